Source: an optimization exercise on an open RTL-to-GDS flow (aim: small area, a short achievable clock period and few clock cycles per item). Production flows keep margins and buffers that such runs may drop. RTL that was checked went through simulation tests only; none was proved equivalent to the original. The runs stand in the order in which they began. Some may have run side by side, so a run need not build on the results above it, and the first need not be the original design. The series may have gaps, and a smaller design here may also do less where the tests do not look. Only the layout flow was run in runs 12 to 14, 19 to 21, 24 to 29, 31 and 32; the RTL was not checked for function there.

<file path="design/flow/run.sh">
#!/bin/bash
# synth_recipe.tcl (not shown) runs the flow's synth.tcl, then flattens the netlist and writes it again
# the make line also repeats each setting of config.mk as NAME=value (left out here)
make -C /OpenROAD-flow-scripts/flow DESIGN_CONFIG=/design/flow/config.mk WORK_HOME=/design/flow/orfs CLKGATE_MAP_FILE= SYNTH_SCRIPT=/design/flow/synth_recipe.tcl finish
</file>
<file path="design/flow/config.mk">
export PLATFORM = sky130hd
export DESIGN_NAME = CNC
export DESIGN_NICKNAME = CNC
export VERILOG_FILES = /design/flow/design.v
export SDC_FILE = /design/flow/constraint.sdc
export NUM_CORES = 4
export LEC_CHECK = 0
export CAP_MARGIN = 20
export CORE_MARGIN = 2
export CORE_UTILIZATION = 40
export SLEW_MARGIN = 20
</file>
<file path="design/flow/constraint.sdc">
create_clock -name core_clock -period 7.5 [get_ports {clk}]
set_input_delay 1.5000 -clock core_clock [delete_from_list [all_inputs] [get_ports {clk}]]
set_output_delay 1.5000 -clock core_clock [all_outputs]
set_load 0.01 [all_outputs]
</file>
<file path="design/flow/design.v">
module CNC(
    clk,
    rst_n,
    IN_VALID,
    MODE,
    IN,
    OUT_VALID,
    OUT
    );
input           clk, rst_n, IN_VALID;
input   [ 1:0]  MODE;
input   [ 7:0]  IN;
output          OUT_VALID;
output  [16:0]  OUT;
parameter s_idle = 3'd0; 
parameter s_input = 3'd1;
parameter s_add = 3'd2;
parameter s_sub = 3'd3;
parameter s_mul = 3'd4;
parameter s_output = 3'd6; 
reg        OUT_VALID;
reg [16:0] OUT;
reg [2:0] current_state, next_state;
reg [2:0] cnt;
reg [1:0] MODE_r;
reg signed  [7:0] A, B, C, D;
reg signed [16:0] E, F;
wire       [16:0] ACC_OUT;
reg signed  [8:0] ACC_A, ACC_B;
reg signed [15:0] ACC_C;
always @(posedge clk) begin
    if(!rst_n)
        current_state <= s_idle;
    else
        current_state <= next_state;
end
always @(*) begin
    case(current_state)
		s_idle: if(IN_VALID) next_state = s_input;
				else         next_state = s_idle;
		s_input: if(cnt==2'd2)
					 case(MODE_r)
					 2'd0: next_state = s_add;
					 2'd1: next_state = s_sub;
					 2'd2: next_state = s_mul;
					 default: next_state = s_input;
					 endcase
				 else
					 next_state = s_input;
		s_add:   if(cnt==2'd1) next_state = s_output;
				 else next_state = s_add;
		s_sub:   if(cnt==2'd1) next_state = s_output;
				 else next_state = s_sub;
		s_mul:   if(cnt==2'd3) next_state = s_output;
				 else next_state = s_mul;
		s_output: if(cnt==2'd1) next_state = s_idle;
				 else next_state = s_output; 
		default: next_state = current_state;
    endcase
end
always @(posedge clk) begin
    if(!rst_n)
        cnt <= 'b0;
    else
		case(current_state)
			s_idle: cnt <= 2'b0;
			s_input: if(cnt==2'd2) cnt <= 2'b0;
					 else cnt <= cnt+1'b1;
			s_add:   if(cnt==2'd1) cnt <= 2'b0;
					 else cnt <= cnt+1'b1;
			s_sub:   if(cnt==2'd1) cnt <= 2'b0;
					 else cnt <= cnt+1'b1;
			s_mul:   if(cnt==2'd3) cnt <= 2'b0;
					 else cnt <= cnt+1'b1;
			s_output: if(cnt==2'd1) cnt <= 2'b0;
					 else cnt <= cnt+1'b1;
			default: cnt <= cnt;
		endcase
end
always @(posedge clk) begin
    if(!rst_n)
        MODE_r <= 2'b0;
    else
		case(current_state)
			s_idle: if(IN_VALID) MODE_r <= MODE;
			default: MODE_r <= MODE_r;
		endcase
end
always @(posedge clk) begin
    if(!rst_n)
        A <= 8'b0;
    else
		case(current_state)
			s_input: if(IN_VALID) A <= B;
			default: A <= A;
		endcase
end
always @(posedge clk) begin
    if(!rst_n)
        B <= 8'b0;
    else
		case(current_state)
			s_input: if(IN_VALID) B <= C;
			default: B <= B;
		endcase
end
always @(posedge clk) begin
    if(!rst_n)
        C <= 8'b0;
    else
		case(current_state)
			s_input: if(IN_VALID) C <= D;
			default: C <= C;
		endcase
end
always @(posedge clk) begin
    if(!rst_n)
        D <= 8'b0;
    else
		case(current_state)
			s_idle: if(IN_VALID) D <= IN;
			s_input: if(IN_VALID) D <= IN;
			default: D <= D;
		endcase
end
assign ACC_OUT = ACC_C + ACC_A * ACC_B;
always @(*) begin
    case(current_state)
		s_add: if(cnt==2'b0) ACC_C = A; else ACC_C = B;
		s_sub: if(cnt==2'b0) ACC_C = A; else ACC_C = B;
		s_mul: if(cnt==0) ACC_C = 0;
		       else if(cnt==1)  ACC_C = E;
			   else if(cnt==2)  ACC_C = 0;
			   else  		ACC_C = F;  
		default: ACC_C = 8'b0;
    endcase
end
always @(*) begin
    case(current_state)
		s_add: if(cnt==2'b0) ACC_A = C; else ACC_A = D;
		s_sub: if(cnt==0) ACC_A = C; else ACC_A = D;
		s_mul: if(cnt==0) ACC_A = A;
			else if(cnt==1)  ACC_A = B;
                        else if(cnt==2)  ACC_A = A;
                        else  ACC_A = B;
		default: ACC_A = 8'b0;
    endcase
end
always @(*) begin
    case(current_state)
		s_add: ACC_B = 8'b1;
		s_sub: ACC_B = -1;
		s_mul: if(cnt==2'b0) ACC_B = C;
		       else if(cnt==1)  ACC_B = -D;
                       else if(cnt==2)  ACC_B = D;
                       else ACC_B = C;
		default: ACC_B = 8'b0;
    endcase
end
always @(posedge clk) begin
    if(!rst_n)
        E <= 17'b0;
    else
    case(current_state)
		s_add: if(cnt==2'b0) E <= ACC_OUT; else E <= E;
		s_sub: if(cnt==2'b0) E <= ACC_OUT; else E <= E;
		s_mul: begin
			if(cnt==2'd0 || cnt==2'd1) E <= ACC_OUT;  
			else E <= E;
		end
		default: E <= E;
    endcase
end
always @(posedge clk) begin
    if(!rst_n)
        F <= 17'b0;
    else
    case(current_state)
		s_add: if(cnt==2'b1) F <= ACC_OUT; else F <= F;
		s_sub: if(cnt==2'b1) F <= ACC_OUT; else F <= F;
		s_mul: begin
			if(cnt==2'd2 || cnt==2'd3) F <= ACC_OUT;  
			else F <= F;
		end
		default: F <= F;
    endcase
end
always @(posedge clk) begin
    if(!rst_n)
        OUT_VALID <= 1'b0;
    else
		case(current_state)
		s_output: OUT_VALID <= 1'b1;
		default: OUT_VALID <= 1'b0;
		endcase
end
always @(posedge clk) begin
    if(!rst_n)
        OUT <= 17'b0;
    else
		case(current_state)
		s_output: if(cnt==2'b00) OUT <= E; else OUT <= F;
		default: OUT <= 17'b0;
		endcase
end
endmodule
</file>
==> results of run 1 <==
-- worst paths after layout --
path / startpoint / cells after the start / slack, ps / to
hold / removal: E[16]$_SDFFE_PN0P_ / 2 / 460 / OUT[16]$_SDFF_PN0_
hold reg to reg: E[16]$_SDFFE_PN0P_ / 2 / 460 / OUT[16]$_SDFF_PN0_
setup / recovery: cnt[1]$_SDFFE_PN0P_ / 24 / 480 / E[14]$_SDFFE_PN0P_
setup reg to reg: cnt[1]$_SDFFE_PN0P_ / 24 / 480 / E[14]$_SDFFE_PN0P_
-- layout make-up --
| type | count | area, um2 | share of cell area [%] |
|---|---|---|---|
| clock buffers | 9 | 225 | 2.50 |
| clock inverters | 7 | 86.3 | 0.957 |
| inverters | 113 | 424 | 4.70 |
| multi-input cells | 750 | 5670 | 62.8 |
| flip-flops and latches | 92 | 1840 | 20.4 |
| well taps | 270 | 338 | 3.75 |
| repair buffers | 49 | 438 | 4.86 |
-- cells in the final DEF (no fill, tap or decap), types with 9 or more instances in the layout --
| cell type | n |
|---|---|
| sky130_fd_sc_hd__nand2b_1 | 15 |
| sky130_fd_sc_hd__xnor2_1 | 15 |
| sky130_fd_sc_hd__a21boi_0 | 53 |
| sky130_fd_sc_hd__nand2_1 | 202 |
| sky130_fd_sc_hd__dfxtp_1 | 92 |
| sky130_fd_sc_hd__mux2i_1 | 15 |
| sky130_fd_sc_hd__a21oi_1 | 58 |
| sky130_fd_sc_hd__clkdlybuf4s50_1 | 29 |
| sky130_fd_sc_hd__clkbuf_16 | 9 |
| sky130_fd_sc_hd__buf_4 | 19 |
| sky130_fd_sc_hd__nor2_1 | 64 |
| sky130_fd_sc_hd__o21ai_0 | 43 |
| sky130_fd_sc_hd__a22oi_1 | 16 |
| sky130_fd_sc_hd__ha_1 | 52 |
| sky130_fd_sc_hd__nand4_1 | 10 |
| sky130_fd_sc_hd__inv_1 | 111 |
| sky130_fd_sc_hd__fa_1 | 76 |
| sky130_fd_sc_hd__nand3_1 | 15 |
-- registers in the layout, indices dropped and copies added (netlist names) --
| name | flops |
|---|---|
| A | 8 |
| E | 17 |
| cnt | 3 |
| OUT_VALID | 1 |
| D | 8 |
| current_state | 3 |
| OUT | 17 |
| C | 8 |
| MODE_r | 2 |
| B | 8 |
| F | 17 |
-- per-stage QoR --
stage / setup slack (ps) / cell area, um2
after floorplan: 1060 / 8230
after global placement: 642 / 8710
after detailed placement: 580 / 8710
after CTS: 515 / 9020
after global routing: 23.1 / 9020
final: 478 / 9020
-- per-layer routing --
metal	GRT usage (%)	wire length [um]	vias up
met2	32.5	9560	185
met1	30.1	10500	3331
li1	-	-	3336
met5	0	0	-
met3	2.59	1010	37
met4	6.97	442	0
-- worst register-to-register path: cells and delay by family (launching register included) --
kind | cells | cell delay, ps
adder cells (fa/ha/maj) | 7 | 3590
AO/OA/AOI/OAI | 5 | 1130
AND/OR/NAND/NOR | 4 | 790
buffers and inverters | 6 | 610
flip-flops | 1 | 430
multiplexers | 1 | 250
XOR/XNOR | 1 | 130
-- logic make-up after synthesis --
family          Yosys count  synth area share, %
simple gates            356                 19.6
mux                      15                 1.82
fa+ha+maj               128                 26.4
compound gates          232                 18.9
buf+inv                 166                 8.79
flops                    92                 22.4
xor+xnor                 19                 2.02
==> results.py, run 1 <==
metrics = {
    "synthesis": {
        "postSynthAreaPerCell_um2": 8.16,
        "synthFlopType": "sky130_fd_sc_hd__dfxtp_1",
        "async_flop_share_pct": 0,
        "ff_latch_count_synth": 92,
        "ys_seq_area_share_pct": 22.4,
        "yosysMostFrequentCell": "sky130_fd_sc_hd__nand2_1",
        "ys_top_cells_by_area": "sky130_fd_sc_hd__dfxtp_1 (22%), sky130_fd_sc_hd__fa_1 (18%), sky130_fd_sc_hd__nand2_1 (9.2%)",
        "synthesis.area_um2": 8230,
        "synth-edff-count": 0,
        "synth.largest_area_cell": "sky130_fd_sc_hd__dfxtp_1",
        "synth_top_area_share_pct": 22.4,
        "synthesis.yosys.warnings": 1,
        "yosys-top-cells-count": "sky130_fd_sc_hd__nand2_1 (202), sky130_fd_sc_hd__inv_1 (111), sky130_fd_sc_hd__dfxtp_1 (92)",
        "synth_nets": 1149,
        "synth_cells": 1008,
        "netlist-cell-type-count": 72,
    },
    "clock_tree": {
        "cts_tree": "yes",
        "post_cts_setup_buffer_count": 0,
        "clock_insertion_delay_worst_skew_ps": 360,
        "cts_hold_buf": 0,
        "htree_levels": 3,
        "clk_pin_slew_ps": 80,
        "clock_tree.buffer_depth": 2,
        "clock-sinks": 92,
        "cts-buffers-inserted": 9,
        "postCtsResizedCells": 0,
        "clk_root_buffer_cell": "sky130_fd_sc_hd__clkbuf_16",
    },
    "critical_path": {
        "max_stage_delay_ps": 660,
        "timing.critical_path.required_ps": 7760,
        "critical_path_buf_inv_count": 6,
        "worstPathCellList": "inv_1 > ha_1 > nand2b_4 > a21oi_2 > buf_4 > mux2i_1 > o22a_1 > a21oi_1 > fa_1 > inv_1 > fa_1 > inv_1 > fa_1 > fa_1 > inv_1 > fa_1 > inv_1 > ha_1 > and4_1 > nand4_1 > and3_1 > o21ai_0 > xor2_1 > a31o_2",
        "path_class": "flop to flop",
        "startpoint_types": "flop",
        "crit_family": "adder cells",
        "arrival_time_of_the_worst_setup_path_ps": 7280,
        "worst_setup_path_end_kind": "flop",
        "cp_max_fo": 14,
        "slowest_stage": "sky130_fd_sc_hd__fa_1",
    },
    "placement": {
        "portBuffers": 30,
        "routability_congestion_estimate": 0.885,
        "placedCellCount": 1274,
        "detailedPlacementHpwl_um": 16200,
    },
    "detailed_routing": {
        "first_iter_violations": 446,
        "drt_pre_antenna_iters": 5,
        "drc": 0,
        "via_per_inst": 5.34,
        "ant_nets": 0,
        "routed-via-count": 6889,
        "route.detailed.wl_per_inst_um": 16.7,
        "routed_wirelength_um": 21500,
    },
    "sta": {
        "maxSlewViolCount": 0,
        "max_clock_skew_ps": 12.3,
        "worst_pin_slew_ps": 978,
        "setup_repair_after_global_routing_missed_its_margin": "false",
        "hold_fails_final_rpt": 0,
        "timing.fmax_mhz": 142,
        "max-slew-margin-rel_pct": 34.6,
        "fin_crit_sh_pct": 93.6,
        "fin_crit_ps": 7020,
        "final-setup-viol-count": 0,
        "final.setup.tns_ps": 0,
        "holdWs_ps": 462,
    },
    "finish": {
        "diodes": 0,
        "areaGrowthSynthToFinish_pct": 9.61,
        "final_net_count": 1156,
        "nFillCells": 1993,
        "post_route_cells_drive_above_1_share_pct": 6.18,
        "instances_no_fill": 1290,
        "layout.core_utilization_pct": 44.6,
    },
    "floorplanning": {
        "num_rows": 52,
        "die-width_um": 147,
        "design.core.area_um2": 20200,
        "dieHeight_um": 147,
        "floorplan.initialDensity_pct": 40.7,
        "floorplan.die_area_um2": 21700,
        "design.portCount": 31,
    },
    "global_route": {
        "grt_first_pass_wirelength_um": 36300,
        "number_of_antenna_violations_at_the_first_check_in_global_routing": 0,
        "grt_max_degree": 60,
        "grt.overflow.total": 0,
        "grt_usage_pct": 20.8,
        "vias_in_the_first_global_route": 6884,
    },
    "min_path": {
        "holdCritPathClass": "flop to flop",
    },
    "status": {
        "status": "timing/DRC/antenna clean",
    },
    "job": {
        "max-cap-violations": 0,
    },
}
Testbench counts, summed over its fixed seeds: cycles 10,420, items 1,200.
Power of run 1 is not shown: the default activity estimate is doubtful for this run.
==> run 2, diff against run 1 <==
==> design/flow/design.v (replaced) <==
module CNC(
    clk,
    rst_n,
    IN_VALID,
    MODE,
    IN,
    OUT_VALID,
    OUT
    );
input           clk, rst_n, IN_VALID;
input   [ 1:0]  MODE;
input   [ 7:0]  IN;
output          OUT_VALID;
output  [16:0]  OUT;
reg        OUT_VALID;
reg [16:0] OUT;
reg p1, p2, p3, p4;
reg mul, sub;
reg [8:0]  X;      
reg [8:0]  AB;     
reg [8:0]  S;      
reg [15:0] P;      
wire busy = p1 | p2 | p3;
wire [8:0] in_s = {IN[7], IN};
wire [8:0]  Y  = p4 ? S : in_s;
wire        g  = p4 & mul;                       
wire        z  = (p2 & mul) | (p4 & !mul);       
wire [16:0] A1 = !(busy | p4) ? {{8{IN[7]}}, in_s} : (z ? 17'd0 : OUT);
    wire pp0_0 = X[0] & Y[0];
    wire pp0_1 = X[0] & Y[1];
    wire pp0_2 = X[0] & Y[2];
    wire pp0_3 = X[0] & Y[3];
    wire pp0_4 = X[0] & Y[4];
    wire pp0_5 = X[0] & Y[5];
    wire pp0_6 = X[0] & Y[6];
    wire pp0_7 = X[0] & Y[7];
    wire pp0_8 = ~(X[0] & Y[8]);
    wire pp1_0 = X[1] & Y[0];
    wire pp1_1 = X[1] & Y[1];
    wire pp1_2 = X[1] & Y[2];
    wire pp1_3 = X[1] & Y[3];
    wire pp1_4 = X[1] & Y[4];
    wire pp1_5 = X[1] & Y[5];
    wire pp1_6 = X[1] & Y[6];
    wire pp1_7 = X[1] & Y[7];
    wire pp1_8 = ~(X[1] & Y[8]);
    wire pp2_0 = X[2] & Y[0];
    wire pp2_1 = X[2] & Y[1];
    wire pp2_2 = X[2] & Y[2];
    wire pp2_3 = X[2] & Y[3];
    wire pp2_4 = X[2] & Y[4];
    wire pp2_5 = X[2] & Y[5];
    wire pp2_6 = X[2] & Y[6];
    wire pp2_7 = X[2] & Y[7];
    wire pp2_8 = ~(X[2] & Y[8]);
    wire pp3_0 = X[3] & Y[0];
    wire pp3_1 = X[3] & Y[1];
    wire pp3_2 = X[3] & Y[2];
    wire pp3_3 = X[3] & Y[3];
    wire pp3_4 = X[3] & Y[4];
    wire pp3_5 = X[3] & Y[5];
    wire pp3_6 = X[3] & Y[6];
    wire pp3_7 = X[3] & Y[7];
    wire pp3_8 = ~(X[3] & Y[8]);
    wire pp4_0 = X[4] & Y[0];
    wire pp4_1 = X[4] & Y[1];
    wire pp4_2 = X[4] & Y[2];
    wire pp4_3 = X[4] & Y[3];
    wire pp4_4 = X[4] & Y[4];
    wire pp4_5 = X[4] & Y[5];
    wire pp4_6 = X[4] & Y[6];
    wire pp4_7 = X[4] & Y[7];
    wire pp4_8 = ~(X[4] & Y[8]);
    wire pp5_0 = X[5] & Y[0];
    wire pp5_1 = X[5] & Y[1];
    wire pp5_2 = X[5] & Y[2];
    wire pp5_3 = X[5] & Y[3];
    wire pp5_4 = X[5] & Y[4];
    wire pp5_5 = X[5] & Y[5];
    wire pp5_6 = X[5] & Y[6];
    wire pp5_7 = X[5] & Y[7];
    wire pp5_8 = ~(X[5] & Y[8]);
    wire pp6_0 = X[6] & Y[0];
    wire pp6_1 = X[6] & Y[1];
    wire pp6_2 = X[6] & Y[2];
    wire pp6_3 = X[6] & Y[3];
    wire pp6_4 = X[6] & Y[4];
    wire pp6_5 = X[6] & Y[5];
    wire pp6_6 = X[6] & Y[6];
    wire pp6_7 = X[6] & Y[7];
    wire pp6_8 = ~(X[6] & Y[8]);
    wire pp7_0 = X[7] & Y[0];
    wire pp7_1 = X[7] & Y[1];
    wire pp7_2 = X[7] & Y[2];
    wire pp7_3 = X[7] & Y[3];
    wire pp7_4 = X[7] & Y[4];
    wire pp7_5 = X[7] & Y[5];
    wire pp7_6 = X[7] & Y[6];
    wire pp7_7 = X[7] & Y[7];
    wire pp7_8 = ~(X[7] & Y[8]);
    wire pp8_0 = ~(X[8] & Y[0]);
    wire pp8_1 = ~(X[8] & Y[1]);
    wire pp8_2 = ~(X[8] & Y[2]);
    wire pp8_3 = ~(X[8] & Y[3]);
    wire pp8_4 = ~(X[8] & Y[4]);
    wire pp8_5 = ~(X[8] & Y[5]);
    wire pp8_6 = ~(X[8] & Y[6]);
    wire pp8_7 = ~(X[8] & Y[7]);
    wire pp8_8 = X[8] & Y[8];
    wire a2_1 = g & ~P[0];
    wire a2_2 = g & ~P[1];
    wire a2_3 = g & ~P[2];
    wire a2_4 = g & ~P[3];
    wire a2_5 = g & ~P[4];
    wire a2_6 = g & ~P[5];
    wire a2_7 = g & ~P[6];
    wire a2_8 = g & ~P[7];
    wire a2_9 = g & ~P[8];
    wire a2_10 = g & ~P[9];
    wire a2_11 = g & ~P[10];
    wire a2_12 = g & ~P[11];
    wire a2_13 = g & ~P[12];
    wire a2_14 = g & ~P[13];
    wire a2_15 = g & ~P[14];
    wire a2_16 = g & ~P[15];
    wire ts0 = A1[7] ^ a2_7;
    wire tc0 = A1[7] & a2_7;
    wire ts1 = A1[8] ^ a2_8 ^ pp0_8;
    wire tc1 = (A1[8] & a2_8) | (A1[8] & pp0_8) | (a2_8 & pp0_8);
    wire ts2 = pp1_7 ^ pp2_6;
    wire tc2 = pp1_7 & pp2_6;
    wire ts3 = 1'b1 ^ A1[9] ^ a2_9;
    wire tc3 = (1'b1 & A1[9]) | (1'b1 & a2_9) | (A1[9] & a2_9);
    wire ts4 = pp1_8 ^ pp2_7 ^ pp3_6;
    wire tc4 = (pp1_8 & pp2_7) | (pp1_8 & pp3_6) | (pp2_7 & pp3_6);
    wire ts5 = A1[10] ^ a2_10 ^ pp2_8;
    wire tc5 = (A1[10] & a2_10) | (A1[10] & pp2_8) | (a2_10 & pp2_8);
    wire ts6 = A1[4] ^ a2_4;
    wire tc6 = A1[4] & a2_4;
    wire ts7 = A1[5] ^ a2_5 ^ pp0_5;
    wire tc7 = (A1[5] & a2_5) | (A1[5] & pp0_5) | (a2_5 & pp0_5);
    wire ts8 = pp1_4 ^ pp2_3;
    wire tc8 = pp1_4 & pp2_3;
    wire ts9 = A1[6] ^ a2_6 ^ pp0_6;
    wire tc9 = (A1[6] & a2_6) | (A1[6] & pp0_6) | (a2_6 & pp0_6);
    wire ts10 = pp1_5 ^ pp2_4 ^ pp3_3;
    wire tc10 = (pp1_5 & pp2_4) | (pp1_5 & pp3_3) | (pp2_4 & pp3_3);
    wire ts11 = pp4_2 ^ pp5_1;
    wire tc11 = pp4_2 & pp5_1;
    wire ts12 = ts0 ^ pp0_7 ^ pp1_6;
    wire tc12 = (ts0 & pp0_7) | (ts0 & pp1_6) | (pp0_7 & pp1_6);
    wire ts13 = pp2_5 ^ pp3_4 ^ pp4_3;
    wire tc13 = (pp2_5 & pp3_4) | (pp2_5 & pp4_3) | (pp3_4 & pp4_3);
    wire ts14 = pp5_2 ^ pp6_1 ^ pp7_0;
    wire tc14 = (pp5_2 & pp6_1) | (pp5_2 & pp7_0) | (pp6_1 & pp7_0);
    wire ts15 = tc0 ^ pp3_5 ^ pp4_4;
    wire tc15 = (tc0 & pp3_5) | (tc0 & pp4_4) | (pp3_5 & pp4_4);
    wire ts16 = pp5_3 ^ pp6_2 ^ pp7_1;
    wire tc16 = (pp5_3 & pp6_2) | (pp5_3 & pp7_1) | (pp6_2 & pp7_1);
    wire ts17 = pp8_0 ^ ts2 ^ ts1;
    wire tc17 = (pp8_0 & ts2) | (pp8_0 & ts1) | (ts2 & ts1);
    wire ts18 = ts3 ^ pp4_5 ^ pp5_4;
    wire tc18 = (ts3 & pp4_5) | (ts3 & pp5_4) | (pp4_5 & pp5_4);
    wire ts19 = pp6_3 ^ pp7_2 ^ pp8_1;
    wire tc19 = (pp6_3 & pp7_2) | (pp6_3 & pp8_1) | (pp7_2 & pp8_1);
    wire ts20 = tc2 ^ tc1 ^ ts4;
    wire tc20 = (tc2 & tc1) | (tc2 & ts4) | (tc1 & ts4);
    wire ts21 = tc3 ^ pp3_7 ^ pp4_6;
    wire tc21 = (tc3 & pp3_7) | (tc3 & pp4_6) | (pp3_7 & pp4_6);
    wire ts22 = pp5_5 ^ pp6_4 ^ pp7_3;
    wire tc22 = (pp5_5 & pp6_4) | (pp5_5 & pp7_3) | (pp6_4 & pp7_3);
    wire ts23 = pp8_2 ^ tc4 ^ ts5;
    wire tc23 = (pp8_2 & tc4) | (pp8_2 & ts5) | (tc4 & ts5);
    wire ts24 = A1[11] ^ a2_11 ^ pp3_8;
    wire tc24 = (A1[11] & a2_11) | (A1[11] & pp3_8) | (a2_11 & pp3_8);
    wire ts25 = pp4_7 ^ pp5_6 ^ pp6_5;
    wire tc25 = (pp4_7 & pp5_6) | (pp4_7 & pp6_5) | (pp5_6 & pp6_5);
    wire ts26 = pp7_4 ^ pp8_3 ^ tc5;
    wire tc26 = (pp7_4 & pp8_3) | (pp7_4 & tc5) | (pp8_3 & tc5);
    wire ts27 = A1[12] ^ a2_12 ^ pp4_8;
    wire tc27 = (A1[12] & a2_12) | (A1[12] & pp4_8) | (a2_12 & pp4_8);
    wire ts28 = pp5_7 ^ pp6_6 ^ pp7_5;
    wire tc28 = (pp5_7 & pp6_6) | (pp5_7 & pp7_5) | (pp6_6 & pp7_5);
    wire ts29 = A1[13] ^ a2_13 ^ pp5_8;
    wire tc29 = (A1[13] & a2_13) | (A1[13] & pp5_8) | (a2_13 & pp5_8);
    wire ts30 = A1[1] ^ a2_1;
    wire tc30 = A1[1] & a2_1;
    wire ts31 = A1[2] ^ a2_2 ^ pp0_2;
    wire tc31 = (A1[2] & a2_2) | (A1[2] & pp0_2) | (a2_2 & pp0_2);
    wire ts32 = A1[3] ^ a2_3 ^ pp0_3;
    wire tc32 = (A1[3] & a2_3) | (A1[3] & pp0_3) | (a2_3 & pp0_3);
    wire ts33 = pp1_2 ^ pp2_1;
    wire tc33 = pp1_2 & pp2_1;
    wire ts34 = ts6 ^ pp0_4 ^ pp1_3;
    wire tc34 = (ts6 & pp0_4) | (ts6 & pp1_3) | (pp0_4 & pp1_3);
    wire ts35 = pp2_2 ^ pp3_1 ^ pp4_0;
    wire tc35 = (pp2_2 & pp3_1) | (pp2_2 & pp4_0) | (pp3_1 & pp4_0);
    wire ts36 = tc6 ^ pp3_2 ^ pp4_1;
    wire tc36 = (tc6 & pp3_2) | (tc6 & pp4_1) | (pp3_2 & pp4_1);
    wire ts37 = pp5_0 ^ ts8 ^ ts7;
    wire tc37 = (pp5_0 & ts8) | (pp5_0 & ts7) | (ts8 & ts7);
    wire ts38 = pp6_0 ^ tc8 ^ ts11;
    wire tc38 = (pp6_0 & tc8) | (pp6_0 & ts11) | (tc8 & ts11);
    wire ts39 = tc7 ^ ts9 ^ ts10;
    wire tc39 = (tc7 & ts9) | (tc7 & ts10) | (ts9 & ts10);
    wire ts40 = tc11 ^ tc9 ^ tc10;
    wire tc40 = (tc11 & tc9) | (tc11 & tc10) | (tc9 & tc10);
    wire ts41 = ts12 ^ ts13 ^ ts14;
    wire tc41 = (ts12 & ts13) | (ts12 & ts14) | (ts13 & ts14);
    wire ts42 = tc12 ^ tc13 ^ tc14;
    wire tc42 = (tc12 & tc13) | (tc12 & tc14) | (tc13 & tc14);
    wire ts43 = ts15 ^ ts16 ^ ts17;
    wire tc43 = (ts15 & ts16) | (ts15 & ts17) | (ts16 & ts17);
    wire ts44 = tc15 ^ tc16 ^ ts18;
    wire tc44 = (tc15 & tc16) | (tc15 & ts18) | (tc16 & ts18);
    wire ts45 = ts19 ^ tc17 ^ ts20;
    wire tc45 = (ts19 & tc17) | (ts19 & ts20) | (tc17 & ts20);
    wire ts46 = tc18 ^ tc19 ^ ts21;
    wire tc46 = (tc18 & tc19) | (tc18 & ts21) | (tc19 & ts21);
    wire ts47 = ts22 ^ tc20 ^ ts23;
    wire tc47 = (ts22 & tc20) | (ts22 & ts23) | (tc20 & ts23);
    wire ts48 = tc21 ^ tc22 ^ ts24;
    wire tc48 = (tc21 & tc22) | (tc21 & ts24) | (tc22 & ts24);
    wire ts49 = ts25 ^ tc23 ^ ts26;
    wire tc49 = (ts25 & tc23) | (ts25 & ts26) | (tc23 & ts26);
    wire ts50 = pp8_4 ^ tc24 ^ tc25;
    wire tc50 = (pp8_4 & tc24) | (pp8_4 & tc25) | (tc24 & tc25);
    wire ts51 = ts27 ^ ts28 ^ tc26;
    wire tc51 = (ts27 & ts28) | (ts27 & tc26) | (ts28 & tc26);
    wire ts52 = pp6_7 ^ pp7_6 ^ pp8_5;
    wire tc52 = (pp6_7 & pp7_6) | (pp6_7 & pp8_5) | (pp7_6 & pp8_5);
    wire ts53 = tc27 ^ tc28 ^ ts29;
    wire tc53 = (tc27 & tc28) | (tc27 & ts29) | (tc28 & ts29);
    wire ts54 = A1[14] ^ a2_14 ^ pp6_8;
    wire tc54 = (A1[14] & a2_14) | (A1[14] & pp6_8) | (a2_14 & pp6_8);
    wire ts55 = pp7_7 ^ pp8_6 ^ tc29;
    wire tc55 = (pp7_7 & pp8_6) | (pp7_7 & tc29) | (pp8_6 & tc29);
    wire ts56 = A1[15] ^ a2_15 ^ pp7_8;
    wire tc56 = (A1[15] & a2_15) | (A1[15] & pp7_8) | (a2_15 & pp7_8);
    wire ts57 = g ^ ts30;
    wire tc57 = g & ts30;
    wire ts58 = tc30 ^ pp1_1 ^ pp2_0;
    wire tc58 = (tc30 & pp1_1) | (tc30 & pp2_0) | (pp1_1 & pp2_0);
    wire ts59 = pp3_0 ^ ts33 ^ tc31;
    wire tc59 = (pp3_0 & ts33) | (pp3_0 & tc31) | (ts33 & tc31);
    wire ts60 = tc33 ^ tc32 ^ ts34;
    wire tc60 = (tc33 & tc32) | (tc33 & ts34) | (tc32 & ts34);
    wire ts61 = tc34 ^ tc35 ^ ts36;
    wire tc61 = (tc34 & tc35) | (tc34 & ts36) | (tc35 & ts36);
    wire ts62 = tc36 ^ ts38 ^ tc37;
    wire tc62 = (tc36 & ts38) | (tc36 & tc37) | (ts38 & tc37);
    wire ts63 = tc38 ^ tc39 ^ ts40;
    wire tc63 = (tc38 & tc39) | (tc38 & ts40) | (tc39 & ts40);
    wire ts64 = tc40 ^ tc41 ^ ts42;
    wire tc64 = (tc40 & tc41) | (tc40 & ts42) | (tc41 & ts42);
    wire ts65 = tc42 ^ ts44 ^ tc43;
    wire tc65 = (tc42 & ts44) | (tc42 & tc43) | (ts44 & tc43);
    wire ts66 = tc44 ^ ts46 ^ tc45;
    wire tc66 = (tc44 & ts46) | (tc44 & tc45) | (ts46 & tc45);
    wire ts67 = tc46 ^ ts48 ^ tc47;
    wire tc67 = (tc46 & ts48) | (tc46 & tc47) | (ts48 & tc47);
    wire ts68 = tc48 ^ ts50 ^ tc49;
    wire tc68 = (tc48 & ts50) | (tc48 & tc49) | (ts50 & tc49);
    wire ts69 = ts52 ^ tc50 ^ ts53;
    wire tc69 = (ts52 & tc50) | (ts52 & ts53) | (tc50 & ts53);
    wire ts70 = tc52 ^ ts54 ^ tc53;
    wire tc70 = (tc52 & ts54) | (tc52 & tc53) | (ts54 & tc53);
    wire ts71 = pp8_7 ^ tc54 ^ ts56;
    wire tc71 = (pp8_7 & tc54) | (pp8_7 & ts56) | (tc54 & ts56);
    wire ts72 = A1[16] ^ a2_16 ^ pp8_8;
    wire tc72 = (A1[16] & a2_16) | (A1[16] & pp8_8) | (a2_16 & pp8_8);
    wire ts73 = ts57 ^ pp0_1;
    wire tc73 = ts57 & pp0_1;
    wire ts74 = tc57 ^ ts58 ^ ts31;
    wire tc74 = (tc57 & ts58) | (tc57 & ts31) | (ts58 & ts31);
    wire ts75 = tc58 ^ ts32 ^ ts59;
    wire tc75 = (tc58 & ts32) | (tc58 & ts59) | (ts32 & ts59);
    wire ts76 = ts35 ^ tc59 ^ ts60;
    wire tc76 = (ts35 & tc59) | (ts35 & ts60) | (tc59 & ts60);
    wire ts77 = tc60 ^ ts61 ^ ts37;
    wire tc77 = (tc60 & ts61) | (tc60 & ts37) | (ts61 & ts37);
    wire ts78 = tc61 ^ ts39 ^ ts62;
    wire tc78 = (tc61 & ts39) | (tc61 & ts62) | (ts39 & ts62);
    wire ts79 = ts41 ^ tc62 ^ ts63;
    wire tc79 = (ts41 & tc62) | (ts41 & ts63) | (tc62 & ts63);
    wire ts80 = tc63 ^ ts64 ^ ts43;
    wire tc80 = (tc63 & ts64) | (tc63 & ts43) | (ts64 & ts43);
    wire ts81 = tc64 ^ ts45 ^ ts65;
    wire tc81 = (tc64 & ts45) | (tc64 & ts65) | (ts45 & ts65);
    wire ts82 = ts47 ^ tc65 ^ ts66;
    wire tc82 = (ts47 & tc65) | (ts47 & ts66) | (tc65 & ts66);
    wire ts83 = ts49 ^ tc66 ^ ts67;
    wire tc83 = (ts49 & tc66) | (ts49 & ts67) | (tc66 & ts67);
    wire ts84 = ts51 ^ tc67 ^ ts68;
    wire tc84 = (ts51 & tc67) | (ts51 & ts68) | (tc67 & ts68);
    wire ts85 = tc51 ^ ts69 ^ tc68;
    wire tc85 = (tc51 & ts69) | (tc51 & tc68) | (ts69 & tc68);
    wire ts86 = ts55 ^ tc69 ^ ts70;
    wire tc86 = (ts55 & tc69) | (ts55 & ts70) | (tc69 & ts70);
    wire ts87 = tc55 ^ ts71 ^ tc70;
    wire tc87 = (tc55 & ts71) | (tc55 & tc70) | (ts71 & tc70);
    wire ts88 = tc56 ^ ts72 ^ tc71;
    wire tc88 = (tc56 & ts72) | (tc56 & tc71) | (ts72 & tc71);
    wire [16:0] R0 = {ts88, tc86, ts86, tc84, tc83, tc82, tc81, tc80, tc79, tc78, tc77, tc76, tc75, tc74, tc73, pp1_0, A1[0]};
    wire [16:0] R1 = {tc87, ts87, tc85, ts85, ts84, ts83, ts82, ts81, ts80, ts79, ts78, ts77, ts76, ts75, ts74, ts73, pp0_0};
    wire [16:0] M = R0 + R1;
always @(posedge clk) begin
    OUT <= M;
    if (p3) P <= OUT[15:0];
    if (rst_n & p1)      X <= mul ? OUT[8:0] : (sub ? 9'h1ff : 9'h001);
    else if (rst_n & p2) X <= mul ? X - AB : 9'h000;
    else if (rst_n & p3) X <= mul ? AB : 9'h001;
    else                 X <= 9'h000;
    if (p1) AB <= OUT[8:0] + in_s;
    if (p1 | (p2 & mul)) S <= in_s;
    else if (p3)         S <= sub ? S - in_s : S + in_s;
end
always @(posedge clk) begin
    if (!busy) begin
        mul <= MODE[1];
        sub <= MODE[0];
    end
end
always @(posedge clk) begin
    if (!rst_n) begin
        p1 <= 1'b0; p2 <= 1'b0; p3 <= 1'b0; p4 <= 1'b0;
        OUT_VALID <= 1'b0;
    end else begin
        p1 <= IN_VALID & !busy;
        p2 <= p1;
        p3 <= p2;
        p4 <= p3;
        OUT_VALID <= p3 | p4;
    end
end
endmodule
==> results.py, run 2 <==
metrics = {
    "critical_path": {
        "arrival_time_of_the_worst_setup_path_ps": 6730,
        "critPathLaunch": "IN[7]",
        "r2r-start": "p1$_SDFF_PN0_",
        "worst_setup_path_end_kind": "flop",
        "regToRegSetupSlack_ps": 1570,
        "path_class": "input pin to flop",
        "startpoint_types": "input pin",
        "timing.critical_path.required_ps": 7730,
        "cp_max_fo": 10,
    },
    "synthesis": {
        "yosys-top-cells-count": "sky130_fd_sc_hd__inv_1 (113), sky130_fd_sc_hd__fa_1 (81), sky130_fd_sc_hd__nand2_1 (53)",
        "synth_nets": 879,
        "postSynthAreaPerCell_um2": 9.44,
        "synth.largest_area_cell": "sky130_fd_sc_hd__fa_1",
        "ys_seq_area_share_pct": 24.5,
        "async_flop_share_pct": 0,
        "netlist-cell-type-count": 53,
        "synth-edff-count": 36,
        "synthesis.yosys.warnings": 1,
        "synthFlopType": "sky130_fd_sc_hd__edfxtp_1",
        "ys_top_cells_by_area": "sky130_fd_sc_hd__fa_1 (23%), sky130_fd_sc_hd__edfxtp_1 (16%), sky130_fd_sc_hd__ha_1 (9.2%)",
        "yosysMostFrequentCell": "sky130_fd_sc_hd__inv_1",
        "ff_latch_count_synth": 67,
        "synth_top_area_share_pct": 23.4,
        "synth_cells": 734,
        "synthesis.area_um2": 6930,
    },
    "sta": {
        "setup_repair_after_global_routing_missed_its_margin": "false",
        "fin_crit_ps": 6490,
        "final.setup.tns_ps": 0,
        "timing.fmax_mhz": 154,
        "max-slew-margin-rel_pct": 27.0,
        "worst_pin_slew_ps": 1060,
        "hold_fails_final_rpt": 0,
        "fin_crit_sh_pct": 86.6,
        "final-setup-viol-count": 0,
        "max_clock_skew_ps": 8.13,
        "holdWs_ps": 550,
        "maxSlewViolCount": 0,
    },
    "placement": {
        "placedCellCount": 979,
        "portBuffers": 30,
        "detailedPlacementHpwl_um": 13800,
        "routability_congestion_estimate": 0.862,
    },
    "detailed_routing": {
        "first_iter_violations": 407,
        "routed_wirelength_um": 17800,
        "ant_nets": 0,
        "routed-via-count": 5278,
        "drc": 0,
        "via_per_inst": 5.30,
        "route.detailed.wl_per_inst_um": 17.9,
        "drt_pre_antenna_iters": 4,
    },
    "finish": {
        "areaGrowthSynthToFinish_pct": 12.5,
        "final_net_count": 910,
        "largest_reg_flops": 17,
        "instances_no_fill": 995,
        "layout_common_cells": "sky130_fd_sc_hd__inv_1 (113), sky130_fd_sc_hd__fa_1 (81), sky130_fd_sc_hd__nand2_1 (53)",
        "final_common_cell": "sky130_fd_sc_hd__inv_1",
        "post_route_cells_drive_above_1_share_pct": 4.55,
        "max_flop_register": "OUT",
        "diodes": 0,
        "largestRegisters": "OUT (17), P (16)",
        "nFillCells": 1627,
    },
    "status": {
        "status": "timing/DRC/antenna clean",
    },
    "clock_tree": {
        "htree_levels": 3,
        "postCtsResizedCells": 0,
        "cts-buffers-inserted": 9,
        "clock_tree.buffer_depth": 2,
        "clk_root_buffer_cell": "sky130_fd_sc_hd__clkbuf_16",
        "clock-sinks": 67,
        "cts_tree": "yes",
        "clk_pin_slew_ps": 60,
        "post_cts_setup_buffer_count": 0,
        "cts_hold_buf": 0,
        "clock_insertion_delay_worst_skew_ps": 350,
    },
    "global_route": {
        "number_of_antenna_violations_at_the_first_check_in_global_routing": 0,
        "grt_usage_pct": 20.8,
        "grt.overflow.total": 0,
        "grt_first_pass_wirelength_um": 29000,
        "vias_in_the_first_global_route": 5618,
        "grt_max_degree": 24,
    },
    "min_path": {
        "holdCritPathClass": "flop to flop",
        "hold_start": "OUT[12]$_DFF_P_",
    },
    "floorplanning": {
        "die-width_um": 136,
        "dieHeight_um": 136,
        "design.portCount": 31,
        "design.core.area_um2": 17100,
        "num_rows": 48,
        "floorplan.die_area_um2": 18400,
        "floorplan.initialDensity_pct": 40.5,
    },
    "job": {
        "max-cap-violations": 0,
    },
}
run 2: cell families after synthesis:
family	share of synthesized area (%)
xor gates and xnor gates	5.31
DFF	24.5
adders and majority gates	32.6
AOI/OAI and AO/OA	12.3
buffers and inverters	7.17
and+or+nand+nor	16.6
muxes	1.48
run 2: worst max-delay path, stage by stage:
cell                              delay (ps)
sky130_fd_sc_hd__clkdlybuf4s50_1         650
sky130_fd_sc_hd__nor2b_1                 210
sky130_fd_sc_hd__and2_1                  500
sky130_fd_sc_hd__a21oi_1                 100
sky130_fd_sc_hd__ha_1                    320
sky130_fd_sc_hd__inv_1                    60
sky130_fd_sc_hd__fa_1                    530
sky130_fd_sc_hd__inv_1                    50
sky130_fd_sc_hd__fa_1                    470
sky130_fd_sc_hd__inv_1                    50
sky130_fd_sc_hd__fa_1                    510
sky130_fd_sc_hd__fa_1                    410
sky130_fd_sc_hd__ha_1                    390
sky130_fd_sc_hd__nand4_1                 140
sky130_fd_sc_hd__a21oi_1                 140
sky130_fd_sc_hd__a21oi_1                 120
sky130_fd_sc_hd__a21oi_1                 280
sky130_fd_sc_hd__a31oi_1                 150
sky130_fd_sc_hd__xnor2_1                 140
run 2: cell type report:
type	instances	area [um2]	share of cell area (%)
clock buffers	10	239	3.06
clock inverters	6	62.6	0.802
inverters	113	424	5.44
multi-input cells	537	4740	60.8
flip-flops and latches	67	1700	21.8
well taps	225	282	3.61
repair buffers	37	353	4.52
run 2: final timing paths:
kind	cells past startpoint	end
max reg2reg	19	OUT[16]$_DFF_P_
min	0	P[12]$_DFFE_PP_
max	19	OUT[16]$_DFF_P_
min reg2reg	0	P[12]$_DFFE_PP_
run 2: through the flow:
step,worst slack (ps),cell area (um2),util [%]
3_3_place_gp,796,7490,43.8
4_1_cts,1040,7790,45.5
6_report,1010,7800,45.6
5_1_grt,676,7800,45.6
2_1_floorplan,1630,6930,-
3_5_place_dp,680,7490,43.8
run 2: per-layer routing:
layer	wire, um	up-vias	global-route usage (%)
met5	0	-	0
met4	386	0	8.56
met3	652	24	2.10
met2	8700	100	35.1
met1	8090	2669	27.3
li1	-	2485	-
Testbench counts for the RTL of run 2, summed over its fixed seeds: cycles 6,008, items 1,200.
Power of run 2 is not shown: the default activity estimate is doubtful for this run.
==> run 3, diff against run 2 <==
--- a/design/flow/config.mk
+++ b/design/flow/config.mk
@@ -7,5 +7,6 @@
 export LEC_CHECK = 0
 export CAP_MARGIN = 20
 export CORE_MARGIN = 2
-export CORE_UTILIZATION = 40
+export CORE_UTILIZATION = 65
+export SETUP_SLACK_MARGIN = 1.5
 export SLEW_MARGIN = 20
==> results.py, run 3 <==
metrics = {
    "finish": {
        "multi_input_area_um2": 4810,
        "post_route_cells_drive_above_1_share_pct": 5.59,
        "regArea_um2": 1700,
        "max_flop_register": "OUT",
        "final_common_cell": "sky130_fd_sc_hd__inv_1",
        "areaGrowthSynthToFinish_pct": 10.2,
        "largest_reg_flops": 17,
        "diodes": 0,
        "nFillCells": 773,
        "largestRegisters": "OUT (17), P (16)",
        "layout_common_cells": "sky130_fd_sc_hd__inv_1 (113), sky130_fd_sc_hd__fa_1 (81), sky130_fd_sc_hd__nand2_1 (53)",
        "final_net_count": 909,
    },
    "critical_path": {
        "startpoint_types": "input pin",
        "max_stage_delay_ps": 610,
        "worstPathCellList": "clkdlybuf4s50_1 > mux2i_4 > nor2b_1 > fa_1 > inv_1 > fa_1 > fa_1 > inv_1 > fa_1 > ha_1 > a21oi_1 > nor2b_1 > o31ai_2 > nand3b_1 > a211oi_1 > nor2_1",
        "arrival_time_of_the_worst_setup_path_ps": 6000,
        "worst_setup_path_end_kind": "flop",
        "slowest_stage": "sky130_fd_sc_hd__clkdlybuf4s50_1",
        "timing.critical_path.required_ps": 7770,
        "worst_path_most_repeated_cell": "sky130_fd_sc_hd__fa_1",
        "cp_max_fo": 9,
        "path_class": "input pin to flop",
    },
    "sta": {
        "worst_pin_slew_ps": 743,
        "maxSlewViolCount": 0,
        "fin_crit_ps": 5730,
        "final.setup.tns_ps": 0,
        "setup_repair_after_global_routing_missed_its_margin": "false",
        "fin_crit_sh_pct": 76.4,
        "timing.fmax_mhz": 174,
        "max-slew-margin-rel_pct": 50.5,
        "hold_fails_final_rpt": 0,
        "max_clock_skew_ps": 11.0,
        "final-setup-viol-count": 0,
    },
    "synthesis": {
        "synth-edff-count": 36,
        "ys_top_cells_by_area": "sky130_fd_sc_hd__fa_1 (23%), sky130_fd_sc_hd__edfxtp_1 (16%), sky130_fd_sc_hd__ha_1 (9.2%)",
        "async_flop_share_pct": 0,
        "synth_nets": 879,
        "postSynthAreaPerCell_um2": 9.44,
        "ys_seq_area_share_pct": 24.5,
        "synth.largest_area_cell": "sky130_fd_sc_hd__fa_1",
        "synth_cells": 734,
        "synthesis.area_um2": 6930,
        "ff_latch_count_synth": 67,
        "netlist-cell-type-count": 53,
        "synthesis.yosys.warnings": 1,
        "yosysMostFrequentCell": "sky130_fd_sc_hd__inv_1",
        "synthFlopType": "sky130_fd_sc_hd__edfxtp_1",
        "yosys-top-cells-count": "sky130_fd_sc_hd__inv_1 (113), sky130_fd_sc_hd__fa_1 (81), sky130_fd_sc_hd__nand2_1 (53)",
        "synth_top_area_share_pct": 23.4,
    },
    "floorplanning": {
        "design.portCount": 31,
        "floorplan.die_area_um2": 11500,
        "num_rows": 37,
        "dieHeight_um": 107,
        "design.core.area_um2": 10300,
        "floorplan.initialDensity_pct": 67.1,
        "die-width_um": 107,
    },
    "clock_tree": {
        "clk_pin_slew_ps": 80,
        "clock-sinks": 67,
        "cts_tree": "yes",
        "post_cts_setup_buffer_count": 0,
        "clk_root_buffer_cell": "sky130_fd_sc_hd__clkbuf_8",
        "clock_tree.buffer_depth": 2,
        "cts-buffers-inserted": 9,
        "clock_insertion_delay_worst_skew_ps": 380,
        "cts_hold_buf": 0,
        "htree_levels": 3,
    },
    "placement": {
        "detailedPlacementHpwl_um": 13200,
        "routability_congestion_estimate": 0.854,
        "portBuffers": 30,
    },
    "global_route": {
        "grt.overflow.total": 0,
        "grt_max_degree": 24,
        "vias_in_the_first_global_route": 5596,
        "number_of_antenna_violations_at_the_first_check_in_global_routing": 0,
        "grt_first_pass_wirelength_um": 27700,
        "grt_usage_pct": 32.1,
    },
    "detailed_routing": {
        "drc": 0,
        "met2WireLength_um": 8030,
        "route.detailed.wl_per_inst_um": 18.8,
        "routed_wirelength_um": 17000,
        "drt_pre_antenna_iters": 6,
        "via_per_inst": 5.88,
        "routed-via-count": 5325,
        "detail_route.wirelength.met1_um": 7440,
        "ant_nets": 0,
        "wl_met3_um": 1220,
        "top_layer_used": "met4",
        "first_iter_violations": 308,
    },
    "status": {
        "status": "timing/DRC/antenna clean",
    },
    "job": {
        "max-cap-violations": 0,
    },
    "min_path": {
        "holdCritPathClass": "flop to flop",
    },
}
[run 3: metrics by stage]
| step | area (um2) | setup WS (ps) | instances | util (%) | hold WS [ps] |
|---|---|---|---|---|---|
| after global routing | 7640 | 1490 | 905 | 74.0 | 539 |
| after detailed placement | 7370 | 749 | 889 | 71.4 | 523 |
| final | 7640 | 1770 | 905 | 74.0 | 545 |
| after floorplan | 6930 | 1630 | 734 | - | 500 |
| after CTS | 7570 | 1500 | 905 | 73.4 | 534 |
| after global placement | 7370 | 884 | 889 | 71.4 | 525 |
[run 3: layer usage]
layer / vias to the layer above / GRT usage [%]
met5: - / 0
met4: 0 / 12.2
met3: 33 / 5.99
met2: 196 / 52.0
met1: 2609 / 43.2
li1: 2487 / -
[run 3: worst max-delay path: cells and delay by family]
family / cells / cell delay, ps
AO/OA/AOI/OAI: 3 / 690
AND/OR/NAND/NOR: 4 / 390
adder cells (fa/ha/maj): 5 / 2270
buffers and inverters: 3 / 710
multiplexers: 1 / 440
[run 3: what timing repair did]
item                       4_1_cts  5_1_grt
gates resized for setup          6       16
pin swaps                        0        0
setup endpoints to repair        5        6
[run 3: area by class of cell]
class                      instances  area share, %
multi-input combinational        537           63.0
sequential                        67           22.3
inverter                         113           5.55
timing repair buffer              36           4.55
tap                              136           2.23
clock buffer                      10           1.67
clock inverter                     6          0.737
[run 3: worst paths after layout]
check / cells after the start / slack, ps / start / endpoint
worst max-delay path: 16 / 1770 / IN[2] / OUT[13]$_DFF_P_
worst min-delay path: 0 / 550 / OUT[13]$_DFF_P_ / P[13]$_DFFE_PP_
worst max register to register: 20 / 1770 / mul$_DFFE_PN_ / OUT[16]$_DFF_P_
worst min register to register: 0 / 550 / OUT[13]$_DFF_P_ / P[13]$_DFFE_PP_
[run 3: cell families (layout without fill, tap and decap cells)]
family | after synthesis | after routing | synth area share [%]
DFF | 67 | 67 | 24.5
xor gates and xnor gates | 42 | 42 | 5.31
and+or+nand+nor | 223 | 223 | 16.6
muxes | 10 | 10 | 1.48
buffers and inverters | 130 | 165 | 7.17
adders and majority gates | 132 | 132 | 32.6
AOI/OAI and AO/OA | 130 | 130 | 12.3
Power of run 3 is not shown: the default activity estimate is doubtful for this run.
==> run 4, diff against run 3 <==
--- a/design/flow/config.mk
+++ b/design/flow/config.mk
@@ -7,6 +7,6 @@
 export LEC_CHECK = 0
 export CAP_MARGIN = 20
 export CORE_MARGIN = 2
-export CORE_UTILIZATION = 65
+export CORE_UTILIZATION = 40
 export SETUP_SLACK_MARGIN = 1.5
 export SLEW_MARGIN = 20
==> results.py, run 4 <==
metrics = {
    "clock_tree": {
        "cts_tree": "yes",
        "clk_pin_slew_ps": 60,
        "cts-buffers-inserted": 9,
        "clock_insertion_delay_worst_skew_ps": 350,
        "htree_levels": 3,
        "clk_root_buffer_cell": "sky130_fd_sc_hd__clkbuf_16",
        "clock-sinks": 67,
        "clock_tree.buffer_depth": 2,
    },
    "global_route": {
        "grt_usage_pct": 20.8,
        "number_of_antenna_violations_at_the_first_check_in_global_routing": 0,
        "grt.overflow.total": 0,
        "grt_max_degree": 24,
        "vias_in_the_first_global_route": 5629,
        "grt_first_pass_wirelength_um": 29100,
    },
    "finish": {
        "final_net_count": 912,
        "layout_common_cells": "sky130_fd_sc_hd__inv_1 (113), sky130_fd_sc_hd__fa_1 (81), sky130_fd_sc_hd__nand2_1 (53)",
        "areaGrowthSynthToFinish_pct": 13.5,
        "max_flop_register": "OUT",
        "diodes": 0,
        "largest_reg_flops": 17,
        "post_route_cells_drive_above_1_share_pct": 6.22,
        "layout.core_utilization_pct": 46.0,
        "final_common_cell": "sky130_fd_sc_hd__inv_1",
        "finalInstanceArea_um2": 7870,
        "largestRegisters": "OUT (17), P (16)",
    },
    "critical_path": {
        "worst_setup_path_end_kind": "flop",
        "startpoint_types": "input pin",
        "timing.reg2reg.worst_path_depth": 17,
        "path_class": "input pin to flop",
        "regToRegEndpoint": "OUT[16]$_DFF_P_",
        "timing.critical_path.required_ps": 7730,
        "regToRegSetupSlack_ps": 1930,
        "r2r-start": "mul$_DFFE_PN_",
        "cp_max_fo": 9,
        "arrival_time_of_the_worst_setup_path_ps": 6040,
    },
    "min_path": {
        "holdCritPathClass": "flop to flop",
        "hold_start": "OUT[9]$_DFF_P_",
        "timing.hold.worst_path_depth": 0,
        "holdPathEnd": "P[9]$_DFFE_PP_",
    },
    "synthesis": {
        "synthesis.area_um2": 6930,
        "synthFlopType": "sky130_fd_sc_hd__edfxtp_1",
        "synth_top_area_share_pct": 23.4,
        "netlist-cell-type-count": 53,
        "synth.largest_area_cell": "sky130_fd_sc_hd__fa_1",
        "ff_latch_count_synth": 67,
        "ys_top_cells_by_area": "sky130_fd_sc_hd__fa_1 (23%), sky130_fd_sc_hd__edfxtp_1 (16%), sky130_fd_sc_hd__ha_1 (9.2%)",
        "synthesis.yosys.warnings": 1,
        "async_flop_share_pct": 0,
        "yosys-top-cells-count": "sky130_fd_sc_hd__inv_1 (113), sky130_fd_sc_hd__fa_1 (81), sky130_fd_sc_hd__nand2_1 (53)",
        "yosysMostFrequentCell": "sky130_fd_sc_hd__inv_1",
        "synth_nets": 879,
        "synth_cells": 734,
        "ys_seq_area_share_pct": 24.5,
        "postSynthAreaPerCell_um2": 9.44,
        "synth-edff-count": 36,
    },
    "placement": {
        "routability_congestion_estimate": 0.862,
        "detailedPlacementHpwl_um": 13800,
        "dpl-instance-area_um2": 7490,
        "portBuffers": 30,
    },
    "detailed_routing": {
        "first_iter_violations": 387,
        "routed-via-count": 5339,
        "routed_wirelength_um": 18000,
        "ant_nets": 0,
        "via_per_inst": 5.36,
        "drc": 0,
        "route.detailed.wl_per_inst_um": 18.1,
        "drt_pre_antenna_iters": 6,
    },
    "sta": {
        "worst_pin_slew_ps": 723,
        "final.setup.tns_ps": 0,
        "hold_fails_final_rpt": 0,
        "fin_crit_sh_pct": 77.4,
        "setup_repair_after_global_routing_missed_its_margin": "false",
        "maxSlewViolCount": 0,
        "max_clock_skew_ps": 14.9,
        "final-setup-viol-count": 0,
        "max-slew-margin-rel_pct": 51.4,
        "timing.fmax_mhz": 172,
        "fin_crit_ps": 5810,
    },
    "floorplanning": {
        "die-width_um": 136,
        "dieHeight_um": 136,
        "design.portCount": 31,
        "num_rows": 48,
        "design.core.area_um2": 17100,
        "floorplan.initialDensity_pct": 40.5,
        "floorplan.die_area_um2": 18400,
    },
    "status": {
        "status": "timing/DRC/antenna clean",
    },
    "job": {
        "max-cap-violations": 0,
    },
}
-- run 4: cell counts after synthesis --
Identical to the previous run, type by type.
-- run 4: cell families (layout without fill, tap and decap cells) --
| kind of cell | count (synthesis) | after routing | synth area share, % |
|---|---|---|---|
| and+or+nand+nor | 223 | 223 | 16.6 |
| DFF | 67 | 67 | 24.5 |
| xor gates and xnor gates | 42 | 42 | 5.31 |
| buffers and inverters | 130 | 168 | 7.17 |
| adders and majority gates | 132 | 132 | 32.6 |
| muxes | 10 | 10 | 1.48 |
| AOI/OAI and AO/OA | 130 | 130 | 12.3 |
-- run 4: cell type report --
cell class,count,area [um2]
inverter,113,424
timing repair buffer,39,364
multi-input combinational,537,4790
fill,1623,9250
clock buffer,10,239
sequential,67,1700
tap,225,282
clock inverter,6,62.6
-- run 4: critical path, cell delays in order --
cell and delay (ps):
sky130_fd_sc_hd__dlygate4sd2_1 350, sky130_fd_sc_hd__mux2_4 390, sky130_fd_sc_hd__and2_1 190, sky130_fd_sc_hd__fa_1 490
sky130_fd_sc_hd__fa_1 440, sky130_fd_sc_hd__fa_1 430, sky130_fd_sc_hd__fa_1 530, sky130_fd_sc_hd__fa_1 420
sky130_fd_sc_hd__ha_1 380, sky130_fd_sc_hd__nand4_1 140, sky130_fd_sc_hd__a21oi_1 190, sky130_fd_sc_hd__a21oi_2 100
sky130_fd_sc_hd__a21oi_2 210, sky130_fd_sc_hd__a31oi_1 130, sky130_fd_sc_hd__xnor2_1 140
-- run 4: how the worst max path moves through the flow --
| stage | from | endpoint | slack, ps | depth (start not counted) |
|---|---|---|---|---|
| global route | IN[7] | OUT[16]$_DFF_P_ | 1470 | 19 |
| global placement | IN[7] | OUT[16]$_DFF_P_ | 800 | 19 |
| detailed placement | IN[7] | OUT[16]$_DFF_P_ | 680 | 19 |
| CTS | IN[5] | OUT[13]$_DFF_P_ | 1520 | 17 |
| floorplan | IN[7] | OUT[16]$_DFF_P_ | 1630 | 19 |
| finish | IN[6] | OUT[16]$_DFF_P_ | 1690 | 15 |
-- run 4: through the flow --
step | hold WS [ps] | cells | setup slack [ps]
after floorplan | 500 | 734 | 1630
after global placement | 530 | 979 | 796
after detailed placement | 521 | 979 | 680
after CTS | 535 | 995 | 1520
after global routing | 544 | 997 | 1470
final | 545 | 997 | 1690
-- run 4: metal layers --
layer  vias up  GRT usage [%]  share of wire, %
met3        29           2.10               3.9
li1       2491              -                 -
met4         0           8.56               2.4
met2       124           35.2                49
met5         -              0                 0
met1      2695           27.4                45
-- run 4: what timing repair did --
action                                  4_1_cts  5_1_grt
hold buffers                                  0        0
buffers inserted                              0        2
endpoints found under the hold margin         0        0
endpoints found under the setup margin        7        4
gates cloned                                  0        0
resized for setup                            10       10
Power of run 4 is not shown: the default activity estimate is doubtful for this run.
==> run 5, diff against run 4 <==
==> design/flow/design.v (replaced) <==
module CNC(
    clk,
    rst_n,
    IN_VALID,
    MODE,
    IN,
    OUT_VALID,
    OUT
    );
input           clk, rst_n, IN_VALID;
input   [ 1:0]  MODE;
input   [ 7:0]  IN;
output          OUT_VALID;
output  [16:0]  OUT;
reg        OUT_VALID;
reg [16:0] OUT;
reg p1, p2, p3, p4, p5;
reg mul, sub;
reg [4:0]  BO, BT, BN;  
reg [8:0]  X;      
reg [8:0]  S;      
reg [15:0] P;      
wire busy = p1 | p2 | p3;
wire [8:0] V = p4 ? S : {IN[7], IN};
wire [10:0] Vx = {V[8], V, 1'b0};
wire [4:0] vo, vt, vn;
genvar k;
generate for (k = 0; k < 5; k = k + 1) begin : enc
    assign vo[k] = Vx[2*k+1] ^ Vx[2*k];
    assign vt[k] = (Vx[2*k+2] & ~Vx[2*k+1] & ~Vx[2*k]) | (~Vx[2*k+2] & Vx[2*k+1] & Vx[2*k]);
    assign vn[k] = Vx[2*k+2] & ~(Vx[2*k+1] & Vx[2*k]);
end endgenerate
reg         g;                                   
reg         a1en;                                
wire [16:0] A1 = a1en ? OUT : 17'd0;
    wire pp0_0 = ((BO[0] & X[0])) ^ BN[0];
    wire pp0_1 = ((BO[0] & X[1]) | (BT[0] & X[0])) ^ BN[0];
    wire pp0_2 = ((BO[0] & X[2]) | (BT[0] & X[1])) ^ BN[0];
    wire pp0_3 = ((BO[0] & X[3]) | (BT[0] & X[2])) ^ BN[0];
    wire pp0_4 = ((BO[0] & X[4]) | (BT[0] & X[3])) ^ BN[0];
    wire pp0_5 = ((BO[0] & X[5]) | (BT[0] & X[4])) ^ BN[0];
    wire pp0_6 = ((BO[0] & X[6]) | (BT[0] & X[5])) ^ BN[0];
    wire pp0_7 = ((BO[0] & X[7]) | (BT[0] & X[6])) ^ BN[0];
    wire pp0_8 = ((BO[0] & X[8]) | (BT[0] & X[7])) ^ BN[0];
    wire pp0_9 = ~(((BO[0] & X[8]) | (BT[0] & X[8])) ^ BN[0]);
    wire pp1_0 = ((BO[1] & X[0])) ^ BN[1];
    wire pp1_1 = ((BO[1] & X[1]) | (BT[1] & X[0])) ^ BN[1];
    wire pp1_2 = ((BO[1] & X[2]) | (BT[1] & X[1])) ^ BN[1];
    wire pp1_3 = ((BO[1] & X[3]) | (BT[1] & X[2])) ^ BN[1];
    wire pp1_4 = ((BO[1] & X[4]) | (BT[1] & X[3])) ^ BN[1];
    wire pp1_5 = ((BO[1] & X[5]) | (BT[1] & X[4])) ^ BN[1];
    wire pp1_6 = ((BO[1] & X[6]) | (BT[1] & X[5])) ^ BN[1];
    wire pp1_7 = ((BO[1] & X[7]) | (BT[1] & X[6])) ^ BN[1];
    wire pp1_8 = ((BO[1] & X[8]) | (BT[1] & X[7])) ^ BN[1];
    wire pp1_9 = ~(((BO[1] & X[8]) | (BT[1] & X[8])) ^ BN[1]);
    wire pp2_0 = ((BO[2] & X[0])) ^ BN[2];
    wire pp2_1 = ((BO[2] & X[1]) | (BT[2] & X[0])) ^ BN[2];
    wire pp2_2 = ((BO[2] & X[2]) | (BT[2] & X[1])) ^ BN[2];
    wire pp2_3 = ((BO[2] & X[3]) | (BT[2] & X[2])) ^ BN[2];
    wire pp2_4 = ((BO[2] & X[4]) | (BT[2] & X[3])) ^ BN[2];
    wire pp2_5 = ((BO[2] & X[5]) | (BT[2] & X[4])) ^ BN[2];
    wire pp2_6 = ((BO[2] & X[6]) | (BT[2] & X[5])) ^ BN[2];
    wire pp2_7 = ((BO[2] & X[7]) | (BT[2] & X[6])) ^ BN[2];
    wire pp2_8 = ((BO[2] & X[8]) | (BT[2] & X[7])) ^ BN[2];
    wire pp2_9 = ~(((BO[2] & X[8]) | (BT[2] & X[8])) ^ BN[2]);
    wire pp3_0 = ((BO[3] & X[0])) ^ BN[3];
    wire pp3_1 = ((BO[3] & X[1]) | (BT[3] & X[0])) ^ BN[3];
    wire pp3_2 = ((BO[3] & X[2]) | (BT[3] & X[1])) ^ BN[3];
    wire pp3_3 = ((BO[3] & X[3]) | (BT[3] & X[2])) ^ BN[3];
    wire pp3_4 = ((BO[3] & X[4]) | (BT[3] & X[3])) ^ BN[3];
    wire pp3_5 = ((BO[3] & X[5]) | (BT[3] & X[4])) ^ BN[3];
    wire pp3_6 = ((BO[3] & X[6]) | (BT[3] & X[5])) ^ BN[3];
    wire pp3_7 = ((BO[3] & X[7]) | (BT[3] & X[6])) ^ BN[3];
    wire pp3_8 = ((BO[3] & X[8]) | (BT[3] & X[7])) ^ BN[3];
    wire pp3_9 = ~(((BO[3] & X[8]) | (BT[3] & X[8])) ^ BN[3]);
    wire pp4_0 = ((BO[4] & X[0])) ^ BN[4];
    wire pp4_1 = ((BO[4] & X[1]) | (BT[4] & X[0])) ^ BN[4];
    wire pp4_2 = ((BO[4] & X[2]) | (BT[4] & X[1])) ^ BN[4];
    wire pp4_3 = ((BO[4] & X[3]) | (BT[4] & X[2])) ^ BN[4];
    wire pp4_4 = ((BO[4] & X[4]) | (BT[4] & X[3])) ^ BN[4];
    wire pp4_5 = ((BO[4] & X[5]) | (BT[4] & X[4])) ^ BN[4];
    wire pp4_6 = ((BO[4] & X[6]) | (BT[4] & X[5])) ^ BN[4];
    wire pp4_7 = ((BO[4] & X[7]) | (BT[4] & X[6])) ^ BN[4];
    wire pp4_8 = ((BO[4] & X[8]) | (BT[4] & X[7])) ^ BN[4];
    wire a2_1 = g & ~P[0];
    wire a2_2 = g & ~P[1];
    wire a2_3 = g & ~P[2];
    wire a2_4 = g & ~P[3];
    wire a2_5 = g & ~P[4];
    wire a2_6 = g & ~P[5];
    wire a2_7 = g & ~P[6];
    wire a2_8 = g & ~P[7];
    wire a2_9 = g & ~P[8];
    wire a2_10 = g & ~P[9];
    wire a2_11 = g & ~P[10];
    wire a2_12 = g & ~P[11];
    wire a2_13 = g & ~P[12];
    wire a2_14 = g & ~P[13];
    wire a2_15 = g & ~P[14];
    wire a2_16 = g & ~P[15];
    wire ts0, tc0;
    CNC_ha uts0 (.a(pp0_6), .b(pp1_4), .s(ts0), .co(tc0));
    wire ts1, tc1;
    CNC_ha uts1 (.a(pp0_7), .b(pp1_5), .s(ts1), .co(tc1));
    wire ts2, tc2;
    CNC_fa uts2 (.a(pp0_8), .b(pp1_6), .c(pp2_4), .s(ts2), .co(tc2));
    wire ts3, tc3;
    CNC_ha uts3 (.a(pp3_2), .b(pp4_0), .s(ts3), .co(tc3));
    wire ts4 = ~(pp0_9 ^ pp1_7);
    wire tc4 = pp0_9 | pp1_7;
    wire ts5, tc5;
    CNC_fa uts5 (.a(pp2_5), .b(pp3_3), .c(pp4_1), .s(ts5), .co(tc5));
    wire ts6 = ~(pp1_8 ^ pp2_6);
    wire tc6 = pp1_8 | pp2_6;
    wire ts7, tc7;
    CNC_ha uts7 (.a(pp3_4), .b(pp4_2), .s(ts7), .co(tc7));
    wire ts8, tc8;
    CNC_fa uts8 (.a(pp1_9), .b(pp2_7), .c(pp3_5), .s(ts8), .co(tc8));
    wire ts9 = ~pp2_8;
    wire tc9 = pp2_8;
    wire ts10, tc10;
    CNC_ha uts10 (.a(pp0_2), .b(pp1_0), .s(ts10), .co(tc10));
    wire ts11, tc11;
    CNC_ha uts11 (.a(pp0_3), .b(pp1_1), .s(ts11), .co(tc11));
    wire ts12, tc12;
    CNC_fa uts12 (.a(pp0_4), .b(pp1_2), .c(pp2_0), .s(ts12), .co(tc12));
    wire ts13, tc13;
    CNC_ha uts13 (.a(BN[2]), .b(A1[4]), .s(ts13), .co(tc13));
    wire ts14, tc14;
    CNC_fa uts14 (.a(pp0_5), .b(pp1_3), .c(pp2_1), .s(ts14), .co(tc14));
    wire ts15, tc15;
    CNC_ha uts15 (.a(A1[5]), .b(a2_5), .s(ts15), .co(tc15));
    wire ts16, tc16;
    CNC_fa uts16 (.a(pp2_2), .b(pp3_0), .c(BN[3]), .s(ts16), .co(tc16));
    wire ts17, tc17;
    CNC_fa uts17 (.a(A1[6]), .b(a2_6), .c(ts0), .s(ts17), .co(tc17));
    wire ts18, tc18;
    CNC_fa uts18 (.a(pp2_3), .b(pp3_1), .c(A1[7]), .s(ts18), .co(tc18));
    wire ts19, tc19;
    CNC_fa uts19 (.a(a2_7), .b(tc0), .c(ts1), .s(ts19), .co(tc19));
    wire ts20, tc20;
    CNC_fa uts20 (.a(BN[4]), .b(A1[8]), .c(a2_8), .s(ts20), .co(tc20));
    wire ts21, tc21;
    CNC_fa uts21 (.a(tc1), .b(ts3), .c(ts2), .s(ts21), .co(tc21));
    wire ts22, tc22;
    CNC_fa uts22 (.a(A1[9]), .b(a2_9), .c(tc3), .s(ts22), .co(tc22));
    wire ts23, tc23;
    CNC_fa uts23 (.a(tc2), .b(ts4), .c(ts5), .s(ts23), .co(tc23));
    wire ts24, tc24;
    CNC_fa uts24 (.a(A1[10]), .b(a2_10), .c(ts7), .s(ts24), .co(tc24));
    wire ts25, tc25;
    CNC_fa uts25 (.a(tc4), .b(tc5), .c(ts6), .s(ts25), .co(tc25));
    wire ts26, tc26;
    CNC_fa uts26 (.a(pp4_3), .b(A1[11]), .c(a2_11), .s(ts26), .co(tc26));
    wire ts27, tc27;
    CNC_fa uts27 (.a(tc7), .b(tc6), .c(ts8), .s(ts27), .co(tc27));
    wire ts28, tc28;
    CNC_fa uts28 (.a(pp3_6), .b(pp4_4), .c(A1[12]), .s(ts28), .co(tc28));
    wire ts29, tc29;
    CNC_fa uts29 (.a(a2_12), .b(ts9), .c(tc8), .s(ts29), .co(tc29));
    wire ts30, tc30;
    CNC_fa uts30 (.a(pp2_9), .b(pp3_7), .c(pp4_5), .s(ts30), .co(tc30));
    wire ts31, tc31;
    CNC_fa uts31 (.a(A1[13]), .b(a2_13), .c(tc9), .s(ts31), .co(tc31));
    wire ts32 = ~(pp3_8 ^ pp4_6);
    wire tc32 = pp3_8 | pp4_6;
    wire ts33, tc33;
    CNC_ha uts33 (.a(A1[14]), .b(a2_14), .s(ts33), .co(tc33));
    wire ts34, tc34;
    CNC_fa uts34 (.a(pp3_9), .b(pp4_7), .c(A1[15]), .s(ts34), .co(tc34));
    wire ts35 = ~pp4_8;
    wire tc35 = pp4_8;
    wire ts36, tc36;
    CNC_ha uts36 (.a(pp0_1), .b(A1[1]), .s(ts36), .co(tc36));
    wire ts37, tc37;
    CNC_fa uts37 (.a(BN[1]), .b(A1[2]), .c(a2_2), .s(ts37), .co(tc37));
    wire ts38, tc38;
    CNC_fa uts38 (.a(A1[3]), .b(a2_3), .c(tc10), .s(ts38), .co(tc38));
    wire ts39, tc39;
    CNC_fa uts39 (.a(a2_4), .b(tc11), .c(ts13), .s(ts39), .co(tc39));
    wire ts40, tc40;
    CNC_fa uts40 (.a(tc13), .b(ts15), .c(tc12), .s(ts40), .co(tc40));
    wire ts41, tc41;
    CNC_fa uts41 (.a(tc15), .b(tc14), .c(ts16), .s(ts41), .co(tc41));
    wire ts42, tc42;
    CNC_fa uts42 (.a(tc16), .b(ts18), .c(tc17), .s(ts42), .co(tc42));
    wire ts43, tc43;
    CNC_fa uts43 (.a(tc18), .b(ts20), .c(tc19), .s(ts43), .co(tc43));
    wire ts44, tc44;
    CNC_fa uts44 (.a(tc20), .b(ts22), .c(tc21), .s(ts44), .co(tc44));
    wire ts45, tc45;
    CNC_fa uts45 (.a(tc22), .b(ts24), .c(tc23), .s(ts45), .co(tc45));
    wire ts46, tc46;
    CNC_fa uts46 (.a(ts26), .b(tc24), .c(tc25), .s(ts46), .co(tc46));
    wire ts47, tc47;
    CNC_fa uts47 (.a(tc26), .b(ts28), .c(ts29), .s(ts47), .co(tc47));
    wire ts48, tc48;
    CNC_fa uts48 (.a(tc28), .b(ts30), .c(ts31), .s(ts48), .co(tc48));
    wire ts49, tc49;
    CNC_fa uts49 (.a(ts33), .b(tc30), .c(ts32), .s(ts49), .co(tc49));
    wire ts50, tc50;
    CNC_fa uts50 (.a(a2_15), .b(tc33), .c(tc32), .s(ts50), .co(tc50));
    wire ts51, tc51;
    CNC_fa uts51 (.a(A1[16]), .b(a2_16), .c(ts35), .s(ts51), .co(tc51));
    wire ts52, tc52;
    CNC_ha uts52 (.a(pp0_0), .b(BN[0]), .s(ts52), .co(tc52));
    wire ts53, tc53;
    CNC_fa uts53 (.a(a2_1), .b(g), .c(ts36), .s(ts53), .co(tc53));
    wire ts54, tc54;
    CNC_fa uts54 (.a(tc36), .b(ts10), .c(ts37), .s(ts54), .co(tc54));
    wire ts55, tc55;
    CNC_fa uts55 (.a(ts11), .b(tc37), .c(ts38), .s(ts55), .co(tc55));
    wire ts56, tc56;
    CNC_fa uts56 (.a(ts12), .b(tc38), .c(ts39), .s(ts56), .co(tc56));
    wire ts57, tc57;
    CNC_fa uts57 (.a(ts14), .b(tc39), .c(ts40), .s(ts57), .co(tc57));
    wire ts58, tc58;
    CNC_fa uts58 (.a(ts17), .b(tc40), .c(ts41), .s(ts58), .co(tc58));
    wire ts59, tc59;
    CNC_fa uts59 (.a(ts19), .b(tc41), .c(ts42), .s(ts59), .co(tc59));
    wire ts60, tc60;
    CNC_fa uts60 (.a(ts21), .b(tc42), .c(ts43), .s(ts60), .co(tc60));
    wire ts61, tc61;
    CNC_fa uts61 (.a(ts23), .b(tc43), .c(ts44), .s(ts61), .co(tc61));
    wire ts62, tc62;
    CNC_fa uts62 (.a(ts25), .b(tc44), .c(ts45), .s(ts62), .co(tc62));
    wire ts63, tc63;
    CNC_fa uts63 (.a(ts27), .b(tc45), .c(ts46), .s(ts63), .co(tc63));
    wire ts64, tc64;
    CNC_fa uts64 (.a(tc27), .b(tc46), .c(ts47), .s(ts64), .co(tc64));
    wire ts65, tc65;
    CNC_fa uts65 (.a(tc29), .b(ts48), .c(tc47), .s(ts65), .co(tc65));
    wire ts66, tc66;
    CNC_fa uts66 (.a(tc31), .b(ts49), .c(tc48), .s(ts66), .co(tc66));
    wire ts67, tc67;
    CNC_fa uts67 (.a(ts34), .b(ts50), .c(tc49), .s(ts67), .co(tc67));
    wire ts68, tc68;
    CNC_fa uts68 (.a(tc34), .b(ts51), .c(tc50), .s(ts68), .co(tc68));
    wire [16:0] R0 = {ts68, ts67, ts66, tc64, tc63, tc62, tc61, tc60, tc59, tc58, tc57, tc56, tc55, tc54, tc53, tc52, A1[0]};
    wire [16:0] R1 = {tc67, tc66, tc65, ts65, ts64, ts63, ts62, ts61, ts60, ts59, ts58, ts57, ts56, ts55, ts54, ts53, ts52};
    wire [16:0] M = R0 + R1;
always @(posedge clk) begin
    OUT <= M;
    g    <= p4 & mul;
    a1en <= p3 | (p4 & mul) | ((p1 | p2) & !mul);
    P[15:9] <= OUT[15:9];
    P[8:0]  <= p3 ? X + OUT[8:0] : OUT[8:0];
    BO  <= vo;
    BT  <= vt;
    BN  <= vn;
    if (p3)              S <= sub ? S - {IN[7], IN} : S + {IN[7], IN};
    else if (p2 & !mul)  S <= S;
    else                 S <= {IN[7], IN};
    if (!rst_n)          X <= 9'h001;
    else if (p1)         X <= mul ? 9'h001 : 9'h000;
    else if (p2)         X <= mul ? OUT[8:0] : (sub ? 9'h1ff : 9'h001);
    else if (p3)         X <= mul ? -OUT[8:0] : 9'h000;
    else if (p4)         X <= mul ? P[8:0] : 9'h001;
    else                 X <= 9'h001;
end
always @(posedge clk) begin
    if (!(busy | p4 | p5)) begin
        mul <= MODE[1];
        sub <= MODE[0];
    end
end
always @(posedge clk) begin
    if (!rst_n) begin
        p1 <= 1'b0; p2 <= 1'b0; p3 <= 1'b0; p4 <= 1'b0; p5 <= 1'b0;
        OUT_VALID <= 1'b0;
    end else begin
        p1 <= IN_VALID & !busy;
        p2 <= p1;
        p3 <= p2;
        p4 <= p3;
        p5 <= p4;
        OUT_VALID <= p4 | p5;
    end
end
endmodule
module CNC_fa(a, b, c, s, co);
input a, b, c;
output s, co;
assign s = a ^ b ^ c;
assign co = (a & b) | (a & c) | (b & c);
endmodule
module CNC_ha(a, b, s, co);
input a, b;
output s, co;
assign s = a ^ b;
assign co = a & b;
endmodule
--- a/design/flow/config.mk
+++ b/design/flow/config.mk
@@ -7,6 +7,8 @@
 export LEC_CHECK = 0
 export CAP_MARGIN = 20
 export CORE_MARGIN = 2
-export CORE_UTILIZATION = 40
-export SETUP_SLACK_MARGIN = 1.5
+export CORE_UTILIZATION = 65
+export SETUP_SLACK_MARGIN = 2.5
 export SLEW_MARGIN = 20
+export SYNTH_HIERARCHICAL = 1
+export SYNTH_MINIMUM_KEEP_SIZE = 0
==> results.py, run 5 <==
metrics = {
    "synthesis": {
        "netlist-cell-type-count": 68,
        "synth_cells": 702,
        "synthesis.yosys.warnings": 7,
        "async_flop_share_pct": 0,
        "ff_latch_count_synth": 75,
        "synthFlopType": "sky130_fd_sc_hd__dfxtp_1",
        "synth_nets": 823,
        "synthesis.area_um2": 6650,
        "ys_seq_area_share_pct": 24.2,
        "synth.largest_area_cell": "sky130_fd_sc_hd__dfxtp_1",
        "yosysMostFrequentCell": "sky130_fd_sc_hd__dfxtp_1",
        "ys_top_cells_by_area": "sky130_fd_sc_hd__dfxtp_1 (19%), sky130_fd_sc_hd__fa_1 (17%), sky130_fd_sc_hd__ha_1 (9.8%)",
        "postSynthAreaPerCell_um2": 9.47,
        "yosys-top-cells-count": "sky130_fd_sc_hd__dfxtp_1 (64), sky130_fd_sc_hd__xnor2_1 (62), sky130_fd_sc_hd__fa_1 (56)",
        "synth_top_area_share_pct": 19.3,
        "synth-edff-count": 11,
    },
    "detailed_routing": {
        "detail_route.wirelength.met1_um": 6680,
        "ant_nets": 0,
        "routed-via-count": 5118,
        "drt_pre_antenna_iters": 5,
        "via_per_inst": 6.11,
        "met2WireLength_um": 6950,
        "routed_wirelength_um": 14700,
        "top_layer_used": "met4",
        "drc": 0,
        "wl_met3_um": 761,
        "first_iter_violations": 252,
        "route.detailed.wl_per_inst_um": 17.5,
    },
    "finish": {
        "largestRegisters": "OUT (17), P (16)",
        "post_route_cells_drive_above_1_share_pct": 3.97,
        "final_common_cell": "sky130_fd_sc_hd__dfxtp_1",
        "final_net_count": 822,
        "diodes": 0,
        "areaGrowthSynthToFinish_pct": 6.72,
        "max_flop_register": "OUT",
        "layout_common_cells": "sky130_fd_sc_hd__dfxtp_1 (64), sky130_fd_sc_hd__xnor2_1 (62), sky130_fd_sc_hd__fa_1 (56)",
        "largest_reg_flops": 17,
    },
    "critical_path": {
        "r2r-start": "X[8]$_SDFF_PP0_",
        "crit_family": "adder cells",
        "worstSetupPathDepth": 12,
        "worst_path_most_repeated_cell": "sky130_fd_sc_hd__fa_1",
        "regToRegEndpoint": "OUT[16]$_DFF_P_",
        "critical_path_buf_inv_count": 0,
        "regToRegSetupSlack_ps": 3120,
        "timing.critical_path.required_ps": 7790,
        "cp_max_fo": 14,
        "critPathCapture": "OUT[16]$_DFF_P_",
        "worst_setup_path_end_kind": "flop",
        "timing.reg2reg.worst_path_depth": 12,
        "max_stage_delay_ps": 600,
        "slowest_stage": "sky130_fd_sc_hd__dfxtp_1",
        "worstPathCellList": "a22oi_1 > xnor2_1 > fa_1 > fa_1 > fa_1 > fa_1 > ha_1 > a21oi_1 > o21ai_0 > a21oi_1 > a21oi_1 > nor3b_1",
        "arrival_time_of_the_worst_setup_path_ps": 4670,
        "critPathLaunch": "X[8]$_SDFF_PP0_",
        "startpoint_types": "flop",
        "path_class": "flop to flop",
    },
    "floorplanning": {
        "dieHeight_um": 105,
        "design.portCount": 31,
        "floorplan.die_area_um2": 11100,
        "num_rows": 36,
        "die-width_um": 105,
        "floorplan.initialDensity_pct": 67.4,
        "design.core.area_um2": 9860,
    },
    "placement": {
        "detailedPlacementHpwl_um": 11500,
        "routability_congestion_estimate": 0.883,
        "portBuffers": 30,
    },
    "clock_tree": {
        "postCtsResizedCells": 0,
        "clock_insertion_delay_worst_skew_ps": 380,
        "cts_hold_buf": 0,
        "clock-sinks": 75,
        "cts-buffers-inserted": 9,
        "cts_tree": "yes",
        "clk_pin_slew_ps": 80,
        "post_cts_setup_buffer_count": 0,
        "clk_root_buffer_cell": "sky130_fd_sc_hd__clkbuf_8",
        "clock_tree.buffer_depth": 2,
        "htree_levels": 3,
    },
    "global_route": {
        "grt_first_pass_wirelength_um": 24900,
        "grt.overflow.total": 0,
        "grt_usage_pct": 28.4,
        "vias_in_the_first_global_route": 5209,
        "number_of_antenna_violations_at_the_first_check_in_global_routing": 0,
        "grt_max_degree": 38,
    },
    "sta": {
        "maxSlewViolCount": 0,
        "final-setup-viol-count": 0,
        "setup_repair_after_global_routing_missed_its_margin": "false",
        "max-slew-margin-rel_pct": 42.0,
        "fin_crit_sh_pct": 58.4,
        "final.setup.tns_ps": 0,
        "hold_fails_final_rpt": 0,
        "max_clock_skew_ps": 18.7,
        "fin_crit_ps": 4380,
        "worst_pin_slew_ps": 869,
        "timing.fmax_mhz": 228,
    },
    "min_path": {
        "holdCritPathClass": "flop to flop",
    },
    "status": {
        "status": "timing/DRC/antenna clean",
    },
    "job": {
        "max-cap-violations": 0,
    },
}
[run 5: worst min path at each step]
stage                    endpoint  depth (start not counted)       startpoint  slack (ps)
finish              P[10]$_DFF_P_                          0  OUT[10]$_DFF_P_         370
global route        P[10]$_DFF_P_                          0  OUT[10]$_DFF_P_         390
CTS                 P[10]$_DFF_P_                          0  OUT[10]$_DFF_P_         380
detailed placement   P[9]$_DFF_P_                          0   OUT[9]$_DFF_P_         360
global placement     P[9]$_DFF_P_                          0   OUT[9]$_DFF_P_         360
floorplan           P[10]$_DFF_P_                          0  OUT[10]$_DFF_P_         390
[run 5: logic make-up (layout without fill, tap and decap cells)]
kind of cell | after synthesis | after routing | synth area share (%)
buffers and inverters | 81 | 84 | 4.98
DFF | 75 | 75 | 24.2
and+or+nand+nor | 172 | 172 | 13.8
AOI/OAI and AO/OA | 172 | 172 | 17.6
xor gates and xnor gates | 79 | 79 | 10.4
adders and majority gates | 108 | 108 | 26.6
muxes | 15 | 15 | 2.35
[run 5: modules after synthesis (local to each module, per instance)]
module	cells	flops+latches	area, um2
CNC	638	75	5450
CNC_fa	1	0	20.0
CNC_ha	1	0	12.5
[run 5: metrics by stage]
step | util [%] | cells | area [um2] | setup WS, ps | hold slack (ps)
after global placement | 70.3 | 823 | 6940 | 3260 | 356
final | 72.0 | 838 | 7100 | 3120 | 373
after floorplan | - | 702 | 6650 | 3420 | 389
after detailed placement | 70.3 | 823 | 6940 | 3130 | 363
after global routing | 72.0 | 838 | 7100 | 2830 | 389
after CTS | 72.0 | 838 | 7100 | 3150 | 377
[run 5: worst reg2reg max path, delay by kind of cell (launching register included)]
family | cells | cell delay, ps
adders and majority gates | 5 | 2260
AOI/OAI and AO/OA | 5 | 1050
DFF | 1 | 600
and+or+nand+nor | 1 | 220
xor gates and xnor gates | 1 | 200
[run 5: final cells by class]
type	count	area [um2]
Multi-Input combinational cell	546	4710
Clock buffer	13	149
Sequential cell	75	1610
Clock inverter	2	12.5
Inverter	38	143
Fill cell	780	2770
Tap cell	133	166
Timing Repair Buffer	31	308
[run 5: metal layers]
metal / global-route usage (%) / vias up
met5: 0 / -
met3: 4.62 / 21
met4: 10.6 / 0
met2: 46.3 / 165
li1: - / 2443
met1: 38.2 / 2489
Testbench counts for the RTL of run 5, summed over its fixed seeds: cycles 7,208, items 1,200.
Power of run 5 is not shown: the default activity estimate is doubtful for this run.
==> run 6, diff against run 5 <==
--- a/design/flow/config.mk
+++ b/design/flow/config.mk
@@ -8,7 +8,7 @@
 export CAP_MARGIN = 20
 export CORE_MARGIN = 2
 export CORE_UTILIZATION = 65
-export SETUP_SLACK_MARGIN = 2.5
+export SETUP_SLACK_MARGIN = 3.5
 export SLEW_MARGIN = 20
 export SYNTH_HIERARCHICAL = 1
 export SYNTH_MINIMUM_KEEP_SIZE = 0
==> results.py, run 6 <==
metrics = {
    "critical_path": {
        "timing.critical_path.required_ps": 7740,
        "critical_path_buf_inv_count": 1,
        "crit_family": "adder cells",
        "critPathLaunch": "X[6]$_SDFF_PP0_",
        "worstPathCellList": "a22oi_1 > xnor2_1 > fa_1 > fa_2 > fa_1 > fa_1 > ha_4 > clkbuf_2 > nor3b_1 > a311o_1 > a311o_1",
        "arrival_time_of_the_worst_setup_path_ps": 4210,
        "worst_setup_path_end_kind": "flop",
        "r2r-start": "X[6]$_SDFF_PP0_",
        "startpoint_types": "flop",
        "max_stage_delay_ps": 500,
        "path_class": "flop to flop",
        "cp_max_fo": 10,
        "slowest_stage": "sky130_fd_sc_hd__fa_1",
        "worst_path_most_repeated_cell": "sky130_fd_sc_hd__fa_1",
    },
    "global_route": {
        "grt_usage_pct": 28.3,
        "grt_first_pass_wirelength_um": 24700,
        "grt_max_degree": 37,
        "number_of_antenna_violations_at_the_first_check_in_global_routing": 0,
        "grt.overflow.total": 0,
        "vias_in_the_first_global_route": 5058,
    },
    "finish": {
        "layout_common_cells": "sky130_fd_sc_hd__xnor2_1 (61), sky130_fd_sc_hd__fa_1 (54), sky130_fd_sc_hd__ha_1 (47)",
        "final_net_count": 828,
        "diodes": 0,
        "layout.core_utilization_pct": 74.8,
        "post_route_cells_drive_above_1_share_pct": 11.0,
        "largest_reg_flops": 17,
        "areaGrowthSynthToFinish_pct": 11.0,
        "max_flop_register": "OUT",
        "final_common_cell": "sky130_fd_sc_hd__xnor2_1",
        "largestRegisters": "OUT (17), P (16)",
    },
    "min_path": {
        "hold_start": "OUT[11]$_DFF_P_",
        "holdCritPathClass": "flop to flop",
    },
    "synthesis": {
        "synth.largest_area_cell": "sky130_fd_sc_hd__dfxtp_1",
        "ys_seq_area_share_pct": 24.2,
        "synth_nets": 823,
        "ff_latch_count_synth": 75,
        "synthesis.yosys.warnings": 7,
        "ys_top_cells_by_area": "sky130_fd_sc_hd__dfxtp_1 (19%), sky130_fd_sc_hd__fa_1 (17%), sky130_fd_sc_hd__ha_1 (9.8%)",
        "yosysMostFrequentCell": "sky130_fd_sc_hd__dfxtp_1",
        "synth-edff-count": 11,
        "synthesis.area_um2": 6650,
        "synthFlopType": "sky130_fd_sc_hd__dfxtp_1",
        "async_flop_share_pct": 0,
        "synth_cells": 702,
        "synth_top_area_share_pct": 19.3,
        "yosys-top-cells-count": "sky130_fd_sc_hd__dfxtp_1 (64), sky130_fd_sc_hd__xnor2_1 (62), sky130_fd_sc_hd__fa_1 (56)",
        "netlist-cell-type-count": 68,
        "postSynthAreaPerCell_um2": 9.47,
    },
    "job": {
        "max-cap-violations": 0,
    },
    "sta": {
        "fin_crit_ps": 3970,
        "holdWs_ps": 374,
        "worst_pin_slew_ps": 837,
        "max-slew-margin-rel_pct": 44.1,
        "final-setup-viol-count": 0,
        "hold_fails_final_rpt": 0,
        "max_clock_skew_ps": 11.0,
        "setup_repair_after_global_routing_missed_its_margin": "true",
        "timing.fmax_mhz": 252,
        "maxSlewViolCount": 0,
        "fin_crit_sh_pct": 52.9,
        "final.setup.tns_ps": 0,
    },
    "detailed_routing": {
        "met2WireLength_um": 7340,
        "routed-via-count": 5142,
        "routed_wirelength_um": 15100,
        "via_per_inst": 6.09,
        "wl_met3_um": 787,
        "ant_nets": 0,
        "first_iter_violations": 324,
        "drt_pre_antenna_iters": 5,
        "top_layer_used": "met4",
        "drc": 0,
        "route.detailed.wl_per_inst_um": 17.9,
        "detail_route.wirelength.met1_um": 6710,
    },
    "floorplanning": {
        "die-width_um": 105,
        "num_rows": 36,
        "dieHeight_um": 105,
        "floorplan.die_area_um2": 11100,
        "design.portCount": 31,
        "floorplan.initialDensity_pct": 67.4,
        "design.core.area_um2": 9860,
    },
    "placement": {
        "detailedPlacementHpwl_um": 11500,
        "routability_congestion_estimate": 0.902,
        "portBuffers": 30,
    },
    "clock_tree": {
        "clk_root_buffer_cell": "sky130_fd_sc_hd__clkbuf_8",
        "cts-buffers-inserted": 9,
        "clock-sinks": 75,
        "clock_tree.buffer_depth": 2,
        "clk_pin_slew_ps": 80,
        "cts_tree": "yes",
        "htree_levels": 3,
        "clock_insertion_delay_worst_skew_ps": 370,
    },
    "status": {
        "status": "timing/DRC/antenna clean",
    },
}
-- run 6: cell counts after synthesis --
No cell type changed its count.
-- run 6: worst register-to-register path, cell delays in order, from the launching register on --
cell and delay, ps:
sky130_fd_sc_hd__dfxtp_4 390, sky130_fd_sc_hd__a22oi_1 230, sky130_fd_sc_hd__xnor2_1 170, sky130_fd_sc_hd__fa_1 470, sky130_fd_sc_hd__fa_2 360, sky130_fd_sc_hd__fa_1 500, sky130_fd_sc_hd__fa_1 460, sky130_fd_sc_hd__ha_4 290
sky130_fd_sc_hd__clkbuf_2 150, sky130_fd_sc_hd__nor3b_1 160, sky130_fd_sc_hd__a311o_1 320, sky130_fd_sc_hd__a311o_1 340
-- run 6: cell type report --
type | instances | area [um2]
Fill cell | 704 | 2480
Inverter | 38 | 143
Multi-Input combinational cell | 546 | 4810
Clock inverter | 3 | 68.8
Timing Repair Buffer | 37 | 360
Sequential cell | 75 | 1670
Tap cell | 133 | 166
Clock buffer | 13 | 169
-- run 6: Yosys stat by module, one instance, submodules excluded --
module / flip-flops and latches / cells / copies in the design
CNC_ha: 0 / 1 / 11
CNC_fa: 0 / 1 / 53
CNC: 75 / 638 / 1
-- run 6: through the flow --
stage,setup slack (ps),std cells,instance area [um2]
2_1_floorplan,3510,702,6660
5_1_grt,3440,845,7380
4_1_cts,3520,839,7220
6_report,3530,845,7380
3_3_place_gp,3270,823,6940
3_5_place_dp,3150,823,6940
-- run 6: metal layers --
metal	vias to the layer above	track usage [%]
li1	2465	-
met5	-	0
met3	20	5.86
met1	2501	37.1
met2	156	46.9
met4	0	9.14
-- run 6: worst paths after layout --
path              cells past startpoint             end  slack (ps)
setup / recovery                     11  OUT[9]$_DFF_P_        3530
hold / removal                        0   P[11]$_DFF_P_         370
setup reg to reg                     11  OUT[9]$_DFF_P_        3530
hold reg to reg                       0   P[11]$_DFF_P_         370
-- run 6: what timing repair did --
action | in CTS | in global routing
gates resized for setup | 27 | 32
pin swaps | 1 | 7
buffers inserted | 0 | 6
hold endpoints to repair | 0 | 0
setup endpoints to repair | 7 | 7
hold buffers | 0 | 0
-- run 6: cells by family after synthesis --
group | count (synthesis) | synth area share (%)
compound gates | 172 | 17.6
simple gates | 172 | 13.8
fa+ha+maj | 108 | 26.6
buf+inv | 81 | 4.98
xor+xnor | 79 | 10.4
flops | 75 | 24.2
mux | 15 | 2.35
Power of run 6 is not shown: the default activity estimate is doubtful for this run.
==> run 7, diff against run 6 <==
--- a/design/flow/config.mk
+++ b/design/flow/config.mk
@@ -8,7 +8,7 @@
 export CAP_MARGIN = 20
 export CORE_MARGIN = 2
 export CORE_UTILIZATION = 65
-export SETUP_SLACK_MARGIN = 3.5
+export SETUP_SLACK_MARGIN = 4.5
 export SLEW_MARGIN = 20
 export SYNTH_HIERARCHICAL = 1
 export SYNTH_MINIMUM_KEEP_SIZE = 0
==> results.py, run 7 <==
metrics = {
    "finish": {
        "instances_no_fill": 872,
        "max_flop_register": "OUT",
        "final_net_count": 855,
        "largest_reg_flops": 17,
        "areaGrowthSynthToFinish_pct": 20.1,
        "regArea_um2": 1690,
        "multi_input_area_um2": 5190,
        "post_route_cells_drive_above_1_share_pct": 24.1,
        "largestRegisters": "OUT (17), P (16)",
        "nFillCells": 612,
        "diodes": 0,
        "final_common_cell": "sky130_fd_sc_hd__xnor2_1",
        "layout_common_cells": "sky130_fd_sc_hd__xnor2_1 (57), sky130_fd_sc_hd__fa_1 (48), sky130_fd_sc_hd__nand2_1 (41)",
    },
    "global_route": {
        "grt_usage_pct": 30.6,
        "number_of_antenna_violations_at_the_first_check_in_global_routing": 0,
        "grt_first_pass_wirelength_um": 26600,
        "vias_in_the_first_global_route": 5458,
        "grt.overflow.total": 0,
        "grt_max_degree": 37,
    },
    "sta": {
        "maxSlewViolCount": 0,
        "fin_crit_sh_pct": 52.3,
        "final.setup.tns_ps": 0,
        "fin_crit_ps": 3920,
        "max_clock_skew_ps": 14.7,
        "timing.fmax_mhz": 255,
        "max-slew-margin-rel_pct": 42.5,
        "setup_repair_after_global_routing_missed_its_margin": "true",
        "hold_fails_final_rpt": 0,
        "final-setup-viol-count": 0,
        "holdWs_ps": 369,
        "worst_pin_slew_ps": 862,
    },
    "detailed_routing": {
        "routed-via-count": 5389,
        "routed_wirelength_um": 16500,
        "drc": 0,
        "drt_pre_antenna_iters": 5,
        "via_per_inst": 6.18,
        "route.detailed.wl_per_inst_um": 19.0,
        "first_iter_violations": 403,
        "ant_nets": 0,
    },
    "synthesis": {
        "ff_latch_count_synth": 75,
        "yosysMostFrequentCell": "sky130_fd_sc_hd__dfxtp_1",
        "ys_top_cells_by_area": "sky130_fd_sc_hd__dfxtp_1 (19%), sky130_fd_sc_hd__fa_1 (17%), sky130_fd_sc_hd__ha_1 (9.8%)",
        "ys_seq_area_share_pct": 24.2,
        "synthesis.yosys.warnings": 7,
        "synth-edff-count": 11,
        "synth_top_area_share_pct": 19.3,
        "postSynthAreaPerCell_um2": 9.47,
        "synth.largest_area_cell": "sky130_fd_sc_hd__dfxtp_1",
        "synthFlopType": "sky130_fd_sc_hd__dfxtp_1",
        "synthesis.area_um2": 6650,
        "async_flop_share_pct": 0,
        "netlist-cell-type-count": 68,
        "synth_cells": 702,
        "yosys-top-cells-count": "sky130_fd_sc_hd__dfxtp_1 (64), sky130_fd_sc_hd__xnor2_1 (62), sky130_fd_sc_hd__fa_1 (56)",
        "synth_nets": 823,
    },
    "clock_tree": {
        "clock-sinks": 75,
        "clk_pin_slew_ps": 80,
        "clock_tree.buffer_depth": 2,
        "cts_hold_buf": 0,
        "cts_tree": "yes",
        "cts-buffers-inserted": 9,
        "clock_insertion_delay_worst_skew_ps": 380,
        "htree_levels": 3,
        "clk_root_buffer_cell": "sky130_fd_sc_hd__clkbuf_8",
    },
    "placement": {
        "portBuffers": 30,
        "routability_congestion_estimate": 0.890,
        "detailedPlacementHpwl_um": 11600,
        "placedCellCount": 823,
    },
    "min_path": {
        "holdCritPathClass": "flop to flop",
    },
    "critical_path": {
        "timing.critical_path.required_ps": 7750,
        "startpoint_types": "flop",
        "arrival_time_of_the_worst_setup_path_ps": 4170,
        "path_class": "flop to flop",
        "cp_max_fo": 5,
        "worst_setup_path_end_kind": "flop",
    },
    "floorplanning": {
        "die-width_um": 105,
        "floorplan.die_area_um2": 11100,
        "design.portCount": 31,
        "dieHeight_um": 105,
        "floorplan.initialDensity_pct": 67.4,
        "design.core.area_um2": 9860,
        "num_rows": 36,
    },
    "status": {
        "status": "timing/DRC/antenna clean",
    },
    "job": {
        "max-cap-violations": 0,
    },
}
-- run 7: cell counts after synthesis --
No cell type changed its count.
-- run 7: cell families (layout without fill, tap and decap cells) --
kind of cell,Yosys count,in the layout,synth area share [%]
flops,75,75,24.2
xor+xnor,79,79,10.4
compound gates,172,172,17.6
simple gates,172,172,13.8
buf+inv,81,118,4.98
mux,15,15,2.35
fa+ha+maj,108,108,26.6
-- run 7: area by class of cell --
| class | count | share of cell area, % |
|---|---|---|
| flip-flops and latches | 75 | 21.2 |
| repair buffers | 64 | 7.52 |
| well taps | 133 | 2.08 |
| multi-input cells | 546 | 65.0 |
| clock buffers | 12 | 1.69 |
| clock inverters | 4 | 0.642 |
| inverters | 38 | 1.88 |
-- run 7: per-module statistics from Yosys (local to each module, per instance) --
module / flops+latches / area, um2 / cells inside / copies in the design
CNC_ha: 0 / 12.5 / 1 / 11
CNC_fa: 0 / 20.0 / 1 / 53
CNC: 75 / 5450 / 638 / 1
-- run 7: critical path: stages (launching register included) --
cell and delay (ps):
sky130_fd_sc_hd__dfxtp_4 370, sky130_fd_sc_hd__a22oi_2 240, sky130_fd_sc_hd__xnor2_2 150, sky130_fd_sc_hd__fa_1 470, sky130_fd_sc_hd__fa_2 370, sky130_fd_sc_hd__fa_1 510, sky130_fd_sc_hd__fa_1 450, sky130_fd_sc_hd__ha_4 320
sky130_fd_sc_hd__buf_12 100, sky130_fd_sc_hd__nand3b_1 90, sky130_fd_sc_hd__o21ai_1 70, sky130_fd_sc_hd__a311o_1 330, sky130_fd_sc_hd__a311o_1 300
-- run 7: final timing paths --
path | from | end | slack, ps | depth (start not counted)
worst max register to register | BO[0]$_DFF_P_ | OUT[9]$_DFF_P_ | 3580 | 12
worst min register to register | OUT[11]$_DFF_P_ | P[11]$_DFF_P_ | 370 | 0
worst max-delay path | BO[0]$_DFF_P_ | OUT[9]$_DFF_P_ | 3580 | 12
worst min-delay path | OUT[11]$_DFF_P_ | P[11]$_DFF_P_ | 370 | 0
-- run 7: timing repair --
item	CTS	global route
resized for setup	116	36
endpoints found under the setup margin	29	19
setup buffers	29	4
pin swaps	37	19
-- run 7: layer usage --
layer | wire length [um] | part of all wire, % | GRT usage (%)
met1 | 7110 | 43 | 39.1
met2 | 8200 | 50 | 52.2
met3 | 905 | 5.5 | 5.99
met4 | 321 | 1.9 | 9.90
met5 | 0 | 0 | 0
-- run 7: metrics by stage --
step	util (%)	setup slack [ps]	cell area [um2]
floorplan	-	3730	6930
global placement	72.1	3180	7110
detailed placement	72.1	3060	7110
CTS	78.8	3690	7780
global route	81.0	3510	7990
finish	81.0	3580	7990
Power of run 7 is not shown: the default activity estimate is doubtful for this run.
==> run 8, diff against run 7 <==
--- a/design/flow/config.mk
+++ b/design/flow/config.mk
@@ -8,7 +8,7 @@
 export CAP_MARGIN = 20
 export CORE_MARGIN = 2
 export CORE_UTILIZATION = 65
-export SETUP_SLACK_MARGIN = 4.5
+export SETUP_SLACK_MARGIN = 5.0
 export SLEW_MARGIN = 20
 export SYNTH_HIERARCHICAL = 1
 export SYNTH_MINIMUM_KEEP_SIZE = 0
==> results.py, run 8 <==
metrics = {
    "sta": {
        "maxSlewViolCount": 0,
        "hold_fails_final_rpt": 0,
        "setup_repair_after_global_routing_missed_its_margin": "true",
        "max_clock_skew_ps": 16.6,
        "timing.fmax_mhz": 258,
        "fin_crit_sh_pct": 51.7,
        "worst_pin_slew_ps": 877,
        "max-slew-margin-rel_pct": 41.5,
        "fin_crit_ps": 3880,
        "timing.final.ws_setup_ps": 3620,
        "final.setup.tns_ps": 0,
        "final-setup-viol-count": 0,
    },
    "synthesis": {
        "synth_nets": 823,
        "ys_top_cells_by_area": "sky130_fd_sc_hd__dfxtp_1 (19%), sky130_fd_sc_hd__fa_1 (17%), sky130_fd_sc_hd__ha_1 (9.8%)",
        "synthesis.yosys.warnings": 7,
        "netlist-cell-type-count": 68,
        "synth.largest_area_cell": "sky130_fd_sc_hd__dfxtp_1",
        "ff_latch_count_synth": 75,
        "synthesis.area_um2": 6650,
        "yosysMostFrequentCell": "sky130_fd_sc_hd__dfxtp_1",
        "synth_cells": 702,
        "synth-edff-count": 11,
        "async_flop_share_pct": 0,
        "yosys-top-cells-count": "sky130_fd_sc_hd__dfxtp_1 (64), sky130_fd_sc_hd__xnor2_1 (62), sky130_fd_sc_hd__fa_1 (56)",
        "ys_seq_area_share_pct": 24.2,
        "synth_top_area_share_pct": 19.3,
        "postSynthAreaPerCell_um2": 9.47,
        "synthFlopType": "sky130_fd_sc_hd__dfxtp_1",
    },
    "floorplanning": {
        "num_rows": 36,
        "design.portCount": 31,
        "floorplan.die_area_um2": 11100,
        "die-width_um": 105,
        "design.core.area_um2": 9860,
        "dieHeight_um": 105,
        "floorplan.initialDensity_pct": 67.4,
    },
    "detailed_routing": {
        "routed_wirelength_um": 17500,
        "drt_pre_antenna_iters": 7,
        "drc": 0,
        "ant_nets": 0,
        "first_iter_violations": 349,
        "routed-via-count": 5600,
        "route.detailed.wl_per_inst_um": 19.6,
        "via_per_inst": 6.29,
    },
    "finish": {
        "max_flop_register": "OUT",
        "areaGrowthSynthToFinish_pct": 24.2,
        "final_common_cell": "sky130_fd_sc_hd__xnor2_1",
        "final_net_count": 875,
        "layout_common_cells": "sky130_fd_sc_hd__xnor2_1 (55), sky130_fd_sc_hd__fa_1 (49), sky130_fd_sc_hd__buf_4 (43)",
        "post_route_cells_drive_above_1_share_pct": 29.2,
        "largest_reg_flops": 17,
        "finalInstanceArea_um2": 8260,
        "diodes": 0,
        "largestRegisters": "OUT (17), P (16)",
    },
    "critical_path": {
        "cp_max_fo": 5,
        "max_stage_delay_ps": 510,
        "worstPathCellList": "a22oi_2 > xnor2_2 > fa_1 > fa_2 > fa_1 > fa_1 > ha_4 > buf_12 > nand3b_1 > o21ai_1 > a311o_1 > a311o_1",
        "worst_path_most_repeated_cell": "sky130_fd_sc_hd__fa_1",
        "path_class": "flop to flop",
        "startpoint_types": "flop",
        "worst_setup_path_end_kind": "flop",
        "slowest_stage": "sky130_fd_sc_hd__fa_1",
        "arrival_time_of_the_worst_setup_path_ps": 4140,
        "timing.critical_path.required_ps": 7760,
    },
    "placement": {
        "dpl-instance-area_um2": 7130,
        "detailedPlacementHpwl_um": 11600,
        "dp_worst_setup_slack_ps": 3090,
        "portBuffers": 30,
        "routability_congestion_estimate": 0.894,
    },
    "global_route": {
        "vias_in_the_first_global_route": 5593,
        "grt.overflow.total": 0,
        "number_of_antenna_violations_at_the_first_check_in_global_routing": 0,
        "grt_first_pass_wirelength_um": 27900,
        "grt_max_degree": 37,
        "grt_usage_pct": 31.9,
    },
    "min_path": {
        "holdCritPathClass": "flop to flop",
    },
    "clock_tree": {
        "clk_pin_slew_ps": 90,
        "clock-sinks": 75,
        "cts_tree": "yes",
        "htree_levels": 3,
        "clk_root_buffer_cell": "sky130_fd_sc_hd__clkbuf_8",
        "cts-buffers-inserted": 9,
        "clock_tree.buffer_depth": 2,
        "cts_hold_buf": 0,
        "clock_insertion_delay_worst_skew_ps": 380,
    },
    "status": {
        "status": "timing/DRC/antenna clean",
    },
    "job": {
        "max-cap-violations": 0,
    },
}
-- run 8: changes by cell type in the layout (fill, tap and decap cells not counted), sizes merged --
cell and change:
buf +25, clkbuf +1, clkdlybuf4s15 +7, clkdlybuf4s50 -15
clkinv -1, dlygate4sd2 +1, dlymetal6s2s +1
-- run 8: cell families after synthesis --
logic type	share of synthesized area, %
compound gates	17.6
xor+xnor	10.4
fa+ha+maj	26.6
buf+inv	4.98
flops	24.2
mux	2.35
simple gates	13.8
-- run 8: area by class of cell --
cell class              count  area, um2
clock buffers              12        156
clock inverters             3       46.3
fillers                   557       1600
inverters                  38        150
multi-input cells         546       5250
flip-flops and latches     75       1710
well taps                 133        166
repair buffers             84        786
-- run 8: worst paths after layout --
check | startpoint | end | slack, ps | cells after the start
setup / recovery | X[8]$_SDFF_PP0_ | OUT[9]$_DFF_P_ | 3620 | 12
hold / removal | OUT[11]$_DFF_P_ | P[11]$_DFF_P_ | 380 | 0
setup reg to reg | X[8]$_SDFF_PP0_ | OUT[9]$_DFF_P_ | 3620 | 12
hold reg to reg | OUT[11]$_DFF_P_ | P[11]$_DFF_P_ | 380 | 0
-- run 8: Yosys stat by module (local to each module, per instance) --
module | cell area, um2 | times used
CNC | 5450 | 1
CNC_fa | 20.0 | 53
CNC_ha | 12.5 | 11
-- run 8: metrics by stage --
step / utilization [%] / hold WS [ps] / std cells
floorplan: - / 389 / 702
global placement: 72.3 / 355 / 824
detailed placement: 72.3 / 360 / 824
CTS: 80.7 / 368 / 874
global route: 83.8 / 382 / 891
finish: 83.8 / 378 / 891
-- run 8: what timing repair did --
item | CTS | global route
pin swaps | 42 | 25
setup endpoints to repair | 47 | 38
gates cloned | 0 | 0
setup buffers | 35 | 17
resized for setup | 181 | 40
-- run 8: per-layer routing --
metal	track usage, %	wire, um	share of wire, %	up-vias
li1	-	-	-	2560
met1	40.7	7340	42	2782
met2	54.3	8750	50	208
met3	6.92	1020	5.8	50
met4	10.0	382	2.2	0
met5	0	0	0	-
-- run 8: critical path, delay by kind of cell (launching register included) --
kind,cells,cell delay [ps]
flip-flops,1,370
XOR/XNOR,1,140
buffers and inverters,1,100
AND/OR/NAND/NOR,1,100
AO/OA/AOI/OAI,4,920
adder cells (fa/ha/maj),5,2120
Power of run 8 is not shown: the default activity estimate is doubtful for this run.
==> run 9, diff against run 8 <==
--- a/design/flow/config.mk
+++ b/design/flow/config.mk
@@ -5,10 +5,11 @@
 export SDC_FILE = /design/flow/constraint.sdc
 export NUM_CORES = 4
 export LEC_CHECK = 0
+export ABC_CLOCK_PERIOD_IN_PS = 3500
 export CAP_MARGIN = 20
 export CORE_MARGIN = 2
 export CORE_UTILIZATION = 65
-export SETUP_SLACK_MARGIN = 5.0
+export SETUP_SLACK_MARGIN = 3.5
 export SLEW_MARGIN = 20
 export SYNTH_HIERARCHICAL = 1
 export SYNTH_MINIMUM_KEEP_SIZE = 0
==> results.py, run 9 <==
metrics = {
    "status": {
        "status": "timing/DRC/antenna clean",
    },
    "synthesis": {
        "synthesis.yosys.warnings": 7,
        "postSynthAreaPerCell_um2": 9.47,
        "ys_seq_area_share_pct": 24.2,
        "ff_latch_count_synth": 75,
        "synth-edff-count": 11,
        "synthFlopType": "sky130_fd_sc_hd__dfxtp_1",
        "synth_nets": 823,
        "netlist-cell-type-count": 68,
        "yosysMostFrequentCell": "sky130_fd_sc_hd__dfxtp_1",
        "async_flop_share_pct": 0,
        "yosys-top-cells-count": "sky130_fd_sc_hd__dfxtp_1 (64), sky130_fd_sc_hd__xnor2_1 (62), sky130_fd_sc_hd__fa_1 (56)",
        "synthesis.area_um2": 6650,
        "synth_top_area_share_pct": 19.3,
        "synth_cells": 702,
        "ys_top_cells_by_area": "sky130_fd_sc_hd__dfxtp_1 (19%), sky130_fd_sc_hd__fa_1 (17%), sky130_fd_sc_hd__ha_1 (9.8%)",
        "synth.largest_area_cell": "sky130_fd_sc_hd__dfxtp_1",
    },
    "clock_tree": {
        "clock-sinks": 75,
        "clk_root_buffer_cell": "sky130_fd_sc_hd__clkbuf_8",
        "clock_insertion_delay_worst_skew_ps": 370,
        "cts-buffers-inserted": 9,
        "clk_pin_slew_ps": 80,
        "cts_tree": "yes",
        "clock_tree.buffer_depth": 2,
        "htree_levels": 3,
    },
    "placement": {
        "routability_congestion_estimate": 0.902,
        "portBuffers": 30,
        "placedCellCount": 823,
        "detailedPlacementHpwl_um": 11500,
    },
    "sta": {
        "setup_repair_after_global_routing_missed_its_margin": "true",
        "final.setup.tns_ps": 0,
        "maxSlewViolCount": 0,
        "fin_crit_ps": 3970,
        "worst_pin_slew_ps": 837,
        "timing.fmax_mhz": 252,
        "holdWs_ps": 374,
        "final-setup-viol-count": 0,
        "max_clock_skew_ps": 11.0,
        "hold_fails_final_rpt": 0,
        "max-slew-margin-rel_pct": 44.1,
        "fin_crit_sh_pct": 52.9,
    },
    "global_route": {
        "grt_usage_pct": 28.3,
        "grt.overflow.total": 0,
        "grt_max_degree": 37,
        "grt_first_pass_wirelength_um": 24700,
        "vias_in_the_first_global_route": 5058,
        "number_of_antenna_violations_at_the_first_check_in_global_routing": 0,
    },
    "finish": {
        "largestRegisters": "OUT (17), P (16)",
        "final_common_cell": "sky130_fd_sc_hd__xnor2_1",
        "largest_reg_flops": 17,
        "diodes": 0,
        "instances_no_fill": 845,
        "layout.core_utilization_pct": 74.8,
        "max_flop_register": "OUT",
        "nFillCells": 704,
        "post_route_cells_drive_above_1_share_pct": 11.0,
        "areaGrowthSynthToFinish_pct": 11.0,
        "layout_common_cells": "sky130_fd_sc_hd__xnor2_1 (61), sky130_fd_sc_hd__fa_1 (54), sky130_fd_sc_hd__ha_1 (47)",
        "final_net_count": 828,
    },
    "critical_path": {
        "cp_max_fo": 10,
        "worst_setup_path_end_kind": "flop",
        "timing.critical_path.required_ps": 7740,
        "regToRegSetupSlack_ps": 3530,
        "arrival_time_of_the_worst_setup_path_ps": 4210,
        "path_class": "flop to flop",
        "startpoint_types": "flop",
    },
    "detailed_routing": {
        "route.detailed.wl_per_inst_um": 17.9,
        "drc": 0,
        "detail_route.wirelength.met1_um": 6710,
        "via_per_inst": 6.09,
        "wl_met3_um": 787,
        "first_iter_violations": 324,
        "drt_pre_antenna_iters": 5,
        "top_layer_used": "met4",
        "routed_wirelength_um": 15100,
        "routed-via-count": 5142,
        "ant_nets": 0,
        "met2WireLength_um": 7340,
    },
    "floorplanning": {
        "die-width_um": 105,
        "floorplan.initialDensity_pct": 67.4,
        "design.core.area_um2": 9860,
        "floorplan.die_area_um2": 11100,
        "dieHeight_um": 105,
        "num_rows": 36,
        "design.portCount": 31,
    },
    "min_path": {
        "holdCritPathClass": "flop to flop",
    },
    "job": {
        "max-cap-violations": 0,
    },
}
## run 9: modules after synthesis (local to each module, per instance)
module | area (um2) | flops+latches
CNC_fa | 20.0 | 0
CNC_ha | 12.5 | 0
CNC | 5450 | 75
## run 9: area by class of cell
| type | instances | area, um2 | share of cell area [%] |
|---|---|---|---|
| well taps | 133 | 166 | 2.25 |
| flip-flops and latches | 75 | 1670 | 22.6 |
| multi-input cells | 546 | 4810 | 65.2 |
| clock inverters | 3 | 68.8 | 0.932 |
| clock buffers | 13 | 169 | 2.29 |
| repair buffers | 37 | 360 | 4.88 |
| inverters | 38 | 143 | 1.93 |
## run 9: worst paths after layout
path | startpoint | end | cells past startpoint
setup / recovery | X[6]$_SDFF_PP0_ | OUT[9]$_DFF_P_ | 11
hold / removal | OUT[11]$_DFF_P_ | P[11]$_DFF_P_ | 0
setup reg to reg | X[6]$_SDFF_PP0_ | OUT[9]$_DFF_P_ | 11
hold reg to reg | OUT[11]$_DFF_P_ | P[11]$_DFF_P_ | 0
## run 9: cells by family (layout without fill, tap and decap cells)
| family | after synthesis | after routing | share of synthesized area, % |
|---|---|---|---|
| compound gates | 172 | 172 | 17.6 |
| simple gates | 172 | 172 | 13.8 |
| fa+ha+maj | 108 | 108 | 26.6 |
| buf+inv | 81 | 91 | 4.98 |
| xor+xnor | 79 | 79 | 10.4 |
| flops | 75 | 75 | 24.2 |
| mux | 15 | 15 | 2.35 |
## run 9: metrics by stage
stage | instance area (um2) | setup slack [ps]
finish | 7380 | 3530
global route | 7380 | 3440
CTS | 7220 | 3520
detailed placement | 6940 | 3150
global placement | 6940 | 3270
floorplan | 6660 | 3510
## run 9: repair_timing
item | in CTS | in global routing
hold buffers | 0 | 0
buffers inserted | 0 | 6
pin swaps | 1 | 7
resized for setup | 27 | 32
setup endpoints to repair | 7 | 7
## run 9: critical path, cell delays in order, from the launching register on
cell	delay, ps
sky130_fd_sc_hd__dfxtp_4	390
sky130_fd_sc_hd__a22oi_1	220
sky130_fd_sc_hd__xnor2_1	170
sky130_fd_sc_hd__fa_1	470
sky130_fd_sc_hd__fa_2	360
sky130_fd_sc_hd__fa_1	500
sky130_fd_sc_hd__fa_1	460
sky130_fd_sc_hd__ha_4	290
sky130_fd_sc_hd__clkbuf_2	150
sky130_fd_sc_hd__nor3b_1	160
sky130_fd_sc_hd__a311o_1	320
sky130_fd_sc_hd__a311o_1	340
## run 9: metal layers
| metal | track usage [%] | vias up |
|---|---|---|
| li1 | - | 2465 |
| met4 | 9.14 | 0 |
| met3 | 5.86 | 20 |
| met1 | 37.1 | 2501 |
| met2 | 46.9 | 156 |
| met5 | 0 | - |
Power of run 9 is not shown: the default activity estimate is doubtful for this run.
==> run 10, diff against run 9 <==
==> design/flow/flow/run.sh (new file) <==
#!/bin/bash
set -euo pipefail
export BUFFER_PORTS_ARGS="-buffer_cell sky130_fd_sc_hd__buf_2"
bash standard.sh > flow_make.log 2>&1
==> design/flow/standard.sh (new file) <==
#!/bin/bash
# synth_recipe.tcl (not shown) runs the flow's synth.tcl, then flattens the netlist and writes it again
# the make line also repeats each setting of config.mk as NAME=value (left out here)
make -C /OpenROAD-flow-scripts/flow DESIGN_CONFIG=/design/flow/config.mk WORK_HOME=/design/flow/orfs CLKGATE_MAP_FILE= SYNTH_SCRIPT=/design/flow/synth_recipe.tcl "${@:-finish}"
--- a/design/flow/config.mk
+++ b/design/flow/config.mk
@@ -5,7 +5,6 @@
 export SDC_FILE = /design/flow/constraint.sdc
 export NUM_CORES = 4
 export LEC_CHECK = 0
-export ABC_CLOCK_PERIOD_IN_PS = 3500
 export CAP_MARGIN = 20
 export CORE_MARGIN = 2
 export CORE_UTILIZATION = 65
removed: design/flow/run.sh
==> results.py, run 10 <==
metrics = {
    "min_path": {
        "hold_start": "OUT[10]$_DFF_P_",
        "holdCritPathClass": "flop to flop",
    },
    "clock_tree": {
        "cts_tree": "yes",
        "clock_tree.buffer_depth": 2,
        "clock_insertion_delay_worst_skew_ps": 390,
        "htree_levels": 3,
        "clock-sinks": 75,
        "clk_pin_slew_ps": 90,
        "cts-buffers-inserted": 9,
        "clk_root_buffer_cell": "sky130_fd_sc_hd__clkbuf_8",
        "cts_hold_buf": 0,
    },
    "critical_path": {
        "r2r-start": "X[3]$_SDFF_PP0_",
        "timing.critical_path.required_ps": 7790,
        "worst_setup_path_end_kind": "flop",
        "arrival_time_of_the_worst_setup_path_ps": 4170,
        "critPathLaunch": "X[3]$_SDFF_PP0_",
        "cp_max_fo": 12,
        "path_class": "flop to flop",
        "startpoint_types": "flop",
    },
    "detailed_routing": {
        "drc": 0,
        "routed_wirelength_um": 15500,
        "first_iter_violations": 257,
        "routed-via-count": 5127,
        "ant_nets": 0,
        "drt_pre_antenna_iters": 5,
        "route.detailed.wl_per_inst_um": 18.4,
        "via_per_inst": 6.09,
    },
    "synthesis": {
        "synth_cells": 702,
        "synth.largest_area_cell": "sky130_fd_sc_hd__dfxtp_1",
        "yosys-top-cells-count": "sky130_fd_sc_hd__dfxtp_1 (64), sky130_fd_sc_hd__xnor2_1 (62), sky130_fd_sc_hd__fa_1 (56)",
        "ys_seq_area_share_pct": 24.2,
        "synthFlopType": "sky130_fd_sc_hd__dfxtp_1",
        "netlist-cell-type-count": 68,
        "synthesis.yosys.warnings": 7,
        "async_flop_share_pct": 0,
        "synth_top_area_share_pct": 19.3,
        "ff_latch_count_synth": 75,
        "synth-edff-count": 11,
        "ys_top_cells_by_area": "sky130_fd_sc_hd__dfxtp_1 (19%), sky130_fd_sc_hd__fa_1 (17%), sky130_fd_sc_hd__ha_1 (9.8%)",
        "yosysMostFrequentCell": "sky130_fd_sc_hd__dfxtp_1",
        "synth_nets": 823,
        "postSynthAreaPerCell_um2": 9.47,
        "synthesis.area_um2": 6650,
    },
    "sta": {
        "worst_pin_slew_ps": 804,
        "fin_crit_sh_pct": 51.8,
        "setup_repair_after_global_routing_missed_its_margin": "false",
        "timing.fmax_mhz": 258,
        "final.setup.tns_ps": 0,
        "fin_crit_ps": 3880,
        "max-slew-margin-rel_pct": 46.3,
        "maxSlewViolCount": 0,
        "max_clock_skew_ps": 10.0,
        "final-setup-viol-count": 0,
        "hold_fails_final_rpt": 0,
    },
    "global_route": {
        "grt_first_pass_wirelength_um": 24900,
        "number_of_antenna_violations_at_the_first_check_in_global_routing": 0,
        "grt_max_degree": 37,
        "vias_in_the_first_global_route": 5004,
        "grt_usage_pct": 28.8,
        "grt.overflow.total": 0,
    },
    "status": {
        "status": "timing/DRC/antenna clean",
    },
    "finish": {
        "nFillCells": 740,
        "final_common_cell": "sky130_fd_sc_hd__xnor2_1",
        "final_net_count": 825,
        "multi_input_area_um2": 4780,
        "max_flop_register": "OUT",
        "regArea_um2": 1660,
        "areaGrowthSynthToFinish_pct": 6.92,
        "largest_reg_flops": 17,
        "post_route_cells_drive_above_1_share_pct": 14.0,
        "largestRegisters": "OUT (17), P (16)",
        "diodes": 0,
        "layout_common_cells": "sky130_fd_sc_hd__xnor2_1 (62), sky130_fd_sc_hd__fa_1 (56), sky130_fd_sc_hd__ha_1 (48)",
        "finalInstanceArea_um2": 7110,
    },
    "placement": {
        "routability_congestion_estimate": 0.895,
        "portBuffers": 30,
        "dpl-instance-area_um2": 6790,
        "detailedPlacementHpwl_um": 11700,
    },
    "floorplanning": {
        "floorplan.initialDensity_pct": 67.4,
        "design.core.area_um2": 9860,
        "design.portCount": 31,
        "dieHeight_um": 105,
        "floorplan.die_area_um2": 11100,
        "die-width_um": 105,
        "num_rows": 36,
    },
    "job": {
        "max-cap-violations": 0,
    },
}
==> run 10: through the flow <==
step,hold WS [ps],instances,util (%),worst slack (ps)
detailed placement,371,823,68.8,3220
floorplan,389,702,-,3510
global placement,362,823,68.8,3370
global route,389,842,72.1,3520
CTS,381,839,71.0,3490
finish,382,842,72.1,3620
==> run 10: cell families (layout without fill, tap and decap cells) <==
group	after synthesis	in the layout	share of synthesized area (%)
AOI/OAI and AO/OA	172	172	17.6
and+or+nand+nor	172	172	13.8
adders and majority gates	108	108	26.6
buffers and inverters	81	88	4.98
xor gates and xnor gates	79	79	10.4
DFF	75	75	24.2
muxes	15	15	2.35
==> run 10: what timing repair did <==
action	in CTS	in global routing
setup buffers	0	3
endpoints found under the setup margin	7	7
pin swaps	0	1
gates resized for setup	23	23
==> run 10: final timing paths <==
kind                            slack [ps]             end  cells past startpoint
worst min-delay path                   380   P[10]$_DFF_P_                      0
worst max-delay path                  3620  OUT[9]$_DFF_P_                     11
worst min register to register         380   P[10]$_DFF_P_                      0
worst max register to register        3620  OUT[9]$_DFF_P_                     11
==> run 10: cell type report <==
class / count / share of cell area (%)
multi-input cells: 546 / 67.2
flip-flops and latches: 75 / 23.3
repair buffers: 34 / 2.53
well taps: 133 / 2.34
inverters: 38 / 2.01
clock buffers: 9 / 1.74
clock inverters: 7 / 0.862
==> run 10: worst max-delay path, cell delays in order (launching register included) <==
cell and delay, ps:
sky130_fd_sc_hd__dfxtp_2 390, sky130_fd_sc_hd__a22oi_1 250, sky130_fd_sc_hd__xnor2_1 170, sky130_fd_sc_hd__fa_1 460, sky130_fd_sc_hd__fa_1 400, sky130_fd_sc_hd__fa_1 510
sky130_fd_sc_hd__fa_1 450, sky130_fd_sc_hd__ha_4 360, sky130_fd_sc_hd__nand3b_1 110, sky130_fd_sc_hd__o21ai_0 100, sky130_fd_sc_hd__a311o_1 270, sky130_fd_sc_hd__a311o_1 310
==> run 10: routing by layer <==
layer / global-route usage [%] / wire length, um
met5: 0 / 0
met3: 7.11 / 1030
met1: 39.0 / 6970
met2: 46.7 / 7230
met4: 6.86 / 242
==> run 10: Yosys stat by module (local to each module, per instance) <==
module	times used	cells	flip-flops and latches	area (um2)
CNC	1	638	75	5450
CNC_fa	53	1	0	20.0
CNC_ha	11	1	0	12.5
Power of run 10 is not shown: the default activity estimate is doubtful for this run.
==> run 11, diff against run 10 <==
--- a/design/flow/config.mk
+++ b/design/flow/config.mk
@@ -5,6 +5,7 @@
 export SDC_FILE = /design/flow/constraint.sdc
 export NUM_CORES = 4
 export LEC_CHECK = 0
+export ABC_AREA = 1
 export CAP_MARGIN = 20
 export CORE_MARGIN = 2
 export CORE_UTILIZATION = 65
==> results.py, run 11 <==
metrics = {
    "status": {
        "status": "timing/DRC/antenna clean",
    },
    "floorplanning": {
        "die-width_um": 105,
        "num_rows": 36,
        "design.core.area_um2": 9820,
        "floorplan.initialDensity_pct": 67.2,
        "dieHeight_um": 105,
        "floorplan.die_area_um2": 11000,
        "design.portCount": 31,
    },
    "detailed_routing": {
        "via_per_inst": 5.66,
        "drt_pre_antenna_iters": 5,
        "drc": 0,
        "detail_route.wirelength.met1_um": 7220,
        "routed-via-count": 5702,
        "wl_met3_um": 1190,
        "routed_wirelength_um": 17100,
        "ant_nets": 0,
        "first_iter_violations": 476,
        "met2WireLength_um": 8110,
        "top_layer_used": "met4",
        "route.detailed.wl_per_inst_um": 16.9,
    },
    "sta": {
        "timing.fmax_mhz": 261,
        "maxSlewViolCount": 0,
        "max_clock_skew_ps": 13.4,
        "final-setup-viol-count": 0,
        "setup_repair_after_global_routing_missed_its_margin": "true",
        "max-slew-margin-rel_pct": 57.2,
        "fin_crit_sh_pct": 51.2,
        "hold_fails_final_rpt": 0,
        "fin_crit_ps": 3840,
        "holdWs_ps": 390,
        "final.setup.tns_ps": 0,
        "worst_pin_slew_ps": 641,
    },
    "synthesis": {
        "synthesis.yosys.warnings": 7,
        "yosysMostFrequentCell": "sky130_fd_sc_hd__nand2_1",
        "synthFlopType": "sky130_fd_sc_hd__dfxtp_1",
        "synth-edff-count": 11,
        "async_flop_share_pct": 0,
        "netlist-cell-type-count": 35,
        "synth_cells": 844,
        "yosys-top-cells-count": "sky130_fd_sc_hd__nand2_1 (178), sky130_fd_sc_hd__inv_1 (134), sky130_fd_sc_hd__dfxtp_1 (64)",
        "synth.largest_area_cell": "sky130_fd_sc_hd__dfxtp_1",
        "synth_nets": 965,
        "synthesis.area_um2": 6600,
        "ff_latch_count_synth": 75,
        "postSynthAreaPerCell_um2": 7.82,
        "synth_top_area_share_pct": 19.4,
        "ys_seq_area_share_pct": 24.4,
        "ys_top_cells_by_area": "sky130_fd_sc_hd__dfxtp_1 (19%), sky130_fd_sc_hd__fa_1 (17%), sky130_fd_sc_hd__nand2_1 (10%)",
    },
    "finish": {
        "max_flop_register": "OUT",
        "layout.core_utilization_pct": 72.6,
        "largestRegisters": "OUT (17), P (16)",
        "instances_no_fill": 1008,
        "diodes": 0,
        "areaGrowthSynthToFinish_pct": 8.00,
        "layout_common_cells": "sky130_fd_sc_hd__nand2_1 (178), sky130_fd_sc_hd__inv_1 (125), sky130_fd_sc_hd__xor2_1 (59)",
        "final_net_count": 991,
        "post_route_cells_drive_above_1_share_pct": 10.7,
        "final_common_cell": "sky130_fd_sc_hd__nand2_1",
        "largest_reg_flops": 17,
    },
    "clock_tree": {
        "htree_levels": 3,
        "clock_tree.buffer_depth": 2,
        "clk_pin_slew_ps": 90,
        "cts_tree": "yes",
        "cts-buffers-inserted": 9,
        "clk_root_buffer_cell": "sky130_fd_sc_hd__clkbuf_8",
        "post_cts_setup_buffer_count": 0,
        "clock_insertion_delay_worst_skew_ps": 390,
        "clock-sinks": 75,
    },
    "global_route": {
        "grt_usage_pct": 32.0,
        "grt.overflow.total": 0,
        "vias_in_the_first_global_route": 5640,
        "grt_max_degree": 30,
        "number_of_antenna_violations_at_the_first_check_in_global_routing": 0,
        "grt_first_pass_wirelength_um": 27300,
    },
    "critical_path": {
        "arrival_time_of_the_worst_setup_path_ps": 4110,
        "regToRegSetupSlack_ps": 3660,
        "worst_setup_path_end_kind": "flop",
        "timing.critical_path.required_ps": 7770,
        "startpoint_types": "flop",
        "path_class": "flop to flop",
        "cp_max_fo": 8,
    },
    "placement": {
        "portBuffers": 30,
        "routability_congestion_estimate": 0.953,
        "detailedPlacementHpwl_um": 13500,
        "placedCellCount": 992,
    },
    "min_path": {
        "holdCritPathClass": "flop to flop",
    },
    "job": {
        "max-cap-violations": 0,
    },
}
-- run 11: cells by family (layout without fill, tap and decap cells) --
group,count (synthesis),in the layout,synth area share [%]
AO/OA/AOI/OAI,138,138,11.8
XOR/XNOR,64,64,8.49
adder cells (fa/ha/maj),108,108,26.8
buffers and inverters,155,186,9.10
flip-flops,75,75,24.4
AND/OR/NAND/NOR,304,304,19.3
-- run 11: area by class of cell --
| class | count | area (um2) |
|---|---|---|
| clock buffers | 12 | 156 |
| inverters | 139 | 522 |
| clock inverters | 4 | 33.8 |
| fillers | 786 | 2690 |
| flip-flops and latches | 75 | 1620 |
| repair buffers | 31 | 158 |
| well taps | 133 | 166 |
| multi-input cells | 614 | 4470 |
-- run 11: worst paths after layout --
kind | depth (start not counted) | start | endpoint
setup / recovery | 13 | BO[0]$_DFF_P_ | OUT[10]$_DFF_P_
setup reg to reg | 13 | BO[0]$_DFF_P_ | OUT[10]$_DFF_P_
hold reg to reg | 0 | OUT[9]$_DFF_P_ | P[9]$_DFF_P_
hold / removal | 0 | OUT[9]$_DFF_P_ | P[9]$_DFF_P_
-- run 11: worst max-delay path, cell delays in order, from the launching register on --
cell and delay, ps:
sky130_fd_sc_hd__dfxtp_1 350, sky130_fd_sc_hd__inv_1 130, sky130_fd_sc_hd__o22ai_2 240, sky130_fd_sc_hd__xor2_2 210, sky130_fd_sc_hd__fa_2 470, sky130_fd_sc_hd__fa_1 420, sky130_fd_sc_hd__fa_1 520, sky130_fd_sc_hd__fa_1 460
sky130_fd_sc_hd__ha_4 340, sky130_fd_sc_hd__nand2_1 90, sky130_fd_sc_hd__nor2_1 220, sky130_fd_sc_hd__nand2_1 120, sky130_fd_sc_hd__nand4_1 90, sky130_fd_sc_hd__nand2_1 70
-- run 11: routing by layer --
metal / vias up / track usage, %
met3: 45 / 7.42
met1: 2661 / 40.1
met4: 0 / 12.0
met5: - / 0
met2: 229 / 53.8
li1: 2767 / -
-- run 11: what timing repair did --
| action | in CTS | in global routing |
|---|---|---|
| gates resized for setup | 0 | 30 |
| hold buffers | 0 | 0 |
| setup endpoints to repair | 0 | 7 |
-- run 11: Yosys stat by module, one instance, submodules excluded --
module / cell area (um2) / flip-flops and latches / cells inside / copies in the design
CNC: 5400 / 75 / 780 / 1
CNC_fa: 20.0 / 0 / 1 / 53
CNC_ha: 12.5 / 0 / 1 / 11
-- run 11: through the flow --
step / setup WS (ps) / instance area (um2)
3_5_place_dp: 3560 / 6850
6_report: 3660 / 7130
4_1_cts: 3520 / 7040
2_1_floorplan: 3900 / 6600
5_1_grt: 3450 / 7130
3_3_place_gp: 3640 / 6850
Power of run 11 is not shown: the default activity estimate is doubtful for this run.
==> run 12, diff against run 11 <==
==> design/flow/design.v (replaced) <==
module CNC(
    clk,
    rst_n,
    IN_VALID,
    MODE,
    IN,
    OUT_VALID,
    OUT
    );
input           clk, rst_n, IN_VALID;
input   [ 1:0]  MODE;
input   [ 7:0]  IN;
output          OUT_VALID;
output  [16:0]  OUT;
reg        OUT_VALID;
reg [16:0] OUT;
reg p1, p2, p3, p4, p5;
reg mul, sub;
reg [4:0]  BO, BT, BN;  
reg [8:0]  X;      
reg [8:0]  S;      
reg [15:0] P;      
wire busy = p1 | p2 | p3;
wire [8:0] V = p4 ? S : {IN[7], IN};
wire [10:0] Vx = {V[8], V, 1'b0};
wire [4:0] vo, vt, vn;
genvar k;
generate for (k = 0; k < 5; k = k + 1) begin : enc
    assign vo[k] = Vx[2*k+1] ^ Vx[2*k];
    assign vt[k] = (Vx[2*k+2] & ~Vx[2*k+1] & ~Vx[2*k]) | (~Vx[2*k+2] & Vx[2*k+1] & Vx[2*k]);
    assign vn[k] = Vx[2*k+2] & ~(Vx[2*k+1] & Vx[2*k]);
end endgenerate
wire       s_keep = p3 | (p2 & !mul);
wire       s_in   = !(p2 & !mul);
wire       s_neg  = p3 & sub;
wire [8:0] s_a    = s_keep ? S : 9'd0;
wire [8:0] s_b    = s_in ? ({IN[7], IN} ^ {9{s_neg}}) : 9'd0;
wire [8:0] s_next = s_a + s_b + s_neg;
reg         g;                                   
reg         a1en;                                
wire [16:0] A1 = a1en ? OUT : 17'd0;
    wire pp0_0 = ((BO[0] & X[0])) ^ BN[0];
    wire pp0_1 = ((BO[0] & X[1]) | (BT[0] & X[0])) ^ BN[0];
    wire pp0_2 = ((BO[0] & X[2]) | (BT[0] & X[1])) ^ BN[0];
    wire pp0_3 = ((BO[0] & X[3]) | (BT[0] & X[2])) ^ BN[0];
    wire pp0_4 = ((BO[0] & X[4]) | (BT[0] & X[3])) ^ BN[0];
    wire pp0_5 = ((BO[0] & X[5]) | (BT[0] & X[4])) ^ BN[0];
    wire pp0_6 = ((BO[0] & X[6]) | (BT[0] & X[5])) ^ BN[0];
    wire pp0_7 = ((BO[0] & X[7]) | (BT[0] & X[6])) ^ BN[0];
    wire pp0_8 = ((BO[0] & X[8]) | (BT[0] & X[7])) ^ BN[0];
    wire pp0_9 = ~(((BO[0] & X[8]) | (BT[0] & X[8])) ^ BN[0]);
    wire pp1_0 = ((BO[1] & X[0])) ^ BN[1];
    wire pp1_1 = ((BO[1] & X[1]) | (BT[1] & X[0])) ^ BN[1];
    wire pp1_2 = ((BO[1] & X[2]) | (BT[1] & X[1])) ^ BN[1];
    wire pp1_3 = ((BO[1] & X[3]) | (BT[1] & X[2])) ^ BN[1];
    wire pp1_4 = ((BO[1] & X[4]) | (BT[1] & X[3])) ^ BN[1];
    wire pp1_5 = ((BO[1] & X[5]) | (BT[1] & X[4])) ^ BN[1];
    wire pp1_6 = ((BO[1] & X[6]) | (BT[1] & X[5])) ^ BN[1];
    wire pp1_7 = ((BO[1] & X[7]) | (BT[1] & X[6])) ^ BN[1];
    wire pp1_8 = ((BO[1] & X[8]) | (BT[1] & X[7])) ^ BN[1];
    wire pp1_9 = ~(((BO[1] & X[8]) | (BT[1] & X[8])) ^ BN[1]);
    wire pp2_0 = ((BO[2] & X[0])) ^ BN[2];
    wire pp2_1 = ((BO[2] & X[1]) | (BT[2] & X[0])) ^ BN[2];
    wire pp2_2 = ((BO[2] & X[2]) | (BT[2] & X[1])) ^ BN[2];
    wire pp2_3 = ((BO[2] & X[3]) | (BT[2] & X[2])) ^ BN[2];
    wire pp2_4 = ((BO[2] & X[4]) | (BT[2] & X[3])) ^ BN[2];
    wire pp2_5 = ((BO[2] & X[5]) | (BT[2] & X[4])) ^ BN[2];
    wire pp2_6 = ((BO[2] & X[6]) | (BT[2] & X[5])) ^ BN[2];
    wire pp2_7 = ((BO[2] & X[7]) | (BT[2] & X[6])) ^ BN[2];
    wire pp2_8 = ((BO[2] & X[8]) | (BT[2] & X[7])) ^ BN[2];
    wire pp2_9 = ~(((BO[2] & X[8]) | (BT[2] & X[8])) ^ BN[2]);
    wire pp3_0 = ((BO[3] & X[0])) ^ BN[3];
    wire pp3_1 = ((BO[3] & X[1]) | (BT[3] & X[0])) ^ BN[3];
    wire pp3_2 = ((BO[3] & X[2]) | (BT[3] & X[1])) ^ BN[3];
    wire pp3_3 = ((BO[3] & X[3]) | (BT[3] & X[2])) ^ BN[3];
    wire pp3_4 = ((BO[3] & X[4]) | (BT[3] & X[3])) ^ BN[3];
    wire pp3_5 = ((BO[3] & X[5]) | (BT[3] & X[4])) ^ BN[3];
    wire pp3_6 = ((BO[3] & X[6]) | (BT[3] & X[5])) ^ BN[3];
    wire pp3_7 = ((BO[3] & X[7]) | (BT[3] & X[6])) ^ BN[3];
    wire pp3_8 = ((BO[3] & X[8]) | (BT[3] & X[7])) ^ BN[3];
    wire pp3_9 = ~(((BO[3] & X[8]) | (BT[3] & X[8])) ^ BN[3]);
    wire pp4_0 = ((BO[4] & X[0])) ^ BN[4];
    wire pp4_1 = ((BO[4] & X[1]) | (BT[4] & X[0])) ^ BN[4];
    wire pp4_2 = ((BO[4] & X[2]) | (BT[4] & X[1])) ^ BN[4];
    wire pp4_3 = ((BO[4] & X[3]) | (BT[4] & X[2])) ^ BN[4];
    wire pp4_4 = ((BO[4] & X[4]) | (BT[4] & X[3])) ^ BN[4];
    wire pp4_5 = ((BO[4] & X[5]) | (BT[4] & X[4])) ^ BN[4];
    wire pp4_6 = ((BO[4] & X[6]) | (BT[4] & X[5])) ^ BN[4];
    wire pp4_7 = ((BO[4] & X[7]) | (BT[4] & X[6])) ^ BN[4];
    wire pp4_8 = ((BO[4] & X[8]) | (BT[4] & X[7])) ^ BN[4];
    wire a2_1 = g & ~P[0];
    wire a2_2 = g & ~P[1];
    wire a2_3 = g & ~P[2];
    wire a2_4 = g & ~P[3];
    wire a2_5 = g & ~P[4];
    wire a2_6 = g & ~P[5];
    wire a2_7 = g & ~P[6];
    wire a2_8 = g & ~P[7];
    wire a2_9 = g & ~P[8];
    wire a2_10 = g & ~P[9];
    wire a2_11 = g & ~P[10];
    wire a2_12 = g & ~P[11];
    wire a2_13 = g & ~P[12];
    wire a2_14 = g & ~P[13];
    wire a2_15 = g & ~P[14];
    wire a2_16 = g & ~P[15];
    wire ts0, tc0;
    CNC_ha uts0 (.a(pp0_6), .b(pp1_4), .s(ts0), .co(tc0));
    wire ts1, tc1;
    CNC_ha uts1 (.a(pp0_7), .b(pp1_5), .s(ts1), .co(tc1));
    wire ts2, ts2x, tc2;
    CNC_x2 uts2a (.a(pp0_8), .b(pp1_6), .s(ts2x));
    CNC_x2 uts2b (.a(ts2x), .b(pp2_4), .s(ts2));
    CNC_mj utc2 (.a(pp0_8), .b(pp1_6), .c(pp2_4), .co(tc2));
    wire ts3, tc3;
    CNC_ha uts3 (.a(pp3_2), .b(pp4_0), .s(ts3), .co(tc3));
    wire ts4 = ~(pp0_9 ^ pp1_7);
    wire tc4 = pp0_9 | pp1_7;
    wire ts5, ts5x, tc5;
    CNC_x2 uts5a (.a(pp2_5), .b(pp3_3), .s(ts5x));
    CNC_x2 uts5b (.a(ts5x), .b(pp4_1), .s(ts5));
    CNC_mj utc5 (.a(pp2_5), .b(pp3_3), .c(pp4_1), .co(tc5));
    wire ts6 = ~(pp1_8 ^ pp2_6);
    wire tc6 = pp1_8 | pp2_6;
    wire ts7, tc7;
    CNC_ha uts7 (.a(pp3_4), .b(pp4_2), .s(ts7), .co(tc7));
    wire ts8, ts8x, tc8;
    CNC_x2 uts8a (.a(pp1_9), .b(pp2_7), .s(ts8x));
    CNC_x2 uts8b (.a(ts8x), .b(pp3_5), .s(ts8));
    CNC_mj utc8 (.a(pp1_9), .b(pp2_7), .c(pp3_5), .co(tc8));
    wire ts9 = ~pp2_8;
    wire tc9 = pp2_8;
    wire ts10, tc10;
    CNC_ha uts10 (.a(pp0_2), .b(pp1_0), .s(ts10), .co(tc10));
    wire ts11, tc11;
    CNC_ha uts11 (.a(pp0_3), .b(pp1_1), .s(ts11), .co(tc11));
    wire ts12, ts12x, tc12;
    CNC_x2 uts12a (.a(pp0_4), .b(pp1_2), .s(ts12x));
    CNC_x2 uts12b (.a(ts12x), .b(pp2_0), .s(ts12));
    CNC_mj utc12 (.a(pp0_4), .b(pp1_2), .c(pp2_0), .co(tc12));
    wire ts13, tc13;
    CNC_ha uts13 (.a(BN[2]), .b(A1[4]), .s(ts13), .co(tc13));
    wire ts14, ts14x, tc14;
    CNC_x2 uts14a (.a(pp0_5), .b(pp1_3), .s(ts14x));
    CNC_x2 uts14b (.a(ts14x), .b(pp2_1), .s(ts14));
    CNC_mj utc14 (.a(pp0_5), .b(pp1_3), .c(pp2_1), .co(tc14));
    wire ts15, tc15;
    CNC_ha uts15 (.a(A1[5]), .b(a2_5), .s(ts15), .co(tc15));
    wire ts16, ts16x, tc16;
    CNC_x2 uts16a (.a(pp2_2), .b(pp3_0), .s(ts16x));
    CNC_x2 uts16b (.a(ts16x), .b(BN[3]), .s(ts16));
    CNC_mj utc16 (.a(pp2_2), .b(pp3_0), .c(BN[3]), .co(tc16));
    wire ts17, ts17x, tc17;
    CNC_x2 uts17a (.a(A1[6]), .b(a2_6), .s(ts17x));
    CNC_x2 uts17b (.a(ts17x), .b(ts0), .s(ts17));
    CNC_mj utc17 (.a(A1[6]), .b(a2_6), .c(ts0), .co(tc17));
    wire ts18, ts18x, tc18;
    CNC_x2 uts18a (.a(pp2_3), .b(pp3_1), .s(ts18x));
    CNC_x2 uts18b (.a(ts18x), .b(A1[7]), .s(ts18));
    CNC_mj utc18 (.a(pp2_3), .b(pp3_1), .c(A1[7]), .co(tc18));
    wire ts19, ts19x, tc19;
    CNC_x2 uts19a (.a(a2_7), .b(tc0), .s(ts19x));
    CNC_x2 uts19b (.a(ts19x), .b(ts1), .s(ts19));
    CNC_mj utc19 (.a(a2_7), .b(tc0), .c(ts1), .co(tc19));
    wire ts20, ts20x, tc20;
    CNC_x2 uts20a (.a(BN[4]), .b(A1[8]), .s(ts20x));
    CNC_x2 uts20b (.a(ts20x), .b(a2_8), .s(ts20));
    CNC_mj utc20 (.a(BN[4]), .b(A1[8]), .c(a2_8), .co(tc20));
    wire ts21, ts21x, tc21;
    CNC_x2 uts21a (.a(tc1), .b(ts3), .s(ts21x));
    CNC_x2 uts21b (.a(ts21x), .b(ts2), .s(ts21));
    CNC_mj utc21 (.a(tc1), .b(ts3), .c(ts2), .co(tc21));
    wire ts22, ts22x, tc22;
    CNC_x2 uts22a (.a(A1[9]), .b(a2_9), .s(ts22x));
    CNC_x2 uts22b (.a(ts22x), .b(tc3), .s(ts22));
    CNC_mj utc22 (.a(A1[9]), .b(a2_9), .c(tc3), .co(tc22));
    wire ts23, ts23x, tc23;
    CNC_x2 uts23a (.a(tc2), .b(ts4), .s(ts23x));
    CNC_x2 uts23b (.a(ts23x), .b(ts5), .s(ts23));
    CNC_mj utc23 (.a(tc2), .b(ts4), .c(ts5), .co(tc23));
    wire ts24, ts24x, tc24;
    CNC_x2 uts24a (.a(A1[10]), .b(a2_10), .s(ts24x));
    CNC_x2 uts24b (.a(ts24x), .b(ts7), .s(ts24));
    CNC_mj utc24 (.a(A1[10]), .b(a2_10), .c(ts7), .co(tc24));
    wire ts25, ts25x, tc25;
    CNC_x2 uts25a (.a(tc4), .b(tc5), .s(ts25x));
    CNC_x2 uts25b (.a(ts25x), .b(ts6), .s(ts25));
    CNC_mj utc25 (.a(tc4), .b(tc5), .c(ts6), .co(tc25));
    wire ts26, ts26x, tc26;
    CNC_x2 uts26a (.a(pp4_3), .b(A1[11]), .s(ts26x));
    CNC_x2 uts26b (.a(ts26x), .b(a2_11), .s(ts26));
    CNC_mj utc26 (.a(pp4_3), .b(A1[11]), .c(a2_11), .co(tc26));
    wire ts27, ts27x, tc27;
    CNC_x2 uts27a (.a(tc7), .b(tc6), .s(ts27x));
    CNC_x2 uts27b (.a(ts27x), .b(ts8), .s(ts27));
    CNC_mj utc27 (.a(tc7), .b(tc6), .c(ts8), .co(tc27));
    wire ts28, ts28x, tc28;
    CNC_x2 uts28a (.a(pp3_6), .b(pp4_4), .s(ts28x));
    CNC_x2 uts28b (.a(ts28x), .b(A1[12]), .s(ts28));
    CNC_mj utc28 (.a(pp3_6), .b(pp4_4), .c(A1[12]), .co(tc28));
    wire ts29, ts29x, tc29;
    CNC_x2 uts29a (.a(a2_12), .b(ts9), .s(ts29x));
    CNC_x2 uts29b (.a(ts29x), .b(tc8), .s(ts29));
    CNC_mj utc29 (.a(a2_12), .b(ts9), .c(tc8), .co(tc29));
    wire ts30, ts30x, tc30;
    CNC_x2 uts30a (.a(pp2_9), .b(pp3_7), .s(ts30x));
    CNC_x2 uts30b (.a(ts30x), .b(pp4_5), .s(ts30));
    CNC_mj utc30 (.a(pp2_9), .b(pp3_7), .c(pp4_5), .co(tc30));
    wire ts31, ts31x, tc31;
    CNC_x2 uts31a (.a(A1[13]), .b(a2_13), .s(ts31x));
    CNC_x2 uts31b (.a(ts31x), .b(tc9), .s(ts31));
    CNC_mj utc31 (.a(A1[13]), .b(a2_13), .c(tc9), .co(tc31));
    wire ts32 = ~(pp3_8 ^ pp4_6);
    wire tc32 = pp3_8 | pp4_6;
    wire ts33, tc33;
    CNC_ha uts33 (.a(A1[14]), .b(a2_14), .s(ts33), .co(tc33));
    wire ts34, ts34x, tc34;
    CNC_x2 uts34a (.a(pp3_9), .b(pp4_7), .s(ts34x));
    CNC_x2 uts34b (.a(ts34x), .b(A1[15]), .s(ts34));
    CNC_mj utc34 (.a(pp3_9), .b(pp4_7), .c(A1[15]), .co(tc34));
    wire ts35 = ~pp4_8;
    wire tc35 = pp4_8;
    wire ts36, tc36;
    CNC_ha uts36 (.a(pp0_1), .b(A1[1]), .s(ts36), .co(tc36));
    wire ts37, ts37x, tc37;
    CNC_x2 uts37a (.a(BN[1]), .b(A1[2]), .s(ts37x));
    CNC_x2 uts37b (.a(ts37x), .b(a2_2), .s(ts37));
    CNC_mj utc37 (.a(BN[1]), .b(A1[2]), .c(a2_2), .co(tc37));
    wire ts38, ts38x, tc38;
    CNC_x2 uts38a (.a(A1[3]), .b(a2_3), .s(ts38x));
    CNC_x2 uts38b (.a(ts38x), .b(tc10), .s(ts38));
    CNC_mj utc38 (.a(A1[3]), .b(a2_3), .c(tc10), .co(tc38));
    wire ts39, ts39x, tc39;
    CNC_x2 uts39a (.a(a2_4), .b(tc11), .s(ts39x));
    CNC_x2 uts39b (.a(ts39x), .b(ts13), .s(ts39));
    CNC_mj utc39 (.a(a2_4), .b(tc11), .c(ts13), .co(tc39));
    wire ts40, ts40x, tc40;
    CNC_x2 uts40a (.a(tc13), .b(ts15), .s(ts40x));
    CNC_x2 uts40b (.a(ts40x), .b(tc12), .s(ts40));
    CNC_mj utc40 (.a(tc13), .b(ts15), .c(tc12), .co(tc40));
    wire ts41, ts41x, tc41;
    CNC_x2 uts41a (.a(tc15), .b(tc14), .s(ts41x));
    CNC_x2 uts41b (.a(ts41x), .b(ts16), .s(ts41));
    CNC_mj utc41 (.a(tc15), .b(tc14), .c(ts16), .co(tc41));
    wire ts42, ts42x, tc42;
    CNC_x2 uts42a (.a(tc16), .b(ts18), .s(ts42x));
    CNC_x2 uts42b (.a(ts42x), .b(tc17), .s(ts42));
    CNC_mj utc42 (.a(tc16), .b(ts18), .c(tc17), .co(tc42));
    wire ts43, ts43x, tc43;
    CNC_x2 uts43a (.a(tc18), .b(ts20), .s(ts43x));
    CNC_x2 uts43b (.a(ts43x), .b(tc19), .s(ts43));
    CNC_mj utc43 (.a(tc18), .b(ts20), .c(tc19), .co(tc43));
    wire ts44, ts44x, tc44;
    CNC_x2 uts44a (.a(tc20), .b(ts22), .s(ts44x));
    CNC_x2 uts44b (.a(ts44x), .b(tc21), .s(ts44));
    CNC_mj utc44 (.a(tc20), .b(ts22), .c(tc21), .co(tc44));
    wire ts45, ts45x, tc45;
    CNC_x2 uts45a (.a(tc22), .b(ts24), .s(ts45x));
    CNC_x2 uts45b (.a(ts45x), .b(tc23), .s(ts45));
    CNC_mj utc45 (.a(tc22), .b(ts24), .c(tc23), .co(tc45));
    wire ts46, ts46x, tc46;
    CNC_x2 uts46a (.a(ts26), .b(tc24), .s(ts46x));
    CNC_x2 uts46b (.a(ts46x), .b(tc25), .s(ts46));
    CNC_mj utc46 (.a(ts26), .b(tc24), .c(tc25), .co(tc46));
    wire ts47, ts47x, tc47;
    CNC_x2 uts47a (.a(tc26), .b(ts28), .s(ts47x));
    CNC_x2 uts47b (.a(ts47x), .b(ts29), .s(ts47));
    CNC_mj utc47 (.a(tc26), .b(ts28), .c(ts29), .co(tc47));
    wire ts48, ts48x, tc48;
    CNC_x2 uts48a (.a(tc28), .b(ts30), .s(ts48x));
    CNC_x2 uts48b (.a(ts48x), .b(ts31), .s(ts48));
    CNC_mj utc48 (.a(tc28), .b(ts30), .c(ts31), .co(tc48));
    wire ts49, ts49x, tc49;
    CNC_x2 uts49a (.a(ts33), .b(tc30), .s(ts49x));
    CNC_x2 uts49b (.a(ts49x), .b(ts32), .s(ts49));
    CNC_mj utc49 (.a(ts33), .b(tc30), .c(ts32), .co(tc49));
    wire ts50, ts50x, tc50;
    CNC_x2 uts50a (.a(a2_15), .b(tc33), .s(ts50x));
    CNC_x2 uts50b (.a(ts50x), .b(tc32), .s(ts50));
    CNC_mj utc50 (.a(a2_15), .b(tc33), .c(tc32), .co(tc50));
    wire ts51, ts51x, tc51;
    CNC_x2 uts51a (.a(A1[16]), .b(a2_16), .s(ts51x));
    CNC_x2 uts51b (.a(ts51x), .b(ts35), .s(ts51));
    CNC_mj utc51 (.a(A1[16]), .b(a2_16), .c(ts35), .co(tc51));
    wire ts52, tc52;
    CNC_ha uts52 (.a(pp0_0), .b(BN[0]), .s(ts52), .co(tc52));
    wire ts53, ts53x, tc53;
    CNC_x2 uts53a (.a(a2_1), .b(g), .s(ts53x));
    CNC_x2 uts53b (.a(ts53x), .b(ts36), .s(ts53));
    CNC_mj utc53 (.a(a2_1), .b(g), .c(ts36), .co(tc53));
    wire ts54, ts54x, tc54;
    CNC_x2 uts54a (.a(tc36), .b(ts10), .s(ts54x));
    CNC_x2 uts54b (.a(ts54x), .b(ts37), .s(ts54));
    CNC_mj utc54 (.a(tc36), .b(ts10), .c(ts37), .co(tc54));
    wire ts55, ts55x, tc55;
    CNC_x2 uts55a (.a(ts11), .b(tc37), .s(ts55x));
    CNC_x2 uts55b (.a(ts55x), .b(ts38), .s(ts55));
    CNC_mj utc55 (.a(ts11), .b(tc37), .c(ts38), .co(tc55));
    wire ts56, ts56x, tc56;
    CNC_x2 uts56a (.a(ts12), .b(tc38), .s(ts56x));
    CNC_x2 uts56b (.a(ts56x), .b(ts39), .s(ts56));
    CNC_mj utc56 (.a(ts12), .b(tc38), .c(ts39), .co(tc56));
    wire ts57, ts57x, tc57;
    CNC_x2 uts57a (.a(ts14), .b(tc39), .s(ts57x));
    CNC_x2 uts57b (.a(ts57x), .b(ts40), .s(ts57));
    CNC_mj utc57 (.a(ts14), .b(tc39), .c(ts40), .co(tc57));
    wire ts58, ts58x, tc58;
    CNC_x2 uts58a (.a(ts17), .b(tc40), .s(ts58x));
    CNC_x2 uts58b (.a(ts58x), .b(ts41), .s(ts58));
    CNC_mj utc58 (.a(ts17), .b(tc40), .c(ts41), .co(tc58));
    wire ts59, ts59x, tc59;
    CNC_x2 uts59a (.a(ts19), .b(tc41), .s(ts59x));
    CNC_x2 uts59b (.a(ts59x), .b(ts42), .s(ts59));
    CNC_mj utc59 (.a(ts19), .b(tc41), .c(ts42), .co(tc59));
    wire ts60, ts60x, tc60;
    CNC_x2 uts60a (.a(ts21), .b(tc42), .s(ts60x));
    CNC_x2 uts60b (.a(ts60x), .b(ts43), .s(ts60));
    CNC_mj utc60 (.a(ts21), .b(tc42), .c(ts43), .co(tc60));
    wire ts61, ts61x, tc61;
    CNC_x2 uts61a (.a(ts23), .b(tc43), .s(ts61x));
    CNC_x2 uts61b (.a(ts61x), .b(ts44), .s(ts61));
    CNC_mj utc61 (.a(ts23), .b(tc43), .c(ts44), .co(tc61));
    wire ts62, ts62x, tc62;
    CNC_x2 uts62a (.a(ts25), .b(tc44), .s(ts62x));
    CNC_x2 uts62b (.a(ts62x), .b(ts45), .s(ts62));
    CNC_mj utc62 (.a(ts25), .b(tc44), .c(ts45), .co(tc62));
    wire ts63, ts63x, tc63;
    CNC_x2 uts63a (.a(ts27), .b(tc45), .s(ts63x));
    CNC_x2 uts63b (.a(ts63x), .b(ts46), .s(ts63));
    CNC_mj utc63 (.a(ts27), .b(tc45), .c(ts46), .co(tc63));
    wire ts64, ts64x, tc64;
    CNC_x2 uts64a (.a(tc27), .b(tc46), .s(ts64x));
    CNC_x2 uts64b (.a(ts64x), .b(ts47), .s(ts64));
    CNC_mj utc64 (.a(tc27), .b(tc46), .c(ts47), .co(tc64));
    wire ts65, ts65x, tc65;
    CNC_x2 uts65a (.a(tc29), .b(ts48), .s(ts65x));
    CNC_x2 uts65b (.a(ts65x), .b(tc47), .s(ts65));
    CNC_mj utc65 (.a(tc29), .b(ts48), .c(tc47), .co(tc65));
    wire ts66, ts66x, tc66;
    CNC_x2 uts66a (.a(tc31), .b(ts49), .s(ts66x));
    CNC_x2 uts66b (.a(ts66x), .b(tc48), .s(ts66));
    CNC_mj utc66 (.a(tc31), .b(ts49), .c(tc48), .co(tc66));
    wire ts67, ts67x, tc67;
    CNC_x2 uts67a (.a(ts34), .b(ts50), .s(ts67x));
    CNC_x2 uts67b (.a(ts67x), .b(tc49), .s(ts67));
    CNC_mj utc67 (.a(ts34), .b(ts50), .c(tc49), .co(tc67));
    wire ts68, ts68x, tc68;
    CNC_x2 uts68a (.a(tc34), .b(ts51), .s(ts68x));
    CNC_x2 uts68b (.a(ts68x), .b(tc50), .s(ts68));
    CNC_mj utc68 (.a(tc34), .b(ts51), .c(tc50), .co(tc68));
    wire [16:0] R0 = {ts68, ts67, ts66, tc64, tc63, tc62, tc61, tc60, tc59, tc58, tc57, tc56, tc55, tc54, tc53, tc52, A1[0]};
    wire [16:0] R1 = {tc67, tc66, tc65, ts65, ts64, ts63, ts62, ts61, ts60, ts59, ts58, ts57, ts56, ts55, ts54, ts53, ts52};
    wire [16:0] M = R0 + R1;
always @(posedge clk) begin
    OUT <= M;
    g    <= p4 & mul;
    a1en <= p3 | (p4 & mul) | ((p1 | p2) & !mul);
    P[15:9] <= OUT[15:9];
    P[8:0]  <= p3 ? X + OUT[8:0] : OUT[8:0];
    BO  <= vo;
    BT  <= vt;
    BN  <= vn;
    S   <= s_next;
    if (!rst_n)          X <= 9'h001;
    else if (p1)         X <= mul ? 9'h001 : 9'h000;
    else if (p2)         X <= mul ? OUT[8:0] : (sub ? 9'h1ff : 9'h001);
    else if (p3)         X <= mul ? -OUT[8:0] : 9'h000;
    else if (p4)         X <= mul ? P[8:0] : 9'h001;
    else                 X <= 9'h001;
end
always @(posedge clk) begin
    if (!(busy | p4 | p5)) begin
        mul <= MODE[1];
        sub <= MODE[0];
    end
end
always @(posedge clk) begin
    if (!rst_n) begin
        p1 <= 1'b0; p2 <= 1'b0; p3 <= 1'b0; p4 <= 1'b0; p5 <= 1'b0;
        OUT_VALID <= 1'b0;
    end else begin
        p1 <= IN_VALID & !busy;
        p2 <= p1;
        p3 <= p2;
        p4 <= p3;
        p5 <= p4;
        OUT_VALID <= p4 | p5;
    end
end
endmodule
module CNC_fa(a, b, c, s, co);
input a, b, c;
output s, co;
assign s = a ^ b ^ c;
assign co = (a & b) | (a & c) | (b & c);
endmodule
module CNC_x2(a, b, s);
input a, b;
output s;
assign s = a ^ b;
endmodule
module CNC_mj(a, b, c, co);
input a, b, c;
output co;
assign co = (a & b) | (a & c) | (b & c);
endmodule
module CNC_ha(a, b, s, co);
input a, b;
output s, co;
assign s = a ^ b;
assign co = a & b;
endmodule
--- a/design/flow/config.mk
+++ b/design/flow/config.mk
@@ -5,7 +5,6 @@
 export SDC_FILE = /design/flow/constraint.sdc
 export NUM_CORES = 4
 export LEC_CHECK = 0
-export ABC_AREA = 1
 export CAP_MARGIN = 20
 export CORE_MARGIN = 2
 export CORE_UTILIZATION = 65
==> results.py, run 12 <==
metrics = {
    "status": {
        "status": "timing/DRC/antenna clean",
    },
    "synthesis": {
        "synthFlopType": "sky130_fd_sc_hd__dfxtp_1",
        "ff_latch_count_synth": 75,
        "ys_top_cells_by_area": "sky130_fd_sc_hd__dfxtp_1 (22%), sky130_fd_sc_hd__xor2_1 (17%), sky130_fd_sc_hd__ha_1 (9.3%)",
        "yosysMostFrequentCell": "sky130_fd_sc_hd__xor2_1",
        "synthesis.area_um2": 6710,
        "synthesis.yosys.warnings": 7,
        "synth-edff-count": 2,
        "postSynthAreaPerCell_um2": 8.75,
        "synth_top_area_share_pct": 21.8,
        "synth_cells": 767,
        "ys_seq_area_share_pct": 22.7,
        "async_flop_share_pct": 0,
        "yosys-top-cells-count": "sky130_fd_sc_hd__xor2_1 (132), sky130_fd_sc_hd__dfxtp_1 (73), sky130_fd_sc_hd__xnor2_1 (64)",
        "synth_nets": 834,
        "netlist-cell-type-count": 54,
        "synth.largest_area_cell": "sky130_fd_sc_hd__dfxtp_1",
    },
    "detailed_routing": {
        "drc": 0,
        "via_per_inst": 5.87,
        "routed_wirelength_um": 15400,
        "drt_pre_antenna_iters": 5,
        "ant_nets": 0,
        "routed-via-count": 5369,
        "route.detailed.wl_per_inst_um": 16.8,
        "first_iter_violations": 308,
    },
    "sta": {
        "fin_crit_ps": 3870,
        "maxSlewViolCount": 0,
        "timing.fmax_mhz": 259,
        "timing.final.ws_setup_ps": 3630,
        "hold_fails_final_rpt": 0,
        "final.setup.tns_ps": 0,
        "fin_crit_sh_pct": 51.6,
        "worst_pin_slew_ps": 947,
        "max-slew-margin-rel_pct": 36.8,
        "setup_repair_after_global_routing_missed_its_margin": "true",
        "final-setup-viol-count": 0,
        "max_clock_skew_ps": 19.9,
    },
    "clock_tree": {
        "clock_insertion_delay_worst_skew_ps": 390,
        "clock_tree.buffer_depth": 2,
        "cts_tree": "yes",
        "clk_pin_slew_ps": 80,
        "htree_levels": 3,
        "clock-sinks": 75,
        "cts_hold_buf": 0,
        "clk_root_buffer_cell": "sky130_fd_sc_hd__clkbuf_8",
        "cts-buffers-inserted": 9,
    },
    "critical_path": {
        "cp_max_fo": 10,
        "max_stage_delay_ps": 560,
        "arrival_time_of_the_worst_setup_path_ps": 4170,
        "slowest_stage": "sky130_fd_sc_hd__dfxtp_1",
        "path_class": "flop to flop",
        "worst_path_most_repeated_cell": "sky130_fd_sc_hd__xor2_1",
        "crit_family": "XOR/XNOR gates",
        "worst_setup_path_end_kind": "flop",
        "startpoint_types": "flop",
        "worstPathCellList": "a22oi_1 > xnor2_1 > xor2_1 > xor2_1 > maj3_2 > maj3_2 > xor2_1 > xor2_1 > ha_1 > nand2_1 > or3_1 > o31ai_2 > xor2_1",
        "timing.critical_path.required_ps": 7800,
        "critical_path_buf_inv_count": 0,
    },
    "global_route": {
        "vias_in_the_first_global_route": 5269,
        "grt_usage_pct": 28.8,
        "grt_first_pass_wirelength_um": 25300,
        "grt_max_degree": 25,
        "number_of_antenna_violations_at_the_first_check_in_global_routing": 0,
        "grt.overflow.total": 0,
    },
    "finish": {
        "layout_common_cells": "sky130_fd_sc_hd__xor2_1 (132), sky130_fd_sc_hd__xnor2_1 (64), sky130_fd_sc_hd__dfxtp_1 (58)",
        "areaGrowthSynthToFinish_pct": 5.82,
        "max_flop_register": "OUT",
        "largestRegisters": "OUT (17), P (16)",
        "final_net_count": 840,
        "layout.core_utilization_pct": 69.7,
        "post_route_cells_drive_above_1_share_pct": 16.1,
        "diodes": 0,
        "largest_reg_flops": 17,
        "final_common_cell": "sky130_fd_sc_hd__xor2_1",
    },
    "floorplanning": {
        "floorplan.initialDensity_pct": 65.9,
        "die-width_um": 106,
        "num_rows": 37,
        "floorplan.die_area_um2": 11100,
        "design.core.area_um2": 10200,
        "design.portCount": 31,
        "dieHeight_um": 106,
    },
    "placement": {
        "dp_worst_setup_slack_ps": 3510,
        "detailedPlacementHpwl_um": 12100,
        "portBuffers": 30,
        "routability_congestion_estimate": 0.903,
    },
    "job": {
        "max-cap-violations": 0,
    },
    "min_path": {
        "holdCritPathClass": "flop to flop",
    },
}
-- run 12: path summary, 6_finish.rpt --
path,from,to,cells after the start,slack (ps)
worst max-delay path,X[4]$_SDFF_PP0_,OUT[15]$_DFF_P_,13,3630
worst min-delay path,OUT[11]$_DFF_P_,P[11]$_DFF_P_,0,360
worst max register to register,X[4]$_SDFF_PP0_,OUT[15]$_DFF_P_,13,3630
worst min register to register,OUT[11]$_DFF_P_,P[11]$_DFF_P_,0,360
-- run 12: metrics by stage --
step                hold slack, ps  instances  cell area [um2]
global placement               347        898             6890
global route                   378        914             7100
CTS                            366        914             7070
detailed placement             356        898             6890
floorplan                      389        767             6710
finish                         363        914             7100
-- run 12: logic make-up after synthesis --
logic type               share of synthesized area, %
AND/OR/NAND/NOR                                  12.2
XOR/XNOR                                         25.6
buffers and inverters                            3.94
multiplexers                                     2.16
flip-flops                                       22.7
AO/OA/AOI/OAI                                    14.3
adder cells (fa/ha/maj)                          19.1
-- run 12: timing repair --
action                                  4_1_cts  5_1_grt
hold endpoints to repair                      0        0
resized for setup                             2       16
endpoints found under the setup margin        1        4
setup buffers                                 0        0
gates cloned                                  0        0
-- run 12: worst register-to-register path, cell delays in order (launching register included) --
cell and delay [ps]:
sky130_fd_sc_hd__dfxtp_1 560, sky130_fd_sc_hd__a22oi_1 170, sky130_fd_sc_hd__xnor2_1 250, sky130_fd_sc_hd__xor2_1 230
sky130_fd_sc_hd__xor2_1 140, sky130_fd_sc_hd__maj3_2 360, sky130_fd_sc_hd__maj3_2 330, sky130_fd_sc_hd__xor2_1 170
sky130_fd_sc_hd__xor2_1 150, sky130_fd_sc_hd__ha_1 390, sky130_fd_sc_hd__nand2_1 130, sky130_fd_sc_hd__or3_1 420
sky130_fd_sc_hd__o31ai_2 300, sky130_fd_sc_hd__xor2_1 190
-- run 12: area by class of cell --
| class | instances | area [um2] |
|---|---|---|
| well taps | 136 | 170 |
| flip-flops and latches | 75 | 1540 |
| clock inverters | 5 | 36.3 |
| inverters | 33 | 124 |
| fillers | 860 | 3090 |
| repair buffers | 30 | 150 |
| multi-input cells | 624 | 4940 |
| clock buffers | 11 | 141 |
-- run 12: routing by layer --
layer	vias up	share of wire [%]	global-route usage [%]
met2	156	48	49.0
met5	-	0	0
met4	0	1.9	9.30
met1	2536	45	35.9
met3	29	5.1	6.80
li1	2648	-	-
-- run 12: Yosys stat by module, one instance, submodules excluded --
module  flops+latches  times used  cell area [um2]
CNC                75           1             5070
CNC_ha              0          11             12.5
CNC_mj              0          51             11.3
CNC_x2              0         106             8.76
Power of run 12 is not shown: the default activity estimate is doubtful for this run.
==> run 13, diff against run 12 <==
--- a/design/flow/config.mk
+++ b/design/flow/config.mk
@@ -8,7 +8,7 @@
 export CAP_MARGIN = 20
 export CORE_MARGIN = 2
 export CORE_UTILIZATION = 65
-export SETUP_SLACK_MARGIN = 3.5
+export SETUP_SLACK_MARGIN = 4.0
 export SLEW_MARGIN = 20
 export SYNTH_HIERARCHICAL = 1
 export SYNTH_MINIMUM_KEEP_SIZE = 0
==> results.py, run 13 <==
metrics = {
    "status": {
        "status": "timing/DRC/antenna clean",
    },
    "synthesis": {
        "yosysMostFrequentCell": "sky130_fd_sc_hd__xor2_1",
        "synthFlopType": "sky130_fd_sc_hd__dfxtp_1",
        "ff_latch_count_synth": 75,
        "synth_top_area_share_pct": 21.8,
        "yosys-top-cells-count": "sky130_fd_sc_hd__xor2_1 (132), sky130_fd_sc_hd__dfxtp_1 (73), sky130_fd_sc_hd__xnor2_1 (64)",
        "async_flop_share_pct": 0,
        "ys_top_cells_by_area": "sky130_fd_sc_hd__dfxtp_1 (22%), sky130_fd_sc_hd__xor2_1 (17%), sky130_fd_sc_hd__ha_1 (9.3%)",
        "synthesis.area_um2": 6710,
        "netlist-cell-type-count": 54,
        "synthesis.yosys.warnings": 7,
        "synth_nets": 834,
        "ys_seq_area_share_pct": 22.7,
        "synth.largest_area_cell": "sky130_fd_sc_hd__dfxtp_1",
        "synth_cells": 767,
        "postSynthAreaPerCell_um2": 8.75,
        "synth-edff-count": 2,
    },
    "clock_tree": {
        "clk_root_buffer_cell": "sky130_fd_sc_hd__clkbuf_8",
        "cts_hold_buf": 0,
        "cts-buffers-inserted": 9,
        "clock-sinks": 75,
        "clock_insertion_delay_worst_skew_ps": 380,
        "clk_pin_slew_ps": 110,
        "clock_tree.buffer_depth": 2,
        "cts_tree": "yes",
        "htree_levels": 3,
    },
    "detailed_routing": {
        "drt_pre_antenna_iters": 6,
        "ant_nets": 0,
        "routed-via-count": 5575,
        "drc": 0,
        "via_per_inst": 5.92,
        "route.detailed.wl_per_inst_um": 18.1,
        "first_iter_violations": 331,
        "routed_wirelength_um": 17000,
    },
    "sta": {
        "fin_crit_ps": 3570,
        "setup_repair_after_global_routing_missed_its_margin": "true",
        "final-setup-viol-count": 0,
        "max_clock_skew_ps": 22.2,
        "fin_crit_sh_pct": 47.6,
        "holdWs_ps": 372,
        "max-slew-margin-rel_pct": 54.3,
        "worst_pin_slew_ps": 684,
        "maxSlewViolCount": 0,
        "hold_fails_final_rpt": 0,
        "final.setup.tns_ps": 0,
        "timing.final.ws_setup_ps": 3930,
        "timing.fmax_mhz": 280,
    },
    "global_route": {
        "grt_usage_pct": 30.5,
        "grt_first_pass_wirelength_um": 27100,
        "vias_in_the_first_global_route": 5617,
        "grt.overflow.total": 0,
        "grt_max_degree": 24,
        "number_of_antenna_violations_at_the_first_check_in_global_routing": 0,
    },
    "critical_path": {
        "crit_family": "adder cells",
        "cp_max_fo": 6,
        "worst_path_most_repeated_cell": "sky130_fd_sc_hd__xor2_1",
        "slowest_stage": "sky130_fd_sc_hd__dfxtp_4",
        "worstPathCellList": "buf_4 > a22oi_1 > xor2_1 > ha_1 > inv_1 > maj3_2 > buf_4 > xor2_1 > maj3_2 > ha_1 > a21oi_1 > o21ai_0 > a21oi_2 > o31ai_4 > xor2_1",
        "worst_setup_path_end_kind": "flop",
        "max_stage_delay_ps": 380,
        "path_class": "flop to flop",
        "timing.critical_path.required_ps": 7750,
        "startpoint_types": "flop",
        "critical_path_buf_inv_count": 3,
        "arrival_time_of_the_worst_setup_path_ps": 3820,
    },
    "finish": {
        "layout_common_cells": "sky130_fd_sc_hd__xor2_1 (129), sky130_fd_sc_hd__xnor2_1 (60), sky130_fd_sc_hd__maj3_2 (51)",
        "post_route_cells_drive_above_1_share_pct": 25.2,
        "final_common_cell": "sky130_fd_sc_hd__xor2_1",
        "multi_input_area_um2": 5240,
        "diodes": 0,
        "largest_reg_flops": 17,
        "max_flop_register": "OUT",
        "areaGrowthSynthToFinish_pct": 15.0,
        "final_net_count": 867,
        "regArea_um2": 1600,
        "instances_no_fill": 941,
        "largestRegisters": "OUT (17), P (16)",
        "nFillCells": 723,
    },
    "floorplanning": {
        "design.portCount": 31,
        "die-width_um": 106,
        "floorplan.die_area_um2": 11100,
        "num_rows": 37,
        "floorplan.initialDensity_pct": 65.9,
        "design.core.area_um2": 10200,
        "dieHeight_um": 106,
    },
    "placement": {
        "detailedPlacementHpwl_um": 12200,
        "portBuffers": 30,
        "routability_congestion_estimate": 0.925,
        "dp_worst_setup_slack_ps": 3550,
        "placedCellCount": 900,
    },
    "min_path": {
        "holdCritPathClass": "flop to flop",
    },
    "job": {
        "max-cap-violations": 0,
    },
}
[run 13: Yosys stat by module, one instance, submodules excluded]
module	copies in the design	flip-flops and latches	area (um2)	cells
CNC_x2	106	0	8.76	1
CNC	1	75	5070	599
CNC_ha	11	0	12.5	1
CNC_mj	51	0	11.3	1
[run 13: worst reg2reg max path: cells and delay by family, from the launching register on]
kind                       cells  cell delay, ps
xor gates and xnor gates       3             420
buffers and inverters          3             360
DFF                            1             380
AOI/OAI and AO/OA              5             960
adders and majority gates      4            1310
[run 13: path summary, 6_finish.rpt]
| check | start | to | slack, ps | cells after the start |
|---|---|---|---|---|
| worst min-delay path | OUT[13]$_DFF_P_ | P[13]$_DFF_P_ | 370 | 0 |
| worst min register to register | OUT[13]$_DFF_P_ | P[13]$_DFF_P_ | 370 | 0 |
| worst max-delay path | X[8]$_SDFF_PP0_ | OUT[15]$_DFF_P_ | 3930 | 15 |
| worst max register to register | X[8]$_SDFF_PP0_ | OUT[15]$_DFF_P_ | 3930 | 15 |
[run 13: through the flow]
stage | area, um2 | utilization, %
2_1_floorplan | 6710 | -
3_3_place_gp | 6900 | 67.8
3_5_place_dp | 6900 | 67.8
4_1_cts | 7400 | 72.7
5_1_grt | 7710 | 75.7
6_report | 7710 | 75.7
[run 13: cell families (layout without fill, tap and decap cells)]
kind of cell / Yosys count / in the layout / synth area share (%)
adders and majority gates: 105 / 105 / 19.1
AOI/OAI and AO/OA: 144 / 144 / 14.3
DFF: 75 / 75 / 22.7
buffers and inverters: 68 / 106 / 3.94
and+or+nand+nor: 165 / 165 / 12.2
muxes: 14 / 14 / 2.16
xor gates and xnor gates: 196 / 196 / 25.6
[run 13: final cells by class]
type                       count  area share (%)
inverter                      33            1.61
tap                          136            2.21
multi-input combinational    624            67.9
clock buffer                   9            1.61
sequential                    75            20.7
timing repair buffer          57            4.67
clock inverter                 7            1.28
[run 13: timing repair]
action / CTS / global route
hold endpoints to repair: 0 / 0
gates resized for setup: 64 / 42
cloned: 0 / 0
pin swaps: 15 / 37
endpoints found under the setup margin: 7 / 9
buffers inserted: 12 / 13
[run 13: per-layer routing]
| metal | part of all wire (%) | wire [um] | vias up | track usage, % |
|---|---|---|---|---|
| met3 | 6.6 | 1120 | 37 | 6.56 |
| met1 | 42 | 7190 | 2629 | 37.8 |
| met4 | 2.4 | 402 | 0 | 10.2 |
| met2 | 49 | 8300 | 196 | 52.4 |
| li1 | - | - | 2713 | - |
| met5 | 0 | 0 | - | 0 |
Power of run 13 is not shown: the default activity estimate is doubtful for this run.
==> run 14, diff against run 13 <==
--- a/design/flow/config.mk
+++ b/design/flow/config.mk
@@ -8,7 +8,7 @@
 export CAP_MARGIN = 20
 export CORE_MARGIN = 2
 export CORE_UTILIZATION = 65
-export SETUP_SLACK_MARGIN = 4.0
+export SETUP_SLACK_MARGIN = 4.5
 export SLEW_MARGIN = 20
 export SYNTH_HIERARCHICAL = 1
 export SYNTH_MINIMUM_KEEP_SIZE = 0
==> results.py, run 14 <==
metrics = {
    "critical_path": {
        "worst_setup_path_end_kind": "flop",
        "path_class": "flop to flop",
        "r2r-start": "X[2]$_SDFF_PP0_",
        "crit_family": "XOR/XNOR gates",
        "cp_max_fo": 6,
        "critPathLaunch": "X[2]$_SDFF_PP0_",
        "max_stage_delay_ps": 430,
        "timing.critical_path.required_ps": 7790,
        "worst_path_most_repeated_cell": "sky130_fd_sc_hd__xor2_1",
        "arrival_time_of_the_worst_setup_path_ps": 3780,
        "slowest_stage": "sky130_fd_sc_hd__or3_4",
        "timing.reg2reg.worst_path_depth": 13,
        "critical_path_buf_inv_count": 1,
        "worstPathCellList": "clkbuf_2 > a22oi_2 > xnor2_2 > xor2_1 > xor2_1 > xor2_1 > xor2_1 > maj3_2 > ha_4 > nand2_1 > or3_4 > o31ai_4 > xor2_1",
        "startpoint_types": "flop",
        "worstSetupPathDepth": 13,
    },
    "sta": {
        "max-slew-margin-rel_pct": 55.5,
        "worst_pin_slew_ps": 667,
        "fin_crit_sh_pct": 46.7,
        "fin_crit_ps": 3500,
        "holdWs_ps": 367,
        "maxSlewViolCount": 0,
        "max_clock_skew_ps": 13.9,
        "setup_repair_after_global_routing_missed_its_margin": "true",
        "timing.fmax_mhz": 286,
        "final.setup.tns_ps": 0,
        "final-setup-viol-count": 0,
        "hold_fails_final_rpt": 0,
    },
    "clock_tree": {
        "cts_hold_buf": 0,
        "htree_levels": 3,
        "clk_root_buffer_cell": "sky130_fd_sc_hd__clkbuf_8",
        "clock_tree.buffer_depth": 2,
        "cts_tree": "yes",
        "cts-buffers-inserted": 9,
        "clock-sinks": 75,
        "clock_insertion_delay_worst_skew_ps": 380,
        "clk_pin_slew_ps": 90,
    },
    "detailed_routing": {
        "routed_wirelength_um": 18100,
        "drt_pre_antenna_iters": 5,
        "top_layer_used": "met4",
        "first_iter_violations": 320,
        "via_per_inst": 6.00,
        "met2WireLength_um": 8880,
        "routed-via-count": 5796,
        "detail_route.wirelength.met1_um": 7810,
        "ant_nets": 0,
        "wl_met3_um": 866,
        "route.detailed.wl_per_inst_um": 18.7,
        "drc": 0,
    },
    "synthesis": {
        "ff_latch_count_synth": 75,
        "postSynthAreaPerCell_um2": 8.75,
        "synth_top_family_by_area": "XOR/XNOR gates",
        "synth_xor_area_share_pct": 25.6,
        "synthesis.yosys.warnings": 7,
        "netlist-cell-type-count": 54,
        "synth-simple-area-share_pct": 12.2,
        "share_of_the_synthesized_area_in_compound_gates_ao_oa_aoi_oai_pct": 14.3,
        "ys_seq_area_share_pct": 22.7,
        "ys_top_cells_by_area": "sky130_fd_sc_hd__dfxtp_1 (22%), sky130_fd_sc_hd__xor2_1 (17%), sky130_fd_sc_hd__ha_1 (9.3%)",
        "synth_mux_area_share_pct": 2.16,
        "synth.largest_area_cell": "sky130_fd_sc_hd__dfxtp_1",
        "yosysMostFrequentCell": "sky130_fd_sc_hd__xor2_1",
        "synthesis.area_um2": 6710,
        "synth_fa_ha_area_share_pct": 19.1,
        "async_flop_share_pct": 0,
        "synth_cells": 767,
        "synthFlopType": "sky130_fd_sc_hd__dfxtp_1",
        "synth_top_area_share_pct": 21.8,
        "synth_nets": 834,
        "synth-edff-count": 2,
        "yosys-top-cells-count": "sky130_fd_sc_hd__xor2_1 (132), sky130_fd_sc_hd__dfxtp_1 (73), sky130_fd_sc_hd__xnor2_1 (64)",
    },
    "finish": {
        "final_net_count": 891,
        "nFillCells": 628,
        "layout_common_cells": "sky130_fd_sc_hd__xor2_1 (125), sky130_fd_sc_hd__xnor2_1 (53), sky130_fd_sc_hd__maj3_2 (51)",
        "largestRegisters": "OUT (17), P (16)",
        "layout.core_utilization_pct": 80.2,
        "final_common_cell": "sky130_fd_sc_hd__xor2_1",
        "largest_reg_flops": 17,
        "post_route_cells_drive_above_1_share_pct": 31.7,
        "areaGrowthSynthToFinish_pct": 21.8,
        "max_flop_register": "OUT",
    },
    "floorplanning": {
        "design.portCount": 31,
        "floorplan.die_area_um2": 11100,
        "die-width_um": 106,
        "floorplan.initialDensity_pct": 65.9,
        "num_rows": 37,
        "dieHeight_um": 106,
        "design.core.area_um2": 10200,
    },
    "global_route": {
        "grt_max_degree": 25,
        "number_of_antenna_violations_at_the_first_check_in_global_routing": 0,
        "grt.overflow.total": 0,
        "vias_in_the_first_global_route": 5667,
        "grt_usage_pct": 30.9,
        "grt_first_pass_wirelength_um": 27400,
    },
    "placement": {
        "routability_congestion_estimate": 0.964,
        "portBuffers": 30,
        "detailedPlacementHpwl_um": 12200,
    },
    "min_path": {
        "hold_start": "OUT[11]$_DFF_P_",
        "holdCritPathClass": "flop to flop",
        "timing.hold.worst_path_depth": 0,
    },
    "status": {
        "status": "timing/DRC/antenna clean",
    },
    "job": {
        "max-cap-violations": 0,
    },
}
==> run 14: cell type report <==
type                            instances  area (um2)  share of cell area, %
Sequential cell                        75        1610                   19.7
Inverter                               33         124                   1.52
Clock inverter                          5        61.3                  0.750
Antenna cell                            1        2.50                 0.0306
Clock buffer                           11         141                   1.73
Timing Repair Buffer                   81         556                   6.80
Multi-Input combinational cell        624        5510                   67.4
Tap cell                              136         170                   2.08
==> run 14: kinds of logic (layout without fill, tap and decap cells) <==
logic type,after synthesis,count (layout)
compound gates,144,144
xor+xnor,196,196
fa+ha+maj,105,105
buf+inv,68,130
flops,75,75
mux,14,14
other cells,0,1
simple gates,165,165
==> run 14: stage by stage <==
step	setup WS [ps]	instance area, um2	instances
after floorplan	4180	6960	767
after global placement	3740	7040	899
after detailed placement	3660	7040	899
after CTS	4150	7840	950
after global routing	3890	8170	965
final	4000	8170	966
==> run 14: path summary, 6_finish.rpt <==
kind                            slack, ps               to
worst max-delay path                 4000  OUT[14]$_DFF_P_
worst min-delay path                  370    P[11]$_DFF_P_
worst max register to register       4000  OUT[14]$_DFF_P_
worst min register to register        370    P[11]$_DFF_P_
==> run 14: modules after synthesis, one instance, submodules excluded <==
module / times used / flip-flops and latches / cell area (um2) / cells inside
CNC_mj: 51 / 0 / 11.3 / 1
CNC_x2: 106 / 0 / 8.76 / 1
CNC: 1 / 75 / 5070 / 599
CNC_ha: 11 / 0 / 12.5 / 1
==> run 14: what timing repair did <==
item	CTS	global route
endpoints found under the setup margin	14	14
pin swaps	40	38
setup buffers	35	15
resized for setup	96	40
==> run 14: worst reg2reg max path, cell delays in order (launching register included) <==
cell                       delay [ps]
sky130_fd_sc_hd__dfxtp_4          380
sky130_fd_sc_hd__clkbuf_2         160
sky130_fd_sc_hd__a22oi_2          240
sky130_fd_sc_hd__xnor2_2          160
sky130_fd_sc_hd__xor2_1           190
sky130_fd_sc_hd__xor2_1           270
sky130_fd_sc_hd__xor2_1           210
sky130_fd_sc_hd__xor2_1           130
sky130_fd_sc_hd__maj3_2           350
sky130_fd_sc_hd__ha_4             320
sky130_fd_sc_hd__nand2_1           90
sky130_fd_sc_hd__or3_4            430
sky130_fd_sc_hd__o31ai_4          250
sky130_fd_sc_hd__xor2_1           220
==> run 14: metal layers <==
layer,global-route usage (%),vias up
met1,38.3,2819
met5,0,-
met3,5.94,38
met2,52.8,186
met4,12.4,0
li1,-,2753
Power of run 14 is not shown: the default activity estimate is doubtful for this run.
==> run 15, diff against run 14 <==
==> design/flow/design.v (replaced) <==
module CNC(
    clk,
    rst_n,
    IN_VALID,
    MODE,
    IN,
    OUT_VALID,
    OUT
    );
input           clk, rst_n, IN_VALID;
input   [ 1:0]  MODE;
input   [ 7:0]  IN;
output          OUT_VALID;
output  [16:0]  OUT;
reg        OUT_VALID;
reg [16:0] OUT;
reg p1, p2, p3, p4, p5;
reg mul, sub;
reg [4:0]  BO, BT, BN;  
reg [8:0]  X;      
reg [8:0]  S;      
reg [15:0] P;      
wire busy = p1 | p2 | p3;
wire [8:0] V = p4 ? S : {IN[7], IN};
wire [10:0] Vx = {V[8], V, 1'b0};
wire [4:0] vo, vt, vn;
genvar k;
generate for (k = 0; k < 5; k = k + 1) begin : enc
    assign vo[k] = Vx[2*k+1] ^ Vx[2*k];
    assign vt[k] = (Vx[2*k+2] & ~Vx[2*k+1] & ~Vx[2*k]) | (~Vx[2*k+2] & Vx[2*k+1] & Vx[2*k]);
    assign vn[k] = Vx[2*k+2] & ~(Vx[2*k+1] & Vx[2*k]);
end endgenerate
wire       s_keep = p3 | (p2 & !mul);
wire       s_in   = !(p2 & !mul);
wire       s_neg  = p3 & sub;
wire [8:0] s_a    = s_keep ? S : 9'd0;
wire [8:0] s_b    = s_in ? ({IN[7], IN} ^ {9{s_neg}}) : 9'd0;
wire [8:0] s_next = s_a + s_b + s_neg;
reg         g;                                   
reg         a1en;                                
wire [16:0] A1 = a1en ? OUT : 17'd0;
    wire pp0_0 = ((BO[0] & X[0])) ^ BN[0];
    wire pp0_1 = ((BO[0] & X[1]) | (BT[0] & X[0])) ^ BN[0];
    wire pp0_2 = ((BO[0] & X[2]) | (BT[0] & X[1])) ^ BN[0];
    wire pp0_3 = ((BO[0] & X[3]) | (BT[0] & X[2])) ^ BN[0];
    wire pp0_4 = ((BO[0] & X[4]) | (BT[0] & X[3])) ^ BN[0];
    wire pp0_5 = ((BO[0] & X[5]) | (BT[0] & X[4])) ^ BN[0];
    wire pp0_6 = ((BO[0] & X[6]) | (BT[0] & X[5])) ^ BN[0];
    wire pp0_7 = ((BO[0] & X[7]) | (BT[0] & X[6])) ^ BN[0];
    wire pp0_8 = ((BO[0] & X[8]) | (BT[0] & X[7])) ^ BN[0];
    wire pp0_9 = ~(((BO[0] & X[8]) | (BT[0] & X[8])) ^ BN[0]);
    wire pp1_0 = ((BO[1] & X[0])) ^ BN[1];
    wire pp1_1 = ((BO[1] & X[1]) | (BT[1] & X[0])) ^ BN[1];
    wire pp1_2 = ((BO[1] & X[2]) | (BT[1] & X[1])) ^ BN[1];
    wire pp1_3 = ((BO[1] & X[3]) | (BT[1] & X[2])) ^ BN[1];
    wire pp1_4 = ((BO[1] & X[4]) | (BT[1] & X[3])) ^ BN[1];
    wire pp1_5 = ((BO[1] & X[5]) | (BT[1] & X[4])) ^ BN[1];
    wire pp1_6 = ((BO[1] & X[6]) | (BT[1] & X[5])) ^ BN[1];
    wire pp1_7 = ((BO[1] & X[7]) | (BT[1] & X[6])) ^ BN[1];
    wire pp1_8 = ((BO[1] & X[8]) | (BT[1] & X[7])) ^ BN[1];
    wire pp1_9 = ~(((BO[1] & X[8]) | (BT[1] & X[8])) ^ BN[1]);
    wire pp2_0 = ((BO[2] & X[0])) ^ BN[2];
    wire pp2_1 = ((BO[2] & X[1]) | (BT[2] & X[0])) ^ BN[2];
    wire pp2_2 = ((BO[2] & X[2]) | (BT[2] & X[1])) ^ BN[2];
    wire pp2_3 = ((BO[2] & X[3]) | (BT[2] & X[2])) ^ BN[2];
    wire pp2_4 = ((BO[2] & X[4]) | (BT[2] & X[3])) ^ BN[2];
    wire pp2_5 = ((BO[2] & X[5]) | (BT[2] & X[4])) ^ BN[2];
    wire pp2_6 = ((BO[2] & X[6]) | (BT[2] & X[5])) ^ BN[2];
    wire pp2_7 = ((BO[2] & X[7]) | (BT[2] & X[6])) ^ BN[2];
    wire pp2_8 = ((BO[2] & X[8]) | (BT[2] & X[7])) ^ BN[2];
    wire pp2_9 = ~(((BO[2] & X[8]) | (BT[2] & X[8])) ^ BN[2]);
    wire pp3_0 = ((BO[3] & X[0])) ^ BN[3];
    wire pp3_1 = ((BO[3] & X[1]) | (BT[3] & X[0])) ^ BN[3];
    wire pp3_2 = ((BO[3] & X[2]) | (BT[3] & X[1])) ^ BN[3];
    wire pp3_3 = ((BO[3] & X[3]) | (BT[3] & X[2])) ^ BN[3];
    wire pp3_4 = ((BO[3] & X[4]) | (BT[3] & X[3])) ^ BN[3];
    wire pp3_5 = ((BO[3] & X[5]) | (BT[3] & X[4])) ^ BN[3];
    wire pp3_6 = ((BO[3] & X[6]) | (BT[3] & X[5])) ^ BN[3];
    wire pp3_7 = ((BO[3] & X[7]) | (BT[3] & X[6])) ^ BN[3];
    wire pp3_8 = ((BO[3] & X[8]) | (BT[3] & X[7])) ^ BN[3];
    wire pp3_9 = ~(((BO[3] & X[8]) | (BT[3] & X[8])) ^ BN[3]);
    wire pp4_0 = ((BO[4] & X[0])) ^ BN[4];
    wire pp4_1 = ((BO[4] & X[1]) | (BT[4] & X[0])) ^ BN[4];
    wire pp4_2 = ((BO[4] & X[2]) | (BT[4] & X[1])) ^ BN[4];
    wire pp4_3 = ((BO[4] & X[3]) | (BT[4] & X[2])) ^ BN[4];
    wire pp4_4 = ((BO[4] & X[4]) | (BT[4] & X[3])) ^ BN[4];
    wire pp4_5 = ((BO[4] & X[5]) | (BT[4] & X[4])) ^ BN[4];
    wire pp4_6 = ((BO[4] & X[6]) | (BT[4] & X[5])) ^ BN[4];
    wire pp4_7 = ((BO[4] & X[7]) | (BT[4] & X[6])) ^ BN[4];
    wire pp4_8 = ((BO[4] & X[8]) | (BT[4] & X[7])) ^ BN[4];
    wire a2_1 = g & ~P[0];
    wire a2_2 = g & ~P[1];
    wire a2_3 = g & ~P[2];
    wire a2_4 = g & ~P[3];
    wire a2_5 = g & ~P[4];
    wire a2_6 = g & ~P[5];
    wire a2_7 = g & ~P[6];
    wire a2_8 = g & ~P[7];
    wire a2_9 = g & ~P[8];
    wire a2_10 = g & ~P[9];
    wire a2_11 = g & ~P[10];
    wire a2_12 = g & ~P[11];
    wire a2_13 = g & ~P[12];
    wire a2_14 = g & ~P[13];
    wire a2_15 = g & ~P[14];
    wire a2_16 = g & ~P[15];
    wire ts0, tc0;
    CNC_ha uts0 (.a(pp0_6), .b(pp1_4), .s(ts0), .co(tc0));
    wire ts1, tc1;
    CNC_ha uts1 (.a(pp0_7), .b(pp1_5), .s(ts1), .co(tc1));
    wire ts2, ts2x, tc2;
CNC_x2 uts2a (.a(pp0_8), .b(pp1_6), .s(ts2x));
CNC_x2 uts2b (.a(ts2x), .b(pp2_4), .s(ts2));
CNC_mj utc2 (.a(pp0_8), .b(pp1_6), .c(pp2_4), .co(tc2));
    wire ts3, tc3;
    CNC_ha uts3 (.a(pp3_2), .b(pp4_0), .s(ts3), .co(tc3));
    wire ts4 = ~(pp0_9 ^ pp1_7);
    wire tc4 = pp0_9 | pp1_7;
    wire ts5, ts5x, tc5;
CNC_x2 uts5a (.a(pp2_5), .b(pp3_3), .s(ts5x));
CNC_x2 uts5b (.a(ts5x), .b(pp4_1), .s(ts5));
CNC_mj utc5 (.a(pp2_5), .b(pp3_3), .c(pp4_1), .co(tc5));
    wire ts6 = ~(pp1_8 ^ pp2_6);
    wire tc6 = pp1_8 | pp2_6;
    wire ts7, tc7;
    CNC_ha uts7 (.a(pp3_4), .b(pp4_2), .s(ts7), .co(tc7));
    wire ts8, ts8x, tc8;
CNC_x2 uts8a (.a(pp1_9), .b(pp2_7), .s(ts8x));
CNC_x2 uts8b (.a(ts8x), .b(pp3_5), .s(ts8));
CNC_mj utc8 (.a(pp1_9), .b(pp2_7), .c(pp3_5), .co(tc8));
    wire ts9 = ~pp2_8;
    wire tc9 = pp2_8;
    wire ts10, tc10;
    CNC_ha uts10 (.a(pp0_2), .b(pp1_0), .s(ts10), .co(tc10));
    wire ts11, tc11;
    CNC_ha uts11 (.a(pp0_3), .b(pp1_1), .s(ts11), .co(tc11));
    wire ts12, tc12;
CNC_fa uts12 (.a(pp0_4), .b(pp1_2), .c(pp2_0), .s(ts12), .co(tc12));
    wire ts13, tc13;
    CNC_ha uts13 (.a(BN[2]), .b(A1[4]), .s(ts13), .co(tc13));
    wire ts14, tc14;
CNC_fa uts14 (.a(pp0_5), .b(pp1_3), .c(pp2_1), .s(ts14), .co(tc14));
    wire ts15, tc15;
    CNC_ha uts15 (.a(A1[5]), .b(a2_5), .s(ts15), .co(tc15));
    wire ts16, tc16;
CNC_fa uts16 (.a(pp2_2), .b(pp3_0), .c(BN[3]), .s(ts16), .co(tc16));
    wire ts17, ts17x, tc17;
CNC_x2 uts17a (.a(A1[6]), .b(a2_6), .s(ts17x));
CNC_x2 uts17b (.a(ts17x), .b(ts0), .s(ts17));
CNC_mj utc17 (.a(A1[6]), .b(a2_6), .c(ts0), .co(tc17));
    wire ts18, tc18;
CNC_fa uts18 (.a(pp2_3), .b(pp3_1), .c(A1[7]), .s(ts18), .co(tc18));
    wire ts19, ts19x, tc19;
CNC_x2 uts19a (.a(a2_7), .b(tc0), .s(ts19x));
CNC_x2 uts19b (.a(ts19x), .b(ts1), .s(ts19));
CNC_mj utc19 (.a(a2_7), .b(tc0), .c(ts1), .co(tc19));
    wire ts20, tc20;
CNC_fa uts20 (.a(BN[4]), .b(A1[8]), .c(a2_8), .s(ts20), .co(tc20));
    wire ts21, ts21x, tc21;
CNC_x2 uts21a (.a(tc1), .b(ts3), .s(ts21x));
CNC_x2 uts21b (.a(ts21x), .b(ts2), .s(ts21));
CNC_mj utc21 (.a(tc1), .b(ts3), .c(ts2), .co(tc21));
    wire ts22, tc22;
CNC_fa uts22 (.a(A1[9]), .b(a2_9), .c(tc3), .s(ts22), .co(tc22));
    wire ts23, ts23x, tc23;
CNC_x2 uts23a (.a(tc2), .b(ts4), .s(ts23x));
CNC_x2 uts23b (.a(ts23x), .b(ts5), .s(ts23));
CNC_mj utc23 (.a(tc2), .b(ts4), .c(ts5), .co(tc23));
    wire ts24, ts24x, tc24;
CNC_x2 uts24a (.a(A1[10]), .b(a2_10), .s(ts24x));
CNC_x2 uts24b (.a(ts24x), .b(ts7), .s(ts24));
CNC_mj utc24 (.a(A1[10]), .b(a2_10), .c(ts7), .co(tc24));
    wire ts25, ts25x, tc25;
CNC_x2 uts25a (.a(tc4), .b(tc5), .s(ts25x));
CNC_x2 uts25b (.a(ts25x), .b(ts6), .s(ts25));
CNC_mj utc25 (.a(tc4), .b(tc5), .c(ts6), .co(tc25));
    wire ts26, tc26;
CNC_fa uts26 (.a(pp4_3), .b(A1[11]), .c(a2_11), .s(ts26), .co(tc26));
    wire ts27, tc27;
CNC_fa uts27 (.a(tc7), .b(tc6), .c(ts8), .s(ts27), .co(tc27));
    wire ts28, tc28;
CNC_fa uts28 (.a(pp3_6), .b(pp4_4), .c(A1[12]), .s(ts28), .co(tc28));
    wire ts29, ts29x, tc29;
CNC_x2 uts29a (.a(a2_12), .b(ts9), .s(ts29x));
CNC_x2 uts29b (.a(ts29x), .b(tc8), .s(ts29));
CNC_mj utc29 (.a(a2_12), .b(ts9), .c(tc8), .co(tc29));
    wire ts30, tc30;
CNC_fa uts30 (.a(pp2_9), .b(pp3_7), .c(pp4_5), .s(ts30), .co(tc30));
    wire ts31, tc31;
CNC_fa uts31 (.a(A1[13]), .b(a2_13), .c(tc9), .s(ts31), .co(tc31));
    wire ts32 = ~(pp3_8 ^ pp4_6);
    wire tc32 = pp3_8 | pp4_6;
    wire ts33, tc33;
    CNC_ha uts33 (.a(A1[14]), .b(a2_14), .s(ts33), .co(tc33));
    wire ts34, tc34;
CNC_fa uts34 (.a(pp3_9), .b(pp4_7), .c(A1[15]), .s(ts34), .co(tc34));
    wire ts35 = ~pp4_8;
    wire tc35 = pp4_8;
    wire ts36, tc36;
    CNC_ha uts36 (.a(pp0_1), .b(A1[1]), .s(ts36), .co(tc36));
    wire ts37, tc37;
CNC_fa uts37 (.a(BN[1]), .b(A1[2]), .c(a2_2), .s(ts37), .co(tc37));
    wire ts38, tc38;
CNC_fa uts38 (.a(A1[3]), .b(a2_3), .c(tc10), .s(ts38), .co(tc38));
    wire ts39, tc39;
CNC_fa uts39 (.a(a2_4), .b(tc11), .c(ts13), .s(ts39), .co(tc39));
    wire ts40, tc40;
CNC_fa uts40 (.a(tc13), .b(ts15), .c(tc12), .s(ts40), .co(tc40));
    wire ts41, tc41;
CNC_fa uts41 (.a(tc15), .b(tc14), .c(ts16), .s(ts41), .co(tc41));
    wire ts42, ts42x, tc42;
CNC_x2 uts42a (.a(tc16), .b(ts18), .s(ts42x));
CNC_x2 uts42b (.a(ts42x), .b(tc17), .s(ts42));
CNC_mj utc42 (.a(tc16), .b(ts18), .c(tc17), .co(tc42));
    wire ts43, ts43x, tc43;
CNC_x2 uts43a (.a(tc18), .b(ts20), .s(ts43x));
CNC_x2 uts43b (.a(ts43x), .b(tc19), .s(ts43));
CNC_mj utc43 (.a(tc18), .b(ts20), .c(tc19), .co(tc43));
    wire ts44, ts44x, tc44;
CNC_x2 uts44a (.a(tc20), .b(ts22), .s(ts44x));
CNC_x2 uts44b (.a(ts44x), .b(tc21), .s(ts44));
CNC_mj utc44 (.a(tc20), .b(ts22), .c(tc21), .co(tc44));
    wire ts45, ts45x, tc45;
CNC_x2 uts45a (.a(tc22), .b(ts24), .s(ts45x));
CNC_x2 uts45b (.a(ts45x), .b(tc23), .s(ts45));
CNC_mj utc45 (.a(tc22), .b(ts24), .c(tc23), .co(tc45));
    wire ts46, ts46x, tc46;
CNC_x2 uts46a (.a(ts26), .b(tc24), .s(ts46x));
CNC_x2 uts46b (.a(ts46x), .b(tc25), .s(ts46));
CNC_mj utc46 (.a(ts26), .b(tc24), .c(tc25), .co(tc46));
    wire ts47, ts47x, tc47;
CNC_x2 uts47a (.a(tc26), .b(ts28), .s(ts47x));
CNC_x2 uts47b (.a(ts47x), .b(ts29), .s(ts47));
CNC_mj utc47 (.a(tc26), .b(ts28), .c(ts29), .co(tc47));
    wire ts48, ts48x, tc48;
CNC_x2 uts48a (.a(tc28), .b(ts30), .s(ts48x));
CNC_x2 uts48b (.a(ts48x), .b(ts31), .s(ts48));
CNC_mj utc48 (.a(tc28), .b(ts30), .c(ts31), .co(tc48));
    wire ts49, tc49;
CNC_fa uts49 (.a(ts33), .b(tc30), .c(ts32), .s(ts49), .co(tc49));
    wire ts50, tc50;
CNC_fa uts50 (.a(a2_15), .b(tc33), .c(tc32), .s(ts50), .co(tc50));
    wire ts51, tc51;
CNC_fa uts51 (.a(A1[16]), .b(a2_16), .c(ts35), .s(ts51), .co(tc51));
    wire ts52, tc52;
    CNC_ha uts52 (.a(pp0_0), .b(BN[0]), .s(ts52), .co(tc52));
    wire ts53, tc53;
CNC_fa uts53 (.a(a2_1), .b(g), .c(ts36), .s(ts53), .co(tc53));
    wire ts54, tc54;
CNC_fa uts54 (.a(tc36), .b(ts10), .c(ts37), .s(ts54), .co(tc54));
    wire ts55, tc55;
CNC_fa uts55 (.a(ts11), .b(tc37), .c(ts38), .s(ts55), .co(tc55));
    wire ts56, tc56;
CNC_fa uts56 (.a(ts12), .b(tc38), .c(ts39), .s(ts56), .co(tc56));
    wire ts57, tc57;
CNC_fa uts57 (.a(ts14), .b(tc39), .c(ts40), .s(ts57), .co(tc57));
    wire ts58, ts58x, tc58;
CNC_x2 uts58a (.a(ts17), .b(tc40), .s(ts58x));
CNC_x2 uts58b (.a(ts58x), .b(ts41), .s(ts58));
CNC_mj utc58 (.a(ts17), .b(tc40), .c(ts41), .co(tc58));
    wire ts59, ts59x, tc59;
CNC_x2 uts59a (.a(ts19), .b(tc41), .s(ts59x));
CNC_x2 uts59b (.a(ts59x), .b(ts42), .s(ts59));
CNC_mj utc59 (.a(ts19), .b(tc41), .c(ts42), .co(tc59));
    wire ts60, ts60x, tc60;
CNC_x2 uts60a (.a(ts21), .b(tc42), .s(ts60x));
CNC_x2 uts60b (.a(ts60x), .b(ts43), .s(ts60));
CNC_mj utc60 (.a(ts21), .b(tc42), .c(ts43), .co(tc60));
    wire ts61, ts61x, tc61;
CNC_x2 uts61a (.a(ts23), .b(tc43), .s(ts61x));
CNC_x2 uts61b (.a(ts61x), .b(ts44), .s(ts61));
CNC_mj utc61 (.a(ts23), .b(tc43), .c(ts44), .co(tc61));
    wire ts62, ts62x, tc62;
CNC_x2 uts62a (.a(ts25), .b(tc44), .s(ts62x));
CNC_x2 uts62b (.a(ts62x), .b(ts45), .s(ts62));
CNC_mj utc62 (.a(ts25), .b(tc44), .c(ts45), .co(tc62));
    wire ts63, ts63x, tc63;
CNC_x2 uts63a (.a(ts27), .b(tc45), .s(ts63x));
CNC_x2 uts63b (.a(ts63x), .b(ts46), .s(ts63));
CNC_mj utc63 (.a(ts27), .b(tc45), .c(ts46), .co(tc63));
    wire ts64, ts64x, tc64;
CNC_x2 uts64a (.a(tc27), .b(tc46), .s(ts64x));
CNC_x2 uts64b (.a(ts64x), .b(ts47), .s(ts64));
CNC_mj utc64 (.a(tc27), .b(tc46), .c(ts47), .co(tc64));
    wire ts65, ts65x, tc65;
CNC_x2 uts65a (.a(tc29), .b(ts48), .s(ts65x));
CNC_x2 uts65b (.a(ts65x), .b(tc47), .s(ts65));
CNC_mj utc65 (.a(tc29), .b(ts48), .c(tc47), .co(tc65));
    wire ts66, tc66;
CNC_fa uts66 (.a(tc31), .b(ts49), .c(tc48), .s(ts66), .co(tc66));
    wire ts67, tc67;
CNC_fa uts67 (.a(ts34), .b(ts50), .c(tc49), .s(ts67), .co(tc67));
    wire ts68, tc68;
CNC_fa uts68 (.a(tc34), .b(ts51), .c(tc50), .s(ts68), .co(tc68));
    wire [16:0] R0 = {ts68, ts67, ts66, tc64, tc63, tc62, tc61, tc60, tc59, tc58, tc57, tc56, tc55, tc54, tc53, tc52, A1[0]};
    wire [16:0] R1 = {tc67, tc66, tc65, ts65, ts64, ts63, ts62, ts61, ts60, ts59, ts58, ts57, ts56, ts55, ts54, ts53, ts52};
    wire [16:0] M = R0 + R1;
always @(posedge clk) begin
    OUT <= M;
    g    <= p4 & mul;
    a1en <= p3 | (p4 & mul) | ((p1 | p2) & !mul);
    P[15:9] <= OUT[15:9];
    P[8:0]  <= p3 ? X + OUT[8:0] : OUT[8:0];
    BO  <= vo;
    BT  <= vt;
    BN  <= vn;
    S   <= s_next;
    if (!rst_n)          X <= 9'h001;
    else if (p1)         X <= mul ? 9'h001 : 9'h000;
    else if (p2)         X <= mul ? OUT[8:0] : (sub ? 9'h1ff : 9'h001);
    else if (p3)         X <= mul ? -OUT[8:0] : 9'h000;
    else if (p4)         X <= mul ? P[8:0] : 9'h001;
    else                 X <= 9'h001;
end
always @(posedge clk) begin
    if (!(busy | p4 | p5)) begin
        mul <= MODE[1];
        sub <= MODE[0];
    end
end
always @(posedge clk) begin
    if (!rst_n) begin
        p1 <= 1'b0; p2 <= 1'b0; p3 <= 1'b0; p4 <= 1'b0; p5 <= 1'b0;
        OUT_VALID <= 1'b0;
    end else begin
        p1 <= IN_VALID & !busy;
        p2 <= p1;
        p3 <= p2;
        p4 <= p3;
        p5 <= p4;
        OUT_VALID <= p4 | p5;
    end
end
endmodule
module CNC_fa(a, b, c, s, co);
input a, b, c;
output s, co;
assign s = a ^ b ^ c;
assign co = (a & b) | (a & c) | (b & c);
endmodule
module CNC_x2(a, b, s);
input a, b;
output s;
assign s = a ^ b;
endmodule
module CNC_mj(a, b, c, co);
input a, b, c;
output co;
assign co = (a & b) | (a & c) | (b & c);
endmodule
module CNC_ha(a, b, s, co);
input a, b;
output s, co;
assign s = a ^ b;
assign co = a & b;
endmodule
--- a/design/flow/config.mk
+++ b/design/flow/config.mk
@@ -8,7 +8,7 @@
 export CAP_MARGIN = 20
 export CORE_MARGIN = 2
 export CORE_UTILIZATION = 65
-export SETUP_SLACK_MARGIN = 4.5
+export SETUP_SLACK_MARGIN = 3.0
 export SLEW_MARGIN = 20
 export SYNTH_HIERARCHICAL = 1
 export SYNTH_MINIMUM_KEEP_SIZE = 0
==> results.py, run 15 <==
metrics = {
    "synthesis": {
        "netlist-cell-type-count": 61,
        "synth-edff-count": 2,
        "synthesis.yosys.warnings": 7,
        "ys_seq_area_share_pct": 23.1,
        "synthFlopType": "sky130_fd_sc_hd__dfxtp_1",
        "synth_nets": 807,
        "ff_latch_count_synth": 75,
        "yosysMostFrequentCell": "sky130_fd_sc_hd__xor2_1",
        "async_flop_share_pct": 0,
        "postSynthAreaPerCell_um2": 9.25,
        "ys_top_cells_by_area": "sky130_fd_sc_hd__dfxtp_1 (22%), sky130_fd_sc_hd__xor2_1 (10%), sky130_fd_sc_hd__fa_1 (9.7%)",
        "synth.largest_area_cell": "sky130_fd_sc_hd__dfxtp_1",
        "yosys-top-cells-count": "sky130_fd_sc_hd__xor2_1 (77), sky130_fd_sc_hd__dfxtp_1 (73), sky130_fd_sc_hd__xnor2_1 (63)",
        "synthesis.area_um2": 6590,
        "synth_cells": 712,
        "synth_top_area_share_pct": 22.2,
    },
    "finish": {
        "largestRegisters": "OUT (17), P (16)",
        "regArea_um2": 1520,
        "diodes": 0,
        "layout_common_cells": "sky130_fd_sc_hd__xor2_1 (77), sky130_fd_sc_hd__dfxtp_1 (73), sky130_fd_sc_hd__xnor2_1 (63)",
        "nFillCells": 788,
        "final_common_cell": "sky130_fd_sc_hd__xor2_1",
        "post_route_cells_drive_above_1_share_pct": 13.1,
        "final_net_count": 810,
        "max_flop_register": "OUT",
        "multi_input_area_um2": 4790,
        "largest_reg_flops": 17,
        "areaGrowthSynthToFinish_pct": 5.26,
    },
    "detailed_routing": {
        "route.detailed.wl_per_inst_um": 18.2,
        "routed_wirelength_um": 15500,
        "first_iter_violations": 266,
        "ant_nets": 0,
        "via_per_inst": 5.99,
        "drt_pre_antenna_iters": 5,
        "drc": 0,
        "routed-via-count": 5109,
    },
    "global_route": {
        "grt_first_pass_wirelength_um": 25900,
        "grt_max_degree": 24,
        "grt.overflow.total": 0,
        "number_of_antenna_violations_at_the_first_check_in_global_routing": 0,
        "vias_in_the_first_global_route": 5142,
        "grt_usage_pct": 29.6,
    },
    "critical_path": {
        "startpoint_types": "flop",
        "timing.critical_path.required_ps": 7770,
        "path_class": "flop to flop",
        "max_stage_delay_ps": 640,
        "worstPathCellList": "a22oi_1 > xnor2_1 > fa_1 > fa_1 > maj3_2 > ha_1 > a21oi_1 > nand2_1 > o21ai_1 > o31ai_2 > xnor2_1",
        "slowest_stage": "sky130_fd_sc_hd__dfxtp_1",
        "cp_max_fo": 11,
        "worst_setup_path_end_kind": "flop",
        "arrival_time_of_the_worst_setup_path_ps": 4210,
    },
    "sta": {
        "hold_fails_final_rpt": 0,
        "fin_crit_sh_pct": 52.5,
        "maxSlewViolCount": 0,
        "fin_crit_ps": 3940,
        "final.setup.tns_ps": 0,
        "holdWs_ps": 367,
        "final-setup-viol-count": 0,
        "worst_pin_slew_ps": 960,
        "setup_repair_after_global_routing_missed_its_margin": "false",
        "timing.fmax_mhz": 254,
        "max-slew-margin-rel_pct": 35.9,
        "max_clock_skew_ps": 10.3,
    },
    "floorplanning": {
        "num_rows": 36,
        "design.portCount": 31,
        "floorplan.initialDensity_pct": 67.1,
        "die-width_um": 105,
        "floorplan.die_area_um2": 11000,
        "design.core.area_um2": 9820,
        "dieHeight_um": 105,
    },
    "clock_tree": {
        "clock_insertion_delay_worst_skew_ps": 380,
        "cts-buffers-inserted": 9,
        "clock-sinks": 75,
        "post_cts_setup_buffer_count": 0,
        "clock_tree.buffer_depth": 2,
        "htree_levels": 3,
        "cts_hold_buf": 0,
        "clk_pin_slew_ps": 100,
        "postCtsResizedCells": 0,
        "cts_tree": "yes",
        "clk_root_buffer_cell": "sky130_fd_sc_hd__clkbuf_8",
    },
    "placement": {
        "detailedPlacementHpwl_um": 12200,
        "routability_congestion_estimate": 0.949,
        "portBuffers": 30,
    },
    "job": {
        "max-cap-violations": 0,
    },
    "min_path": {
        "holdCritPathClass": "flop to flop",
    },
    "status": {
        "status": "timing/DRC/antenna clean",
    },
}
run 15: cell types whose count changed after synthesis, moves of 9 or more:
| cell | before | now |
|---|---|---|
| sky130_fd_sc_hd__maj3_2 | 51 | 25 |
| sky130_fd_sc_hd__xor2_1 | 132 | 77 |
| sky130_fd_sc_hd__o21ai_1 | 0 | 9 |
| sky130_fd_sc_hd__fa_1 | 4 | 32 |
| sky130_fd_sc_hd__buf_2 | 3 | 14 |
| sky130_fd_sc_hd__o21ai_0 | 37 | 24 |
run 15: cell type report:
type                       count  share of cell area, %
timing repair buffer          30                   2.17
clock buffer                   9                   1.79
tap                          133                   2.40
sequential                    75                   21.9
inverter                      31                   1.68
clock inverter                 7                   1.01
multi-input combinational    568                   69.0
run 15: critical path, delay by kind of cell (launching register included):
| kind | cells | cell delay [ps] |
|---|---|---|
| compound gates | 4 | 970 |
| xor+xnor | 2 | 310 |
| fa+ha+maj | 4 | 1800 |
| flops | 1 | 640 |
| simple gates | 1 | 130 |
run 15: cell families (layout without fill, tap and decap cells):
| kind of cell | Yosys count | count (layout) | synth area share [%] |
|---|---|---|---|
| compound gates | 141 | 141 | 15.2 |
| xor+xnor | 140 | 140 | 18.6 |
| fa+ha+maj | 107 | 107 | 23.5 |
| buf+inv | 69 | 77 | 4.25 |
| flops | 75 | 75 | 23.1 |
| mux | 14 | 14 | 2.26 |
| simple gates | 166 | 166 | 13.1 |
run 15: Yosys stat by module, one instance, submodules excluded:
| module | flip-flops and latches | cells inside | area, um2 |
|---|---|---|---|
| CNC_x2 | 0 | 1 | 8.76 |
| CNC_ha | 0 | 1 | 12.5 |
| CNC_mj | 0 | 1 | 11.3 |
| CNC | 75 | 598 | 5170 |
| CNC_fa | 0 | 1 | 20.0 |
run 15: metal layers:
metal	vias up	routed length (um)	track usage (%)
li1	2463	-	-
met3	39	850	4.55
met2	164	7540	49.3
met1	2443	6480	37.4
met5	-	0	0
met4	0	614	14.8
run 15: worst paths after layout:
kind / startpoint / end / slack (ps) / cells past startpoint
worst max register to register: X[1]$_SDFF_PP0_ / OUT[16]$_DFF_P_ / 3560 / 11
worst min-delay path: OUT[11]$_DFF_P_ / P[11]$_DFF_P_ / 370 / 0
worst max-delay path: X[1]$_SDFF_PP0_ / OUT[16]$_DFF_P_ / 3560 / 11
worst min register to register: OUT[11]$_DFF_P_ / P[11]$_DFF_P_ / 370 / 0
run 15: through the flow:
step	worst slack, ps	area, um2	std cells	utilization (%)
after floorplan	3930	6590	712	-
after global placement	3570	6740	837	68.6
after detailed placement	3600	6740	837	68.6
after CTS	3580	6930	853	70.6
after global routing	3340	6930	853	70.6
final	3560	6930	853	70.6
Testbench counts for the RTL of run 15, summed over its fixed seeds: cycles 7,208, items 1,200.
Power of run 15 is not shown: the default activity estimate is doubtful for this run.
==> run 16, diff against run 15 <==
--- a/design/flow/config.mk
+++ b/design/flow/config.mk
@@ -8,7 +8,7 @@
 export CAP_MARGIN = 20
 export CORE_MARGIN = 2
 export CORE_UTILIZATION = 65
-export SETUP_SLACK_MARGIN = 3.0
+export SETUP_SLACK_MARGIN = 4.2
 export SLEW_MARGIN = 20
 export SYNTH_HIERARCHICAL = 1
 export SYNTH_MINIMUM_KEEP_SIZE = 0
==> results.py, run 16 <==
metrics = {
    "synthesis": {
        "ys_top_cells_by_area": "sky130_fd_sc_hd__dfxtp_1 (22%), sky130_fd_sc_hd__xor2_1 (10%), sky130_fd_sc_hd__fa_1 (9.7%)",
        "synth-edff-count": 2,
        "ys_seq_area_share_pct": 23.1,
        "postSynthAreaPerCell_um2": 9.25,
        "ff_latch_count_synth": 75,
        "synthesis.area_um2": 6590,
        "synthFlopType": "sky130_fd_sc_hd__dfxtp_1",
        "async_flop_share_pct": 0,
        "synth_cells": 712,
        "netlist-cell-type-count": 61,
        "yosys-top-cells-count": "sky130_fd_sc_hd__xor2_1 (77), sky130_fd_sc_hd__dfxtp_1 (73), sky130_fd_sc_hd__xnor2_1 (63)",
        "synth_nets": 807,
        "yosysMostFrequentCell": "sky130_fd_sc_hd__xor2_1",
        "synth_top_area_share_pct": 22.2,
        "synth.largest_area_cell": "sky130_fd_sc_hd__dfxtp_1",
        "synthesis.yosys.warnings": 7,
    },
    "clock_tree": {
        "clock-sinks": 75,
        "cts_tree": "yes",
        "htree_levels": 3,
        "clk_pin_slew_ps": 80,
        "cts_hold_buf": 0,
        "clock_tree.buffer_depth": 2,
        "clock_insertion_delay_worst_skew_ps": 390,
        "clk_root_buffer_cell": "sky130_fd_sc_hd__clkbuf_8",
        "cts-buffers-inserted": 9,
    },
    "floorplanning": {
        "die-width_um": 105,
        "num_rows": 36,
        "design.portCount": 31,
        "floorplan.initialDensity_pct": 67.1,
        "dieHeight_um": 105,
        "floorplan.die_area_um2": 11000,
        "design.core.area_um2": 9820,
    },
    "global_route": {
        "grt_first_pass_wirelength_um": 27400,
        "grt_max_degree": 24,
        "number_of_antenna_violations_at_the_first_check_in_global_routing": 0,
        "grt.overflow.total": 0,
        "grt_usage_pct": 31.9,
        "vias_in_the_first_global_route": 5444,
    },
    "finish": {
        "regArea_um2": 1600,
        "max_flop_register": "OUT",
        "layout_common_cells": "sky130_fd_sc_hd__xor2_1 (73), sky130_fd_sc_hd__xnor2_1 (56), sky130_fd_sc_hd__dfxtp_1 (47)",
        "final_net_count": 853,
        "nFillCells": 622,
        "post_route_cells_drive_above_1_share_pct": 31.2,
        "diodes": 0,
        "largestRegisters": "OUT (17), P (16)",
        "final_common_cell": "sky130_fd_sc_hd__xor2_1",
        "multi_input_area_um2": 5350,
        "areaGrowthSynthToFinish_pct": 20.3,
        "largest_reg_flops": 17,
    },
    "sta": {
        "max_clock_skew_ps": 11.7,
        "worst_pin_slew_ps": 665,
        "fin_crit_ps": 3550,
        "holdWs_ps": 390,
        "maxSlewViolCount": 0,
        "max-slew-margin-rel_pct": 55.6,
        "setup_repair_after_global_routing_missed_its_margin": "true",
        "hold_fails_final_rpt": 0,
        "final.setup.tns_ps": 0,
        "fin_crit_sh_pct": 47.4,
        "final-setup-viol-count": 0,
        "timing.fmax_mhz": 281,
    },
    "detailed_routing": {
        "via_per_inst": 6.18,
        "ant_nets": 0,
        "route.detailed.wl_per_inst_um": 20.0,
        "routed_wirelength_um": 17900,
        "routed-via-count": 5534,
        "drt_pre_antenna_iters": 5,
        "drc": 0,
        "first_iter_violations": 383,
    },
    "min_path": {
        "timing.hold.worst_path_depth": 0,
        "holdCritPathClass": "flop to flop",
    },
    "critical_path": {
        "timing.reg2reg.worst_path_depth": 14,
        "path_class": "flop to flop",
        "startpoint_types": "flop",
        "regToRegSetupSlack_ps": 3950,
        "timing.critical_path.required_ps": 7820,
        "worst_setup_path_end_kind": "flop",
        "arrival_time_of_the_worst_setup_path_ps": 3870,
        "cp_max_fo": 7,
        "worst_path_most_repeated_cell": "sky130_fd_sc_hd__xor2_1",
        "slowest_stage": "sky130_fd_sc_hd__dfxtp_4",
        "max_stage_delay_ps": 380,
        "worstPathCellList": "clkbuf_4 > a22oi_1 > xor2_1 > ha_1 > inv_1 > maj3_2 > buf_4 > xor2_1 > maj3_2 > ha_4 > nand4_1 > or3_4 > o211ai_2 > xor2_1",
    },
    "placement": {
        "detailedPlacementHpwl_um": 12500,
        "routability_congestion_estimate": 0.945,
        "portBuffers": 30,
    },
    "job": {
        "max-cap-violations": 0,
    },
    "status": {
        "status": "timing/DRC/antenna clean",
    },
}
run 16: cell count changes in the layout (fill, tap and decap cells not counted), moves of 8 or more:
cell / before / now
sky130_fd_sc_hd__ha_1: 50 / 37
sky130_fd_sc_hd__a22oi_2: 0 / 17
sky130_fd_sc_hd__a22oi_1: 32 / 15
sky130_fd_sc_hd__buf_4: 0 / 37
sky130_fd_sc_hd__dfxtp_4: 0 / 18
sky130_fd_sc_hd__dfxtp_2: 0 / 8
sky130_fd_sc_hd__ha_4: 0 / 11
sky130_fd_sc_hd__dfxtp_1: 73 / 47
sky130_fd_sc_hd__a21oi_1: 26 / 17
run 16: metrics by stage:
step                area (um2)  worst slack (ps)  utilization [%]  instances
floorplan                 6670              4170                -        712
global placement          6800              3720             69.2        837
detailed placement        6800              3700             69.2        837
CTS                       7600              4110             77.4        880
global route              7930              3860             80.7        896
finish                    7930              3950             80.7        896
run 16: layout make-up:
class / instances / share of cell area (%)
clock buffer: 9 / 1.56
sequential: 75 / 20.2
clock inverter: 7 / 0.963
timing repair buffer: 73 / 6.20
tap: 133 / 2.10
multi-input combinational: 568 / 67.5
inverter: 31 / 1.47
run 16: repair_timing:
action / CTS / global route
buffers inserted: 27 / 16
pin swaps: 41 / 56
gates resized for setup: 106 / 43
endpoints found under the setup margin: 12 / 12
run 16: per-module statistics from Yosys, one instance, submodules excluded:
module | flops+latches | cells inside
CNC_mj | 0 | 1
CNC_ha | 0 | 1
CNC | 75 | 598
CNC_x2 | 0 | 1
CNC_fa | 0 | 1
run 16: kinds of logic after synthesis:
kind of cell / synth area share [%]
flip-flops: 23.1
buffers and inverters: 4.25
adder cells (fa/ha/maj): 23.5
multiplexers: 2.26
XOR/XNOR: 18.6
AND/OR/NAND/NOR: 13.1
AO/OA/AOI/OAI: 15.2
run 16: path summary, 6_finish.rpt:
check	start	endpoint
max	X[6]$_SDFF_PP0_	OUT[15]$_DFF_P_
min	OUT[13]$_DFF_P_	P[13]$_DFF_P_
max reg2reg	X[6]$_SDFF_PP0_	OUT[15]$_DFF_P_
min reg2reg	OUT[13]$_DFF_P_	P[13]$_DFF_P_
run 16: routing by layer:
metal	track usage (%)	routed length, um	vias up
met1	37.5	7170	2692
li1	-	-	2542
met5	0	0	-
met4	13.1	790	0
met3	6.61	1090	74
met2	56.4	8880	226
run 16: worst max-delay path: cells and delay by family, from the launching register on:
family	cells	cell delay, ps
adders and majority gates	4	1310
DFF	1	380
xor gates and xnor gates	3	450
AOI/OAI and AO/OA	2	380
buffers and inverters	3	390
and+or+nand+nor	2	580
Power of run 16 is not shown: the default activity estimate is doubtful for this run.
==> run 17, diff against run 16 <==
--- a/design/flow/config.mk
+++ b/design/flow/config.mk
@@ -8,7 +8,7 @@
 export CAP_MARGIN = 20
 export CORE_MARGIN = 2
 export CORE_UTILIZATION = 65
-export SETUP_SLACK_MARGIN = 4.2
+export SETUP_SLACK_MARGIN = 4.6
 export SLEW_MARGIN = 20
 export SYNTH_HIERARCHICAL = 1
 export SYNTH_MINIMUM_KEEP_SIZE = 0
==> results.py, run 17 <==
metrics = {
    "finish": {
        "layout.core_utilization_pct": 82.7,
        "nFillCells": 557,
        "areaGrowthSynthToFinish_pct": 23.3,
        "final_common_cell": "sky130_fd_sc_hd__xor2_1",
        "largestRegisters": "OUT (17), P (16)",
        "layout_common_cells": "sky130_fd_sc_hd__xor2_1 (68), sky130_fd_sc_hd__xnor2_1 (49), sky130_fd_sc_hd__dfxtp_1 (46)",
        "diodes": 0,
        "post_route_cells_drive_above_1_share_pct": 35.7,
        "largest_reg_flops": 17,
        "final_net_count": 858,
        "max_flop_register": "OUT",
    },
    "placement": {
        "detailedPlacementHpwl_um": 12600,
        "dp_worst_setup_slack_ps": 3650,
        "portBuffers": 30,
        "routability_congestion_estimate": 0.965,
    },
    "clock_tree": {
        "clock-sinks": 75,
        "clk_pin_slew_ps": 100,
        "clock_tree.buffer_depth": 2,
        "cts_hold_buf": 0,
        "cts-buffers-inserted": 9,
        "clk_root_buffer_cell": "sky130_fd_sc_hd__clkbuf_8",
        "htree_levels": 3,
        "cts_tree": "yes",
        "clock_insertion_delay_worst_skew_ps": 380,
    },
    "detailed_routing": {
        "drt_pre_antenna_iters": 6,
        "ant_nets": 0,
        "drc": 0,
        "routed-via-count": 5894,
        "routed_wirelength_um": 21100,
        "first_iter_violations": 498,
        "via_per_inst": 6.54,
        "route.detailed.wl_per_inst_um": 23.5,
    },
    "critical_path": {
        "timing.reg2reg.worst_path_depth": 14,
        "regToRegEndpoint": "OUT[14]$_DFF_P_",
        "worst_path_most_repeated_cell": "sky130_fd_sc_hd__xor2_1",
        "max_stage_delay_ps": 390,
        "r2r-start": "BO[2]$_DFF_P_",
        "timing.critical_path.required_ps": 7760,
        "arrival_time_of_the_worst_setup_path_ps": 3930,
        "crit_family": "XOR/XNOR gates",
        "slowest_stage": "sky130_fd_sc_hd__dfxtp_4",
        "path_class": "flop to flop",
        "critical_path_buf_inv_count": 0,
        "regToRegSetupSlack_ps": 3830,
        "worst_setup_path_end_kind": "flop",
        "startpoint_types": "flop",
        "critPathCapture": "OUT[14]$_DFF_P_",
        "worstPathCellList": "a22oi_2 > xnor2_2 > xor2_1 > xor2_1 > maj3_2 > maj3_2 > xor2_2 > xor2_1 > ha_4 > a21oi_4 > o211a_1 > o21a_1 > o31ai_2 > xor2_1",
        "worstSetupPathDepth": 14,
        "cp_max_fo": 6,
        "critPathLaunch": "BO[2]$_DFF_P_",
    },
    "floorplanning": {
        "design.core.area_um2": 9820,
        "design.portCount": 31,
        "floorplan.initialDensity_pct": 67.1,
        "die-width_um": 105,
        "floorplan.die_area_um2": 11000,
        "dieHeight_um": 105,
        "num_rows": 36,
    },
    "global_route": {
        "grt_first_pass_wirelength_um": 28400,
        "vias_in_the_first_global_route": 5484,
        "grt_max_degree": 24,
        "grt_usage_pct": 33.1,
        "grt.overflow.total": 0,
        "number_of_antenna_violations_at_the_first_check_in_global_routing": 0,
    },
    "sta": {
        "max-slew-margin-rel_pct": 56.7,
        "maxSlewViolCount": 0,
        "final.setup.tns_ps": 0,
        "worst_pin_slew_ps": 648,
        "fin_crit_ps": 3670,
        "timing.fmax_mhz": 273,
        "max_clock_skew_ps": 13.6,
        "timing.final.ws_setup_ps": 3830,
        "setup_repair_after_global_routing_missed_its_margin": "true",
        "hold_fails_final_rpt": 0,
        "final-setup-viol-count": 0,
        "fin_crit_sh_pct": 48.9,
    },
    "synthesis": {
        "synthesis.area_um2": 6590,
        "yosysMostFrequentCell": "sky130_fd_sc_hd__xor2_1",
        "yosys-top-cells-count": "sky130_fd_sc_hd__xor2_1 (77), sky130_fd_sc_hd__dfxtp_1 (73), sky130_fd_sc_hd__xnor2_1 (63)",
        "postSynthAreaPerCell_um2": 9.25,
        "synth_cells": 712,
        "ys_seq_area_share_pct": 23.1,
        "synth_top_area_share_pct": 22.2,
        "synthesis.yosys.warnings": 7,
        "netlist-cell-type-count": 61,
        "synthFlopType": "sky130_fd_sc_hd__dfxtp_1",
        "synth_nets": 807,
        "async_flop_share_pct": 0,
        "synth-edff-count": 2,
        "ys_top_cells_by_area": "sky130_fd_sc_hd__dfxtp_1 (22%), sky130_fd_sc_hd__xor2_1 (10%), sky130_fd_sc_hd__fa_1 (9.7%)",
        "synth.largest_area_cell": "sky130_fd_sc_hd__dfxtp_1",
        "ff_latch_count_synth": 75,
    },
    "min_path": {
        "holdCritPathClass": "flop to flop",
    },
    "job": {
        "max-cap-violations": 0,
    },
    "status": {
        "status": "timing/DRC/antenna clean",
    },
}
## run 17: cell types whose count changed in the layout (fill, tap and decap cells not counted), moves of 3 or more
cell                      change
sky130_fd_sc_hd__a22oi_1      -8
sky130_fd_sc_hd__xor2_1       -5
sky130_fd_sc_hd__nor2_1       -5
sky130_fd_sc_hd__xor2_2       +5
sky130_fd_sc_hd__a22oi_2      +8
sky130_fd_sc_hd__buf_4        +7
sky130_fd_sc_hd__o21ai_1      -3
sky130_fd_sc_hd__xnor2_2      +7
sky130_fd_sc_hd__nor2_2       +5
sky130_fd_sc_hd__xnor2_1      -7
sky130_fd_sc_hd__o21ai_0      +3
## run 17: layer usage
metal  vias up  track usage (%)  share of wire (%)
li1       2552                -                  -
met5         -                0                  0
met1      2864             40.1                 36
met2       359             59.1                 50
met4         0             15.1                6.1
met3       119             3.43                7.6
## run 17: timing repair
item / in CTS / in global routing
setup buffers: 23 / 25
pin swaps: 28 / 56
endpoints found under the setup margin: 18 / 16
gates resized for setup: 85 / 50
## run 17: cell type report
type	instances	area, um2	share of cell area [%]
inverter	31	116	1.43
multi-input combinational	568	5510	67.8
tap	133	166	2.05
clock buffer	9	124	1.53
sequential	75	1600	19.7
timing repair buffer	78	519	6.39
clock inverter	7	82.6	1.02
## run 17: cells by family after synthesis
| kind of cell | Yosys count | synth area share (%) |
|---|---|---|
| AO/OA/AOI/OAI | 141 | 15.2 |
| XOR/XNOR | 140 | 18.6 |
| flip-flops | 75 | 23.1 |
| multiplexers | 14 | 2.26 |
| adder cells (fa/ha/maj) | 107 | 23.5 |
| buffers and inverters | 69 | 4.25 |
| AND/OR/NAND/NOR | 166 | 13.1 |
## run 17: modules after synthesis, one instance, submodules excluded
module | cell area [um2] | times used | flops+latches | cells inside
CNC_fa | 20.0 | 28 | 0 | 1
CNC_mj | 11.3 | 25 | 0 | 1
CNC_ha | 12.5 | 11 | 0 | 1
CNC | 5170 | 1 | 75 | 598
CNC_x2 | 8.76 | 50 | 0 | 1
## run 17: worst min-delay path by stage
| stage | start | end | slack (ps) | depth (start not counted) |
|---|---|---|---|---|
| after global routing | OUT[10]$_DFF_P_ | P[10]$_DFF_P_ | 390 | 0 |
| after global placement | OUT[11]$_DFF_P_ | P[11]$_DFF_P_ | 370 | 0 |
| after CTS | OUT[11]$_DFF_P_ | P[11]$_DFF_P_ | 380 | 0 |
| final | OUT[10]$_DFF_P_ | P[10]$_DFF_P_ | 380 | 0 |
| after detailed placement | OUT[11]$_DFF_P_ | P[11]$_DFF_P_ | 370 | 0 |
| after floorplan | OUT[10]$_DFF_P_ | P[10]$_DFF_P_ | 390 | 0 |
## run 17: through the flow
stage	area (um2)	hold slack, ps	cells
detailed placement	7010	367	837
finish	8120	381	901
global route	8120	388	901
CTS	7700	380	876
floorplan	7020	389	712
global placement	7010	366	837
Power of run 17 is not shown: the default activity estimate is doubtful for this run.
==> run 18, diff against run 17 <==
--- a/design/flow/config.mk
+++ b/design/flow/config.mk
@@ -8,7 +8,7 @@
 export CAP_MARGIN = 20
 export CORE_MARGIN = 2
 export CORE_UTILIZATION = 65
-export SETUP_SLACK_MARGIN = 4.6
+export SETUP_SLACK_MARGIN = 3.8
 export SLEW_MARGIN = 20
 export SYNTH_HIERARCHICAL = 1
 export SYNTH_MINIMUM_KEEP_SIZE = 0
==> results.py, run 18 <==
metrics = {
    "min_path": {
        "holdCritPathClass": "flop to flop",
    },
    "synthesis": {
        "synthesis.yosys.warnings": 7,
        "yosys-top-cells-count": "sky130_fd_sc_hd__xor2_1 (77), sky130_fd_sc_hd__dfxtp_1 (73), sky130_fd_sc_hd__xnor2_1 (63)",
        "synth.largest_area_cell": "sky130_fd_sc_hd__dfxtp_1",
        "synth-edff-count": 2,
        "netlist-cell-type-count": 61,
        "synthFlopType": "sky130_fd_sc_hd__dfxtp_1",
        "synth_top_area_share_pct": 22.2,
        "synthesis.area_um2": 6590,
        "synth_nets": 807,
        "ys_seq_area_share_pct": 23.1,
        "yosysMostFrequentCell": "sky130_fd_sc_hd__xor2_1",
        "ff_latch_count_synth": 75,
        "ys_top_cells_by_area": "sky130_fd_sc_hd__dfxtp_1 (22%), sky130_fd_sc_hd__xor2_1 (10%), sky130_fd_sc_hd__fa_1 (9.7%)",
        "postSynthAreaPerCell_um2": 9.25,
        "async_flop_share_pct": 0,
        "synth_cells": 712,
    },
    "sta": {
        "fin_crit_ps": 3580,
        "final-setup-viol-count": 0,
        "fin_crit_sh_pct": 47.7,
        "timing.final.ws_setup_ps": 3920,
        "worst_pin_slew_ps": 895,
        "setup_repair_after_global_routing_missed_its_margin": "true",
        "maxSlewViolCount": 0,
        "max_clock_skew_ps": 8.57,
        "max-slew-margin-rel_pct": 40.2,
        "timing.fmax_mhz": 279,
        "hold_fails_final_rpt": 0,
        "final.setup.tns_ps": 0,
    },
    "placement": {
        "detailedPlacementHpwl_um": 12200,
        "routability_congestion_estimate": 0.949,
        "dp_worst_setup_slack_ps": 3600,
        "portBuffers": 30,
        "dpl-instance-area_um2": 6740,
    },
    "detailed_routing": {
        "drc": 0,
        "routed-via-count": 5090,
        "routed_wirelength_um": 15500,
        "drt_pre_antenna_iters": 5,
        "first_iter_violations": 279,
        "via_per_inst": 5.97,
        "ant_nets": 0,
        "route.detailed.wl_per_inst_um": 18.2,
    },
    "finish": {
        "max_flop_register": "OUT",
        "final_common_cell": "sky130_fd_sc_hd__xor2_1",
        "layout_common_cells": "sky130_fd_sc_hd__xor2_1 (77), sky130_fd_sc_hd__xnor2_1 (63), sky130_fd_sc_hd__dfxtp_1 (48), sky130_fd_sc_hd__ha_1 (48), sky130_fd_sc_hd__nand2_1 (41)",
        "diodes": 0,
        "post_route_cells_drive_above_1_share_pct": 18.2,
        "final_net_count": 810,
        "largestRegisters": "OUT (17), P (16)",
        "areaGrowthSynthToFinish_pct": 6.69,
        "layout.core_utilization_pct": 71.6,
        "finalInstanceArea_um2": 7030,
        "largest_reg_flops": 17,
    },
    "critical_path": {
        "startpoint_types": "flop",
        "timing.critical_path.required_ps": 7780,
        "worst_setup_path_end_kind": "flop",
        "path_class": "flop to flop",
        "arrival_time_of_the_worst_setup_path_ps": 3860,
        "cp_max_fo": 10,
    },
    "global_route": {
        "grt_first_pass_wirelength_um": 25900,
        "number_of_antenna_violations_at_the_first_check_in_global_routing": 0,
        "grt_max_degree": 24,
        "grt.overflow.total": 0,
        "vias_in_the_first_global_route": 5143,
        "grt_usage_pct": 29.6,
    },
    "floorplanning": {
        "design.portCount": 31,
        "num_rows": 36,
        "die-width_um": 105,
        "floorplan.initialDensity_pct": 67.1,
        "dieHeight_um": 105,
        "floorplan.die_area_um2": 11000,
        "design.core.area_um2": 9820,
    },
    "clock_tree": {
        "htree_levels": 3,
        "clock_insertion_delay_worst_skew_ps": 370,
        "clk_root_buffer_cell": "sky130_fd_sc_hd__clkbuf_8",
        "clock-sinks": 75,
        "cts_tree": "yes",
        "clk_pin_slew_ps": 100,
        "clock_tree.buffer_depth": 2,
        "cts-buffers-inserted": 9,
    },
    "job": {
        "max-cap-violations": 0,
    },
    "status": {
        "status": "timing/DRC/antenna clean",
    },
}
## run 18: cell counts after synthesis
Identical to the previous run, type by type.
## run 18: timing repair
action / in CTS / in global routing
resized for setup: 20 / 26
buffers inserted: 0 / 0
endpoints found under the setup margin: 8 / 10
pin swaps: 0 / 3
hold buffers: 0 / 0
hold endpoints to repair: 0 / 0
## run 18: worst max-delay path, cell delays in order (launching register included)
cell and delay [ps]:
sky130_fd_sc_hd__dfxtp_4 400, sky130_fd_sc_hd__a22oi_1 230, sky130_fd_sc_hd__xnor2_1 130, sky130_fd_sc_hd__fa_1 460, sky130_fd_sc_hd__fa_1 510, sky130_fd_sc_hd__fa_1 410
sky130_fd_sc_hd__ha_1 360, sky130_fd_sc_hd__nand2_1 130, sky130_fd_sc_hd__o21ai_2 200, sky130_fd_sc_hd__a41oi_2 170, sky130_fd_sc_hd__o21ai_1 210, sky130_fd_sc_hd__xor2_1 250
## run 18: path summary, 6_finish.rpt
check	start	to	slack, ps	cells past startpoint
setup / recovery	X[3]$_SDFF_PP0_	OUT[11]$_DFF_P_	3920	11
hold / removal	OUT[11]$_DFF_P_	P[11]$_DFF_P_	370	0
setup reg to reg	X[3]$_SDFF_PP0_	OUT[11]$_DFF_P_	3920	11
hold reg to reg	OUT[11]$_DFF_P_	P[11]$_DFF_P_	370	0
## run 18: modules after synthesis (local to each module, per instance)
module / times used / flip-flops and latches / area (um2) / cells
CNC_fa: 28 / 0 / 20.0 / 1
CNC_x2: 50 / 0 / 8.76 / 1
CNC_ha: 11 / 0 / 12.5 / 1
CNC: 1 / 75 / 5170 / 598
CNC_mj: 25 / 0 / 11.3 / 1
## run 18: stage by stage
stage | cells | hold slack, ps
2_1_floorplan | 712 | 389
3_3_place_gp | 837 | 357
3_5_place_dp | 837 | 357
4_1_cts | 853 | 371
5_1_grt | 853 | 387
6_report | 853 | 372
## run 18: area by class of cell
class / count / area (um2)
repair buffers: 30 / 150
fillers: 781 / 2790
multi-input cells: 568 / 4830
flip-flops and latches: 75 / 1570
clock inverters: 7 / 70.1
clock buffers: 9 / 124
inverters: 31 / 116
well taps: 133 / 166
## run 18: cells by family after synthesis
| group | Yosys count | share of synthesized area [%] |
|---|---|---|
| buffers and inverters | 69 | 4.25 |
| DFF | 75 | 23.1 |
| xor gates and xnor gates | 140 | 18.6 |
| muxes | 14 | 2.26 |
| adders and majority gates | 107 | 23.5 |
| and+or+nand+nor | 166 | 13.1 |
| AOI/OAI and AO/OA | 141 | 15.2 |
## run 18: routing by layer
metal / global-route usage (%) / vias to the layer above / share of wire (%)
met4: 14.5 / 0 / 3.7
li1: - / 2457 / -
met5: 0 / - / 0
met1: 37.3 / 2456 / 43
met3: 4.62 / 38 / 4.5
met2: 49.4 / 139 / 49
Power of run 18 is not shown: the default activity estimate is doubtful for this run.
==> run 19, diff against run 18 <==
--- a/design/flow/design.v
+++ b/design/flow/design.v
@@ -160,8 +160,10 @@
 CNC_x2 uts21a (.a(tc1), .b(ts3), .s(ts21x));
 CNC_x2 uts21b (.a(ts21x), .b(ts2), .s(ts21));
 CNC_mj utc21 (.a(tc1), .b(ts3), .c(ts2), .co(tc21));
-    wire ts22, tc22;
-CNC_fa uts22 (.a(A1[9]), .b(a2_9), .c(tc3), .s(ts22), .co(tc22));
+    wire ts22, ts22x, tc22;
+CNC_x2 uts22a (.a(A1[9]), .b(a2_9), .s(ts22x));
+CNC_x2 uts22b (.a(ts22x), .b(tc3), .s(ts22));
+CNC_mj utc22 (.a(A1[9]), .b(a2_9), .c(tc3), .co(tc22));
     wire ts23, ts23x, tc23;
 CNC_x2 uts23a (.a(tc2), .b(ts4), .s(ts23x));
 CNC_x2 uts23b (.a(ts23x), .b(ts5), .s(ts23));
@@ -178,16 +180,22 @@
 CNC_fa uts26 (.a(pp4_3), .b(A1[11]), .c(a2_11), .s(ts26), .co(tc26));
     wire ts27, tc27;
 CNC_fa uts27 (.a(tc7), .b(tc6), .c(ts8), .s(ts27), .co(tc27));
-    wire ts28, tc28;
-CNC_fa uts28 (.a(pp3_6), .b(pp4_4), .c(A1[12]), .s(ts28), .co(tc28));
+    wire ts28, ts28x, tc28;
+CNC_x2 uts28a (.a(pp3_6), .b(pp4_4), .s(ts28x));
+CNC_x2 uts28b (.a(ts28x), .b(A1[12]), .s(ts28));
+CNC_mj utc28 (.a(pp3_6), .b(pp4_4), .c(A1[12]), .co(tc28));
     wire ts29, ts29x, tc29;
 CNC_x2 uts29a (.a(a2_12), .b(ts9), .s(ts29x));
 CNC_x2 uts29b (.a(ts29x), .b(tc8), .s(ts29));
 CNC_mj utc29 (.a(a2_12), .b(ts9), .c(tc8), .co(tc29));
-    wire ts30, tc30;
-CNC_fa uts30 (.a(pp2_9), .b(pp3_7), .c(pp4_5), .s(ts30), .co(tc30));
-    wire ts31, tc31;
-CNC_fa uts31 (.a(A1[13]), .b(a2_13), .c(tc9), .s(ts31), .co(tc31));
+    wire ts30, ts30x, tc30;
+CNC_x2 uts30a (.a(pp2_9), .b(pp3_7), .s(ts30x));
+CNC_x2 uts30b (.a(ts30x), .b(pp4_5), .s(ts30));
+CNC_mj utc30 (.a(pp2_9), .b(pp3_7), .c(pp4_5), .co(tc30));
+    wire ts31, ts31x, tc31;
+CNC_x2 uts31a (.a(A1[13]), .b(a2_13), .s(ts31x));
+CNC_x2 uts31b (.a(ts31x), .b(tc9), .s(ts31));
+CNC_mj utc31 (.a(A1[13]), .b(a2_13), .c(tc9), .co(tc31));
     wire ts32 = ~(pp3_8 ^ pp4_6);
     wire tc32 = pp3_8 | pp4_6;
     wire ts33, tc33;
@@ -204,10 +212,14 @@
 CNC_fa uts38 (.a(A1[3]), .b(a2_3), .c(tc10), .s(ts38), .co(tc38));
     wire ts39, tc39;
 CNC_fa uts39 (.a(a2_4), .b(tc11), .c(ts13), .s(ts39), .co(tc39));
-    wire ts40, tc40;
-CNC_fa uts40 (.a(tc13), .b(ts15), .c(tc12), .s(ts40), .co(tc40));
-    wire ts41, tc41;
-CNC_fa uts41 (.a(tc15), .b(tc14), .c(ts16), .s(ts41), .co(tc41));
+    wire ts40, ts40x, tc40;
+CNC_x2 uts40a (.a(tc13), .b(ts15), .s(ts40x));
+CNC_x2 uts40b (.a(ts40x), .b(tc12), .s(ts40));
+CNC_mj utc40 (.a(tc13), .b(ts15), .c(tc12), .co(tc40));
+    wire ts41, ts41x, tc41;
+CNC_x2 uts41a (.a(tc15), .b(tc14), .s(ts41x));
+CNC_x2 uts41b (.a(ts41x), .b(ts16), .s(ts41));
+CNC_mj utc41 (.a(tc15), .b(tc14), .c(ts16), .co(tc41));
     wire ts42, ts42x, tc42;
 CNC_x2 uts42a (.a(tc16), .b(ts18), .s(ts42x));
 CNC_x2 uts42b (.a(ts42x), .b(tc17), .s(ts42));
@@ -236,8 +248,10 @@
 CNC_x2 uts48a (.a(tc28), .b(ts30), .s(ts48x));
 CNC_x2 uts48b (.a(ts48x), .b(ts31), .s(ts48));
 CNC_mj utc48 (.a(tc28), .b(ts30), .c(ts31), .co(tc48));
-    wire ts49, tc49;
-CNC_fa uts49 (.a(ts33), .b(tc30), .c(ts32), .s(ts49), .co(tc49));
+    wire ts49, ts49x, tc49;
+CNC_x2 uts49a (.a(ts33), .b(tc30), .s(ts49x));
+CNC_x2 uts49b (.a(ts49x), .b(ts32), .s(ts49));
+CNC_mj utc49 (.a(ts33), .b(tc30), .c(ts32), .co(tc49));
     wire ts50, tc50;
 CNC_fa uts50 (.a(a2_15), .b(tc33), .c(tc32), .s(ts50), .co(tc50));
     wire ts51, tc51;
@@ -250,10 +264,14 @@
 CNC_fa uts54 (.a(tc36), .b(ts10), .c(ts37), .s(ts54), .co(tc54));
     wire ts55, tc55;
 CNC_fa uts55 (.a(ts11), .b(tc37), .c(ts38), .s(ts55), .co(tc55));
-    wire ts56, tc56;
-CNC_fa uts56 (.a(ts12), .b(tc38), .c(ts39), .s(ts56), .co(tc56));
-    wire ts57, tc57;
-CNC_fa uts57 (.a(ts14), .b(tc39), .c(ts40), .s(ts57), .co(tc57));
+    wire ts56, ts56x, tc56;
+CNC_x2 uts56a (.a(ts12), .b(tc38), .s(ts56x));
+CNC_x2 uts56b (.a(ts56x), .b(ts39), .s(ts56));
+CNC_mj utc56 (.a(ts12), .b(tc38), .c(ts39), .co(tc56));
+    wire ts57, ts57x, tc57;
+CNC_x2 uts57a (.a(ts14), .b(tc39), .s(ts57x));
+CNC_x2 uts57b (.a(ts57x), .b(ts40), .s(ts57));
+CNC_mj utc57 (.a(ts14), .b(tc39), .c(ts40), .co(tc57));
     wire ts58, ts58x, tc58;
 CNC_x2 uts58a (.a(ts17), .b(tc40), .s(ts58x));
 CNC_x2 uts58b (.a(ts58x), .b(ts41), .s(ts58));
==> results.py, run 19 <==
metrics = {
    "sta": {
        "hold_fails_final_rpt": 0,
        "holdWs_ps": 374,
        "max_clock_skew_ps": 18.7,
        "worst_pin_slew_ps": 957,
        "final-setup-viol-count": 0,
        "setup_repair_after_global_routing_missed_its_margin": "true",
        "fin_crit_sh_pct": 48.2,
        "maxSlewViolCount": 0,
        "timing.fmax_mhz": 276,
        "fin_crit_ps": 3620,
        "final.setup.tns_ps": 0,
        "max-slew-margin-rel_pct": 36.1,
    },
    "synthesis": {
        "ff_latch_count_synth": 75,
        "synth-edff-count": 2,
        "synth.largest_area_cell": "sky130_fd_sc_hd__dfxtp_1",
        "postSynthAreaPerCell_um2": 9.13,
        "synthesis.area_um2": 6670,
        "netlist-cell-type-count": 61,
        "synth_cells": 730,
        "synth_nets": 816,
        "async_flop_share_pct": 0,
        "yosys-top-cells-count": "sky130_fd_sc_hd__xor2_1 (95), sky130_fd_sc_hd__dfxtp_1 (73), sky130_fd_sc_hd__xnor2_1 (63)",
        "ys_seq_area_share_pct": 22.8,
        "synthesis.yosys.warnings": 7,
        "synth_top_area_share_pct": 21.9,
        "synthFlopType": "sky130_fd_sc_hd__dfxtp_1",
        "yosysMostFrequentCell": "sky130_fd_sc_hd__xor2_1",
        "ys_top_cells_by_area": "sky130_fd_sc_hd__dfxtp_1 (22%), sky130_fd_sc_hd__xor2_1 (12%), sky130_fd_sc_hd__ha_1 (9.4%)",
    },
    "global_route": {
        "grt_first_pass_wirelength_um": 26000,
        "gr-usage-met2_pct": 48.5,
        "grt.overflow.total": 0,
        "number_of_antenna_violations_at_the_first_check_in_global_routing": 0,
        "grt_usage_pct": 29.5,
        "grt_max_degree": 24,
        "global_route.usage.met1_pct": 37.4,
        "globalRoute.busiestLayer": "met2",
        "grt.met3_usage_pct": 7.36,
        "vias_in_the_first_global_route": 5244,
    },
    "detailed_routing": {
        "routed-via-count": 5280,
        "via_per_inst": 6.03,
        "routed_wirelength_um": 15900,
        "ant_nets": 0,
        "drc": 0,
        "route.detailed.wl_per_inst_um": 18.1,
        "first_iter_violations": 313,
        "drt_pre_antenna_iters": 7,
    },
    "floorplanning": {
        "design.portCount": 31,
        "floorplan.initialDensity_pct": 67.6,
        "design.core.area_um2": 9860,
        "num_rows": 36,
        "dieHeight_um": 105,
        "die-width_um": 105,
        "floorplan.die_area_um2": 11100,
    },
    "critical_path": {
        "worst_setup_path_end_kind": "flop",
        "arrival_time_of_the_worst_setup_path_ps": 3930,
        "path_class": "flop to flop",
        "timing.critical_path.required_ps": 7820,
        "startpoint_types": "flop",
        "cp_max_fo": 10,
    },
    "finish": {
        "largest_reg_flops": 17,
        "layout_common_cells": "sky130_fd_sc_hd__xor2_1 (95), sky130_fd_sc_hd__xnor2_1 (63), sky130_fd_sc_hd__dfxtp_1 (48)",
        "diodes": 0,
        "post_route_cells_drive_above_1_share_pct": 19.4,
        "largestRegisters": "OUT (17), P (16)",
        "layout.core_utilization_pct": 72.7,
        "max_flop_register": "OUT",
        "final_net_count": 824,
        "final_common_cell": "sky130_fd_sc_hd__xor2_1",
        "areaGrowthSynthToFinish_pct": 7.64,
    },
    "clock_tree": {
        "clk_pin_slew_ps": 90,
        "cts-buffers-inserted": 9,
        "htree_levels": 3,
        "clk_root_buffer_cell": "sky130_fd_sc_hd__clkbuf_8",
        "clock_tree.buffer_depth": 2,
        "clock_insertion_delay_worst_skew_ps": 380,
        "clock-sinks": 75,
        "cts_tree": "yes",
    },
    "placement": {
        "portBuffers": 30,
        "routability_congestion_estimate": 0.971,
        "detailedPlacementHpwl_um": 12200,
    },
    "min_path": {
        "holdCritPathClass": "flop to flop",
    },
    "status": {
        "status": "timing/DRC/antenna clean",
    },
    "job": {
        "max-cap-violations": 0,
    },
}
[run 19: changes by cell type after synthesis]
cell,change
sky130_fd_sc_hd__fa_1,-9
sky130_fd_sc_hd__maj3_2,+9
sky130_fd_sc_hd__xor2_1,+18
[run 19: repair_timing]
action / CTS / global route
resized for setup: 19 / 34
setup endpoints to repair: 5 / 6
hold buffers: 0 / 0
pin swaps: 0 / 5
setup buffers: 0 / 5
[run 19: worst max-delay path, stage by stage, from the launching register on]
cell                      delay (ps)
sky130_fd_sc_hd__dfxtp_4         400
sky130_fd_sc_hd__a22oi_2         210
sky130_fd_sc_hd__xnor2_1         130
sky130_fd_sc_hd__buf_4           160
sky130_fd_sc_hd__maj3_2          330
sky130_fd_sc_hd__maj3_2          360
sky130_fd_sc_hd__maj3_2          340
sky130_fd_sc_hd__xor2_1          170
sky130_fd_sc_hd__xor2_1          150
sky130_fd_sc_hd__ha_2            400
sky130_fd_sc_hd__and2_1          260
sky130_fd_sc_hd__nand4_1         220
sky130_fd_sc_hd__o31ai_2         270
sky130_fd_sc_hd__xor2_1          170
[run 19: per-stage QoR]
stage          cells  worst slack [ps]  cell area, um2
6_report         875              3880            7180
5_1_grt          875              3770            7180
4_1_cts          870              3740            7020
3_5_place_dp     855              3640            6820
3_3_place_gp     855              3720            6820
2_1_floorplan    730              3930            6670
[run 19: path summary, 6_finish.rpt]
check / from / end / slack [ps] / depth (start not counted)
worst max register to register: X[2]$_SDFF_PP0_ / OUT[14]$_DFF_P_ / 3880 / 13
worst max-delay path: X[2]$_SDFF_PP0_ / OUT[14]$_DFF_P_ / 3880 / 13
worst min register to register: OUT[15]$_DFF_P_ / P[15]$_DFF_P_ / 370 / 0
worst min-delay path: OUT[15]$_DFF_P_ / P[15]$_DFF_P_ / 370 / 0
[run 19: per-layer routing]
metal,vias up,wire length [um]
li1,2530,-
met1,2570,6910
met2,157,7620
met3,23,1010
met4,0,319
met5,-,0
[run 19: cells by family after synthesis]
family	Yosys count	synth area share (%)
multiplexers	14	2.23
buffers and inverters	69	4.20
AO/OA/AOI/OAI	141	15.0
AND/OR/NAND/NOR	166	12.9
XOR/XNOR	158	20.8
adder cells (fa/ha/maj)	107	22.0
flip-flops	75	22.8
[run 19: area by class of cell]
| class | instances | area (um2) |
|---|---|---|
| clock buffers | 11 | 141 |
| inverters | 31 | 116 |
| well taps | 133 | 166 |
| flip-flops and latches | 75 | 1580 |
| multi-input cells | 586 | 4940 |
| clock inverters | 4 | 28.8 |
| repair buffers | 35 | 200 |
| fillers | 786 | 2690 |
[run 19: per-module statistics from Yosys, one instance, submodules excluded]
| module | cells | times used | area, um2 | flops+latches |
|---|---|---|---|---|
| CNC_fa | 1 | 19 | 20.0 | 0 |
| CNC_ha | 1 | 11 | 12.5 | 0 |
| CNC | 598 | 1 | 5170 | 75 |
| CNC_mj | 1 | 34 | 11.3 | 0 |
| CNC_x2 | 1 | 68 | 8.76 | 0 |
Power of run 19 is not shown: the default activity estimate is doubtful for this run.
==> run 20, diff against run 19 <==
--- a/design/flow/design.v
+++ b/design/flow/design.v
@@ -312,7 +312,142 @@
 CNC_fa uts68 (.a(tc34), .b(ts51), .c(tc50), .s(ts68), .co(tc68));
     wire [16:0] R0 = {ts68, ts67, ts66, tc64, tc63, tc62, tc61, tc60, tc59, tc58, tc57, tc56, tc55, tc54, tc53, tc52, A1[0]};
     wire [16:0] R1 = {tc67, tc66, tc65, ts65, ts64, ts63, ts62, ts61, ts60, ts59, ts58, ts57, ts56, ts55, ts54, ts53, ts52};
-    wire [16:0] M = R0 + R1;
+    wire [16:0] cp, cg, cc;
+    CNC_x2 ucp0 (.a(R0[0]), .b(R1[0]), .s(cp[0]));
+    CNC_an ucg0 (.a(R0[0]), .b(R1[0]), .y(cg[0]));
+    CNC_x2 ucp1 (.a(R0[1]), .b(R1[1]), .s(cp[1]));
+    CNC_an ucg1 (.a(R0[1]), .b(R1[1]), .y(cg[1]));
+    CNC_x2 ucp2 (.a(R0[2]), .b(R1[2]), .s(cp[2]));
+    CNC_an ucg2 (.a(R0[2]), .b(R1[2]), .y(cg[2]));
+    CNC_x2 ucp3 (.a(R0[3]), .b(R1[3]), .s(cp[3]));
+    CNC_an ucg3 (.a(R0[3]), .b(R1[3]), .y(cg[3]));
+    CNC_x2 ucp4 (.a(R0[4]), .b(R1[4]), .s(cp[4]));
+    CNC_an ucg4 (.a(R0[4]), .b(R1[4]), .y(cg[4]));
+    CNC_x2 ucp5 (.a(R0[5]), .b(R1[5]), .s(cp[5]));
+    CNC_an ucg5 (.a(R0[5]), .b(R1[5]), .y(cg[5]));
+    CNC_x2 ucp6 (.a(R0[6]), .b(R1[6]), .s(cp[6]));
+    CNC_an ucg6 (.a(R0[6]), .b(R1[6]), .y(cg[6]));
+    CNC_x2 ucp7 (.a(R0[7]), .b(R1[7]), .s(cp[7]));
+    CNC_an ucg7 (.a(R0[7]), .b(R1[7]), .y(cg[7]));
+    CNC_x2 ucp8 (.a(R0[8]), .b(R1[8]), .s(cp[8]));
+    CNC_an ucg8 (.a(R0[8]), .b(R1[8]), .y(cg[8]));
+    CNC_x2 ucp9 (.a(R0[9]), .b(R1[9]), .s(cp[9]));
+    CNC_an ucg9 (.a(R0[9]), .b(R1[9]), .y(cg[9]));
+    CNC_x2 ucp10 (.a(R0[10]), .b(R1[10]), .s(cp[10]));
+    CNC_an ucg10 (.a(R0[10]), .b(R1[10]), .y(cg[10]));
+    CNC_x2 ucp11 (.a(R0[11]), .b(R1[11]), .s(cp[11]));
+    CNC_an ucg11 (.a(R0[11]), .b(R1[11]), .y(cg[11]));
+    CNC_x2 ucp12 (.a(R0[12]), .b(R1[12]), .s(cp[12]));
+    CNC_an ucg12 (.a(R0[12]), .b(R1[12]), .y(cg[12]));
+    CNC_x2 ucp13 (.a(R0[13]), .b(R1[13]), .s(cp[13]));
+    CNC_an ucg13 (.a(R0[13]), .b(R1[13]), .y(cg[13]));
+    CNC_x2 ucp14 (.a(R0[14]), .b(R1[14]), .s(cp[14]));
+    CNC_an ucg14 (.a(R0[14]), .b(R1[14]), .y(cg[14]));
+    CNC_x2 ucp15 (.a(R0[15]), .b(R1[15]), .s(cp[15]));
+    CNC_an ucg15 (.a(R0[15]), .b(R1[15]), .y(cg[15]));
+    CNC_x2 ucp16 (.a(R0[16]), .b(R1[16]), .s(cp[16]));
+    CNC_an ucg16 (.a(R0[16]), .b(R1[16]), .y(cg[16]));
+    wire gg1_0 = cg[1] | (cp[1] & cg[0]);
+    wire pp1_0x = cp[1] & cp[0];
+    wire gg3_2 = cg[3] | (cp[3] & cg[2]);
+    wire pp3_2x = cp[3] & cp[2];
+    wire gg5_4 = cg[5] | (cp[5] & cg[4]);
+    wire pp5_4x = cp[5] & cp[4];
+    wire gg7_6 = cg[7] | (cp[7] & cg[6]);
+    wire pp7_6x = cp[7] & cp[6];
+    wire gg9_8 = cg[9] | (cp[9] & cg[8]);
+    wire pp9_8x = cp[9] & cp[8];
+    wire gg11_10 = cg[11] | (cp[11] & cg[10]);
+    wire pp11_10x = cp[11] & cp[10];
+    wire gg13_12 = cg[13] | (cp[13] & cg[12]);
+    wire pp13_12x = cp[13] & cp[12];
+    wire gg15_14 = cg[15] | (cp[15] & cg[14]);
+    wire pp15_14x = cp[15] & cp[14];
+    wire gg2_0 = cg[2] | (cp[2] & gg1_0);
+    wire pp2_0x = cp[2] & pp1_0x;
+    wire gg3_0 = gg3_2 | (pp3_2x & gg1_0);
+    wire pp3_0x = pp3_2x & pp1_0x;
+    wire gg6_4 = cg[6] | (cp[6] & gg5_4);
+    wire pp6_4x = cp[6] & pp5_4x;
+    wire gg7_4 = gg7_6 | (pp7_6x & gg5_4);
+    wire pp7_4x = pp7_6x & pp5_4x;
+    wire gg10_8 = cg[10] | (cp[10] & gg9_8);
+    wire pp10_8x = cp[10] & pp9_8x;
+    wire gg11_8 = gg11_10 | (pp11_10x & gg9_8);
+    wire pp11_8x = pp11_10x & pp9_8x;
+    wire gg14_12 = cg[14] | (cp[14] & gg13_12);
+    wire pp14_12x = cp[14] & pp13_12x;
+    wire gg15_12 = gg15_14 | (pp15_14x & gg13_12);
+    wire pp15_12x = pp15_14x & pp13_12x;
+    wire gg4_0 = cg[4] | (cp[4] & gg3_0);
+    wire pp4_0x = cp[4] & pp3_0x;
+    wire gg5_0 = gg5_4 | (pp5_4x & gg3_0);
+    wire pp5_0x = pp5_4x & pp3_0x;
+    wire gg6_0 = gg6_4 | (pp6_4x & gg3_0);
+    wire pp6_0x = pp6_4x & pp3_0x;
+    wire gg7_0 = gg7_4 | (pp7_4x & gg3_0);
+    wire pp7_0x = pp7_4x & pp3_0x;
+    wire gg12_8 = cg[12] | (cp[12] & gg11_8);
+    wire pp12_8x = cp[12] & pp11_8x;
+    wire gg13_8 = gg13_12 | (pp13_12x & gg11_8);
+    wire pp13_8x = pp13_12x & pp11_8x;
+    wire gg14_8 = gg14_12 | (pp14_12x & gg11_8);
+    wire pp14_8x = pp14_12x & pp11_8x;
+    wire gg15_8 = gg15_12 | (pp15_12x & gg11_8);
+    wire pp15_8x = pp15_12x & pp11_8x;
+    wire gg8_0 = cg[8] | (cp[8] & gg7_0);
+    wire pp8_0x = cp[8] & pp7_0x;
+    wire gg9_0 = gg9_8 | (pp9_8x & gg7_0);
+    wire pp9_0x = pp9_8x & pp7_0x;
+    wire gg10_0 = gg10_8 | (pp10_8x & gg7_0);
+    wire pp10_0x = pp10_8x & pp7_0x;
+    wire gg11_0 = gg11_8 | (pp11_8x & gg7_0);
+    wire pp11_0x = pp11_8x & pp7_0x;
+    wire gg12_0 = gg12_8 | (pp12_8x & gg7_0);
+    wire pp12_0x = pp12_8x & pp7_0x;
+    wire gg13_0 = gg13_8 | (pp13_8x & gg7_0);
+    wire pp13_0x = pp13_8x & pp7_0x;
+    wire gg14_0 = gg14_8 | (pp14_8x & gg7_0);
+    wire pp14_0x = pp14_8x & pp7_0x;
+    wire gg15_0 = gg15_8 | (pp15_8x & gg7_0);
+    wire pp15_0x = pp15_8x & pp7_0x;
+    wire gg16_0 = cg[16] | (cp[16] & gg15_0);
+    wire pp16_0x = cp[16] & pp15_0x;
+    assign cc[0] = 1'b0;
+    assign cc[1] = cg[0];
+    assign cc[2] = gg1_0;
+    assign cc[3] = gg2_0;
+    assign cc[4] = gg3_0;
+    assign cc[5] = gg4_0;
+    assign cc[6] = gg5_0;
+    assign cc[7] = gg6_0;
+    assign cc[8] = gg7_0;
+    assign cc[9] = gg8_0;
+    assign cc[10] = gg9_0;
+    assign cc[11] = gg10_0;
+    assign cc[12] = gg11_0;
+    assign cc[13] = gg12_0;
+    assign cc[14] = gg13_0;
+    assign cc[15] = gg14_0;
+    assign cc[16] = gg15_0;
+    wire [16:0] M;
+    CNC_x2 ucs0 (.a(cp[0]), .b(cc[0]), .s(M[0]));
+    CNC_x2 ucs1 (.a(cp[1]), .b(cc[1]), .s(M[1]));
+    CNC_x2 ucs2 (.a(cp[2]), .b(cc[2]), .s(M[2]));
+    CNC_x2 ucs3 (.a(cp[3]), .b(cc[3]), .s(M[3]));
+    CNC_x2 ucs4 (.a(cp[4]), .b(cc[4]), .s(M[4]));
+    CNC_x2 ucs5 (.a(cp[5]), .b(cc[5]), .s(M[5]));
+    CNC_x2 ucs6 (.a(cp[6]), .b(cc[6]), .s(M[6]));
+    CNC_x2 ucs7 (.a(cp[7]), .b(cc[7]), .s(M[7]));
+    CNC_x2 ucs8 (.a(cp[8]), .b(cc[8]), .s(M[8]));
+    CNC_x2 ucs9 (.a(cp[9]), .b(cc[9]), .s(M[9]));
+    CNC_x2 ucs10 (.a(cp[10]), .b(cc[10]), .s(M[10]));
+    CNC_x2 ucs11 (.a(cp[11]), .b(cc[11]), .s(M[11]));
+    CNC_x2 ucs12 (.a(cp[12]), .b(cc[12]), .s(M[12]));
+    CNC_x2 ucs13 (.a(cp[13]), .b(cc[13]), .s(M[13]));
+    CNC_x2 ucs14 (.a(cp[14]), .b(cc[14]), .s(M[14]));
+    CNC_x2 ucs15 (.a(cp[15]), .b(cc[15]), .s(M[15]));
+    CNC_x2 ucs16 (.a(cp[16]), .b(cc[16]), .s(M[16]));
 always @(posedge clk) begin
     OUT <= M;
     g    <= p4 & mul;
@@ -361,6 +496,11 @@
 output s;
 assign s = a ^ b;
 endmodule
+module CNC_an(a, b, y);
+input a, b;
+output y;
+assign y = a & b;
+endmodule
 module CNC_mj(a, b, c, co);
 input a, b, c;
 output co;
==> results.py, run 20 <==
metrics = {
    "status": {
        "status": "timing/DRC/antenna clean",
    },
    "detailed_routing": {
        "drc": 0,
        "first_iter_violations": 314,
        "route.detailed.wl_per_inst_um": 16.9,
        "via_per_inst": 5.83,
        "routed-via-count": 5052,
        "drt_pre_antenna_iters": 5,
        "ant_nets": 0,
        "routed_wirelength_um": 14600,
    },
    "synthesis": {
        "netlist-cell-type-count": 61,
        "async_flop_share_pct": 0,
        "synth.largest_area_cell": "sky130_fd_sc_hd__dfxtp_1",
        "yosysMostFrequentCell": "sky130_fd_sc_hd__xor2_1",
        "synthesis.area_um2": 6450,
        "synth_top_area_share_pct": 22.6,
        "yosys-top-cells-count": "sky130_fd_sc_hd__xor2_1 (124), sky130_fd_sc_hd__dfxtp_1 (73), sky130_fd_sc_hd__xnor2_1 (53)",
        "synth_nets": 782,
        "ys_seq_area_share_pct": 23.6,
        "ys_top_cells_by_area": "sky130_fd_sc_hd__dfxtp_1 (23%), sky130_fd_sc_hd__xor2_1 (17%), sky130_fd_sc_hd__xnor2_1 (7.2%)",
        "postSynthAreaPerCell_um2": 9.05,
        "ff_latch_count_synth": 75,
        "synthFlopType": "sky130_fd_sc_hd__dfxtp_1",
        "synth-edff-count": 2,
        "synthesis.yosys.warnings": 7,
        "synth_cells": 713,
    },
    "finish": {
        "final_common_cell": "sky130_fd_sc_hd__xor2_1",
        "multi_input_area_um2": 4780,
        "post_route_cells_drive_above_1_share_pct": 21.4,
        "nFillCells": 757,
        "regArea_um2": 1590,
        "largest_reg_flops": 17,
        "max_flop_register": "OUT",
        "largestRegisters": "OUT (17), P (16)",
        "diodes": 0,
        "areaGrowthSynthToFinish_pct": 10.3,
        "final_net_count": 798,
        "layout_common_cells": "sky130_fd_sc_hd__xor2_1 (119), sky130_fd_sc_hd__xnor2_1 (50), sky130_fd_sc_hd__dfxtp_1 (48)",
        "finalInstanceArea_um2": 7120,
    },
    "sta": {
        "max-slew-margin-rel_pct": 55.2,
        "max_clock_skew_ps": 8.76,
        "fin_crit_sh_pct": 49.4,
        "final-setup-viol-count": 0,
        "maxSlewViolCount": 0,
        "worst_pin_slew_ps": 671,
        "hold_fails_final_rpt": 0,
        "final.setup.tns_ps": 0,
        "fin_crit_ps": 3710,
        "holdWs_ps": 364,
        "setup_repair_after_global_routing_missed_its_margin": "true",
        "timing.fmax_mhz": 270,
    },
    "global_route": {
        "number_of_antenna_violations_at_the_first_check_in_global_routing": 0,
        "grt_usage_pct": 28.3,
        "grt_first_pass_wirelength_um": 24600,
        "grt_max_degree": 26,
        "vias_in_the_first_global_route": 5118,
        "grt.overflow.total": 0,
    },
    "floorplanning": {
        "floorplan.initialDensity_pct": 66.6,
        "design.portCount": 31,
        "die-width_um": 104,
        "floorplan.die_area_um2": 10700,
        "num_rows": 36,
        "design.core.area_um2": 9680,
        "dieHeight_um": 104,
    },
    "clock_tree": {
        "clk_root_buffer_cell": "sky130_fd_sc_hd__clkbuf_8",
        "clk_pin_slew_ps": 80,
        "cts-buffers-inserted": 9,
        "cts_tree": "yes",
        "htree_levels": 3,
        "clock-sinks": 75,
        "clock_insertion_delay_worst_skew_ps": 360,
        "clock_tree.buffer_depth": 2,
    },
    "placement": {
        "portBuffers": 30,
        "detailedPlacementHpwl_um": 11000,
        "dpl-instance-area_um2": 6620,
        "routability_congestion_estimate": 0.949,
    },
    "critical_path": {
        "timing.critical_path.required_ps": 7790,
        "timing.reg2reg.worst_path_depth": 16,
        "arrival_time_of_the_worst_setup_path_ps": 3990,
        "regToRegSetupSlack_ps": 3790,
        "startpoint_types": "flop",
        "worst_setup_path_end_kind": "flop",
        "regToRegEndpoint": "OUT[16]$_DFF_P_",
        "path_class": "flop to flop",
        "r2r-start": "X[2]$_SDFF_PP0_",
        "cp_max_fo": 10,
    },
    "min_path": {
        "timing.hold.worst_path_depth": 0,
        "holdCritPathClass": "flop to flop",
        "holdPathEnd": "P[10]$_DFF_P_",
        "hold_start": "OUT[10]$_DFF_P_",
    },
    "job": {
        "max-cap-violations": 0,
    },
}
[run 20: cell type report]
cell class | count | share of cell area [%]
Clock buffer | 11 | 1.99
Clock inverter | 5 | 1.20
Inverter | 30 | 1.58
Multi-Input combinational cell | 570 | 67.1
Sequential cell | 75 | 22.3
Tap cell | 133 | 2.34
Timing Repair Buffer | 43 | 3.50
[run 20: how the worst max path moves through the flow]
stage                          startpoint         endpoint  slack (ps)  cells past startpoint
after floorplan             BN[3]$_DFF_P_  OUT[16]$_DFF_P_        3830                     16
after CTS                 X[1]$_SDFF_PP0_  OUT[16]$_DFF_P_        3820                     14
after global placement    X[1]$_SDFF_PP0_  OUT[11]$_DFF_P_        3660                     14
final                     X[2]$_SDFF_PP0_  OUT[16]$_DFF_P_        3790                     16
after detailed placement    BN[3]$_DFF_P_  OUT[16]$_DFF_P_        3490                     15
after global routing      X[8]$_SDFF_PP0_  OUT[16]$_DFF_P_        3570                     16
[run 20: what timing repair did]
item / in CTS / in global routing
buffers inserted: 3 / 9
endpoints found under the setup margin: 6 / 8
resized for setup: 29 / 35
pin swaps: 4 / 13
hold buffers: 0 / 0
[run 20: metal layers]
layer	GRT usage [%]	part of all wire [%]	vias up
met1	36.9	44	2408
met5	0	0	-
met4	10.3	2.7	0
met3	4.85	5.8	34
met2	47.2	48	181
li1	-	-	2429
[run 20: stage by stage]
step                setup WS (ps)  util, %  std cells
floorplan                    3830        -        713
global placement             3660     68.4        839
detailed placement           3490     68.4        839
CTS                          3820     71.4        858
global route                 3570     73.5        867
finish                       3790     73.5        867
[run 20: critical path, stage by stage, from the launching register on]
cell and delay, ps:
sky130_fd_sc_hd__dfxtp_4 430, sky130_fd_sc_hd__a22oi_1 120, sky130_fd_sc_hd__xnor2_1 280, sky130_fd_sc_hd__xor2_1 230, sky130_fd_sc_hd__xor2_1 130, sky130_fd_sc_hd__maj3_2 360, sky130_fd_sc_hd__maj3_2 340, sky130_fd_sc_hd__xor2_1 210
sky130_fd_sc_hd__xor2_1 280, sky130_fd_sc_hd__xor2_2 260, sky130_fd_sc_hd__nand3_1 110, sky130_fd_sc_hd__o22ai_1 210, sky130_fd_sc_hd__o21ai_1 110, sky130_fd_sc_hd__o311ai_2 120, sky130_fd_sc_hd__nand2_1 120, sky130_fd_sc_hd__o21ai_1 150
sky130_fd_sc_hd__xor2_1 160
[run 20: cells by family after synthesis]
family	Yosys count	share of synthesized area (%)
flops	75	23.6
mux	13	2.13
xor+xnor	177	24.0
compound gates	123	13.0
simple gates	166	13.7
fa+ha+maj	90	19.4
buf+inv	68	4.17
other cells	1	0.0581
[run 20: per-module statistics from Yosys, one instance, submodules excluded]
module,copies in the design,cells inside
CNC_fa,19,1
CNC_x2,102,1
CNC_an,16,1
CNC_mj,34,1
CNC,1,531
CNC_ha,11,1
Power of run 20 is not shown: the default activity estimate is doubtful for this run.
==> run 21, diff against run 20 <==
--- a/design/flow/design.v
+++ b/design/flow/design.v
@@ -160,10 +160,8 @@
 CNC_x2 uts21a (.a(tc1), .b(ts3), .s(ts21x));
 CNC_x2 uts21b (.a(ts21x), .b(ts2), .s(ts21));
 CNC_mj utc21 (.a(tc1), .b(ts3), .c(ts2), .co(tc21));
-    wire ts22, ts22x, tc22;
-CNC_x2 uts22a (.a(A1[9]), .b(a2_9), .s(ts22x));
-CNC_x2 uts22b (.a(ts22x), .b(tc3), .s(ts22));
-CNC_mj utc22 (.a(A1[9]), .b(a2_9), .c(tc3), .co(tc22));
+    wire ts22, tc22;
+CNC_fa uts22 (.a(A1[9]), .b(a2_9), .c(tc3), .s(ts22), .co(tc22));
     wire ts23, ts23x, tc23;
 CNC_x2 uts23a (.a(tc2), .b(ts4), .s(ts23x));
 CNC_x2 uts23b (.a(ts23x), .b(ts5), .s(ts23));
@@ -180,22 +178,16 @@
 CNC_fa uts26 (.a(pp4_3), .b(A1[11]), .c(a2_11), .s(ts26), .co(tc26));
     wire ts27, tc27;
 CNC_fa uts27 (.a(tc7), .b(tc6), .c(ts8), .s(ts27), .co(tc27));
-    wire ts28, ts28x, tc28;
-CNC_x2 uts28a (.a(pp3_6), .b(pp4_4), .s(ts28x));
-CNC_x2 uts28b (.a(ts28x), .b(A1[12]), .s(ts28));
-CNC_mj utc28 (.a(pp3_6), .b(pp4_4), .c(A1[12]), .co(tc28));
+    wire ts28, tc28;
+CNC_fa uts28 (.a(pp3_6), .b(pp4_4), .c(A1[12]), .s(ts28), .co(tc28));
     wire ts29, ts29x, tc29;
 CNC_x2 uts29a (.a(a2_12), .b(ts9), .s(ts29x));
 CNC_x2 uts29b (.a(ts29x), .b(tc8), .s(ts29));
 CNC_mj utc29 (.a(a2_12), .b(ts9), .c(tc8), .co(tc29));
-    wire ts30, ts30x, tc30;
-CNC_x2 uts30a (.a(pp2_9), .b(pp3_7), .s(ts30x));
-CNC_x2 uts30b (.a(ts30x), .b(pp4_5), .s(ts30));
-CNC_mj utc30 (.a(pp2_9), .b(pp3_7), .c(pp4_5), .co(tc30));
-    wire ts31, ts31x, tc31;
-CNC_x2 uts31a (.a(A1[13]), .b(a2_13), .s(ts31x));
-CNC_x2 uts31b (.a(ts31x), .b(tc9), .s(ts31));
-CNC_mj utc31 (.a(A1[13]), .b(a2_13), .c(tc9), .co(tc31));
+    wire ts30, tc30;
+CNC_fa uts30 (.a(pp2_9), .b(pp3_7), .c(pp4_5), .s(ts30), .co(tc30));
+    wire ts31, tc31;
+CNC_fa uts31 (.a(A1[13]), .b(a2_13), .c(tc9), .s(ts31), .co(tc31));
     wire ts32 = ~(pp3_8 ^ pp4_6);
     wire tc32 = pp3_8 | pp4_6;
     wire ts33, tc33;
@@ -212,14 +204,10 @@
 CNC_fa uts38 (.a(A1[3]), .b(a2_3), .c(tc10), .s(ts38), .co(tc38));
     wire ts39, tc39;
 CNC_fa uts39 (.a(a2_4), .b(tc11), .c(ts13), .s(ts39), .co(tc39));
-    wire ts40, ts40x, tc40;
-CNC_x2 uts40a (.a(tc13), .b(ts15), .s(ts40x));
-CNC_x2 uts40b (.a(ts40x), .b(tc12), .s(ts40));
-CNC_mj utc40 (.a(tc13), .b(ts15), .c(tc12), .co(tc40));
-    wire ts41, ts41x, tc41;
-CNC_x2 uts41a (.a(tc15), .b(tc14), .s(ts41x));
-CNC_x2 uts41b (.a(ts41x), .b(ts16), .s(ts41));
-CNC_mj utc41 (.a(tc15), .b(tc14), .c(ts16), .co(tc41));
+    wire ts40, tc40;
+CNC_fa uts40 (.a(tc13), .b(ts15), .c(tc12), .s(ts40), .co(tc40));
+    wire ts41, tc41;
+CNC_fa uts41 (.a(tc15), .b(tc14), .c(ts16), .s(ts41), .co(tc41));
     wire ts42, ts42x, tc42;
 CNC_x2 uts42a (.a(tc16), .b(ts18), .s(ts42x));
 CNC_x2 uts42b (.a(ts42x), .b(tc17), .s(ts42));
@@ -248,10 +236,8 @@
 CNC_x2 uts48a (.a(tc28), .b(ts30), .s(ts48x));
 CNC_x2 uts48b (.a(ts48x), .b(ts31), .s(ts48));
 CNC_mj utc48 (.a(tc28), .b(ts30), .c(ts31), .co(tc48));
-    wire ts49, ts49x, tc49;
-CNC_x2 uts49a (.a(ts33), .b(tc30), .s(ts49x));
-CNC_x2 uts49b (.a(ts49x), .b(ts32), .s(ts49));
-CNC_mj utc49 (.a(ts33), .b(tc30), .c(ts32), .co(tc49));
+    wire ts49, tc49;
+CNC_fa uts49 (.a(ts33), .b(tc30), .c(ts32), .s(ts49), .co(tc49));
     wire ts50, tc50;
 CNC_fa uts50 (.a(a2_15), .b(tc33), .c(tc32), .s(ts50), .co(tc50));
     wire ts51, tc51;
@@ -264,14 +250,10 @@
 CNC_fa uts54 (.a(tc36), .b(ts10), .c(ts37), .s(ts54), .co(tc54));
     wire ts55, tc55;
 CNC_fa uts55 (.a(ts11), .b(tc37), .c(ts38), .s(ts55), .co(tc55));
-    wire ts56, ts56x, tc56;
-CNC_x2 uts56a (.a(ts12), .b(tc38), .s(ts56x));
-CNC_x2 uts56b (.a(ts56x), .b(ts39), .s(ts56));
-CNC_mj utc56 (.a(ts12), .b(tc38), .c(ts39), .co(tc56));
-    wire ts57, ts57x, tc57;
-CNC_x2 uts57a (.a(ts14), .b(tc39), .s(ts57x));
-CNC_x2 uts57b (.a(ts57x), .b(ts40), .s(ts57));
-CNC_mj utc57 (.a(ts14), .b(tc39), .c(ts40), .co(tc57));
+    wire ts56, tc56;
+CNC_fa uts56 (.a(ts12), .b(tc38), .c(ts39), .s(ts56), .co(tc56));
+    wire ts57, tc57;
+CNC_fa uts57 (.a(ts14), .b(tc39), .c(ts40), .s(ts57), .co(tc57));
     wire ts58, ts58x, tc58;
 CNC_x2 uts58a (.a(ts17), .b(tc40), .s(ts58x));
 CNC_x2 uts58b (.a(ts58x), .b(ts41), .s(ts58));
==> results.py, run 21 <==
metrics = {
    "finish": {
        "areaGrowthSynthToFinish_pct": 12.1,
        "layout_common_cells": "sky130_fd_sc_hd__xor2_1 (95), sky130_fd_sc_hd__xnor2_1 (49), sky130_fd_sc_hd__dfxtp_1 (48)",
        "largestRegisters": "OUT (17), P (16)",
        "max_flop_register": "OUT",
        "diodes": 0,
        "largest_reg_flops": 17,
        "final_net_count": 791,
        "post_route_cells_drive_above_1_share_pct": 23.4,
        "final_common_cell": "sky130_fd_sc_hd__xor2_1",
    },
    "critical_path": {
        "startpoint_types": "flop",
        "cp_max_fo": 6,
        "arrival_time_of_the_worst_setup_path_ps": 3960,
        "regToRegSetupSlack_ps": 3790,
        "critPathLaunch": "BT[0]$_DFF_P_",
        "critPathCapture": "OUT[15]$_DFF_P_",
        "r2r-start": "BT[0]$_DFF_P_",
        "worst_setup_path_end_kind": "flop",
        "regToRegEndpoint": "OUT[15]$_DFF_P_",
        "timing.reg2reg.worst_path_depth": 16,
        "timing.critical_path.required_ps": 7750,
        "path_class": "flop to flop",
    },
    "global_route": {
        "grt_max_degree": 27,
        "number_of_antenna_violations_at_the_first_check_in_global_routing": 0,
        "grt_first_pass_wirelength_um": 22900,
        "grt_usage_pct": 28.5,
        "vias_in_the_first_global_route": 4623,
        "grt.overflow.total": 0,
    },
    "synthesis": {
        "synth_cells": 695,
        "synthesis.yosys.warnings": 7,
        "async_flop_share_pct": 0,
        "postSynthAreaPerCell_um2": 9.17,
        "ys_seq_area_share_pct": 23.9,
        "ys_top_cells_by_area": "sky130_fd_sc_hd__dfxtp_1 (23%), sky130_fd_sc_hd__xor2_1 (15%), sky130_fd_sc_hd__fa_1 (9.7%)",
        "synth.largest_area_cell": "sky130_fd_sc_hd__dfxtp_1",
        "synth_top_area_share_pct": 22.9,
        "yosys-top-cells-count": "sky130_fd_sc_hd__xor2_1 (106), sky130_fd_sc_hd__dfxtp_1 (73), sky130_fd_sc_hd__xnor2_1 (53)",
        "synthFlopType": "sky130_fd_sc_hd__dfxtp_1",
        "yosysMostFrequentCell": "sky130_fd_sc_hd__xor2_1",
        "ff_latch_count_synth": 75,
        "synthesis.area_um2": 6370,
        "netlist-cell-type-count": 61,
        "synth_nets": 773,
        "synth-edff-count": 2,
    },
    "sta": {
        "max-slew-margin-rel_pct": 55.4,
        "max_clock_skew_ps": 19.2,
        "fin_crit_sh_pct": 49.4,
        "worst_pin_slew_ps": 668,
        "setup_repair_after_global_routing_missed_its_margin": "true",
        "timing.fmax_mhz": 270,
        "fin_crit_ps": 3710,
        "maxSlewViolCount": 0,
        "final-setup-viol-count": 0,
        "hold_fails_final_rpt": 0,
        "final.setup.tns_ps": 0,
    },
    "job": {
        "max-cap-violations": 0,
    },
    "clock_tree": {
        "clk_pin_slew_ps": 90,
        "clock_insertion_delay_worst_skew_ps": 390,
        "htree_levels": 3,
        "clk_root_buffer_cell": "sky130_fd_sc_hd__clkbuf_8",
        "cts_tree": "yes",
        "clock-sinks": 75,
        "cts-buffers-inserted": 9,
        "clock_tree.buffer_depth": 2,
        "cts_hold_buf": 0,
    },
    "detailed_routing": {
        "routed-via-count": 4889,
        "drt_pre_antenna_iters": 5,
        "route.detailed.wl_per_inst_um": 17.6,
        "via_per_inst": 5.75,
        "first_iter_violations": 322,
        "drc": 0,
        "ant_nets": 0,
        "routed_wirelength_um": 15000,
    },
    "placement": {
        "detailedPlacementHpwl_um": 11000,
        "routability_congestion_estimate": 0.956,
        "portBuffers": 30,
    },
    "floorplanning": {
        "design.core.area_um2": 9640,
        "die-width_um": 103,
        "dieHeight_um": 103,
        "num_rows": 36,
        "floorplan.initialDensity_pct": 66.1,
        "design.portCount": 31,
        "floorplan.die_area_um2": 10600,
    },
    "status": {
        "status": "timing/DRC/antenna clean",
    },
    "min_path": {
        "holdCritPathClass": "flop to flop",
    },
}
[run 21: how the worst min path moves through the flow]
stage / start / end / slack, ps / depth (start not counted)
3_5_place_dp: OUT[10]$_DFF_P_ / P[10]$_DFF_P_ / 360 / 0
4_1_cts: OUT[9]$_DFF_P_ / P[9]$_DFF_P_ / 370 / 0
3_3_place_gp: OUT[10]$_DFF_P_ / P[10]$_DFF_P_ / 350 / 0
2_1_floorplan: OUT[10]$_DFF_P_ / P[10]$_DFF_P_ / 390 / 0
5_1_grt: OUT[9]$_DFF_P_ / P[9]$_DFF_P_ / 380 / 0
6_report: OUT[9]$_DFF_P_ / P[9]$_DFF_P_ / 370 / 0
[run 21: what timing repair did]
action,CTS,global route
gates cloned,0,0
endpoints found under the setup margin,5,9
pin swaps,6,26
resized for setup,37,49
setup buffers,2,12
[run 21: per-module statistics from Yosys (local to each module, per instance)]
module | cell area, um2 | cells inside
CNC | 4560 | 531
CNC_an | 6.26 | 1
CNC_fa | 20.0 | 1
CNC_ha | 12.5 | 1
CNC_mj | 11.3 | 1
CNC_x2 | 8.76 | 1
[run 21: worst max-delay path, cell delays in order, from the launching register on]
cell and delay [ps]:
sky130_fd_sc_hd__dfxtp_4 380, sky130_fd_sc_hd__clkbuf_2 150, sky130_fd_sc_hd__a22oi_1 240, sky130_fd_sc_hd__xnor2_1 120
sky130_fd_sc_hd__ha_1 360, sky130_fd_sc_hd__maj3_2 340, sky130_fd_sc_hd__maj3_2 360, sky130_fd_sc_hd__xor2_2 200
sky130_fd_sc_hd__xor2_2 210, sky130_fd_sc_hd__xor2_2 220, sky130_fd_sc_hd__a21oi_1 200, sky130_fd_sc_hd__o22ai_2 90
sky130_fd_sc_hd__o21ai_1 170, sky130_fd_sc_hd__o311ai_2 140, sky130_fd_sc_hd__nand2_1 130, sky130_fd_sc_hd__nand2b_1 80
sky130_fd_sc_hd__xor2_1 160
[run 21: cell families after synthesis]
logic type / synth area share (%)
and+or+nand+nor: 13.8
muxes: 2.16
other: 0.0588
adders and majority gates: 20.8
DFF: 23.9
AOI/OAI and AO/OA: 13.2
buffers and inverters: 4.22
xor gates and xnor gates: 21.8
[run 21: area by class of cell]
cell class                 instances  area [um2]
multi-input combinational        552        4810
fill                             740        2490
sequential                        75        1600
timing repair buffer              45         260
tap                              133         166
clock buffer                      11         141
inverter                          30         113
clock inverter                     5        60.1
[run 21: routing by layer]
layer / vias up / GRT usage (%) / share of wire [%]
met5: - / 0 / 0
met4: 0 / 8.00 / 1.7
met3: 27 / 6.98 / 5.4
met2: 150 / 46.3 / 47
met1: 2356 / 38.1 / 45
li1: 2356 / - / -
[run 21: stage by stage]
stage	utilization, %	std cells	setup slack (ps)	hold slack [ps]	area, um2
3_5_place_dp	67.9	821	3480	360	6550
2_1_floorplan	-	695	3810	389	6390
4_1_cts	70.9	839	3810	369	6840
3_3_place_gp	67.9	821	3550	347	6550
6_report	74.1	851	3790	366	7150
5_1_grt	74.1	851	3650	376	7150
Power of run 21 is not shown: the default activity estimate is doubtful for this run.
==> run 22, diff against run 21 <==
==> design/flow/design.v: back to that of run 15 <==
--- a/design/flow/config.mk
+++ b/design/flow/config.mk
@@ -5,6 +5,7 @@
 export SDC_FILE = /design/flow/constraint.sdc
 export NUM_CORES = 4
 export LEC_CHECK = 0
+export ABC_AREA = 1
 export CAP_MARGIN = 20
 export CORE_MARGIN = 2
 export CORE_UTILIZATION = 65
==> results.py, run 22 <==
metrics = {
    "floorplanning": {
        "floorplan.initialDensity_pct": 67.1,
        "design.portCount": 31,
        "dieHeight_um": 113,
        "floorplan.die_area_um2": 12700,
        "die-width_um": 113,
        "design.core.area_um2": 11500,
        "num_rows": 39,
    },
    "sta": {
        "maxSlewViolCount": 0,
        "hold_fails_final_rpt": 0,
        "fin_crit_ps": 3490,
        "fin_crit_sh_pct": 46.5,
        "max-slew-margin-rel_pct": 46.4,
        "worst_pin_slew_ps": 803,
        "final.setup.tns_ps": 0,
        "max_clock_skew_ps": 8.10,
        "timing.fmax_mhz": 287,
        "setup_repair_after_global_routing_missed_its_margin": "true",
        "final-setup-viol-count": 0,
    },
    "detailed_routing": {
        "ant_nets": 0,
        "via_per_inst": 5.21,
        "route.detailed.wl_per_inst_um": 13.9,
        "drt_pre_antenna_iters": 5,
        "routed_wirelength_um": 19300,
        "routed-via-count": 7255,
        "first_iter_violations": 514,
        "drc": 0,
    },
    "clock_tree": {
        "clock_tree.buffer_depth": 2,
        "cts_tree": "yes",
        "htree_levels": 3,
        "clk_root_buffer_cell": "sky130_fd_sc_hd__clkbuf_16",
        "clock-sinks": 75,
        "clk_pin_slew_ps": 60,
        "post_cts_setup_buffer_count": 0,
        "clock_insertion_delay_worst_skew_ps": 340,
        "cts-buffers-inserted": 9,
    },
    "synthesis": {
        "synth-edff-count": 2,
        "synthesis.area_um2": 7690,
        "synth.largest_area_cell": "sky130_fd_sc_hd__nand2_1",
        "ys_seq_area_share_pct": 19.8,
        "synth_nets": 1315,
        "async_flop_share_pct": 0,
        "yosys-top-cells-count": "sky130_fd_sc_hd__nand2_1 (448), sky130_fd_sc_hd__inv_1 (259), sky130_fd_sc_hd__dfxtp_1 (73)",
        "yosysMostFrequentCell": "sky130_fd_sc_hd__nand2_1",
        "ff_latch_count_synth": 75,
        "synthesis.yosys.warnings": 7,
        "netlist-cell-type-count": 37,
        "ys_top_cells_by_area": "sky130_fd_sc_hd__nand2_1 (22%), sky130_fd_sc_hd__dfxtp_1 (19%), sky130_fd_sc_hd__inv_1 (13%)",
        "synth_top_area_share_pct": 21.9,
        "synthFlopType": "sky130_fd_sc_hd__dfxtp_1",
        "synth_cells": 1220,
        "postSynthAreaPerCell_um2": 6.31,
    },
    "finish": {
        "final_common_cell": "sky130_fd_sc_hd__nand2_1",
        "max_flop_register": "OUT",
        "post_route_cells_drive_above_1_share_pct": 8.96,
        "finalInstanceArea_um2": 8290,
        "areaGrowthSynthToFinish_pct": 7.71,
        "largest_reg_flops": 17,
        "layout_common_cells": "sky130_fd_sc_hd__nand2_1 (448), sky130_fd_sc_hd__inv_1 (256), sky130_fd_sc_hd__dfxtp_1 (68)",
        "largestRegisters": "OUT (17), P (16)",
        "instances_no_fill": 1393,
        "diodes": 0,
        "final_net_count": 1340,
    },
    "critical_path": {
        "arrival_time_of_the_worst_setup_path_ps": 3730,
        "worst_path_most_repeated_cell": "sky130_fd_sc_hd__nand2_1",
        "path_class": "flop to flop",
        "worstSetupPathDepth": 25,
        "worst_setup_path_end_kind": "flop",
        "startpoint_types": "flop",
        "max_stage_delay_ps": 400,
        "critical_path_buf_inv_count": 4,
        "timing.critical_path.required_ps": 7740,
        "r2r-start": "BO[3]$_DFF_P_",
        "crit_family": "simple AND/OR/NAND/NOR gates",
        "cp_max_fo": 8,
        "slowest_stage": "sky130_fd_sc_hd__dfxtp_1",
        "timing.reg2reg.worst_path_depth": 25,
        "critPathLaunch": "BO[3]$_DFF_P_",
    },
    "min_path": {
        "timing.hold.worst_path_depth": 0,
        "holdCritPathClass": "flop to flop",
        "hold_start": "OUT[15]$_DFF_P_",
    },
    "status": {
        "status": "timing/DRC/antenna clean",
    },
    "job": {
        "max-cap-violations": 0,
    },
    "placement": {
        "routability_congestion_estimate": 0.957,
        "placedCellCount": 1377,
        "detailedPlacementHpwl_um": 15200,
        "dpl-instance-area_um2": 7920,
        "portBuffers": 30,
    },
    "global_route": {
        "vias_in_the_first_global_route": 6617,
        "grt.overflow.total": 0,
        "grt_first_pass_wirelength_um": 32000,
        "grt_max_degree": 21,
        "number_of_antenna_violations_at_the_first_check_in_global_routing": 0,
        "grt_usage_pct": 31.6,
    },
}
## run 22: cell types whose count changed after synthesis, sizes merged, moves of 19 or more
cell    before  now
a21oi       20   39
a22oi       40    0
and2        38    3
clkbuf      32    3
inv         30  265
maj3        25    0
nand2       36  458
nand3        6   70
nor2        30   56
nor2b       28    0
o22ai        2   34
xnor2       53    5
xor2       106   61
## run 22: worst reg2reg max path, delay by kind of cell, from the launching register on
family                     cells  cell delay (ps)
AOI/OAI and AO/OA              1              230
and+or+nand+nor               18             1740
adders and majority gates      1              400
DFF                            1              400
xor gates and xnor gates       1              310
buffers and inverters          4              310
## run 22: final timing paths
kind,end,slack [ps]
worst max-delay path,OUT[13]$_DFF_P_,4010
worst min-delay path,P[15]$_DFF_P_,380
worst min register to register,P[15]$_DFF_P_,380
worst max register to register,OUT[13]$_DFF_P_,4010
## run 22: cells by family (layout without fill, tap and decap cells)
logic type,after synthesis,after routing,synth area share [%]
and+or+nand+nor,605,605,33.9
AOI/OAI and AO/OA,111,111,8.07
adders and majority gates,82,82,16.5
xor gates and xnor gates,66,66,7.51
buffers and inverters,281,311,14.2
DFF,75,75,19.8
## run 22: final cells by class
type | count | area [um2]
clock inverters | 6 | 71.3
well taps | 143 | 179
multi-input cells | 864 | 5120
inverters | 265 | 997
clock buffers | 10 | 239
repair buffers | 30 | 150
flip-flops and latches | 75 | 1530
fillers | 1013 | 3180
## run 22: timing repair
action / in CTS / in global routing
gates resized for setup: 0 / 16
hold buffers: 0 / 0
hold endpoints to repair: 0 / 0
setup endpoints to repair: 0 / 5
## run 22: per-module statistics from Yosys (local to each module, per instance)
| module | area [um2] | cells | copies in the design |
|---|---|---|---|
| CNC_mj | 21.3 | 4 | 25 |
| CNC_fa | 20.0 | 1 | 28 |
| CNC | 5520 | 831 | 1 |
| CNC_x2 | 18.8 | 5 | 50 |
| CNC_ha | 12.5 | 1 | 11 |
## run 22: routing by layer
| metal | up-vias | wire, um | global-route usage (%) |
|---|---|---|---|
| li1 | 3754 | - | - |
| met1 | 3233 | 8750 | 41.9 |
| met2 | 229 | 8600 | 51.6 |
| met3 | 39 | 1420 | 7.18 |
| met4 | 0 | 536 | 9.51 |
| met5 | - | 0 | 0 |
## run 22: through the flow
| stage | hold WS (ps) | utilization [%] | setup slack, ps |
|---|---|---|---|
| final | 377 | 72.3 | 4010 |
| after global routing | 381 | 72.3 | 3770 |
| after global placement | 363 | 69.1 | 4060 |
| after detailed placement | 368 | 69.1 | 4010 |
| after floorplan | 393 | - | 4400 |
| after CTS | 376 | 71.8 | 3970 |
Testbench counts for the RTL of run 22, summed over its fixed seeds: cycles 7,208, items 1,200.
Power of run 22 is not shown: the default activity estimate is doubtful for this run.
==> run 23, diff against run 22 <==
--- a/design/flow/config.mk
+++ b/design/flow/config.mk
@@ -5,10 +5,9 @@
 export SDC_FILE = /design/flow/constraint.sdc
 export NUM_CORES = 4
 export LEC_CHECK = 0
-export ABC_AREA = 1
 export CAP_MARGIN = 20
 export CORE_MARGIN = 2
-export CORE_UTILIZATION = 65
+export CORE_UTILIZATION = 75
 export SETUP_SLACK_MARGIN = 3.8
 export SLEW_MARGIN = 20
 export SYNTH_HIERARCHICAL = 1
==> results.py, run 23 <==
metrics = {
    "global_route": {
        "number_of_antenna_violations_at_the_first_check_in_global_routing": 0,
        "grt_max_degree": 24,
        "grt.overflow.total": 0,
        "vias_in_the_first_global_route": 5418,
        "grt_usage_pct": 34.1,
        "grt_first_pass_wirelength_um": 26300,
    },
    "critical_path": {
        "cp_max_fo": 10,
        "startpoint_types": "flop",
        "worstPathCellList": "a22oi_1 > xnor2_1 > buf_4 > maj3_2 > maj3_2 > maj3_2 > xor2_1 > xor2_1 > ha_2 > a21oi_2 > o21ai_1 > a41oi_2 > o31ai_2 > xnor2_1",
        "max_stage_delay_ps": 390,
        "worst_path_most_repeated_cell": "sky130_fd_sc_hd__maj3_2",
        "arrival_time_of_the_worst_setup_path_ps": 3870,
        "timing.critical_path.required_ps": 7760,
        "path_class": "flop to flop",
        "critPathLaunch": "X[6]$_SDFF_PP0_",
        "r2r-start": "X[6]$_SDFF_PP0_",
        "worst_setup_path_end_kind": "flop",
        "slowest_stage": "sky130_fd_sc_hd__dfxtp_4",
    },
    "floorplanning": {
        "die-width_um": 97.7,
        "dieHeight_um": 97.7,
        "floorplan.die_area_um2": 9550,
        "num_rows": 34,
        "floorplan.initialDensity_pct": 76.3,
        "design.portCount": 31,
        "design.core.area_um2": 8640,
    },
    "synthesis": {
        "synthesis.yosys.warnings": 7,
        "synthesis.area_um2": 6590,
        "synth.largest_area_cell": "sky130_fd_sc_hd__dfxtp_1",
        "synth_nets": 807,
        "postSynthAreaPerCell_um2": 9.25,
        "synth_cells": 712,
        "synth-edff-count": 2,
        "synthFlopType": "sky130_fd_sc_hd__dfxtp_1",
        "ys_top_cells_by_area": "sky130_fd_sc_hd__dfxtp_1 (22%), sky130_fd_sc_hd__xor2_1 (10%), sky130_fd_sc_hd__fa_1 (9.7%)",
        "synth_top_area_share_pct": 22.2,
        "yosys-top-cells-count": "sky130_fd_sc_hd__xor2_1 (77), sky130_fd_sc_hd__dfxtp_1 (73), sky130_fd_sc_hd__xnor2_1 (63)",
        "netlist-cell-type-count": 61,
        "async_flop_share_pct": 0,
        "ys_seq_area_share_pct": 23.1,
        "ff_latch_count_synth": 75,
        "yosysMostFrequentCell": "sky130_fd_sc_hd__xor2_1",
    },
    "clock_tree": {
        "clock-sinks": 75,
        "clk_root_buffer_cell": "sky130_fd_sc_hd__clkbuf_8",
        "clk_pin_slew_ps": 90,
        "htree_levels": 3,
        "cts-buffers-inserted": 9,
        "clock_insertion_delay_worst_skew_ps": 370,
        "clock_tree.buffer_depth": 2,
        "cts_tree": "yes",
    },
    "sta": {
        "max-slew-margin-rel_pct": 36.9,
        "timing.fmax_mhz": 277,
        "worst_pin_slew_ps": 945,
        "setup_repair_after_global_routing_missed_its_margin": "true",
        "final-setup-viol-count": 0,
        "maxSlewViolCount": 0,
        "max_clock_skew_ps": 15.4,
        "final.setup.tns_ps": 0,
        "hold_fails_final_rpt": 0,
        "fin_crit_sh_pct": 48.1,
        "fin_crit_ps": 3610,
    },
    "job": {
        "max-cap-violations": 0,
    },
    "detailed_routing": {
        "drc": 0,
        "drt_pre_antenna_iters": 5,
        "first_iter_violations": 315,
        "routed-via-count": 5185,
        "ant_nets": 0,
        "routed_wirelength_um": 15700,
        "via_per_inst": 6.25,
        "route.detailed.wl_per_inst_um": 19.0,
    },
    "finish": {
        "post_route_cells_drive_above_1_share_pct": 17.9,
        "largestRegisters": "OUT (17), P (16)",
        "final_net_count": 811,
        "final_common_cell": "sky130_fd_sc_hd__xor2_1",
        "layout_common_cells": "sky130_fd_sc_hd__xor2_1 (77), sky130_fd_sc_hd__xnor2_1 (63), sky130_fd_sc_hd__dfxtp_1 (49)",
        "diodes": 0,
        "largest_reg_flops": 17,
        "areaGrowthSynthToFinish_pct": 5.91,
        "max_flop_register": "OUT",
    },
    "status": {
        "status": "timing/DRC/antenna clean",
    },
    "placement": {
        "routability_congestion_estimate": 0.928,
        "portBuffers": 30,
        "detailedPlacementHpwl_um": 12200,
    },
    "min_path": {
        "holdCritPathClass": "flop to flop",
        "hold_start": "OUT[9]$_DFF_P_",
    },
}
[run 23: cell types whose count changed in the layout (fill, tap and decap cells not counted), moves of 25 or more]
cell                      delta
sky130_fd_sc_hd__nand3_1    -38
sky130_fd_sc_hd__nand2_1   -407
sky130_fd_sc_hd__o22ai_1    -31
sky130_fd_sc_hd__xnor2_1    +58
sky130_fd_sc_hd__a22oi_1    +32
sky130_fd_sc_hd__maj3_2     +25
sky130_fd_sc_hd__inv_1     -225
sky130_fd_sc_hd__nor2b_1    +26
sky130_fd_sc_hd__nand3_2    -27
[run 23: critical path, delay by kind of cell, from the launching register on]
family,cells,cell delay (ps)
adder cells (fa/ha/maj),4,1350
AO/OA/AOI/OAI,5,950
buffers and inverters,1,160
XOR/XNOR,4,660
flip-flops,1,390
[run 23: path summary, 6_finish.rpt]
kind,cells past startpoint,end,slack (ps)
min reg2reg,0,P[9]$_DFF_P_,380
min,0,P[9]$_DFF_P_,380
max,14,OUT[16]$_DFF_P_,3890
max reg2reg,14,OUT[16]$_DFF_P_,3890
[run 23: per-module statistics from Yosys, one instance, submodules excluded]
module	flip-flops and latches	cells inside	copies in the design	cell area (um2)
CNC_x2	0	1	50	8.76
CNC	75	598	1	5170
CNC_fa	0	1	28	20.0
CNC_ha	0	1	11	12.5
CNC_mj	0	1	25	11.3
[run 23: area by class of cell]
cell class              instances  area (um2)
fillers                       585        1660
clock inverters                 7        56.3
repair buffers                 31         158
clock buffers                   9         124
flip-flops and latches         75        1560
well taps                     108         135
inverters                      31         116
multi-input cells             568        4820
[run 23: cells by family after synthesis]
group / synth area share (%)
mux: 2.26
flops: 23.1
fa+ha+maj: 23.5
simple gates: 13.1
xor+xnor: 18.6
buf+inv: 4.25
compound gates: 15.2
[run 23: timing repair]
item | in CTS | in global routing
resized for setup | 19 | 22
pin swaps | 0 | 1
buffers inserted | 0 | 1
hold buffers | 0 | 0
endpoints found under the setup margin | 9 | 10
[run 23: stage by stage]
step	hold WS, ps	std cells	cell area [um2]	worst slack, ps	utilization, %
global route	386	829	6980	3730	80.8
detailed placement	362	812	6710	3530	77.7
finish	376	829	6980	3890	80.8
floorplan	389	712	6590	3930	-
global placement	359	812	6710	3560	77.7
CTS	374	828	6920	3820	80.1
[run 23: layer usage]
layer | share of wire (%) | vias up | global-route usage, %
met3 | 5.2 | 45 | 5.11
met1 | 41 | 2493 | 43.0
met5 | 0 | - | 0
met2 | 50 | 190 | 58.9
met4 | 3.1 | 0 | 13.7
li1 | - | 2457 | -
Power of run 23 is not shown: the default activity estimate is doubtful for this run.
==> run 24, diff against run 23 <==
--- a/design/flow/design.v
+++ b/design/flow/design.v
@@ -22,13 +22,14 @@
 reg [15:0] P;      
 wire busy = p1 | p2 | p3;
 wire [8:0] V = p4 ? S : {IN[7], IN};
+wire       vneg = p3 & mul;
 wire [10:0] Vx = {V[8], V, 1'b0};
 wire [4:0] vo, vt, vn;
 genvar k;
 generate for (k = 0; k < 5; k = k + 1) begin : enc
     assign vo[k] = Vx[2*k+1] ^ Vx[2*k];
     assign vt[k] = (Vx[2*k+2] & ~Vx[2*k+1] & ~Vx[2*k]) | (~Vx[2*k+2] & Vx[2*k+1] & Vx[2*k]);
-    assign vn[k] = Vx[2*k+2] & ~(Vx[2*k+1] & Vx[2*k]);
+    assign vn[k] = (Vx[2*k+2] & ~(Vx[2*k+1] & Vx[2*k])) ^ (vneg & (vo[k] | vt[k]));
 end endgenerate
 wire       s_keep = p3 | (p2 & !mul);
 wire       s_in   = !(p2 & !mul);
@@ -308,7 +309,7 @@
     if (!rst_n)          X <= 9'h001;
     else if (p1)         X <= mul ? 9'h001 : 9'h000;
     else if (p2)         X <= mul ? OUT[8:0] : (sub ? 9'h1ff : 9'h001);
-    else if (p3)         X <= mul ? -OUT[8:0] : 9'h000;
+    else if (p3)         X <= mul ? OUT[8:0] : 9'h000;
     else if (p4)         X <= mul ? P[8:0] : 9'h001;
     else                 X <= 9'h001;
 end
--- a/design/flow/config.mk
+++ b/design/flow/config.mk
@@ -7,8 +7,8 @@
 export LEC_CHECK = 0
 export CAP_MARGIN = 20
 export CORE_MARGIN = 2
-export CORE_UTILIZATION = 75
-export SETUP_SLACK_MARGIN = 3.8
+export CORE_UTILIZATION = 65
+export SETUP_SLACK_MARGIN = 3.6
 export SLEW_MARGIN = 20
 export SYNTH_HIERARCHICAL = 1
 export SYNTH_MINIMUM_KEEP_SIZE = 0
==> results.py, run 24 <==
metrics = {
    "critical_path": {
        "startpoint_types": "flop",
        "cp_max_fo": 9,
        "arrival_time_of_the_worst_setup_path_ps": 4100,
        "regToRegEndpoint": "OUT[14]$_DFF_P_",
        "timing.reg2reg.worst_path_depth": 15,
        "timing.critical_path.required_ps": 7810,
        "regToRegSetupSlack_ps": 3700,
        "worst_setup_path_end_kind": "flop",
        "r2r-start": "X[2]$_SDFF_PP0_",
        "path_class": "flop to flop",
    },
    "detailed_routing": {
        "routed_wirelength_um": 14500,
        "route.detailed.wl_per_inst_um": 17.2,
        "drt_pre_antenna_iters": 5,
        "first_iter_violations": 327,
        "drc": 0,
        "routed-via-count": 4958,
        "via_per_inst": 5.86,
        "ant_nets": 0,
    },
    "finish": {
        "largest_reg_flops": 17,
        "nFillCells": 759,
        "max_flop_register": "OUT",
        "layout_common_cells": "sky130_fd_sc_hd__xor2_1 (70), sky130_fd_sc_hd__xnor2_1 (58), sky130_fd_sc_hd__nand2_1 (49)",
        "largestRegisters": "OUT (17), P (16)",
        "areaGrowthSynthToFinish_pct": 11.2,
        "finalInstanceArea_um2": 7080,
        "final_common_cell": "sky130_fd_sc_hd__xor2_1",
        "post_route_cells_drive_above_1_share_pct": 21.3,
        "diodes": 0,
        "final_net_count": 802,
        "multi_input_area_um2": 4760,
        "regArea_um2": 1600,
    },
    "global_route": {
        "grt_first_pass_wirelength_um": 23800,
        "gr-usage-met2_pct": 47.2,
        "grt.met3_usage_pct": 4.47,
        "grt_usage_pct": 28.8,
        "globalRoute.busiestLayer": "met2",
        "global_route.usage.met1_pct": 39.0,
        "grt.overflow.total": 0,
        "number_of_antenna_violations_at_the_first_check_in_global_routing": 0,
        "vias_in_the_first_global_route": 4936,
        "grt_max_degree": 20,
    },
    "synthesis": {
        "synth_cells": 688,
        "postSynthAreaPerCell_um2": 9.25,
        "synthFlopType": "sky130_fd_sc_hd__dfxtp_1",
        "synthesis.area_um2": 6370,
        "ys_seq_area_share_pct": 23.9,
        "async_flop_share_pct": 0,
        "synth_top_area_share_pct": 23.0,
        "ff_latch_count_synth": 75,
        "yosysMostFrequentCell": "sky130_fd_sc_hd__xor2_1",
        "yosys-top-cells-count": "sky130_fd_sc_hd__xor2_1 (74), sky130_fd_sc_hd__dfxtp_1 (73), sky130_fd_sc_hd__xnor2_1 (61)",
        "synth_nets": 782,
        "synthesis.yosys.warnings": 7,
        "synth-edff-count": 2,
        "netlist-cell-type-count": 58,
        "synth.largest_area_cell": "sky130_fd_sc_hd__dfxtp_1",
        "ys_top_cells_by_area": "sky130_fd_sc_hd__dfxtp_1 (23%), sky130_fd_sc_hd__xor2_1 (10%), sky130_fd_sc_hd__fa_1 (10%)",
    },
    "sta": {
        "timing.final.ws_setup_ps": 3700,
        "holdWs_ps": 382,
        "worst_pin_slew_ps": 948,
        "hold_fails_final_rpt": 0,
        "setup_repair_after_global_routing_missed_its_margin": "false",
        "max-slew-margin-rel_pct": 36.7,
        "fin_crit_sh_pct": 50.6,
        "maxSlewViolCount": 0,
        "final.setup.tns_ps": 0,
        "fin_crit_ps": 3800,
        "final-setup-viol-count": 0,
        "max_clock_skew_ps": 13.2,
        "timing.fmax_mhz": 263,
    },
    "clock_tree": {
        "cts-buffers-inserted": 9,
        "cts_hold_buf": 0,
        "clock-sinks": 75,
        "clk_pin_slew_ps": 90,
        "clk_root_buffer_cell": "sky130_fd_sc_hd__clkbuf_8",
        "clock_tree.buffer_depth": 2,
        "cts_tree": "yes",
        "htree_levels": 3,
        "clock_insertion_delay_worst_skew_ps": 360,
    },
    "floorplanning": {
        "design.portCount": 31,
        "dieHeight_um": 103,
        "floorplan.die_area_um2": 10600,
        "die-width_um": 103,
        "floorplan.initialDensity_pct": 66.0,
        "num_rows": 36,
        "design.core.area_um2": 9640,
    },
    "min_path": {
        "timing.hold.worst_path_depth": 0,
        "holdCritPathClass": "flop to flop",
        "hold_start": "OUT[13]$_DFF_P_",
        "holdPathEnd": "P[13]$_DFF_P_",
    },
    "job": {
        "max-cap-violations": 0,
    },
    "placement": {
        "detailedPlacementHpwl_um": 11100,
        "portBuffers": 30,
        "routability_congestion_estimate": 0.887,
        "dp_worst_setup_slack_ps": 3440,
        "dpl-instance-area_um2": 6550,
    },
    "status": {
        "status": "timing/DRC/antenna clean",
    },
}
## run 24: logic make-up (layout without fill, tap and decap cells)
family | count (synthesis) | after routing | synth area share (%)
adders and majority gates | 106 | 106 | 24.1
DFF | 75 | 75 | 23.9
muxes | 15 | 15 | 2.52
xor gates and xnor gates | 135 | 135 | 18.6
buffers and inverters | 63 | 88 | 3.77
AOI/OAI and AO/OA | 130 | 130 | 14.0
and+or+nand+nor | 164 | 164 | 13.2
## run 24: worst max path at each step
stage | start | end | slack [ps] | depth (start not counted)
global route | BT[2]$_DFF_P_ | OUT[14]$_DFF_P_ | 3530 | 12
global placement | X[3]$_SDFF_PP0_ | OUT[14]$_DFF_P_ | 3490 | 13
detailed placement | BN[1]$_DFF_P_ | OUT[14]$_DFF_P_ | 3440 | 13
finish | X[2]$_SDFF_PP0_ | OUT[14]$_DFF_P_ | 3700 | 15
floorplan | BN[1]$_DFF_P_ | OUT[15]$_DFF_P_ | 3680 | 14
CTS | BO[4]$_DFF_P_ | OUT[14]$_DFF_P_ | 3610 | 14
## run 24: layer usage
layer  routed length (um)  vias up
met5                    0        -
met4                  232        0
met3                  631       24
met2                 6900      132
met1                 6770     2398
li1                     -     2404
## run 24: modules after synthesis (local to each module, per instance)
module | copies in the design | flip-flops and latches
CNC_fa | 28 | 0
CNC_x2 | 50 | 0
CNC_mj | 25 | 0
CNC_ha | 11 | 0
CNC | 1 | 75
## run 24: worst max-delay path: stages (launching register included)
cell,delay [ps]
sky130_fd_sc_hd__dfxtp_4,400
sky130_fd_sc_hd__a22oi_2,240
sky130_fd_sc_hd__xnor2_2,160
sky130_fd_sc_hd__xor2_1,230
sky130_fd_sc_hd__xor2_1,150
sky130_fd_sc_hd__maj3_2,380
sky130_fd_sc_hd__maj3_2,360
sky130_fd_sc_hd__xor2_2,180
sky130_fd_sc_hd__xor2_1,150
sky130_fd_sc_hd__ha_2,220
sky130_fd_sc_hd__a2111oi_4,340
sky130_fd_sc_hd__o21ai_1,110
sky130_fd_sc_hd__o211ai_1,130
sky130_fd_sc_hd__a21oi_2,130
sky130_fd_sc_hd__or4b_1,480
sky130_fd_sc_hd__nand4_1,80
## run 24: layout make-up
type                            count  area share, %
Sequential cell                    75           22.6
Inverter                           28           1.48
Tap cell                          133           2.35
Clock buffer                        9           1.75
Timing Repair Buffer               44           3.53
Clock inverter                      7           1.04
Multi-Input combinational cell    550           67.3
## run 24: repair_timing
| item | 4_1_cts | 5_1_grt |
|---|---|---|
| pin swaps | 0 | 17 |
| endpoints found under the setup margin | 4 | 4 |
| endpoints found under the hold margin | 0 | 0 |
| gates resized for setup | 26 | 46 |
| buffers inserted | 0 | 14 |
## run 24: through the flow
step           cells  utilization (%)
2_1_floorplan    688                -
3_3_place_gp     816             67.9
3_5_place_dp     816             67.9
4_1_cts          832             70.3
6_report         846             73.5
5_1_grt          846             73.5
Power of run 24 is not shown: the default activity estimate is doubtful for this run.
==> run 25, diff against run 24 <==
--- a/design/flow/config.mk
+++ b/design/flow/config.mk
@@ -8,7 +8,7 @@
 export CAP_MARGIN = 20
 export CORE_MARGIN = 2
 export CORE_UTILIZATION = 65
-export SETUP_SLACK_MARGIN = 3.6
+export SETUP_SLACK_MARGIN = 3.8
 export SLEW_MARGIN = 20
 export SYNTH_HIERARCHICAL = 1
 export SYNTH_MINIMUM_KEEP_SIZE = 0
==> results.py, run 25 <==
metrics = {
    "status": {
        "status": "timing/DRC/antenna clean",
    },
    "synthesis": {
        "synth_cells": 688,
        "ys_seq_area_share_pct": 23.9,
        "postSynthAreaPerCell_um2": 9.25,
        "ys_top_cells_by_area": "sky130_fd_sc_hd__dfxtp_1 (23%), sky130_fd_sc_hd__xor2_1 (10%), sky130_fd_sc_hd__fa_1 (10%)",
        "netlist-cell-type-count": 58,
        "synth_top_area_share_pct": 23.0,
        "synthesis.area_um2": 6370,
        "yosysMostFrequentCell": "sky130_fd_sc_hd__xor2_1",
        "synth-edff-count": 2,
        "async_flop_share_pct": 0,
        "synthFlopType": "sky130_fd_sc_hd__dfxtp_1",
        "synthesis.yosys.warnings": 7,
        "synth_nets": 782,
        "ff_latch_count_synth": 75,
        "yosys-top-cells-count": "sky130_fd_sc_hd__xor2_1 (74), sky130_fd_sc_hd__dfxtp_1 (73), sky130_fd_sc_hd__xnor2_1 (61)",
        "synth.largest_area_cell": "sky130_fd_sc_hd__dfxtp_1",
    },
    "placement": {
        "detailedPlacementHpwl_um": 10900,
        "portBuffers": 30,
        "routability_congestion_estimate": 0.885,
    },
    "critical_path": {
        "path_class": "flop to flop",
        "cp_max_fo": 10,
        "startpoint_types": "flop",
        "arrival_time_of_the_worst_setup_path_ps": 4070,
        "worst_setup_path_end_kind": "flop",
        "timing.critical_path.required_ps": 7810,
    },
    "finish": {
        "areaGrowthSynthToFinish_pct": 13.4,
        "final_common_cell": "sky130_fd_sc_hd__xor2_1",
        "largestRegisters": "OUT (17), P (16)",
        "diodes": 0,
        "layout_common_cells": "sky130_fd_sc_hd__xor2_1 (70), sky130_fd_sc_hd__xnor2_1 (57), sky130_fd_sc_hd__nand2_1 (49)",
        "post_route_cells_drive_above_1_share_pct": 23.2,
        "max_flop_register": "OUT",
        "nFillCells": 716,
        "final_net_count": 808,
        "largest_reg_flops": 17,
    },
    "clock_tree": {
        "clock_tree.buffer_depth": 2,
        "clock-sinks": 75,
        "htree_levels": 3,
        "cts-buffers-inserted": 9,
        "clk_root_buffer_cell": "sky130_fd_sc_hd__clkbuf_8",
        "clk_pin_slew_ps": 90,
        "cts_hold_buf": 0,
        "cts_tree": "yes",
        "clock_insertion_delay_worst_skew_ps": 370,
    },
    "detailed_routing": {
        "routed-via-count": 4963,
        "drt_pre_antenna_iters": 5,
        "first_iter_violations": 290,
        "via_per_inst": 5.83,
        "routed_wirelength_um": 14700,
        "ant_nets": 0,
        "drc": 0,
        "route.detailed.wl_per_inst_um": 17.2,
    },
    "global_route": {
        "grt.overflow.total": 0,
        "grt_usage_pct": 28.4,
        "grt_first_pass_wirelength_um": 23300,
        "grt_max_degree": 20,
        "vias_in_the_first_global_route": 4722,
        "number_of_antenna_violations_at_the_first_check_in_global_routing": 0,
    },
    "sta": {
        "timing.fmax_mhz": 266,
        "max_clock_skew_ps": 15.1,
        "max-slew-margin-rel_pct": 44.4,
        "maxSlewViolCount": 0,
        "setup_repair_after_global_routing_missed_its_margin": "true",
        "final.setup.tns_ps": 0,
        "fin_crit_ps": 3760,
        "hold_fails_final_rpt": 0,
        "final-setup-viol-count": 0,
        "fin_crit_sh_pct": 50.1,
        "worst_pin_slew_ps": 832,
    },
    "floorplanning": {
        "dieHeight_um": 103,
        "floorplan.initialDensity_pct": 66.0,
        "design.core.area_um2": 9640,
        "design.portCount": 31,
        "num_rows": 36,
        "floorplan.die_area_um2": 10600,
        "die-width_um": 103,
    },
    "job": {
        "max-cap-violations": 0,
    },
    "min_path": {
        "holdCritPathClass": "flop to flop",
    },
}
[run 25: cell counts after synthesis]
No cell type changed its count.
[run 25: timing repair]
item,4_1_cts,5_1_grt
pin swaps,16,35
endpoints found under the setup margin,7,9
setup buffers,11,9
resized for setup,51,36
[run 25: cell families (layout without fill, tap and decap cells)]
logic type / count (synthesis) / count (layout) / synth area share [%]
AO/OA/AOI/OAI: 130 / 130 / 14.0
XOR/XNOR: 135 / 135 / 18.6
adder cells (fa/ha/maj): 106 / 106 / 24.1
buffers and inverters: 63 / 94 / 3.77
flip-flops: 75 / 75 / 23.9
multiplexers: 15 / 15 / 2.52
AND/OR/NAND/NOR: 164 / 164 / 13.2
[run 25: final timing paths]
path,to,startpoint,cells after the start,slack (ps)
worst min register to register,P[13]$_DFF_P_,OUT[13]$_DFF_P_,0,380
worst max register to register,OUT[14]$_DFF_P_,X[3]$_SDFF_PP0_,15,3740
worst max-delay path,OUT[14]$_DFF_P_,X[3]$_SDFF_PP0_,15,3740
worst min-delay path,P[13]$_DFF_P_,OUT[13]$_DFF_P_,0,380
[run 25: through the flow]
step	utilization (%)	cells	instance area (um2)	hold WS (ps)	setup WS (ps)
after floorplan	-	688	6380	389	3800
after global placement	67.9	816	6550	370	3500
after detailed placement	67.9	816	6550	366	3390
after CTS	72.4	843	6980	377	3800
after global routing	74.9	852	7220	394	3590
final	74.9	852	7220	382	3740
[run 25: routing by layer]
metal | vias up | track usage, % | share of wire, %
met5 | - | 0 | 0
met4 | 0 | 10.0 | 1.5
met3 | 24 | 3.53 | 4.6
met2 | 137 | 46.2 | 48
met1 | 2392 | 39.2 | 46
li1 | 2410 | - | -
[run 25: worst max-delay path: stages, from the launching register on]
cell and delay, ps:
sky130_fd_sc_hd__dfxtp_4 400, sky130_fd_sc_hd__a22oi_1 250, sky130_fd_sc_hd__xnor2_1 140, sky130_fd_sc_hd__maj3_2 350, sky130_fd_sc_hd__maj3_2 360, sky130_fd_sc_hd__maj3_2 350
sky130_fd_sc_hd__xor2_1 160, sky130_fd_sc_hd__xor2_1 210, sky130_fd_sc_hd__ha_2 340, sky130_fd_sc_hd__buf_6 130, sky130_fd_sc_hd__nand4_1 100, sky130_fd_sc_hd__nor2_1 70
sky130_fd_sc_hd__a21oi_2 170, sky130_fd_sc_hd__a21oi_2 90, sky130_fd_sc_hd__or4b_1 510, sky130_fd_sc_hd__nand4_1 80
[run 25: modules after synthesis (local to each module, per instance)]
module,cell area [um2],copies in the design,flops+latches
CNC_mj,11.3,25,0
CNC_fa,20.0,28,0
CNC,4950,1,75
CNC_ha,12.5,11,0
CNC_x2,8.76,50,0
[run 25: cell type report]
class,count,area (um2),area share [%]
Multi-Input combinational cell,550,4830,66.8
Clock buffer,10,128,1.77
Clock inverter,6,86.3,1.20
Inverter,28,105,1.46
Timing Repair Buffer,50,308,4.26
Sequential cell,75,1600,22.2
Tap cell,133,166,2.31
Power of run 25 is not shown: the default activity estimate is doubtful for this run.
==> run 26, diff against run 25 <==
--- a/design/flow/config.mk
+++ b/design/flow/config.mk
@@ -8,7 +8,7 @@
 export CAP_MARGIN = 20
 export CORE_MARGIN = 2
 export CORE_UTILIZATION = 65
-export SETUP_SLACK_MARGIN = 3.8
+export SETUP_SLACK_MARGIN = 3.4
 export SLEW_MARGIN = 20
 export SYNTH_HIERARCHICAL = 1
 export SYNTH_MINIMUM_KEEP_SIZE = 0
==> results.py, run 26 <==
metrics = {
    "finish": {
        "largestRegisters": "OUT (17), P (16)",
        "diodes": 0,
        "areaGrowthSynthToFinish_pct": 7.37,
        "finalInstanceArea_um2": 6840,
        "final_net_count": 791,
        "final_common_cell": "sky130_fd_sc_hd__xor2_1",
        "layout_common_cells": "sky130_fd_sc_hd__xor2_1 (74), sky130_fd_sc_hd__xnor2_1 (61), sky130_fd_sc_hd__nand2_1 (49)",
        "largest_reg_flops": 17,
        "post_route_cells_drive_above_1_share_pct": 16.8,
        "max_flop_register": "OUT",
        "instances_no_fill": 835,
    },
    "sta": {
        "fin_crit_ps": 3910,
        "hold_fails_final_rpt": 0,
        "final-setup-viol-count": 0,
        "setup_repair_after_global_routing_missed_its_margin": "false",
        "max-slew-margin-rel_pct": 36.2,
        "final.setup.tns_ps": 0,
        "maxSlewViolCount": 0,
        "fin_crit_sh_pct": 52.1,
        "worst_pin_slew_ps": 955,
        "timing.fmax_mhz": 256,
        "max_clock_skew_ps": 15.2,
        "holdWs_ps": 382,
    },
    "clock_tree": {
        "htree_levels": 3,
        "clk_root_buffer_cell": "sky130_fd_sc_hd__clkbuf_8",
        "clk_pin_slew_ps": 90,
        "clock_insertion_delay_worst_skew_ps": 360,
        "cts-buffers-inserted": 9,
        "cts_tree": "yes",
        "clock_tree.buffer_depth": 2,
        "clock-sinks": 75,
    },
    "critical_path": {
        "regToRegEndpoint": "OUT[14]$_DFF_P_",
        "timing.critical_path.required_ps": 7810,
        "path_class": "flop to flop",
        "r2r-start": "X[1]$_SDFF_PP0_",
        "worst_setup_path_end_kind": "flop",
        "timing.reg2reg.worst_path_depth": 14,
        "regToRegSetupSlack_ps": 3590,
        "arrival_time_of_the_worst_setup_path_ps": 4210,
        "cp_max_fo": 11,
        "startpoint_types": "flop",
    },
    "global_route": {
        "grt_max_degree": 20,
        "global_route.usage.met1_pct": 38.9,
        "vias_in_the_first_global_route": 4945,
        "globalRoute.busiestLayer": "met2",
        "grt.overflow.total": 0,
        "number_of_antenna_violations_at_the_first_check_in_global_routing": 0,
        "gr-usage-met2_pct": 47.3,
        "grt.met3_usage_pct": 4.47,
        "grt_usage_pct": 28.8,
        "grt_first_pass_wirelength_um": 23800,
    },
    "detailed_routing": {
        "drc": 0,
        "first_iter_violations": 393,
        "routed_wirelength_um": 14000,
        "routed-via-count": 4845,
        "route.detailed.wl_per_inst_um": 16.8,
        "via_per_inst": 5.80,
        "drt_pre_antenna_iters": 5,
        "ant_nets": 0,
    },
    "floorplanning": {
        "design.core.area_um2": 9640,
        "floorplan.die_area_um2": 10600,
        "num_rows": 36,
        "design.portCount": 31,
        "dieHeight_um": 103,
        "die-width_um": 103,
        "floorplan.initialDensity_pct": 66.0,
    },
    "synthesis": {
        "postSynthAreaPerCell_um2": 9.25,
        "synthesis.area_um2": 6370,
        "synth-edff-count": 2,
        "synth_top_area_share_pct": 23.0,
        "yosys-top-cells-count": "sky130_fd_sc_hd__xor2_1 (74), sky130_fd_sc_hd__dfxtp_1 (73), sky130_fd_sc_hd__xnor2_1 (61)",
        "ys_top_cells_by_area": "sky130_fd_sc_hd__dfxtp_1 (23%), sky130_fd_sc_hd__xor2_1 (10%), sky130_fd_sc_hd__fa_1 (10%)",
        "synth_cells": 688,
        "async_flop_share_pct": 0,
        "synthesis.yosys.warnings": 7,
        "synthFlopType": "sky130_fd_sc_hd__dfxtp_1",
        "yosysMostFrequentCell": "sky130_fd_sc_hd__xor2_1",
        "ff_latch_count_synth": 75,
        "ys_seq_area_share_pct": 23.9,
        "synth.largest_area_cell": "sky130_fd_sc_hd__dfxtp_1",
        "netlist-cell-type-count": 58,
        "synth_nets": 782,
    },
    "min_path": {
        "holdCritPathClass": "flop to flop",
        "hold_start": "OUT[13]$_DFF_P_",
        "timing.hold.worst_path_depth": 0,
        "holdPathEnd": "P[13]$_DFF_P_",
    },
    "job": {
        "max-cap-violations": 0,
    },
    "placement": {
        "routability_congestion_estimate": 0.887,
        "portBuffers": 30,
        "placedCellCount": 816,
        "dpl-instance-area_um2": 6550,
        "detailedPlacementHpwl_um": 11100,
    },
    "status": {
        "status": "timing/DRC/antenna clean",
    },
}
run 26: per-layer routing:
metal	part of all wire, %	vias to the layer above	wire length (um)
met5	0	-	0
met4	1.6	0	225
met3	3.9	24	547
met2	47	101	6610
met1	47	2333	6650
li1	-	2387	-
run 26: cell type report:
type,instances,area (um2)
multi-input cells,550,4610
clock buffers,9,124
inverters,28,105
fillers,815,2800
repair buffers,33,173
well taps,133,166
clock inverters,7,73.8
flip-flops and latches,75,1580
run 26: kinds of logic (layout without fill, tap and decap cells):
kind of cell / after synthesis / in the layout / synth area share, %
adder cells (fa/ha/maj): 106 / 106 / 24.1
multiplexers: 15 / 15 / 2.52
flip-flops: 75 / 75 / 23.9
XOR/XNOR: 135 / 135 / 18.6
AND/OR/NAND/NOR: 164 / 164 / 13.2
buffers and inverters: 63 / 77 / 3.77
AO/OA/AOI/OAI: 130 / 130 / 14.0
run 26: Yosys stat by module (local to each module, per instance):
module | flip-flops and latches | cells inside | copies in the design | cell area, um2
CNC | 75 | 574 | 1 | 4950
CNC_fa | 0 | 1 | 28 | 20.0
CNC_ha | 0 | 1 | 11 | 12.5
CNC_mj | 0 | 1 | 25 | 11.3
CNC_x2 | 0 | 1 | 50 | 8.76
run 26: worst max-delay path, stage by stage, from the launching register on:
cell and delay (ps):
sky130_fd_sc_hd__dfxtp_4 410, sky130_fd_sc_hd__a22oi_1 230, sky130_fd_sc_hd__xnor2_1 100, sky130_fd_sc_hd__ha_1 220, sky130_fd_sc_hd__fa_1 480, sky130_fd_sc_hd__xor2_1 190
sky130_fd_sc_hd__xor2_1 180, sky130_fd_sc_hd__buf_4 140, sky130_fd_sc_hd__maj3_2 300, sky130_fd_sc_hd__ha_1 400, sky130_fd_sc_hd__or3_1 370, sky130_fd_sc_hd__o211ai_1 130
sky130_fd_sc_hd__a21oi_2 130, sky130_fd_sc_hd__or4b_1 480, sky130_fd_sc_hd__nand4_1 80
run 26: per-stage QoR:
step	util, %	setup WS [ps]
after floorplan	-	3680
after global placement	67.9	3490
after detailed placement	67.9	3440
after CTS	70.0	3400
after global routing	70.9	3380
final	70.9	3590
run 26: how the worst max path moves through the flow:
stage | from | endpoint | slack, ps | cells after the start
3_5_place_dp | BN[1]$_DFF_P_ | OUT[14]$_DFF_P_ | 3440 | 13
6_report | X[1]$_SDFF_PP0_ | OUT[14]$_DFF_P_ | 3590 | 14
5_1_grt | X[1]$_SDFF_PP0_ | OUT[14]$_DFF_P_ | 3380 | 14
3_3_place_gp | X[3]$_SDFF_PP0_ | OUT[14]$_DFF_P_ | 3490 | 13
4_1_cts | X[1]$_SDFF_PP0_ | OUT[14]$_DFF_P_ | 3400 | 14
2_1_floorplan | BN[1]$_DFF_P_ | OUT[15]$_DFF_P_ | 3680 | 14
run 26: what timing repair did:
| item | in CTS | in global routing |
|---|---|---|
| setup endpoints to repair | 1 | 5 |
| hold endpoints to repair | 0 | 0 |
| buffers inserted | 0 | 3 |
| hold buffers | 0 | 0 |
| pin swaps | 0 | 3 |
| resized for setup | 1 | 38 |
Power of run 26 is not shown: the default activity estimate is doubtful for this run.
==> run 27, diff against run 26 <==
--- a/design/flow/config.mk
+++ b/design/flow/config.mk
@@ -8,7 +8,7 @@
 export CAP_MARGIN = 20
 export CORE_MARGIN = 2
 export CORE_UTILIZATION = 65
-export SETUP_SLACK_MARGIN = 3.4
+export SETUP_SLACK_MARGIN = 3.2
 export SLEW_MARGIN = 20
 export SYNTH_HIERARCHICAL = 1
 export SYNTH_MINIMUM_KEEP_SIZE = 0
==> results.py, run 27 <==
metrics = {
    "status": {
        "status": "timing/DRC/antenna clean",
    },
    "floorplanning": {
        "num_rows": 36,
        "floorplan.die_area_um2": 10600,
        "dieHeight_um": 103,
        "design.portCount": 31,
        "die-width_um": 103,
        "floorplan.initialDensity_pct": 66.0,
        "design.core.area_um2": 9640,
    },
    "synthesis": {
        "synth_cells": 688,
        "synth.largest_area_cell": "sky130_fd_sc_hd__dfxtp_1",
        "synth_nets": 782,
        "netlist-cell-type-count": 58,
        "synth_top_area_share_pct": 23.0,
        "synthesis.area_um2": 6370,
        "ff_latch_count_synth": 75,
        "ys_top_cells_by_area": "sky130_fd_sc_hd__dfxtp_1 (23%), sky130_fd_sc_hd__xor2_1 (10%), sky130_fd_sc_hd__fa_1 (10%)",
        "synth-edff-count": 2,
        "ys_seq_area_share_pct": 23.9,
        "synthesis.yosys.warnings": 7,
        "synthFlopType": "sky130_fd_sc_hd__dfxtp_1",
        "async_flop_share_pct": 0,
        "yosysMostFrequentCell": "sky130_fd_sc_hd__xor2_1",
        "yosys-top-cells-count": "sky130_fd_sc_hd__xor2_1 (74), sky130_fd_sc_hd__dfxtp_1 (73), sky130_fd_sc_hd__xnor2_1 (61)",
        "postSynthAreaPerCell_um2": 9.25,
    },
    "sta": {
        "max_clock_skew_ps": 16.8,
        "final.setup.tns_ps": 0,
        "setup_repair_after_global_routing_missed_its_margin": "false",
        "worst_pin_slew_ps": 953,
        "final-setup-viol-count": 0,
        "max-slew-margin-rel_pct": 36.4,
        "fin_crit_ps": 4060,
        "timing.fmax_mhz": 246,
        "hold_fails_final_rpt": 0,
        "maxSlewViolCount": 0,
        "fin_crit_sh_pct": 54.2,
    },
    "global_route": {
        "grt.overflow.total": 0,
        "grt_first_pass_wirelength_um": 23800,
        "number_of_antenna_violations_at_the_first_check_in_global_routing": 0,
        "vias_in_the_first_global_route": 4945,
        "grt_usage_pct": 28.8,
        "grt_max_degree": 20,
    },
    "finish": {
        "diodes": 0,
        "final_net_count": 788,
        "max_flop_register": "OUT",
        "layout_common_cells": "sky130_fd_sc_hd__xor2_1 (74), sky130_fd_sc_hd__xnor2_1 (61), sky130_fd_sc_hd__dfxtp_1 (57)",
        "final_common_cell": "sky130_fd_sc_hd__xor2_1",
        "largestRegisters": "OUT (17), P (16)",
        "nFillCells": 815,
        "largest_reg_flops": 17,
        "instances_no_fill": 832,
        "post_route_cells_drive_above_1_share_pct": 14.9,
        "areaGrowthSynthToFinish_pct": 6.27,
    },
    "placement": {
        "detailedPlacementHpwl_um": 11100,
        "portBuffers": 30,
        "routability_congestion_estimate": 0.887,
        "placedCellCount": 816,
    },
    "detailed_routing": {
        "first_iter_violations": 318,
        "drc": 0,
        "drt_pre_antenna_iters": 5,
        "routed_wirelength_um": 14000,
        "via_per_inst": 5.81,
        "route.detailed.wl_per_inst_um": 16.9,
        "routed-via-count": 4833,
        "ant_nets": 0,
    },
    "clock_tree": {
        "clock_tree.buffer_depth": 2,
        "post_cts_setup_buffer_count": 0,
        "htree_levels": 3,
        "clock-sinks": 75,
        "cts_hold_buf": 0,
        "clock_insertion_delay_worst_skew_ps": 370,
        "clk_root_buffer_cell": "sky130_fd_sc_hd__clkbuf_8",
        "cts_tree": "yes",
        "clk_pin_slew_ps": 90,
        "cts-buffers-inserted": 9,
    },
    "critical_path": {
        "worstPathCellList": "a22oi_1 > xnor2_1 > ha_1 > maj3_2 > maj3_2 > xor2_1 > xor2_1 > ha_1 > a2111oi_2 > o21ai_1 > o211ai_1 > a21oi_2 > or4b_1 > nand4_1",
        "slowest_stage": "sky130_fd_sc_hd__dfxtp_1",
        "timing.critical_path.required_ps": 7810,
        "cp_max_fo": 11,
        "arrival_time_of_the_worst_setup_path_ps": 4370,
        "worst_setup_path_end_kind": "flop",
        "path_class": "flop to flop",
        "max_stage_delay_ps": 540,
        "startpoint_types": "flop",
    },
    "min_path": {
        "holdCritPathClass": "flop to flop",
    },
    "job": {
        "max-cap-violations": 0,
    },
}
==> run 27: layout make-up <==
class                   instances  area, um2  area share (%)
inverters                      28        105            1.55
multi-input cells             550       4600            68.1
clock buffers                   9        124            1.83
repair buffers                 30        150            2.22
clock inverters                 7       73.8            1.09
well taps                     133        166            2.46
flip-flops and latches         75       1540            22.8
==> run 27: Yosys stat by module, one instance, submodules excluded <==
module | flip-flops and latches | cells inside | times used
CNC_ha | 0 | 1 | 11
CNC_mj | 0 | 1 | 25
CNC_fa | 0 | 1 | 28
CNC | 75 | 574 | 1
CNC_x2 | 0 | 1 | 50
==> run 27: timing repair <==
action | CTS | global route
resized for setup | 0 | 16
hold endpoints to repair | 0 | 0
setup endpoints to repair | 0 | 3
==> run 27: through the flow <==
step	hold slack [ps]	worst slack (ps)	instance area, um2	utilization (%)
final	382	3440	6770	70.2
after global routing	401	3200	6770	70.2
after CTS	383	3400	6750	70.0
after detailed placement	371	3440	6550	67.9
after global placement	369	3490	6550	67.9
after floorplan	389	3680	6370	-
==> run 27: cell families after synthesis <==
logic type / share of synthesized area (%)
muxes: 2.52
xor gates and xnor gates: 18.6
buffers and inverters: 3.77
DFF: 23.9
adders and majority gates: 24.1
and+or+nand+nor: 13.2
AOI/OAI and AO/OA: 14.0
==> run 27: final timing paths <==
check	end	cells past startpoint	slack [ps]	from
max	OUT[14]$_DFF_P_	14	3440	BO[0]$_DFF_P_
min	P[13]$_DFF_P_	0	380	OUT[13]$_DFF_P_
max reg2reg	OUT[14]$_DFF_P_	14	3440	BO[0]$_DFF_P_
min reg2reg	P[13]$_DFF_P_	0	380	OUT[13]$_DFF_P_
==> run 27: critical path, delay by kind of cell (launching register included) <==
family	cells	cell delay, ps
flops	1	540
xor+xnor	3	490
fa+ha+maj	4	1460
simple gates	2	560
compound gates	5	960
==> run 27: metal layers <==
layer  vias up  share of wire (%)  global-route usage, %
met2       125                 47                   47.3
met3        28                4.9                   4.47
li1       2372                  -                      -
met4         0                1.6                   9.92
met5         -                  0                      0
met1      2308                 47                   38.9
Power of run 27 is not shown: the default activity estimate is doubtful for this run.
==> run 28, diff against run 27 <==
--- a/design/flow/config.mk
+++ b/design/flow/config.mk
@@ -7,8 +7,8 @@
 export LEC_CHECK = 0
 export CAP_MARGIN = 20
 export CORE_MARGIN = 2
-export CORE_UTILIZATION = 65
-export SETUP_SLACK_MARGIN = 3.2
+export CORE_UTILIZATION = 55
+export SETUP_SLACK_MARGIN = 3.6
 export SLEW_MARGIN = 20
 export SYNTH_HIERARCHICAL = 1
 export SYNTH_MINIMUM_KEEP_SIZE = 0
==> results.py, run 28 <==
metrics = {
    "synthesis": {
        "synth_fa_ha_area_share_pct": 24.1,
        "synthesis.area_um2": 6370,
        "ys_top_cells_by_area": "sky130_fd_sc_hd__dfxtp_1 (23%), sky130_fd_sc_hd__xor2_1 (10%), sky130_fd_sc_hd__fa_1 (10%)",
        "yosys-top-cells-count": "sky130_fd_sc_hd__xor2_1 (74), sky130_fd_sc_hd__dfxtp_1 (73), sky130_fd_sc_hd__xnor2_1 (61)",
        "synth-edff-count": 2,
        "synth_top_area_share_pct": 23.0,
        "ys_seq_area_share_pct": 23.9,
        "synth_cells": 688,
        "synth-simple-area-share_pct": 13.2,
        "synthesis.yosys.warnings": 7,
        "synth_xor_area_share_pct": 18.6,
        "synthFlopType": "sky130_fd_sc_hd__dfxtp_1",
        "ff_latch_count_synth": 75,
        "synth_top_family_by_area": "adder cells",
        "postSynthAreaPerCell_um2": 9.25,
        "yosysMostFrequentCell": "sky130_fd_sc_hd__xor2_1",
        "synth_mux_area_share_pct": 2.52,
        "synth_nets": 782,
        "async_flop_share_pct": 0,
        "netlist-cell-type-count": 58,
        "share_of_the_synthesized_area_in_compound_gates_ao_oa_aoi_oai_pct": 14.0,
        "synth.largest_area_cell": "sky130_fd_sc_hd__dfxtp_1",
    },
    "sta": {
        "max_clock_skew_ps": 9.85,
        "fin_crit_sh_pct": 51.2,
        "maxSlewViolCount": 0,
        "worst_pin_slew_ps": 934,
        "setup_repair_after_global_routing_missed_its_margin": "true",
        "final.setup.tns_ps": 0,
        "timing.final.ws_setup_ps": 3660,
        "fin_crit_ps": 3840,
        "final-setup-viol-count": 0,
        "max-slew-margin-rel_pct": 37.6,
        "timing.fmax_mhz": 260,
        "hold_fails_final_rpt": 0,
    },
    "finish": {
        "final_net_count": 797,
        "final_common_cell": "sky130_fd_sc_hd__xor2_1",
        "largestRegisters": "OUT (17), P (16)",
        "areaGrowthSynthToFinish_pct": 11.7,
        "multi_input_area_um2": 4730,
        "layout_common_cells": "sky130_fd_sc_hd__xor2_1 (70), sky130_fd_sc_hd__xnor2_1 (60), sky130_fd_sc_hd__nand2_1 (49)",
        "diodes": 0,
        "layout.core_utilization_pct": 62.6,
        "nFillCells": 960,
        "largest_reg_flops": 17,
        "post_route_cells_drive_above_1_share_pct": 19.4,
        "max_flop_register": "OUT",
        "regArea_um2": 1590,
    },
    "detailed_routing": {
        "routed-via-count": 4834,
        "via_per_inst": 5.68,
        "ant_nets": 0,
        "first_iter_violations": 364,
        "routed_wirelength_um": 14500,
        "route.detailed.wl_per_inst_um": 17.0,
        "drt_pre_antenna_iters": 5,
        "drc": 0,
    },
    "floorplanning": {
        "design.core.area_um2": 11400,
        "die-width_um": 112,
        "num_rows": 39,
        "floorplan.initialDensity_pct": 56.0,
        "dieHeight_um": 112,
        "design.portCount": 31,
        "floorplan.die_area_um2": 12500,
    },
    "clock_tree": {
        "clock_tree.buffer_depth": 2,
        "cts_hold_buf": 0,
        "clock-sinks": 75,
        "htree_levels": 3,
        "clk_pin_slew_ps": 60,
        "cts_tree": "yes",
        "cts-buffers-inserted": 9,
        "clk_root_buffer_cell": "sky130_fd_sc_hd__clkbuf_16",
        "clock_insertion_delay_worst_skew_ps": 350,
    },
    "critical_path": {
        "path_class": "flop to flop",
        "cp_max_fo": 10,
        "timing.critical_path.required_ps": 7780,
        "arrival_time_of_the_worst_setup_path_ps": 4120,
        "startpoint_types": "flop",
        "worst_setup_path_end_kind": "flop",
        "timing.reg2reg.worst_path_depth": 14,
    },
    "global_route": {
        "vias_in_the_first_global_route": 4870,
        "grt_first_pass_wirelength_um": 24000,
        "grt.overflow.total": 0,
        "grt_usage_pct": 24.1,
        "number_of_antenna_violations_at_the_first_check_in_global_routing": 0,
        "grt_max_degree": 20,
    },
    "placement": {
        "portBuffers": 30,
        "dp_worst_setup_slack_ps": 3390,
        "routability_congestion_estimate": 0.884,
        "detailedPlacementHpwl_um": 11200,
    },
    "min_path": {
        "timing.hold.worst_path_depth": 0,
        "holdCritPathClass": "flop to flop",
    },
    "status": {
        "status": "timing/DRC/antenna clean",
    },
    "job": {
        "max-cap-violations": 0,
    },
}
run 28: modules after synthesis, one instance, submodules excluded:
module	flops+latches	area, um2	cells
CNC	75	4950	574
CNC_fa	0	20.0	1
CNC_ha	0	12.5	1
CNC_mj	0	11.3	1
CNC_x2	0	8.76	1
run 28: path summary, 6_finish.rpt:
path | start | to | slack (ps)
setup reg to reg | X[6]$_SDFF_PP0_ | OUT[14]$_DFF_P_ | 3660
setup / recovery | X[6]$_SDFF_PP0_ | OUT[14]$_DFF_P_ | 3660
hold reg to reg | OUT[13]$_DFF_P_ | P[13]$_DFF_P_ | 370
hold / removal | OUT[13]$_DFF_P_ | P[13]$_DFF_P_ | 370
run 28: cell type report:
type	count	area share [%]
clock buffers	9	3.17
clock inverters	7	0.950
inverters	28	1.48
multi-input cells	550	66.5
flip-flops and latches	75	22.4
well taps	143	2.52
repair buffers	39	3.03
run 28: per-stage QoR:
stage / hold slack, ps / instance area, um2 / instances
floorplan: 389 / 6370 / 688
global placement: 366 / 6560 / 826
detailed placement: 364 / 6560 / 826
CTS: 372 / 6890 / 842
global route: 386 / 7110 / 851
finish: 371 / 7110 / 851
run 28: critical path: stages (launching register included):
cell                       delay, ps
sky130_fd_sc_hd__dfxtp_4         390
sky130_fd_sc_hd__a22oi_1         240
sky130_fd_sc_hd__xnor2_1         200
sky130_fd_sc_hd__xor2_1          200
sky130_fd_sc_hd__xor2_1          130
sky130_fd_sc_hd__maj3_2          350
sky130_fd_sc_hd__maj3_2          350
sky130_fd_sc_hd__xor2_2          180
sky130_fd_sc_hd__xor2_1          190
sky130_fd_sc_hd__ha_2            340
sky130_fd_sc_hd__or3_1           350
sky130_fd_sc_hd__o211ai_1        150
sky130_fd_sc_hd__a21oi_2         130
sky130_fd_sc_hd__or4b_1          480
sky130_fd_sc_hd__nand4_1          80
run 28: repair_timing:
action                                  CTS  global route
pin swaps                                 0            13
endpoints found under the setup margin    4             4
gates resized for setup                  25            36
setup buffers                             0             9
run 28: cells by family after synthesis:
kind of cell	Yosys count
adders and majority gates	106
xor gates and xnor gates	135
and+or+nand+nor	164
muxes	15
DFF	75
buffers and inverters	63
AOI/OAI and AO/OA	130
run 28: metal layers:
| metal | track usage, % | up-vias | share of wire, % |
|---|---|---|---|
| met2 | 39.5 | 102 | 46 |
| met4 | 8.64 | 0 | 1.9 |
| met1 | 32.7 | 2311 | 48 |
| li1 | - | 2399 | - |
| met3 | 3.48 | 22 | 3.4 |
| met5 | 0 | - | 0 |
Power of run 28 is not shown: the default activity estimate is doubtful for this run.
==> run 29, diff against run 28 <==
--- a/design/flow/config.mk
+++ b/design/flow/config.mk
@@ -7,7 +7,7 @@
 export LEC_CHECK = 0
 export CAP_MARGIN = 20
 export CORE_MARGIN = 2
-export CORE_UTILIZATION = 55
+export CORE_UTILIZATION = 75
 export SETUP_SLACK_MARGIN = 3.6
 export SLEW_MARGIN = 20
 export SYNTH_HIERARCHICAL = 1
==> results.py, run 29 <==
metrics = {
    "status": {
        "status": "timing/DRC/antenna clean",
    },
    "clock_tree": {
        "clk_root_buffer_cell": "sky130_fd_sc_hd__clkbuf_8",
        "clk_pin_slew_ps": 100,
        "cts_hold_buf": 0,
        "htree_levels": 3,
        "cts-buffers-inserted": 9,
        "cts_tree": "yes",
        "clock_tree.buffer_depth": 2,
        "clock-sinks": 75,
        "clock_insertion_delay_worst_skew_ps": 380,
    },
    "critical_path": {
        "crit_family": "adder cells",
        "worst_setup_path_end_kind": "flop",
        "arrival_time_of_the_worst_setup_path_ps": 4310,
        "cp_max_fo": 11,
        "worstPathCellList": "a22oi_1 > xnor2_1 > buf_4 > maj3_2 > maj3_2 > maj3_2 > xor2_2 > xor2_1 > ha_2 > a2111oi_4 > o21ai_1 > o211ai_1 > a21oi_2 > or4b_1 > nand4_1",
        "startpoint_types": "flop",
        "max_stage_delay_ps": 520,
        "worst_path_most_repeated_cell": "sky130_fd_sc_hd__maj3_2",
        "path_class": "flop to flop",
        "timing.critical_path.required_ps": 7820,
        "slowest_stage": "sky130_fd_sc_hd__or4b_1",
        "critical_path_buf_inv_count": 1,
    },
    "synthesis": {
        "synth-simple-area-share_pct": 13.2,
        "synth_mux_area_share_pct": 2.52,
        "synth_top_family_by_area": "adder cells",
        "ys_seq_area_share_pct": 23.9,
        "synth_top_area_share_pct": 23.0,
        "synth_cells": 688,
        "netlist-cell-type-count": 58,
        "synth-edff-count": 2,
        "synthesis.area_um2": 6370,
        "share_of_the_synthesized_area_in_compound_gates_ao_oa_aoi_oai_pct": 14.0,
        "async_flop_share_pct": 0,
        "yosysMostFrequentCell": "sky130_fd_sc_hd__xor2_1",
        "synth.largest_area_cell": "sky130_fd_sc_hd__dfxtp_1",
        "synth_fa_ha_area_share_pct": 24.1,
        "synth_xor_area_share_pct": 18.6,
        "yosys-top-cells-count": "sky130_fd_sc_hd__xor2_1 (74), sky130_fd_sc_hd__dfxtp_1 (73), sky130_fd_sc_hd__xnor2_1 (61)",
        "synthesis.yosys.warnings": 7,
        "ff_latch_count_synth": 75,
        "ys_top_cells_by_area": "sky130_fd_sc_hd__dfxtp_1 (23%), sky130_fd_sc_hd__xor2_1 (10%), sky130_fd_sc_hd__fa_1 (10%)",
        "synthFlopType": "sky130_fd_sc_hd__dfxtp_1",
        "postSynthAreaPerCell_um2": 9.25,
        "synth_nets": 782,
    },
    "sta": {
        "fin_crit_sh_pct": 53.2,
        "max_clock_skew_ps": 20.6,
        "final.setup.tns_ps": 0,
        "hold_fails_final_rpt": 0,
        "maxSlewViolCount": 0,
        "max-slew-margin-rel_pct": 44.3,
        "timing.fmax_mhz": 250,
        "timing.final.ws_setup_ps": 3510,
        "worst_pin_slew_ps": 834,
        "final-setup-viol-count": 0,
        "setup_repair_after_global_routing_missed_its_margin": "true",
        "fin_crit_ps": 3990,
    },
    "floorplanning": {
        "design.portCount": 31,
        "dieHeight_um": 96.1,
        "design.core.area_um2": 8220,
        "floorplan.die_area_um2": 9240,
        "num_rows": 33,
        "floorplan.initialDensity_pct": 77.5,
        "die-width_um": 96.1,
    },
    "detailed_routing": {
        "first_iter_violations": 523,
        "via_per_inst": 6.60,
        "drc": 0,
        "ant_nets": 0,
        "drt_pre_antenna_iters": 7,
        "route.detailed.wl_per_inst_um": 21.1,
        "routed_wirelength_um": 17300,
        "routed-via-count": 5395,
    },
    "finish": {
        "post_route_cells_drive_above_1_share_pct": 21.5,
        "layout_common_cells": "sky130_fd_sc_hd__xor2_1 (69), sky130_fd_sc_hd__xnor2_1 (58), sky130_fd_sc_hd__nand2_1 (49)",
        "areaGrowthSynthToFinish_pct": 11.2,
        "nFillCells": 450,
        "final_common_cell": "sky130_fd_sc_hd__xor2_1",
        "diodes": 0,
        "max_flop_register": "OUT",
        "largest_reg_flops": 17,
        "largestRegisters": "OUT (17), P (16)",
        "final_net_count": 802,
        "regArea_um2": 1600,
        "multi_input_area_um2": 4770,
    },
    "min_path": {
        "holdCritPathClass": "flop to flop",
    },
    "placement": {
        "portBuffers": 30,
        "dp_worst_setup_slack_ps": 3360,
        "routability_congestion_estimate": 0.956,
        "detailedPlacementHpwl_um": 11500,
    },
    "global_route": {
        "grt_max_degree": 20,
        "grt.overflow.total": 0,
        "grt_usage_pct": 35.1,
        "number_of_antenna_violations_at_the_first_check_in_global_routing": 0,
        "grt_first_pass_wirelength_um": 24700,
        "vias_in_the_first_global_route": 5130,
    },
    "job": {
        "max-cap-violations": 0,
    },
}
## run 29: cell types whose count changed in the layout (fill, tap and decap cells not counted), sizes merged
cell	change
clkbuf	+2
clkinv	-3
inv	+2
buf	+4
## run 29: logic make-up after synthesis
logic type | Yosys count
buffers and inverters | 63
DFF | 75
xor gates and xnor gates | 135
muxes | 15
AOI/OAI and AO/OA | 130
adders and majority gates | 106
and+or+nand+nor | 164
## run 29: metal layers
metal  part of all wire [%]  vias up  global-route usage [%]
li1                       -     2397                       -
met1                     40     2593                    43.9
met2                     48      334                    59.5
met3                    8.1       71                    7.28
met4                    3.7        0                    13.1
met5                      0        -                       0
## run 29: cell type report
class | instances | area share (%)
Multi-Input combinational cell | 550 | 67.3
Sequential cell | 75 | 22.6
Timing Repair Buffer | 44 | 3.57
Clock buffer | 10 | 2.10
Tap cell | 105 | 1.86
Inverter | 28 | 1.48
Clock inverter | 6 | 1.08
## run 29: what timing repair did
action / in CTS / in global routing
pin swaps: 2 / 23
buffers inserted: 2 / 12
resized for setup: 34 / 39
endpoints found under the setup margin: 4 / 5
## run 29: modules after synthesis, one instance, submodules excluded
module  area (um2)  copies in the design  cells inside  flops+latches
CNC           4950                     1           574             75
CNC_fa        20.0                    28             1              0
CNC_ha        12.5                    11             1              0
CNC_mj        11.3                    25             1              0
CNC_x2        8.76                    50             1              0
## run 29: final timing paths
kind                     end  cells past startpoint            start  slack [ps]
max          OUT[14]$_DFF_P_                     15  X[8]$_SDFF_PP0_        3510
min            P[11]$_DFF_P_                      0  OUT[11]$_DFF_P_         390
max reg2reg  OUT[14]$_DFF_P_                     15  X[8]$_SDFF_PP0_        3510
min reg2reg    P[11]$_DFF_P_                      0  OUT[11]$_DFF_P_         390
## run 29: per-stage QoR
stage	hold slack (ps)	std cells	area, um2	util [%]
3_5_place_dp	367	788	6510	79.3
2_1_floorplan	389	688	6370	-
3_3_place_gp	366	788	6510	79.3
6_report	385	818	7080	86.2
4_1_cts	380	806	6810	82.8
5_1_grt	387	818	7080	86.2
Power of run 29 is not shown: the default activity estimate is doubtful for this run.
==> run 30, diff against run 29 <==
--- a/design/flow/design.v
+++ b/design/flow/design.v
@@ -22,14 +22,13 @@
 reg [15:0] P;      
 wire busy = p1 | p2 | p3;
 wire [8:0] V = p4 ? S : {IN[7], IN};
-wire       vneg = p3 & mul;
 wire [10:0] Vx = {V[8], V, 1'b0};
 wire [4:0] vo, vt, vn;
 genvar k;
 generate for (k = 0; k < 5; k = k + 1) begin : enc
     assign vo[k] = Vx[2*k+1] ^ Vx[2*k];
     assign vt[k] = (Vx[2*k+2] & ~Vx[2*k+1] & ~Vx[2*k]) | (~Vx[2*k+2] & Vx[2*k+1] & Vx[2*k]);
-    assign vn[k] = (Vx[2*k+2] & ~(Vx[2*k+1] & Vx[2*k])) ^ (vneg & (vo[k] | vt[k]));
+    assign vn[k] = Vx[2*k+2] & ~(Vx[2*k+1] & Vx[2*k]);
 end endgenerate
 wire       s_keep = p3 | (p2 & !mul);
 wire       s_in   = !(p2 & !mul);
@@ -309,7 +308,7 @@
     if (!rst_n)          X <= 9'h001;
     else if (p1)         X <= mul ? 9'h001 : 9'h000;
     else if (p2)         X <= mul ? OUT[8:0] : (sub ? 9'h1ff : 9'h001);
-    else if (p3)         X <= mul ? OUT[8:0] : 9'h000;
+    else if (p3)         X <= mul ? -OUT[8:0] : 9'h000;
     else if (p4)         X <= mul ? P[8:0] : 9'h001;
     else                 X <= 9'h001;
 end
--- a/design/flow/config.mk
+++ b/design/flow/config.mk
@@ -7,8 +7,9 @@
 export LEC_CHECK = 0
 export CAP_MARGIN = 20
 export CORE_MARGIN = 2
-export CORE_UTILIZATION = 75
-export SETUP_SLACK_MARGIN = 3.6
+export CORE_UTILIZATION = 65
+export CTS_BUF_LIST = sky130_fd_sc_hd__clkbuf_8
+export SETUP_SLACK_MARGIN = 3.8
 export SLEW_MARGIN = 20
 export SYNTH_HIERARCHICAL = 1
 export SYNTH_MINIMUM_KEEP_SIZE = 0
==> results.py, run 30 <==
metrics = {
    "sta": {
        "max-slew-margin-rel_pct": 40.2,
        "max_clock_skew_ps": 8.57,
        "holdWs_ps": 372,
        "fin_crit_sh_pct": 47.7,
        "timing.fmax_mhz": 279,
        "fin_crit_ps": 3580,
        "final-setup-viol-count": 0,
        "worst_pin_slew_ps": 895,
        "setup_repair_after_global_routing_missed_its_margin": "true",
        "timing.final.ws_setup_ps": 3920,
        "hold_fails_final_rpt": 0,
        "final.setup.tns_ps": 0,
        "maxSlewViolCount": 0,
    },
    "finish": {
        "largest_reg_flops": 17,
        "max_flop_register": "OUT",
        "post_route_cells_drive_above_1_share_pct": 18.2,
        "nFillCells": 781,
        "largestRegisters": "OUT (17), P (16)",
        "areaGrowthSynthToFinish_pct": 6.69,
        "layout_common_cells": "sky130_fd_sc_hd__xor2_1 (77), sky130_fd_sc_hd__xnor2_1 (63), sky130_fd_sc_hd__dfxtp_1 (48), sky130_fd_sc_hd__ha_1 (48), sky130_fd_sc_hd__nand2_1 (41)",
        "final_common_cell": "sky130_fd_sc_hd__xor2_1",
        "final_net_count": 810,
        "diodes": 0,
    },
    "detailed_routing": {
        "ant_nets": 0,
        "routed_wirelength_um": 15500,
        "route.detailed.wl_per_inst_um": 18.2,
        "routed-via-count": 5090,
        "first_iter_violations": 279,
        "drc": 0,
        "via_per_inst": 5.97,
        "drt_pre_antenna_iters": 5,
    },
    "clock_tree": {
        "clock_insertion_delay_worst_skew_ps": 370,
        "clock-sinks": 75,
        "cts-buffers-inserted": 9,
        "clk_pin_slew_ps": 100,
        "cts_hold_buf": 0,
        "htree_levels": 3,
        "clock_tree.buffer_depth": 2,
        "cts_tree": "yes",
        "clk_root_buffer_cell": "sky130_fd_sc_hd__clkbuf_8",
    },
    "floorplanning": {
        "design.portCount": 31,
        "floorplan.die_area_um2": 11000,
        "num_rows": 36,
        "dieHeight_um": 105,
        "design.core.area_um2": 9820,
        "die-width_um": 105,
        "floorplan.initialDensity_pct": 67.1,
    },
    "synthesis": {
        "synth_cells": 712,
        "ff_latch_count_synth": 75,
        "ys_top_cells_by_area": "sky130_fd_sc_hd__dfxtp_1 (22%), sky130_fd_sc_hd__xor2_1 (10%), sky130_fd_sc_hd__fa_1 (9.7%)",
        "ys_seq_area_share_pct": 23.1,
        "yosys-top-cells-count": "sky130_fd_sc_hd__xor2_1 (77), sky130_fd_sc_hd__dfxtp_1 (73), sky130_fd_sc_hd__xnor2_1 (63)",
        "netlist-cell-type-count": 61,
        "async_flop_share_pct": 0,
        "synth.largest_area_cell": "sky130_fd_sc_hd__dfxtp_1",
        "synthesis.area_um2": 6590,
        "synth_top_area_share_pct": 22.2,
        "synth_nets": 807,
        "yosysMostFrequentCell": "sky130_fd_sc_hd__xor2_1",
        "synthesis.yosys.warnings": 7,
        "synthFlopType": "sky130_fd_sc_hd__dfxtp_1",
        "postSynthAreaPerCell_um2": 9.25,
        "synth-edff-count": 2,
    },
    "critical_path": {
        "cp_max_fo": 10,
        "regToRegSetupSlack_ps": 3920,
        "startpoint_types": "flop",
        "worst_setup_path_end_kind": "flop",
        "timing.reg2reg.worst_path_depth": 11,
        "timing.critical_path.required_ps": 7780,
        "arrival_time_of_the_worst_setup_path_ps": 3860,
        "path_class": "flop to flop",
    },
    "placement": {
        "detailedPlacementHpwl_um": 12200,
        "portBuffers": 30,
        "dp_worst_setup_slack_ps": 3600,
        "routability_congestion_estimate": 0.949,
    },
    "min_path": {
        "holdCritPathClass": "flop to flop",
        "timing.hold.worst_path_depth": 0,
    },
    "global_route": {
        "number_of_antenna_violations_at_the_first_check_in_global_routing": 0,
        "vias_in_the_first_global_route": 5143,
        "grt_first_pass_wirelength_um": 25900,
        "grt_max_degree": 24,
        "grt_usage_pct": 29.6,
        "grt.overflow.total": 0,
    },
    "job": {
        "max-cap-violations": 0,
    },
    "status": {
        "status": "timing/DRC/antenna clean",
    },
}
[run 30: worst paths after layout]
path / startpoint / endpoint
max: X[3]$_SDFF_PP0_ / OUT[11]$_DFF_P_
min: OUT[11]$_DFF_P_ / P[11]$_DFF_P_
max reg2reg: X[3]$_SDFF_PP0_ / OUT[11]$_DFF_P_
min reg2reg: OUT[11]$_DFF_P_ / P[11]$_DFF_P_
[run 30: stage by stage]
stage | utilization (%) | cell area, um2 | instances
after floorplan | - | 6590 | 712
after global placement | 68.6 | 6740 | 837
after detailed placement | 68.6 | 6740 | 837
after CTS | 70.9 | 6960 | 853
after global routing | 71.6 | 7030 | 853
final | 71.6 | 7030 | 853
[run 30: worst max-delay path, stage by stage (launching register included)]
cell	delay [ps]
sky130_fd_sc_hd__dfxtp_4	400
sky130_fd_sc_hd__a22oi_1	230
sky130_fd_sc_hd__xnor2_1	130
sky130_fd_sc_hd__fa_1	460
sky130_fd_sc_hd__fa_1	510
sky130_fd_sc_hd__fa_1	410
sky130_fd_sc_hd__ha_1	360
sky130_fd_sc_hd__nand2_1	130
sky130_fd_sc_hd__o21ai_2	200
sky130_fd_sc_hd__a41oi_2	170
sky130_fd_sc_hd__o21ai_1	210
sky130_fd_sc_hd__xor2_1	250
[run 30: cell families (layout without fill, tap and decap cells)]
logic type	count (synthesis)	count (layout)	synth area share [%]
mux	14	14	2.26
fa+ha+maj	107	107	23.5
xor+xnor	140	140	18.6
buf+inv	69	77	4.25
flops	75	75	23.1
simple gates	166	166	13.1
compound gates	141	141	15.2
[run 30: what timing repair did]
item	in CTS	in global routing
endpoints found under the setup margin	8	10
cloned	0	0
gates resized for setup	20	26
buffers inserted	0	0
pin swaps	0	3
[run 30: layout make-up]
class                   count  area, um2  share of cell area (%)
multi-input cells         568       4830                    68.7
flip-flops and latches     75       1570                    22.4
well taps                 133        166                    2.37
repair buffers             30        150                    2.14
clock buffers               9        124                    1.76
inverters                  31        116                    1.66
clock inverters             7       70.1                   0.997
[run 30: layer usage]
metal / vias up / track usage (%) / wire, um
li1: 2457 / - / -
met1: 2456 / 37.3 / 6620
met2: 139 / 49.4 / 7620
met3: 38 / 4.62 / 701
met4: 0 / 14.5 / 580
met5: - / 0 / 0
[run 30: modules after synthesis, one instance, submodules excluded]
module | area [um2] | copies in the design
CNC_ha | 12.5 | 11
CNC_x2 | 8.76 | 50
CNC | 5170 | 1
CNC_mj | 11.3 | 25
CNC_fa | 20.0 | 28
Testbench counts for the RTL of run 30, summed over its fixed seeds: cycles 7,208, items 1,200.
Power of run 30 is not shown: the default activity estimate is doubtful for this run.
==> run 31, diff against run 30 <==
--- a/design/flow/design.v
+++ b/design/flow/design.v
@@ -22,13 +22,14 @@
 reg [15:0] P;      
 wire busy = p1 | p2 | p3;
 wire [8:0] V = p4 ? S : {IN[7], IN};
+wire       vneg = p3 & mul;
 wire [10:0] Vx = {V[8], V, 1'b0};
 wire [4:0] vo, vt, vn;
 genvar k;
 generate for (k = 0; k < 5; k = k + 1) begin : enc
     assign vo[k] = Vx[2*k+1] ^ Vx[2*k];
     assign vt[k] = (Vx[2*k+2] & ~Vx[2*k+1] & ~Vx[2*k]) | (~Vx[2*k+2] & Vx[2*k+1] & Vx[2*k]);
-    assign vn[k] = Vx[2*k+2] & ~(Vx[2*k+1] & Vx[2*k]);
+    assign vn[k] = (Vx[2*k+2] & ~(Vx[2*k+1] & Vx[2*k])) ^ (vneg & (vo[k] | vt[k]));
 end endgenerate
 wire       s_keep = p3 | (p2 & !mul);
 wire       s_in   = !(p2 & !mul);
@@ -160,8 +161,10 @@
 CNC_x2 uts21a (.a(tc1), .b(ts3), .s(ts21x));
 CNC_x2 uts21b (.a(ts21x), .b(ts2), .s(ts21));
 CNC_mj utc21 (.a(tc1), .b(ts3), .c(ts2), .co(tc21));
-    wire ts22, tc22;
-CNC_fa uts22 (.a(A1[9]), .b(a2_9), .c(tc3), .s(ts22), .co(tc22));
+    wire ts22, ts22x, tc22;
+CNC_x2 uts22a (.a(A1[9]), .b(a2_9), .s(ts22x));
+CNC_x2 uts22b (.a(ts22x), .b(tc3), .s(ts22));
+CNC_mj utc22 (.a(A1[9]), .b(a2_9), .c(tc3), .co(tc22));
     wire ts23, ts23x, tc23;
 CNC_x2 uts23a (.a(tc2), .b(ts4), .s(ts23x));
 CNC_x2 uts23b (.a(ts23x), .b(ts5), .s(ts23));
@@ -178,16 +181,22 @@
 CNC_fa uts26 (.a(pp4_3), .b(A1[11]), .c(a2_11), .s(ts26), .co(tc26));
     wire ts27, tc27;
 CNC_fa uts27 (.a(tc7), .b(tc6), .c(ts8), .s(ts27), .co(tc27));
-    wire ts28, tc28;
-CNC_fa uts28 (.a(pp3_6), .b(pp4_4), .c(A1[12]), .s(ts28), .co(tc28));
+    wire ts28, ts28x, tc28;
+CNC_x2 uts28a (.a(pp3_6), .b(pp4_4), .s(ts28x));
+CNC_x2 uts28b (.a(ts28x), .b(A1[12]), .s(ts28));
+CNC_mj utc28 (.a(pp3_6), .b(pp4_4), .c(A1[12]), .co(tc28));
     wire ts29, ts29x, tc29;
 CNC_x2 uts29a (.a(a2_12), .b(ts9), .s(ts29x));
 CNC_x2 uts29b (.a(ts29x), .b(tc8), .s(ts29));
 CNC_mj utc29 (.a(a2_12), .b(ts9), .c(tc8), .co(tc29));
-    wire ts30, tc30;
-CNC_fa uts30 (.a(pp2_9), .b(pp3_7), .c(pp4_5), .s(ts30), .co(tc30));
-    wire ts31, tc31;
-CNC_fa uts31 (.a(A1[13]), .b(a2_13), .c(tc9), .s(ts31), .co(tc31));
+    wire ts30, ts30x, tc30;
+CNC_x2 uts30a (.a(pp2_9), .b(pp3_7), .s(ts30x));
+CNC_x2 uts30b (.a(ts30x), .b(pp4_5), .s(ts30));
+CNC_mj utc30 (.a(pp2_9), .b(pp3_7), .c(pp4_5), .co(tc30));
+    wire ts31, ts31x, tc31;
+CNC_x2 uts31a (.a(A1[13]), .b(a2_13), .s(ts31x));
+CNC_x2 uts31b (.a(ts31x), .b(tc9), .s(ts31));
+CNC_mj utc31 (.a(A1[13]), .b(a2_13), .c(tc9), .co(tc31));
     wire ts32 = ~(pp3_8 ^ pp4_6);
     wire tc32 = pp3_8 | pp4_6;
     wire ts33, tc33;
@@ -204,10 +213,14 @@
 CNC_fa uts38 (.a(A1[3]), .b(a2_3), .c(tc10), .s(ts38), .co(tc38));
     wire ts39, tc39;
 CNC_fa uts39 (.a(a2_4), .b(tc11), .c(ts13), .s(ts39), .co(tc39));
-    wire ts40, tc40;
-CNC_fa uts40 (.a(tc13), .b(ts15), .c(tc12), .s(ts40), .co(tc40));
-    wire ts41, tc41;
-CNC_fa uts41 (.a(tc15), .b(tc14), .c(ts16), .s(ts41), .co(tc41));
+    wire ts40, ts40x, tc40;
+CNC_x2 uts40a (.a(tc13), .b(ts15), .s(ts40x));
+CNC_x2 uts40b (.a(ts40x), .b(tc12), .s(ts40));
+CNC_mj utc40 (.a(tc13), .b(ts15), .c(tc12), .co(tc40));
+    wire ts41, ts41x, tc41;
+CNC_x2 uts41a (.a(tc15), .b(tc14), .s(ts41x));
+CNC_x2 uts41b (.a(ts41x), .b(ts16), .s(ts41));
+CNC_mj utc41 (.a(tc15), .b(tc14), .c(ts16), .co(tc41));
     wire ts42, ts42x, tc42;
 CNC_x2 uts42a (.a(tc16), .b(ts18), .s(ts42x));
 CNC_x2 uts42b (.a(ts42x), .b(tc17), .s(ts42));
@@ -236,8 +249,10 @@
 CNC_x2 uts48a (.a(tc28), .b(ts30), .s(ts48x));
 CNC_x2 uts48b (.a(ts48x), .b(ts31), .s(ts48));
 CNC_mj utc48 (.a(tc28), .b(ts30), .c(ts31), .co(tc48));
-    wire ts49, tc49;
-CNC_fa uts49 (.a(ts33), .b(tc30), .c(ts32), .s(ts49), .co(tc49));
+    wire ts49, ts49x, tc49;
+CNC_x2 uts49a (.a(ts33), .b(tc30), .s(ts49x));
+CNC_x2 uts49b (.a(ts49x), .b(ts32), .s(ts49));
+CNC_mj utc49 (.a(ts33), .b(tc30), .c(ts32), .co(tc49));
     wire ts50, tc50;
 CNC_fa uts50 (.a(a2_15), .b(tc33), .c(tc32), .s(ts50), .co(tc50));
     wire ts51, tc51;
@@ -250,10 +265,14 @@
 CNC_fa uts54 (.a(tc36), .b(ts10), .c(ts37), .s(ts54), .co(tc54));
     wire ts55, tc55;
 CNC_fa uts55 (.a(ts11), .b(tc37), .c(ts38), .s(ts55), .co(tc55));
-    wire ts56, tc56;
-CNC_fa uts56 (.a(ts12), .b(tc38), .c(ts39), .s(ts56), .co(tc56));
-    wire ts57, tc57;
-CNC_fa uts57 (.a(ts14), .b(tc39), .c(ts40), .s(ts57), .co(tc57));
+    wire ts56, ts56x, tc56;
+CNC_x2 uts56a (.a(ts12), .b(tc38), .s(ts56x));
+CNC_x2 uts56b (.a(ts56x), .b(ts39), .s(ts56));
+CNC_mj utc56 (.a(ts12), .b(tc38), .c(ts39), .co(tc56));
+    wire ts57, ts57x, tc57;
+CNC_x2 uts57a (.a(ts14), .b(tc39), .s(ts57x));
+CNC_x2 uts57b (.a(ts57x), .b(ts40), .s(ts57));
+CNC_mj utc57 (.a(ts14), .b(tc39), .c(ts40), .co(tc57));
     wire ts58, ts58x, tc58;
 CNC_x2 uts58a (.a(ts17), .b(tc40), .s(ts58x));
 CNC_x2 uts58b (.a(ts58x), .b(ts41), .s(ts58));
@@ -308,7 +327,7 @@
     if (!rst_n)          X <= 9'h001;
     else if (p1)         X <= mul ? 9'h001 : 9'h000;
     else if (p2)         X <= mul ? OUT[8:0] : (sub ? 9'h1ff : 9'h001);
-    else if (p3)         X <= mul ? -OUT[8:0] : 9'h000;
+    else if (p3)         X <= mul ? OUT[8:0] : 9'h000;
     else if (p4)         X <= mul ? P[8:0] : 9'h001;
     else                 X <= 9'h001;
 end
--- a/design/flow/config.mk
+++ b/design/flow/config.mk
@@ -8,8 +8,7 @@
 export CAP_MARGIN = 20
 export CORE_MARGIN = 2
 export CORE_UTILIZATION = 65
-export CTS_BUF_LIST = sky130_fd_sc_hd__clkbuf_8
-export SETUP_SLACK_MARGIN = 3.8
+export SETUP_SLACK_MARGIN = 3.6
 export SLEW_MARGIN = 20
 export SYNTH_HIERARCHICAL = 1
 export SYNTH_MINIMUM_KEEP_SIZE = 0
==> results.py, run 31 <==
metrics = {
    "status": {
        "status": "timing/DRC/antenna clean",
    },
    "sta": {
        "max_clock_skew_ps": 17.1,
        "setup_repair_after_global_routing_missed_its_margin": "false",
        "fin_crit_ps": 3790,
        "final.setup.tns_ps": 0,
        "final-setup-viol-count": 0,
        "max-slew-margin-rel_pct": 33.7,
        "worst_pin_slew_ps": 993,
        "hold_fails_final_rpt": 0,
        "timing.fmax_mhz": 264,
        "fin_crit_sh_pct": 50.5,
        "maxSlewViolCount": 0,
    },
    "critical_path": {
        "arrival_time_of_the_worst_setup_path_ps": 4110,
        "regToRegEndpoint": "OUT[14]$_DFF_P_",
        "cp_max_fo": 6,
        "r2r-start": "X[5]$_SDFF_PP0_",
        "critPathLaunch": "X[5]$_SDFF_PP0_",
        "critPathCapture": "OUT[14]$_DFF_P_",
        "path_class": "flop to flop",
        "startpoint_types": "flop",
        "timing.critical_path.required_ps": 7820,
        "timing.reg2reg.worst_path_depth": 14,
        "worst_setup_path_end_kind": "flop",
        "regToRegSetupSlack_ps": 3710,
    },
    "synthesis": {
        "synth_top_area_share_pct": 22.7,
        "postSynthAreaPerCell_um2": 9.13,
        "synth_nets": 791,
        "synthFlopType": "sky130_fd_sc_hd__dfxtp_1",
        "yosys-top-cells-count": "sky130_fd_sc_hd__xor2_1 (92), sky130_fd_sc_hd__dfxtp_1 (73), sky130_fd_sc_hd__xnor2_1 (61)",
        "synthesis.yosys.warnings": 7,
        "synthesis.area_um2": 6440,
        "ff_latch_count_synth": 75,
        "ys_seq_area_share_pct": 23.6,
        "async_flop_share_pct": 0,
        "netlist-cell-type-count": 58,
        "synth-edff-count": 2,
        "ys_top_cells_by_area": "sky130_fd_sc_hd__dfxtp_1 (23%), sky130_fd_sc_hd__xor2_1 (13%), sky130_fd_sc_hd__ha_1 (9.5%)",
        "synth_cells": 706,
        "yosysMostFrequentCell": "sky130_fd_sc_hd__xor2_1",
        "synth.largest_area_cell": "sky130_fd_sc_hd__dfxtp_1",
    },
    "floorplanning": {
        "num_rows": 36,
        "floorplan.initialDensity_pct": 66.6,
        "dieHeight_um": 104,
        "die-width_um": 104,
        "floorplan.die_area_um2": 10700,
        "design.portCount": 31,
        "design.core.area_um2": 9680,
    },
    "placement": {
        "detailedPlacementHpwl_um": 11400,
        "routability_congestion_estimate": 0.938,
        "portBuffers": 30,
    },
    "detailed_routing": {
        "first_iter_violations": 353,
        "via_per_inst": 5.95,
        "drc": 0,
        "ant_nets": 0,
        "route.detailed.wl_per_inst_um": 17.3,
        "routed_wirelength_um": 14800,
        "routed-via-count": 5085,
        "drt_pre_antenna_iters": 5,
    },
    "clock_tree": {
        "cts-buffers-inserted": 9,
        "clock_insertion_delay_worst_skew_ps": 380,
        "clock_tree.buffer_depth": 2,
        "clock-sinks": 75,
        "cts_hold_buf": 0,
        "clk_pin_slew_ps": 90,
        "cts_tree": "yes",
        "clk_root_buffer_cell": "sky130_fd_sc_hd__clkbuf_8",
        "htree_levels": 3,
    },
    "finish": {
        "post_route_cells_drive_above_1_share_pct": 19.7,
        "areaGrowthSynthToFinish_pct": 9.03,
        "largestRegisters": "OUT (17), P (16)",
        "final_common_cell": "sky130_fd_sc_hd__xor2_1",
        "layout_common_cells": "sky130_fd_sc_hd__xor2_1 (91), sky130_fd_sc_hd__xnor2_1 (58), sky130_fd_sc_hd__nand2_1 (49)",
        "largest_reg_flops": 17,
        "nFillCells": 773,
        "layout.core_utilization_pct": 72.6,
        "diodes": 0,
        "final_net_count": 802,
        "max_flop_register": "OUT",
    },
    "global_route": {
        "grt_max_degree": 20,
        "global_route.usage.met1_pct": 35.2,
        "vias_in_the_first_global_route": 5103,
        "grt_usage_pct": 28.1,
        "grt.overflow.total": 0,
        "globalRoute.busiestLayer": "met2",
        "number_of_antenna_violations_at_the_first_check_in_global_routing": 0,
        "gr-usage-met2_pct": 48.0,
        "grt.met3_usage_pct": 6.36,
        "grt_first_pass_wirelength_um": 24500,
    },
    "min_path": {
        "holdCritPathClass": "flop to flop",
    },
    "job": {
        "max-cap-violations": 0,
    },
}
-- run 31: changes by cell type after synthesis, sizes merged, moves of 7 or more --
| cell | before | now |
|---|---|---|
| buf | 15 | 4 |
| nor3 | 15 | 5 |
| fa | 32 | 23 |
| o21ai | 34 | 27 |
| nand2 | 42 | 50 |
| clkbuf | 23 | 31 |
| xor2 | 77 | 92 |
| nor2 | 36 | 29 |
| maj3 | 25 | 34 |
-- run 31: kinds of logic after synthesis --
group / Yosys count / synth area share (%)
mux: 15 / 2.49
compound gates: 130 / 13.8
simple gates: 164 / 13.0
flops: 75 / 23.6
xor+xnor: 153 / 20.8
fa+ha+maj: 106 / 22.6
buf+inv: 63 / 3.73
-- run 31: modules after synthesis, one instance, submodules excluded --
| module | cells inside | area (um2) |
|---|---|---|
| CNC_x2 | 1 | 8.76 |
| CNC_ha | 1 | 12.5 |
| CNC | 574 | 4950 |
| CNC_mj | 1 | 11.3 |
| CNC_fa | 1 | 20.0 |
-- run 31: worst max-delay path, stage by stage, from the launching register on --
cell	delay, ps
sky130_fd_sc_hd__dfxtp_4	380
sky130_fd_sc_hd__a22oi_2	210
sky130_fd_sc_hd__xnor2_1	150
sky130_fd_sc_hd__ha_1	290
sky130_fd_sc_hd__maj3_2	350
sky130_fd_sc_hd__maj3_2	340
sky130_fd_sc_hd__xor2_1	190
sky130_fd_sc_hd__xor2_1	270
sky130_fd_sc_hd__ha_4	280
sky130_fd_sc_hd__a2111oi_4	340
sky130_fd_sc_hd__o21ai_1	110
sky130_fd_sc_hd__o211ai_1	130
sky130_fd_sc_hd__a21oi_2	140
sky130_fd_sc_hd__or4b_1	480
sky130_fd_sc_hd__nand4_1	80
-- run 31: final cells by class --
cell class,count,area (um2),area share [%]
repair buffers,35,190,2.71
well taps,133,166,2.37
flip-flops and latches,75,1590,22.7
inverters,28,105,1.50
multi-input cells,568,4790,68.2
clock buffers,9,124,1.76
clock inverters,7,57.6,0.819
-- run 31: worst min-delay path by stage --
| stage | start | to | slack (ps) | cells past startpoint |
|---|---|---|---|---|
| 2_1_floorplan | OUT[10]$_DFF_P_ | P[10]$_DFF_P_ | 390 | 0 |
| 3_3_place_gp | OUT[13]$_DFF_P_ | P[13]$_DFF_P_ | 370 | 0 |
| 3_5_place_dp | OUT[11]$_DFF_P_ | P[11]$_DFF_P_ | 370 | 0 |
| 4_1_cts | OUT[9]$_DFF_P_ | P[9]$_DFF_P_ | 370 | 0 |
| 5_1_grt | OUT[9]$_DFF_P_ | P[9]$_DFF_P_ | 390 | 0 |
| 6_report | OUT[9]$_DFF_P_ | P[9]$_DFF_P_ | 380 | 0 |
-- run 31: per-stage QoR --
stage               hold slack (ps)  cells  area (um2)  setup WS (ps)
detailed placement              371    834        6630           3420
global placement                369    834        6630           3530
CTS                             374    850        6840           3620
finish                          375    855        7030           3710
floorplan                       389    706        6440           3680
global route                    388    855        7030           3550
-- run 31: repair_timing --
action,in CTS,in global routing
setup buffers,0,5
endpoints found under the setup margin,3,3
gates resized for setup,24,36
cloned,0,0
pin swaps,0,14
-- run 31: metal layers --
layer	share of wire, %	up-vias
met4	2.0	0
met5	0	-
met1	45	2439
met2	48	162
met3	5.5	31
li1	-	2453
Power of run 31 is not shown: the default activity estimate is doubtful for this run.
==> run 32, diff against run 31 <==
--- a/design/flow/config.mk
+++ b/design/flow/config.mk
@@ -8,7 +8,7 @@
 export CAP_MARGIN = 20
 export CORE_MARGIN = 2
 export CORE_UTILIZATION = 65
-export SETUP_SLACK_MARGIN = 3.6
+export SETUP_SLACK_MARGIN = 3.8
 export SLEW_MARGIN = 20
 export SYNTH_HIERARCHICAL = 1
 export SYNTH_MINIMUM_KEEP_SIZE = 0
==> results.py, run 32 <==
metrics = {
    "placement": {
        "dpl-instance-area_um2": 6630,
        "routability_congestion_estimate": 0.909,
        "dp_worst_setup_slack_ps": 3380,
        "placedCellCount": 834,
        "portBuffers": 30,
        "detailedPlacementHpwl_um": 11500,
    },
    "clock_tree": {
        "cts-buffers-inserted": 9,
        "clock_insertion_delay_worst_skew_ps": 370,
        "cts_tree": "yes",
        "clock-sinks": 75,
        "clk_root_buffer_cell": "sky130_fd_sc_hd__clkbuf_8",
        "cts_hold_buf": 0,
        "clk_pin_slew_ps": 90,
        "htree_levels": 3,
        "clock_tree.buffer_depth": 2,
    },
    "critical_path": {
        "slowest_stage": "sky130_fd_sc_hd__a2111o_1",
        "worst_setup_path_end_kind": "flop",
        "worstPathCellList": "a22oi_2 > xnor2_2 > buf_4 > buf_4 > maj3_2 > maj3_2 > maj3_2 > xor2_1 > xor2_1 > ha_1 > o21a_1 > o21ai_2 > nor4_1 > a2111o_1 > a21oi_1 > xnor2_1",
        "max_stage_delay_ps": 390,
        "regToRegSetupSlack_ps": 3740,
        "startpoint_types": "flop",
        "critical_path_buf_inv_count": 2,
        "timing.critical_path.required_ps": 7810,
        "r2r-start": "BT[3]$_DFF_P_",
        "worst_path_most_repeated_cell": "sky130_fd_sc_hd__maj3_2",
        "cp_max_fo": 6,
        "crit_family": "adder cells",
        "path_class": "flop to flop",
        "regToRegEndpoint": "OUT[15]$_DFF_P_",
        "timing.reg2reg.worst_path_depth": 16,
        "arrival_time_of_the_worst_setup_path_ps": 4070,
    },
    "global_route": {
        "vias_in_the_first_global_route": 5196,
        "number_of_antenna_violations_at_the_first_check_in_global_routing": 1,
        "grt.met3_usage_pct": 4.15,
        "grt_max_degree": 20,
        "grt.overflow.total": 0,
        "grt_usage_pct": 28.9,
        "gr-usage-met2_pct": 48.6,
        "global_route.usage.met1_pct": 38.1,
        "grt_first_pass_wirelength_um": 25300,
        "globalRoute.busiestLayer": "met2",
    },
    "floorplanning": {
        "design.portCount": 31,
        "floorplan.initialDensity_pct": 66.6,
        "floorplan.die_area_um2": 10700,
        "die-width_um": 104,
        "dieHeight_um": 104,
        "design.core.area_um2": 9680,
        "num_rows": 36,
    },
    "sta": {
        "timing.final.ws_setup_ps": 3740,
        "max-slew-margin-rel_pct": 42.8,
        "final-setup-viol-count": 0,
        "worst_pin_slew_ps": 857,
        "fin_crit_sh_pct": 50.2,
        "fin_crit_ps": 3760,
        "timing.fmax_mhz": 266,
        "hold_fails_final_rpt": 0,
        "max_clock_skew_ps": 9.71,
        "maxSlewViolCount": 0,
        "setup_repair_after_global_routing_missed_its_margin": "true",
        "final.setup.tns_ps": 0,
    },
    "synthesis": {
        "netlist-cell-type-count": 58,
        "synthFlopType": "sky130_fd_sc_hd__dfxtp_1",
        "synth-edff-count": 2,
        "synthesis.yosys.warnings": 7,
        "async_flop_share_pct": 0,
        "postSynthAreaPerCell_um2": 9.13,
        "synth_nets": 791,
        "synthesis.area_um2": 6440,
        "ff_latch_count_synth": 75,
        "synth_top_area_share_pct": 22.7,
        "synth.largest_area_cell": "sky130_fd_sc_hd__dfxtp_1",
        "yosys-top-cells-count": "sky130_fd_sc_hd__xor2_1 (92), sky130_fd_sc_hd__dfxtp_1 (73), sky130_fd_sc_hd__xnor2_1 (61)",
        "ys_top_cells_by_area": "sky130_fd_sc_hd__dfxtp_1 (23%), sky130_fd_sc_hd__xor2_1 (13%), sky130_fd_sc_hd__ha_1 (9.5%)",
        "yosysMostFrequentCell": "sky130_fd_sc_hd__xor2_1",
        "ys_seq_area_share_pct": 23.6,
        "synth_cells": 706,
    },
    "finish": {
        "instances_no_fill": 870,
        "max_flop_register": "OUT",
        "final_common_cell": "sky130_fd_sc_hd__xor2_1",
        "final_net_count": 818,
        "largestRegisters": "OUT (17), P (16)",
        "largest_reg_flops": 17,
        "nFillCells": 752,
        "diodes": 0,
        "finalInstanceArea_um2": 7220,
        "multi_input_area_um2": 4840,
        "regArea_um2": 1590,
        "post_route_cells_drive_above_1_share_pct": 22.9,
        "areaGrowthSynthToFinish_pct": 12.0,
        "layout_common_cells": "sky130_fd_sc_hd__xor2_1 (89), sky130_fd_sc_hd__xnor2_1 (57), sky130_fd_sc_hd__dfxtp_1 (49), sky130_fd_sc_hd__nand2_1 (49), sky130_fd_sc_hd__ha_1 (45)",
    },
    "detailed_routing": {
        "drc": 0,
        "via_per_inst": 5.96,
        "first_iter_violations": 337,
        "ant_nets": 0,
        "routed_wirelength_um": 15100,
        "route.detailed.wl_per_inst_um": 17.3,
        "drt_pre_antenna_iters": 5,
        "routed-via-count": 5181,
    },
    "status": {
        "status": "timing/DRC/antenna clean",
    },
    "min_path": {
        "holdCritPathClass": "flop to flop",
        "hold_start": "OUT[11]$_DFF_P_",
        "holdPathEnd": "P[11]$_DFF_P_",
        "timing.hold.worst_path_depth": 0,
    },
    "job": {
        "max-cap-violations": 0,
    },
}
## run 32: logic make-up (layout without fill, tap and decap cells)
| logic type | after synthesis | in the layout | share of synthesized area [%] |
|---|---|---|---|
| multiplexers | 15 | 15 | 2.49 |
| flip-flops | 75 | 75 | 23.6 |
| buffers and inverters | 63 | 94 | 3.73 |
| adder cells (fa/ha/maj) | 106 | 106 | 22.6 |
| XOR/XNOR | 153 | 153 | 20.8 |
| AO/OA/AOI/OAI | 130 | 130 | 13.8 |
| AND/OR/NAND/NOR | 164 | 164 | 13.0 |
## run 32: what timing repair did
action,in CTS,in global routing
buffers inserted,13,8
gates resized for setup,52,21
endpoints found under the setup margin,6,8
pin swaps,13,14
## run 32: worst register-to-register path, cell delays in order (launching register included)
cell and delay, ps:
sky130_fd_sc_hd__dfxtp_4 380, sky130_fd_sc_hd__a22oi_2 230, sky130_fd_sc_hd__xnor2_2 110, sky130_fd_sc_hd__buf_4 150, sky130_fd_sc_hd__buf_4 120, sky130_fd_sc_hd__maj3_2 320, sky130_fd_sc_hd__maj3_2 340, sky130_fd_sc_hd__maj3_2 330
sky130_fd_sc_hd__xor2_1 170, sky130_fd_sc_hd__xor2_1 150, sky130_fd_sc_hd__ha_1 320, sky130_fd_sc_hd__o21a_1 150, sky130_fd_sc_hd__o21ai_2 140, sky130_fd_sc_hd__nor4_1 90, sky130_fd_sc_hd__a2111o_1 390, sky130_fd_sc_hd__a21oi_1 180
sky130_fd_sc_hd__xnor2_1 130
## run 32: area by class of cell
type / count / share of cell area [%]
Multi-Input combinational cell: 568 / 67.0
Sequential cell: 75 / 22.1
Timing Repair Buffer: 51 / 4.23
Tap cell: 133 / 2.30
Clock buffer: 10 / 2.06
Inverter: 28 / 1.46
Clock inverter: 5 / 0.832
## run 32: worst max-delay path by stage
stage	startpoint	endpoint	cells past startpoint
2_1_floorplan	BO[0]$_DFF_P_	OUT[15]$_DFF_P_	15
3_3_place_gp	BN[2]$_DFF_P_	OUT[15]$_DFF_P_	13
3_5_place_dp	BN[1]$_DFF_P_	OUT[16]$_DFF_P_	13
4_1_cts	X[2]$_SDFF_PP0_	OUT[15]$_DFF_P_	15
5_1_grt	X[2]$_SDFF_PP0_	OUT[15]$_DFF_P_	16
6_report	BT[3]$_DFF_P_	OUT[15]$_DFF_P_	16
## run 32: per-stage QoR
step           hold WS (ps)  util, %
2_1_floorplan           389        -
3_5_place_dp            376     68.4
4_1_cts                 388     73.0
6_report                385     74.6
3_3_place_gp            370     68.4
5_1_grt                 395     74.6
## run 32: routing by layer
metal | share of wire [%] | vias up
met5 | 0 | -
met4 | 1.6 | 0
met3 | 4.9 | 30
met2 | 48 | 160
met1 | 45 | 2512
li1 | - | 2479
## run 32: modules after synthesis, one instance, submodules excluded
module | cells | copies in the design | area [um2] | flops+latches
CNC | 574 | 1 | 4950 | 75
CNC_fa | 1 | 19 | 20.0 | 0
CNC_ha | 1 | 11 | 12.5 | 0
CNC_mj | 1 | 34 | 11.3 | 0
CNC_x2 | 1 | 68 | 8.76 | 0
Power of run 32 is not shown: the default activity estimate is doubtful for this run.
==> run 33, diff against run 32 <==
--- a/design/flow/design.v
+++ b/design/flow/design.v
@@ -161,10 +161,8 @@
 CNC_x2 uts21a (.a(tc1), .b(ts3), .s(ts21x));
 CNC_x2 uts21b (.a(ts21x), .b(ts2), .s(ts21));
 CNC_mj utc21 (.a(tc1), .b(ts3), .c(ts2), .co(tc21));
-    wire ts22, ts22x, tc22;
-CNC_x2 uts22a (.a(A1[9]), .b(a2_9), .s(ts22x));
-CNC_x2 uts22b (.a(ts22x), .b(tc3), .s(ts22));
-CNC_mj utc22 (.a(A1[9]), .b(a2_9), .c(tc3), .co(tc22));
+    wire ts22, tc22;
+CNC_fa uts22 (.a(A1[9]), .b(a2_9), .c(tc3), .s(ts22), .co(tc22));
     wire ts23, ts23x, tc23;
 CNC_x2 uts23a (.a(tc2), .b(ts4), .s(ts23x));
 CNC_x2 uts23b (.a(ts23x), .b(ts5), .s(ts23));
@@ -181,22 +179,16 @@
 CNC_fa uts26 (.a(pp4_3), .b(A1[11]), .c(a2_11), .s(ts26), .co(tc26));
     wire ts27, tc27;
 CNC_fa uts27 (.a(tc7), .b(tc6), .c(ts8), .s(ts27), .co(tc27));
-    wire ts28, ts28x, tc28;
-CNC_x2 uts28a (.a(pp3_6), .b(pp4_4), .s(ts28x));
-CNC_x2 uts28b (.a(ts28x), .b(A1[12]), .s(ts28));
-CNC_mj utc28 (.a(pp3_6), .b(pp4_4), .c(A1[12]), .co(tc28));
+    wire ts28, tc28;
+CNC_fa uts28 (.a(pp3_6), .b(pp4_4), .c(A1[12]), .s(ts28), .co(tc28));
     wire ts29, ts29x, tc29;
 CNC_x2 uts29a (.a(a2_12), .b(ts9), .s(ts29x));
 CNC_x2 uts29b (.a(ts29x), .b(tc8), .s(ts29));
 CNC_mj utc29 (.a(a2_12), .b(ts9), .c(tc8), .co(tc29));
-    wire ts30, ts30x, tc30;
-CNC_x2 uts30a (.a(pp2_9), .b(pp3_7), .s(ts30x));
-CNC_x2 uts30b (.a(ts30x), .b(pp4_5), .s(ts30));
-CNC_mj utc30 (.a(pp2_9), .b(pp3_7), .c(pp4_5), .co(tc30));
-    wire ts31, ts31x, tc31;
-CNC_x2 uts31a (.a(A1[13]), .b(a2_13), .s(ts31x));
-CNC_x2 uts31b (.a(ts31x), .b(tc9), .s(ts31));
-CNC_mj utc31 (.a(A1[13]), .b(a2_13), .c(tc9), .co(tc31));
+    wire ts30, tc30;
+CNC_fa uts30 (.a(pp2_9), .b(pp3_7), .c(pp4_5), .s(ts30), .co(tc30));
+    wire ts31, tc31;
+CNC_fa uts31 (.a(A1[13]), .b(a2_13), .c(tc9), .s(ts31), .co(tc31));
     wire ts32 = ~(pp3_8 ^ pp4_6);
     wire tc32 = pp3_8 | pp4_6;
     wire ts33, tc33;
@@ -213,14 +205,10 @@
 CNC_fa uts38 (.a(A1[3]), .b(a2_3), .c(tc10), .s(ts38), .co(tc38));
     wire ts39, tc39;
 CNC_fa uts39 (.a(a2_4), .b(tc11), .c(ts13), .s(ts39), .co(tc39));
-    wire ts40, ts40x, tc40;
-CNC_x2 uts40a (.a(tc13), .b(ts15), .s(ts40x));
-CNC_x2 uts40b (.a(ts40x), .b(tc12), .s(ts40));
-CNC_mj utc40 (.a(tc13), .b(ts15), .c(tc12), .co(tc40));
-    wire ts41, ts41x, tc41;
-CNC_x2 uts41a (.a(tc15), .b(tc14), .s(ts41x));
-CNC_x2 uts41b (.a(ts41x), .b(ts16), .s(ts41));
-CNC_mj utc41 (.a(tc15), .b(tc14), .c(ts16), .co(tc41));
+    wire ts40, tc40;
+CNC_fa uts40 (.a(tc13), .b(ts15), .c(tc12), .s(ts40), .co(tc40));
+    wire ts41, tc41;
+CNC_fa uts41 (.a(tc15), .b(tc14), .c(ts16), .s(ts41), .co(tc41));
     wire ts42, ts42x, tc42;
 CNC_x2 uts42a (.a(tc16), .b(ts18), .s(ts42x));
 CNC_x2 uts42b (.a(ts42x), .b(tc17), .s(ts42));
@@ -249,10 +237,8 @@
 CNC_x2 uts48a (.a(tc28), .b(ts30), .s(ts48x));
 CNC_x2 uts48b (.a(ts48x), .b(ts31), .s(ts48));
 CNC_mj utc48 (.a(tc28), .b(ts30), .c(ts31), .co(tc48));
-    wire ts49, ts49x, tc49;
-CNC_x2 uts49a (.a(ts33), .b(tc30), .s(ts49x));
-CNC_x2 uts49b (.a(ts49x), .b(ts32), .s(ts49));
-CNC_mj utc49 (.a(ts33), .b(tc30), .c(ts32), .co(tc49));
+    wire ts49, tc49;
+CNC_fa uts49 (.a(ts33), .b(tc30), .c(ts32), .s(ts49), .co(tc49));
     wire ts50, tc50;
 CNC_fa uts50 (.a(a2_15), .b(tc33), .c(tc32), .s(ts50), .co(tc50));
     wire ts51, tc51;
@@ -265,14 +251,10 @@
 CNC_fa uts54 (.a(tc36), .b(ts10), .c(ts37), .s(ts54), .co(tc54));
     wire ts55, tc55;
 CNC_fa uts55 (.a(ts11), .b(tc37), .c(ts38), .s(ts55), .co(tc55));
-    wire ts56, ts56x, tc56;
-CNC_x2 uts56a (.a(ts12), .b(tc38), .s(ts56x));
-CNC_x2 uts56b (.a(ts56x), .b(ts39), .s(ts56));
-CNC_mj utc56 (.a(ts12), .b(tc38), .c(ts39), .co(tc56));
-    wire ts57, ts57x, tc57;
-CNC_x2 uts57a (.a(ts14), .b(tc39), .s(ts57x));
-CNC_x2 uts57b (.a(ts57x), .b(ts40), .s(ts57));
-CNC_mj utc57 (.a(ts14), .b(tc39), .c(ts40), .co(tc57));
+    wire ts56, tc56;
+CNC_fa uts56 (.a(ts12), .b(tc38), .c(ts39), .s(ts56), .co(tc56));
+    wire ts57, tc57;
+CNC_fa uts57 (.a(ts14), .b(tc39), .c(ts40), .s(ts57), .co(tc57));
     wire ts58, ts58x, tc58;
 CNC_x2 uts58a (.a(ts17), .b(tc40), .s(ts58x));
 CNC_x2 uts58b (.a(ts58x), .b(ts41), .s(ts58));
@@ -313,7 +295,142 @@
 CNC_fa uts68 (.a(tc34), .b(ts51), .c(tc50), .s(ts68), .co(tc68));
     wire [16:0] R0 = {ts68, ts67, ts66, tc64, tc63, tc62, tc61, tc60, tc59, tc58, tc57, tc56, tc55, tc54, tc53, tc52, A1[0]};
     wire [16:0] R1 = {tc67, tc66, tc65, ts65, ts64, ts63, ts62, ts61, ts60, ts59, ts58, ts57, ts56, ts55, ts54, ts53, ts52};
-    wire [16:0] M = R0 + R1;
+    wire [16:0] cp, cg, cc;
+    CNC_x2 ucp0 (.a(R0[0]), .b(R1[0]), .s(cp[0]));
+    CNC_an ucg0 (.a(R0[0]), .b(R1[0]), .y(cg[0]));
+    CNC_x2 ucp1 (.a(R0[1]), .b(R1[1]), .s(cp[1]));
+    CNC_an ucg1 (.a(R0[1]), .b(R1[1]), .y(cg[1]));
+    CNC_x2 ucp2 (.a(R0[2]), .b(R1[2]), .s(cp[2]));
+    CNC_an ucg2 (.a(R0[2]), .b(R1[2]), .y(cg[2]));
+    CNC_x2 ucp3 (.a(R0[3]), .b(R1[3]), .s(cp[3]));
+    CNC_an ucg3 (.a(R0[3]), .b(R1[3]), .y(cg[3]));
+    CNC_x2 ucp4 (.a(R0[4]), .b(R1[4]), .s(cp[4]));
+    CNC_an ucg4 (.a(R0[4]), .b(R1[4]), .y(cg[4]));
+    CNC_x2 ucp5 (.a(R0[5]), .b(R1[5]), .s(cp[5]));
+    CNC_an ucg5 (.a(R0[5]), .b(R1[5]), .y(cg[5]));
+    CNC_x2 ucp6 (.a(R0[6]), .b(R1[6]), .s(cp[6]));
+    CNC_an ucg6 (.a(R0[6]), .b(R1[6]), .y(cg[6]));
+    CNC_x2 ucp7 (.a(R0[7]), .b(R1[7]), .s(cp[7]));
+    CNC_an ucg7 (.a(R0[7]), .b(R1[7]), .y(cg[7]));
+    CNC_x2 ucp8 (.a(R0[8]), .b(R1[8]), .s(cp[8]));
+    CNC_an ucg8 (.a(R0[8]), .b(R1[8]), .y(cg[8]));
+    CNC_x2 ucp9 (.a(R0[9]), .b(R1[9]), .s(cp[9]));
+    CNC_an ucg9 (.a(R0[9]), .b(R1[9]), .y(cg[9]));
+    CNC_x2 ucp10 (.a(R0[10]), .b(R1[10]), .s(cp[10]));
+    CNC_an ucg10 (.a(R0[10]), .b(R1[10]), .y(cg[10]));
+    CNC_x2 ucp11 (.a(R0[11]), .b(R1[11]), .s(cp[11]));
+    CNC_an ucg11 (.a(R0[11]), .b(R1[11]), .y(cg[11]));
+    CNC_x2 ucp12 (.a(R0[12]), .b(R1[12]), .s(cp[12]));
+    CNC_an ucg12 (.a(R0[12]), .b(R1[12]), .y(cg[12]));
+    CNC_x2 ucp13 (.a(R0[13]), .b(R1[13]), .s(cp[13]));
+    CNC_an ucg13 (.a(R0[13]), .b(R1[13]), .y(cg[13]));
+    CNC_x2 ucp14 (.a(R0[14]), .b(R1[14]), .s(cp[14]));
+    CNC_an ucg14 (.a(R0[14]), .b(R1[14]), .y(cg[14]));
+    CNC_x2 ucp15 (.a(R0[15]), .b(R1[15]), .s(cp[15]));
+    CNC_an ucg15 (.a(R0[15]), .b(R1[15]), .y(cg[15]));
+    CNC_x2 ucp16 (.a(R0[16]), .b(R1[16]), .s(cp[16]));
+    CNC_an ucg16 (.a(R0[16]), .b(R1[16]), .y(cg[16]));
+    wire gg1_0 = cg[1] | (cp[1] & cg[0]);
+    wire pp1_0x = cp[1] & cp[0];
+    wire gg3_2 = cg[3] | (cp[3] & cg[2]);
+    wire pp3_2x = cp[3] & cp[2];
+    wire gg5_4 = cg[5] | (cp[5] & cg[4]);
+    wire pp5_4x = cp[5] & cp[4];
+    wire gg7_6 = cg[7] | (cp[7] & cg[6]);
+    wire pp7_6x = cp[7] & cp[6];
+    wire gg9_8 = cg[9] | (cp[9] & cg[8]);
+    wire pp9_8x = cp[9] & cp[8];
+    wire gg11_10 = cg[11] | (cp[11] & cg[10]);
+    wire pp11_10x = cp[11] & cp[10];
+    wire gg13_12 = cg[13] | (cp[13] & cg[12]);
+    wire pp13_12x = cp[13] & cp[12];
+    wire gg15_14 = cg[15] | (cp[15] & cg[14]);
+    wire pp15_14x = cp[15] & cp[14];
+    wire gg2_0 = cg[2] | (cp[2] & gg1_0);
+    wire pp2_0x = cp[2] & pp1_0x;
+    wire gg3_0 = gg3_2 | (pp3_2x & gg1_0);
+    wire pp3_0x = pp3_2x & pp1_0x;
+    wire gg6_4 = cg[6] | (cp[6] & gg5_4);
+    wire pp6_4x = cp[6] & pp5_4x;
+    wire gg7_4 = gg7_6 | (pp7_6x & gg5_4);
+    wire pp7_4x = pp7_6x & pp5_4x;
+    wire gg10_8 = cg[10] | (cp[10] & gg9_8);
+    wire pp10_8x = cp[10] & pp9_8x;
+    wire gg11_8 = gg11_10 | (pp11_10x & gg9_8);
+    wire pp11_8x = pp11_10x & pp9_8x;
+    wire gg14_12 = cg[14] | (cp[14] & gg13_12);
+    wire pp14_12x = cp[14] & pp13_12x;
+    wire gg15_12 = gg15_14 | (pp15_14x & gg13_12);
+    wire pp15_12x = pp15_14x & pp13_12x;
+    wire gg4_0 = cg[4] | (cp[4] & gg3_0);
+    wire pp4_0x = cp[4] & pp3_0x;
+    wire gg5_0 = gg5_4 | (pp5_4x & gg3_0);
+    wire pp5_0x = pp5_4x & pp3_0x;
+    wire gg6_0 = gg6_4 | (pp6_4x & gg3_0);
+    wire pp6_0x = pp6_4x & pp3_0x;
+    wire gg7_0 = gg7_4 | (pp7_4x & gg3_0);
+    wire pp7_0x = pp7_4x & pp3_0x;
+    wire gg12_8 = cg[12] | (cp[12] & gg11_8);
+    wire pp12_8x = cp[12] & pp11_8x;
+    wire gg13_8 = gg13_12 | (pp13_12x & gg11_8);
+    wire pp13_8x = pp13_12x & pp11_8x;
+    wire gg14_8 = gg14_12 | (pp14_12x & gg11_8);
+    wire pp14_8x = pp14_12x & pp11_8x;
+    wire gg15_8 = gg15_12 | (pp15_12x & gg11_8);
+    wire pp15_8x = pp15_12x & pp11_8x;
+    wire gg8_0 = cg[8] | (cp[8] & gg7_0);
+    wire pp8_0x = cp[8] & pp7_0x;
+    wire gg9_0 = gg9_8 | (pp9_8x & gg7_0);
+    wire pp9_0x = pp9_8x & pp7_0x;
+    wire gg10_0 = gg10_8 | (pp10_8x & gg7_0);
+    wire pp10_0x = pp10_8x & pp7_0x;
+    wire gg11_0 = gg11_8 | (pp11_8x & gg7_0);
+    wire pp11_0x = pp11_8x & pp7_0x;
+    wire gg12_0 = gg12_8 | (pp12_8x & gg7_0);
+    wire pp12_0x = pp12_8x & pp7_0x;
+    wire gg13_0 = gg13_8 | (pp13_8x & gg7_0);
+    wire pp13_0x = pp13_8x & pp7_0x;
+    wire gg14_0 = gg14_8 | (pp14_8x & gg7_0);
+    wire pp14_0x = pp14_8x & pp7_0x;
+    wire gg15_0 = gg15_8 | (pp15_8x & gg7_0);
+    wire pp15_0x = pp15_8x & pp7_0x;
+    wire gg16_0 = cg[16] | (cp[16] & gg15_0);
+    wire pp16_0x = cp[16] & pp15_0x;
+    assign cc[0] = 1'b0;
+    assign cc[1] = cg[0];
+    assign cc[2] = gg1_0;
+    assign cc[3] = gg2_0;
+    assign cc[4] = gg3_0;
+    assign cc[5] = gg4_0;
+    assign cc[6] = gg5_0;
+    assign cc[7] = gg6_0;
+    assign cc[8] = gg7_0;
+    assign cc[9] = gg8_0;
+    assign cc[10] = gg9_0;
+    assign cc[11] = gg10_0;
+    assign cc[12] = gg11_0;
+    assign cc[13] = gg12_0;
+    assign cc[14] = gg13_0;
+    assign cc[15] = gg14_0;
+    assign cc[16] = gg15_0;
+    wire [16:0] M;
+    CNC_x2 ucs0 (.a(cp[0]), .b(cc[0]), .s(M[0]));
+    CNC_x2 ucs1 (.a(cp[1]), .b(cc[1]), .s(M[1]));
+    CNC_x2 ucs2 (.a(cp[2]), .b(cc[2]), .s(M[2]));
+    CNC_x2 ucs3 (.a(cp[3]), .b(cc[3]), .s(M[3]));
+    CNC_x2 ucs4 (.a(cp[4]), .b(cc[4]), .s(M[4]));
+    CNC_x2 ucs5 (.a(cp[5]), .b(cc[5]), .s(M[5]));
+    CNC_x2 ucs6 (.a(cp[6]), .b(cc[6]), .s(M[6]));
+    CNC_x2 ucs7 (.a(cp[7]), .b(cc[7]), .s(M[7]));
+    CNC_x2 ucs8 (.a(cp[8]), .b(cc[8]), .s(M[8]));
+    CNC_x2 ucs9 (.a(cp[9]), .b(cc[9]), .s(M[9]));
+    CNC_x2 ucs10 (.a(cp[10]), .b(cc[10]), .s(M[10]));
+    CNC_x2 ucs11 (.a(cp[11]), .b(cc[11]), .s(M[11]));
+    CNC_x2 ucs12 (.a(cp[12]), .b(cc[12]), .s(M[12]));
+    CNC_x2 ucs13 (.a(cp[13]), .b(cc[13]), .s(M[13]));
+    CNC_x2 ucs14 (.a(cp[14]), .b(cc[14]), .s(M[14]));
+    CNC_x2 ucs15 (.a(cp[15]), .b(cc[15]), .s(M[15]));
+    CNC_x2 ucs16 (.a(cp[16]), .b(cc[16]), .s(M[16]));
 always @(posedge clk) begin
     OUT <= M;
     g    <= p4 & mul;
@@ -362,6 +479,11 @@
 output s;
 assign s = a ^ b;
 endmodule
+module CNC_an(a, b, y);
+input a, b;
+output y;
+assign y = a & b;
+endmodule
 module CNC_mj(a, b, c, co);
 input a, b, c;
 output co;
--- a/design/flow/config.mk
+++ b/design/flow/config.mk
@@ -8,7 +8,7 @@
 export CAP_MARGIN = 20
 export CORE_MARGIN = 2
 export CORE_UTILIZATION = 65
-export SETUP_SLACK_MARGIN = 3.8
+export SETUP_SLACK_MARGIN = 3.6
 export SLEW_MARGIN = 20
 export SYNTH_HIERARCHICAL = 1
 export SYNTH_MINIMUM_KEEP_SIZE = 0
==> results.py, run 33 <==
metrics = {
    "floorplanning": {
        "dieHeight_um": 102,
        "floorplan.die_area_um2": 10400,
        "die-width_um": 102,
        "design.core.area_um2": 9280,
        "floorplan.initialDensity_pct": 67.4,
        "design.portCount": 31,
        "num_rows": 35,
    },
    "clock_tree": {
        "clk_root_buffer_cell": "sky130_fd_sc_hd__clkbuf_8",
        "cts_hold_buf": 0,
        "postCtsResizedCells": 3,
        "clk_pin_slew_ps": 90,
        "post_cts_setup_buffer_count": 0,
        "clock_tree.buffer_depth": 2,
        "cts_tree": "yes",
        "htree_levels": 3,
        "clock-sinks": 75,
        "clock_insertion_delay_worst_skew_ps": 370,
        "cts-buffers-inserted": 9,
    },
    "placement": {
        "routability_congestion_estimate": 0.880,
        "placedCellCount": 797,
        "detailedPlacementHpwl_um": 10600,
        "portBuffers": 30,
    },
    "global_route": {
        "grt.overflow.total": 0,
        "number_of_antenna_violations_at_the_first_check_in_global_routing": 0,
        "grt_usage_pct": 28.9,
        "vias_in_the_first_global_route": 4865,
        "grt_max_degree": 21,
        "grt_first_pass_wirelength_um": 22900,
    },
    "finish": {
        "instances_no_fill": 813,
        "largest_reg_flops": 17,
        "max_flop_register": "OUT",
        "largestRegisters": "OUT (17), P (16)",
        "layout_common_cells": "sky130_fd_sc_hd__xor2_1 (100), sky130_fd_sc_hd__xnor2_1 (53), sky130_fd_sc_hd__dfxtp_1 (51)",
        "diodes": 0,
        "areaGrowthSynthToFinish_pct": 7.26,
        "post_route_cells_drive_above_1_share_pct": 16.7,
        "nFillCells": 741,
        "final_net_count": 756,
        "final_common_cell": "sky130_fd_sc_hd__xor2_1",
    },
    "synthesis": {
        "ys_seq_area_share_pct": 24.3,
        "async_flop_share_pct": 0,
        "ff_latch_count_synth": 75,
        "synth_top_area_share_pct": 23.4,
        "yosys-top-cells-count": "sky130_fd_sc_hd__xor2_1 (104), sky130_fd_sc_hd__dfxtp_1 (73), sky130_fd_sc_hd__xnor2_1 (53)",
        "synthFlopType": "sky130_fd_sc_hd__dfxtp_1",
        "synth-edff-count": 2,
        "synthesis.area_um2": 6260,
        "synth.largest_area_cell": "sky130_fd_sc_hd__dfxtp_1",
        "synth_nets": 746,
        "yosysMostFrequentCell": "sky130_fd_sc_hd__xor2_1",
        "postSynthAreaPerCell_um2": 9.36,
        "synthesis.yosys.warnings": 7,
        "synth_cells": 669,
        "ys_top_cells_by_area": "sky130_fd_sc_hd__dfxtp_1 (23%), sky130_fd_sc_hd__xor2_1 (15%), sky130_fd_sc_hd__fa_1 (9.9%)",
        "netlist-cell-type-count": 54,
    },
    "min_path": {
        "holdCritPathClass": "flop to flop",
    },
    "sta": {
        "setup_repair_after_global_routing_missed_its_margin": "true",
        "final-setup-viol-count": 0,
        "max_clock_skew_ps": 13.6,
        "fin_crit_ps": 3720,
        "max-slew-margin-rel_pct": 39.8,
        "timing.fmax_mhz": 269,
        "maxSlewViolCount": 0,
        "fin_crit_sh_pct": 49.6,
        "hold_fails_final_rpt": 0,
        "worst_pin_slew_ps": 902,
        "final.setup.tns_ps": 0,
    },
    "detailed_routing": {
        "drt_pre_antenna_iters": 5,
        "ant_nets": 0,
        "routed-via-count": 4749,
        "routed_wirelength_um": 14100,
        "first_iter_violations": 279,
        "drc": 0,
        "via_per_inst": 5.84,
        "route.detailed.wl_per_inst_um": 17.4,
    },
    "critical_path": {
        "worst_setup_path_end_kind": "flop",
        "arrival_time_of_the_worst_setup_path_ps": 3970,
        "critPathLaunch": "BT[1]$_DFF_P_",
        "regToRegSetupSlack_ps": 3780,
        "path_class": "flop to flop",
        "r2r-start": "BT[1]$_DFF_P_",
        "startpoint_types": "flop",
        "cp_max_fo": 9,
        "timing.critical_path.required_ps": 7750,
        "regToRegEndpoint": "OUT[11]$_DFF_P_",
        "timing.reg2reg.worst_path_depth": 12,
        "critPathCapture": "OUT[11]$_DFF_P_",
    },
    "status": {
        "status": "timing/DRC/antenna clean",
    },
    "job": {
        "max-cap-violations": 0,
    },
}
## run 33: changes by cell type in the layout (fill, tap and decap cells not counted), sizes merged, moves of 4 or more
cell / delta
xor2: +12
fa: +8
a21oi: -11
xnor2: -8
maj3: -9
nand4: -4
buf: -19
ha: -16
and2: +13
a21o: +6
or3: -4
## run 33: how the worst min path moves through the flow
stage               startpoint       endpoint  slack (ps)  cells after the start
2_1_floorplan  OUT[10]$_DFF_P_  P[10]$_DFF_P_         390                      0
3_3_place_gp   OUT[11]$_DFF_P_  P[11]$_DFF_P_         350                      0
3_5_place_dp    OUT[9]$_DFF_P_   P[9]$_DFF_P_         360                      0
4_1_cts         OUT[9]$_DFF_P_   P[9]$_DFF_P_         370                      0
5_1_grt         OUT[9]$_DFF_P_   P[9]$_DFF_P_         370                      0
6_report        OUT[9]$_DFF_P_   P[9]$_DFF_P_         370                      0
## run 33: per-layer routing
metal | wire length, um | vias to the layer above | global-route usage [%]
li1 | - | 2280 | -
met1 | 6150 | 2303 | 35.6
met2 | 6920 | 139 | 49.3
met3 | 717 | 27 | 6.02
met4 | 339 | 0 | 11.9
met5 | 0 | - | 0
## run 33: kinds of logic after synthesis
kind of cell,after synthesis,share of synthesized area (%)
mux,15,2.74
xor+xnor,157,22.0
simple gates,162,13.3
fa+ha+maj,89,21.0
flops,75,24.3
buf+inv,55,3.54
compound gates,115,13.1
other cells,1,0.0599
## run 33: area by class of cell
class | count | area (um2) | share of cell area (%)
inverters | 23 | 86.3 | 1.29
well taps | 129 | 161 | 2.40
clock inverters | 7 | 81.3 | 1.21
multi-input cells | 539 | 4550 | 67.7
clock buffers | 9 | 124 | 1.85
flip-flops and latches | 75 | 1560 | 23.2
repair buffers | 31 | 158 | 2.35
## run 33: worst max-delay path, stage by stage, from the launching register on
cell	delay [ps]
sky130_fd_sc_hd__dfxtp_1	540
sky130_fd_sc_hd__a22oi_1	180
sky130_fd_sc_hd__xnor2_1	170
sky130_fd_sc_hd__fa_1	430
sky130_fd_sc_hd__fa_1	510
sky130_fd_sc_hd__fa_1	460
sky130_fd_sc_hd__xor2_2	230
sky130_fd_sc_hd__a21o_1	190
sky130_fd_sc_hd__nand3_1	90
sky130_fd_sc_hd__o211ai_2	160
sky130_fd_sc_hd__a31o_1	290
sky130_fd_sc_hd__a21o_1	190
sky130_fd_sc_hd__xor2_1	160
## run 33: per-module statistics from Yosys (local to each module, per instance)
module | cells inside | copies in the design | cell area, um2 | flops+latches
CNC_mj | 1 | 25 | 11.3 | 0
CNC_fa | 1 | 28 | 20.0 | 0
CNC_ha | 1 | 11 | 12.5 | 0
CNC | 505 | 1 | 4440 | 75
CNC_x2 | 1 | 84 | 8.76 | 0
CNC_an | 1 | 16 | 6.26 | 0
## run 33: stage by stage
step | area [um2] | worst slack [ps] | hold WS [ps] | utilization [%]
finish | 6710 | 3780 | 365 | 72.3
global route | 6710 | 3540 | 375 | 72.3
global placement | 6440 | 3650 | 347 | 69.4
floorplan | 6260 | 3950 | 389 | -
CTS | 6650 | 3620 | 370 | 71.6
detailed placement | 6440 | 3590 | 363 | 69.4
Testbench counts for the RTL of run 33, summed over its fixed seeds: cycles 7,208, items 1,200.
Power of run 33 is not shown: the default activity estimate is doubtful for this run.
==> run 34, diff against run 33 <==
--- a/design/flow/config.mk
+++ b/design/flow/config.mk
@@ -8,7 +8,7 @@
 export CAP_MARGIN = 20
 export CORE_MARGIN = 2
 export CORE_UTILIZATION = 65
-export SETUP_SLACK_MARGIN = 3.6
+export SETUP_SLACK_MARGIN = 3.8
 export SLEW_MARGIN = 20
 export SYNTH_HIERARCHICAL = 1
 export SYNTH_MINIMUM_KEEP_SIZE = 0
==> results.py, run 34 <==
metrics = {
    "status": {
        "status": "timing/DRC/antenna clean",
    },
    "floorplanning": {
        "die-width_um": 102,
        "dieHeight_um": 102,
        "num_rows": 35,
        "design.portCount": 31,
        "design.core.area_um2": 9280,
        "floorplan.initialDensity_pct": 67.4,
        "floorplan.die_area_um2": 10400,
    },
    "synthesis": {
        "synthesis.yosys.warnings": 7,
        "ff_latch_count_synth": 75,
        "synthesis.area_um2": 6260,
        "synth-edff-count": 2,
        "synth_top_family_by_area": "XOR/XNOR gates",
        "synth-simple-area-share_pct": 13.3,
        "synth_fa_ha_area_share_pct": 21.0,
        "synthFlopType": "sky130_fd_sc_hd__dfxtp_1",
        "postSynthAreaPerCell_um2": 9.36,
        "async_flop_share_pct": 0,
        "ys_top_cells_by_area": "sky130_fd_sc_hd__dfxtp_1 (23%), sky130_fd_sc_hd__xor2_1 (15%), sky130_fd_sc_hd__fa_1 (9.9%)",
        "netlist-cell-type-count": 54,
        "share_of_the_synthesized_area_in_compound_gates_ao_oa_aoi_oai_pct": 13.1,
        "synth_xor_area_share_pct": 22.0,
        "synth_mux_area_share_pct": 2.74,
        "synth_nets": 746,
        "yosysMostFrequentCell": "sky130_fd_sc_hd__xor2_1",
        "synth_cells": 669,
        "ys_seq_area_share_pct": 24.3,
        "yosys-top-cells-count": "sky130_fd_sc_hd__xor2_1 (104), sky130_fd_sc_hd__dfxtp_1 (73), sky130_fd_sc_hd__xnor2_1 (53)",
        "synth_top_area_share_pct": 23.4,
        "synth.largest_area_cell": "sky130_fd_sc_hd__dfxtp_1",
    },
    "sta": {
        "timing.fmax_mhz": 280,
        "fin_crit_ps": 3570,
        "setup_repair_after_global_routing_missed_its_margin": "true",
        "max_clock_skew_ps": 13.4,
        "maxSlewViolCount": 0,
        "fin_crit_sh_pct": 47.6,
        "worst_pin_slew_ps": 889,
        "final-setup-viol-count": 0,
        "max-slew-margin-rel_pct": 40.6,
        "final.setup.tns_ps": 0,
        "hold_fails_final_rpt": 0,
    },
    "detailed_routing": {
        "first_iter_violations": 244,
        "drc": 0,
        "routed-via-count": 4772,
        "drt_pre_antenna_iters": 5,
        "routed_wirelength_um": 14400,
        "route.detailed.wl_per_inst_um": 17.5,
        "ant_nets": 0,
        "via_per_inst": 5.79,
    },
    "clock_tree": {
        "htree_levels": 3,
        "cts_hold_buf": 0,
        "cts_tree": "yes",
        "clock-sinks": 75,
        "clock_tree.buffer_depth": 2,
        "clk_pin_slew_ps": 90,
        "cts-buffers-inserted": 9,
        "clock_insertion_delay_worst_skew_ps": 370,
        "clk_root_buffer_cell": "sky130_fd_sc_hd__clkbuf_8",
    },
    "critical_path": {
        "cp_max_fo": 10,
        "arrival_time_of_the_worst_setup_path_ps": 3820,
        "startpoint_types": "flop",
        "worstPathCellList": "a22oi_2 > xnor2_1 > fa_1 > fa_1 > fa_2 > xor2_2 > a21o_1 > nand3_1 > o211ai_4 > a31o_1 > a21o_1 > xor2_1",
        "timing.critical_path.required_ps": 7750,
        "worst_setup_path_end_kind": "flop",
        "slowest_stage": "sky130_fd_sc_hd__fa_1",
        "path_class": "flop to flop",
        "max_stage_delay_ps": 520,
    },
    "placement": {
        "routability_congestion_estimate": 0.880,
        "portBuffers": 30,
        "detailedPlacementHpwl_um": 10600,
    },
    "global_route": {
        "grt.overflow.total": 0,
        "grt_first_pass_wirelength_um": 22900,
        "grt_max_degree": 21,
        "vias_in_the_first_global_route": 4850,
        "number_of_antenna_violations_at_the_first_check_in_global_routing": 0,
        "grt_usage_pct": 28.9,
    },
    "finish": {
        "layout_common_cells": "sky130_fd_sc_hd__xor2_1 (95), sky130_fd_sc_hd__xnor2_1 (53), sky130_fd_sc_hd__dfxtp_1 (48)",
        "nFillCells": 700,
        "regArea_um2": 1590,
        "max_flop_register": "OUT",
        "final_common_cell": "sky130_fd_sc_hd__xor2_1",
        "multi_input_area_um2": 4650,
        "final_net_count": 767,
        "diodes": 0,
        "largestRegisters": "OUT (17), P (16)",
        "largest_reg_flops": 17,
        "areaGrowthSynthToFinish_pct": 10.7,
        "post_route_cells_drive_above_1_share_pct": 20.9,
    },
    "min_path": {
        "holdCritPathClass": "flop to flop",
    },
    "job": {
        "max-cap-violations": 0,
    },
}
==> run 34: cell counts after synthesis <==
Identical to the previous run, type by type.
==> run 34: repair_timing <==
action / 4_1_cts / 5_1_grt
resized for setup: 22 / 41
pin swaps: 0 / 12
setup endpoints to repair: 8 / 8
setup buffers: 0 / 11
==> run 34: metrics by stage <==
stage                     worst slack, ps  instances  hold slack, ps  util [%]  area [um2]
after CTS                            3800        813             370      72.0        6680
final                                3930        824             365      74.6        6930
after floorplan                      3950        669             389         -        6260
after global routing                 3780        824             375      74.6        6930
after detailed placement             3590        797             363      69.4        6440
after global placement               3650        797             347      69.4        6440
==> run 34: cell families after synthesis <==
family                   Yosys count
AO/OA/AOI/OAI                    115
XOR/XNOR                         157
adder cells (fa/ha/maj)           89
buffers and inverters             55
flip-flops                        75
multiplexers                      15
other                              1
AND/OR/NAND/NOR                  162
==> run 34: worst max-delay path, delay by kind of cell, from the launching register on <==
family,cells,cell delay [ps]
compound gates,5,980
xor+xnor,3,480
fa+ha+maj,3,1440
flops,1,410
simple gates,1,130
==> run 34: modules after synthesis (local to each module, per instance) <==
module	times used	cells	area (um2)	flip-flops and latches
CNC_x2	84	1	8.76	0
CNC_ha	11	1	12.5	0
CNC_fa	28	1	20.0	0
CNC_mj	25	1	11.3	0
CNC	1	505	4440	75
CNC_an	16	1	6.26	0
==> run 34: area by class of cell <==
type                            count  share of cell area (%)
Inverter                           23                    1.25
Clock inverter                      7                    1.17
Sequential cell                    75                    22.9
Timing Repair Buffer               42                    3.47
Tap cell                          129                    2.33
Clock buffer                        9                    1.79
Multi-Input combinational cell    539                    67.1
==> run 34: final timing paths <==
check / start / end / slack (ps) / cells after the start
worst max-delay path: X[3]$_SDFF_PP0_ / OUT[11]$_DFF_P_ / 3930 / 12
worst min-delay path: OUT[9]$_DFF_P_ / P[9]$_DFF_P_ / 370 / 0
worst max register to register: X[3]$_SDFF_PP0_ / OUT[11]$_DFF_P_ / 3930 / 12
worst min register to register: OUT[9]$_DFF_P_ / P[9]$_DFF_P_ / 370 / 0
==> run 34: metal layers <==
layer | GRT usage [%] | vias up | wire length, um
met1 | 35.8 | 2301 | 6180
met3 | 6.36 | 30 | 821
met2 | 49.8 | 144 | 7090
met4 | 10.4 | 0 | 352
met5 | 0 | - | 0
li1 | - | 2297 | -
Power of run 34 is not shown: the default activity estimate is doubtful for this run.
==> run 35, diff against run 34 <==
--- a/design/flow/config.mk
+++ b/design/flow/config.mk
@@ -8,7 +8,7 @@
 export CAP_MARGIN = 20
 export CORE_MARGIN = 2
 export CORE_UTILIZATION = 65
-export SETUP_SLACK_MARGIN = 3.8
+export SETUP_SLACK_MARGIN = 4.0
 export SLEW_MARGIN = 20
 export SYNTH_HIERARCHICAL = 1
 export SYNTH_MINIMUM_KEEP_SIZE = 0
==> results.py, run 35 <==
metrics = {
    "critical_path": {
        "startpoint_types": "flop",
        "arrival_time_of_the_worst_setup_path_ps": 3770,
        "path_class": "flop to flop",
        "cp_max_fo": 10,
        "worst_setup_path_end_kind": "flop",
        "regToRegSetupSlack_ps": 3990,
        "timing.critical_path.required_ps": 7750,
    },
    "detailed_routing": {
        "drt_pre_antenna_iters": 6,
        "first_iter_violations": 203,
        "drc": 0,
        "wl_met3_um": 892,
        "via_per_inst": 5.77,
        "route.detailed.wl_per_inst_um": 17.8,
        "detail_route.wirelength.met1_um": 6270,
        "met2WireLength_um": 7300,
        "top_layer_used": "met4",
        "routed_wirelength_um": 14700,
        "ant_nets": 0,
        "routed-via-count": 4782,
    },
    "finish": {
        "final_net_count": 772,
        "layout_common_cells": "sky130_fd_sc_hd__xor2_1 (85), sky130_fd_sc_hd__xnor2_1 (51), sky130_fd_sc_hd__dfxtp_1 (48)",
        "max_flop_register": "OUT",
        "final_common_cell": "sky130_fd_sc_hd__xor2_1",
        "post_route_cells_drive_above_1_share_pct": 24.6,
        "finalInstanceArea_um2": 7140,
        "nFillCells": 693,
        "largest_reg_flops": 17,
        "largestRegisters": "OUT (17), P (16)",
        "areaGrowthSynthToFinish_pct": 14.1,
        "diodes": 0,
    },
    "clock_tree": {
        "htree_levels": 3,
        "clock-sinks": 75,
        "clk_pin_slew_ps": 80,
        "cts-buffers-inserted": 9,
        "clock_tree.buffer_depth": 2,
        "cts_tree": "yes",
        "clk_root_buffer_cell": "sky130_fd_sc_hd__clkbuf_8",
        "clock_insertion_delay_worst_skew_ps": 370,
    },
    "sta": {
        "holdWs_ps": 376,
        "max_clock_skew_ps": 6.93,
        "maxSlewViolCount": 0,
        "fin_crit_ps": 3510,
        "final.setup.tns_ps": 0,
        "fin_crit_sh_pct": 46.9,
        "worst_pin_slew_ps": 868,
        "max-slew-margin-rel_pct": 41.9,
        "timing.fmax_mhz": 285,
        "hold_fails_final_rpt": 0,
        "final-setup-viol-count": 0,
        "setup_repair_after_global_routing_missed_its_margin": "true",
    },
    "global_route": {
        "number_of_antenna_violations_at_the_first_check_in_global_routing": 0,
        "grt_usage_pct": 29.3,
        "grt_max_degree": 21,
        "grt.overflow.total": 0,
        "vias_in_the_first_global_route": 4803,
        "grt_first_pass_wirelength_um": 23500,
    },
    "synthesis": {
        "ys_seq_area_share_pct": 24.3,
        "synthesis.area_um2": 6260,
        "synth_cells": 669,
        "synthFlopType": "sky130_fd_sc_hd__dfxtp_1",
        "synth_nets": 746,
        "async_flop_share_pct": 0,
        "netlist-cell-type-count": 54,
        "synth.largest_area_cell": "sky130_fd_sc_hd__dfxtp_1",
        "synthesis.yosys.warnings": 7,
        "yosys-top-cells-count": "sky130_fd_sc_hd__xor2_1 (104), sky130_fd_sc_hd__dfxtp_1 (73), sky130_fd_sc_hd__xnor2_1 (53)",
        "yosysMostFrequentCell": "sky130_fd_sc_hd__xor2_1",
        "synth_top_area_share_pct": 23.4,
        "synth-edff-count": 2,
        "ys_top_cells_by_area": "sky130_fd_sc_hd__dfxtp_1 (23%), sky130_fd_sc_hd__xor2_1 (15%), sky130_fd_sc_hd__fa_1 (9.9%)",
        "ff_latch_count_synth": 75,
        "postSynthAreaPerCell_um2": 9.36,
    },
    "floorplanning": {
        "floorplan.die_area_um2": 10400,
        "design.portCount": 31,
        "num_rows": 35,
        "design.core.area_um2": 9280,
        "floorplan.initialDensity_pct": 67.4,
        "die-width_um": 102,
        "dieHeight_um": 102,
    },
    "job": {
        "max-cap-violations": 0,
    },
    "placement": {
        "routability_congestion_estimate": 0.914,
        "portBuffers": 30,
        "detailedPlacementHpwl_um": 10600,
        "dpl-instance-area_um2": 6440,
    },
    "min_path": {
        "holdCritPathClass": "flop to flop",
    },
    "status": {
        "status": "timing/DRC/antenna clean",
    },
}
-- run 35: layout make-up --
class / instances / area [um2] / share of cell area (%)
inverter: 23 / 86.3 / 1.21
tap: 129 / 161 / 2.26
timing repair buffer: 47 / 278 / 3.89
multi-input combinational: 539 / 4810 / 67.3
clock buffer: 10 / 128 / 1.79
clock inverter: 6 / 73.8 / 1.03
sequential: 75 / 1610 / 22.5
-- run 35: metal layers --
layer,up-vias,GRT usage [%]
li1,2294,-
met2,152,50.8
met5,-,0
met1,2312,36.6
met3,24,5.88
met4,0,9.54
-- run 35: final timing paths --
kind,startpoint,cells past startpoint,endpoint
setup / recovery,X[3]$_SDFF_PP0_,12,OUT[11]$_DFF_P_
setup reg to reg,X[3]$_SDFF_PP0_,12,OUT[11]$_DFF_P_
hold / removal,OUT[13]$_DFF_P_,0,P[13]$_DFF_P_
hold reg to reg,OUT[13]$_DFF_P_,0,P[13]$_DFF_P_
-- run 35: through the flow --
step	setup slack, ps	instances	utilization (%)
2_1_floorplan	4010	669	-
3_3_place_gp	3730	797	69.4
3_5_place_dp	3650	797	69.4
4_1_cts	4000	814	73.0
5_1_grt	3790	829	76.9
6_report	3990	829	76.9
-- run 35: Yosys stat by module, one instance, submodules excluded --
module / times used / area, um2 / cells / flops+latches
CNC: 1 / 4440 / 505 / 75
CNC_ha: 11 / 12.5 / 1 / 0
CNC_x2: 84 / 8.76 / 1 / 0
CNC_an: 16 / 6.26 / 1 / 0
CNC_fa: 28 / 20.0 / 1 / 0
CNC_mj: 25 / 11.3 / 1 / 0
-- run 35: kinds of logic (layout without fill, tap and decap cells) --
family	Yosys count	after routing	share of synthesized area (%)
flops	75	75	24.3
compound gates	115	115	13.1
simple gates	162	162	13.3
buf+inv	55	86	3.54
other cells	1	1	0.0599
mux	15	15	2.74
fa+ha+maj	89	89	21.0
xor+xnor	157	157	22.0
-- run 35: timing repair --
action / in CTS / in global routing
setup endpoints to repair: 9 / 9
hold endpoints to repair: 0 / 0
hold buffers: 0 / 0
pin swaps: 8 / 34
gates resized for setup: 48 / 53
buffers inserted: 1 / 15
-- run 35: critical path, stage by stage, from the launching register on --
cell and delay, ps:
sky130_fd_sc_hd__dfxtp_4 400, sky130_fd_sc_hd__a22oi_2 210, sky130_fd_sc_hd__xnor2_1 130, sky130_fd_sc_hd__fa_2 420
sky130_fd_sc_hd__fa_1 500, sky130_fd_sc_hd__fa_1 460, sky130_fd_sc_hd__xor2_2 190, sky130_fd_sc_hd__a21o_1 190
sky130_fd_sc_hd__nand3_1 120, sky130_fd_sc_hd__o211ai_4 140, sky130_fd_sc_hd__a31o_1 270, sky130_fd_sc_hd__a21o_1 200
sky130_fd_sc_hd__xor2_1 170
Power of run 35 is not shown: the default activity estimate is doubtful for this run.
==> run 36, diff against run 35 <==
--- a/design/flow/config.mk
+++ b/design/flow/config.mk
@@ -8,7 +8,7 @@
 export CAP_MARGIN = 20
 export CORE_MARGIN = 2
 export CORE_UTILIZATION = 65
-export SETUP_SLACK_MARGIN = 4.0
+export SETUP_SLACK_MARGIN = 3.9
 export SLEW_MARGIN = 20
 export SYNTH_HIERARCHICAL = 1
 export SYNTH_MINIMUM_KEEP_SIZE = 0
==> results.py, run 36 <==
metrics = {
    "status": {
        "status": "timing/DRC/antenna clean",
    },
    "finish": {
        "final_net_count": 781,
        "finalInstanceArea_um2": 7130,
        "diodes": 0,
        "areaGrowthSynthToFinish_pct": 14.0,
        "largestRegisters": "OUT (17), P (16)",
        "layout.core_utilization_pct": 76.8,
        "final_common_cell": "sky130_fd_sc_hd__xor2_1",
        "layout_common_cells": "sky130_fd_sc_hd__xor2_1 (90), sky130_fd_sc_hd__xnor2_1 (50), sky130_fd_sc_hd__dfxtp_1 (48)",
        "post_route_cells_drive_above_1_share_pct": 24.8,
        "max_flop_register": "OUT",
        "instances_no_fill": 838,
        "largest_reg_flops": 17,
    },
    "sta": {
        "final-setup-viol-count": 0,
        "maxSlewViolCount": 0,
        "timing.fmax_mhz": 276,
        "final.setup.tns_ps": 0,
        "max_clock_skew_ps": 14.5,
        "fin_crit_sh_pct": 48.3,
        "max-slew-margin-rel_pct": 38.6,
        "fin_crit_ps": 3620,
        "setup_repair_after_global_routing_missed_its_margin": "true",
        "worst_pin_slew_ps": 920,
        "hold_fails_final_rpt": 0,
    },
    "clock_tree": {
        "clock-sinks": 75,
        "cts_tree": "yes",
        "clk_root_buffer_cell": "sky130_fd_sc_hd__clkbuf_8",
        "cts-buffers-inserted": 9,
        "clock_tree.buffer_depth": 2,
        "htree_levels": 3,
        "clk_pin_slew_ps": 90,
        "clock_insertion_delay_worst_skew_ps": 370,
        "cts_hold_buf": 0,
    },
    "detailed_routing": {
        "drc": 0,
        "drt_pre_antenna_iters": 5,
        "routed_wirelength_um": 15500,
        "routed-via-count": 4965,
        "first_iter_violations": 270,
        "route.detailed.wl_per_inst_um": 18.4,
        "via_per_inst": 5.92,
        "ant_nets": 0,
    },
    "synthesis": {
        "postSynthAreaPerCell_um2": 9.36,
        "ys_top_cells_by_area": "sky130_fd_sc_hd__dfxtp_1 (23%), sky130_fd_sc_hd__xor2_1 (15%), sky130_fd_sc_hd__fa_1 (9.9%)",
        "synthesis.yosys.warnings": 7,
        "synth_nets": 746,
        "synth_cells": 669,
        "async_flop_share_pct": 0,
        "synth_top_area_share_pct": 23.4,
        "ys_seq_area_share_pct": 24.3,
        "ff_latch_count_synth": 75,
        "synth.largest_area_cell": "sky130_fd_sc_hd__dfxtp_1",
        "yosysMostFrequentCell": "sky130_fd_sc_hd__xor2_1",
        "synthesis.area_um2": 6260,
        "yosys-top-cells-count": "sky130_fd_sc_hd__xor2_1 (104), sky130_fd_sc_hd__dfxtp_1 (73), sky130_fd_sc_hd__xnor2_1 (53)",
        "synth-edff-count": 2,
        "synthFlopType": "sky130_fd_sc_hd__dfxtp_1",
        "netlist-cell-type-count": 54,
    },
    "global_route": {
        "grt_max_degree": 21,
        "grt.met3_usage_pct": 6.77,
        "gr-usage-met2_pct": 50.2,
        "grt_first_pass_wirelength_um": 23100,
        "grt_usage_pct": 29.1,
        "global_route.usage.met1_pct": 35.9,
        "number_of_antenna_violations_at_the_first_check_in_global_routing": 0,
        "grt.overflow.total": 0,
        "globalRoute.busiestLayer": "met2",
        "vias_in_the_first_global_route": 4875,
    },
    "critical_path": {
        "worst_path_most_repeated_cell": "sky130_fd_sc_hd__xor2_1",
        "worstPathCellList": "buf_2 > a22oi_2 > xnor2_1 > ha_1 > maj3_2 > xor2_1 > xor2_1 > maj3_2 > and2_1 > a21oi_2 > nor2b_1 > nor2_1 > o21ai_1 > a311o_1 > xor2_1",
        "max_stage_delay_ps": 430,
        "startpoint_types": "flop",
        "timing.critical_path.required_ps": 7750,
        "worst_setup_path_end_kind": "flop",
        "cp_max_fo": 6,
        "slowest_stage": "sky130_fd_sc_hd__dfxtp_4",
        "path_class": "flop to flop",
        "arrival_time_of_the_worst_setup_path_ps": 3870,
    },
    "placement": {
        "placedCellCount": 797,
        "detailedPlacementHpwl_um": 10600,
        "routability_congestion_estimate": 0.880,
        "dpl-instance-area_um2": 6440,
        "portBuffers": 30,
    },
    "min_path": {
        "holdCritPathClass": "flop to flop",
    },
    "floorplanning": {
        "floorplan.initialDensity_pct": 67.4,
        "die-width_um": 102,
        "design.portCount": 31,
        "floorplan.die_area_um2": 10400,
        "dieHeight_um": 102,
        "num_rows": 35,
        "design.core.area_um2": 9280,
    },
    "job": {
        "max-cap-violations": 0,
    },
}
## run 36: Yosys stat by module, one instance, submodules excluded
module / cells inside / flip-flops and latches / copies in the design / cell area, um2
CNC: 505 / 75 / 1 / 4440
CNC_an: 1 / 0 / 16 / 6.26
CNC_fa: 1 / 0 / 28 / 20.0
CNC_ha: 1 / 0 / 11 / 12.5
CNC_mj: 1 / 0 / 25 / 11.3
CNC_x2: 1 / 0 / 84 / 8.76
## run 36: cell families after synthesis
group	count (synthesis)	synth area share, %
buffers and inverters	55	3.54
other	1	0.0599
xor gates and xnor gates	157	22.0
AOI/OAI and AO/OA	115	13.1
adders and majority gates	89	21.0
and+or+nand+nor	162	13.3
muxes	15	2.74
DFF	75	24.3
## run 36: layer usage
metal | part of all wire (%) | vias up
li1 | - | 2318
met1 | 42 | 2438
met2 | 49 | 169
met3 | 6.1 | 40
met4 | 2.8 | 0
met5 | 0 | -
## run 36: worst paths after layout
path              startpoint              end  slack [ps]  cells past startpoint
min           OUT[9]$_DFF_P_     P[9]$_DFF_P_         370                      0
max reg2reg  X[3]$_SDFF_PP0_  OUT[16]$_DFF_P_        3880                     15
max          X[3]$_SDFF_PP0_  OUT[16]$_DFF_P_        3880                     15
min reg2reg   OUT[9]$_DFF_P_     P[9]$_DFF_P_         370                      0
## run 36: cell type report
class	instances	area, um2
multi-input combinational	539	4740
tap	129	161
sequential	75	1600
clock inverter	7	81.3
timing repair buffer	56	348
inverter	23	86.3
fill	667	2150
clock buffer	9	124
## run 36: worst max-delay path, delay by kind of cell (launching register included)
kind                       cells  cell delay, ps
AOI/OAI and AO/OA              4             680
xor gates and xnor gates       4             690
DFF                            1             430
and+or+nand+nor                3             460
buffers and inverters          1             230
adders and majority gates      3            1010
## run 36: through the flow
step / setup WS, ps / hold WS, ps
2_1_floorplan: 3950 / 389
3_3_place_gp: 3650 / 347
3_5_place_dp: 3590 / 363
4_1_cts: 3910 / 370
5_1_grt: 3640 / 375
6_report: 3880 / 367
## run 36: repair_timing
item | CTS | global route
pin swaps | 3 | 38
resized for setup | 31 | 60
cloned | 0 | 0
endpoints found under the setup margin | 9 | 8
setup buffers | 1 | 24
Power of run 36 is not shown: the default activity estimate is doubtful for this run.
==> run 37, diff against run 36 <==
--- a/design/flow/config.mk
+++ b/design/flow/config.mk
@@ -8,7 +8,7 @@
 export CAP_MARGIN = 20
 export CORE_MARGIN = 2
 export CORE_UTILIZATION = 65
-export SETUP_SLACK_MARGIN = 3.9
+export SETUP_SLACK_MARGIN = 3.7
 export SLEW_MARGIN = 20
 export SYNTH_HIERARCHICAL = 1
 export SYNTH_MINIMUM_KEEP_SIZE = 0
==> results.py, run 37 <==
metrics = {
    "floorplanning": {
        "die-width_um": 102,
        "design.portCount": 31,
        "dieHeight_um": 102,
        "num_rows": 35,
        "floorplan.die_area_um2": 10400,
        "design.core.area_um2": 9280,
        "floorplan.initialDensity_pct": 67.4,
    },
    "finish": {
        "final_common_cell": "sky130_fd_sc_hd__xor2_1",
        "final_net_count": 756,
        "finalInstanceArea_um2": 6740,
        "max_flop_register": "OUT",
        "areaGrowthSynthToFinish_pct": 7.72,
        "largestRegisters": "OUT (17), P (16)",
        "layout_common_cells": "sky130_fd_sc_hd__xor2_1 (99), sky130_fd_sc_hd__xnor2_1 (53), sky130_fd_sc_hd__dfxtp_1 (48)",
        "diodes": 0,
        "largest_reg_flops": 17,
        "nFillCells": 731,
        "post_route_cells_drive_above_1_share_pct": 17.4,
    },
    "synthesis": {
        "ys_top_cells_by_area": "sky130_fd_sc_hd__dfxtp_1 (23%), sky130_fd_sc_hd__xor2_1 (15%), sky130_fd_sc_hd__fa_1 (9.9%)",
        "synthFlopType": "sky130_fd_sc_hd__dfxtp_1",
        "synth.largest_area_cell": "sky130_fd_sc_hd__dfxtp_1",
        "synthesis.yosys.warnings": 7,
        "synth_nets": 746,
        "synth_top_area_share_pct": 23.4,
        "ff_latch_count_synth": 75,
        "yosysMostFrequentCell": "sky130_fd_sc_hd__xor2_1",
        "synth-edff-count": 2,
        "ys_seq_area_share_pct": 24.3,
        "async_flop_share_pct": 0,
        "postSynthAreaPerCell_um2": 9.36,
        "synth_cells": 669,
        "synthesis.area_um2": 6260,
        "netlist-cell-type-count": 54,
        "yosys-top-cells-count": "sky130_fd_sc_hd__xor2_1 (104), sky130_fd_sc_hd__dfxtp_1 (73), sky130_fd_sc_hd__xnor2_1 (53)",
    },
    "sta": {
        "timing.fmax_mhz": 278,
        "fin_crit_sh_pct": 48.0,
        "final.setup.tns_ps": 0,
        "max_clock_skew_ps": 13.8,
        "maxSlewViolCount": 0,
        "holdWs_ps": 365,
        "hold_fails_final_rpt": 0,
        "setup_repair_after_global_routing_missed_its_margin": "true",
        "final-setup-viol-count": 0,
        "worst_pin_slew_ps": 917,
        "max-slew-margin-rel_pct": 38.8,
        "fin_crit_ps": 3600,
    },
    "clock_tree": {
        "cts-buffers-inserted": 9,
        "clock_insertion_delay_worst_skew_ps": 370,
        "post_cts_setup_buffer_count": 0,
        "htree_levels": 3,
        "clk_root_buffer_cell": "sky130_fd_sc_hd__clkbuf_8",
        "clock-sinks": 75,
        "clk_pin_slew_ps": 90,
        "clock_tree.buffer_depth": 2,
        "cts_hold_buf": 0,
        "cts_tree": "yes",
    },
    "job": {
        "max-cap-violations": 0,
    },
    "critical_path": {
        "r2r-start": "X[3]$_SDFF_PP0_",
        "startpoint_types": "flop",
        "path_class": "flop to flop",
        "critPathLaunch": "X[3]$_SDFF_PP0_",
        "worst_setup_path_end_kind": "flop",
        "cp_max_fo": 10,
        "timing.critical_path.required_ps": 7750,
        "arrival_time_of_the_worst_setup_path_ps": 3850,
    },
    "placement": {
        "dpl-instance-area_um2": 6440,
        "portBuffers": 30,
        "detailedPlacementHpwl_um": 10600,
        "routability_congestion_estimate": 0.880,
    },
    "min_path": {
        "holdCritPathClass": "flop to flop",
        "hold_start": "OUT[9]$_DFF_P_",
    },
    "detailed_routing": {
        "first_iter_violations": 318,
        "drc": 0,
        "drt_pre_antenna_iters": 5,
        "routed_wirelength_um": 14000,
        "ant_nets": 0,
        "route.detailed.wl_per_inst_um": 17.3,
        "routed-via-count": 4722,
        "via_per_inst": 5.81,
    },
    "status": {
        "status": "timing/DRC/antenna clean",
    },
    "global_route": {
        "grt_usage_pct": 28.9,
        "vias_in_the_first_global_route": 4852,
        "grt_first_pass_wirelength_um": 23000,
        "grt.overflow.total": 0,
        "number_of_antenna_violations_at_the_first_check_in_global_routing": 0,
        "grt_max_degree": 21,
    },
}
run 37: changes by cell type in the layout (fill, tap and decap cells not counted), sizes merged:
cell,previous run,this run
clkbuf,10,9
buf,55,31
run 37: cell type report:
class | instances | area (um2) | share of cell area, %
timing repair buffer | 31 | 158 | 2.34
sequential | 75 | 1570 | 23.2
multi-input combinational | 539 | 4570 | 67.7
clock buffer | 9 | 124 | 1.84
tap | 129 | 161 | 2.39
inverter | 23 | 86.3 | 1.28
clock inverter | 7 | 81.3 | 1.21
run 37: path summary, 6_finish.rpt:
check               endpoint  slack (ps)  cells after the start
max          OUT[11]$_DFF_P_        3900                     12
min             P[9]$_DFF_P_         370                      0
max reg2reg  OUT[11]$_DFF_P_        3900                     12
min reg2reg     P[9]$_DFF_P_         370                      0
run 37: cells by family after synthesis:
kind of cell,share of synthesized area (%)
other,0.0599
buffers and inverters,3.54
AND/OR/NAND/NOR,13.3
flip-flops,24.3
AO/OA/AOI/OAI,13.1
multiplexers,2.74
XOR/XNOR,22.0
adder cells (fa/ha/maj),21.0
run 37: metal layers:
layer | vias up | global-route usage [%] | share of wire [%]
li1 | 2281 | - | -
met1 | 2276 | 35.9 | 43
met2 | 142 | 49.7 | 49
met3 | 23 | 6.36 | 5.8
met4 | 0 | 10.4 | 1.8
met5 | - | 0 | 0
run 37: metrics by stage:
| step | setup WS, ps | cells | util (%) |
|---|---|---|---|
| finish | 3900 | 813 | 72.6 |
| global route | 3680 | 813 | 72.6 |
| CTS | 3710 | 813 | 71.7 |
| detailed placement | 3590 | 797 | 69.4 |
| global placement | 3650 | 797 | 69.4 |
| floorplan | 3950 | 669 | - |
run 37: per-module statistics from Yosys (local to each module, per instance):
module  copies in the design  cells  area, um2
CNC                        1    505       4440
CNC_fa                    28      1       20.0
CNC_ha                    11      1       12.5
CNC_mj                    25      1       11.3
CNC_x2                    84      1       8.76
CNC_an                    16      1       6.26
run 37: timing repair:
item	CTS	global route
endpoints found under the setup margin	5	8
pin swaps	0	2
resized for setup	10	28
hold endpoints to repair	0	0
run 37: critical path: stages, from the launching register on:
cell and delay [ps]:
sky130_fd_sc_hd__dfxtp_4 410, sky130_fd_sc_hd__a22oi_1 230, sky130_fd_sc_hd__xnor2_1 120, sky130_fd_sc_hd__fa_1 460
sky130_fd_sc_hd__fa_1 510, sky130_fd_sc_hd__fa_1 460, sky130_fd_sc_hd__xor2_2 220, sky130_fd_sc_hd__a21o_1 190
sky130_fd_sc_hd__nand3_1 130, sky130_fd_sc_hd__o211ai_4 130, sky130_fd_sc_hd__a31o_1 280, sky130_fd_sc_hd__a21o_1 190
sky130_fd_sc_hd__xor2_1 160
Power of run 37 is not shown: the default activity estimate is doubtful for this run.

-- port drivers added, routing unchanged --
How much do the figures lean on ideal ports? The routed layouts below were timed once more, with nothing changed but the port constraints.
Step 1: set_driving_cell puts a clkbuf_16 on clk and a buf_2 on each other input, an assumption about the parent block.
Step 2 times the ports against the registers' clock, not the clock port: input delays grow and output delays shrink by t, the midpoint of the rising clock arrivals with the driver on.
a / b / c = ideal ports / drivers / drivers and shift; a / b = the first two.
run	t, ns	setup slack, ns	worst setup path at the end	clock arrival spread, ns
run 1	0.394	0.478 / 0.478 / 0.478	register to register	0.012 / 0.012
run 2	0.387	1.006 / 1.026 / 0.640	input to register	0.008 / 0.009
run 3	0.411	1.767 / 1.770 / 1.368	input to register	0.012 / 0.011
run 4	0.391	1.694 / 1.720 / 1.330	input to register	0.015 / 0.015
run 5	0.405	3.117 / 3.117 / 3.117	input to register	0.019 / 0.019
run 6	0.401	3.531 / 3.531 / 3.258	input to register	0.011 / 0.011
run 7	0.413	3.576 / 3.576 / 3.576	register to register	0.015 / 0.016
run 8	0.401	3.622 / 3.622 / 3.622	register to register	0.017 / 0.018
run 9	0.401	3.531 / 3.531 / 3.258	input to register	0.011 / 0.011
run 10	0.417	3.617 / 3.617 / 3.560	input to register	0.011 / 0.011
run 11	0.421	3.663 / 3.663 / 3.642	input to register	0.013 / 0.013
run 12	0.415	3.634 / 3.634 / 3.634	register to register	0.020 / 0.019
run 13	0.411	3.930 / 3.930 / 3.930	register to register	0.023 / 0.024
run 14	0.407	4.001 / 4.001 / 4.001	register to register	0.016 / 0.016
run 15	0.406	3.559 / 3.559 / 3.559	register to register	0.010 / 0.010
run 16	0.425	3.945 / 3.945 / 3.945	register to register	0.011 / 0.012
run 17	0.412	3.831 / 3.831 / 3.831	register to register	0.015 / 0.014
run 18	0.403	3.922 / 3.922 / 3.922	register to register	0.008 / 0.008
run 19	0.408	3.881 / 3.881 / 3.881	register to register	0.019 / 0.019
run 20	0.394	3.794 / 3.794 / 3.768	input to register	0.008 / 0.009
run 21	0.414	3.794 / 3.794 / 3.783	input to register	0.019 / 0.019
run 22	0.382	4.011 / 4.011 / 4.011	register to register	0.008 / 0.008
run 23	0.397	3.893 / 3.893 / 3.893	register to register	0.016 / 0.016
run 24	0.392	3.704 / 3.704 / 3.704	register to register	0.013 / 0.013
run 25	0.395	3.742 / 3.742 / 3.742	register to register	0.016 / 0.015
run 26	0.392	3.594 / 3.594 / 3.594	register to register	0.015 / 0.016
run 27	0.394	3.438 / 3.438 / 3.438	register to register	0.017 / 0.017
run 28	0.384	3.659 / 3.659 / 3.659	register to register	0.010 / 0.009
run 29	0.405	3.507 / 3.507 / 3.507	register to register	0.021 / 0.021
run 30	0.403	3.922 / 3.922 / 3.922	register to register	0.008 / 0.008
run 31	0.407	3.710 / 3.711 / 3.711	register to register	0.017 / 0.017
run 32	0.397	3.735 / 3.735 / 3.735	register to register	0.010 / 0.010
run 33	0.399	3.777 / 3.777 / 3.777	register to register	0.014 / 0.014
run 34	0.397	3.930 / 3.930 / 3.869	input to register	0.014 / 0.013
run 35	0.400	3.986 / 3.986 / 3.899	input to register	0.008 / 0.007
run 36	0.399	3.877 / 3.877 / 3.863	input to register	0.015 / 0.015
run 37	0.397	3.899 / 3.899 / 3.865	input to register	0.014 / 0.014
After both steps setup and hold are still met in every run listed. The setup slack of run 3, which loses most, moves by +0.003 ns with the drivers and by -0.399 ns with both steps.
